Background: an optimization exercise with open tools, aiming at small area and a short achievable clock period. Do not read the settings as production practice. RTL that was checked went through simulation tests only; none was proved equivalent to the original. Runs are listed by start time; runs that overlapped did not see each other's results, and the first one shown may already differ from the original design. The series may have gaps, and a smaller design here may also do less where the tests do not look. Only the layout flow was run in runs 3 to 16; the RTL was not checked for function there. In runs 17 to 36 the design's own scripts or RTL, not TritonCTS, make the clock network. The clock input has no modelled driver; a real chip could not lean on it and would need a root buffer or a full tree.

File: flow/design.v
module UART_TX_CTRL
#(
    parameter [ 1:0] RDY       = 2'b01,
    parameter [ 1:0] LOAD      = 2'b10,
    parameter [ 1:0] SEND      = 2'b11,
    parameter [ 3:0] IDX_MAX   = 10,
    parameter [13:0] TMR_MAX   = 14'b10100010110000  
)
(
    input  wire       CLK,
    input  wire       rst,
    input  wire       send,
    input  wire [7:0] send_data,
    output wire       ready,
    output wire       UART_TX
);
reg         tx_bit;
reg  [ 1:0] tx_state;
reg  [ 9:0] tx_data;
reg  [ 3:0] index;
reg  [13:0] tx_tmr;
wire        bit_done;
always @(posedge CLK) begin : state_transition
    if (rst)
        tx_state <= RDY;
    else
    case (tx_state)
        RDY:
            if (send)
                tx_state <= LOAD;
        LOAD:
            tx_state <= SEND;
        SEND:
            if (bit_done) begin
                if (index == IDX_MAX)
                    tx_state <= RDY;
                else
                    tx_state <= LOAD;
            end
        default:  
            tx_state <= RDY;
    endcase
end
always @(posedge CLK) begin : timing
    if (rst || tx_state == RDY) begin
        tx_tmr <= 14'd0;
    end
    else begin
        if (bit_done)
            tx_tmr <= 14'd0;
        else
            tx_tmr <= tx_tmr + 1;
    end
end
always @(posedge CLK) begin : increment_index
    if (rst || tx_state == RDY)
        index <= 0;
    else if (tx_state == LOAD)
        index <= index + 1;
end
always @(posedge CLK) begin : data_latch
    if (send)
        tx_data <= {1'b1, send_data, 1'b0};
end
always @(posedge CLK) begin : bit0
    if (rst || tx_state == RDY)
        tx_bit <= 1'b1;
    else if (tx_state == LOAD)
        tx_bit <= tx_data[index];
end
assign bit_done = (tx_tmr == TMR_MAX)? 1 : 0;
assign UART_TX   = tx_bit;
assign ready     = (tx_state == RDY)? 1 : 0;
endmodule
module UART_RX_CTRL
#(
    parameter [ 2:0] WAIT_START  = 3'b001,
    parameter [ 2:0] STORE_START = 3'b010,
    parameter [ 2:0] STORE_DATA  = 3'b011,
    parameter [ 2:0] STORE_STOP  = 3'b100,
    parameter [ 2:0] STORE_LAST  = 3'b101,
    parameter [13:0] TMR_MAX     = 14'b10100010110000  
)(
    input  wire        CLK,
    input  wire        rst,
    input  wire        UART_RX,
    output reg  [ 7:0] recv_data,
    output wire        vald_data
);
reg  [ 2:0] rx_reg;
reg  [ 2:0] rx_state;
reg  [13:0] rx_tmr;
reg  [ 2:0] bit_count;
wire        sample_point;
wire        startbit_detected;
always @(posedge CLK) begin : rx_latch_n_shift
    if (rst)
        rx_reg <= 3'd0;
    else
        rx_reg <= {rx_reg[1:0], UART_RX};
end
function set_startbit_detected;
    input state, rx2, rx1;
    begin
        if (state==WAIT_START && rx2==1'b1 && rx1==1'b0)
            set_startbit_detected = 1'b1;
        else
            set_startbit_detected = 1'b0;
    end
endfunction
assign startbit_detected = set_startbit_detected(
                            rx_state,
                            rx_reg[2],
                            rx_reg[1]
                        );
always @(posedge CLK) begin : rx_timer
    if (rst) begin
        rx_tmr <= 14'd0;
    end
    else if (startbit_detected == 1'b1) begin
        rx_tmr <= 14'd0;
    end
    else begin
        if (rx_tmr == TMR_MAX)
            rx_tmr <= 14'd0;
        else
            rx_tmr <= rx_tmr + 14'd1;
    end
end
assign sample_point = (rx_tmr == 14'd0)? 1'b1 : 1'b0;
always @(posedge CLK) begin : state_transition_n_bit_count
    if (rst) begin
        rx_state  <= WAIT_START;
        bit_count <= 3'd0;
    end
    else
    case (rx_state)
        WAIT_START:
            if (startbit_detected == 1'b1) begin
                rx_state <= STORE_START;
                bit_count <= 3'd0;
            end
        STORE_START:
            if (sample_point == 1'b1) begin
                if (rx_reg[1] == 1'b0)
                    rx_state <= STORE_DATA;
                else  
                    rx_state <= WAIT_START;
            end
        STORE_DATA:
            if (sample_point == 1'b1) begin
                recv_data <= {rx_reg[1], recv_data[7:1]};
                if (bit_count == 3'd7)
                    rx_state <= STORE_STOP;
                else
                    bit_count <= bit_count + 3'd1;
            end
        STORE_STOP:
            if (sample_point == 1'b1) begin
                if (rx_reg[1] == 1'b1)
                    rx_state <= STORE_LAST;
                else  
                    rx_state <= WAIT_START;
            end
        STORE_LAST:
            rx_state <= WAIT_START;
        default:  
            rx_state <= WAIT_START;
    endcase
end
assign vald_data = (rx_state == STORE_LAST)? 1'b1 : 1'b0;
endmodule
module FIFO
#(
    parameter ADDR_WIDTH = 8,
    parameter DATA_WIDTH = 8
)
(
    input  wire                  CLK,
    input  wire                  rst,
    input  wire                  w_enable,
    input  wire                  r_enable,
    input  wire [DATA_WIDTH-1:0] w_data,
    output reg  [DATA_WIDTH-1:0] r_data,
    output reg  [ADDR_WIDTH:0]   count
);
reg [ADDR_WIDTH-1:0] w_addr;
reg [ADDR_WIDTH-1:0] r_addr;
reg [DATA_WIDTH-1:0] ram [2**ADDR_WIDTH-1:0];
always @(posedge CLK) begin : dpm
    if (w_enable)
        ram[w_addr] <= w_data;
    if (rst)
        r_data      <= 0;
    else if (r_enable)
        r_data      <= ram[r_addr];
end
always @(posedge CLK) begin : addr
    if (rst) begin
        w_addr <= 0;
        r_addr <= 0;
    end
    else begin
        if (w_enable)
            w_addr <= w_addr + 1'b1;
        if (r_enable)
            r_addr <= r_addr + 1'b1;
    end
end
always @(posedge CLK) begin : count_data
    if (rst)
        count <= 0;
    else
    case ({w_enable, r_enable})
        2'b00: count <= count;
        2'b01: count <= count - 1'b1;
        2'b10: count <= count + 1'b1;
        2'b11: count <= count;
    endcase
end
endmodule
module UART
#(
    parameter [ 2:0] WAIT_ACTI      = 3'b001,
    parameter [ 2:0] SEND_CHAR      = 3'b010,
    parameter [ 2:0] RDY            = 3'b011,
    parameter [ 2:0] WAIT_RDY       = 3'b100,
    parameter [ 3:0] BTN_STR_LEN    = 4'd8,
    parameter [ 1:0] PARROT_STR_LEN = 2'd3,
    parameter        BTN            = 1'b0,
    parameter        PARROT         = 1'b1,
    parameter [13:0] BAUD_TMR_MAX   = 14'd15  
)
(
    input  wire CLK,        
    input  wire rst,        
    input  wire btn_0,      
    output wire UART_TX,    
    input  wire UART_RX     
);
reg  [ 2:0] uart_state;
wire [ 7:0] btn_str        [ 7:0];
reg  [ 3:0] str_idx;
reg         send_mode;
reg         send_char;
wire        send;
reg  [ 7:0] send_data;
wire        ready;
assign send = send_char;
wire [ 7:0] recv_data;
wire        vald_data;
wire        w_enable;
wire        r_enable;
wire [ 7:0] r_data;
wire [ 8:0] count;
assign btn_str[0] = 8'h02;  
assign btn_str[1] = 8'h41;  
assign btn_str[2] = 8'h52;  
assign btn_str[3] = 8'h54;  
assign btn_str[4] = 8'h59;  
assign btn_str[5] = 8'h0D;  
assign btn_str[6] = 8'h0A;  
assign btn_str[7] = 8'h03;  
UART_TX_CTRL #(.TMR_MAX(BAUD_TMR_MAX)) uart_tx_ctrl (
    CLK,
    rst,
    send,
    send_data,
    ready,
    UART_TX
);
UART_RX_CTRL #(.TMR_MAX(BAUD_TMR_MAX)) uart_rx_ctrl (
    CLK,
    rst,
    UART_RX,
    recv_data,
    vald_data
);
assign w_enable = (vald_data == 1'b1 && count < 2**8);
assign r_enable = (count > 0 && uart_state == WAIT_ACTI)? 1 : 0;
FIFO fifo (
    CLK,
    rst,
    w_enable,
    r_enable,
    recv_data,  
    r_data,
    count
);
always @(posedge CLK) begin : state_transition
    if (rst) begin
        uart_state <= WAIT_ACTI;
        send_mode  <= BTN;
    end
    else
    case (uart_state)
        WAIT_ACTI:
            if (r_enable) begin
                uart_state <= SEND_CHAR;
                send_mode  <= PARROT;
            end
            else if (btn_0 == 1'b1) begin
                uart_state <= SEND_CHAR;
                send_mode  <= BTN;
            end
        SEND_CHAR:
            uart_state <= RDY;
        RDY:
            uart_state <= WAIT_RDY;
        WAIT_RDY:
            if (ready == 1'b1) begin
                case (send_mode)
                    PARROT: begin
                        uart_state <= WAIT_ACTI;
                    end
                    BTN: begin
                        if (str_idx == BTN_STR_LEN)
                            uart_state <= WAIT_ACTI;
                        else
                            uart_state <= SEND_CHAR;
                    end
                endcase
            end
        default:  
            uart_state <= WAIT_ACTI;
    endcase
end
always @(posedge CLK) begin : inc_idx
    if (rst || uart_state == WAIT_ACTI)
        str_idx <= 0;
    else if (uart_state == SEND_CHAR)
        str_idx <= str_idx + 1;
end
always @(posedge CLK) begin : char_load
    if (rst) begin
        send_char <= 1'b0;
        send_data <= 0;
    end
    else if (uart_state == SEND_CHAR) begin
        send_char <= 1'b1;
        if (send_mode == PARROT)
            send_data <= r_data;
        else if (send_mode == BTN)
            send_data <= btn_str[str_idx[2:0]];
    end
    else begin
        send_char <= 1'b0;
    end
end
endmodule
File: flow/run.sh
#!/bin/bash
# synth_recipe.tcl (not shown) runs the flow's synth.tcl, then flattens the netlist and writes it again
# the make line also repeats each setting of config.mk as NAME=value (left out here)
make -C /OpenROAD-flow-scripts/flow DESIGN_CONFIG=/design/flow/config.mk WORK_HOME=/design/flow/orfs CLKGATE_MAP_FILE= SYNTH_SCRIPT=/design/flow/synth_recipe.tcl finish
File: flow/config.mk
export PLATFORM = sky130hd
export DESIGN_NAME = UART
export DESIGN_NICKNAME = UART
export VERILOG_FILES = /design/flow/design.v
export SDC_FILE = /design/flow/constraint.sdc
export NUM_CORES = 4
export LEC_CHECK = 0
export CAP_MARGIN = 20
export CORE_MARGIN = 2
export CORE_UTILIZATION = 40
export SLEW_MARGIN = 20
File: flow/constraint.sdc
create_clock -name core_clock -period 10.0 [get_ports {CLK}]
set_input_delay 2.0000 -clock core_clock [delete_from_list [all_inputs] [get_ports {CLK}]]
set_output_delay 2.0000 -clock core_clock [all_outputs]
set_load 0.01 [all_outputs]
==> metrics list, run 1 <==
* Status: timing/DRC/antenna clean
- The net count of the finished layout is roughly 4,400.
- Start point of the critical path: fifo.r_addr[0]$_SDFFE_PP0N_
- Routability-driven placement finished with a final weighted congestion of 0.899.
* Synth async-reset ratio: 0%
- Entering global routing, the biggest net connects between 150 and 200 pins.
- After technology mapping, the gate count stands at 4,352.
- The worst pin sits at a relative slew slack of 15.3%.
- Layout Area Growth over Synthesis: 11.8%
* Count of port buffers added during placement: 4
- TritonCTS Buffers: 211
- Initial core utilization: 40.3%
- Residual DRC count: 0
* Number of DRC markers after the initial detailed-route iteration: approximately 6,000
* Number of synthesized register bits: approximately 2,200
- Total nets after synthesis: roughly 4,400
* Quantity of hold-fixing buffers added after cts: 0
* Source-to-sink clock delay at the later pin of the worst-skew pair: ~0.87 ns
- From left edge to right edge, the die measures 464 um.
- Registers with the highest flip-flop counts: fifo.ram x2048, uart_rx_ctrl.rx_tmr x14, uart_tx_ctrl.tx_tmr x14
- Share of layout cells above drive strength 1: 20.0%
- Placeable core region: 210,000 sq um
- Counting flops with a built-in enable in the synthesized netlist gives 2,064.
- Worst hold path class: flip-flop to flip-flop
* Flip-flop count of the largest register, all copies and words added: between 2,000 and 2,500
- Post-synthesis cell type count: 81
* Shortest clock period the worst path allows after layout: roughly 5 ns
- The HPWL after detailed placement is roughly 140 mm.
* Master cell of the clock root buffer: sky130_fd_sc_hd__clkbuf_16
- The most used flip-flop cell after synthesis is sky130_fd_sc_hd__edfxtp_1.
- Start of the worst register-to-register path: fifo.r_addr[0]$_SDFFE_PP0N_
- Required time at the endpoint of the critical path: 10.73 ns
- After synthesis the cells add up to 84,600 sq um.
- In the global route stage, overall resource usage came out at 21.1%.
* Sequential-to-total area share from yosys stat: about three quarters
- Along the worst path, the maximum fanout reaches just under 70.
* Cell with the largest stage delay on the worst path: sky130_fd_sc_hd__dfxtp_4
* Reg with most FFs: fifo.ram
- For this run, the slowest stage of the critical path takes 0.86 ns.
- In this run the core area contains around 170 standard-cell rows.
* Warnings from Yosys: 4
- DIE AREA: between 200,000 and 250,000 sq um
- Critical setup path kind: flip-flop to flip-flop
- Once layout is done, the placed cells without fillers occupy about 95,000 sq um.
* Clock-pin slew on the worst setup and hold paths: roughly 0.070 ns
* Fmax: 199 MHz
* Total congestion overflow after global routing: 0
- In this run the deepest clock path goes through 3 buffers.
- I/O pin count: 5
- Startpoint of the tightest hold check path: send_data[0]$_SDFFE_PP0P_
- After synthesis, the cell types taking the most area are sky130_fd_sc_hd__edfxtp_1 (73%), sky130_fd_sc_hd__mux4_2 (12%), sky130_fd_sc_hd__dfxtp_1 (2.2%), sky130_fd_sc_hd__mux2i_1 (2.1%), sky130_fd_sc_hd__nor2_1 (1.7%).
- PostCTS Resize Cnt: 0
* Routed via count: 43,627
* Critical path launch point type: flip-flop
- Clock skew on the completed layout was measured at ~0.051 ns.
* Top cell types by occurrence after synthesis: sky130_fd_sc_hd__edfxtp_1 (2,064), sky130_fd_sc_hd__mux4_2 (448), sky130_fd_sc_hd__nor2_1 (375)
- Max Cap Viol: 0
- STA classifies the critical path endpoint as a flip-flop.
- For this run, the detailed router's first-pass iteration total came to 6.
* # H-tree levels: 4
- Setup repair after global routing left no endpoint under its margin.
- The total count of max-transition violations in the final report came to 0.
- TritonCTS built the clock tree.
- After detailed placement, the total cell area comes to ~88,000 sq um.
- Cells along the critical path: buf_12 > buf_4 > mux4_2 > a22oi_1 > a21oi_1 > or4_1 > a32oi_1 > o31ai_1
* Final setup fails: 0
- Post-CTS Setup Bufs: 0
- Measured along the y axis, the die boundary spans approximately 460 um.
- The number of hold violations in the final report came to 0.
* Summed negative setup slack over all endpoints: 0 ns
* Avg WL per Cell: just over 30 um
* Largest area contributor in the synthesized netlist: sky130_fd_sc_hd__edfxtp_1
- First-pass GRT wire length: 327 mm
- Averaged over all synthesized cells, the footprint is 19.5 sq um.
- Clock sinks: around 2,200
* Transition time at the pin with the least slew margin: 1.26 ns
- After layout, the worst path uses 50.1% of the clock period.
- Summed over its instances, the top area cell type makes up 73.2% of the synthesized netlist area.
- Number of global-route vias before repair: 42,575
- Wirelength, routed: ~230 mm
* Residual antenna-violating net count after detailed routing: 0
* Arrival time at the worst endpoint: ~5.7 ns
- Initial antenna violation count: 5
- The most common cell in the synthesized netlist is sky130_fd_sc_hd__edfxtp_1.
- Post-detailed-route via-to-cell ratio: just under 6
cell families after synthesis:
family                   Yosys count  synth area share (%)
AO/OA/AOI/OAI                    446                  3.63
multiplexers                     646                  14.3
XOR/XNOR                          45                 0.466
buffers and inverters            285                  1.83
flip-flops                      2158                  75.4
AND/OR/NAND/NOR                  745                  3.92
adder cells (fa/ha/maj)           27                 0.408
metal layers:
layer | vias up | GRT usage [%] | share of wire [%]
li1 | 17917 | - | -
met1 | 23147 | 29.4 | 40
met2 | 2127 | 32.8 | 47
met3 | 436 | 4.48 | 8.9
met4 | 0 | 7.91 | 4.0
met5 | - | 0 | 0
final cells by class:
| type | instances | area (sq um) |
|---|---|---|
| fill | 17687 | 115000 |
| clock inverter | 136 | 1330 |
| inverter | 24 | 92.6 |
| multi-input combinational | 1909 | 19300 |
| sequential | 2158 | 63900 |
| tap | 2805 | 3510 |
| timing repair buffer | 104 | 943 |
| clock buffer | 257 | 5520 |
| antenna | 2 | 5.00 |
cell usage in the layout (no fill, tap or decap), types with 72 or more instances in the layout:
cell type	instances
sky130_fd_sc_hd__dfxtp_1	88
sky130_fd_sc_hd__clkbuf_16	212
sky130_fd_sc_hd__mux2i_1	176
sky130_fd_sc_hd__a21oi_1	92
sky130_fd_sc_hd__buf_4	88
sky130_fd_sc_hd__nor2_1	367
sky130_fd_sc_hd__nand2_1	136
sky130_fd_sc_hd__a22oi_1	72
sky130_fd_sc_hd__mux4_2	448
sky130_fd_sc_hd__edfxtp_1	2064
worst max-delay path, delay by kind of cell, from the launching register on:
kind | cells | cell delay (ns)
buffers and inverters | 2 | 1.24
AOI/OAI and AO/OA | 4 | 1.38
DFF | 1 | 0.86
muxes | 1 | 0.59
and+or+nand+nor | 1 | 0.60
through the flow:
stage / hold WS [ns] / std cells / util (%) / setup WS, ns
floorplan: 0.403 / 4352 / - / 5.94
global placement: 0.416 / 6998 / 41.8 / 4.98
detailed placement: 0.417 / 7000 / 41.8 / 5.05
CTS: 0.431 / 7393 / 45.0 / 5.03
global route: 0.433 / 7393 / 45.1 / 4.77
finish: 0.430 / 7395 / 45.1 / 4.99
worst paths after layout:
check        cells after the start                                end  slack (ns)
max                              8        fifo.r_data[3]$_SDFFE_PP0N_        4.99
min                              0  uart_tx_ctrl.tx_data[1]$_DFFE_PP_        0.43
max reg2reg                      8        fifo.r_data[3]$_SDFFE_PP0N_        4.99
min reg2reg                      0  uart_tx_ctrl.tx_data[1]$_DFFE_PP_        0.43
Power of run 1 is not shown: the default activity estimate is doubtful for this run.
==> inputs of run 2 (changes only) <==
==> flow/design.v (replaced) <==
module UART_TX_CTRL (
    input  wire       CLK,
    input  wire       rst,
    input  wire       send,
    input  wire       load,
    input  wire [7:0] load_data,
    output wire       ready,
    output wire       UART_TX
);
localparam [1:0] RDY  = 2'b01,
                 LOAD = 2'b10,
                 SEND = 2'b11;
reg        tx_bit;
reg  [1:0] tx_state;
reg  [7:0] tx_data;
reg  [3:0] index;
reg  [3:0] tx_tmr;
wire       bit_done = (tx_tmr == 4'd15);
always @(posedge CLK) begin
    if (rst)
        tx_state <= RDY;
    else
    case (tx_state)
        RDY:
            if (send)
                tx_state <= LOAD;
        LOAD:
            tx_state <= SEND;
        SEND:
            if (bit_done)
                tx_state <= (index == 4'd10) ? RDY : LOAD;
        default:
            tx_state <= RDY;
    endcase
end
always @(posedge CLK) begin
    if (rst || tx_state == RDY)
        tx_tmr <= 4'd0;
    else
        tx_tmr <= tx_tmr + 4'd1;
end
always @(posedge CLK) begin
    if (rst || tx_state == RDY)
        index <= 4'd0;
    else if (tx_state == LOAD)
        index <= index + 4'd1;
end
always @(posedge CLK) begin
    if (load)
        tx_data <= load_data;
end
reg frame_bit;
always @(*) begin
    case (index)
        4'd0: frame_bit = 1'b0;
        4'd1: frame_bit = tx_data[0];
        4'd2: frame_bit = tx_data[1];
        4'd3: frame_bit = tx_data[2];
        4'd4: frame_bit = tx_data[3];
        4'd5: frame_bit = tx_data[4];
        4'd6: frame_bit = tx_data[5];
        4'd7: frame_bit = tx_data[6];
        4'd8: frame_bit = tx_data[7];
        default: frame_bit = 1'b1;
    endcase
end
always @(posedge CLK) begin
    if (rst || tx_state == RDY)
        tx_bit <= 1'b1;
    else if (tx_state == LOAD)
        tx_bit <= frame_bit;
end
assign UART_TX = tx_bit;
assign ready   = (tx_state == RDY);
endmodule
module UART_RX_CTRL (
    input  wire       CLK,
    input  wire       rst,
    input  wire       UART_RX,
    output reg  [7:0] recv_data,
    output wire       vald_data
);
localparam [2:0] WAIT_START  = 3'b001,
                 STORE_START = 3'b010,
                 STORE_DATA  = 3'b011,
                 STORE_STOP  = 3'b100,
                 STORE_LAST  = 3'b101;
reg  [2:0] rx_reg;
reg  [2:0] rx_state;
reg  [3:0] rx_tmr;
reg  [2:0] bit_count;
wire startbit_detected = rx_state[0] & rx_reg[2] & ~rx_reg[1];
wire sample_point      = (rx_tmr == 4'd0);
always @(posedge CLK) begin
    if (rst)
        rx_reg <= 3'd0;
    else
        rx_reg <= {rx_reg[1:0], UART_RX};
end
always @(posedge CLK) begin
    if (rst || startbit_detected)
        rx_tmr <= 4'd0;
    else
        rx_tmr <= rx_tmr + 4'd1;
end
always @(posedge CLK) begin
    if (rst) begin
        rx_state  <= WAIT_START;
        bit_count <= 3'd0;
    end
    else
    case (rx_state)
        WAIT_START:
            if (startbit_detected) begin
                rx_state  <= STORE_START;
                bit_count <= 3'd0;
            end
        STORE_START:
            if (sample_point)
                rx_state <= rx_reg[1] ? WAIT_START : STORE_DATA;
        STORE_DATA:
            if (sample_point) begin
                recv_data <= {rx_reg[1], recv_data[7:1]};
                if (bit_count == 3'd7)
                    rx_state <= STORE_STOP;
                else
                    bit_count <= bit_count + 3'd1;
            end
        STORE_STOP:
            if (sample_point)
                rx_state <= rx_reg[1] ? STORE_LAST : WAIT_START;
        default:
            rx_state <= WAIT_START;
    endcase
end
assign vald_data = (rx_state == STORE_LAST);
endmodule
module FIFO (
    input  wire       CLK,
    input  wire       rst,
    input  wire       w_enable,
    input  wire       r_enable,
    input  wire [7:0] w_data,
    output wire [7:0] head,      
    output reg  [8:0] count
);
reg  [4:0] ph;
reg  [7:0] w_buf;
reg        w_pend;
reg  [7:0] w_addr;
reg  [7:0] r_addr;
reg  [7:0] head_buf;
reg        fetch;
wire [7:0] wsel;
wire [7:0] tap [0:7];
always @(posedge CLK) begin
    if (rst)
        ph <= 5'd0;
    else
        ph <= ph + 5'd1;
end
wire flush = w_pend && (ph == w_addr[7:3]);
genvar l, b;
generate
    for (l = 0; l < 8; l = l + 1) begin : lane
        assign wsel[l] = flush && (w_addr[2:0] == l);
        for (b = 0; b < 8; b = b + 1) begin : bits
            reg [31:0] ring;
            always @(posedge CLK)
                ring <= {ring[30:0], wsel[l] ? w_buf[b] : ring[31]};
            assign tap[l][b] = ring[31];
        end
    end
endgenerate
always @(posedge CLK) begin
    if (w_enable)
        w_buf <= w_data;
end
always @(posedge CLK) begin
    if (rst) begin
        w_pend <= 1'b0;
        w_addr <= 8'd0;
    end
    else if (w_enable)
        w_pend <= 1'b1;
    else if (flush) begin
        w_pend <= 1'b0;
        w_addr <= w_addr + 8'd1;
    end
end
always @(posedge CLK) begin
    if (rst)
        r_addr <= 8'd0;
    else if (r_enable)
        r_addr <= r_addr + 8'd1;
end
wire one = (count == 9'd1);
wire two = (count == 9'd2);
always @(posedge CLK) begin
    if (rst)
        fetch <= 1'b0;
    else if (r_enable && !one && !two)
        fetch <= 1'b1;
    else if (ph == r_addr[7:3])
        fetch <= 1'b0;
end
always @(posedge CLK) begin
    if ((w_enable && !r_enable && one) || (r_enable && two))
        head_buf <= w_buf;
    else if (fetch && ph == r_addr[7:3])
        head_buf <= tap[r_addr[2:0]];
end
assign head = one ? w_buf : head_buf;
always @(posedge CLK) begin
    if (rst)
        count <= 9'd0;
    else if (w_enable && !r_enable)
        count <= count + 9'd1;
    else if (r_enable && !w_enable)
        count <= count - 9'd1;
end
endmodule
module UART (
    input  wire CLK,        
    input  wire rst,        
    input  wire btn_0,      
    output wire UART_TX,    
    input  wire UART_RX     
);
localparam [1:0] WAIT_ACTI = 2'd0,
                 SEND_CHAR = 2'd1,
                 RDY       = 2'd2,
                 WAIT_RDY  = 2'd3;
localparam       BTN       = 1'b0,
                 PARROT    = 1'b1;
reg  [1:0] uart_state;
reg  [3:0] str_idx;
reg        send_mode;
reg        send_char;
reg  [7:0] btn_char;
wire       ready;
wire [7:0] recv_data;
wire       vald_data;
wire [7:0] head;
wire [8:0] count;
wire w_enable = vald_data && !count[8];
wire r_enable = (count != 9'd0) && (uart_state == WAIT_ACTI);
always @(*) begin
    case (str_idx[2:0])
        3'd0: btn_char = 8'h02;  
        3'd1: btn_char = 8'h41;  
        3'd2: btn_char = 8'h52;  
        3'd3: btn_char = 8'h54;  
        3'd4: btn_char = 8'h59;  
        3'd5: btn_char = 8'h0D;  
        3'd6: btn_char = 8'h0A;  
        default: btn_char = 8'h03;  
    endcase
end
wire       tx_load      = r_enable || (uart_state == SEND_CHAR && send_mode == BTN);
wire [7:0] tx_load_data = r_enable ? head : btn_char;
UART_TX_CTRL uart_tx_ctrl (
    .CLK(CLK),
    .rst(rst),
    .send(send_char),
    .load(tx_load),
    .load_data(tx_load_data),
    .ready(ready),
    .UART_TX(UART_TX)
);
UART_RX_CTRL uart_rx_ctrl (
    .CLK(CLK),
    .rst(rst),
    .UART_RX(UART_RX),
    .recv_data(recv_data),
    .vald_data(vald_data)
);
FIFO fifo (
    .CLK(CLK),
    .rst(rst),
    .w_enable(w_enable),
    .r_enable(r_enable),
    .w_data(recv_data),
    .head(head),
    .count(count)
);
always @(posedge CLK) begin
    if (rst) begin
        uart_state <= WAIT_ACTI;
        send_mode  <= BTN;
    end
    else
    case (uart_state)
        WAIT_ACTI:
            if (r_enable) begin
                uart_state <= SEND_CHAR;
                send_mode  <= PARROT;
            end
            else if (btn_0) begin
                uart_state <= SEND_CHAR;
                send_mode  <= BTN;
            end
        SEND_CHAR:
            uart_state <= RDY;
        RDY:
            uart_state <= WAIT_RDY;
        WAIT_RDY:
            if (ready) begin
                if (send_mode == PARROT || str_idx == 4'd8)
                    uart_state <= WAIT_ACTI;
                else
                    uart_state <= SEND_CHAR;
            end
    endcase
end
always @(posedge CLK) begin
    if (rst || uart_state == WAIT_ACTI)
        str_idx <= 4'd0;
    else if (uart_state == SEND_CHAR)
        str_idx <= str_idx + 4'd1;
end
always @(posedge CLK) begin
    if (rst)
        send_char <= 1'b0;
    else
        send_char <= (uart_state == SEND_CHAR);
end
endmodule
==> run 2 against run 1 <==
Net effect:
- still clean
- core utilization increased by 1.9 points
- critical path depth increased by 1
- first-iteration DRC count decreased by 85%
- synthesized cell count decreased by 38%
- sequential cell count decreased by 14
- sequential share of layout area increased by 11 points
- synthesized area decreased by 44%
- clock skew decreased by 0.027 ns
- final cell count decreased by 39%
- critical endpoint is now fifo.head_buf[2]$_DFFE_PP_
==> metrics list, run 2 <==
- The worst hold path belongs to the class flip-flop to flip-flop.
- Number of iterations in the first detailed-routing pass: 5 (-1)
- Tracing the worst setup path back leads to its startpoint at fifo.count[0]$_SDFFE_PP0P_.
* Count of port buffers added during placement: 4 (unchanged)
- The largest registers in the layout are fifo.lane.bits.ring x2048, fifo.count x9.
* Total nets after synthesis: 2,737 (-38%)
- The yosys synthesis warning count was 4 (unchanged).
- The total count of max-transition violations in the final report came to 0 (unchanged).
- Most common cell after layout, fill and taps aside: sky130_fd_sc_hd__dfxtp_1
- The critical path's largest stage delay came to 0.65 ns (-0.21 ns).
* Highest net fanout along the worst path: 19 (-72%)
- Largest net degree at the start of global routing: 62 (-69%)
- Critical path launch point type: flip-flop
- Share of the cycle needed by the critical path after routing: 37.5% (-13 points)
- The slew at the pin closest to its max-slew limit came to 1.12 ns (-0.134 ns).
- Placeable core region: 118,000 sq um (-44%)
* Shortest clock period the worst path allows after layout: 3.75 ns (-1.27 ns)
- Summed negative setup slack over all endpoints: 0 ns (unchanged)
- The fraction of synthesized cell area taken by the top area cell type came to 89.4% (+16 points).
- The setup fix buffers added after clock tree synthesis is 0 (unchanged).
- TritonCTS built the clock tree.
- Type of destination of the critical path: flip-flop
- Most used flip-flop cell after synthesis: sky130_fd_sc_hd__dfxtp_1
- The flip-flop count of the largest register after layout came to 2,048 (unchanged).
* Source-to-sink clock delay at the later pin of the worst-skew pair: 0.76 ns (-0.11 ns)
- The via count of the first global-routing pass is 17,481 (-59%).
- Endpoint of the most critical register-to-register path: fifo.head_buf[2]$_DFFE_PP_
* Mapped Cells: 2,697 (-38%)
- Sequential-to-total area share from yosys stat: 91.4% (+16 points)
- Required time at the endpoint of the critical path: 10.43 ns (-0.30 ns)
* Share of layout cells above drive strength 1: 13.0% (-7.0 points)
* Post-synthesis cell type count: 68 (-16%)
- Clock tree synthesis selected as its root buffer the cell sky130_fd_sc_hd__clkbuf_16.
- By area the synthesized netlist is led by sky130_fd_sc_hd__dfxtp_1 (89%), sky130_fd_sc_hd__edfxtp_1 (2.0%), sky130_fd_sc_hd__mux2_2 (1.7%), sky130_fd_sc_hd__ha_1 (0.95%), sky130_fd_sc_hd__nor2_1 (0.40%).
- Total congestion overflow after global routing: 0 (unchanged)
* Clock sinks: 2,144 (-0.65%)
* # H-tree levels: 4 (unchanged)
* Number of cells on the worst reg-to-reg path: 9 (+1)
* Max Root-Sink Buffers: 3 (unchanged)
- Startpoint of the tightest hold check path: fifo.lane[5].bits[2].ring[17]$_DFF_P_
- The number of buffers inserted during clock tree synthesis came to 187 (-11%).
- The width of the chip came to 348 um (-25%).
* Start of the worst register-to-register path: fifo.count[0]$_SDFFE_PP0P_
- The clock transition at the registers of the reported paths came to 0.06 ns (about the same).
- The worst slew slack as a fraction of its limit came to 25.2% (+9.9 points).
* Wirelength, routed: 58.4 mm (-75%)
- The setup clock skew after layout came to 0.0233 ns (-0.0273 ns).
* Number of synthesized register bits: 2,144 (-0.65%)
- Following the worst setup path forward leads to its endpoint at fifo.head_buf[2]$_DFFE_PP_.
* Total half-perimeter wirelength after legalization and detailed placement: 33.6 mm (-76%)
- Number of DRC markers after the initial detailed-route iteration: 906 (-85%)
* Floorplan row count: 126 (-25%)
- The final routed wire length divided by cell count came to 12.9 um (-59%).
- I/O pin count: 5 (unchanged)
* Status: timing/DRC/antenna clean
* Setup repair after global routing missed its margin: false
- The number of max-cap violations was 0 (unchanged).
* Cells along the critical path: inv_1 > ha_1 > nor4b_2 > a21boi_2 > inv_2 > ha_1 > nand2_1 > a211oi_4 > a21o_1
- Initial antenna violation count: 7 (+2)
- Routed via count: 17,974 (-59%)
* PostCTS Resize Cnt: 0 (unchanged)
- First-pass GRT wire length: 92.8 mm (-72%)
- Die height: 348 um (-25%)
* GP Congestion: 0.797 (-11%)
- Fmax: 267 MHz (+34%)
- The number of enable flip-flop cells after synthesis was 32 (-98%).
* Reg with most FFs: fifo.lane.bits.ring
- Quantity of hold-fixing buffers added after cts: 0 (unchanged)
* Total GRT Usage: 9.86% (-11 points)
- The ratio of routed vias to standard cells was 3.96 (-33%).
* DIE AREA: 121,000 sq um (-44%)
* Most frequent cells in the layout: sky130_fd_sc_hd__dfxtp_1 (2,112), sky130_fd_sc_hd__clkbuf_16 (195), sky130_fd_sc_hd__mux2_2 (73)
- WP depth: 9 (+1)
- Initial core utilization: 40.2% (-0.13 points)
- Top delay family on crit path: compound AO/OA/AOI/OAI gates
* Worst-case register-to-register setup slack: 6.25 ns (+1.27 ns)
- Area of the mapped netlist: 47,300 sq um (-44%)
- The number of nets at the end of the flow is 2,891 (-35%).
- CP bufs+invs: 2 (unchanged)
- Synthesized area per cell: 17.5 sq um (-9.8%)
- The most common cell in the synthesized netlist is sky130_fd_sc_hd__dfxtp_1.
- The number of setup violations in the final report came to 0 (unchanged).
* Top cell types by occurrence after synthesis: sky130_fd_sc_hd__dfxtp_1 (2,112), sky130_fd_sc_hd__mux2_2 (73), sky130_fd_sc_hd__nor2_1 (50)
* Cell with the largest stage delay on the worst path: sky130_fd_sc_hd__a211oi_4
- Number of hold violations in the final report: 0 (unchanged)
* Residual DRC count: 0 (unchanged)
- The cell that appears most often on the critical path is sky130_fd_sc_hd__ha_1.
- Largest area contributor in the synthesized netlist: sky130_fd_sc_hd__dfxtp_1
* Critical setup path kind: flip-flop to flip-flop
- Arrival time at the worst endpoint: 4.18 ns (-1.56 ns)
- Residual antenna-violating net count after detailed routing: 0 (unchanged)
- The proportion of register bits with asynchronous set or reset after synthesis came to 0% (unchanged).
- Layout Area Growth over Synthesis: 16.9%
-- run 2: cell type report --
cell class / count / area, sq um
Fill cell: 9809 / 62400
Sequential cell: 2144 / 43200
Clock buffer: 283 / 5620
Multi-Input combinational cell: 487 / 3780
Tap cell: 1536 / 1920
Clock inverter: 56 / 602
Inverter: 25 / 93.8
Timing Repair Buffer: 6 / 50.0
Antenna cell: 7 / 17.5
-- run 2: through the flow --
stage	worst slack, ns	utilization (%)	instance area [sq um]	instances	hold slack (ns)
finish	6.25	47.0	55300	4544	0.305
global route	5.89	47.0	55300	4537	0.314
CTS	6.18	47.0	55300	4537	0.303
detailed placement	6.22	41.7	49100	4198	0.312
global placement	6.29	41.7	49100	4198	0.310
floorplan	6.78	-	47300	2697	0.310
-- run 2: cell families after synthesis --
group / share of synthesized area [%]
DFF: 91.4
xor gates and xnor gates: 0.518
adders and majority gates: 0.952
and+or+nand+nor: 2.58
muxes: 1.99
buffers and inverters: 0.640
AOI/OAI and AO/OA: 1.93
-- run 2: worst min path at each step --
stage                                                        to  slack, ns  cells past startpoint
final                     fifo.lane[5].bits[2].ring[18]$_DFF_P_       0.31                      0
after global placement    fifo.lane[7].bits[4].ring[18]$_DFF_P_       0.31                      0
after CTS                 fifo.lane[5].bits[3].ring[13]$_DFF_P_       0.30                      0
after global routing      fifo.lane[5].bits[2].ring[18]$_DFF_P_       0.31                      0
after floorplan           fifo.lane[0].bits[0].ring[10]$_DFF_P_       0.31                      0
after detailed placement  fifo.lane[3].bits[6].ring[26]$_DFF_P_       0.31                      0
-- run 2: worst register-to-register path: stages, from the launching register on --
cell and delay, ns:
sky130_fd_sc_hd__dfxtp_1 0.39, sky130_fd_sc_hd__inv_1 0.14, sky130_fd_sc_hd__ha_1 0.21, sky130_fd_sc_hd__nor4b_2 0.48
sky130_fd_sc_hd__a21boi_2 0.23, sky130_fd_sc_hd__inv_2 0.30, sky130_fd_sc_hd__ha_1 0.54, sky130_fd_sc_hd__nand2_1 0.17
sky130_fd_sc_hd__a211oi_4 0.65, sky130_fd_sc_hd__a21o_1 0.33
-- run 2: routing by layer --
metal,GRT usage [%],share of wire (%),vias up
met3,2.73,4.6,160
met5,0,0,-
met2,13.4,39,291
li1,-,-,9064
met1,13.9,52,8459
met4,5.92,4.2,0
Power of run 2 is not shown: the default activity estimate is doubtful for this run.
==> inputs of run 3 (changes only) <==
--- a/flow/design.v
+++ b/flow/design.v
@@ -142,8 +142,12 @@
     input  wire       r_enable,
     input  wire [7:0] w_data,
     output wire [7:0] head,      
-    output reg  [8:0] count
+    output reg        nempty,    
+    output reg        full       
 );
+reg  [8:0] count;
+reg        one;      
+reg        two;      
 reg  [4:0] ph;
 reg  [7:0] w_buf;
 reg        w_pend;
@@ -151,7 +155,8 @@
 reg  [7:0] r_addr;
 reg  [7:0] head_buf;
 reg        fetch;
-wire [7:0] wsel;
+reg        hit;
+reg  [7:0] wsel;
 wire [7:0] tap [0:7];
 always @(posedge CLK) begin
     if (rst)
@@ -159,19 +164,24 @@
     else
         ph <= ph + 5'd1;
 end
-wire flush = w_pend && (ph == w_addr[7:3]);
 genvar l, b;
 generate
     for (l = 0; l < 8; l = l + 1) begin : lane
-        assign wsel[l] = flush && (w_addr[2:0] == l);
         for (b = 0; b < 8; b = b + 1) begin : bits
             reg [31:0] ring;
             always @(posedge CLK)
                 ring <= {ring[30:0], wsel[l] ? w_buf[b] : ring[31]};
             assign tap[l][b] = ring[31];
         end
+        always @(posedge CLK) begin
+            if (rst)
+                wsel[l] <= 1'b0;
+            else
+                wsel[l] <= w_pend && (ph == w_addr[7:3]) && (w_addr[2:0] == l);
+        end
     end
 endgenerate
+wire flush = |wsel;
 always @(posedge CLK) begin
     if (w_enable)
         w_buf <= w_data;
@@ -194,30 +204,48 @@
     else if (r_enable)
         r_addr <= r_addr + 8'd1;
 end
-wire one = (count == 9'd1);
-wire two = (count == 9'd2);
 always @(posedge CLK) begin
-    if (rst)
-        fetch <= 1'b0;
-    else if (r_enable && !one && !two)
-        fetch <= 1'b1;
-    else if (ph == r_addr[7:3])
+    if (rst) begin
         fetch <= 1'b0;
+        hit   <= 1'b0;
+    end
+    else begin
+        hit <= fetch && (ph == r_addr[7:3]);
+        if (r_enable && !one && !two)
+            fetch <= 1'b1;
+        else if (ph == r_addr[7:3])
+            fetch <= 1'b0;
+    end
 end
 always @(posedge CLK) begin
     if ((w_enable && !r_enable && one) || (r_enable && two))
         head_buf <= w_buf;
-    else if (fetch && ph == r_addr[7:3])
+    else if (hit)
         head_buf <= tap[r_addr[2:0]];
 end
 assign head = one ? w_buf : head_buf;
 always @(posedge CLK) begin
-    if (rst)
-        count <= 9'd0;
-    else if (w_enable && !r_enable)
-        count <= count + 9'd1;
-    else if (r_enable && !w_enable)
-        count <= count - 9'd1;
+    if (rst) begin
+        count  <= 9'd0;
+        nempty <= 1'b0;
+        one    <= 1'b0;
+        two    <= 1'b0;
+        full   <= 1'b0;
+    end
+    else if (w_enable && !r_enable) begin
+        count  <= count + 9'd1;
+        nempty <= 1'b1;
+        one    <= !nempty;
+        two    <= one;
+        full   <= (count == 9'd255);
+    end
+    else if (r_enable && !w_enable) begin
+        count  <= count - 9'd1;
+        nempty <= !one;
+        one    <= two;
+        two    <= (count == 9'd3);
+        full   <= 1'b0;
+    end
 end
 endmodule
 module UART (
@@ -242,9 +270,10 @@
 wire [7:0] recv_data;
 wire       vald_data;
 wire [7:0] head;
-wire [8:0] count;
-wire w_enable = vald_data && !count[8];
-wire r_enable = (count != 9'd0) && (uart_state == WAIT_ACTI);
+wire       nempty;
+wire       full;
+wire w_enable = vald_data && !full;
+wire r_enable = nempty && (uart_state == WAIT_ACTI);
 always @(*) begin
     case (str_idx[2:0])
         3'd0: btn_char = 8'h02;  
@@ -282,7 +311,8 @@
     .r_enable(r_enable),
     .w_data(recv_data),
     .head(head),
-    .count(count)
+    .nempty(nempty),
+    .full(full)
 );
 always @(posedge CLK) begin
     if (rst) begin
==> run 3 against run 2 <==
Net effect:
- final area grew 0.59%
- maximum frequency fell by 3.9%
- hold slack got worse by 0.0028 ns
- still clean on timing, DRC and antenna
==> metrics list, run 3 <==
- The run finished with no timing, DRC or antenna violations.
- Most common cell after layout, fill and taps aside: sky130_fd_sc_hd__dfxtp_1
- The clock transition at the registers of the reported paths came to 0.06 ns (about the same).
- TritonCTS built the clock tree.
* Library cell with the highest instance count after synthesis: sky130_fd_sc_hd__dfxtp_1
* DIE AREA: 122,000 sq um (+0.60%)
- Critical path launch point type: flip-flop
* Final nets: 2,923 (+1.1%)
- Most used flip-flop cell after synthesis: sky130_fd_sc_hd__dfxtp_1
- Arrival time at the worst endpoint: 4.52 ns (+0.34 ns)
* Startpoint of the tightest hold check path: fifo.lane[6].bits[4].ring[8]$_DFF_P_
- Routed via count: 18,133 (+0.88%)
- For hold timing, the worst endpoint is fifo.lane[6].bits[4].ring[9]$_DFF_P_.
- The number of cells in the finished layout apart from fillers was 4,556 (+0.26%).
- Proportion of netlist area held by the largest area contributor: 89.4% (about the same)
* Count of flip-flops with a built-in enable after synthesis: 32 (unchanged)
* Top delay family on crit path: adder cells
* Warnings from Yosys: 4 (unchanged)
- Initial core utilization: 40.3% (+0.14 points)
- PostCTS Resize Cnt: 0 (unchanged)
* Area of the mapped netlist: 47,600 sq um (+0.61%)
- Start of the worst register-to-register path: uart_state[0]$_SDFFE_PP0P_
* First-pass GRT wire length: 92.3 mm (-0.52%)
- The distinct cell type count of the synthesized netlist is 63 (-7.4%).
- Number of filler cells placed in the layout: 9,872 (+0.64%)
- Registers with the highest flip-flop counts: fifo.lane.bits.ring x2048, fifo.count x9
- The number of ports placed on the die boundary was 5 (unchanged).
- Count of port buffers added during placement: 4 (unchanged)
- The final routed wire length divided by cell count came to 12.7 um (-1.5%).
* GP Congestion: 0.753 (-5.5%)
* Mapped Cells: 2,738 (+1.5%)
- Largest area contributor in the synthesized netlist: sky130_fd_sc_hd__dfxtp_1
- WHS Path Cells: 0 (unchanged)
- The peak fanout along the critical path was 14 (-5).
* Summed negative setup slack over all endpoints: 0 ns (unchanged)
* Residual antenna-violating net count after detailed routing: 0 (unchanged)
- Flip-flop count of the largest register, all copies and words added: 2,048 (unchanged)
- The number of antenna violations at the first check in global routing was 5 (-2).
- Shortest clock period the worst path allows after layout: 3.90 ns (+0.150 ns)
- Master cell of the clock root buffer: sky130_fd_sc_hd__clkbuf_16
* Most frequent cells in the layout: sky130_fd_sc_hd__dfxtp_1 (2,125), sky130_fd_sc_hd__clkbuf_16 (187), sky130_fd_sc_hd__mux2_2 (69)
- The count of placed standard cells including taps came to 4,228 (+0.71%).
- Synth async-reset ratio: 0% (unchanged)
- Cells along the critical path: inv_1 > ha_1 > and2_0 > inv_1 > ha_1 > inv_1 > ha_1 > a211oi_1 > o21ai_0 > xnor2_1 > o22ai_1
* Post-detailed-route via-to-cell ratio: 3.98 (+0.62%)
* Chip width: 349 um (+0.30%)
- Die height: 349 um (+0.30%)
- Type of destination of the critical path: flip-flop
* TritonCTS Buffers: 185 (-1.1%)
- Transition time at the pin with the least slew margin: 0.851 ns (-0.270 ns)
- Cell with the largest stage delay on the worst path: sky130_fd_sc_hd__and2_0
- The number of register bits inferred by synthesis is 2,157 (+0.61%).
* Wirelength, routed: 57.7 mm (-1.2%)
- The via count of the first global-routing pass was 17,673 (+1.1%).
* Share of the cycle needed by the critical path after routing: 39.0% (+1.5 points)
* Total congestion overflow after global routing: 0 (unchanged)
* Quantity of hold-fixing buffers added after cts: 0 (unchanged)
- Worst hold path class: flip-flop to flip-flop
- Layout Area Growth over Synthesis: 16.9% (about the same)
- Total half-perimeter wirelength after legalization and detailed placement: 33.0 mm (-1.8%)
- Clock sinks: 2,157 (+0.61%)
* Floorplan row count: 126 (unchanged)
* Endpoint of the most critical register-to-register path: fifo.count[6]$_SDFFE_PP0P_
* Setup repair after global routing missed its margin: false
- Number of hold violations in the final report: 0 (unchanged)
* Fmax: 257 MHz (-3.9%)
- Largest net degree at the start of global routing: 62 (unchanged)
- Number of iterations in the first detailed-routing pass: 7 (+2)
* Worst-case register-to-register setup slack: 6.10 ns (-0.15 ns)
* Setup Skew: 0.0373 ns (+0.0140 ns)
- Critical setup path kind: flip-flop to flip-flop
* Stage delay of the slowest cell on the critical path: 0.67 ns (+0.02 ns)
- CP bufs+invs: 3 (+1)
- Synthesized area per cell: 17.4 sq um (-0.90%)
* Max Root-Sink Buffers: 3 (unchanged)
- The critical path data required time was 10.62 ns (+0.19 ns).
- Number of DRC markers after the initial detailed-route iteration: 1,095 (+21%)
- Top area cells in the synthesized netlist: sky130_fd_sc_hd__dfxtp_1 (89%), sky130_fd_sc_hd__edfxtp_1 (2.0%), sky130_fd_sc_hd__mux2_2 (1.6%), sky130_fd_sc_hd__ha_1 (1.0%), sky130_fd_sc_hd__a21oi_1 (0.42%)
* # H-tree levels: 4 (unchanged)
* Sequential-to-total area share from yosys stat: 91.4% (about the same)
* Worst slew margin relative to its limit: 43.2% (+18 points)
- Reg with most FFs: fifo.lane.bits.ring
* Total nets after synthesis: 2,782 (+1.6%)
* Residual DRC count: 0 (unchanged)
- Counting instances in the post-synthesis netlist gives the leading cell types as sky130_fd_sc_hd__dfxtp_1 (2,125), sky130_fd_sc_hd__mux2_2 (69), sky130_fd_sc_hd__nor2_1 (50).
- Post-CTS Setup Bufs: 0 (unchanged)
* Placeable core region: 118,000 sq um (+0.27%)
- Source-to-sink clock delay at the later pin of the worst-skew pair: 0.77 ns (about the same)
- The number of setup violations in the final report came to 0 (unchanged).
- The number of cells on the worst reg-to-reg path was 11 (+2).
- Total GRT Usage: 9.71% (-0.15 points)
- Share of layout cells above drive strength 1: 12.2% (-0.77 points)
* Final slew viol count: 0 (unchanged)
* Max Cap Viol: 0 (unchanged)
==> run 3: metrics by stage <==
| stage | hold slack [ns] | setup WS, ns | cell area, sq um | utilization, % |
|---|---|---|---|---|
| finish | 0.302 | 6.10 | 55700 | 47.1 |
| global route | 0.305 | 5.71 | 55600 | 47.1 |
| CTS | 0.297 | 6.16 | 55600 | 47.1 |
| detailed placement | 0.312 | 6.15 | 49300 | 41.8 |
| global placement | 0.310 | 6.16 | 49300 | 41.8 |
| floorplan | 0.310 | 6.81 | 47600 | - |
==> run 3: worst max path at each step <==
stage,slack (ns),cells past startpoint,start,to
6_report,6.10,11,uart_state[0]$_SDFFE_PP0P_,fifo.count[6]$_SDFFE_PP0P_
5_1_grt,5.71,11,uart_state[0]$_SDFFE_PP0P_,fifo.count[7]$_SDFFE_PP0P_
3_5_place_dp,6.15,11,uart_state[0]$_SDFFE_PP0P_,fifo.count[7]$_SDFFE_PP0P_
3_3_place_gp,6.16,5,rst,uart_rx_ctrl.recv_data[3]$_DFFE_PP_
4_1_cts,6.16,11,uart_state[0]$_SDFFE_PP0P_,fifo.count[7]$_SDFFE_PP0P_
2_1_floorplan,6.81,15,uart_state[0]$_SDFFE_PP0P_,fifo.count[7]$_SDFFE_PP0P_
==> run 3: layout make-up <==
class	instances	area (sq um)	share of cell area (%)
diodes	1	2.50	0.00450
clock inverters	59	903	1.62
multi-input cells	504	3780	6.80
clock buffers	268	5390	9.69
well taps	1536	1920	3.45
repair buffers	6	50.0	0.0899
inverters	25	93.8	0.169
flip-flops and latches	2157	43500	78.2
==> run 3: per-layer routing <==
metal / routed length (um) / vias to the layer above / track usage, %
met3: 2710 / 147 / 2.80
met1: 30100 / 8518 / 13.6
li1: - / 9142 / -
met4: 2070 / 0 / 5.32
met5: 0 / - / 0
met2: 22800 / 326 / 13.4
==> run 3: cells by family (layout without fill, tap and decap cells) <==
kind of cell	Yosys count	after routing	share of synthesized area, %
compound gates	135	135	1.91
xor+xnor	34	34	0.626
fa+ha+maj	40	40	1.07
buf+inv	77	358	0.683
flops	2157	2157	91.4
mux	83	83	1.93
other cells	0	1	0
simple gates	212	212	2.40
Power of run 3 is not shown: the default activity estimate is doubtful for this run.
==> inputs of run 4 (changes only) <==
--- a/flow/design.v
+++ b/flow/design.v
@@ -37,13 +37,13 @@
     if (rst || tx_state == RDY)
         tx_tmr <= 4'd0;
     else
-        tx_tmr <= tx_tmr + 4'd1;
+        tx_tmr <= tx_tmr ^ {&tx_tmr[2:0], &tx_tmr[1:0], tx_tmr[0], 1'b1};
 end
 always @(posedge CLK) begin
     if (rst || tx_state == RDY)
         index <= 4'd0;
     else if (tx_state == LOAD)
-        index <= index + 4'd1;
+        index <= index ^ {&index[2:0], &index[1:0], index[0], 1'b1};
 end
 always @(posedge CLK) begin
     if (load)
@@ -101,7 +101,7 @@
     if (rst || startbit_detected)
         rx_tmr <= 4'd0;
     else
-        rx_tmr <= rx_tmr + 4'd1;
+        rx_tmr <= rx_tmr ^ {&rx_tmr[2:0], &rx_tmr[1:0], rx_tmr[0], 1'b1};
 end
 always @(posedge CLK) begin
     if (rst) begin
@@ -124,7 +124,7 @@
                 if (bit_count == 3'd7)
                     rx_state <= STORE_STOP;
                 else
-                    bit_count <= bit_count + 3'd1;
+                    bit_count <= bit_count ^ {&bit_count[1:0], bit_count[0], 1'b1};
             end
         STORE_STOP:
             if (sample_point)
@@ -156,13 +156,18 @@
 reg  [7:0] head_buf;
 reg        fetch;
 reg        hit;
-reg  [7:0] wsel;
+reg        flush;
+wire [7:0] wsel;
 wire [7:0] tap [0:7];
+function [7:0] inc8;
+    input [7:0] x;
+    inc8 = x ^ {&x[6:0], &x[5:0], &x[4:0], &x[3:0], &x[2:0], &x[1:0], x[0], 1'b1};
+endfunction
 always @(posedge CLK) begin
     if (rst)
         ph <= 5'd0;
     else
-        ph <= ph + 5'd1;
+        ph <= ph ^ {&ph[3:0], &ph[2:0], &ph[1:0], ph[0], 1'b1};
 end
 genvar l, b;
 generate
@@ -173,15 +178,15 @@
                 ring <= {ring[30:0], wsel[l] ? w_buf[b] : ring[31]};
             assign tap[l][b] = ring[31];
         end
-        always @(posedge CLK) begin
-            if (rst)
-                wsel[l] <= 1'b0;
-            else
-                wsel[l] <= w_pend && (ph == w_addr[7:3]) && (w_addr[2:0] == l);
-        end
+        assign wsel[l] = flush && (w_addr[2:0] == l);
     end
 endgenerate
-wire flush = |wsel;
+always @(posedge CLK) begin
+    if (rst)
+        flush <= 1'b0;
+    else
+        flush <= w_pend && !flush && (ph == w_addr[7:3]);
+end
 always @(posedge CLK) begin
     if (w_enable)
         w_buf <= w_data;
@@ -195,14 +200,14 @@
         w_pend <= 1'b1;
     else if (flush) begin
         w_pend <= 1'b0;
-        w_addr <= w_addr + 8'd1;
+        w_addr <= inc8(w_addr);
     end
 end
 always @(posedge CLK) begin
     if (rst)
         r_addr <= 8'd0;
     else if (r_enable)
-        r_addr <= r_addr + 8'd1;
+        r_addr <= inc8(r_addr);
 end
 always @(posedge CLK) begin
     if (rst) begin
@@ -233,14 +238,14 @@
         full   <= 1'b0;
     end
     else if (w_enable && !r_enable) begin
-        count  <= count + 9'd1;
+        count  <= count ^ {&count[7:0], &count[6:0], &count[5:0], &count[4:0], &count[3:0], &count[2:0], &count[1:0], count[0], 1'b1};
         nempty <= 1'b1;
         one    <= !nempty;
         two    <= one;
         full   <= (count == 9'd255);
     end
     else if (r_enable && !w_enable) begin
-        count  <= count - 9'd1;
+        count  <= count ^ {~|count[7:0], ~|count[6:0], ~|count[5:0], ~|count[4:0], ~|count[3:0], ~|count[2:0], ~|count[1:0], ~count[0], 1'b1};
         nempty <= !one;
         one    <= two;
         two    <= (count == 9'd3);
@@ -347,7 +352,7 @@
     if (rst || uart_state == WAIT_ACTI)
         str_idx <= 4'd0;
     else if (uart_state == SEND_CHAR)
-        str_idx <= str_idx + 4'd1;
+        str_idx <= str_idx ^ {&str_idx[2:0], &str_idx[1:0], str_idx[0], 1'b1};
 end
 always @(posedge CLK) begin
     if (rst)
--- a/flow/config.mk
+++ b/flow/config.mk
@@ -5,6 +5,7 @@
 export SDC_FILE = /design/flow/constraint.sdc
 export NUM_CORES = 4
 export LEC_CHECK = 0
+export ABC_CLOCK_PERIOD_IN_PS = 2000
 export CAP_MARGIN = 20
 export CORE_MARGIN = 2
 export CORE_UTILIZATION = 40
==> run 4 against run 3 <==
Net effect:
- via count decreased by 2.2%
- core utilization is 0.14 points lower
- maximum frequency rose by 6.5%
- sequential cell count is 7 lower
- sequential share of layout area is 0.30 points higher
- routed wire length is 2.7% lower
- critical endpoint is now UART_TX
- non-clock buffer count stayed put
- die area decreased by 0.70%
- synthesized cell count down 2.1%
- synthesized area decreased by 0.71%
- first-iteration DRC count is 14% lower
- hold slack got worse by 0.0012 ns
==> metrics list, run 4 <==
- The run finished with no timing, DRC or antenna violations.
- Most frequent cells in the layout: sky130_fd_sc_hd__dfxtp_1 (2,118), sky130_fd_sc_hd__clkbuf_16 (189), sky130_fd_sc_hd__nor2_1 (58)
* Count of flip-flops with a built-in enable after synthesis: 32 (unchanged)
* Total GRT Usage: 9.40% (-0.31 points)
- In the post-synthesis netlist, the biggest area contributors are sky130_fd_sc_hd__dfxtp_1 (90%), sky130_fd_sc_hd__edfxtp_1 (2.0%), sky130_fd_sc_hd__ha_1 (1.0%), sky130_fd_sc_hd__mux2_2 (1.0%), sky130_fd_sc_hd__mux2_1 (0.88%).
- The slew at the pin closest to its max-slew limit came to 0.835 ns (-0.0165 ns).
- The worst setup slack after placement is 6.31 ns (+0.155 ns).
* Simple-gate area share of the yosys netlist: 2.16% (-0.24 points)
* Number of hold violations in the final report: 0 (unchanged)
- Quantity of hold-fixing buffers added after cts: 0 (unchanged)
- Total congestion overflow after global routing: 0 (unchanged)
* Post-detailed-route via-to-cell ratio: 3.92 (-1.5%)
- Largest area contributor in the synthesized netlist: sky130_fd_sc_hd__dfxtp_1
- Clock tree from TritonCTS: done
* Share of the cycle needed by the critical path after routing: 36.6% (-2.4 points)
- By area, the combinational part of the netlist is dominated by multiplexers.
* Source-to-sink clock delay at the later pin of the worst-skew pair: 0.77 ns (about the same)
- Clock-pin slew on the worst setup and hold paths: 0.06 ns (about the same)
- The floorplan core area came to 118,000 sq um (-0.40%).
- Adder and majority gate portion of the synthesized area: 1.01% (-0.061 points)
- The total length of routed wires came to 56.1 mm (-2.7%).
- Setup repair after global routing left no endpoint under its margin.
* Post-synthesis cell type count: 70 (+11%)
* Most common cell after layout, fill and taps aside: sky130_fd_sc_hd__dfxtp_1
* Die height: 348 um (-0.35%)
* Number of global-route vias before repair: 17,033 (-3.6%)
- The number of setup violations in the final report is 0 (unchanged).
- The detailed router's first-iteration violation count is 943 (-14%).
- The number of register bits inferred by synthesis was 2,150 (-0.32%).
* DIE AREA: 121,000 sq um (-0.70%)
* Shortest clock period the worst path allows after layout: 3.66 ns (-0.237 ns)
- Number of iterations in the first detailed-routing pass: 6 (-1)
- Routed via count: 17,735 (-2.2%)
* Worst-case register-to-register setup slack: 7.09 ns (+0.99 ns)
- The global placer's final weighted congestion came to 0.833 (+11%).
- Arrival time at the worst endpoint: 1.66 ns (-2.86 ns)
- Floorplan row count: 126 (unchanged)
- The largest registers in the layout are fifo.lane.bits.ring x2048, fifo.count x9.
- In this run the critical register-to-register path is launched from uart_rx_ctrl.rx_state[1]$_SDFFE_PP0P_.
- Hold slack final: 0.301 ns (-0.00117 ns)
- Sequential-to-total area share from yosys stat: 91.7% (+0.35 points)
* Highest net fanout along the worst path: 2 (-12)
* Cells along the critical path: clkdlybuf4s50_1
* Initial core utilization: 40.2% (-0.12 points)
- The total half-perimeter wirelength after legalization and detailed placement is 32.1 mm (-2.9%).
- The post-cts sizing count was 0 (unchanged).
- Ranked by flip-flop count, first place goes to fifo.lane.bits.ring.
* Max Root-Sink Buffers: 3 (unchanged)
* Top cell types by occurrence after synthesis: sky130_fd_sc_hd__dfxtp_1 (2,118), sky130_fd_sc_hd__nor2_1 (58), sky130_fd_sc_hd__mux2_2 (42)
* Residual DRC count: 0 (unchanged)
* Critical path launch point type: flip-flop
* CP bufs+invs: 1 (-2)
- The total negative slack is 0 ns (unchanged).
- Largest net degree at the start of global routing: 75 (+21%)
- The proportion of register bits with asynchronous set or reset after synthesis was 0% (unchanged).
* Total nets after synthesis: 2,723 (-2.1%)
- Warnings from Yosys: 4 (unchanged)
- The number of antenna violations at the first check in global routing is 3 (-2).
- The critical path data required time is 8.00 ns (-2.62 ns).
- The number of nets at the end of the flow was 2,872 (-1.7%).
- The xor and xnor area share after synthesis is 0.593% (-0.033 points).
- The worst hold path begins at fifo.lane[4].bits[2].ring[30]$_DFF_P_.
- The setup fix buffers added after clock tree synthesis is 0 (unchanged).
- The critical path's largest stage delay came to 0.57 ns (-0.10 ns).
* I/O pin count: 5 (unchanged)
- The setup clock skew after layout was 0.0392 ns (+0.00191 ns).
- Cell with the largest stage delay on the worst path: sky130_fd_sc_hd__clkdlybuf4s50_1
- Share of cell area taken by muxes after synthesis: 2.30% (+0.37 points)
- The number of cells on the worst reg-to-reg path is 7 (-4).
- Type of destination of the critical path: primary output
- Clock sinks: 2,150 (-0.32%)
* Worst slew margin relative to its limit: 44.3% (+1.0 points)
- WHS Path Cells: 0 (unchanged)
- Residual antenna-violating net count after detailed routing: 0 (unchanged)
* Avg WL per Cell: 12.4 um (-2.0%)
* Fmax: 273 MHz (+6.5%)
* Most used flip-flop cell after synthesis: sky130_fd_sc_hd__dfxtp_1
- Layout Area Growth over Synthesis: 16.9% (about the same)
* Chip width: 348 um (-0.35%)
- In this run the worst hold path is classified as flip-flop to flip-flop.
* First-pass GRT wire length: 88.5 mm (-4.1%)
- Proportion of netlist area held by the largest area contributor: 89.7% (+0.34 points)
* Top delay family on crit path: buffers and inverters
- The netlist area before placement was 47,300 sq um (-0.71%).
- Final slew viol count: 0 (unchanged)
- The number of buffers inserted during clock tree synthesis came to 185 (unchanged).
- The post-synthesis instance total came to 2,681 (-2.1%).
- The tree is rooted in a sky130_fd_sc_hd__clkbuf_16.
- Count of port buffers added during placement: 4 (unchanged)
- The count of H-tree levels built during CTS was 4 (unchanged).
- Library cell with the highest instance count after synthesis: sky130_fd_sc_hd__dfxtp_1
- Critical setup path kind: flip-flop to primary output
* Fin worst setup slack: 6.34 ns (+0.237 ns)
* Hold Crit Endpoint: fifo.lane[4].bits[2].ring[31]$_DFF_P_
- Endpoint of the most critical register-to-register path: fifo.count[7]$_SDFFE_PP0P_
- Compound-gate portion of the synthesized area: 1.54% (-0.37 points)
* Share of layout cells above drive strength 1: 11.6% (-0.57 points)
- The mean instance size in the synthesized netlist was 17.6 sq um (+1.4%).
- The flip-flop count of the largest register after layout is 2,048 (unchanged).
- The number of max-cap violations is 0 (unchanged).
==> run 4: cell count changes after synthesis, sizes merged, moves of 5 or more <==
cell    delta
a22oi     -11
nor2       +8
dfxtp      -7
clkbuf    -13
mux2      +11
a22o       +7
buf        +5
or3        -6
a221oi     +6
a31oi      -5
nand2      +7
nand3     -11
a21oi     -11
and3      -11
==> run 4: cells by family (layout without fill, tap and decap cells) <==
group                    after synthesis  in the layout
flip-flops                          2150           2150
other                                  0              9
adder cells (fa/ha/maj)               38             38
XOR/XNOR                              32             32
buffers and inverters                 71            367
multiplexers                          98             98
AO/OA/AOI/OAI                        100            100
AND/OR/NAND/NOR                      192            192
==> run 4: worst max path at each step <==
stage                                                 from                                   to  slack (ns)  cells after the start
after floorplan                                        rst  uart_rx_ctrl.recv_data[0]$_DFFE_PP_        6.90                      3
after global placement                                 rst  uart_rx_ctrl.recv_data[2]$_DFFE_PP_        6.38                      4
after detailed placement                               rst  uart_rx_ctrl.recv_data[6]$_DFFE_PP_        6.31                      4
after CTS                 uart_tx_ctrl.tx_bit$_SDFFE_PP1P_                              UART_TX        6.26                      1
after global routing      uart_tx_ctrl.tx_bit$_SDFFE_PP1P_                              UART_TX        6.24                      1
final                     uart_tx_ctrl.tx_bit$_SDFFE_PP1P_                              UART_TX        6.34                      1
==> run 4: routing by layer <==
| metal | vias to the layer above | part of all wire (%) | wire length (um) | track usage [%] |
|---|---|---|---|---|
| met5 | - | 0 | 0 | 0 |
| met1 | 8333 | 52 | 28900 | 12.9 |
| li1 | 8926 | - | - | - |
| met4 | 0 | 4.9 | 2730 | 5.89 |
| met3 | 163 | 4.5 | 2510 | 2.93 |
| met2 | 313 | 39 | 22000 | 12.8 |
==> run 4: final cells by class <==
| cell class | instances | area, sq um |
|---|---|---|
| sequential | 2150 | 43400 |
| multi-input combinational | 460 | 3590 |
| inverter | 27 | 101 |
| antenna | 9 | 22.5 |
| tap | 1536 | 1920 |
| fill | 9889 | 62300 |
| clock buffer | 271 | 5430 |
| clock inverter | 63 | 790 |
| timing repair buffer | 6 | 50.0 |
==> run 4: metrics by stage <==
stage	utilization (%)	cell area (sq um)	std cells
after global placement	41.7	49000	4179
after floorplan	-	47300	2681
after CTS	47.0	55200	4513
after detailed placement	41.7	49000	4179
after global routing	47.0	55200	4513
final	47.0	55300	4522
==> run 4: worst reg2reg max path: stages (launching register included) <==
cell and delay [ns]:
sky130_fd_sc_hd__dfxtp_1 0.40, sky130_fd_sc_hd__nand4bb_1 0.41, sky130_fd_sc_hd__inv_1 0.43, sky130_fd_sc_hd__ha_1 0.50, sky130_fd_sc_hd__nand4_1 0.16, sky130_fd_sc_hd__or3_1 0.39
sky130_fd_sc_hd__a21oi_1 0.16, sky130_fd_sc_hd__mux2_1 0.33
Power of run 4 is not shown: the default activity estimate is doubtful for this run.
==> inputs of run 5 (changes only) <==
--- a/flow/config.mk
+++ b/flow/config.mk
@@ -5,7 +5,6 @@
 export SDC_FILE = /design/flow/constraint.sdc
 export NUM_CORES = 4
 export LEC_CHECK = 0
-export ABC_CLOCK_PERIOD_IN_PS = 2000
 export CAP_MARGIN = 20
 export CORE_MARGIN = 2
 export CORE_UTILIZATION = 40
==> run 5 against run 4 <==
Net effect:
- still clean on timing, DRC and antenna
- clock-buffer cell count unchanged
- sequential cell count unchanged
- critical path depth is the same
- via count did not move
- highest routed layer unchanged
==> metrics list, run 5 <==
* Final slew viol count: 0 (unchanged)
- The slowest stage of the critical path belongs to the cell sky130_fd_sc_hd__clkdlybuf4s50_1.
- Startpoint of the tightest hold check path: fifo.lane[4].bits[2].ring[30]$_DFF_P_
* Clock-pin slew on the worst setup and hold paths: 0.06 ns (about the same)
- The slew at the pin closest to its max-slew limit was 0.835 ns (unchanged).
- I/O pin count: 5 (unchanged)
* Final nets: 2,872 (unchanged)
- The yosys synthesis warning count is 4 (unchanged).
* Critical path launch point type: flip-flop
- In this run the critical register-to-register path is launched from uart_rx_ctrl.rx_state[1]$_SDFFE_PP0P_.
- On the critical path the largest part of the delay comes from buffers and inverters.
- Max Root-Sink Buffers: 3 (unchanged)
- Top area cells in the synthesized netlist: sky130_fd_sc_hd__dfxtp_1 (90%), sky130_fd_sc_hd__edfxtp_1 (2.0%), sky130_fd_sc_hd__ha_1 (1.0%), sky130_fd_sc_hd__mux2_2 (1.0%), sky130_fd_sc_hd__mux2_1 (0.88%)
- Number of DRC markers after the initial detailed-route iteration: 943 (unchanged)
- The arithmetic-cell share of the synthesized area counting full adders, half adders and majority gates came to 1.01% (unchanged).
- Top cell types by occurrence after synthesis: sky130_fd_sc_hd__dfxtp_1 (2,118), sky130_fd_sc_hd__nor2_1 (58), sky130_fd_sc_hd__mux2_2 (42)
- Clock tree synthesis selected as its root buffer the cell sky130_fd_sc_hd__clkbuf_16.
- Status: timing/DRC/antenna clean
- The number of max-cap violations was 0 (unchanged).
- PostCTS Resize Cnt: 0 (unchanged)
- The worst hold path belongs to the class flip-flop to flip-flop.
* Largest area contributor in the synthesized netlist: sky130_fd_sc_hd__dfxtp_1
* Cells along the critical path: clkdlybuf4s50_1
* Die height: 348 um (unchanged)
- The post-synthesis instance total came to 2,681 (unchanged).
* DIE AREA: 121,000 sq um (unchanged)
- The total met2 wirelength after detailed routing came to 22.0 mm (unchanged).
- Registers with the highest flip-flop counts: fifo.lane.bits.ring x2048, fifo.count x9
- Total nets after synthesis: 2,723 (unchanged)
- The total iterations of the first detailed-routing run came to 6 (unchanged).
* Synthesized area per cell: 17.6 sq um (unchanged)
- The clock period minus worst slack came to 3.66 ns (unchanged).
* Arrival time at the worst endpoint: 1.66 ns (about the same)
* GP Congestion: 0.833 (unchanged)
- Leaving out fill and tap cells, the most frequent cells in the layout are sky130_fd_sc_hd__dfxtp_1 (2,118), sky130_fd_sc_hd__clkbuf_16 (189), sky130_fd_sc_hd__nor2_1 (58).
- The flip-flop count of the largest register after layout came to 2,048 (unchanged).
- Avg WL per Cell: 12.4 um (unchanged)
- The number of enable flip-flop cells after synthesis came to 32 (unchanged).
- The critical path in this run is classified as flip-flop to primary output.
* Layout Area Growth over Synthesis: 16.9% (unchanged)
- The total negative slack is 0 ns (unchanged).
* Most common cell after layout, fill and taps aside: sky130_fd_sc_hd__dfxtp_1
- Routed via count: 17,735 (unchanged)
- The peak fanout along the critical path came to 2 (unchanged).
- The number of buffers inserted during clock tree synthesis is 185 (unchanged).
- The TritonCTS sink count is 2,150 (unchanged).
* Number of hold violations in the final report: 0 (unchanged)
* Initial antenna violation count: 3 (unchanged)
- First-pass GRT wire length: 88.5 mm (unchanged)
- Stage delay of the slowest cell on the critical path: 0.57 ns (about the same)
- Hold slack final: 0.301 ns (unchanged)
- The via count of the first global-routing pass was 17,033 (unchanged).
- The number of setup violations in the final report is 0 (unchanged).
- Residual DRC count: 0 (unchanged)
* Type of destination of the critical path: primary output
* Total GRT Usage: 9.40% (unchanged)
* Residual antenna-violating net count after detailed routing: 0 (unchanged)
* Post-CTS Setup Bufs: 0 (unchanged)
- # H-tree levels: 4 (unchanged)
- Fmax: 273 MHz (unchanged)
- Count of port buffers added during placement: 4 (unchanged)
* Post-detailed-route via-to-cell ratio: 3.92 (unchanged)
* Routed met3 length: 2.51 mm (unchanged)
- Most used flip-flop cell after synthesis: sky130_fd_sc_hd__dfxtp_1
- The detailed-route wire length on metal 1 was 28.9 mm (unchanged).
- The buffers plus inverters on the worst setup path is 1 (unchanged).
* Initial core utilization: 40.2% (unchanged)
* Synth async-reset ratio: 0% (unchanged)
- TritonCTS built the clock tree.
* Setup repair after global routing missed its margin: false
- Source-to-sink clock delay at the later pin of the worst-skew pair: 0.77 ns (about the same)
- Proportion of netlist area held by the largest area contributor: 89.7% (unchanged)
- Required time at the endpoint of the critical path: 8.00 ns (about the same)
- Total congestion overflow after global routing: 0 (unchanged)
- Wirelength, routed: 56.1 mm (unchanged)
- The detailed router used layers up to and including met4.
* Start point of the critical path: uart_tx_ctrl.tx_bit$_SDFFE_PP1P_
* Share of cell area taken by muxes after synthesis: 2.30% (unchanged)
- Floorplan row count: 126 (unchanged)
* Compound-gate portion of the synthesized area: 1.54% (unchanged)
- The worst slew slack as a fraction of its limit is 44.3% (unchanged).
- Placeable core region: 118,000 sq um (unchanged)
- The final period utilization came to 36.6% (unchanged).
- More flip-flops sit in one register than any other, and that register is fifo.lane.bits.ring.
- Simple-gate area share of the yosys netlist: 2.16% (unchanged)
- The netlist area before placement was 47,300 sq um (unchanged).
* Parity-gate share of the synthesized area counting xor and xnor cells: 0.593% (unchanged)
* Share of layout cells above drive strength 1: 11.6% (unchanged)
- The width of the chip was 348 um (unchanged).
* Library cell with the highest instance count after synthesis: sky130_fd_sc_hd__dfxtp_1
- After synthesis, the largest family of logic cells by area is multiplexers.
- Largest net degree at the start of global routing: 75 (unchanged)
- Post-synthesis cell type count: 70 (unchanged)
* Number of synthesized register bits: 2,150 (unchanged)
* Total half-perimeter wirelength after legalization and detailed placement: 32.1 mm (unchanged)
- Setup Skew: 0.0392 ns (unchanged)
- The total of hold buffers inserted after clock tree synthesis came to 0 (unchanged).
* Sequential-to-total area share from yosys stat: 91.7% (unchanged)
## run 5: cell counts in the layout (fill, tap and decap cells not counted)
Identical to the previous run, type by type.
## run 5: worst paths after layout
| kind | to | slack, ns | cells past startpoint |
|---|---|---|---|
| setup / recovery | UART_TX | 6.34 | 1 |
| setup reg to reg | fifo.count[7]$_SDFFE_PP0P_ | 7.09 | 7 |
| hold / removal | fifo.lane[4].bits[2].ring[31]$_DFF_P_ | 0.30 | 0 |
| hold reg to reg | fifo.lane[4].bits[2].ring[31]$_DFF_P_ | 0.30 | 0 |
## run 5: routing by layer
metal,vias up,global-route usage (%)
met3,163,2.93
met4,0,5.89
met5,-,0
met1,8333,12.9
met2,313,12.8
li1,8926,-
## run 5: logic make-up after synthesis
group,Yosys count
DFF,2150
and+or+nand+nor,192
AOI/OAI and AO/OA,100
muxes,98
buffers and inverters,71
adders and majority gates,38
xor gates and xnor gates,32
## run 5: layout make-up
| type | count | area, sq um |
|---|---|---|
| tap | 1536 | 1920 |
| multi-input combinational | 460 | 3590 |
| inverter | 27 | 101 |
| fill | 9889 | 62300 |
| clock buffer | 271 | 5430 |
| sequential | 2150 | 43400 |
| antenna | 9 | 22.5 |
| timing repair buffer | 6 | 50.0 |
| clock inverter | 63 | 790 |
## run 5: through the flow
stage | setup WS (ns) | cell area, sq um | utilization, % | instances
3_5_place_dp | 6.31 | 49000 | 41.7 | 4179
6_report | 6.34 | 55300 | 47.0 | 4522
2_1_floorplan | 6.90 | 47300 | - | 2681
5_1_grt | 6.24 | 55200 | 47.0 | 4513
4_1_cts | 6.26 | 55200 | 47.0 | 4513
3_3_place_gp | 6.38 | 49000 | 41.7 | 4179
Power of run 5 is not shown: the default activity estimate is doubtful for this run.
==> inputs of run 6 (changes only) <==
==> flow/flow/run.sh (new file) <==
#!/bin/bash
# The standard layout flow (standard synthesis unchanged), with
#  - a buf_4 on each port instead of the default port buffer,
#  - larger clock-tree sink clusters and no dummy loads in the clock tree.
set -uo pipefail
bash standard.sh \
  BUFFER_PORTS_ARGS="-buffer_cell sky130_fd_sc_hd__buf_4" \
  CTS_ARGS="-sink_clustering_enable -repair_clock_nets -sink_clustering_size 30 -sink_clustering_max_diameter 100 -dont_use_dummy_load" \
  finish > standard.log 2>&1
==> flow/standard.sh (new file) <==
#!/bin/bash
# synth_recipe.tcl (not shown) runs the flow's synth.tcl, then flattens the netlist and writes it again
# the make line also repeats each setting of config.mk as NAME=value (left out here)
make -C /OpenROAD-flow-scripts/flow DESIGN_CONFIG=/design/flow/config.mk WORK_HOME=/design/flow/orfs CLKGATE_MAP_FILE= SYNTH_SCRIPT=/design/flow/synth_recipe.tcl "${@:-finish}"
removed: flow/run.sh
==> run 6 against run 5 <==
Net effect:
- routed wire length decreased by 5.6%
- worst setup slack improved by 0.53 ns
- maximum frequency increased by 17%
- clock skew decreased by 0.011 ns
- sequential cell count unchanged
- via count decreased by 5.6%
- highest routed layer unchanged
- non-clock buffer count decreased by 1
- hold slack improved by 0.015 ns
- still clean
==> metrics list, run 6 <==
- The fraction of the yosys area taken by sequential cells was 91.7% (unchanged).
- Stage delay of the slowest cell on the critical path: 0.35 ns (-0.22 ns)
- The number of buffers inserted during clock tree synthesis is 81 (-56%).
- The distinct cell type count of the synthesized netlist came to 70 (unchanged).
- The total half-perimeter wirelength after legalization and detailed placement is 32.3 mm (+0.64%).
- The tightest min-delay check is of the flip-flop to flip-flop type.
- Critical path launch point type: flip-flop
- The total placed instance area is 49,000 sq um (about the same).
- Master cell of the clock root buffer: sky130_fd_sc_hd__clkbuf_16
* Largest area contributor in the synthesized netlist: sky130_fd_sc_hd__dfxtp_1
- The overall track demand over capacity in global routing was 8.82% (-0.58 points).
* Status: timing/DRC/antenna clean
- The ratio of routed vias to standard cells came to 3.93 (+0.11%).
- The area growth from synthesis to layout is 8.02%.
- Warnings from Yosys: 4 (unchanged)
- I/O pin count: 5 (unchanged)
* Avg WL per Cell: 12.4 um (about the same)
- The die span in y is 348 um (unchanged).
- Fraction of the core area covered by cells at the end of the flow: 43.4% (-3.6 points)
- Residual DRC count: 0 (unchanged)
- Required time at the endpoint of the critical path: 8.00 ns (about the same)
- Shortest clock period the worst path allows after layout: 3.13 ns (-0.527 ns)
- PostCTS Resize Cnt: 0 (unchanged)
- Most frequent cells in the layout: sky130_fd_sc_hd__dfxtp_1 (2,118), sky130_fd_sc_hd__clkbuf_16 (81), sky130_fd_sc_hd__nor2_1 (58)
- Chip width: 348 um (unchanged)
* Highest net fanout along the worst path: 2 (unchanged)
- The buffers plus inverters on the worst setup path is 1 (unchanged).
- Among all stages on the critical path, the largest delay is contributed by sky130_fd_sc_hd__dfxtp_1.
- The cell family contributing the most delay on the critical path is flip-flops.
- Hold slack final: 0.316 ns (+0.0152 ns)
- The setup clock skew after layout came to 0.0286 ns (-0.0106 ns).
- The TritonCTS sink count was 2,150 (unchanged).
- Most common cell after layout, fill and taps aside: sky130_fd_sc_hd__dfxtp_1
- The netlist area before placement came to 47,300 sq um (unchanged).
- Type of destination of the critical path: primary output
- The maximum number of pins on one net before global-route repair came to 75 (unchanged).
- The number of buffers added on ports came to 4 (unchanged).
- Total nets after synthesis: 2,723 (unchanged)
* Library cell with the highest instance count after synthesis: sky130_fd_sc_hd__dfxtp_1
- Setup repair after global routing missed its margin: false
- The fraction of synthesized cell area taken by the top area cell type came to 89.7% (unchanged).
- Final slew viol count: 0 (unchanged)
- The number of setup violations in the final report was 0 (unchanged).
* Placeable core region: 118,000 sq um (unchanged)
* Share of the cycle needed by the critical path after routing: 31.3% (-5.3 points)
- Residual antenna-violating net count after detailed routing: 0 (unchanged)
- The total negative slack is 0 ns (unchanged).
- Worst slew margin relative to its limit: 36.2% (-8.0 points)
* Critical setup path kind: flip-flop to primary output
- The register with the most flip-flops in the final layout is fifo.lane.bits.ring.
* Share of layout cells above drive strength 1: 5.25% (-6.4 points)
- First-pass GRT wire length: 83.7 mm (-5.4%)
- Quantity of hold-fixing buffers added after cts: 0 (unchanged)
* Worst-case register-to-register setup slack: 6.91 ns (-0.18 ns)
- The number of hold violations in the final report came to 0 (unchanged).
- Clock tree from TritonCTS: done
* Initial core utilization: 40.2% (unchanged)
- The number of nets at the end of the flow is 2,767 (-3.7%).
* Source-to-sink clock delay at the later pin of the worst-skew pair: 0.65 ns (-0.12 ns)
- The placement row count was 126 (unchanged).
- Sorting the synthesized cells by how often they occur yields sky130_fd_sc_hd__dfxtp_1 (2,118), sky130_fd_sc_hd__nor2_1 (58), sky130_fd_sc_hd__mux2_2 (42).
- Post-layout instance area: 51,100 sq um (-7.6%)
* Wirelength, routed: 53.0 mm (-5.6%)
* Count of flip-flops with a built-in enable after synthesis: 32 (unchanged)
- Initial antenna violation count: 2 (-1)
* Top area cells in the synthesized netlist: sky130_fd_sc_hd__dfxtp_1 (90%), sky130_fd_sc_hd__edfxtp_1 (2.0%), sky130_fd_sc_hd__ha_1 (1.0%), sky130_fd_sc_hd__mux2_2 (1.0%), sky130_fd_sc_hd__mux2_1 (0.88%)
* # H-tree levels: 3 (-1)
- GP Congestion: 0.838 (+0.55%)
- Clock-pin slew on the worst setup and hold paths: 0.10 ns (+0.04 ns)
- Number of synthesized register bits: 2,150 (unchanged)
- Synthesized area per cell: 17.6 sq um (unchanged)
- The most used flip-flop cell after synthesis is sky130_fd_sc_hd__dfxtp_1.
- Post-CTS Setup Bufs: 0 (unchanged)
- The flip-flop count of the largest register after layout is 2,048 (unchanged).
- The detailed router's first-iteration violation count was 934 (-0.95%).
- Transition time at the pin with the least slew margin: 0.947 ns (+0.112 ns)
- The maximum number of buffers from clock root to sink is 3 (unchanged).
* Total congestion overflow after global routing: 0 (unchanged)
* Max Cap Viol: 0 (unchanged)
- The proportion of register bits with asynchronous set or reset after synthesis is 0% (unchanged).
* Routed via count: 16,745 (-5.6%)
* DIE AREA: 121,000 sq um (unchanged)
* Number of iterations in the first detailed-routing pass: 5 (-1)
- Cells along the critical path: buf_4
* Arrival time at the worst endpoint: 1.13 ns (-0.53 ns)
- The via count of the first global-routing pass was 15,844 (-7.0%).
- The largest registers in the layout are fifo.lane.bits.ring x2048, fifo.count x9.
- Mapped Cells: 2,681 (unchanged)
- Fmax: 319 MHz (+17%)
## run 6: kinds of logic (layout without fill, tap and decap cells)
kind of cell	after synthesis	after routing	synth area share, %
adders and majority gates	38	38	1.01
and+or+nand+nor	192	192	2.16
muxes	98	98	2.30
AOI/OAI and AO/OA	100	100	1.54
DFF	2150	2150	91.7
other	0	6	0
buffers and inverters	71	113	0.664
xor gates and xnor gates	32	32	0.593
## run 6: path summary, 6_finish.rpt
check | startpoint | to | cells after the start
worst max-delay path | uart_tx_ctrl.tx_bit$_SDFFE_PP1P_ | UART_TX | 1
worst min-delay path | fifo.lane[1].bits[5].ring[26]$_DFF_P_ | fifo.lane[1].bits[5].ring[27]$_DFF_P_ | 0
worst max register to register | uart_state[0]$_SDFFE_PP0P_ | fifo.count[8]$_SDFFE_PP0P_ | 10
worst min register to register | fifo.lane[1].bits[5].ring[26]$_DFF_P_ | fifo.lane[1].bits[5].ring[27]$_DFF_P_ | 0
## run 6: layout make-up
class                   instances  area (sq um)
diodes                          6          15.0
clock buffers                  81          2030
fillers                     10348         66600
inverters                      27           101
multi-input cells             460          3590
flip-flops and latches       2150         43400
well taps                    1536          1920
repair buffers                  5          37.5
## run 6: stage by stage
| stage | setup WS, ns | instances |
|---|---|---|
| after floorplan | 6.90 | 2681 |
| after global placement | 6.48 | 4178 |
| after detailed placement | 6.39 | 4178 |
| after CTS | 6.79 | 4259 |
| after global routing | 6.60 | 4259 |
| final | 6.87 | 4265 |
## run 6: worst reg2reg max path: stages, from the launching register on
cell and delay [ns]:
sky130_fd_sc_hd__dfxtp_1 0.35, sky130_fd_sc_hd__inv_1 0.13, sky130_fd_sc_hd__ha_1 0.37, sky130_fd_sc_hd__and2_1 0.18
sky130_fd_sc_hd__buf_4 0.24, sky130_fd_sc_hd__inv_2 0.16, sky130_fd_sc_hd__ha_1 0.56, sky130_fd_sc_hd__nand2b_1 0.25
sky130_fd_sc_hd__nor4_1 0.30, sky130_fd_sc_hd__a21oi_1 0.11, sky130_fd_sc_hd__mux2_4 0.31
## run 6: layer usage
metal	track usage [%]	vias to the layer above	part of all wire [%]
li1	-	8547	-
met1	12.8	7901	53
met2	12.3	190	39
met3	2.05	107	4.0
met4	4.41	0	4.1
met5	0	-	0
Power of run 6 is not shown: the default activity estimate is doubtful for this run.
==> inputs of run 7 (changes only) <==
--- a/flow/design.v
+++ b/flow/design.v
@@ -2,9 +2,9 @@
     input  wire       CLK,
     input  wire       rst,
     input  wire       send,
-    input  wire       load,
-    input  wire [7:0] load_data,
+    input  wire [7:0] data,      
     output wire       ready,
+    output wire       tail,      
     output wire       UART_TX
 );
 localparam [1:0] RDY  = 2'b01,
@@ -12,7 +12,6 @@
                  SEND = 2'b11;
 reg        tx_bit;
 reg  [1:0] tx_state;
-reg  [7:0] tx_data;
 reg  [3:0] index;
 reg  [3:0] tx_tmr;
 wire       bit_done = (tx_tmr == 4'd15);
@@ -45,22 +44,18 @@
     else if (tx_state == LOAD)
         index <= index ^ {&index[2:0], &index[1:0], index[0], 1'b1};
 end
-always @(posedge CLK) begin
-    if (load)
-        tx_data <= load_data;
-end
 reg frame_bit;
 always @(*) begin
     case (index)
         4'd0: frame_bit = 1'b0;
-        4'd1: frame_bit = tx_data[0];
-        4'd2: frame_bit = tx_data[1];
-        4'd3: frame_bit = tx_data[2];
-        4'd4: frame_bit = tx_data[3];
-        4'd5: frame_bit = tx_data[4];
-        4'd6: frame_bit = tx_data[5];
-        4'd7: frame_bit = tx_data[6];
-        4'd8: frame_bit = tx_data[7];
+        4'd1: frame_bit = data[0];
+        4'd2: frame_bit = data[1];
+        4'd3: frame_bit = data[2];
+        4'd4: frame_bit = data[3];
+        4'd5: frame_bit = data[4];
+        4'd6: frame_bit = data[5];
+        4'd7: frame_bit = data[6];
+        4'd8: frame_bit = data[7];
         default: frame_bit = 1'b1;
     endcase
 end
@@ -72,6 +67,7 @@
 end
 assign UART_TX = tx_bit;
 assign ready   = (tx_state == RDY);
+assign tail    = index[3] & (index[1] | index[0]);
 endmodule
 module UART_RX_CTRL (
     input  wire       CLK,
@@ -140,21 +136,20 @@
     input  wire       rst,
     input  wire       w_enable,
     input  wire       r_enable,
+    input  wire       allow,
     input  wire [7:0] w_data,
-    output wire [7:0] head,      
+    output reg  [7:0] cur,
     output reg        nempty,    
     output reg        full       
 );
 reg  [8:0] count;
 reg        one;      
-reg        two;      
 reg  [4:0] ph;
 reg  [7:0] w_buf;
 reg        w_pend;
 reg  [7:0] w_addr;
 reg  [7:0] r_addr;
-reg  [7:0] head_buf;
-reg        fetch;
+reg        cur_ok;   
 reg        hit;
 reg        flush;
 wire [7:0] wsel;
@@ -209,46 +204,43 @@
     else if (r_enable)
         r_addr <= inc8(r_addr);
 end
+wire want = allow && !cur_ok && nempty;
 always @(posedge CLK) begin
     if (rst) begin
-        fetch <= 1'b0;
-        hit   <= 1'b0;
+        cur_ok <= 1'b0;
+        hit    <= 1'b0;
     end
     else begin
-        hit <= fetch && (ph == r_addr[7:3]);
-        if (r_enable && !one && !two)
-            fetch <= 1'b1;
-        else if (ph == r_addr[7:3])
-            fetch <= 1'b0;
+        hit <= want && !one && (ph == r_addr[7:3]);
+        if (r_enable)
+            cur_ok <= 1'b0;
+        else if ((want && one) || hit)
+            cur_ok <= 1'b1;
     end
 end
 always @(posedge CLK) begin
-    if ((w_enable && !r_enable && one) || (r_enable && two))
-        head_buf <= w_buf;
+    if ((r_enable || want) && one)
+        cur <= w_buf;
     else if (hit)
-        head_buf <= tap[r_addr[2:0]];
+        cur <= tap[r_addr[2:0]];
 end
-assign head = one ? w_buf : head_buf;
 always @(posedge CLK) begin
     if (rst) begin
         count  <= 9'd0;
         nempty <= 1'b0;
         one    <= 1'b0;
-        two    <= 1'b0;
         full   <= 1'b0;
     end
     else if (w_enable && !r_enable) begin
         count  <= count ^ {&count[7:0], &count[6:0], &count[5:0], &count[4:0], &count[3:0], &count[2:0], &count[1:0], count[0], 1'b1};
         nempty <= 1'b1;
         one    <= !nempty;
-        two    <= one;
         full   <= (count == 9'd255);
     end
     else if (r_enable && !w_enable) begin
         count  <= count ^ {~|count[7:0], ~|count[6:0], ~|count[5:0], ~|count[4:0], ~|count[3:0], ~|count[2:0], ~|count[1:0], ~count[0], 1'b1};
         nempty <= !one;
-        one    <= two;
-        two    <= (count == 9'd3);
+        one    <= (count == 9'd2);
         full   <= 1'b0;
     end
 end
@@ -272,34 +264,33 @@
 reg        send_char;
 reg  [7:0] btn_char;
 wire       ready;
+wire       tail;
 wire [7:0] recv_data;
 wire       vald_data;
-wire [7:0] head;
+wire [7:0] cur;
 wire       nempty;
 wire       full;
 wire w_enable = vald_data && !full;
 wire r_enable = nempty && (uart_state == WAIT_ACTI);
 always @(*) begin
     case (str_idx[2:0])
-        3'd0: btn_char = 8'h02;  
-        3'd1: btn_char = 8'h41;  
-        3'd2: btn_char = 8'h52;  
-        3'd3: btn_char = 8'h54;  
-        3'd4: btn_char = 8'h59;  
-        3'd5: btn_char = 8'h0D;  
-        3'd6: btn_char = 8'h0A;  
+        3'd1: btn_char = 8'h02;  
+        3'd2: btn_char = 8'h41;  
+        3'd3: btn_char = 8'h52;  
+        3'd4: btn_char = 8'h54;  
+        3'd5: btn_char = 8'h59;  
+        3'd6: btn_char = 8'h0D;  
+        3'd7: btn_char = 8'h0A;  
         default: btn_char = 8'h03;  
     endcase
 end
-wire       tx_load      = r_enable || (uart_state == SEND_CHAR && send_mode == BTN);
-wire [7:0] tx_load_data = r_enable ? head : btn_char;
 UART_TX_CTRL uart_tx_ctrl (
     .CLK(CLK),
     .rst(rst),
     .send(send_char),
-    .load(tx_load),
-    .load_data(tx_load_data),
+    .data(send_mode == PARROT ? cur : btn_char),
     .ready(ready),
+    .tail(tail),
     .UART_TX(UART_TX)
 );
 UART_RX_CTRL uart_rx_ctrl (
@@ -314,8 +305,9 @@
     .rst(rst),
     .w_enable(w_enable),
     .r_enable(r_enable),
+    .allow(uart_state == WAIT_ACTI || send_mode == BTN || tail),
     .w_data(recv_data),
-    .head(head),
+    .cur(cur),
     .nempty(nempty),
     .full(full)
 );
==> run 7 against run 6 <==
Net effect:
- clock skew rose by 0.020 ns
- final area shrank 0.90%
- sequential cell count shrank 9
- die area is 1.0% lower
- first-iteration DRC count is 0.54% higher
- via count fell by 1.3%
- synthesized area down 1.0%
- largest cell class unchanged
- highest routed layer unchanged
==> metrics list, run 7 <==
- Yosys attributes the largest share of cell area to sky130_fd_sc_hd__dfxtp_1 (91%), sky130_fd_sc_hd__mux2_2 (1.8%), sky130_fd_sc_hd__edfxtp_1 (1.5%), sky130_fd_sc_hd__ha_1 (1.1%), sky130_fd_sc_hd__nor2_1 (0.48%).
- Setup Skew: 0.0486 ns (+0.0201 ns)
* Largest area contributor in the synthesized netlist: sky130_fd_sc_hd__dfxtp_1
* Required time at the endpoint of the critical path: 10.50 ns (+2.50 ns)
- The net count after synthesis is 2,686 (-1.4%).
- Post-layout instance area: 50,600 sq um (-0.90%)
- # H-tree levels: 3 (unchanged)
- Counting flops per register, the top entry is fifo.lane.bits.ring.
- Synthesized area per cell: 17.7 sq um (+0.49%)
* Registers with the highest flip-flop counts: fifo.lane.bits.ring x2048, fifo.count x9
- Final setup fails: 0 (unchanged)
- The critical path goes through inv_1 > ha_1 > and2_1 > inv_1 > ha_1 > nor3_1 > a32oi_1 > a21oi_1 > xnor2_1 > nor2_1.
- The total half-perimeter wirelength after legalization and detailed placement was 31.6 mm (-2.0%).
- Initial antenna violation count: 8 (+6)
- The number of register bits inferred by synthesis was 2,141 (-0.42%).
- Stage delay of the slowest cell on the critical path: 0.56 ns (+0.21 ns)
- In this run the most critical hold path is launched from fifo.lane[2].bits[5].ring[6]$_DFF_P_.
- The post-synthesis instance total came to 2,640 (-1.5%).
- Max Cap Viol: 0 (unchanged)
* Type of destination of the critical path: flip-flop
- PostCTS Resize Cnt: 0 (unchanged)
* Highest net fanout along the worst path: 17 (+15)
- Place WS: 6.33 ns (-0.0640 ns)
- The worst register-to-register path ends at fifo.count[8]$_SDFFE_PP0P_.
- Arrival time at the worst endpoint: 3.62 ns (+2.49 ns)
- The count of cells along the worst hold path came to 0 (unchanged).
- The setup fix buffers added after clock tree synthesis came to 0 (unchanged).
- The maximum number of pins on one net before global-route repair came to 69 (-8.0%).
* Number of iterations in the first detailed-routing pass: 7 (+2)
- Post-synthesis cell type count: 58 (-17%)
* Clock-pin slew on the worst setup and hold paths: 0.11 ns (about the same)
- The DRC violation count after routing was 0 (unchanged).
- The number of ports placed on the die boundary was 5 (unchanged).
- Most common cell after layout, fill and taps aside: sky130_fd_sc_hd__dfxtp_1
- The maximum number of buffers from clock root to sink was 3 (unchanged).
- Worst hold path class: flip-flop to flip-flop
- STA classifies the critical path startpoint as a flip-flop.
- Master cell of the clock root buffer: sky130_fd_sc_hd__clkbuf_16
- The clock period minus worst slack is 3.12 ns (-0.0136 ns).
* Source-to-sink clock delay at the later pin of the worst-skew pair: 0.65 ns (about the same)
- Most frequent cells in the layout: sky130_fd_sc_hd__dfxtp_1 (2,117), sky130_fd_sc_hd__clkbuf_16 (81), sky130_fd_sc_hd__mux2_2 (76)
* Layout Area Growth over Synthesis: 8.17%
- The final routed wire length divided by cell count was 12.3 um (-0.90%).
* Total GRT Usage: 8.66% (-0.17 points)
- The netlist area before placement came to 46,800 sq um (-1.0%).
- Initial core utilization: 40.3% (+0.12 points)
- Number of hold violations in the final report: 0 (unchanged)
* Hold slack final: 0.288 ns (-0.0285 ns)
* Most used flip-flop cell after synthesis: sky130_fd_sc_hd__dfxtp_1
- The leftover overflow at the end of global routing was 0 (unchanged).
- Post-detailed-route via-to-cell ratio: 3.92 (-0.27%)
- Final slew viol count: 0 (unchanged)
- The detailed router's first-iteration violation count was 939 (+0.54%).
* Die height: 346 um (-0.52%)
- The number of nets at the end of the flow was 2,741 (-0.94%).
* Sequential-to-total area share from yosys stat: 92.2% (+0.41 points)
- The maximum achievable frequency is 320 MHz (+0.44%).
* Library cell with the highest instance count after synthesis: sky130_fd_sc_hd__dfxtp_1
* Fin worst setup slack: 6.88 ns (+0.0136 ns)
- Flip-flop count of the largest register, all copies and words added: 2,048 (unchanged)
- Placeable core region: 116,000 sq um (-1.3%)
- Warnings from Yosys: 4 (unchanged)
* Proportion of netlist area held by the largest area contributor: 90.6% (+0.90 points)
- The proportion of register bits with asynchronous set or reset after synthesis is 0% (unchanged).
* Summed negative setup slack over all endpoints: 0 ns (unchanged)
- The via count of the first global-routing pass was 15,377 (-2.9%).
* Status: timing/DRC/antenna clean
* Worst-case register-to-register setup slack: 6.88 ns (-0.03 ns)
* Placement-stage cell area: 48,600 sq um (-0.93%)
- Top cell types by occurrence after synthesis: sky130_fd_sc_hd__dfxtp_1 (2,117), sky130_fd_sc_hd__mux2_2 (76), sky130_fd_sc_hd__nor2_1 (60)
* Count of flip-flops with a built-in enable after synthesis: 24 (-25%)
- The number of buffers inserted during clock tree synthesis came to 81 (unchanged).
* Routed via count: 16,528 (-1.3%)
- Residual antenna-violating net count after detailed routing: 0 (unchanged)
- Setup repair after global routing missed its margin: false
* GP Congestion: 0.795 (-5.1%)
- Quantity of hold-fixing buffers added after cts: 0 (unchanged)
* Start of the worst register-to-register path: uart_state[0]$_SDFFE_PP0P_
- First-pass GRT wire length: 81.7 mm (-2.3%)
- The number of cells on the worst reg-to-reg path is 10 (unchanged).
- Share of layout cells above drive strength 1: 6.31% (+1.1 points)
* Clock sinks: 2,141 (-0.42%)
- Cell with the largest stage delay on the worst path: sky130_fd_sc_hd__and2_1
* Hold Crit Endpoint: fifo.lane[2].bits[5].ring[7]$_DFF_P_
- Floorplan row count: 125 (-0.79%)
- The final period utilization is 31.2% (-0.14 points).
- Wirelength, routed: 51.9 mm (-1.9%)
- The area enclosed by the die boundary was 120,000 sq um (-1.0%).
* Count of port buffers added during placement: 4 (unchanged)
- Number of filler cells placed in the layout: 10,136 (-2.0%)
- Worst slew margin relative to its limit: 37.5% (+1.3 points)
* Transition time at the pin with the least slew margin: 0.931 ns (-0.0162 ns)
- Clock tree from TritonCTS: done
- The width of the chip came to 346 um (-0.52%).
* Critical setup path kind: flip-flop to flip-flop
## run 7: critical path: cells and delay by family, from the launching register on
kind                       cells  cell delay [ns]
and+or+nand+nor                3             0.93
adders and majority gates      2             0.92
DFF                            1             0.35
buffers and inverters          2             0.34
AOI/OAI and AO/OA              2             0.30
xor gates and xnor gates       1             0.13
## run 7: how the worst max path moves through the flow
stage / start / to / slack, ns / depth (start not counted)
4_1_cts: uart_tx_ctrl.tx_bit$_SDFFE_PP1P_ / UART_TX / 6.83 / 1
3_3_place_gp: rst / uart_rx_ctrl.recv_data[0]$_DFFE_PP_ / 6.44 / 2
3_5_place_dp: rst / uart_rx_ctrl.recv_data[1]$_DFFE_PP_ / 6.33 / 2
6_report: uart_state[0]$_SDFFE_PP0P_ / fifo.count[8]$_SDFFE_PP0P_ / 6.88 / 10
2_1_floorplan: rst / uart_rx_ctrl.recv_data[0]$_DFFE_PP_ / 6.78 / 2
5_1_grt: uart_state[1]$_SDFFE_PP0P_ / fifo.count[8]$_SDFFE_PP0P_ / 6.66 / 10
## run 7: metrics by stage
stage,util [%],std cells
after floorplan,-,2640
after global placement,41.8,4136
after detailed placement,41.8,4136
after CTS,43.6,4217
after global routing,43.6,4217
final,43.6,4221
## run 7: cell type report
type | instances | area, sq um | area share [%]
timing repair buffer | 4 | 30.0 | 0.0594
antenna | 4 | 10.0 | 0.0198
sequential | 2141 | 43100 | 85.2
tap | 1524 | 1910 | 3.77
multi-input combinational | 445 | 3430 | 6.79
inverter | 22 | 82.6 | 0.163
clock buffer | 81 | 2030 | 4.01
## run 7: metal layers
layer / global-route usage (%) / wire (um) / vias up
li1: - / - / 8451
met1: 13.6 / 29300 / 7766
met2: 11.4 / 19000 / 197
met3: 1.82 / 1830 / 114
met4: 3.48 / 1790 / 0
met5: 0 / 0 / -
## run 7: logic make-up after synthesis
family | after synthesis | share of synthesized area [%]
AO/OA/AOI/OAI | 110 | 1.67
XOR/XNOR | 35 | 0.655
adder cells (fa/ha/maj) | 42 | 1.12
buffers and inverters | 54 | 0.506
flip-flops | 2141 | 92.2
multiplexers | 83 | 1.99
AND/OR/NAND/NOR | 175 | 1.90
Power of run 7 is not shown: the default activity estimate is doubtful for this run.
==> inputs of run 8 (changes only) <==
--- a/flow/design.v
+++ b/flow/design.v
@@ -74,7 +74,8 @@
     input  wire       rst,
     input  wire       UART_RX,
     output reg  [7:0] recv_data,
-    output wire       vald_data
+    output wire       vald_data,
+    output wire       vald_next    
 );
 localparam [2:0] WAIT_START  = 3'b001,
                  STORE_START = 3'b010,
@@ -130,6 +131,7 @@
     endcase
 end
 assign vald_data = (rx_state == STORE_LAST);
+assign vald_next = !rst && (rx_state == STORE_STOP) && sample_point && rx_reg[1];
 endmodule
 module FIFO (
     input  wire       CLK,
@@ -140,7 +142,9 @@
     input  wire [7:0] w_data,
     output reg  [7:0] cur,
     output reg        nempty,    
-    output reg        full       
+    output reg        full,      
+    output reg        nempty_d,  
+    output reg        full_d
 );
 reg  [8:0] count;
 reg        one;      
@@ -224,24 +228,36 @@
     else if (hit)
         cur <= tap[r_addr[2:0]];
 end
+always @(*) begin
+    nempty_d = nempty;
+    full_d   = full;
+    if (rst) begin
+        nempty_d = 1'b0;
+        full_d   = 1'b0;
+    end
+    else if (w_enable && !r_enable) begin
+        nempty_d = 1'b1;
+        full_d   = (count == 9'd255);
+    end
+    else if (r_enable && !w_enable) begin
+        nempty_d = !one;
+        full_d   = 1'b0;
+    end
+end
 always @(posedge CLK) begin
+    nempty <= nempty_d;
+    full   <= full_d;
     if (rst) begin
         count  <= 9'd0;
-        nempty <= 1'b0;
         one    <= 1'b0;
-        full   <= 1'b0;
     end
     else if (w_enable && !r_enable) begin
         count  <= count ^ {&count[7:0], &count[6:0], &count[5:0], &count[4:0], &count[3:0], &count[2:0], &count[1:0], count[0], 1'b1};
-        nempty <= 1'b1;
         one    <= !nempty;
-        full   <= (count == 9'd255);
     end
     else if (r_enable && !w_enable) begin
         count  <= count ^ {~|count[7:0], ~|count[6:0], ~|count[5:0], ~|count[4:0], ~|count[3:0], ~|count[2:0], ~|count[1:0], ~count[0], 1'b1};
-        nempty <= !one;
         one    <= (count == 9'd2);
-        full   <= 1'b0;
     end
 end
 endmodule
@@ -270,8 +286,17 @@
 wire [7:0] cur;
 wire       nempty;
 wire       full;
-wire w_enable = vald_data && !full;
-wire r_enable = nempty && (uart_state == WAIT_ACTI);
+wire       vald_next;
+wire       nempty_d;
+wire       full_d;
+reg        w_enable;
+reg        r_enable;
+wire       acti_d = (uart_state == WAIT_ACTI && !r_enable && !btn_0) ||
+                    (uart_state == WAIT_RDY && ready && (send_mode == PARROT || str_idx == 4'd8));
+always @(posedge CLK) begin
+    w_enable <= vald_next && !full_d;
+    r_enable <= !rst && acti_d && nempty_d;
+end
 always @(*) begin
     case (str_idx[2:0])
         3'd1: btn_char = 8'h02;  
@@ -298,7 +323,8 @@
     .rst(rst),
     .UART_RX(UART_RX),
     .recv_data(recv_data),
-    .vald_data(vald_data)
+    .vald_data(vald_data),
+    .vald_next(vald_next)
 );
 FIFO fifo (
     .CLK(CLK),
@@ -309,7 +335,9 @@
     .w_data(recv_data),
     .cur(cur),
     .nempty(nempty),
-    .full(full)
+    .full(full),
+    .nempty_d(nempty_d),
+    .full_d(full_d)
 );
 always @(posedge CLK) begin
     if (rst) begin
==> run 8 against run 7 <==
Net effect:
- still clean on timing, DRC and antenna
- clock-buffer cell count unchanged
- via count grew 1.4%
- final cell count up 0.59%
- die area grew 0.36%
- worst setup slack got worse by 0.0024 ns
- maximum frequency about the same
- first-iteration DRC count is 1.8% higher
- clock skew up 0.014 ns
- final area is 0.38% higher
- critical path type is now flip-flop to primary output
- largest cell class unchanged
==> metrics list, run 8 <==
- Post-detailed-route via-to-cell ratio: 3.95 (+0.84%)
- The final design utilization was 43.6% (+0.048 points).
- Count of flip-flops with a built-in enable after synthesis: 24 (unchanged)
- PostCTS Resize Cnt: 0 (unchanged)
- Top cell types by occurrence after synthesis: sky130_fd_sc_hd__dfxtp_1 (2,119), sky130_fd_sc_hd__mux2_2 (83), sky130_fd_sc_hd__nor2_1 (50)
- The number of ports placed on the die boundary came to 5 (unchanged).
- Share of the cycle needed by the critical path after routing: 31.2% (about the same)
- The signed area change from the synthesized netlist to the final layout was 8.18% (about the same).
* Cells along the critical path: buf_4
- Top delay family on crit path: flip-flops
- Type of destination of the critical path: primary output
- Clock tree from TritonCTS: done
* Post-synthesis cell type count: 62 (+6.9%)
- Synthesized area per cell: 17.6 sq um (-0.58%)
* Total placed cells including tap cells: 4,159 (+0.56%)
* Clock sinks: 2,143 (+0.093%)
- The area enclosed by the die boundary came to 120,000 sq um (+0.36%).
- Top area cells in the synthesized netlist: sky130_fd_sc_hd__dfxtp_1 (90%), sky130_fd_sc_hd__mux2_2 (2.0%), sky130_fd_sc_hd__edfxtp_1 (1.5%), sky130_fd_sc_hd__ha_1 (1.1%), sky130_fd_sc_hd__nor2_1 (0.40%)
- The total of hold buffers inserted after clock tree synthesis was 0 (unchanged).
* Initial antenna violation count: 11 (+3)
* Master cell of the clock root buffer: sky130_fd_sc_hd__clkbuf_16
- Residual DRC count: 0 (unchanged)
* Synth async-reset ratio: 0% (unchanged)
- The setup clock skew after layout was 0.0629 ns (+0.0142 ns).
- Arrival time at the worst endpoint: 1.12 ns (-2.50 ns)
- The insertion delay to the later sink of the worst-skew pair is 0.66 ns (about the same).
- The global-route wire length before repair is 81.2 mm (-0.63%).
- Final nets: 2,764 (+0.84%)
- Total GRT Usage: 8.66% (about the same)
* WHS Path Cells: 0 (unchanged)
* Total nets after synthesis: 2,711 (+0.93%)
* Highest net fanout along the worst path: 2 (-15)
- Library cell with the highest instance count after synthesis: sky130_fd_sc_hd__dfxtp_1
- The critical path is of the flip-flop to primary output type.
- The maximum achievable frequency came to 320 MHz (about the same).
- Largest area contributor in the synthesized netlist: sky130_fd_sc_hd__dfxtp_1
* Number of filler cells placed in the layout: 10,205 (+0.68%)
- In this run the critical register-to-register path is launched from fifo.r_addr[2]$_SDFFE_PP0P_.
- Max Root-Sink Buffers: 3 (unchanged)
- Area of the mapped netlist: 46,900 sq um (+0.37%)
- Share of layout cells above drive strength 1: 6.52% (+0.20 points)
- The flip-flop count of the largest register after layout is 2,048 (unchanged).
- Required time at the endpoint of the critical path: 8.00 ns (-2.50 ns)
- The fraction of the yosys area taken by sequential cells came to 91.9% (-0.25 points).
- Number of global-route vias before repair: 15,038 (-2.2%)
* Reg area: 43,100 sq um (about the same)
* # H-tree levels: 3 (unchanged)
- Post-CTS Setup Bufs: 0 (unchanged)
* Critical path launch point type: flip-flop
- The placement row count was 125 (unchanged).
- The number of cells on the worst reg-to-reg path came to 6 (-4).
- Reg with most FFs: fifo.lane.bits.ring
- Max Cap Viol: 0 (unchanged)
- Cell with the largest stage delay on the worst path: sky130_fd_sc_hd__dfxtp_1
- The worst register-to-register path ends at fifo.cur[0]$_DFFE_PP_.
* Startpoint of the tightest hold check path: fifo.lane[7].bits[5].ring[0]$_DFF_P_
- Worst hold path class: flip-flop to flip-flop
- The fraction of synthesized cell area taken by the top area cell type came to 90.4% (-0.25 points).
- Total congestion overflow after global routing: 0 (unchanged)
- Final setup fails: 0 (unchanged)
- Chip width: 347 um (+0.18%)
* Shortest clock period the worst path allows after layout: 3.12 ns (+0.00245 ns)
* Die height: 347 um (+0.18%)
- Number of iterations in the first detailed-routing pass: 7 (unchanged)
* Most common cell after layout, fill and taps aside: sky130_fd_sc_hd__dfxtp_1
* TritonCTS Buffers: 81 (unchanged)
* Number of standard cells in the layout, taps in and fillers out: 4,246 (+0.59%)
- The starting utilization of the core area was 40.3% (about the same).
- Most used flip-flop cell after synthesis: sky130_fd_sc_hd__dfxtp_1
- Hold Crit Endpoint: fifo.lane[7].bits[5].ring[1]$_DFF_P_
- In the layout the commonest cells are sky130_fd_sc_hd__dfxtp_1 (2,119), sky130_fd_sc_hd__mux2_2 (83), sky130_fd_sc_hd__clkbuf_16 (81).
- GP Congestion: 0.739 (-7.1%)
- Number of DRC markers after the initial detailed-route iteration: 956 (+1.8%)
- Registers with the highest flip-flop counts: fifo.lane.bits.ring x2048, fifo.count x9
* Count of port buffers added during placement: 4 (unchanged)
* Wirelength, routed: 52.9 mm (+1.9%)
- Worst slew margin relative to its limit: 46.7% (+9.2 points)
- Stage delay of the slowest cell on the critical path: 0.36 ns (-0.20 ns)
- The smallest setup slack after layout was 6.88 ns (-0.00245 ns).
* Avg WL per Cell: 12.5 um (+1.3%)
- Setup repair after global routing missed its margin: false
* Residual antenna-violating net count after detailed routing: 0 (unchanged)
- Number of synthesized register bits: 2,143 (+0.093%)
* Summed negative setup slack over all endpoints: 0 ns (unchanged)
* Number of hold violations in the final report: 0 (unchanged)
* Multi-input gate area in the final layout: 3540 sq um (+3.2%)
* Mapped Cells: 2,665 (+0.95%)
- Final slew viol count: 0 (unchanged)
- Worst-case register-to-register setup slack: 7.07 ns (+0.19 ns)
* Routed via count: 16,765 (+1.4%)
- Status: timing/DRC/antenna clean
- The slew at the pin closest to its max-slew limit came to 0.799 ns (-0.131 ns).
- Placeable core region: 116,000 sq um (+0.27%)
* Largest net degree at the start of global routing: 76 (+10%)
* Clock-pin slew on the worst setup and hold paths: 0.11 ns (about the same)
* Total half-perimeter wirelength after legalization and detailed placement: 32.5 mm (+2.7%)
- CP bufs+invs: 1 (-1)
- The yosys synthesis warning count was 4 (unchanged).
* Place WS: 6.65 ns (+0.323 ns)
-- run 8: cell count changes after synthesis, moves of 8 or more --
cell / previous run / this run
sky130_fd_sc_hd__inv_1: 22 / 30
sky130_fd_sc_hd__a21oi_1: 40 / 26
sky130_fd_sc_hd__clkbuf_1: 14 / 23
sky130_fd_sc_hd__a31oi_1: 4 / 12
sky130_fd_sc_hd__nor2_1: 60 / 50
-- run 8: cell families (layout without fill, tap and decap cells) --
family | Yosys count | in the layout | synth area share [%]
simple gates | 187 | 187 | 2.14
other cells | 0 | 6 | 0
buf+inv | 65 | 116 | 0.549
mux | 88 | 88 | 2.10
xor+xnor | 28 | 28 | 0.522
compound gates | 112 | 112 | 1.67
flops | 2143 | 2143 | 91.9
fa+ha+maj | 42 | 42 | 1.12
-- run 8: area by class of cell --
class	instances	share of cell area, %
Sequential cell	2143	85.0
Multi-Input combinational cell	457	6.98
Clock buffer	81	3.99
Tap cell	1524	3.75
Inverter	30	0.222
Timing Repair Buffer	5	0.0739
Antenna cell	6	0.0296
-- run 8: per-stage QoR --
stage | cell area (sq um) | hold WS [ns]
after floorplan | 46900 | 0.310
after global placement | 48700 | 0.310
after detailed placement | 48700 | 0.312
after CTS | 50800 | 0.288
after global routing | 50800 | 0.285
final | 50800 | 0.287
-- run 8: worst max path at each step --
stage                                                start                                  end  slack [ns]  depth (start not counted)
final                     uart_tx_ctrl.tx_bit$_SDFFE_PP1P_                              UART_TX        6.88                          1
after global routing      uart_tx_ctrl.tx_bit$_SDFFE_PP1P_                              UART_TX        6.79                          1
after CTS                 uart_tx_ctrl.tx_bit$_SDFFE_PP1P_                              UART_TX        6.79                          1
after floorplan                                        rst  uart_rx_ctrl.recv_data[0]$_DFFE_PP_        6.50                          2
after detailed placement                               rst     uart_tx_ctrl.tx_bit$_SDFFE_PP1P_        6.65                          4
after global placement                                 rst  uart_rx_ctrl.recv_data[0]$_DFFE_PP_        6.75                          3
-- run 8: metal layers --
metal | share of wire, % | vias up | wire, um | global-route usage [%]
met5 | 0 | - | 0 | 0
met4 | 3.7 | 0 | 1960 | 3.55
met3 | 3.5 | 131 | 1840 | 1.82
met2 | 38 | 221 | 19900 | 11.7
met1 | 55 | 7860 | 29200 | 13.3
li1 | - | 8553 | - | -
Power of run 8 is not shown: the default activity estimate is doubtful for this run.
==> inputs of run 9 (changes only) <==
--- a/flow/config.mk
+++ b/flow/config.mk
@@ -7,5 +7,5 @@
 export LEC_CHECK = 0
 export CAP_MARGIN = 20
 export CORE_MARGIN = 2
-export CORE_UTILIZATION = 40
+export CORE_UTILIZATION = 65
 export SLEW_MARGIN = 20
==> run 9 against run 8 <==
Net effect:
- routed wire length grew 7.6%
- register-to-register slack gained 0.05 ns
- non-clock buffer count is the same
- still clean on timing, DRC and antenna
- sequential cell count is the same
- worst setup slack gained 0.053 ns
- die area shrank 38%
- synthesized area is the same
==> metrics list, run 9 <==
- The run finished with no timing, DRC or antenna violations.
- The routed length on met3 was 1.85 mm (+0.43%).
- The number of max-cap violations came to 0 (unchanged).
- The total area of multi-input combinational cells came to 3540 sq um (unchanged).
- The maximum number of buffers from clock root to sink is 3 (unchanged).
- Wire length on met2: 24.3 mm (+22%)
- Clock-pin slew on the worst setup and hold paths: 0.10 ns (about the same)
* Number of iterations in the first detailed-routing pass: 7 (unchanged)
* Arrival time at the worst endpoint: 1.07 ns (-0.05 ns)
- The buffers plus inverters on the worst setup path is 1 (unchanged).
* Count of port buffers added during placement: 4 (unchanged)
* Transition time at the pin with the least slew margin: 0.792 ns (-0.00698 ns)
- The floorplan core area is 71,500 sq um (-39%).
- Quantity of hold-fixing buffers added after cts: 0 (unchanged)
- # H-tree levels: 3 (unchanged)
- Post-detailed-route via-to-cell ratio: 4.62 (+17%)
- Number of global-route vias before repair: 16,598 (+10%)
* Highest layer used for signal routing: met4
- In the layout the commonest cells are sky130_fd_sc_hd__dfxtp_1 (2,119), sky130_fd_sc_hd__mux2_2 (83), sky130_fd_sc_hd__clkbuf_16 (81).
- The number of setup violations in the final report was 0 (unchanged).
- The net count after synthesis was 2,711 (unchanged).
* Area of the mapped netlist: 46,900 sq um (unchanged)
* Library cell with the highest instance count after synthesis: sky130_fd_sc_hd__dfxtp_1
- Registers with the highest flip-flop counts: fifo.lane.bits.ring x2048, fifo.count x9
- The tightest min-delay check is of the flip-flop to flip-flop type.
- The TritonCTS sink count is 2,143 (unchanged).
- Number of synthesized register bits: 2,143 (unchanged)
- The yosys synthesis warning count was 4 (unchanged).
* Final slew viol count: 0 (unchanged)
- Share of layout cells above drive strength 1: 6.52% (unchanged)
* Top area cells in the synthesized netlist: sky130_fd_sc_hd__dfxtp_1 (90%), sky130_fd_sc_hd__mux2_2 (2.0%), sky130_fd_sc_hd__edfxtp_1 (1.5%), sky130_fd_sc_hd__ha_1 (1.1%), sky130_fd_sc_hd__nor2_1 (0.40%)
- The starting utilization of the core area is 65.7% (+25 points).
- The final design utilization was 70.0% (+26 points).
- Number of DRC markers after the initial detailed-route iteration: 824 (-14%)
- Mapped Cells: 2,665 (unchanged)
* Floorplan row count: 98 (-22%)
- Worst slew margin relative to its limit: 47.2% (+0.47 points)
- The number of ports placed on the die boundary came to 5 (unchanged).
* Cell with the largest stage delay on the worst path: sky130_fd_sc_hd__dfxtp_1
* Largest net degree at the start of global routing: 76 (unchanged)
* Synthesized area per cell: 17.6 sq um (unchanged)
- Total placed cells including tap cells: 3,585 (-14%)
- Total half-perimeter wirelength after legalization and detailed placement: 34.4 mm (+5.8%)
- The total length of routed wires came to 56.9 mm (+7.6%).
- Residual antenna-violating net count after detailed routing: 0 (unchanged)
- Sequential-to-total area share from yosys stat: 91.9% (unchanged)
* Setup Skew: 0.0561 ns (-0.00677 ns)
- Critical setup path kind: flip-flop to primary output
* Most common cell after layout, fill and taps aside: sky130_fd_sc_hd__dfxtp_1
* Highest net fanout along the worst path: 2 (unchanged)
- The number of buffers inserted during clock tree synthesis came to 81 (unchanged).
- Clock tree from TritonCTS: done
- The sequential cell area came to 43,100 sq um (unchanged).
* Initial antenna violation count: 5 (-6)
- The kind of cell with the highest combined delay along the critical path is flip-flops.
- Synth async-reset ratio: 0% (unchanged)
- The maximum achievable frequency was 326 MHz (+1.7%).
- The distinct cell type count of the synthesized netlist came to 62 (unchanged).
- The detailed-route wire length on metal 1 is 28.5 mm (-2.4%).
- The biggest area contributor in the post-synthesis netlist is sky130_fd_sc_hd__dfxtp_1.
- The fraction of synthesized cell area taken by the top area cell type is 90.4% (unchanged).
- Chip width: 273 um (-21%)
- fifo.lane.bits.ring holds more flip-flops than any other register.
- The final routed wire length divided by cell count came to 15.5 um (+24%).
* Summed negative setup slack over all endpoints: 0 ns (unchanged)
- Post-CTS Setup Bufs: 0 (unchanged)
- The final period utilization was 30.7% (-0.53 points).
* Count of flip-flops with a built-in enable after synthesis: 24 (unchanged)
* First-pass GRT wire length: 89.1 mm (+9.6%)
- The die span in y is 273 um (-21%).
- Shortest clock period the worst path allows after layout: 3.07 ns (-0.0527 ns)
- The insertion delay to the later sink of the worst-skew pair was 0.66 ns (about the same).
* DIE AREA: 74,400 sq um (-38%)
- Flip-flop count of the largest register, all copies and words added: 2,048 (unchanged)
- The critical path's largest stage delay was 0.34 ns (-0.02 ns).
- Total congestion overflow after global routing: 0 (unchanged)
- The number of cells in the finished layout apart from fillers is 3,676 (-13%).
* Top cell types by occurrence after synthesis: sky130_fd_sc_hd__dfxtp_1 (2,119), sky130_fd_sc_hd__mux2_2 (83), sky130_fd_sc_hd__nor2_1 (50)
- The overall via count from detail_route was 16,973 (+1.2%).
- Type of destination of the critical path: primary output
* Number of filler cells placed in the layout: 4,533 (-56%)
* Master cell of the clock root buffer: sky130_fd_sc_hd__clkbuf_16
- Critical path launch point type: flip-flop
- The global placer's final weighted congestion is 0.820 (+11%).
- The number of nets at the end of the flow came to 2,764 (unchanged).
- PostCTS Resize Cnt: 0 (unchanged)
* Required time at the endpoint of the critical path: 8.00 ns (about the same)
* Cells along the critical path: buf_4
- Residual DRC count: 0 (unchanged)
- The overall track demand over capacity in global routing was 15.6% (+6.9 points).
* Most used flip-flop cell after synthesis: sky130_fd_sc_hd__dfxtp_1
* Setup repair after global routing missed its margin: false
* Layout Area Growth over Synthesis: 6.67%
- The number of hold violations in the final report came to 0 (unchanged).
run 9: cell types whose count changed in the layout (fill, tap and decap cells not counted), sizes merged:
| cell | delta |
|---|---|
| diode | +4 |
run 9: logic make-up after synthesis:
kind of cell             count (synthesis)  share of synthesized area, %
XOR/XNOR                                28                         0.522
AND/OR/NAND/NOR                        187                          2.14
adder cells (fa/ha/maj)                 42                          1.12
multiplexers                            88                          2.10
buffers and inverters                   65                         0.549
AO/OA/AOI/OAI                          112                          1.67
flip-flops                            2143                          91.9
run 9: cell type report:
class | instances | share of cell area (%)
diodes | 10 | 0.0500
flip-flops and latches | 2143 | 86.2
repair buffers | 5 | 0.0750
well taps | 950 | 2.37
multi-input cells | 457 | 7.08
clock buffers | 81 | 4.05
inverters | 30 | 0.225
run 9: routing by layer:
layer  vias to the layer above  GRT usage [%]
li1                       8560              -
met1                      8071           22.4
met2                       210           23.5
met3                       132           2.82
met4                         0           6.55
met5                         -              0
run 9: per-stage QoR:
stage	hold WS [ns]	setup WS, ns	area (sq um)
finish	0.296	6.93	50100
CTS	0.296	6.87	50100
global placement	0.309	6.74	48000
global route	0.299	6.85	50100
detailed placement	0.312	6.73	48000
floorplan	0.310	6.50	46900
run 9: final timing paths:
check / from / end / slack, ns / cells past startpoint
worst max-delay path: uart_tx_ctrl.tx_bit$_SDFFE_PP1P_ / UART_TX / 6.93 / 1
worst min-delay path: fifo.lane[3].bits[0].ring[22]$_DFF_P_ / fifo.lane[3].bits[0].ring[23]$_DFF_P_ / 0.30 / 0
worst max register to register: fifo.r_addr[2]$_SDFFE_PP0P_ / fifo.cur[1]$_DFFE_PP_ / 7.12 / 6
worst min register to register: fifo.lane[3].bits[0].ring[22]$_DFF_P_ / fifo.lane[3].bits[0].ring[23]$_DFF_P_ / 0.30 / 0
Power of run 9 is not shown: the default activity estimate is doubtful for this run.
==> inputs of run 10 (changes only) <==
--- a/flow/config.mk
+++ b/flow/config.mk
@@ -7,5 +7,5 @@
 export LEC_CHECK = 0
 export CAP_MARGIN = 20
 export CORE_MARGIN = 2
-export CORE_UTILIZATION = 65
+export CORE_UTILIZATION = 80
 export SLEW_MARGIN = 20
==> run 10 against run 9 <==
Net effect:
- synthesized cell count stayed put
- synthesized area stayed put
- the flow now stops in 3_5_place_dp
==> metrics list, run 10 <==
* Count of flip-flops with a built-in enable after synthesis: 24 (unchanged)
- By instance count, the leading cell after synthesis is sky130_fd_sc_hd__dfxtp_1.
- The width of the chip came to 246 um (-9.7%).
- Post-synthesis cell type count: 62 (unchanged)
- Error text reported by the tool: [ERROR DPL-0033] detailed placement checks failed during check placement.
- Last flow stage reached: 3_5_place_dp
- Sorting the synthesized cells by area gives the leading types as sky130_fd_sc_hd__dfxtp_1 (90%), sky130_fd_sc_hd__mux2_2 (2.0%), sky130_fd_sc_hd__edfxtp_1 (1.5%), sky130_fd_sc_hd__ha_1 (1.1%), sky130_fd_sc_hd__nor2_1 (0.40%).
- The number of register bits inferred by synthesis was 2,143 (unchanged).
* GP Congestion: 0.869 (+6.0%)
- Synth async-reset ratio: 0% (unchanged)
* Warnings from Yosys: 4 (unchanged)
* Status: aborted with a tool error
- The placement row count was 88 (-10%).
- Among all flip-flop cells after synthesis, the most frequent one is sky130_fd_sc_hd__dfxtp_1.
* Proportion of netlist area held by the largest area contributor: 90.4% (unchanged)
- The netlist area before placement is 46,900 sq um (unchanged).
- I/O pin count: 5 (unchanged)
* Sequential-to-total area share from yosys stat: 91.9% (unchanged)
- The number of buffers added on ports is 4 (unchanged).
* Die height: 246 um (-9.7%)
- The starting utilization of the core area was 81.2% (+16 points).
* Largest area contributor in the synthesized netlist: sky130_fd_sc_hd__dfxtp_1
* Total half-perimeter wirelength after legalization and detailed placement: 48.4 mm (+41%)
* Synthesized area per cell: 17.6 sq um (unchanged)
- The net count after synthesis was 2,711 (unchanged).
- The commonest cells after synthesis are sky130_fd_sc_hd__dfxtp_1 (2,119), sky130_fd_sc_hd__mux2_2 (83), sky130_fd_sc_hd__nor2_1 (50).
- The post-synthesis instance total was 2,665 (unchanged).
-- run 10: cell counts after synthesis --
Identical to the previous run, type by type.
-- run 10: cell families after synthesis --
group,share of synthesized area (%)
flops,91.9
simple gates,2.14
compound gates,1.67
mux,2.10
buf+inv,0.549
fa+ha+maj,1.12
xor+xnor,0.522
-- run 10: how the worst max path moves through the flow --
stage          startpoint                                  end  slack, ns  cells after the start
3_3_place_gp          rst     uart_tx_ctrl.tx_bit$_SDFFE_PP1P_       6.77                      4
2_1_floorplan         rst  uart_rx_ctrl.recv_data[0]$_DFFE_PP_       6.50                      2
-- run 10: through the flow --
stage | hold slack, ns | instance area [sq um]
floorplan | 0.310 | 46900
global placement | 0.310 | 47800
==> inputs of run 11 (changes only) <==
--- a/flow/config.mk
+++ b/flow/config.mk
@@ -7,5 +7,6 @@
 export LEC_CHECK = 0
 export CAP_MARGIN = 20
 export CORE_MARGIN = 2
-export CORE_UTILIZATION = 80
+export CORE_UTILIZATION = 85
+export PLACE_DENSITY = 0.92
 export SLEW_MARGIN = 20
==> run 11 against run 10 <==
Net effect:
- synthesized cell count unchanged
- synthesized area stayed put
- the flow again stops in 3_5_place_dp
==> metrics list, run 11 <==
- Proportion of netlist area held by the largest area contributor: 90.4% (unchanged)
- Synthesized area per cell: 17.6 sq um (unchanged)
* Initial core utilization: 85.5% (+4.3 points)
- Mapped Cells: 2,665 (unchanged)
- The number of buffers added on ports was 4 (unchanged).
- Among all cell types in the netlist, the one instantiated most often is sky130_fd_sc_hd__dfxtp_1.
- The tool reported: "[ERROR DPL-0033] detailed placement checks failed during check placement".
- The number of ports placed on the die boundary came to 5 (unchanged).
- The width of the chip was 239 um (-2.9%).
- GP Congestion: 0.876 (+0.83%)
- The run ended at 3_5_place_dp.
- Status: aborted with a tool error
- The synthesized design spends more area on one cell type than any other, namely sky130_fd_sc_hd__dfxtp_1.
- Post-synthesis cell type count: 62 (unchanged)
- The number of enable flip-flop cells after synthesis came to 24 (unchanged).
- Sequential-to-total area share from yosys stat: 91.9% (unchanged)
- The placement row count came to 86 (-2.3%).
- The proportion of register bits with asynchronous set or reset after synthesis is 0% (unchanged).
- Yosys attributes the largest share of cell area to sky130_fd_sc_hd__dfxtp_1 (90%), sky130_fd_sc_hd__mux2_2 (2.0%), sky130_fd_sc_hd__edfxtp_1 (1.5%), sky130_fd_sc_hd__ha_1 (1.1%), sky130_fd_sc_hd__nor2_1 (0.40%).
- Top cell types by occurrence after synthesis: sky130_fd_sc_hd__dfxtp_1 (2,119), sky130_fd_sc_hd__mux2_2 (83), sky130_fd_sc_hd__nor2_1 (50)
- The number of register bits inferred by synthesis came to 2,143 (unchanged).
- Most used flip-flop cell after synthesis: sky130_fd_sc_hd__dfxtp_1
* Die height: 239 um (-2.9%)
- Warnings from Yosys: 4 (unchanged)
* Total half-perimeter wirelength after legalization and detailed placement: 71.6 mm (+48%)
- The netlist area before placement came to 46,900 sq um (unchanged).
- Total nets after synthesis: 2,711 (unchanged)
## run 11: cell counts after synthesis
No cell type changed its count.
## run 11: cell families after synthesis
kind of cell	after synthesis	synth area share [%]
adders and majority gates	42	1.12
DFF	2143	91.9
AOI/OAI and AO/OA	112	1.67
muxes	88	2.10
and+or+nand+nor	187	2.14
xor gates and xnor gates	28	0.522
buffers and inverters	65	0.549
## run 11: how the worst min path moves through the flow
stage	start	to	slack, ns
2_1_floorplan	fifo.lane[0].bits[0].ring[9]$_DFF_P_	fifo.lane[0].bits[0].ring[10]$_DFF_P_	0.31
3_3_place_gp	fifo.lane[3].bits[7].ring[4]$_DFF_P_	fifo.lane[3].bits[7].ring[5]$_DFF_P_	0.31
## run 11: through the flow
step	instances	hold WS (ns)	setup slack, ns	instance area (sq um)
after floorplan	2665	0.310	6.50	46900
after global placement	3338	0.310	6.17	47700
==> inputs of run 12 (changes only) <==
--- a/flow/config.mk
+++ b/flow/config.mk
@@ -7,6 +7,5 @@
 export LEC_CHECK = 0
 export CAP_MARGIN = 20
 export CORE_MARGIN = 2
-export CORE_UTILIZATION = 85
-export PLACE_DENSITY = 0.92
+export CORE_UTILIZATION = 72
 export SLEW_MARGIN = 20
==> run 12 against run 11 <==
Net effect:
- the run now finishes clean
- synthesized cell count did not move
- synthesized area stayed put
==> metrics list, run 12 <==
* Status: timing/DRC/antenna clean
- The number of ports placed on the die boundary is 5 (unchanged).
* # H-tree levels: 3
* Max Cap Viol: 0
- Critical setup path kind: flip-flop to primary output
* Source-to-sink clock delay at the later pin of the worst-skew pair: roughly 0.66 ns
* Library cell with the highest instance count after synthesis: sky130_fd_sc_hd__dfxtp_1
* Total congestion overflow after global routing: 0
- Number of filler cells placed in the layout: between 3,000 and 4,000
- Together, buffers and inverters on the worst path number 1.
- Clock sinks: 2,143
- Transition time at the pin with the least slew margin: a little over 0.8 ns
- In this run, post-CTS repair resized a total of 0 instances.
- The die span in y came to 259 um (+8.5%).
- First-pass GRT wire length: 110 mm
* Largest area contributor in the synthesized netlist: sky130_fd_sc_hd__dfxtp_1
- Clock-pin slew was measured on the worst setup and hold paths at about 0.11 ns.
- The first routing iteration left 895 violations.
- The min-delay analysis places its worst path in the category flip-flop to flip-flop.
- Max Root-Sink Buffers: 3
- Clock tree from TritonCTS: done
* Total GRT Usage: a little over a fifth
- Post-CTS timing repair inserted 0 buffers for setup.
- TritonCTS Buffers: 81
- Type of destination of the critical path: primary output
- Cell with the largest stage delay on the worst path: sky130_fd_sc_hd__dfxtp_1
- Summing all multi-input logic gate instances after layout gives between 3000 and 4000 sq um.
- Entering global routing, the biggest net connects 76 pins.
* Sequential-to-total area share from yosys stat: 91.9% (unchanged)
* Worst-case register-to-register setup slack: 7.14 ns
- Critical path launch point type: flip-flop
* Warnings from Yosys: 4 (unchanged)
* Flip-flop count of the largest register, all copies and words added: 2,048
- Along the worst hold path, the cell count comes to 0.
- Final setup fails: 0
- For this run, the post-layout net count is about 2,800.
- The routed design has 71.2 mm of wire.
- On the worst path, the slowest cell contributes a delay of between 0.3 and 0.4 ns.
- The placement row count came to 93 (+8.1%).
- Reg with most FFs: fifo.lane.bits.ring
* Number of hold violations in the final report: 0
* Layout Area Growth over Synthesis: 6.38%
* GP Congestion: 0.858 (-2.1%)
- The number of antenna violations at the first check in global routing is 13.
- Once detail routing completed, the nets flagged for antenna violations numbered 0.
* Highest net fanout along the worst path: 2
* Quantity of hold-fixing buffers added after cts: 0
* Post-synthesis cell type count: 62 (unchanged)
- Initial core utilization: 72.8% (-13 points)
* Worst slew margin relative to its limit: a little under half
* Shortest clock period the worst path allows after layout: ~3.1 ns
- The number of buffers added on ports came to 4 (unchanged).
* Arrival time at the worst endpoint: 1.09 ns
- Share of layout cells above drive strength 1: around 6.5%
- Summing all flip-flop and latch instances after layout gives around 43,000 sq um.
* Fmax: roughly 320 MHz
- Proportion of netlist area held by the largest area contributor: 90.4% (unchanged)
* Most used flip-flop cell after synthesis: sky130_fd_sc_hd__dfxtp_1
* Number of cells on the worst reg-to-reg path: 6
* Routed via count: between 15,000 and 20,000
* Synthesized area per cell: 17.6 sq um (unchanged)
- Hold Crit Endpoint: fifo.lane[5].bits[0].ring[28]$_DFF_P_
- Number of global-route vias before repair: between 15,000 and 20,000
- Top delay family on crit path: flip-flops
- Most common cell after layout, fill and taps aside: sky130_fd_sc_hd__dfxtp_1
- Count of flip-flops with a built-in enable after synthesis: 24 (unchanged)
* Most frequent cells in the layout: sky130_fd_sc_hd__dfxtp_1 (2,119), sky130_fd_sc_hd__mux2_2 (83), sky130_fd_sc_hd__clkbuf_16 (81)
- Area of the mapped netlist: 46,900 sq um (unchanged)
- The largest registers in the layout are fifo.lane.bits.ring x2048, fifo.count x9.
- Number of iterations in the first detailed-routing pass: 5
- Summed negative setup slack over all endpoints: 0 ns
* Chip width: 259 um (+8.5%)
* Place WS: a little under 7 ns
- In the post-route analysis, the smallest setup slack over all paths is approximately 6.9 ns.
* Synth async-reset ratio: 0% (unchanged)
- STA puts the critical path data required time at roughly 8.0 ns.
- After synthesis, the cell types taking the most area are sky130_fd_sc_hd__dfxtp_1 (90%), sky130_fd_sc_hd__mux2_2 (2.0%), sky130_fd_sc_hd__edfxtp_1 (1.5%), sky130_fd_sc_hd__ha_1 (1.1%), sky130_fd_sc_hd__nor2_1 (0.40%).
- In the finished design, the share of the clock period the worst path needs comes to a little under a third.
- Avg WL per Cell: 19.9 um
- Cells along the critical path: buf_4
- Setup repair after global routing missed its margin: false
- Total nets after synthesis: 2,711 (unchanged)
- Setup Skew: between 0.06 and 0.07 ns
* Final slew viol count: 0
- The die covers between 60,000 and 70,000 sq um.
- Total half-perimeter wirelength after legalization and detailed placement: 37.8 mm (-47%)
- Top cell types by occurrence after synthesis: sky130_fd_sc_hd__dfxtp_1 (2,119), sky130_fd_sc_hd__mux2_2 (83), sky130_fd_sc_hd__nor2_1 (50)
* Placeable core region: between 60,000 and 70,000 sq um
- Post-detailed-route via-to-cell ratio: a little under 5
* Fraction of the core area covered by cells at the end of the flow: between 70 and 80%
- The post-synthesis instance total was 2,665 (unchanged).
- In this run the critical register-to-register path is captured at fifo.cur[2]$_DFFE_PP_.
- The cell sitting at the root of the clock tree is a sky130_fd_sc_hd__clkbuf_16.
- Residual DRC count: 0
- The number of register bits inferred by synthesis was 2,143 (unchanged).
* Startpoint of the tightest hold check path: fifo.lane[5].bits[0].ring[27]$_DFF_P_
- Start of the worst register-to-register path: fifo.r_addr[2]$_SDFFE_PP0P_
[run 12: cell families after synthesis]
kind of cell    Yosys count  synth area share, %
xor+xnor                 28                0.522
compound gates          112                 1.67
simple gates            187                 2.14
flops                  2143                 91.9
mux                      88                 2.10
fa+ha+maj                42                 1.12
buf+inv                  65                0.549
[run 12: layer usage]
| metal | track usage (%) | up-vias | part of all wire [%] |
|---|---|---|---|
| met4 | 7.22 | 4 | 2.8 |
| li1 | - | 8531 | - |
| met2 | 36.5 | 251 | 49 |
| met5 | 0 | - | 0.032 |
| met1 | 29.4 | 8500 | 45 |
| met3 | 3.30 | 123 | 3.3 |
[run 12: layout make-up]
class / count / area share, %
timing repair buffer: 5 / 0.0752
sequential: 2143 / 86.4
antenna: 2 / 0.0100
inverter: 30 / 0.226
clock buffer: 81 / 4.06
tap: 855 / 2.14
multi-input combinational: 457 / 7.10
[run 12: how the worst max path moves through the flow]
stage | startpoint | endpoint | slack, ns | depth (start not counted)
floorplan | rst | uart_rx_ctrl.recv_data[0]$_DFFE_PP_ | 6.50 | 2
global placement | rst | uart_tx_ctrl.tx_bit$_SDFFE_PP1P_ | 6.74 | 4
detailed placement | rst | uart_tx_ctrl.tx_bit$_SDFFE_PP1P_ | 6.73 | 4
CTS | uart_tx_ctrl.tx_bit$_SDFFE_PP1P_ | UART_TX | 6.89 | 1
global route | uart_tx_ctrl.tx_bit$_SDFFE_PP1P_ | UART_TX | 6.86 | 1
finish | uart_tx_ctrl.tx_bit$_SDFFE_PP1P_ | UART_TX | 6.91 | 1
[run 12: metrics by stage]
stage          hold WS, ns  cell area (sq um)  cells
2_1_floorplan        0.310              46900   2665
3_3_place_gp         0.310              47900   3490
3_5_place_dp         0.312              47900   3490
4_1_cts              0.286              49900   3571
5_1_grt              0.284              49900   3571
6_report             0.283              49900   3573
[run 12: worst register-to-register path: cells and delay by family (launching register included)]
| kind | cells | cell delay (ns) |
|---|---|---|
| AOI/OAI and AO/OA | 1 | 0.21 |
| adders and majority gates | 1 | 0.34 |
| buffers and inverters | 1 | 0.16 |
| DFF | 1 | 0.80 |
| muxes | 1 | 0.19 |
| and+or+nand+nor | 2 | 1.08 |
Power of run 12 is not shown: the default activity estimate is doubtful for this run.
==> inputs of run 13 (changes only) <==
--- a/flow/config.mk
+++ b/flow/config.mk
@@ -6,6 +6,8 @@
 export NUM_CORES = 4
 export LEC_CHECK = 0
 export CAP_MARGIN = 20
+export CELL_PAD_IN_SITES_DETAIL_PLACEMENT = 0
+export CELL_PAD_IN_SITES_GLOBAL_PLACEMENT = 0
 export CORE_MARGIN = 2
-export CORE_UTILIZATION = 72
+export CORE_UTILIZATION = 80
 export SLEW_MARGIN = 20
==> run 13 against run 12 <==
Net effect:
- synthesized area stayed put
- the flow now stops in 3_5_place_dp
- synthesized cell count unchanged
==> metrics list, run 13 <==
- Total half-perimeter wirelength after legalization and detailed placement: 48.4 mm (+28%)
* I/O pin count: 5 (unchanged)
- By instance count, the leading cell after synthesis is sky130_fd_sc_hd__dfxtp_1.
* Largest area contributor in the synthesized netlist: sky130_fd_sc_hd__dfxtp_1
- Chip width: 246 um (-5.1%)
* Die height: 246 um (-5.1%)
* Number of synthesized register bits: 2,143 (unchanged)
- The yosys synthesis warning count came to 4 (unchanged).
- Sequential-to-total area share from yosys stat: 91.9% (unchanged)
* Count of port buffers added during placement: 4 (unchanged)
* Synthesized area per cell: 17.6 sq um (unchanged)
* Count of flip-flops with a built-in enable after synthesis: 24 (unchanged)
* Top cell types by occurrence after synthesis: sky130_fd_sc_hd__dfxtp_1 (2,119), sky130_fd_sc_hd__mux2_2 (83), sky130_fd_sc_hd__nor2_1 (50)
- The starting utilization of the core area came to 81.2% (+8.4 points).
* Area of the mapped netlist: 46,900 sq um (unchanged)
- The post-synthesis instance total came to 2,665 (unchanged).
- Total nets after synthesis: 2,711 (unchanged)
- The run ended at 3_5_place_dp.
* Most used flip-flop cell after synthesis: sky130_fd_sc_hd__dfxtp_1
- The proportion of register bits with asynchronous set or reset after synthesis came to 0% (unchanged).
* Top area cells in the synthesized netlist: sky130_fd_sc_hd__dfxtp_1 (90%), sky130_fd_sc_hd__mux2_2 (2.0%), sky130_fd_sc_hd__edfxtp_1 (1.5%), sky130_fd_sc_hd__ha_1 (1.1%), sky130_fd_sc_hd__nor2_1 (0.40%)
* Post-synthesis cell type count: 62 (unchanged)
* Error text reported by the tool: [ERROR DPL-0033] detailed placement checks failed during check placement.
- The fraction of synthesized cell area taken by the top area cell type was 90.4% (unchanged).
- The global placer's final weighted congestion is 0.869 (+1.3%).
- The placement row count was 88 (-5.4%).
- The run stopped with a tool error.
[run 13: cell counts after synthesis]
No cell type changed its count.
[run 13: worst max path at each step]
stage / start / endpoint / slack, ns / depth (start not counted)
after global placement: rst / uart_tx_ctrl.tx_bit$_SDFFE_PP1P_ / 6.77 / 4
after floorplan: rst / uart_rx_ctrl.recv_data[0]$_DFFE_PP_ / 6.50 / 2
[run 13: logic make-up after synthesis]
kind of cell | share of synthesized area (%)
flip-flops | 91.9
AND/OR/NAND/NOR | 2.14
AO/OA/AOI/OAI | 1.67
multiplexers | 2.10
buffers and inverters | 0.549
adder cells (fa/ha/maj) | 1.12
XOR/XNOR | 0.522
[run 13: stage by stage]
stage             cell area [sq um]  setup slack, ns  instances
floorplan                     46900             6.50       2665
global placement              47800             6.77       3400
==> inputs of run 14 (changes only) <==
==> flow/flow/run.sh (replaced) <==
#!/bin/bash
# The standard layout flow (standard synthesis unchanged), with
#  - a buf_4 on each port instead of the default port buffer,
#  - larger clock-tree sink clusters and no dummy loads in the clock tree,
#  - the top of the clock tree rebuilt after CTS: the clock port drives
#    four root buffers, each driving a quarter of the leaf buffers
#    (retree.tcl), in place of the root and eight mid-level buffers.
set -uo pipefail
ARGS=(BUFFER_PORTS_ARGS="-buffer_cell sky130_fd_sc_hd__buf_4"
      CTS_ARGS="-sink_clustering_enable -repair_clock_nets -sink_clustering_size 30 -sink_clustering_max_diameter 100 -dont_use_dummy_load")
bash standard.sh "${ARGS[@]}" cts > standard_cts.log 2>&1 || exit 1
RES=$(pwd)/orfs/results/sky130hd/UART/base
RES=$RES NROOT=4 NX=2 openroad -no_init -exit flow/retree_run.tcl > retree.log 2>&1 || exit 1
bash standard.sh "${ARGS[@]}" finish > standard_finish.log 2>&1
==> flow/flow/retree.tcl (new file) <==
# Rebuild the top of the clock tree: the clock port drives NROOT root
# buffers directly, each driving a share of the leaf buffers.
set nroot $::env(NROOT)
set block [ord::get_db_block]
set db [ord::get_db]
set clknet [$block findNet CLK]
# the buffer the port drives
set oldroots {}
foreach it [$clknet getITerms] { lappend oldroots [$it getInst] }
set mids {}
foreach r $oldroots {
  set n [[$r findITerm X] getNet]
  foreach it [$n getITerms] { if {[$it isInputSignal]} { lappend mids [$it getInst] } }
}
set leaves {}
foreach m $mids {
  set n [[$m findITerm X] getNet]
  foreach it [$n getITerms] { if {[$it isInputSignal]} { lappend leaves $it } }
}
puts "roots [llength $oldroots] mids [llength $mids] leaves [llength $leaves]"
# leaf positions
set pts {}
foreach it $leaves {
  set b [[$it getInst] getBBox]
  lappend pts [list $it [expr {([$b xMin]+[$b xMax])/2}] [expr {([$b yMin]+[$b yMax])/2}]]
}
# split into groups: by x into nx columns, then by y into ny rows
set nx $::env(NX); set ny [expr {$nroot / $nx}]
set pts [lsort -integer -index 1 $pts]
set per [expr {int(ceil(double([llength $pts]) / $nx))}]
set groups {}
for {set i 0} {$i < $nx} {incr i} {
  set col [lrange $pts [expr {$i*$per}] [expr {($i+1)*$per-1}]]
  set col [lsort -integer -index 2 $col]
  set per2 [expr {int(ceil(double([llength $col]) / $ny))}]
  for {set j 0} {$j < $ny} {incr j} { lappend groups [lrange $col [expr {$j*$per2}] [expr {($j+1)*$per2-1}]] }
}
set master [$db findMaster sky130_fd_sc_hd__clkbuf_16]
# remove old mids and roots
foreach m [concat $mids $oldroots] {
  set n [[$m findITerm X] getNet]
  odb::dbInst_destroy $m
  odb::dbNet_destroy $n
}
set k 0
foreach g $groups {
  set sx 0; set sy 0
  foreach p $g { set sx [expr {$sx + [lindex $p 1]}]; set sy [expr {$sy + [lindex $p 2]}] }
  set cx [expr {$sx / [llength $g]}]; set cy [expr {$sy / [llength $g]}]
  set inst [odb::dbInst_create $block $master "clkroot_$k"]
  $inst setLocation $cx $cy
  $inst setPlacementStatus PLACED
  set net [odb::dbNet_create $block "clkroot_net_$k"]
  $net setSigType CLOCK
  [$inst findITerm A] connect $clknet
  [$inst findITerm X] connect $net
  foreach p $g { set it [lindex $p 0]; $it disconnect; $it connect $net }
  puts "root $k: [llength $g] leaves at $cx $cy"
  incr k
}
global_connect
==> flow/flow/retree_run.tcl (new file) <==
# Load the design after clock-tree synthesis, rebuild the top of the clock
# tree (retree.tcl), legalise, and write the result back for routing.
set R $::env(RES)
read_db $R/4_cts.odb
read_liberty $::env(FLOW_HOME)/platforms/sky130hd/lib/sky130_fd_sc_hd__tt_025C_1v80.lib
read_sdc $R/4_cts.sdc
source $::env(FLOW_HOME)/platforms/sky130hd/setRC.tcl
source [file dirname [info script]]/retree.tcl
detailed_placement
check_placement
estimate_parasitics -placement
set_propagated_clock [all_clocks]
report_clock_skew
report_checks -path_delay max -group_path_count 5 -format end
report_checks -path_delay min -group_path_count 5 -format end
write_db $R/4_cts.odb
==> flow/config.mk (replaced) <==
export PLATFORM = sky130hd
export DESIGN_NAME = UART
export DESIGN_NICKNAME = UART
export VERILOG_FILES = /design/flow/design.v
export SDC_FILE = /design/flow/constraint.sdc
export NUM_CORES = 4
export LEC_CHECK = 0
export CAP_MARGIN = 20
export CORE_MARGIN = 2
export CORE_UTILIZATION = 65
export SLEW_MARGIN = 20
==> run 14 against run 13 <==
Net effect:
- the run now finishes clean
- synthesized area unchanged
- synthesized cell count unchanged
==> metrics list, run 14 <==
* Status: timing/DRC/antenna clean
- After the last flow step, the layout net total stands at between 2,000 and 3,000.
- The endpoint identified for the worst register-to-register timing path is fifo.cur[0]$_DFFE_PP_.
- Post-CTS Setup Bufs: 0
- Setup violations remaining at the end of the flow were counted as 0.
- The yosys synthesis warning count is 4 (unchanged).
* Wire length on met2: 24.1 mm
- Cells along the critical path: buf_4
* CP bufs+invs: 1
* Type of destination of the critical path: primary output
- sky130_fd_sc_hd__dfxtp_1 is the most common cell in the netlist.
* Max Cap Viol: 0
* Largest net degree at the start of global routing: 76
- Static timing analysis puts the maximum clock frequency at between 300 and 400 MHz.
* Highest net fanout along the worst path: 2
* Floorplan row count: 98 (+11%)
* Registers with the highest flip-flop counts: fifo.lane.bits.ring x2048, fifo.count x9
* Most common cell after layout, fill and taps aside: sky130_fd_sc_hd__dfxtp_1
* Initial antenna violation count: 5
* Top delay family on crit path: flip-flops
- Number of DRC markers after the initial detailed-route iteration: 801
- WHS Path Cells: 0
- The worst pin sits at a relative slew slack of between 40 and 50%.
- The fraction of synthesized cell area taken by the top area cell type came to 90.4% (unchanged).
- Largest area contributor in the synthesized netlist: sky130_fd_sc_hd__dfxtp_1
- Number of iterations in the first detailed-routing pass: 7
- Setup Skew: 0.0295 ns
- Total GRT Usage: between 10% and 20%
- The distinct cell type count of the synthesized netlist was 62 (unchanged).
* Source-to-sink clock delay at the later pin of the worst-skew pair: between 0.5 and 0.6 ns
- Area of the mapped netlist: 46,900 sq um (unchanged)
- After detailed routing, the total wire length is roughly 57 mm.
- Transition time at the pin with the least slew margin: roughly 0.8 ns
- The die span in y came to 273 um (+11%).
- The first global-routing pass estimated ~89 mm of wire.
- Total nets after synthesis: 2,711 (unchanged)
- Critical path launch point type: flip-flop
* Number of standard cells in the layout, taps in and fillers out: ~3,700
* Synth async-reset ratio: 0% (unchanged)
- In this run the number of cells on the critical path is 1.
* Number of synthesized register bits: 2,143 (unchanged)
* Start of the worst register-to-register path: fifo.r_addr[2]$_SDFFE_PP0P_
* Clock sinks: approximately 2,100
- Synthesized area per cell: 17.6 sq um (unchanged)
* Post-detailed-route via-to-cell ratio: around 4.6
- STA puts the critical path data required time at approximately 8.0 ns.
- Fin worst setup slack: ~7.0 ns
* Share of the cycle needed by the critical path after routing: between 20% and 30%
- In the synthesized netlist, the cells that appear most often are sky130_fd_sc_hd__dfxtp_1 (2,119), sky130_fd_sc_hd__mux2_2 (83), sky130_fd_sc_hd__nor2_1 (50).
- GP Congestion: 0.820 (-5.7%)
* Count of flip-flops with a built-in enable after synthesis: 24 (unchanged)
- The worst path needs about 3.0 ns of the cycle, external delays included.
* Quantity of hold-fixing buffers added after cts: 0
- The starting utilization of the core area is 65.7% (-16 points).
* Sequential-to-total area share from yosys stat: 91.9% (unchanged)
- Post-CTS repair changed the size of 0 cells.
- Number of hold violations in the final report: 0
* Count of port buffers added during placement: 4 (unchanged)
* Cell with the largest stage delay on the worst path: sky130_fd_sc_hd__dfxtp_1
- For this run, the leading register cell type out of synthesis is sky130_fd_sc_hd__dfxtp_1.
- Total congestion overflow after global routing: 0
- The tightest min-delay check is of the flip-flop to flip-flop type.
- Setup repair after global routing left no endpoint under its margin.
- Place WS: ~6.7 ns
* Total half-perimeter wirelength after legalization and detailed placement: 34.4 mm (-29%)
- Routed via count: between 15,000 and 20,000
- The floorplan step defined a die boundary enclosing between 70,000 and 80,000 sq um.
- The worst setup path is of the flip-flop to primary output kind.
- The number of ports placed on the die boundary was 5 (unchanged).
* Routed met3 length: 1.98 mm
- The most critical setup path has its endpoint at UART_TX.
- Clock-pin slew was measured on the worst setup and hold paths at about 0.1 ns.
* Total placed cells including tap cells: roughly 3,600
- Residual DRC count: 0
- For this run, the share of the core covered by cells in the final layout is between 60 and 70%.
- The post-route netlist has between 6 and 7% of its cells at a drive strength greater than 1.
- Data arrives at the worst endpoint at ~0.98 ns.
* Placeable core region: around 71,000 sq um
- For the worst flop-to-flop path, the logic depth is 6.
- Summed negative setup slack over all endpoints: 0 ns
* Residual antenna-violating net count after detailed routing: 0
* Highest layer used for signal routing: met4
- The post-synthesis instance total came to 2,665 (unchanged).
- The via count of the first global-routing pass was 16,583.
* Top area cells in the synthesized netlist: sky130_fd_sc_hd__dfxtp_1 (90%), sky130_fd_sc_hd__mux2_2 (2.0%), sky130_fd_sc_hd__edfxtp_1 (1.5%), sky130_fd_sc_hd__ha_1 (1.1%), sky130_fd_sc_hd__nor2_1 (0.40%)
- Most frequent cells in the layout: sky130_fd_sc_hd__dfxtp_1 (2,119), sky130_fd_sc_hd__mux2_2 (83), sky130_fd_sc_hd__clkbuf_16 (76)
* Layout Area Growth over Synthesis: 6.39%
- Reg with most FFs: fifo.lane.bits.ring
- Flip-flop count of the largest register, all copies and words added: 2,048
- Fill cells in the final layout number 4,551.
- In this run the worst setup path begins at uart_tx_ctrl.tx_bit$_SDFFE_PP1P_.
- Final slew viol count: 0
- Chip width: 273 um (+11%)
- For this run, the slowest stage of the critical path takes 0.34 ns.
- Avg WL per Cell: around 15 um
* M1 wire length: ~28 mm
* Worst-case register-to-register setup slack: ~7.1 ns
## run 14: cell counts after synthesis
No cell type changed its count.
## run 14: cell families after synthesis
group | synth area share (%)
simple gates | 2.14
flops | 91.9
compound gates | 1.67
xor+xnor | 0.522
fa+ha+maj | 1.12
buf+inv | 0.549
mux | 2.10
## run 14: worst min path at each step
stage                                                        to                                   from  slack, ns
after floorplan           fifo.lane[0].bits[0].ring[10]$_DFF_P_   fifo.lane[0].bits[0].ring[9]$_DFF_P_       0.31
after global placement     fifo.lane[2].bits[5].ring[7]$_DFF_P_   fifo.lane[2].bits[5].ring[6]$_DFF_P_       0.31
after detailed placement  fifo.lane[1].bits[0].ring[12]$_DFF_P_  fifo.lane[1].bits[0].ring[11]$_DFF_P_       0.31
after CTS                 fifo.lane[3].bits[0].ring[13]$_DFF_P_  fifo.lane[3].bits[0].ring[12]$_DFF_P_       0.30
after global routing       fifo.lane[6].bits[6].ring[3]$_DFF_P_   fifo.lane[6].bits[6].ring[2]$_DFF_P_       0.30
final                      fifo.lane[6].bits[6].ring[3]$_DFF_P_   fifo.lane[6].bits[6].ring[2]$_DFF_P_       0.30
## run 14: routing by layer
metal | GRT usage [%] | vias to the layer above
li1 | - | 8550
met3 | 2.97 | 126
met2 | 23.1 | 200
met5 | 0 | -
met4 | 6.26 | 0
met1 | 22.4 | 8116
## run 14: final cells by class
type / count / area, sq um / share of cell area [%]
plain buffers: 4 / 100 / 0.200
well taps: 950 / 1190 / 2.38
repair buffers: 5 / 37.5 / 0.0752
flip-flops and latches: 2143 / 43100 / 86.4
clock buffers: 72 / 1800 / 3.61
diodes: 7 / 17.5 / 0.0351
multi-input cells: 457 / 3540 / 7.09
inverters: 30 / 113 / 0.225
## run 14: per-stage QoR
stage,hold slack (ns),area (sq um)
after floorplan,0.310,46900
after global placement,0.309,48000
after detailed placement,0.312,48000
after CTS,0.296,50100
after global routing,0.299,49900
final,0.298,49900
Power of run 14 is not shown: the default activity estimate is doubtful for this run.
==> inputs of run 15 (changes only) <==
==> flow/flow/run.sh (replaced) <==
#!/bin/bash
# The standard layout flow (standard synthesis unchanged), with
#  - a buf_4 on each port instead of the default port buffer,
#  - clock-tree sink clusters of up to 30 flip-flops, no dummy loads,
#  - the clock tree above the leaf buffers rebuilt as two levels of
#    inverters (post_cts.tcl, retree.tcl): the clock port drives four
#    inv_16, each driving three inv_16 that drive the leaf buffers,
#  - timing repair aiming at a setup slack of SETUP_MARGIN ns.
set -uo pipefail
F=$(pwd)/flow
SETUP_MARGIN=${SETUP_MARGIN:-7.2}
export FANOUTS="4 3"
export CELLS="sky130_fd_sc_hd__inv_16 sky130_fd_sc_hd__inv_16"
export LEAFCELL=sky130_fd_sc_hd__clkbuf_16
bash standard.sh \
  BUFFER_PORTS_ARGS="-buffer_cell sky130_fd_sc_hd__buf_4" \
  CTS_ARGS="-sink_clustering_enable -repair_clock_nets -sink_clustering_size 30 -sink_clustering_max_diameter 100 -dont_use_dummy_load" \
  SKIP_CTS_REPAIR_TIMING=1 POST_CTS_TCL=$F/post_cts.tcl \
  SETUP_SLACK_MARGIN=$SETUP_MARGIN \
  finish > standard.log 2>&1
==> flow/flow/post_cts.tcl (new file) <==
# Runs inside ORFS's CTS step (POST_CTS_TCL), after clock_tree_synthesis
# and with the CTS step's own timing repair skipped: rebuild the clock tree
# above the leaf buffers as two levels of inverters (retree.tcl), then
# repair timing and legalise as the CTS step would have.
source [file dirname [info script]]/retree.tcl
estimate_parasitics -placement
report_clock_skew
repair_timing_helper
detailed_placement
check_placement -verbose
estimate_parasitics -placement
report_clock_skew
report_checks -path_delay max -group_path_count 5 -format end
report_checks -path_delay min -group_path_count 5 -format end
==> flow/flow/retree.tcl (replaced) <==
set block [ord::get_db_block]
set db [ord::get_db]
set clknet [$block findNet CLK]
proc outterm {inst} { foreach it [$inst getITerms] { if {[$it isOutputSignal]} { return $it } } }
proc interm {inst} { foreach it [$inst getITerms] { if {[$it isInputSignal]} { return $it } } }
proc center {inst} { set b [$inst getBBox]; return [list [expr {([$b xMin]+[$b xMax])/2}] [expr {([$b yMin]+[$b yMax])/2}]] }
# collect the CTS tree: every cell on the clock net's fan-out down to the
# cells that drive flip-flops (leaves)
set tree {}
set leaves {}
set front [list $clknet]
while {[llength $front]} {
  set next {}
  foreach n $front {
    foreach it [$n getITerms] {
      if {![$it isInputSignal]} continue
      set inst [$it getInst]
      set m [[$inst getMaster] getName]
      if {![string match "*clkbuf*" $m] && ![string match "*clkinv*" $m]} continue
      set on [[outterm $inst] getNet]
      set isleaf 1
      foreach it2 [$on getITerms] {
        if {[$it2 isInputSignal] && [string match "*clkbuf*" [[[$it2 getInst] getMaster] getName]]} { set isleaf 0 }
      }
      if {$isleaf} { lappend leaves $inst } else { lappend tree $inst; lappend next $on }
    }
  }
  set front $next
}
puts "tree cells [llength $tree], leaves [llength $leaves]"
foreach t $tree {
  set n [[outterm $t] getNet]
  odb::dbInst_destroy $t
  if {$n ne "NULL" && $n ne ""} { odb::dbNet_destroy $n }
}
# replace leaf cells
set lmaster [$db findMaster $::env(LEAFCELL)]
set items {}
set k 0
foreach l $leaves {
  set on [[outterm $l] getNet]
  set loc [$l getLocation]
  odb::dbInst_destroy $l
  set ni [odb::dbInst_create $block $lmaster "clkleaf_$k"]
  $ni setLocation [lindex $loc 0] [lindex $loc 1]
  $ni setPlacementStatus PLACED
  [outterm $ni] connect $on
  lappend items [concat [list $ni] [center $ni]]
  incr k
}
# split a list of {inst x y} into k groups along the longer axis
proc split_pts {pts k} {
  if {$k <= 1} { return [list $pts] }
  set xs {}; set ys {}
  foreach p $pts { lappend xs [lindex $p 1]; lappend ys [lindex $p 2] }
  set xs [lsort -integer $xs]; set ys [lsort -integer $ys]
  set dx [expr {[lindex $xs end] - [lindex $xs 0]}]; set dy [expr {[lindex $ys end] - [lindex $ys 0]}]
  set idx [expr {$dx >= $dy ? 1 : 2}]
  set pts [lsort -integer -index $idx $pts]
  # split into two halves proportional to k, recursively
  set k1 [expr {$k / 2}]; set k2 [expr {$k - $k1}]
  set n1 [expr {int(round(double([llength $pts]) * $k1 / $k))}]
  return [concat [split_pts [lrange $pts 0 [expr {$n1-1}]] $k1] [split_pts [lrange $pts $n1 end] $k2]]
}
set fanouts $::env(FANOUTS)
set cells $::env(CELLS)
set cnt 0
# build bottom-up: groups of items at the lowest level first needs the
# whole partition, so build top-down recursively
proc build {pts level parentnet} {
  global fanouts cells db block cnt
  if {$level >= [llength $fanouts]} {
    foreach p $pts { [interm [lindex $p 0]] connect $parentnet }
    return
  }
  set groups [split_pts $pts [lindex $fanouts $level]]
  set m [$db findMaster [lindex $cells $level]]
  foreach g $groups {
    if {[llength $g] == 0} continue
    set sx 0; set sy 0
    foreach p $g { set sx [expr {$sx + [lindex $p 1]}]; set sy [expr {$sy + [lindex $p 2]}] }
    set cx [expr {$sx / [llength $g]}]; set cy [expr {$sy / [llength $g]}]
    set inst [odb::dbInst_create $block $m "clktree_${level}_$cnt"]
    set net [odb::dbNet_create $block "clktree_net_${level}_$cnt"]
    incr cnt
    $inst setLocation $cx $cy
    $inst setPlacementStatus PLACED
    $net setSigType CLOCK
    [interm $inst] connect $parentnet
    [outterm $inst] connect $net
    build $g [expr {$level+1}] $net
  }
}
build $items 0 $clknet
puts "built [expr {$cnt}] tree cells"
global_connect
removed: flow/flow/retree_run.tcl
==> run 15 against run 14 <==
Net effect:
- the run now fails in 4_1_cts
- synthesized area did not move
- synthesized cell count did not move
==> metrics list, run 15 <==
* Largest area contributor in the synthesized netlist: sky130_fd_sc_hd__dfxtp_1
- The global placer's final weighted congestion is 0.829 (+1.2%).
* Count of port buffers added during placement: 4 (unchanged)
* Proportion of netlist area held by the largest area contributor: 90.4% (unchanged)
- The yosys synthesis warning count is 4 (unchanged).
- The placement row count is 98 (unchanged).
* Chip width: 273 um (unchanged)
- The fraction of the yosys area taken by sequential cells is 91.9% (unchanged).
- Clock sinks: 2,143 (unchanged)
* Die height: 273 um (unchanged)
* Number of synthesized register bits: 2,143 (unchanged)
- Synth async-reset ratio: 0% (unchanged)
- The run stopped with a tool error.
- Ranked by instance count, the synthesized netlist is headed by sky130_fd_sc_hd__dfxtp_1 (2,119), sky130_fd_sc_hd__mux2_2 (83), sky130_fd_sc_hd__nor2_1 (50).
- Post-synthesis cell type count: 62 (unchanged)
- The starting utilization of the core area was 65.7% (unchanged).
* Error text reported by the tool: Error: cts.tcl, 90 can't read "fanouts": no such variable
* Synthesized area per cell: 17.6 sq um (unchanged)
* Area of the mapped netlist: 46,900 sq um (unchanged)
* Library cell with the highest instance count after synthesis: sky130_fd_sc_hd__dfxtp_1
- The total half-perimeter wirelength after legalization and detailed placement came to 34.5 mm (+0.28%).
- Mapped Cells: 2,665 (unchanged)
- Count of flip-flops with a built-in enable after synthesis: 24 (unchanged)
- The number of ports placed on the die boundary is 5 (unchanged).
- Top area cells in the synthesized netlist: sky130_fd_sc_hd__dfxtp_1 (90%), sky130_fd_sc_hd__mux2_2 (2.0%), sky130_fd_sc_hd__edfxtp_1 (1.5%), sky130_fd_sc_hd__ha_1 (1.1%), sky130_fd_sc_hd__nor2_1 (0.40%)
- Last flow stage reached: 4_1_cts
- The net count after synthesis came to 2,711 (unchanged).
* Most used flip-flop cell after synthesis: sky130_fd_sc_hd__dfxtp_1
-- run 15: cell counts after synthesis --
No cell type changed its count.
-- run 15: cells by family after synthesis --
family | after synthesis | synth area share [%]
XOR/XNOR | 28 | 0.522
AO/OA/AOI/OAI | 112 | 1.67
buffers and inverters | 65 | 0.549
multiplexers | 88 | 2.10
flip-flops | 2143 | 91.9
AND/OR/NAND/NOR | 187 | 2.14
adder cells (fa/ha/maj) | 42 | 1.12
-- run 15: how the worst max path moves through the flow --
stage	from	slack, ns	endpoint	cells past startpoint
detailed placement	rst	6.61	uart_rx_ctrl.recv_data[4]$_DFFE_PP_	2
floorplan	rst	7.03	uart_rx_ctrl.recv_data[0]$_DFFE_PP_	2
global placement	rst	6.67	uart_rx_ctrl.recv_data[2]$_DFFE_PP_	2
-- run 15: per-stage QoR --
stage / area, sq um / setup WS (ns) / hold slack [ns] / instances
global placement: 48000 / 6.67 / 0.310 / 3584
detailed placement: 48000 / 6.61 / 0.312 / 3584
floorplan: 47000 / 7.03 / 0.310 / 2665
==> inputs of run 16 (changes only) <==
--- a/flow/flow/run.sh
+++ b/flow/flow/run.sh
@@ -8,7 +8,7 @@
 #  - timing repair aiming at a setup slack of SETUP_MARGIN ns.
 set -uo pipefail
 F=$(pwd)/flow
-SETUP_MARGIN=${SETUP_MARGIN:-7.2}
+SETUP_MARGIN=${SETUP_MARGIN:-0}
 export FANOUTS="4 3"
 export CELLS="sky130_fd_sc_hd__inv_16 sky130_fd_sc_hd__inv_16"
 export LEAFCELL=sky130_fd_sc_hd__clkbuf_16
==> run 16 against run 15 <==
Net effect:
- the run again fails in 4_1_cts
- synthesized cell count unchanged
- synthesized area unchanged
==> metrics list, run 16 <==
- The post-synthesis instance total is 2,665 (unchanged).
- Sequential-to-total area share from yosys stat: 91.9% (unchanged)
- The mean instance size in the synthesized netlist is 17.6 sq um (unchanged).
- GP Congestion: 0.820 (-1.2%)
- Most used flip-flop cell after synthesis: sky130_fd_sc_hd__dfxtp_1
* Synth async-reset ratio: 0% (unchanged)
- The number of enable flip-flop cells after synthesis is 24 (unchanged).
- The largest total area in the synthesized netlist belongs to sky130_fd_sc_hd__dfxtp_1.
- Error text reported by the tool: Error: cts.tcl, 90 can't read "fanouts": no such variable
- The count of placed standard cells including taps is 3,585 (+0.028%).
- Post-synthesis cell type count: 62 (unchanged)
* Chip width: 273 um (unchanged)
- The fraction of synthesized cell area taken by the top area cell type was 90.4% (unchanged).
- The total half-perimeter wirelength after legalization and detailed placement was 34.4 mm (-0.28%).
* Floorplan row count: 98 (unchanged)
- The TritonCTS sink count came to 2,143 (unchanged).
- Count of port buffers added during placement: 4 (unchanged)
- Die height: 273 um (unchanged)
- Top cell types by occurrence after synthesis: sky130_fd_sc_hd__dfxtp_1 (2,119), sky130_fd_sc_hd__mux2_2 (83), sky130_fd_sc_hd__nor2_1 (50)
* I/O pin count: 5 (unchanged)
- The netlist area before placement is 46,900 sq um (unchanged).
* Top area cells in the synthesized netlist: sky130_fd_sc_hd__dfxtp_1 (90%), sky130_fd_sc_hd__mux2_2 (2.0%), sky130_fd_sc_hd__edfxtp_1 (1.5%), sky130_fd_sc_hd__ha_1 (1.1%), sky130_fd_sc_hd__nor2_1 (0.40%)
- The flow stopped in 4_1_cts.
* Initial core utilization: 65.7% (unchanged)
- By instance count, the leading cell after synthesis is sky130_fd_sc_hd__dfxtp_1.
- Number of synthesized register bits: 2,143 (unchanged)
- Status: aborted with a tool error
- The yosys synthesis warning count is 4 (unchanged).
- The net count after synthesis came to 2,711 (unchanged).
## run 16: cell counts after synthesis
Identical to the previous run, type by type.
## run 16: cell families after synthesis
| family | Yosys count | share of synthesized area (%) |
|---|---|---|
| flip-flops | 2143 | 91.9 |
| XOR/XNOR | 28 | 0.522 |
| adder cells (fa/ha/maj) | 42 | 1.12 |
| multiplexers | 88 | 2.10 |
| AO/OA/AOI/OAI | 112 | 1.67 |
| buffers and inverters | 65 | 0.549 |
| AND/OR/NAND/NOR | 187 | 2.14 |
## run 16: worst max-delay path by stage
stage	start	endpoint	slack (ns)	cells past startpoint
2_1_floorplan	rst	uart_rx_ctrl.recv_data[0]$_DFFE_PP_	6.50	2
3_3_place_gp	rst	uart_tx_ctrl.tx_bit$_SDFFE_PP1P_	6.74	4
3_5_place_dp	rst	uart_tx_ctrl.tx_bit$_SDFFE_PP1P_	6.73	4
## run 16: through the flow
stage | setup slack [ns] | utilization (%) | instance area, sq um
after floorplan | 6.50 | - | 46900
after global placement | 6.74 | 67.2 | 48000
after detailed placement | 6.73 | 67.2 | 48000
==> inputs of run 17 (changes only) <==
--- a/flow/design.v
+++ b/flow/design.v
@@ -146,22 +146,27 @@
     output reg        nempty_d,  
     output reg        full_d
 );
-reg  [8:0] count;
 reg        one;      
 reg  [4:0] ph;
 reg  [7:0] w_buf;
 reg        w_pend;
-reg  [7:0] w_addr;
-reg  [7:0] r_addr;
+reg  [7:0] w_addr;   
+reg  [7:0] r_addr;   
 reg        cur_ok;   
 reg        hit;
 reg        flush;
 wire [7:0] wsel;
 wire [7:0] tap [0:7];
+wire [7:0] w_next;
+wire [7:0] r_next;
+wire [7:0] w_next2;
 function [7:0] inc8;
     input [7:0] x;
     inc8 = x ^ {&x[6:0], &x[5:0], &x[4:0], &x[3:0], &x[2:0], &x[1:0], x[0], 1'b1};
 endfunction
+assign w_next  = inc8(w_addr);
+assign r_next  = inc8(r_addr);
+assign w_next2 = {w_addr[7:1] ^ {&w_addr[6:1], &w_addr[5:1], &w_addr[4:1], &w_addr[3:1], &w_addr[2:1], w_addr[1], 1'b1}, w_addr[0]};
 always @(posedge CLK) begin
     if (rst)
         ph <= 5'd0;
@@ -195,18 +200,18 @@
         w_pend <= 1'b0;
         w_addr <= 8'd0;
     end
-    else if (w_enable)
+    else if (w_enable) begin
         w_pend <= 1'b1;
-    else if (flush) begin
-        w_pend <= 1'b0;
-        w_addr <= inc8(w_addr);
+        w_addr <= w_next;
     end
+    else if (flush)
+        w_pend <= 1'b0;
 end
 always @(posedge CLK) begin
     if (rst)
-        r_addr <= 8'd0;
+        r_addr <= 8'd1;
     else if (r_enable)
-        r_addr <= inc8(r_addr);
+        r_addr <= r_next;
 end
 wire want = allow && !cur_ok && nempty;
 always @(posedge CLK) begin
@@ -237,7 +242,7 @@
     end
     else if (w_enable && !r_enable) begin
         nempty_d = 1'b1;
-        full_d   = (count == 9'd255);
+        full_d   = (w_next2 == r_addr);
     end
     else if (r_enable && !w_enable) begin
         nempty_d = !one;
@@ -247,18 +252,12 @@
 always @(posedge CLK) begin
     nempty <= nempty_d;
     full   <= full_d;
-    if (rst) begin
-        count  <= 9'd0;
-        one    <= 1'b0;
-    end
-    else if (w_enable && !r_enable) begin
-        count  <= count ^ {&count[7:0], &count[6:0], &count[5:0], &count[4:0], &count[3:0], &count[2:0], &count[1:0], count[0], 1'b1};
-        one    <= !nempty;
-    end
-    else if (r_enable && !w_enable) begin
-        count  <= count ^ {~|count[7:0], ~|count[6:0], ~|count[5:0], ~|count[4:0], ~|count[3:0], ~|count[2:0], ~|count[1:0], ~count[0], 1'b1};
-        one    <= (count == 9'd2);
-    end
+    if (rst)
+        one <= 1'b0;
+    else if (w_enable && !r_enable)
+        one <= !nempty;
+    else if (r_enable && !w_enable)
+        one <= (r_next == w_addr);
 end
 endmodule
 module UART (
--- a/flow/flow/retree.tcl
+++ b/flow/flow/retree.tcl
@@ -62,27 +62,28 @@
   set n1 [expr {int(round(double([llength $pts]) * $k1 / $k))}]
   return [concat [split_pts [lrange $pts 0 [expr {$n1-1}]] $k1] [split_pts [lrange $pts $n1 end] $k2]]
 }
-set fanouts $::env(FANOUTS)
-set cells $::env(CELLS)
-set cnt 0
+set ::rt_fanouts $::env(FANOUTS)
+set ::rt_cells $::env(CELLS)
+set ::rt_cnt 0
+set ::rt_db $db
+set ::rt_block $block
 # build bottom-up: groups of items at the lowest level first needs the
 # whole partition, so build top-down recursively
 proc build {pts level parentnet} {
-  global fanouts cells db block cnt
-  if {$level >= [llength $fanouts]} {
+  if {$level >= [llength $::rt_fanouts]} {
     foreach p $pts { [interm [lindex $p 0]] connect $parentnet }
     return
   }
-  set groups [split_pts $pts [lindex $fanouts $level]]
-  set m [$db findMaster [lindex $cells $level]]
+  set groups [split_pts $pts [lindex $::rt_fanouts $level]]
+  set m [$::rt_db findMaster [lindex $::rt_cells $level]]
   foreach g $groups {
     if {[llength $g] == 0} continue
     set sx 0; set sy 0
     foreach p $g { set sx [expr {$sx + [lindex $p 1]}]; set sy [expr {$sy + [lindex $p 2]}] }
     set cx [expr {$sx / [llength $g]}]; set cy [expr {$sy / [llength $g]}]
-    set inst [odb::dbInst_create $block $m "clktree_${level}_$cnt"]
-    set net [odb::dbNet_create $block "clktree_net_${level}_$cnt"]
-    incr cnt
+    set inst [odb::dbInst_create $::rt_block $m "clktree_${level}_$::rt_cnt"]
+    set net [odb::dbNet_create $::rt_block "clktree_net_${level}_$::rt_cnt"]
+    incr ::rt_cnt
     $inst setLocation $cx $cy
     $inst setPlacementStatus PLACED
     $net setSigType CLOCK
@@ -92,5 +93,5 @@
   }
 }
 build $items 0 $clknet
-puts "built [expr {$cnt}] tree cells"
+puts "built $::rt_cnt tree cells"
 global_connect
==> run 17 against run 16 <==
Net effect:
- now clean on timing, DRC and antenna
- synthesized area is 0.76% lower
- synthesized cell count down 1.6%
==> metrics list, run 17 <==
* Number of iterations in the first detailed-routing pass: 5
- Number of global-route vias before repair: approximately 16,000
* Total GRT Usage: between 10% and 20%
- Hold Crit Endpoint: fifo.lane[6].bits[4].ring[8]$_DFF_P_
- The fraction of synthesized cell area taken by the top area cell type was 90.7% (+0.31 points).
- The routed design has between 50 and 60 mm of wire.
- Worst slew margin relative to its limit: between 30% and 40%
- Post-synthesis cell type count: 60 (-3.2%)
* Warnings from Yosys: 4 (unchanged)
* Initial antenna violation count: 8
- Setup repair after global routing missed its margin: false
- Worst-case register-to-register setup slack: between 7 and 8 ns
* WHS Path Cells: 0
- The worst setup path is of the input port to flip-flop kind.
* Endpoint of the most critical register-to-register path: fifo.cur[1]$_DFFE_PP_
* Total placed cells including tap cells: 3,545 (-1.1%)
- Final setup fails: 0
* Source-to-sink clock delay at the later pin of the worst-skew pair: approximately 0.32 ns
- The proportion of register bits with asynchronous set or reset after synthesis came to 0% (unchanged).
- For this run, the leading register cell type out of synthesis is sky130_fd_sc_hd__dfxtp_1.
* Cells along the critical path: buf_4 > nor3_1
- The startpoint identified for the worst register-to-register timing path is fifo.r_addr[2]$_SDFFE_PP0P_.
- Once layout is complete, the cells apart from fillers number around 3,600.
- The starting utilization of the core area is 65.4% (-0.28 points).
- Count of flip-flops with a built-in enable after synthesis: 24 (unchanged)
* Top delay family on crit path: simple AND/OR/NAND/NOR gates
* Summed negative setup slack over all endpoints: 0 ns
- Fmax: around 310 MHz
- In the layout the commonest cells are sky130_fd_sc_hd__dfxtp_1 (2,110), sky130_fd_sc_hd__mux2_2 (75), sky130_fd_sc_hd__clkbuf_16 (72).
- Entering global routing, the biggest net connects 56 pins.
- Number of filler cells placed in the layout: roughly 4,600
- Number of cells on the worst reg-to-reg path: 7
- After routing the design area is roughly 50,000 sq um.
* Share of the cycle needed by the critical path after routing: approximately 32%
- Together, buffers and inverters on the worst path number 1.
- For this run, the slowest stage of the critical path takes around 0.90 ns.
* Die height: 272 um (-0.38%)
- Count of port buffers added during placement: 4 (unchanged)
- The placement row count came to 98 (unchanged).
* Fraction of the core area covered by cells at the end of the flow: 69.9%
* Layout Area Growth over Synthesis: 6.87%
- Flip-flop count of the largest register, all copies and words added: approximately 2,000
- The net count after synthesis came to 2,672 (-1.4%).
- The run finished with no timing, DRC or antenna violations.
- First-pass GRT wire length: a little under 90 mm
- STA puts the critical path data arrival time at around 3.2 ns.
- The total half-perimeter wirelength after legalization and detailed placement is 34.3 mm (-0.31%).
- Max-cap violations in this run came to 0.
- Final slew viol count: 0
* Most common cell after layout, fill and taps aside: sky130_fd_sc_hd__dfxtp_1
- Synthesized area per cell: 17.8 sq um (+0.83%)
* Number of synthesized register bits: 2,134 (-0.42%)
* Residual antenna-violating net count after detailed routing: 0
- Among all cell types in the netlist, the one instantiated most often is sky130_fd_sc_hd__dfxtp_1.
* GP Congestion: 0.808 (-1.5%)
- Counting I/O delays and the setup requirement, the final critical path takes roughly 3.2 ns.
- The final layout contains roughly 2,700 nets.
* Number of hold violations in the final report: 0
- The number of ports placed on the die boundary came to 5 (unchanged).
- Post-detailed-route via-to-cell ratio: 4.57
* Area of the mapped netlist: 46,600 sq um (-0.76%)
* Clock-pin slew on the worst setup and hold paths: about 0.1 ns
- Highest net fanout along the worst path: between 50 and 60
- The worst setup path is launched from an input port.
- The total area inside the core boundary comes to around 71,000 sq um.
* Sequential-to-total area share from yosys stat: 92.2% (+0.32 points)
- The critical path crosses 2 cells after its start point.
- Required time at the endpoint of the critical path: approximately 10 ns
* Number of DRC markers after the initial detailed-route iteration: about 800
* Cell with the largest stage delay on the worst path: sky130_fd_sc_hd__nor3_1
* Clock sinks: 2,134 (-0.42%)
- Of the cells placed in the final design, the portion with a size suffix greater than 1 is under 10%.
- Global routing finished with a remaining overflow of 0.
- After detailed routing, the average wire length per cell comes to roughly 15 um.
- Setup Skew: between 0.05 and 0.06 ns
- The die covers 73,800 sq um.
- The post-synthesis instance total was 2,623 (-1.6%).
- Largest area contributor in the synthesized netlist: sky130_fd_sc_hd__dfxtp_1
* Startpoint of the tightest hold check path: fifo.lane[6].bits[4].ring[7]$_DFF_P_
- The total placed instance area came to 47,600 sq um (-0.79%).
* Top cell types by occurrence after synthesis: sky130_fd_sc_hd__dfxtp_1 (2,110), sky130_fd_sc_hd__mux2_2 (75), sky130_fd_sc_hd__nor2_1 (60)
* Transition time at the pin with the least slew margin: a little over 1 ns
- Top area cells in the synthesized netlist: sky130_fd_sc_hd__dfxtp_1 (91%), sky130_fd_sc_hd__mux2_2 (1.8%), sky130_fd_sc_hd__edfxtp_1 (1.5%), sky130_fd_sc_hd__ha_1 (1.2%), sky130_fd_sc_hd__xnor2_1 (0.53%)
* Worst hold path class: flip-flop to flip-flop
- Reg with most FFs: fifo.lane.bits.ring
* Type of destination of the critical path: flip-flop
- The width of the chip came to 272 um (-0.38%).
- After detailed routing, the number of remaining DRC violations is 0.
- Routed via count: about 17,000
[run 17: changes by cell type after synthesis, moves of 5 or more]
cell	before	now
sky130_fd_sc_hd__xnor2_1	14	28
sky130_fd_sc_hd__a221oi_1	8	14
sky130_fd_sc_hd__nor3_1	19	10
sky130_fd_sc_hd__nand2_1	24	29
sky130_fd_sc_hd__xor2_1	14	19
sky130_fd_sc_hd__inv_1	30	24
sky130_fd_sc_hd__dfxtp_1	2119	2110
sky130_fd_sc_hd__mux2_2	83	75
sky130_fd_sc_hd__nand2b_1	15	7
sky130_fd_sc_hd__nor2_1	50	60
[run 17: layer usage]
| layer | GRT usage, % | routed length, um | vias to the layer above |
|---|---|---|---|
| met5 | 0 | 0 | - |
| met4 | 4.99 | 1610 | 0 |
| met3 | 3.17 | 2400 | 99 |
| met2 | 22.9 | 23600 | 219 |
| met1 | 22.9 | 28600 | 7913 |
| li1 | - | - | 8387 |
[run 17: worst max-delay path by stage]
stage | startpoint | to | slack (ns)
floorplan | rst | uart_rx_ctrl.recv_data[0]$_DFFE_PP_ | 6.58
global placement | rst | uart_rx_ctrl.recv_data[0]$_DFFE_PP_ | 6.54
detailed placement | rst | uart_rx_ctrl.recv_data[2]$_DFFE_PP_ | 6.36
global route | rst | uart_rx_ctrl.recv_data[0]$_DFFE_PP_ | 6.71
finish | rst | uart_rx_ctrl.recv_data[0]$_DFFE_PP_ | 6.77
[run 17: through the flow]
step                hold WS (ns)  setup slack [ns]
floorplan                  0.310              6.58
global placement           0.310              6.54
detailed placement         0.312              6.36
global route               0.244              6.71
finish                     0.257              6.77
[run 17: area by class of cell]
cell class	instances	area, sq um	area share [%]
plain buffers	72	1800	3.62
well taps	950	1190	2.39
multi-input cells	433	3380	6.78
flip-flops and latches	2134	43000	86.3
diodes	7	17.5	0.0352
repair buffers	4	30.0	0.0603
inverters	40	410	0.824
[run 17: logic make-up after synthesis]
group | count (synthesis) | share of synthesized area [%]
simple gates | 165 | 1.77
compound gates | 93 | 1.40
mux | 83 | 1.98
fa+ha+maj | 45 | 1.21
flops | 2134 | 92.2
xor+xnor | 47 | 0.884
buf+inv | 56 | 0.532
Power of run 17 is not shown: the default activity estimate is doubtful for this run.
==> inputs of run 18 (changes only) <==
--- a/flow/flow/run.sh
+++ b/flow/flow/run.sh
@@ -8,7 +8,7 @@
 #  - timing repair aiming at a setup slack of SETUP_MARGIN ns.
 set -uo pipefail
 F=$(pwd)/flow
-SETUP_MARGIN=${SETUP_MARGIN:-0}
+SETUP_MARGIN=${SETUP_MARGIN:-7.2}
 export FANOUTS="4 3"
 export CELLS="sky130_fd_sc_hd__inv_16 sky130_fd_sc_hd__inv_16"
 export LEAFCELL=sky130_fd_sc_hd__clkbuf_16
==> run 18 against run 17 <==
Net effect:
- still clean on timing, DRC and antenna
- synthesized area did not move
- register-to-register slack better by 0.25 ns
- sequential share of layout area barely moved
- critical path type is now flip-flop to primary output
==> metrics list, run 18 <==
- Number of hold violations in the final report: 0 (unchanged)
- Post-detailed-route via-to-cell ratio: 4.58 (+0.21%)
- The worst path arrival time was 0.80 ns (-2.41 ns).
* Shortest clock period the worst path allows after layout: 2.80 ns (-0.434 ns)
* WP depth: 1 (-1)
* Chip width: 272 um (unchanged)
- The final antenna-violating net count was 0 (unchanged).
- Area of the mapped netlist: 46,600 sq um (unchanged)
- The startpoint identified for the worst register-to-register timing path is fifo.r_addr[2]$_SDFFE_PP0P_.
- Start point of the critical path: uart_tx_ctrl.tx_bit$_SDFFE_PP1P_
- The number of nets at the end of the flow is 2,735 (+0.037%).
- Number of DRC markers after the initial detailed-route iteration: 887 (+11%)
- Post-synthesis cell type count: 60 (unchanged)
- Reg area: 43,000 sq um (about the same)
- The maximum achievable frequency was 357 MHz (+16%).
* Final setup fails: 0 (unchanged)
* Source-to-sink clock delay at the later pin of the worst-skew pair: 0.33 ns (about the same)
- The total count of max-transition violations in the final report was 0 (unchanged).
- The TritonCTS sink count came to 2,134 (unchanged).
- The number of ports placed on the die boundary was 5 (unchanged).
- The via count of the first global-routing pass is 16,359 (+0.79%).
* Transition time at the pin with the least slew margin: 0.751 ns (-0.265 ns)
- The number of antenna violations at the first check in global routing came to 7 (-1).
- The net count after synthesis is 2,672 (unchanged).
- Endpoint of the most critical register-to-register path: fifo.cur[1]$_DFFE_PP_
- Most used flip-flop cell after synthesis: sky130_fd_sc_hd__dfxtp_1
- Sequential-to-total area share from yosys stat: 92.2% (unchanged)
- Clock-pin slew on the worst setup and hold paths: 0.11 ns (about the same)
- Multi-input gate area in the final layout: 3390 sq um (+0.33%)
* Critical path launch point type: flip-flop
- The maximum number of pins on one net before global-route repair is 56 (unchanged).
- The final period utilization came to 28.0% (-4.3 points).
* Cell with the largest stage delay on the worst path: sky130_fd_sc_hd__dfxtp_2
- Cells along the critical path: buf_6
- Routed via count: 16,640 (+0.13%)
* Top cell types by occurrence after synthesis: sky130_fd_sc_hd__dfxtp_1 (2,110), sky130_fd_sc_hd__mux2_2 (75), sky130_fd_sc_hd__nor2_1 (60)
- The worst setup path is of the flip-flop to primary output kind.
- DIE AREA: 73,800 sq um (unchanged)
- Most frequent cells in the layout: sky130_fd_sc_hd__dfxtp_1 (2,108), sky130_fd_sc_hd__mux2_2 (75), sky130_fd_sc_hd__clkbuf_16 (72)
* Synthesized area per cell: 17.8 sq um (unchanged)
* Worst-case register-to-register setup slack: 7.45 ns (+0.25 ns)
- Type of destination of the critical path: primary output
- Share of layout cells above drive strength 1: 6.56% (+0.15 points)
* Avg WL per Cell: 15.4 um (about the same)
- Synth async-reset ratio: 0% (unchanged)
- Highest net fanout along the worst path: 2 (-96%)
* Top area cells in the synthesized netlist: sky130_fd_sc_hd__dfxtp_1 (91%), sky130_fd_sc_hd__mux2_2 (1.8%), sky130_fd_sc_hd__edfxtp_1 (1.5%), sky130_fd_sc_hd__ha_1 (1.2%), sky130_fd_sc_hd__xnor2_1 (0.53%)
* Number of cells on the worst reg-to-reg path: 7 (unchanged)
- Flip-flop count of the largest register, all copies and words added: 2,048 (unchanged)
- The starting utilization of the core area is 65.4% (unchanged).
* WHS Path Cells: 0 (unchanged)
- Count of port buffers added during placement: 4 (unchanged)
* Floorplan row count: 98 (unchanged)
- CP bufs+invs: 1 (unchanged)
- On the critical path the largest part of the delay comes from flip-flops.
* Number of filler cells placed in the layout: 4,608 (-0.15%)
- Setup Skew: 0.0427 ns (-0.0131 ns)
* Residual DRC count: 0 (unchanged)
- Number of synthesized register bits: 2,134 (unchanged)
* First-pass GRT wire length: 88.1 mm (-0.20%)
* Summed negative setup slack over all endpoints: 0 ns (unchanged)
- Of all cell types, the one taking the most synthesized area is sky130_fd_sc_hd__dfxtp_1.
- The total iterations of the first detailed-routing run is 7 (+2).
- Total placed cells including tap cells: 3,545 (unchanged)
- The post-synthesis instance total is 2,623 (unchanged).
- Total congestion overflow after global routing: 0 (unchanged)
* Worst hold path class: flip-flop to flip-flop
- Proportion of netlist area held by the largest area contributor: 90.7% (unchanged)
- Stage delay of the slowest cell on the critical path: 0.34 ns (-0.56 ns)
- The number of enable flip-flop cells after synthesis came to 24 (unchanged).
- Wirelength, routed: 56.1 mm (-0.17%)
* Status: timing/DRC/antenna clean
* Worst slew margin relative to its limit: 49.8% (+18 points)
- In the post-synthesis netlist, the cell with the most instances is sky130_fd_sc_hd__dfxtp_1.
- The critical path data required time was 8.00 ns (-1.97 ns).
- Counting flops per register, the top entry is fifo.lane.bits.ring.
- The total half-perimeter wirelength after legalization and detailed placement was 33.6 mm (-1.9%).
* Worst setup path endpoint: UART_TX
- Total GRT Usage: 15.3% (-0.080 points)
* Layout Area Growth over Synthesis: 6.91% (about the same)
* Warnings from Yosys: 4 (unchanged)
- Leaving out fill and tap cells, the most frequent cell in the layout is sky130_fd_sc_hd__dfxtp_1.
- Setup repair after global routing could not meet its margin everywhere.
- Placeable core region: 71,200 sq um (unchanged)
- Number of standard cells in the layout, taps in and fillers out: 3,637 (-0.082%)
- GP Congestion: 0.789 (-2.4%)
* Max Cap Viol: 0 (unchanged)
- The die span in y was 272 um (unchanged).
run 18: worst min-delay path by stage:
stage | start | end | slack (ns)
2_1_floorplan | fifo.lane[0].bits[0].ring[9]$_DFF_P_ | fifo.lane[0].bits[0].ring[10]$_DFF_P_ | 0.31
3_3_place_gp | fifo.lane[7].bits[6].ring[8]$_DFF_P_ | fifo.lane[7].bits[6].ring[9]$_DFF_P_ | 0.31
3_5_place_dp | fifo.lane[1].bits[0].ring[7]$_DFF_P_ | fifo.lane[1].bits[0].ring[8]$_DFF_P_ | 0.31
5_1_grt | fifo.lane[6].bits[3].ring[12]$_DFF_P_ | fifo.lane[6].bits[3].ring[13]$_DFF_P_ | 0.29
6_report | fifo.lane[6].bits[3].ring[12]$_DFF_P_ | fifo.lane[6].bits[3].ring[13]$_DFF_P_ | 0.28
run 18: logic make-up after synthesis:
group                    Yosys count  synth area share, %
AND/OR/NAND/NOR                  165                 1.77
flip-flops                      2134                 92.2
multiplexers                      83                 1.98
XOR/XNOR                          47                0.884
adder cells (fa/ha/maj)           45                 1.21
buffers and inverters             56                0.532
AO/OA/AOI/OAI                     93                 1.40
run 18: cell type report:
type,count,area share [%]
sequential,2134,86.3
multi-input combinational,433,6.80
inverter,40,0.824
timing repair buffer,5,0.0904
buffer,72,3.62
antenna,3,0.0151
tap,950,2.39
run 18: metrics by stage:
stage                     hold WS, ns  setup WS, ns  area (sq um)  util (%)
after floorplan                 0.310          7.12         46600         -
after global placement          0.310          6.78         47700      66.9
after detailed placement        0.312          6.76         47700      66.9
after global routing            0.288          7.16         49800      69.9
final                           0.276          7.20         49800      69.9
run 18: metal layers:
layer	wire length (um)	up-vias	share of wire, %	track usage, %
met5	0	-	0	0
met4	1370	0	2.4	4.38
met3	1930	102	3.4	2.91
met2	23800	186	42	23.3
met1	29000	7967	52	22.7
li1	-	8385	-	-
Power of run 18 is not shown: the default activity estimate is doubtful for this run.
==> inputs of run 19 (changes only) <==
==> flow/flow/run.sh (replaced) <==
#!/bin/bash
# The standard layout flow (standard synthesis unchanged), with
#  - a buf_4 on each port instead of the default port buffer,
#  - clock-tree sink clusters of up to 40 flip-flops, no dummy loads,
#  - the clock tree rebuilt as four levels of inv_16 (post_cts.tcl,
#    retree.tcl): the leaf clusters of the CTS tree are kept, each now
#    driven by an inv_16; above them the clock port drives four inv_16,
#    each driving two, each driving two that drive the leaves,
#  - timing repair aiming at a setup slack of SETUP_MARGIN ns.
set -uo pipefail
F=$(pwd)/flow
SETUP_MARGIN=${SETUP_MARGIN:-7.2}
export FANOUTS="4 2 2"
export CELLS="sky130_fd_sc_hd__inv_16 sky130_fd_sc_hd__inv_16 sky130_fd_sc_hd__inv_16"
export LEAFCELL=sky130_fd_sc_hd__inv_16
bash standard.sh \
  BUFFER_PORTS_ARGS="-buffer_cell sky130_fd_sc_hd__buf_4" \
  CTS_ARGS="-sink_clustering_enable -repair_clock_nets -sink_clustering_size 40 -sink_clustering_max_diameter 70 -dont_use_dummy_load" \
  SKIP_CTS_REPAIR_TIMING=1 POST_CTS_TCL=$F/post_cts.tcl \
  SETUP_SLACK_MARGIN=$SETUP_MARGIN \
  finish > standard.log 2>&1
==> run 19 against run 18 <==
Net effect:
- final area decreased by 0.85%
- clock skew grew 0.016 ns
- register-to-register slack about the same
- global-route usage shrank 0.22 points
- critical path depth did not move
- routed wire length shrank 1.5%
- worst setup slack better by 0.035 ns
- synthesized area did not move
- synthesized cell count stayed put
- critical path type unchanged
==> metrics list, run 19 <==
- The proportion of register bits with asynchronous set or reset after synthesis came to 0% (unchanged).
- The arithmetic-cell share of the synthesized area counting full adders, half adders and majority gates is 1.21% (unchanged).
- Total nets after synthesis: 2,672 (unchanged)
- Parity-gate share of the synthesized area counting xor and xnor cells: 0.884% (unchanged)
- Start of the worst register-to-register path: fifo.r_addr[2]$_SDFFE_PP0P_
- The library cell used most frequently in the layout, excluding fill and tap cells, is sky130_fd_sc_hd__dfxtp_1.
* Final nets: 2,732 (-0.11%)
- Start point of the critical path: uart_tx_ctrl.tx_bit$_SDFFE_PP1P_
- DIE AREA: 73,800 sq um (unchanged)
* Avg WL per Cell: 15.2 um (-1.4%)
* Cell with the largest stage delay on the worst path: sky130_fd_sc_hd__dfxtp_2
* First-pass GRT wire length: 86.9 mm (-1.3%)
- Source-to-sink clock delay at the later pin of the worst-skew pair: 0.33 ns (about the same)
- The total half-perimeter wirelength after legalization and detailed placement is 33.6 mm (unchanged).
* Number of cells on the worst reg-to-reg path: 7 (unchanged)
- The buffers plus inverters on the worst setup path was 1 (unchanged).
* Place WS: 6.76 ns (unchanged)
- Hold slack final: 0.255 ns (-0.0207 ns)
- Among all cell types in the netlist, the one instantiated most often is sky130_fd_sc_hd__dfxtp_1.
- The final period utilization came to 27.6% (-0.35 points).
* Mapped Cells: 2,623 (unchanged)
- Most frequent cells in the layout: sky130_fd_sc_hd__dfxtp_1 (2,108), sky130_fd_sc_hd__inv_16 (85), sky130_fd_sc_hd__mux2_2 (75)
- The register-to-register setup slack is 7.45 ns (about the same).
- Clock-pin slew on the worst setup and hold paths: 0.11 ns (about the same)
- Number of synthesized register bits: 2,134 (unchanged)
- Critical path launch point type: flip-flop
- The total placed instance area came to 47,700 sq um (unchanged).
- The flip-flop count of the largest register after layout came to 2,048 (unchanged).
- The fraction of synthesized cell area taken by the top area cell type is 90.7% (unchanged).
- Ranked by flip-flop count, first place goes to fifo.lane.bits.ring.
* Area of the mapped netlist: 46,600 sq um (unchanged)
- Wirelength, routed: 55.3 mm (-1.5%)
* Critical setup path kind: flip-flop to primary output
- Fmax: 362 MHz (+1.3%)
* Highest net fanout along the worst path: 2 (unchanged)
- The die span in y came to 272 um (unchanged).
* Required time at the endpoint of the critical path: 8.00 ns (about the same)
- The critical path's largest stage delay was 0.32 ns (-0.02 ns).
* Final slew viol count: 0 (unchanged)
* Post-detailed-route via-to-cell ratio: 4.56 (-0.40%)
- The distinct cell type count of the synthesized netlist is 60 (unchanged).
- Clock sinks: 2,134 (unchanged)
- The run finished with no timing, DRC or antenna violations.
* Fin worst setup slack: 7.24 ns (+0.0354 ns)
- The worst path arrival time came to 0.76 ns (-0.04 ns).
- Residual antenna-violating net count after detailed routing: 0 (unchanged)
* Largest area contributor in the synthesized netlist: sky130_fd_sc_hd__dfxtp_1
- The via count of the first global-routing pass was 16,103 (-1.6%).
- The post-route standard cell area excluding fillers was 49,400 sq um (-0.85%).
- Share of cell area taken by muxes after synthesis: 1.98% (unchanged)
- The starting utilization of the core area came to 65.4% (unchanged).
- The worst register-to-register path ends at fifo.cur[1]$_DFFE_PP_.
* Largest net degree at the start of global routing: 56 (unchanged)
* Top cell types by occurrence after synthesis: sky130_fd_sc_hd__dfxtp_1 (2,110), sky130_fd_sc_hd__mux2_2 (75), sky130_fd_sc_hd__nor2_1 (60)
- Worst setup path endpoint: UART_TX
- The number of buffers added on ports is 4 (unchanged).
* Worst slew margin relative to its limit: 49.7% (-0.17 points)
- Chip width: 272 um (unchanged)
- The yosys synthesis warning count is 4 (unchanged).
- Shortest clock period the worst path allows after layout: 2.76 ns (-0.0354 ns)
- Simple-gate area share of the yosys netlist: 1.77% (unchanged)
- The number of enable flip-flop cells after synthesis was 24 (unchanged).
* Synthesized area per cell: 17.8 sq um (unchanged)
- The overall track demand over capacity in global routing is 15.1% (-0.22 points).
- The total negative slack is 0 ns (unchanged).
- Floorplan row count: 98 (unchanged)
- Largest family of logic cells by synthesized area: multiplexers
- Relative to the synthesized area, the layout overhead comes to 6.00%.
- The fraction of the yosys area taken by sequential cells is 92.2% (unchanged).
* WHS Path Cells: 0 (unchanged)
- The setup clock skew after layout is 0.0583 ns (+0.0155 ns).
- Total congestion overflow after global routing: 0 (unchanged)
- WP depth: 1 (unchanged)
- The overall via count from detail_route came to 16,556 (-0.50%).
- The number of antenna violations at the first check in global routing came to 6 (-1).
- The global placer's final weighted congestion is 0.789 (unchanged).
- Transition time at the pin with the least slew margin: 0.754 ns (+0.00249 ns)
- Residual DRC count: 0 (unchanged)
- STA classifies the critical path endpoint as a primary output.
- Top delay family on crit path: flip-flops
* Worst hold path class: flip-flop to flip-flop
- Traced cell by cell, the critical path runs through buf_4.
* Number of hold violations in the final report: 0 (unchanged)
- The number of setup violations in the final report came to 0 (unchanged).
- The most used flip-flop cell after synthesis is sky130_fd_sc_hd__dfxtp_1.
- The floorplan core area is 71,200 sq um (unchanged).
- The fraction of layout cells with a size suffix above 1 was 6.45% (-0.10 points).
- The number of ports placed on the die boundary came to 5 (unchanged).
- Max Cap Viol: 0 (unchanged)
* Compound-gate portion of the synthesized area: 1.40% (unchanged)
- The total iterations of the first detailed-routing run is 6 (-1).
- The detailed router's first-iteration violation count is 943 (+6.3%).
- Top area cells in the synthesized netlist: sky130_fd_sc_hd__dfxtp_1 (91%), sky130_fd_sc_hd__mux2_2 (1.8%), sky130_fd_sc_hd__edfxtp_1 (1.5%), sky130_fd_sc_hd__ha_1 (1.2%), sky130_fd_sc_hd__xnor2_1 (0.53%)
- Setup repair after global routing could not meet its margin everywhere.
run 19: cell counts after synthesis:
Identical to the previous run, type by type.
run 19: layer usage:
layer  GRT usage (%)  vias up  share of wire, %
li1                -     8400                 -
met1            22.8     7868                52
met2            22.7      181                42
met3            2.28      107               3.1
met4            5.03        0               2.7
met5               0        -                 0
run 19: how the worst min path moves through the flow:
stage / from / slack [ns] / to
floorplan: fifo.lane[0].bits[0].ring[9]$_DFF_P_ / 0.31 / fifo.lane[0].bits[0].ring[10]$_DFF_P_
global placement: fifo.lane[7].bits[6].ring[8]$_DFF_P_ / 0.31 / fifo.lane[7].bits[6].ring[9]$_DFF_P_
detailed placement: fifo.lane[1].bits[0].ring[7]$_DFF_P_ / 0.31 / fifo.lane[1].bits[0].ring[8]$_DFF_P_
global route: fifo.lane[0].bits[7].ring[0]$_DFF_P_ / 0.25 / fifo.lane[0].bits[7].ring[1]$_DFF_P_
finish: fifo.lane[0].bits[7].ring[0]$_DFF_P_ / 0.25 / fifo.lane[0].bits[7].ring[1]$_DFF_P_
run 19: logic make-up after synthesis:
family,count (synthesis)
DFF,2134
and+or+nand+nor,165
AOI/OAI and AO/OA,93
muxes,83
buffers and inverters,56
xor gates and xnor gates,47
adders and majority gates,45
run 19: stage by stage:
step                      std cells  utilization, %
after floorplan                2623               -
after global placement         3545            66.9
after global routing           3631            69.3
final                          3633            69.3
after detailed placement       3545            66.9
run 19: area by class of cell:
type | instances | area, sq um
Fill cell | 4681 | 21900
Timing Repair Buffer | 5 | 45.0
Antenna cell | 2 | 5.00
Multi-Input combinational cell | 433 | 3390
Tap cell | 950 | 1190
Inverter | 109 | 1790
Sequential cell | 2134 | 43000
Power of run 19 is not shown: the default activity estimate is doubtful for this run.
==> inputs of run 20 (changes only) <==
--- a/flow/design.v
+++ b/flow/design.v
@@ -160,18 +160,22 @@
 wire [7:0] w_next;
 wire [7:0] r_next;
 wire [7:0] w_next2;
-function [7:0] inc8;
+function [7:0] step8;
     input [7:0] x;
-    inc8 = x ^ {&x[6:0], &x[5:0], &x[4:0], &x[3:0], &x[2:0], &x[1:0], x[0], 1'b1};
+    step8 = {x[6:0], x[7] ^ x[5] ^ x[4] ^ x[3] ^ ~|x[6:0]};
 endfunction
-assign w_next  = inc8(w_addr);
-assign r_next  = inc8(r_addr);
-assign w_next2 = {w_addr[7:1] ^ {&w_addr[6:1], &w_addr[5:1], &w_addr[4:1], &w_addr[3:1], &w_addr[2:1], w_addr[1], 1'b1}, w_addr[0]};
+function [4:0] step5;
+    input [4:0] x;
+    step5 = {x[3:0], x[4] ^ x[2] ^ ~|x[3:0]};
+endfunction
+assign w_next  = step8(w_addr);
+assign r_next  = step8(r_addr);
+assign w_next2 = step8(w_next);
 always @(posedge CLK) begin
     if (rst)
         ph <= 5'd0;
     else
-        ph <= ph ^ {&ph[3:0], &ph[2:0], &ph[1:0], ph[0], 1'b1};
+        ph <= step5(ph);
 end
 genvar l, b;
 generate
@@ -209,7 +213,7 @@
 end
 always @(posedge CLK) begin
     if (rst)
-        r_addr <= 8'd1;
+        r_addr <= 8'd1;    
     else if (r_enable)
         r_addr <= r_next;
 end
--- a/flow/flow/post_cts.tcl
+++ b/flow/flow/post_cts.tcl
@@ -1,6 +1,6 @@
 # Runs inside ORFS's CTS step (POST_CTS_TCL), after clock_tree_synthesis
 # and with the CTS step's own timing repair skipped: rebuild the clock tree
-# above the leaf buffers as two levels of inverters (retree.tcl), then
+# as a tree of inverters (retree.tcl), then
 # repair timing and legalise as the CTS step would have.
 source [file dirname [info script]]/retree.tcl
 estimate_parasitics -placement
==> run 20 against run 19 <==
Net effect:
- die area barely moved
- sequential share of layout area hardly changed
- register-to-register slack about the same
- critical endpoint is now w_enable$_DFF_P_
==> metrics list, run 20 <==
* Wire length on met2: 24.1 mm (+3.4%)
- STA classifies the critical path endpoint as a flip-flop.
- Number of hold violations in the final report: 0 (unchanged)
- Critical setup path kind: input port to flip-flop
* Worst slew margin relative to its limit: 34.6% (-15 points)
- The number of max-cap violations came to 0 (unchanged).
- Worst-case register-to-register setup slack: 7.44 ns (about the same)
- The flow ran to the end and the layout has no timing, DRC or antenna violations.
- Initial core utilization: 65.4% (about the same)
* Sequential-to-total area share from yosys stat: 92.2% (about the same)
- Most common cell after layout, fill and taps aside: sky130_fd_sc_hd__dfxtp_1
- Summed negative setup slack over all endpoints: 0 ns (unchanged)
- Total nets after synthesis: 2,664 (-0.30%)
- The number of buffers added on ports came to 4 (unchanged).
* Endpoint of the most critical register-to-register path: fifo.cur[2]$_DFFE_PP_
- Top area cells in the synthesized netlist: sky130_fd_sc_hd__dfxtp_1 (91%), sky130_fd_sc_hd__mux2_2 (1.7%), sky130_fd_sc_hd__edfxtp_1 (1.5%), sky130_fd_sc_hd__ha_1 (0.70%), sky130_fd_sc_hd__mux2i_1 (0.54%)
- The final antenna-violating net count was 0 (unchanged).
- The die span in y is 272 um (about the same).
* CP bufs+invs: 1 (unchanged)
- Stage delay of the slowest cell on the critical path: 0.25 ns (-0.07 ns)
* Library cell with the highest instance count after synthesis: sky130_fd_sc_hd__dfxtp_1
* Number of iterations in the first detailed-routing pass: 8 (+2)
- Final slew viol count: 0 (unchanged)
- Number of global-route vias before repair: 16,616 (+3.2%)
- The setup clock skew after layout is 0.0668 ns (+0.00856 ns).
* Synth async-reset ratio: 0% (unchanged)
* DIE AREA: 73,900 sq um (about the same)
- Warnings from Yosys: 4 (unchanged)
- The overall via count from detail_route was 16,566 (+0.060%).
- The peak fanout along the critical path is 62 (+60).
- Post-detailed-route via-to-cell ratio: 4.56 (about the same)
- The tightest min-delay check is of the flip-flop to flip-flop type.
- The fraction of layout cells with a size suffix above 1 was 6.75% (+0.29 points).
- Cell with the largest stage delay on the worst path: sky130_fd_sc_hd__a211o_1
* Proportion of netlist area held by the largest area contributor: 90.6% (about the same)
* Floorplan row count: 98 (unchanged)
- The number of setup violations in the final report came to 0 (unchanged).
* Hold slack final: 0.276 ns (+0.0207 ns)
- In this run the critical register-to-register path is launched from uart_tx_ctrl.index[0]$_SDFFE_PP0P_.
- Top cell types by occurrence after synthesis: sky130_fd_sc_hd__dfxtp_1 (2,110), sky130_fd_sc_hd__mux2_2 (69), sky130_fd_sc_hd__nor2_1 (54)
- The DRC violation count after routing came to 0 (unchanged).
* Initial antenna violation count: 8 (+2)
- For this run, the leading register cell type out of synthesis is sky130_fd_sc_hd__dfxtp_1.
* Final nets: 2,715 (-0.62%)
- Startpoint of the tightest hold check path: fifo.lane[7].bits[3].ring[22]$_DFF_P_
* Top delay family on crit path: simple AND/OR/NAND/NOR gates
- Most frequent cells in the layout: sky130_fd_sc_hd__dfxtp_1 (2,109), sky130_fd_sc_hd__inv_16 (85), sky130_fd_sc_hd__mux2_2 (69)
- The global-route wire length before repair was 89.6 mm (+3.1%).
- The worst path arrival time came to 2.94 ns (+2.18 ns).
- M1 wire length: 29.0 mm (+0.61%)
- Critical path launch point type: input port
- Setup repair after global routing could not meet its margin everywhere.
- Routed met3 length: 2.06 mm (+22%)
* Share of the cycle needed by the critical path after routing: 27.8% (+0.12 points)
- The netlist area before placement was 46,600 sq um (about the same).
* Number of DRC markers after the initial detailed-route iteration: 991 (+5.1%)
- The critical path data required time was 10.17 ns (+2.17 ns).
- Fmax: 360 MHz (-0.45%)
- The insertion delay to the later sink of the worst-skew pair is 0.33 ns (about the same).
- After detailed routing, no signal wire sits above met4.
* GP Congestion: 0.830 (+5.3%)
- The TritonCTS sink count is 2,134 (unchanged).
- Post-synthesis cell type count: 60 (unchanged)
- Total congestion overflow after global routing: 0 (unchanged)
* Cells along the critical path: buf_8 > nor3b_2 > nand4_1 > a211o_1 > nor4b_4
- The path with the worst hold slack has its endpoint at fifo.lane[7].bits[3].ring[23]$_DFF_P_.
- Layout Area Growth over Synthesis: 6.01% (about the same)
- The final routed wire length divided by cell count came to 15.6 um (+2.5%).
- Transition time at the pin with the least slew margin: 0.979 ns (+0.225 ns)
- Largest net degree at the start of global routing: 63 (+13%)
- Synthesized area per cell: 17.7 sq um (-0.37%)
- Total GRT Usage: 15.6% (+0.49 points)
* Flip-flop count of the largest register, all copies and words added: 2,048 (unchanged)
- Shortest clock period the worst path allows after layout: 2.78 ns (+0.0125 ns)
- The clock transition at the registers of the reported paths came to 0.11 ns (about the same).
* Mapped Cells: 2,634 (+0.42%)
* Placeable core region: 71,200 sq um (unchanged)
- The count of cells along the worst hold path is 0 (unchanged).
- The total length of routed wires came to 56.7 mm (+2.6%).
* Total half-perimeter wirelength after legalization and detailed placement: 33.9 mm (+0.67%)
* I/O pin count: 5 (unchanged)
- Largest area contributor in the synthesized netlist: sky130_fd_sc_hd__dfxtp_1
- The width of the chip came to 272 um (about the same).
- Number of cells on the worst reg-to-reg path: 6 (-1)
* Reg with most FFs: fifo.lane.bits.ring
- The number of register bits inferred by synthesis was 2,134 (unchanged).
- Count of flip-flops with a built-in enable after synthesis: 24 (unchanged)
run 20: final cells by class:
class,instances,area (sq um)
flip-flops and latches,2134,43000
multi-input cells,440,3420
fillers,4627,21800
repair buffers,6,56.3
inverters,103,1770
diodes,3,7.51
well taps,950,1190
run 20: metrics by stage:
step	util, %	std cells	instance area [sq um]	setup slack (ns)
after floorplan	-	2634	46600	7.10
after global placement	66.9	3548	47700	6.74
after detailed placement	66.9	3548	47700	6.71
after global routing	69.3	3633	49400	7.16
final	69.4	3636	49400	7.22
run 20: logic make-up (layout without fill, tap and decap cells):
family	after synthesis	after routing	share of synthesized area, %
flops	2134	2134	92.2
simple gates	185	185	2.12
mux	100	100	2.49
compound gates	93	93	1.27
buf+inv	60	109	0.534
xor+xnor	36	36	0.706
fa+ha+maj	26	26	0.698
other cells	0	3	0
run 20: worst max-delay path by stage:
stage,from,to,depth (start not counted)
after floorplan,rst,uart_rx_ctrl.recv_data[0]$_DFFE_PP_,3
after global placement,rst,w_enable$_DFF_P_,5
after detailed placement,rst,w_enable$_DFF_P_,5
after global routing,rst,w_enable$_DFF_P_,5
final,rst,w_enable$_DFF_P_,5
run 20: metal layers:
layer | up-vias | track usage (%)
met2 | 195 | 23.5
met4 | 0 | 4.90
met1 | 7871 | 23.0
met3 | 95 | 3.15
li1 | 8405 | -
met5 | - | 0
Power of run 20 is not shown: the default activity estimate is doubtful for this run.
==> inputs of run 21 (changes only) <==
--- a/flow/flow/run.sh
+++ b/flow/flow/run.sh
@@ -9,7 +9,7 @@
 #  - timing repair aiming at a setup slack of SETUP_MARGIN ns.
 set -uo pipefail
 F=$(pwd)/flow
-SETUP_MARGIN=${SETUP_MARGIN:-7.2}
+SETUP_MARGIN=${SETUP_MARGIN:-7.5}
 export FANOUTS="4 2 2"
 export CELLS="sky130_fd_sc_hd__inv_16 sky130_fd_sc_hd__inv_16 sky130_fd_sc_hd__inv_16"
 export LEAFCELL=sky130_fd_sc_hd__inv_16
--- a/flow/config.mk
+++ b/flow/config.mk
@@ -5,6 +5,7 @@
 export SDC_FILE = /design/flow/constraint.sdc
 export NUM_CORES = 4
 export LEC_CHECK = 0
+export ABC_AREA = 1
 export CAP_MARGIN = 20
 export CORE_MARGIN = 2
 export CORE_UTILIZATION = 65
==> run 21 against run 20 <==
Net effect:
- still clean
- sequential share of layout area rose by 0.093 points
- core utilization up 0.88 points
- first-iteration DRC count grew 17%
- register-to-register slack better by 0.29 ns
- hold slack improved by 0.030 ns
- maximum frequency rose by 0.83%
- via count up 7.0%
- worst setup slack improved by 0.023 ns
- synthesized cell count increased by 6.9%
- highest routed layer unchanged
==> metrics list, run 21 <==
- The clock transition at the registers of the reported paths was 0.10 ns (about the same).
- Total placed cells including tap cells: 3,742 (+5.5%)
- Setup Skew: 0.0580 ns (-0.00886 ns)
- The netlist area before placement came to 46,300 sq um (-0.59%).
* Fraction of the core area covered by cells at the end of the flow: 70.2% (+0.88 points)
- The final period utilization was 27.5% (-0.23 points).
- Highest net fanout along the worst path: 2 (-97%)
- Top area cells in the synthesized netlist: sky130_fd_sc_hd__dfxtp_1 (91%), sky130_fd_sc_hd__nand2_1 (1.6%), sky130_fd_sc_hd__edfxtp_1 (1.6%), sky130_fd_sc_hd__o21ai_0 (1.1%), sky130_fd_sc_hd__ha_1 (0.70%)
- The critical path data required time was 8.00 ns (-2.17 ns).
* Fmax: 363 MHz (+0.83%)
- Largest area contributor in the synthesized netlist: sky130_fd_sc_hd__dfxtp_1
* Source-to-sink clock delay at the later pin of the worst-skew pair: 0.33 ns (about the same)
- The critical path goes through buf_6.
- Post-synthesis cell type count: 42 (-30%)
- The maximum number of pins on one net before global-route repair came to 41 (-35%).
- Final setup fails: 0 (unchanged)
- Post-detailed-route via-to-cell ratio: 4.62 (+1.4%)
- Transition time at the pin with the least slew margin: 0.990 ns (+0.0108 ns)
- The TritonCTS sink count was 2,134 (unchanged).
- Worst hold path class: flip-flop to flip-flop
- Number of synthesized register bits: 2,134 (unchanged)
* Arrival time at the worst endpoint: 0.75 ns (-2.19 ns)
- Most used flip-flop cell after synthesis: sky130_fd_sc_hd__dfxtp_1
* I/O pin count: 5 (unchanged)
- Number of hold violations in the final report: 0 (unchanged)
- The worst hold slack across all endpoints was 0.306 ns (+0.0301 ns).
- The overall track demand over capacity in global routing came to 16.8% (+1.1 points).
- Floorplan row count: 97 (-1.0%)
- Top delay family on crit path: flip-flops
- Count of port buffers added during placement: 4 (unchanged)
- Setup repair after global routing missed its margin: true
- The buffers plus inverters on the worst setup path is 1 (unchanged).
- The fraction of the yosys area taken by sequential cells is 92.7% (+0.55 points).
- Placeable core region: 70,300 sq um (-1.4%)
- The yosys synthesis warning count was 4 (unchanged).
* Number of standard cells in the layout, taps in and fillers out: 3,838 (+5.6%)
* Stage delay of the slowest cell on the critical path: 0.34 ns (+0.09 ns)
- Total half-perimeter wirelength after legalization and detailed placement: 36.3 mm (+7.3%)
- The total negative slack is 0 ns (unchanged).
* Top cell types by occurrence after synthesis: sky130_fd_sc_hd__dfxtp_1 (2,110), sky130_fd_sc_hd__nand2_1 (196), sky130_fd_sc_hd__o21ai_0 (101)
* Reg with most FFs: fifo.lane.bits.ring
- Wirelength, routed: 61.3 mm (+8.0%)
- First-pass GRT wire length: 95.1 mm (+6.1%)
- Among all stages on the critical path, the largest delay is contributed by sky130_fd_sc_hd__dfxtp_2.
- Critical path launch point type: flip-flop
- Residual antenna-violating net count after detailed routing: 0 (unchanged)
* Chip width: 271 um (-0.29%)
- The clock period minus worst slack was 2.75 ns (-0.0229 ns).
* Synth async-reset ratio: 0% (unchanged)
- Number of global-route vias before repair: 17,517 (+5.4%)
- Proportion of netlist area held by the largest area contributor: 91.2% (+0.54 points)
* DIE AREA: 73,400 sq um (-0.58%)
* Type of destination of the critical path: primary output
- Routed via count: 17,727 (+7.0%)
- Initial antenna violation count: 5 (-3)
* Initial core utilization: 65.9% (+0.51 points)
- The number of nets at the end of the flow came to 2,927 (+7.8%).
- The die span in y came to 271 um (-0.29%).
* Number of iterations in the first detailed-routing pass: 5 (-3)
- Total congestion overflow after global routing: 0 (unchanged)
- The setup path with the least slack is of type flip-flop to primary output.
- Synthesized area per cell: 16.4 sq um (-7.0%)
* Share of layout cells above drive strength 1: 4.66% (-2.1 points)
* Most frequent cells in the layout: sky130_fd_sc_hd__dfxtp_1 (2,109), sky130_fd_sc_hd__nand2_1 (196), sky130_fd_sc_hd__o21ai_0 (98)
- The flow ran to the end and the layout has no timing, DRC or antenna violations.
- Library cell with the highest instance count after synthesis: sky130_fd_sc_hd__dfxtp_1
* Final slew viol count: 0 (unchanged)
* Most common cell after layout, fill and taps aside: sky130_fd_sc_hd__dfxtp_1
- GP Congestion: 0.910 (+9.5%)
* Total nets after synthesis: 2,847 (+6.9%)
- Number of DRC markers after the initial detailed-route iteration: 1,155 (+17%)
- The number of max-cap violations was 0 (unchanged).
* Residual DRC count: 0 (unchanged)
* Worst slew margin relative to its limit: 33.9% (-0.72 points)
- Mapped Cells: 2,817 (+6.9%)
* Count of flip-flops with a built-in enable after synthesis: 24 (unchanged)
* Layout Area Growth over Synthesis: 6.53%
- The final routed wire length divided by cell count is 16.0 um (+2.3%).
* Flip-flop count of the largest register, all copies and words added: 2,048 (unchanged)
==> run 21: cell count changes in the layout (fill, tap and decap cells not counted), moves of 25 or more <==
cell and delta:
sky130_fd_sc_hd__inv_1 +64, sky130_fd_sc_hd__o21ai_0 +78, sky130_fd_sc_hd__mux2i_1 -25, sky130_fd_sc_hd__mux2_2 -69, sky130_fd_sc_hd__nand2_1 +170, sky130_fd_sc_hd__nand3_1 +30
==> run 21: path summary, 6_finish.rpt <==
path         slack (ns)                                  start                                     to  cells past startpoint
max                7.25       uart_tx_ctrl.tx_bit$_SDFFE_PP1P_                                UART_TX                      1
min                0.31  fifo.lane[7].bits[3].ring[28]$_DFF_P_  fifo.lane[7].bits[3].ring[29]$_DFF_P_                      0
min reg2reg        0.31  fifo.lane[7].bits[3].ring[28]$_DFF_P_  fifo.lane[7].bits[3].ring[29]$_DFF_P_                      0
max reg2reg        7.73     uart_tx_ctrl.index[0]$_SDFFE_PP0P_                  fifo.cur[3]$_DFFE_PP_                      7
==> run 21: metal layers <==
layer | part of all wire, % | routed length, um | track usage, %
met1 | 50 | 30700 | 24.6
met2 | 43 | 26300 | 25.3
met3 | 3.6 | 2230 | 2.91
met5 | 0 | 0 | 0
met4 | 3.4 | 2070 | 6.03
==> run 21: cell type report <==
cell class                 count  area (sq um)
sequential                  2134         43000
fill                        4426         20900
multi-input combinational    567          2980
inverter                     182          2080
tap                          940          1180
timing repair buffer          11           144
timing repair inverter         1          8.76
antenna                        3          7.51
==> run 21: metrics by stage <==
| step | instance area (sq um) | setup WS [ns] |
|---|---|---|
| finish | 49400 | 7.25 |
| global route | 49300 | 7.21 |
| detailed placement | 47500 | 6.81 |
| global placement | 47500 | 6.88 |
| floorplan | 46400 | 7.26 |
==> run 21: logic make-up after synthesis <==
group / count (synthesis) / share of synthesized area, %
XOR/XNOR: 8 / 0.151
buffers and inverters: 116 / 0.972
flip-flops: 2134 / 92.7
adder cells (fa/ha/maj): 26 / 0.702
AND/OR/NAND/NOR: 343 / 3.15
AO/OA/AOI/OAI: 190 / 2.30
Power of run 21 is not shown: the default activity estimate is doubtful for this run.
==> inputs of run 22 (changes only) <==
--- a/flow/flow/run.sh
+++ b/flow/flow/run.sh
@@ -9,7 +9,7 @@
 #  - timing repair aiming at a setup slack of SETUP_MARGIN ns.
 set -uo pipefail
 F=$(pwd)/flow
-SETUP_MARGIN=${SETUP_MARGIN:-7.5}
+SETUP_MARGIN=${SETUP_MARGIN:-7.35}
 export FANOUTS="4 2 2"
 export CELLS="sky130_fd_sc_hd__inv_16 sky130_fd_sc_hd__inv_16 sky130_fd_sc_hd__inv_16"
 export LEAFCELL=sky130_fd_sc_hd__inv_16
==> run 22 against run 21 <==
Net effect:
- hold slack worse by 0.029 ns
- critical endpoint unchanged
- synthesized area unchanged
- core utilization down 0.16 points
- first-iteration DRC count down 13%
- die area unchanged
- final area down 0.23%
- global-route usage up 1.1 points
- synthesized cell count unchanged
- clock skew up 0.0052 ns
- sequential cell count unchanged
- highest routed layer unchanged
- worst setup slack worse by 0.021 ns
- via count up 0.21%
==> metrics list, run 22 <==
- The flow ran to the end and the layout has no timing, DRC or antenna violations.
- Most used flip-flop cell after synthesis: sky130_fd_sc_hd__dfxtp_1
- Max Cap Viol: 0 (unchanged)
- Summed negative setup slack over all endpoints: 0 ns (unchanged)
- The arithmetic-cell share of the synthesized area counting full adders, half adders and majority gates was 0.702% (unchanged).
- Total nets after synthesis: 2,847 (unchanged)
- Post-detailed-route via-to-cell ratio: 4.63 (+0.29%)
- The placement row count is 97 (unchanged).
* Highest net fanout along the worst path: 2 (unchanged)
* Sequential-to-total area share from yosys stat: 92.7% (unchanged)
- The starting utilization of the core area is 65.9% (unchanged).
- The number of buffers added on ports was 4 (unchanged).
- The critical path data required time is 8.00 ns (about the same).
* Count of flip-flops with a built-in enable after synthesis: 24 (unchanged)
- Cell with the largest stage delay on the worst path: sky130_fd_sc_hd__dfxtp_2
- Number of global-route vias before repair: 17,939 (+2.4%)
- Source-to-sink clock delay at the later pin of the worst-skew pair: 0.34 ns (about the same)
* Most common cell after layout, fill and taps aside: sky130_fd_sc_hd__dfxtp_1
* Residual antenna-violating net count after detailed routing: 0 (unchanged)
- The maximum number of pins on one net before global-route repair came to 41 (unchanged).
- The overall track demand over capacity in global routing was 17.8% (+1.1 points).
- The total area of multi-input combinational cells came to 2940 sq um (-1.3%).
- The clock transition at the registers of the reported paths came to 0.10 ns (about the same).
* Share of cell area taken by muxes after synthesis: 0% (unchanged)
- Number of synthesized register bits: 2,134 (unchanged)
* Most frequent cells in the layout: sky130_fd_sc_hd__dfxtp_1 (2,108), sky130_fd_sc_hd__nand2_1 (196), sky130_fd_sc_hd__o21ai_0 (100)
* Cells along the critical path: buf_6
- The total iterations of the first detailed-routing run came to 5 (unchanged).
- Placeable core region: 70,300 sq um (unchanged)
- Initial antenna violation count: 3 (-2)
- Mapped Cells: 2,817 (unchanged)
- Reg area: 43,000 sq um (about the same)
- Reg with most FFs: fifo.lane.bits.ring
- The TritonCTS sink count was 2,134 (unchanged).
- The worst path arrival time is 0.77 ns (+0.02 ns).
- Setup repair after global routing could not meet its margin everywhere.
* Number of filler cells placed in the layout: 4,370 (-1.3%)
* Area of the mapped netlist: 46,300 sq um (unchanged)
- The width of the chip came to 271 um (unchanged).
- The DRC violation count after routing came to 0 (unchanged).
- By area the synthesized netlist is led by sky130_fd_sc_hd__dfxtp_1 (91%), sky130_fd_sc_hd__nand2_1 (1.6%), sky130_fd_sc_hd__edfxtp_1 (1.6%), sky130_fd_sc_hd__o21ai_0 (1.1%), sky130_fd_sc_hd__ha_1 (0.70%).
* Final nets: 2,926 (-0.034%)
- Stage delay of the slowest cell on the critical path: 0.35 ns (about the same)
* Largest family of logic cells by synthesized area: simple AND/OR/NAND/NOR gates
* Setup Skew: 0.0631 ns (+0.00518 ns)
- Number of DRC markers after the initial detailed-route iteration: 1,002 (-13%)
- The mean instance size in the synthesized netlist was 16.4 sq um (unchanged).
- The number of hold violations in the final report is 0 (unchanged).
- Critical setup path kind: flip-flop to primary output
* Critical path launch point type: flip-flop
- The global-route wire length before repair was 101 mm (+5.9%).
- Library cell with the highest instance count after synthesis: sky130_fd_sc_hd__dfxtp_1
- Total congestion overflow after global routing: 0 (unchanged)
- Type of destination of the critical path: primary output
- Flip-flop count of the largest register, all copies and words added: 2,048 (unchanged)
- The total count of max-transition violations in the final report was 0 (unchanged).
- Post-synthesis cell type count: 42 (unchanged)
* Proportion of netlist area held by the largest area contributor: 91.2% (unchanged)
- Avg WL per Cell: 16.9 um (+6.1%)
- Compound-gate portion of the synthesized area: 2.30% (unchanged)
* Largest area contributor in the synthesized netlist: sky130_fd_sc_hd__dfxtp_1
* Share of layout cells above drive strength 1: 4.42% (-0.24 points)
- Worst hold path class: flip-flop to flip-flop
- Shortest clock period the worst path allows after layout: 2.77 ns (+0.0215 ns)
* I/O pin count: 5 (unchanged)
- DIE AREA: 73,400 sq um (unchanged)
* Final setup fails: 0 (unchanged)
- Routed via count: 17,765 (+0.21%)
- Fmax: 361 MHz (-0.78%)
* Total half-perimeter wirelength after legalization and detailed placement: 37.6 mm (+3.6%)
- The xor and xnor area share after synthesis came to 0.151% (unchanged).
- Relative to the synthesized area, the layout overhead comes to 6.28%.
- The proportion of register bits with asynchronous set or reset after synthesis came to 0% (unchanged).
- The fraction of the mapped netlist area in simple logic gates was 3.15% (unchanged).
- GP Congestion: 0.838 (-7.8%)
- Wirelength, routed: 64.9 mm (+6.0%)
- The worst slew slack as a fraction of its limit was 33.4% (-0.57 points).
- The buffers plus inverters on the worst setup path was 1 (unchanged).
- After synthesis, the most frequently instantiated cells are sky130_fd_sc_hd__dfxtp_1 (2,110), sky130_fd_sc_hd__nand2_1 (196), sky130_fd_sc_hd__o21ai_0 (101).
- Die height: 271 um (unchanged)
* Top delay family on crit path: flip-flops
- Warnings from Yosys: 4 (unchanged)
- Share of the cycle needed by the critical path after routing: 27.7% (+0.21 points)
* Transition time at the pin with the least slew margin: 0.994 ns (+0.00444 ns)
-- run 22: cell counts after synthesis --
No cell type changed its count.
-- run 22: kinds of logic after synthesis --
logic type               Yosys count
AO/OA/AOI/OAI                    190
XOR/XNOR                           8
adder cells (fa/ha/maj)           26
buffers and inverters            116
flip-flops                      2134
AND/OR/NAND/NOR                  343
-- run 22: layout make-up --
class | instances | area share [%]
inverters | 182 | 4.20
repair inverters | 1 | 0.0152
well taps | 940 | 2.39
diodes | 1 | 0.00508
repair buffers | 10 | 0.168
multi-input cells | 567 | 5.97
flip-flops and latches | 2134 | 87.3
-- run 22: path summary, 6_finish.rpt --
path                                        startpoint                                   end  slack (ns)  cells past startpoint
setup reg to reg    uart_tx_ctrl.index[0]$_SDFFE_PP0P_                 fifo.cur[0]$_DFFE_PP_        7.61                      7
hold / removal    fifo.lane[1].bits[0].ring[0]$_DFF_P_  fifo.lane[1].bits[0].ring[1]$_DFF_P_        0.28                      0
hold reg to reg   fifo.lane[1].bits[0].ring[0]$_DFF_P_  fifo.lane[1].bits[0].ring[1]$_DFF_P_        0.28                      0
setup / recovery      uart_tx_ctrl.tx_bit$_SDFFE_PP1P_                               UART_TX        7.23                      1
-- run 22: metal layers --
| metal | vias to the layer above | part of all wire (%) | routed length [um] | GRT usage, % |
|---|---|---|---|---|
| met5 | - | 0 | 0 | 0 |
| met4 | 0 | 2.6 | 1660 | 5.09 |
| met3 | 116 | 3.1 | 2040 | 2.85 |
| met2 | 312 | 45 | 28900 | 27.9 |
| met1 | 8394 | 50 | 32300 | 26.0 |
| li1 | 8943 | - | - | - |
-- run 22: stage by stage --
stage                     setup WS, ns  cell area [sq um]  util [%]  cells  hold WS, ns
after floorplan                   7.26              46400         -   2817        0.310
after global placement            6.60              47500      67.5   3742        0.310
after detailed placement          6.48              47500      67.5   3742        0.312
after global routing              7.19              49200      70.1   3834        0.281
final                             7.23              49200      70.1   3835        0.277
Power of run 22 is not shown: the default activity estimate is doubtful for this run.
==> inputs of run 23 (changes only) <==
--- a/flow/flow/run.sh
+++ b/flow/flow/run.sh
@@ -9,7 +9,7 @@
 #  - timing repair aiming at a setup slack of SETUP_MARGIN ns.
 set -uo pipefail
 F=$(pwd)/flow
-SETUP_MARGIN=${SETUP_MARGIN:-7.35}
+SETUP_MARGIN=${SETUP_MARGIN:-7.2}
 export FANOUTS="4 2 2"
 export CELLS="sky130_fd_sc_hd__inv_16 sky130_fd_sc_hd__inv_16 sky130_fd_sc_hd__inv_16"
 export LEAFCELL=sky130_fd_sc_hd__inv_16
==> run 23 against run 22 <==
Net effect:
- sequential share of layout area about the same
- synthesized cell count stayed put
- first-iteration DRC count up 2.5%
- global-route usage down 1.7 points
==> metrics list, run 23 <==
* Synth async-reset ratio: 0% (unchanged)
- Max Cap Viol: 0 (unchanged)
- Highest net fanout along the worst path: 2 (unchanged)
- Clock sinks: 2,134 (unchanged)
- Number of hold violations in the final report: 0 (unchanged)
* Arrival time at the worst endpoint: 0.76 ns (about the same)
* Number of global-route vias before repair: 16,778 (-6.5%)
- Total congestion overflow after global routing: 0 (unchanged)
- sky130_fd_sc_hd__dfxtp_1 is the most common cell in the netlist.
- The area enclosed by the die boundary was 73,400 sq um (unchanged).
- The distinct cell type count of the synthesized netlist is 42 (unchanged).
- Share of the cycle needed by the critical path after routing: 27.6% (-0.14 points)
- The register-to-register setup slack was 7.75 ns (+0.14 ns).
- The final antenna-violating net count was 0 (unchanged).
* Flip-flop count of the largest register, all copies and words added: 2,048 (unchanged)
* Source-to-sink clock delay at the later pin of the worst-skew pair: 0.33 ns (about the same)
* Most used flip-flop cell after synthesis: sky130_fd_sc_hd__dfxtp_1
* Layout Area Growth over Synthesis: 6.25% (about the same)
- I/O pin count: 5 (unchanged)
- Transition time at the pin with the least slew margin: 1.01 ns (+0.0169 ns)
- The critical path data required time was 8.00 ns (about the same).
* Most frequent cells in the layout: sky130_fd_sc_hd__dfxtp_1 (2,109), sky130_fd_sc_hd__nand2_1 (196), sky130_fd_sc_hd__o21ai_0 (101)
- Total GRT Usage: 16.1% (-1.7 points)
- Initial core utilization: 65.9% (unchanged)
* Chip width: 271 um (unchanged)
- The die span in y is 271 um (unchanged).
- GP Congestion: 0.946 (+13%)
- Stage delay of the slowest cell on the critical path: 0.34 ns (about the same)
- Synthesized area per cell: 16.4 sq um (unchanged)
- The floorplan core area is 70,300 sq um (unchanged).
- The maximum achievable frequency came to 362 MHz (+0.51%).
* Number of filler cells placed in the layout: 4,645 (+6.3%)
* Residual DRC count: 0 (unchanged)
* First-pass GRT wire length: 91.4 mm (-9.3%)
* Total nets after synthesis: 2,847 (unchanged)
* Final nets: 2,922 (-0.14%)
- STA classifies the critical path startpoint as a flip-flop.
- Count of port buffers added during placement: 4 (unchanged)
- Wirelength, routed: 58.8 mm (-9.5%)
* Setup Skew: 0.0560 ns (-0.00714 ns)
- The worst setup path is captured at a primary output.
- In the synthesized netlist, the cells that appear most often are sky130_fd_sc_hd__dfxtp_1 (2,110), sky130_fd_sc_hd__nand2_1 (196), sky130_fd_sc_hd__o21ai_0 (101).
* Largest net degree at the start of global routing: 41 (unchanged)
- Shortest clock period the worst path allows after layout: 2.76 ns (-0.0142 ns)
- Traced cell by cell, the critical path runs through buf_6.
- The detailed router's first-iteration violation count was 1,027 (+2.5%).
- The fraction of the yosys area taken by sequential cells came to 92.7% (unchanged).
- Number of iterations in the first detailed-routing pass: 11 (+6)
* Mapped Cells: 2,817 (unchanged)
* Reg with most FFs: fifo.lane.bits.ring
- The number of setup violations in the final report came to 0 (unchanged).
* CP bufs+invs: 1 (unchanged)
- The total negative slack came to 0 ns (unchanged).
- Most common cell after layout, fill and taps aside: sky130_fd_sc_hd__dfxtp_1
- Count of flip-flops with a built-in enable after synthesis: 24 (unchanged)
* Worst slew margin relative to its limit: 32.5% (-0.85 points)
* Worst hold path class: flip-flop to flip-flop
- The ratio of routed vias to standard cells came to 4.58 (-1.2%).
- The final routed wire length divided by cell count came to 15.3 um (-9.5%).
- Routed via count: 17,557 (-1.2%)
- Floorplan row count: 97 (unchanged)
- Place WS: 6.57 ns (+0.0817 ns)
* Proportion of netlist area held by the largest area contributor: 91.2% (unchanged)
- Initial antenna violation count: 8 (+5)
* Largest area contributor in the synthesized netlist: sky130_fd_sc_hd__dfxtp_1
- Share of layout cells above drive strength 1: 4.22% (-0.20 points)
* Area of the mapped netlist: 46,300 sq um (unchanged)
- Cell with the largest stage delay on the worst path: sky130_fd_sc_hd__dfxtp_2
* Number of synthesized register bits: 2,134 (unchanged)
- The total count of max-transition violations in the final report was 0 (unchanged).
* Status: timing/DRC/antenna clean
- By area the synthesized netlist is led by sky130_fd_sc_hd__dfxtp_1 (91%), sky130_fd_sc_hd__nand2_1 (1.6%), sky130_fd_sc_hd__edfxtp_1 (1.6%), sky130_fd_sc_hd__o21ai_0 (1.1%), sky130_fd_sc_hd__ha_1 (0.70%).
- Clock-pin slew on the worst setup and hold paths: 0.11 ns (about the same)
- Critical setup path kind: flip-flop to primary output
- The cell family contributing the most delay on the critical path is flip-flops.
- Total half-perimeter wirelength after legalization and detailed placement: 36.0 mm (-4.2%)
* Fin worst setup slack: 7.24 ns (+0.0142 ns)
- Warnings from Yosys: 4 (unchanged)
- Setup repair after global routing missed its margin: false
-- run 23: cell families after synthesis --
| family | synth area share, % |
|---|---|
| adders and majority gates | 0.702 |
| and+or+nand+nor | 3.15 |
| DFF | 92.7 |
| buffers and inverters | 0.972 |
| xor gates and xnor gates | 0.151 |
| AOI/OAI and AO/OA | 2.30 |
-- run 23: final cells by class --
type | instances | area (sq um) | share of cell area (%)
Antenna cell | 7 | 17.5 | 0.0356
Inverter | 182 | 2070 | 4.20
Multi-Input combinational cell | 567 | 2940 | 5.96
Sequential cell | 2134 | 43000 | 87.3
Tap cell | 940 | 1180 | 2.39
Timing Repair Buffer | 6 | 56.3 | 0.114
Timing Repair inverter | 1 | 7.51 | 0.0153
-- run 23: routing by layer --
layer / share of wire, % / global-route usage [%] / up-vias / routed length, um
li1: - / - / 8939 / -
met1: 52 / 24.4 / 8200 / 30600
met2: 41 / 23.3 / 296 / 24000
met3: 3.6 / 2.96 / 122 / 2130
met4: 3.5 / 5.77 / 0 / 2080
met5: 0 / 0 / - / 0
-- run 23: worst paths after layout --
path / start / end / depth (start not counted)
setup / recovery: uart_tx_ctrl.tx_bit$_SDFFE_PP1P_ / UART_TX / 1
hold / removal: fifo.lane[2].bits[0].ring[26]$_DFF_P_ / fifo.lane[2].bits[0].ring[27]$_DFF_P_ / 0
setup reg to reg: uart_tx_ctrl.index[0]$_SDFFE_PP0P_ / fifo.cur[5]$_DFFE_PP_ / 7
hold reg to reg: fifo.lane[2].bits[0].ring[26]$_DFF_P_ / fifo.lane[2].bits[0].ring[27]$_DFF_P_ / 0
-- run 23: per-stage QoR --
step	std cells	cell area (sq um)	hold WS (ns)	util [%]
after floorplan	2817	46300	0.310	-
after global placement	3742	47500	0.310	67.5
after detailed placement	3742	47500	0.312	67.5
after global routing	3830	49200	0.319	70.0
final	3837	49200	0.308	70.0
Power of run 23 is not shown: the default activity estimate is doubtful for this run.
==> inputs of run 24 (changes only) <==
==> flow/flow/run.sh (replaced) <==
#!/bin/bash
# The standard layout flow (standard synthesis unchanged), with
#  - a buf_4 on each port instead of the default port buffer,
#  - clock-tree sink clusters of up to 36 flip-flops, no dummy loads,
#  - the clock tree rebuilt as four levels of inv_16 (post_cts.tcl,
#    retree.tcl): the leaf clusters of the CTS tree are kept, each now
#    driven by an inv_16; above them the clock port drives four inv_16,
#    each driving two, each driving two that drive the leaves; a leaf
#    with a flip-flop clock slew over 112 ps is split in two,
#  - timing repair aiming at a setup slack of SETUP_MARGIN ns.
set -uo pipefail
F=$(pwd)/flow
SETUP_MARGIN=${SETUP_MARGIN:-7.2}
export FANOUTS="4 2 2"
export CELLS="sky130_fd_sc_hd__inv_16 sky130_fd_sc_hd__inv_16 sky130_fd_sc_hd__inv_16"
export LEAFCELL=sky130_fd_sc_hd__inv_16
bash standard.sh \
  BUFFER_PORTS_ARGS="-buffer_cell sky130_fd_sc_hd__buf_4" \
  CTS_ARGS="-sink_clustering_enable -repair_clock_nets -sink_clustering_size 36 -sink_clustering_max_diameter 70 -dont_use_dummy_load" \
  SKIP_CTS_REPAIR_TIMING=1 POST_CTS_TCL=$F/post_cts.tcl \
  SETUP_SLACK_MARGIN=$SETUP_MARGIN \
  finish > standard.log 2>&1
--- a/flow/flow/post_cts.tcl
+++ b/flow/flow/post_cts.tcl
@@ -1,8 +1,15 @@
 # Runs inside ORFS's CTS step (POST_CTS_TCL), after clock_tree_synthesis
 # and with the CTS step's own timing repair skipped: rebuild the clock tree
-# as a tree of inverters (retree.tcl), then
+# as a tree of inverters (retree.tcl), split leaves whose clock slew
+# is high, then
 # repair timing and legalise as the CTS step would have.
 source [file dirname [info script]]/retree.tcl
+set_propagated_clock [all_clocks]
+for {set i 0} {$i < 4} {incr i} {
+  set n [split_slow_leaves 0.112]
+  detailed_placement
+  if {$n == 0} break
+}
 estimate_parasitics -placement
 report_clock_skew
 repair_timing_helper
--- a/flow/flow/retree.tcl
+++ b/flow/flow/retree.tcl
@@ -95,3 +95,50 @@
 build $items 0 $clknet
 puts "built $::rt_cnt tree cells"
 global_connect
+
+# Split every leaf with a flip-flop whose clock slew (placement estimate) is
+# over limit:
+# the half of its flip-flops farther along its longer side moves to a new
+# leaf cell of the same type, driven by the same parent.
+proc split_slow_leaves {limit} {
+  set block [ord::get_db_block]
+  set db [ord::get_db]
+  set nsplit 0
+  estimate_parasitics -placement
+  foreach inst [$block getInsts] {
+    if {![string match "clkleaf_*" [$inst getName]]} continue
+    set oterm [outterm $inst]
+    set net [$oterm getNet]
+    set slew 0
+    foreach it [$net getITerms] {
+      if {![$it isInputSignal]} continue
+      set s [get_property [get_pins [[$it getInst] getName]/[[$it getMTerm] getName]] slew_max]
+      if {$s > $slew} { set slew $s }
+    }
+    if {$slew <= $limit} continue
+    set sinks {}
+    foreach it [$net getITerms] {
+      if {[$it isInputSignal]} { lappend sinks [concat [list $it] [center [$it getInst]]] }
+    }
+    set xs {}; set ys {}
+    foreach p $sinks { lappend xs [lindex $p 1]; lappend ys [lindex $p 2] }
+    set xs [lsort -integer $xs]; set ys [lsort -integer $ys]
+    set idx [expr {[lindex $xs end] - [lindex $xs 0] >= [lindex $ys end] - [lindex $ys 0] ? 1 : 2}]
+    set sinks [lsort -integer -index $idx $sinks]
+    set half [lrange $sinks [expr {[llength $sinks] / 2}] end]
+    set sx 0; set sy 0
+    foreach p $half { set sx [expr {$sx + [lindex $p 1]}]; set sy [expr {$sy + [lindex $p 2]}] }
+    set ni [odb::dbInst_create $block [$inst getMaster] "[$inst getName]_s"]
+    $ni setLocation [expr {$sx / [llength $half]}] [expr {$sy / [llength $half]}]
+    $ni setPlacementStatus PLACED
+    set nn [odb::dbNet_create $block "[$net getName]_s"]
+    $nn setSigType CLOCK
+    [interm $ni] connect [[interm $inst] getNet]
+    [outterm $ni] connect $nn
+    foreach p $half { set it [lindex $p 0]; $it disconnect; $it connect $nn }
+    puts "split [$inst getName]: slew [format %.3f $slew], [llength $sinks] sinks"
+    incr nsplit
+  }
+  global_connect
+  return $nsplit
+}
==> run 24 against run 23 <==
Net effect:
- register-to-register slack lost 0.02 ns
- synthesized area is the same
- sequential share of layout area shrank 0.19 points
- maximum frequency is essentially flat
- worst setup slack lost 0.00091 ns
- critical path depth is the same
- die area is the same
- sequential cell count is the same
- hold slack lost 0.00058 ns
- core utilization grew 0.15 points
- clock skew shrank 0.012 ns
- routed wire length grew 1.1%
- largest cell class unchanged
==> metrics list, run 24 <==
- CP bufs+invs: 1 (unchanged)
- The final period utilization came to 27.6% (about the same).
- Largest family of logic cells by synthesized area: simple AND/OR/NAND/NOR gates
- Routed via count: 17,709 (+0.87%)
- Die height: 271 um (unchanged)
* Sequential-to-total area share from yosys stat: 92.7% (unchanged)
- Required time at the endpoint of the critical path: 8.00 ns (about the same)
- sky130_fd_sc_hd__dfxtp_1 is the most common cell in the netlist.
- Setup repair after global routing left no endpoint under its margin.
- Worst hold path class: flip-flop to flip-flop
* Post-detailed-route via-to-cell ratio: 4.61 (+0.76%)
* Warnings from Yosys: 4 (unchanged)
- Total nets after synthesis: 2,847 (unchanged)
- The critical path's largest stage delay was 0.34 ns (about the same).
* Wirelength, routed: 59.5 mm (+1.1%)
* I/O pin count: 5 (unchanged)
* Share of cell area taken by muxes after synthesis: 0% (unchanged)
- The number of buffers added on ports was 4 (unchanged).
- The peak fanout along the critical path is 2 (unchanged).
* Cell with the largest stage delay on the worst path: sky130_fd_sc_hd__dfxtp_1
- Critical path launch point type: flip-flop
- Post-synthesis cell type count: 42 (unchanged)
* Startpoint of the tightest hold check path: fifo.lane[5].bits[2].ring[29]$_DFF_P_
- After synthesis, the cell types taking the most area are sky130_fd_sc_hd__dfxtp_1 (91%), sky130_fd_sc_hd__nand2_1 (1.6%), sky130_fd_sc_hd__edfxtp_1 (1.6%), sky130_fd_sc_hd__o21ai_0 (1.1%), sky130_fd_sc_hd__ha_1 (0.70%).
- Total half-perimeter wirelength after legalization and detailed placement: 36.0 mm (unchanged)
* Worst setup path endpoint: UART_TX
* Area of the mapped netlist: 46,300 sq um (unchanged)
- Fmax: 362 MHz (about the same)
- Parity-gate share of the synthesized area counting xor and xnor cells: 0.151% (unchanged)
* Layout Area Growth over Synthesis: 6.48%
- Share of layout cells above drive strength 1: 4.35% (+0.13 points)
- Type of destination of the critical path: primary output
* Clock sinks: 2,134 (unchanged)
- The starting utilization of the core area came to 65.9% (unchanged).
* WP depth: 1 (unchanged)
* Start of the worst register-to-register path: uart_tx_ctrl.index[0]$_SDFFE_PP0P_
* Proportion of netlist area held by the largest area contributor: 91.2% (unchanged)
* Final nets: 2,927 (+0.17%)
- In this run the worst setup path begins at uart_tx_ctrl.tx_bit$_SDFFE_PP1P_.
- Number of synthesized register bits: 2,134 (unchanged)
- The proportion of register bits with asynchronous set or reset after synthesis came to 0% (unchanged).
* Worst slew margin relative to its limit: 34.8% (+2.3 points)
- Placeable core region: 70,300 sq um (unchanged)
- The total negative slack came to 0 ns (unchanged).
* Final setup fails: 0 (unchanged)
* Residual DRC count: 0 (unchanged)
* DIE AREA: 73,400 sq um (unchanged)
- Number of hold violations in the final report: 0 (unchanged)
- The post-synthesis instance total is 2,817 (unchanged).
* Max Cap Viol: 0 (unchanged)
- The number of cells on the worst reg-to-reg path came to 7 (unchanged).
- Critical setup path kind: flip-flop to primary output
* Transition time at the pin with the least slew margin: 0.968 ns (-0.0434 ns)
- Most used flip-flop cell after synthesis: sky130_fd_sc_hd__dfxtp_1
- The total count of max-transition violations in the final report is 0 (unchanged).
- The width of the chip came to 271 um (unchanged).
- The setup clock skew after layout came to 0.0443 ns (-0.0117 ns).
- Most common cell after layout, fill and taps aside: sky130_fd_sc_hd__dfxtp_1
- Floorplan row count: 97 (unchanged)
* Initial antenna violation count: 5 (-3)
- Reg with most FFs: fifo.lane.bits.ring
* Endpoint of the most critical register-to-register path: fifo.cur[5]$_DFFE_PP_
* Status: timing/DRC/antenna clean
* Synthesized area per cell: 16.4 sq um (unchanged)
- The flip-flop count of the largest register after layout was 2,048 (unchanged).
* First-pass GRT wire length: 93.1 mm (+1.9%)
- Simple-gate area share of the yosys netlist: 3.15% (unchanged)
- The leftover overflow at the end of global routing was 0 (unchanged).
* Number of global-route vias before repair: 17,169 (+2.3%)
* Compound-gate portion of the synthesized area: 2.30% (unchanged)
- Avg WL per Cell: 15.5 um (+1.0%)
* Total GRT Usage: 16.4% (+0.27 points)
- Arrival time at the worst endpoint: 0.76 ns (about the same)
- Count of flip-flops with a built-in enable after synthesis: 24 (unchanged)
- Adder and majority gate portion of the synthesized area: 0.702% (unchanged)
* Largest area contributor in the synthesized netlist: sky130_fd_sc_hd__dfxtp_1
* Source-to-sink clock delay at the later pin of the worst-skew pair: 0.33 ns (about the same)
- The clock period minus worst slack is 2.76 ns (+0.000910 ns).
* Largest net degree at the start of global routing: 37 (-9.8%)
- Number of iterations in the first detailed-routing pass: 7 (-4)
- In this design, the largest share of critical-path delay is due to flip-flops.
- Number of DRC markers after the initial detailed-route iteration: 994 (-3.2%)
* GP Congestion: 0.946 (unchanged)
- The clock transition at the registers of the reported paths was 0.10 ns (about the same).
* Number of filler cells placed in the layout: 4,593 (-1.1%)
- Residual antenna-violating net count after detailed routing: 0 (unchanged)
- After synthesis, the most frequently instantiated cells are sky130_fd_sc_hd__dfxtp_1 (2,110), sky130_fd_sc_hd__nand2_1 (196), sky130_fd_sc_hd__o21ai_0 (101).
* Most frequent cells in the layout: sky130_fd_sc_hd__dfxtp_1 (2,110), sky130_fd_sc_hd__nand2_1 (196), sky130_fd_sc_hd__o21ai_0 (101)
- The signal on the critical path passes through buf_4.
- Worst-case register-to-register setup slack: 7.73 ns (-0.02 ns)
-- run 24: cell count changes in the layout (fill, tap and decap cells not counted), sizes merged --
cell   before  now
inv       181  187
buf         6    5
diode       7    6
-- run 24: worst min path at each step --
stage	end	slack [ns]	cells after the start
6_report	fifo.lane[5].bits[2].ring[30]$_DFF_P_	0.31	0
5_1_grt	fifo.lane[6].bits[6].ring[22]$_DFF_P_	0.31	0
3_5_place_dp	fifo.lane[0].bits[1].ring[9]$_DFF_P_	0.31	0
3_3_place_gp	fifo.lane[0].bits[1].ring[17]$_DFF_P_	0.31	0
2_1_floorplan	fifo.lane[0].bits[0].ring[10]$_DFF_P_	0.31	0
-- run 24: cells by family (layout without fill, tap and decap cells) --
family                   after synthesis  count (layout)
buffers and inverters                116             194
AO/OA/AOI/OAI                        190             190
XOR/XNOR                               8               8
flip-flops                          2134            2134
other                                  0               6
AND/OR/NAND/NOR                      343             343
adder cells (fa/ha/maj)               26              26
-- run 24: through the flow --
step | instance area [sq um] | util, % | hold slack, ns | cells | setup WS (ns)
5_1_grt | 49300 | 70.2 | 0.312 | 3835 | 7.21
3_3_place_gp | 47500 | 67.5 | 0.310 | 3742 | 6.60
2_1_floorplan | 46300 | - | 0.310 | 2817 | 7.23
3_5_place_dp | 47500 | 67.5 | 0.312 | 3742 | 6.57
6_report | 49300 | 70.2 | 0.307 | 3841 | 7.24
-- run 24: layout make-up --
type	count	area, sq um	share of cell area [%]
Timing Repair inverter	1	7.51	0.0152
Multi-Input combinational cell	567	2940	5.95
Timing Repair Buffer	5	45.0	0.0913
Tap cell	940	1180	2.38
Sequential cell	2134	43000	87.1
Inverter	188	2190	4.44
Antenna cell	6	15.0	0.0304
-- run 24: metal layers --
layer	vias up	track usage [%]	share of wire [%]
met5	-	0	0
met4	0	6.27	3.7
met3	133	3.01	3.9
met2	319	23.8	41
met1	8306	24.6	51
li1	8951	-	-
Power of run 24 is not shown: the default activity estimate is doubtful for this run.
==> inputs of run 25 (changes only) <==
--- a/flow/design.v
+++ b/flow/design.v
@@ -2,7 +2,9 @@
     input  wire       CLK,
     input  wire       rst,
     input  wire       send,
-    input  wire [7:0] data,      
+    input  wire       mode,      
+    input  wire [7:0] cur,       
+    input  wire [2:0] char,      
     output wire       ready,
     output wire       tail,      
     output wire       UART_TX
@@ -44,18 +46,31 @@
     else if (tx_state == LOAD)
         index <= index ^ {&index[2:0], &index[1:0], index[0], 1'b1};
 end
+reg  [7:0] btn_char;
+always @(*) begin
+    case (char)
+        3'd1: btn_char = 8'h02;  
+        3'd2: btn_char = 8'h41;  
+        3'd3: btn_char = 8'h52;  
+        3'd4: btn_char = 8'h54;  
+        3'd5: btn_char = 8'h59;  
+        3'd6: btn_char = 8'h0D;  
+        3'd7: btn_char = 8'h0A;  
+        default: btn_char = 8'h03;  
+    endcase
+end
 reg frame_bit;
 always @(*) begin
     case (index)
         4'd0: frame_bit = 1'b0;
-        4'd1: frame_bit = data[0];
-        4'd2: frame_bit = data[1];
-        4'd3: frame_bit = data[2];
-        4'd4: frame_bit = data[3];
-        4'd5: frame_bit = data[4];
-        4'd6: frame_bit = data[5];
-        4'd7: frame_bit = data[6];
-        4'd8: frame_bit = data[7];
+        4'd1: frame_bit = mode ? cur[0] : btn_char[0];
+        4'd2: frame_bit = mode ? cur[1] : btn_char[1];
+        4'd3: frame_bit = mode ? cur[2] : btn_char[2];
+        4'd4: frame_bit = mode ? cur[3] : btn_char[3];
+        4'd5: frame_bit = mode ? cur[4] : btn_char[4];
+        4'd6: frame_bit = mode ? cur[5] : btn_char[5];
+        4'd7: frame_bit = mode ? cur[6] : btn_char[6];
+        4'd8: frame_bit = mode ? cur[7] : btn_char[7];
         default: frame_bit = 1'b1;
     endcase
 end
@@ -101,10 +116,8 @@
         rx_tmr <= rx_tmr ^ {&rx_tmr[2:0], &rx_tmr[1:0], rx_tmr[0], 1'b1};
 end
 always @(posedge CLK) begin
-    if (rst) begin
+    if (rst)
         rx_state  <= WAIT_START;
-        bit_count <= 3'd0;
-    end
     else
     case (rx_state)
         WAIT_START:
@@ -281,7 +294,6 @@
 reg  [3:0] str_idx;
 reg        send_mode;
 reg        send_char;
-reg  [7:0] btn_char;
 wire       ready;
 wire       tail;
 wire [7:0] recv_data;
@@ -300,23 +312,13 @@
     w_enable <= vald_next && !full_d;
     r_enable <= !rst && acti_d && nempty_d;
 end
-always @(*) begin
-    case (str_idx[2:0])
-        3'd1: btn_char = 8'h02;  
-        3'd2: btn_char = 8'h41;  
-        3'd3: btn_char = 8'h52;  
-        3'd4: btn_char = 8'h54;  
-        3'd5: btn_char = 8'h59;  
-        3'd6: btn_char = 8'h0D;  
-        3'd7: btn_char = 8'h0A;  
-        default: btn_char = 8'h03;  
-    endcase
-end
 UART_TX_CTRL uart_tx_ctrl (
     .CLK(CLK),
     .rst(rst),
     .send(send_char),
-    .data(send_mode == PARROT ? cur : btn_char),
+    .mode(send_mode),
+    .cur(cur),
+    .char(str_idx[2:0]),       
     .ready(ready),
     .tail(tail),
     .UART_TX(UART_TX)
==> run 25 against run 24 <==
Net effect:
- still clean
- via count increased by 0.60%
- worst setup slack better by 0.034 ns
- routed wire length grew 13%
- final area barely moved
- register-to-register slack worse by 0.06 ns
- global-route usage grew 2.2 points
- synthesized area hardly changed
- maximum frequency is 1.3% higher
- clock skew rose by 0.013 ns
- hold slack worse by 0.030 ns
- sequential cell count did not move
==> metrics list, run 25 <==
- Clock sinks: 2,134 (unchanged)
- Critical setup path kind: flip-flop to primary output
- The overall track demand over capacity in global routing was 18.5% (+2.2 points).
- Number of iterations in the first detailed-routing pass: 5 (-2)
- Final nets: 2,930 (+0.10%)
* Final slew viol count: 0 (unchanged)
- Total half-perimeter wirelength after legalization and detailed placement: 36.6 mm (+1.5%)
- On the critical path, the stage with the largest delay is an instance of sky130_fd_sc_hd__dfxtp_1.
- The worst path arrival time was 0.73 ns (-0.03 ns).
- The detailed router's first-iteration violation count came to 1,086 (+9.3%).
- The floorplan core area came to 70,300 sq um (unchanged).
* Startpoint of the tightest hold check path: fifo.lane[7].bits[1].ring[25]$_DFF_P_
- Residual DRC count: 0 (unchanged)
- The compound-gate portion of the synthesized area came to 2.20% (-0.098 points).
* Avg WL per Cell: 17.4 um (+12%)
* Shortest clock period the worst path allows after layout: 2.73 ns (-0.0342 ns)
- In the synthesized netlist the dominant register cell turns out to be sky130_fd_sc_hd__dfxtp_1.
- Initial antenna violation count: 8 (+3)
- Stage delay of the slowest cell on the critical path: 0.33 ns (about the same)
* Proportion of netlist area held by the largest area contributor: 91.0% (-0.18 points)
- DIE AREA: 73,500 sq um (about the same)
- Most frequent cells in the layout: sky130_fd_sc_hd__dfxtp_1 (2,107), sky130_fd_sc_hd__nand2_1 (201), sky130_fd_sc_hd__o21ai_0 (98)
* Final setup fails: 0 (unchanged)
* Chip width: 271 um (about the same)
- The overall via count from detail_route was 17,816 (+0.60%).
- The yosys synthesis warning count was 4 (unchanged).
* Top cell types by occurrence after synthesis: sky130_fd_sc_hd__dfxtp_1 (2,107), sky130_fd_sc_hd__nand2_1 (201), sky130_fd_sc_hd__o21ai_0 (98)
* Setup Skew: 0.0569 ns (+0.0126 ns)
- Fmax: 367 MHz (+1.3%)
* Parity-gate share of the synthesized area counting xor and xnor cells: 0.151% (about the same)
- Required time at the endpoint of the critical path: 8.00 ns (about the same)
- Simple-gate area share of the yosys netlist: 3.17% (+0.017 points)
- Post-synthesis cell type count: 40 (-4.8%)
- The global-route wire length before repair was 103 mm (+11%).
* Largest net degree at the start of global routing: 37 (unchanged)
- Worst slew margin relative to its limit: 25.4% (-9.4 points)
- Number of global-route vias before repair: 18,062 (+5.2%)
* Placement-stage cell area: 47,400 sq um (about the same)
- The arithmetic-cell share of the synthesized area counting full adders, half adders and majority gates is 0.621% (-0.081 points).
- Top area cells in the synthesized netlist: sky130_fd_sc_hd__dfxtp_1 (91%), sky130_fd_sc_hd__edfxtp_1 (1.7%), sky130_fd_sc_hd__nand2_1 (1.6%), sky130_fd_sc_hd__o21ai_0 (1.1%), sky130_fd_sc_hd__inv_1 (0.78%)
- The total length of routed wires came to 66.9 mm (+13%).
* Mapped Cells: 2,823 (+0.21%)
* CP bufs+invs: 1 (unchanged)
- STA classifies the critical path startpoint as a flip-flop.
* Summed negative setup slack over all endpoints: 0 ns (unchanged)
- I/O pin count: 5 (unchanged)
- Most common cell after layout, fill and taps aside: sky130_fd_sc_hd__dfxtp_1
- The die span in y came to 271 um (about the same).
- STA classifies the critical path endpoint as a primary output.
- The startpoint identified for the worst register-to-register timing path is fifo.r_addr[2]$_SDFFE_PP0P_.
* Reg with most FFs: fifo.lane.bits.ring
* Post-layout instance area: 49,300 sq um (about the same)
- Number of synthesized register bits: 2,134 (unchanged)
* Setup repair after global routing missed its margin: false
- Synth async-reset ratio: 0% (unchanged)
- Clock-pin slew on the worst setup and hold paths: 0.10 ns (about the same)
- Transition time at the pin with the least slew margin: 1.12 ns (+0.150 ns)
- The number of buffers added on ports was 4 (unchanged).
- The placement row count came to 97 (unchanged).
- Start point of the critical path: uart_tx_ctrl.tx_bit$_SDFFE_PP1P_
* Share of cell area taken by muxes after synthesis: 0% (unchanged)
* Largest area contributor in the synthesized netlist: sky130_fd_sc_hd__dfxtp_1
* Source-to-sink clock delay at the later pin of the worst-skew pair: 0.33 ns (about the same)
* Largest family of logic cells by synthesized area: simple AND/OR/NAND/NOR gates
- Number of hold violations in the final report: 0 (unchanged)
* Sequential-to-total area share from yosys stat: 92.7% (about the same)
- Post-detailed-route via-to-cell ratio: 4.63 (+0.53%)
- The flip-flop count of the largest register after layout is 2,048 (unchanged).
- Count of flip-flops with a built-in enable after synthesis: 27 (+13%)
- Library cell with the highest instance count after synthesis: sky130_fd_sc_hd__dfxtp_1
- The starting utilization of the core area was 66.0% (about the same).
- The flow ran to the end and the layout has no timing, DRC or antenna violations.
* Cells along the critical path: buf_4
* Max Cap Viol: 0 (unchanged)
- Worst hold path class: flip-flop to flip-flop
- Total congestion overflow after global routing: 0 (unchanged)
- Residual antenna-violating net count after detailed routing: 0 (unchanged)
- The peak fanout along the critical path was 2 (unchanged).
- Total nets after synthesis: 2,850 (+0.11%)
- The global placer's final weighted congestion is 0.880 (-7.0%).
- Share of layout cells above drive strength 1: 4.27% (-0.078 points)
- Area of the mapped netlist: 46,400 sq um (about the same)
* Share of the cycle needed by the critical path after routing: 27.3% (-0.34 points)
- Top delay family on crit path: flip-flops
* Layout Area Growth over Synthesis: 6.38% (about the same)
- The mean instance size in the synthesized netlist is 16.4 sq um (-0.16%).
run 25: changes by cell type after synthesis, moves of 4 or more:
cell / change
sky130_fd_sc_hd__a21oi_1: +13
sky130_fd_sc_hd__inv_1: +11
sky130_fd_sc_hd__a22oi_1: -4
sky130_fd_sc_hd__nand2_1: +5
sky130_fd_sc_hd__buf_6: +6
run 25: final cells by class:
cell class / count / area [sq um]
tap: 940 / 1180
sequential: 2134 / 43000
fill: 4315 / 21000
antenna: 3 / 7.51
multi-input combinational: 565 / 2860
inverter: 196 / 2220
timing repair buffer: 6 / 61.3
run 25: path summary, 6_finish.rpt:
check,to,slack (ns),cells after the start
worst max-delay path,UART_TX,7.27,1
worst min-delay path,fifo.lane[7].bits[1].ring[26]$_DFF_P_,0.28,0
worst max register to register,fifo.cur[2]$_DFFE_PP_,7.67,9
worst min register to register,fifo.lane[7].bits[1].ring[26]$_DFF_P_,0.28,0
run 25: logic make-up (layout without fill, tap and decap cells):
family	count (synthesis)	count (layout)
flip-flops	2134	2134
AND/OR/NAND/NOR	346	346
AO/OA/AOI/OAI	188	188
buffers and inverters	124	202
adder cells (fa/ha/maj)	23	23
XOR/XNOR	8	8
other	0	3
run 25: stage by stage:
step | hold WS, ns | std cells | worst slack (ns) | utilization, %
detailed placement | 0.312 | 3748 | 6.28 | 67.5
floorplan | 0.310 | 2823 | 7.20 | -
finish | 0.277 | 3844 | 7.27 | 70.2
global route | 0.284 | 3841 | 7.23 | 70.2
global placement | 0.309 | 3748 | 6.34 | 67.5
run 25: layer usage:
metal | vias up | global-route usage, % | routed length, um
met5 | - | 0 | 13
met2 | 306 | 29.6 | 30500
met4 | 2 | 5.52 | 2000
met3 | 139 | 3.10 | 2250
met1 | 8433 | 26.3 | 32200
li1 | 8936 | - | -
Power of run 25 is not shown: the default activity estimate is doubtful for this run.
==> inputs of run 26 (changes only) <==
==> flow/flow/post_cts.tcl (replaced) <==
# Runs inside ORFS's CTS step (POST_CTS_TCL), after clock_tree_synthesis
# and with the CTS step's own timing repair skipped: rebuild the clock tree
# as a tree of inverters (retree.tcl), split leaves whose clock slew is
# high, then repair timing and legalise as the CTS step would have.
source [file dirname [info script]]/retree.tcl
set_propagated_clock [all_clocks]
proc legal_split {rounds} {
  for {set i 0} {$i < $rounds} {incr i} {
    detailed_placement
    if {[split_slow_leaves 0.112] == 0} break
  }
  detailed_placement
}
legal_split 4
estimate_parasitics -placement
report_clock_skew
repair_timing_helper
legal_split 2
check_placement -verbose
estimate_parasitics -placement
report_clock_skew
report_checks -path_delay max -group_path_count 5 -format end
report_checks -path_delay min -group_path_count 5 -format end
--- a/flow/config.mk
+++ b/flow/config.mk
@@ -8,5 +8,5 @@
 export ABC_AREA = 1
 export CAP_MARGIN = 20
 export CORE_MARGIN = 2
-export CORE_UTILIZATION = 65
+export CORE_UTILIZATION = 70
 export SLEW_MARGIN = 20
==> run 26 against run 25 <==
Net effect:
- critical path type is now flip-flop to flip-flop
- first-iteration DRC count up 96%
- clock skew up 0.044 ns
- largest cell class unchanged
- global-route usage up 11 points
- routed wire length up 50%
- core utilization up 5.7 points
- register-to-register slack worse by 0.44 ns
- sequential cell count unchanged
- synthesized cell count unchanged
- critical path depth up 8
==> metrics list, run 26 <==
- The number of ports placed on the die boundary was 5 (unchanged).
- The sequential cell area came to 43,000 sq um (about the same).
* Critical path launch point type: flip-flop
* Number of global-route vias before repair: 20,949 (+16%)
* Post-synthesis cell type count: 40 (unchanged)
* Transition time at the pin with the least slew margin: 1.03 ns (-0.0879 ns)
* Placeable core region: 65,600 sq um (-6.6%)
- The library cell used most frequently in the layout, excluding fill and tap cells, is sky130_fd_sc_hd__dfxtp_1.
- The worst register-to-register path begins at fifo.r_addr[2]$_SDFFE_PP0P_.
* Max Cap Viol: 0 (unchanged)
- The leftover overflow at the end of global routing came to 0 (unchanged).
* Wirelength, routed: 100 mm (+50%)
- The count of cells along the worst hold path is 0 (unchanged).
- Sequential-to-total area share from yosys stat: 92.7% (unchanged)
- The fraction of layout cells with a size suffix above 1 came to 5.29% (+1.0 points).
- The critical path in this run is classified as flip-flop to flip-flop.
* Area of the mapped netlist: 46,400 sq um (unchanged)
- Mapped Cells: 2,823 (unchanged)
- Setup repair after global routing missed its margin: false
* Status: timing/DRC/antenna clean
- The buffers plus inverters on the worst setup path is 2 (+1).
* Top cell types by occurrence after synthesis: sky130_fd_sc_hd__dfxtp_1 (2,107), sky130_fd_sc_hd__nand2_1 (201), sky130_fd_sc_hd__o21ai_0 (98)
* Cells along the critical path: inv_1 > nand3_1 > inv_1 > nand2_1 > nand2_1 > a21oi_1 > nand4_1 > a21oi_1 > o21ai_0
- Startpoint of the tightest hold check path: fifo.lane[1].bits[7].ring[12]$_DFF_P_
- Total nets after synthesis: 2,850 (unchanged)
- The path class of the tightest hold or removal check is flip-flop to flip-flop.
* Routed via count: 19,738 (+11%)
- The DRC violation count after routing was 0 (unchanged).
- Type of destination of the critical path: flip-flop
- Top delay family on crit path: flip-flops
- Worst-case register-to-register setup slack: 7.23 ns (-0.44 ns)
- The worst path arrival time is 2.79 ns (+2.06 ns).
- For hold timing, the worst endpoint is fifo.lane[1].bits[7].ring[13]$_DFF_P_.
* Number of DRC markers after the initial detailed-route iteration: 2,125 (+96%)
- Initial core utilization: 70.6% (+4.7 points)
* Reg with most FFs: fifo.lane.bits.ring
- Layout Area Growth over Synthesis: 7.40%
- The total half-perimeter wirelength after legalization and detailed placement came to 40.4 mm (+10%).
- The clock period minus worst slack came to 2.77 ns (+0.0443 ns).
- The mean instance size in the synthesized netlist was 16.4 sq um (unchanged).
- Largest area contributor in the synthesized netlist: sky130_fd_sc_hd__dfxtp_1
- Cell with the largest stage delay on the worst path: sky130_fd_sc_hd__dfxtp_1
- The number of antenna violations at the first check in global routing was 21 (+13).
- The maximum achievable frequency came to 361 MHz (-1.6%).
- After synthesis, the cell types taking the most area are sky130_fd_sc_hd__dfxtp_1 (91%), sky130_fd_sc_hd__edfxtp_1 (1.7%), sky130_fd_sc_hd__nand2_1 (1.6%), sky130_fd_sc_hd__o21ai_0 (1.1%), sky130_fd_sc_hd__inv_1 (0.78%).
* Total GRT Usage: 30.0% (+11 points)
* Number of cells on the worst reg-to-reg path: 9 (unchanged)
* Count of port buffers added during placement: 4 (unchanged)
- Most frequent cells in the layout: sky130_fd_sc_hd__dfxtp_1 (2,105), sky130_fd_sc_hd__nand2_1 (201), sky130_fd_sc_hd__inv_16 (118)
- Total placed cells including tap cells: 3,672 (-2.0%)
* Clock sinks: 2,134 (unchanged)
* Setup Skew: 0.100 ns (+0.0436 ns)
* Avg WL per Cell: 26.4 um (+52%)
- The global placer's final weighted congestion is 0.896 (+1.8%).
* Worst slew margin relative to its limit: 31.0% (+5.6 points)
- The post-route standard cell area excluding fillers is 49,800 sq um (+0.96%).
* First-pass GRT wire length: 145 mm (+40%)
- The maximum number of pins on one net before global-route repair is 37 (unchanged).
- The total count of max-transition violations in the final report came to 0 (unchanged).
- The fill cell instance count of the final layout is 3,362 (-22%).
- Number of iterations in the first detailed-routing pass: 7 (+2)
* Required time at the endpoint of the critical path: 10.01 ns (+2.01 ns)
* Endpoint of the most critical register-to-register path: fifo.cur[2]$_DFFE_PP_
* Flip-flop count of the largest register, all copies and words added: 2,048 (unchanged)
* Residual antenna-violating net count after detailed routing: 0 (unchanged)
- Number of standard cells in the layout, taps in and fillers out: 3,799 (-1.2%)
* Clock-pin slew on the worst setup and hold paths: 0.10 ns (about the same)
- Post-detailed-route via-to-cell ratio: 5.20 (+12%)
- Number of hold violations in the final report: 0 (unchanged)
- Die height: 261 um (-3.6%)
* Synth async-reset ratio: 0% (unchanged)
- The width of the chip is 261 um (-3.6%).
- The area enclosed by the die boundary was 68,300 sq um (-7.0%).
- Highest net fanout along the worst path: 15 (+13)
- Library cell with the highest instance count after synthesis: sky130_fd_sc_hd__dfxtp_1
- The total area of multi-input combinational cells came to 2860 sq um (+0.13%).
- The total placed instance area was 47,400 sq um (-0.20%).
- For this run, the leading register cell type out of synthesis is sky130_fd_sc_hd__dfxtp_1.
- Final nets: 2,959 (+0.99%)
* Count of flip-flops with a built-in enable after synthesis: 27 (unchanged)
- The placement row count is 94 (-3.1%).
* Proportion of netlist area held by the largest area contributor: 91.0% (unchanged)
- Stage delay of the slowest cell on the critical path: 0.75 ns (+0.42 ns)
- The yosys synthesis warning count was 4 (unchanged).
- The total negative slack came to 0 ns (unchanged).
- Final setup fails: 0 (unchanged)
- Source-to-sink clock delay at the later pin of the worst-skew pair: 0.38 ns (+0.05 ns)
- The final period utilization came to 27.7% (+0.44 points).
- Number of synthesized register bits: 2,134 (unchanged)
## run 26: changes by cell type in the layout (fill, tap and decap cells not counted)
| cell | previous run | this run |
|---|---|---|
| sky130_fd_sc_hd__dfxtp_1 | 2107 | 2105 |
| sky130_fd_sc_hd__a31oi_2 | 0 | 1 |
| sky130_fd_sc_hd__dfxtp_2 | 0 | 2 |
| sky130_fd_sc_hd__nor2_1 | 64 | 65 |
| sky130_fd_sc_hd__nor2_2 | 4 | 3 |
| sky130_fd_sc_hd__a31oi_1 | 5 | 4 |
| sky130_fd_sc_hd__diode_2 | 3 | 5 |
| sky130_fd_sc_hd__inv_16 | 91 | 118 |
| sky130_fd_sc_hd__buf_4 | 4 | 6 |
## run 26: how the worst max path moves through the flow
stage | startpoint | to | slack, ns | cells past startpoint
after floorplan | rst | uart_rx_ctrl.bit_count[0]$_SDFFCE_PN0P_ | 7.20 | 3
after global placement | rst | uart_rx_ctrl.bit_count[0]$_SDFFCE_PN0P_ | 6.38 | 4
after detailed placement | rst | uart_rx_ctrl.bit_count[0]$_SDFFCE_PN0P_ | 6.33 | 4
after global routing | uart_tx_ctrl.tx_bit$_SDFFE_PP1P_ | UART_TX | 7.21 | 1
final | fifo.r_addr[2]$_SDFFE_PP0P_ | fifo.cur[2]$_DFFE_PP_ | 7.23 | 9
## run 26: routing by layer
layer  vias up  share of wire (%)  global-route usage [%]
met1      9535                 40                    38.2
met2       860                 49                    50.6
met3       325                6.2                    5.78
li1       9010                  -                       -
met4         8                4.8                    12.3
met5         -              0.058                       0
## run 26: layout make-up
| class | instances | area share (%) |
|---|---|---|
| sequential | 2134 | 86.4 |
| multi-input combinational | 565 | 5.75 |
| inverter | 223 | 5.54 |
| tap | 864 | 2.17 |
| timing repair buffer | 8 | 0.153 |
| antenna | 5 | 0.0251 |
## run 26: through the flow
stage,util [%],setup slack (ns),hold slack [ns]
finish,75.9,7.23,0.284
detailed placement,72.2,6.33,0.312
global route,75.8,7.21,0.284
global placement,72.2,6.38,0.310
floorplan,-,7.20,0.310
## run 26: kinds of logic after synthesis
family	count (synthesis)	synth area share, %
adder cells (fa/ha/maj)	23	0.621
buffers and inverters	124	1.12
flip-flops	2134	92.7
XOR/XNOR	8	0.151
AO/OA/AOI/OAI	188	2.20
AND/OR/NAND/NOR	346	3.17
## run 26: worst reg2reg max path, cell delays in order, from the launching register on
cell and delay (ns):
sky130_fd_sc_hd__dfxtp_1 0.75, sky130_fd_sc_hd__inv_1 0.31, sky130_fd_sc_hd__nand3_1 0.16, sky130_fd_sc_hd__inv_1 0.19, sky130_fd_sc_hd__nand2_1 0.13, sky130_fd_sc_hd__nand2_1 0.07, sky130_fd_sc_hd__a21oi_1 0.28, sky130_fd_sc_hd__nand4_1 0.21
sky130_fd_sc_hd__a21oi_1 0.26, sky130_fd_sc_hd__o21ai_0 0.16
Power of run 26 is not shown: the default activity estimate is doubtful for this run.
==> inputs of run 27 (changes only) <==
--- a/flow/config.mk
+++ b/flow/config.mk
@@ -8,5 +8,5 @@
 export ABC_AREA = 1
 export CAP_MARGIN = 20
 export CORE_MARGIN = 2
-export CORE_UTILIZATION = 70
+export CORE_UTILIZATION = 65
 export SLEW_MARGIN = 20
==> run 27 against run 26 <==
Net effect:
- synthesized cell count unchanged
- clock skew fell by 0.016 ns
- maximum frequency rose by 1.6%
- hold slack lost 0.0073 ns
- critical path depth fell by 8
- core utilization shrank 5.6 points
- first-iteration DRC count shrank 40%
==> metrics list, run 27 <==
- The area enclosed by the die boundary is 73,500 sq um (+7.6%).
* Total half-perimeter wirelength after legalization and detailed placement: 36.6 mm (-9.5%)
- The final period utilization came to 27.3% (-0.44 points).
- Highest net fanout along the worst path: 2 (-13)
- Type of destination of the critical path: primary output
- The insertion delay to the later sink of the worst-skew pair came to 0.36 ns (-0.02 ns).
- Layout Area Growth over Synthesis: 6.51%
- Initial core utilization: 66.0% (-4.7 points)
- The routed length on met3 came to 2.28 mm (-63%).
* Placeable core region: 70,300 sq um (+7.1%)
- The number of enable flip-flop cells after synthesis was 27 (unchanged).
- Share of layout cells above drive strength 1: 4.37% (-0.92 points)
- Most common cell after layout, fill and taps aside: sky130_fd_sc_hd__dfxtp_1
- Wire length on met2: 32.9 mm (-33%)
- The detailed router's first-iteration violation count came to 1,273 (-40%).
- Arrival time at the worst endpoint: 0.73 ns (-2.06 ns)
- Transition time at the pin with the least slew margin: 1.10 ns (+0.0675 ns)
- Proportion of netlist area held by the largest area contributor: 91.0% (unchanged)
- Required time at the endpoint of the critical path: 8.00 ns (-2.01 ns)
- Critical path launch point type: flip-flop
- sky130_fd_sc_hd__dfxtp_1 takes more of the synthesized area than any other cell.
- The final routed wire length divided by cell count was 18.3 um (-31%).
- Start of the worst register-to-register path: fifo.r_addr[2]$_SDFFE_PP0P_
* Worst hold path class: flip-flop to flip-flop
- In the synthesized netlist, the cells that appear most often are sky130_fd_sc_hd__dfxtp_1 (2,107), sky130_fd_sc_hd__nand2_1 (201), sky130_fd_sc_hd__o21ai_0 (98).
* Total congestion overflow after global routing: 0 (unchanged)
* Final nets: 2,933 (-0.88%)
- The width of the chip was 271 um (+3.7%).
* WP depth: 1 (-8)
- Leaving out fill and tap cells, the most frequent cells in the layout are sky130_fd_sc_hd__dfxtp_1 (2,107), sky130_fd_sc_hd__nand2_1 (201), sky130_fd_sc_hd__o21ai_0 (98).
- Library cell with the highest instance count after synthesis: sky130_fd_sc_hd__dfxtp_1
- Start point of the critical path: uart_tx_ctrl.tx_bit$_SDFFE_PP1P_
- Number of global-route vias before repair: 18,409 (-12%)
- The maximum number of pins on one net before global-route repair is 37 (unchanged).
- Summed negative setup slack over all endpoints: 0 ns (unchanged)
- Shortest clock period the worst path allows after layout: 2.73 ns (-0.0443 ns)
- Reg with most FFs: fifo.lane.bits.ring
- The detailed-route wire length on metal 1 was 33.0 mm (-17%).
- Highest layer used for signal routing: met5
- In the synthesized netlist the dominant register cell turns out to be sky130_fd_sc_hd__dfxtp_1.
- The ratio of routed vias to standard cells came to 4.67 (-10%).
* Total GRT Usage: 19.5% (-10 points)
- Mapped Cells: 2,823 (unchanged)
- Flip-flop count of the largest register, all copies and words added: 2,048 (unchanged)
* Wirelength, routed: 70.2 mm (-30%)
- Top delay family on crit path: flip-flops
* Worst-case register-to-register setup slack: 7.65 ns (+0.42 ns)
- The maximum achievable frequency was 367 MHz (+1.6%).
- The overall via count from detail_route is 17,970 (-9.0%).
- Clock sinks: 2,134 (unchanged)
- Post-synthesis cell type count: 40 (unchanged)
- The total count of max-transition violations in the final report came to 0 (unchanged).
- Number of synthesized register bits: 2,134 (unchanged)
* Cell with the largest stage delay on the worst path: sky130_fd_sc_hd__dfxtp_1
- The die span in y was 271 um (+3.7%).
* First-pass GRT wire length: 108 mm (-25%)
- The number of buffers added on ports is 4 (unchanged).
- The number of setup violations in the final report was 0 (unchanged).
* Cells along the critical path: buf_4
- The placement row count is 97 (+3.2%).
- Clock-pin slew on the worst setup and hold paths: 0.10 ns (about the same)
- Fraction of the core area covered by cells at the end of the flow: 70.3% (-5.6 points)
- Top area cells in the synthesized netlist: sky130_fd_sc_hd__dfxtp_1 (91%), sky130_fd_sc_hd__edfxtp_1 (1.7%), sky130_fd_sc_hd__nand2_1 (1.6%), sky130_fd_sc_hd__o21ai_0 (1.1%), sky130_fd_sc_hd__inv_1 (0.78%)
- Warnings from Yosys: 4 (unchanged)
- The worst register-to-register path ends at fifo.cur[2]$_DFFE_PP_.
- Total nets after synthesis: 2,850 (unchanged)
- The fill cell instance count of the final layout was 4,251 (+26%).
- The proportion of register bits with asynchronous set or reset after synthesis came to 0% (unchanged).
- Worst slew margin relative to its limit: 26.8% (-4.2 points)
- Status: timing/DRC/antenna clean
- The total iterations of the first detailed-routing run is 7 (unchanged).
- The final antenna-violating net count came to 0 (unchanged).
- The netlist area before placement came to 46,400 sq um (unchanged).
- Critical setup path kind: flip-flop to primary output
- The critical path's largest stage delay was 0.33 ns (-0.42 ns).
- The buffers plus inverters on the worst setup path is 1 (-1).
* Initial antenna violation count: 7 (-67%)
* Setup repair after global routing missed its margin: false
- The critical path ends at UART_TX.
- The number of cells on the worst reg-to-reg path came to 9 (unchanged).
* Max Cap Viol: 0 (unchanged)
- The mean instance size in the synthesized netlist is 16.4 sq um (unchanged).
- The global placer's final weighted congestion was 0.880 (-1.8%).
* Setup Skew: 0.0842 ns (-0.0163 ns)
- I/O pin count: 5 (unchanged)
* Sequential-to-total area share from yosys stat: 92.7% (unchanged)
* Number of hold violations in the final report: 0 (unchanged)
- Residual DRC count: 0 (unchanged)
-- run 27: cell counts after synthesis --
No cell type changed its count.
-- run 27: cell type report --
cell class	count	area [sq um]	share of cell area [%]
Multi-Input combinational cell	565	2860	5.79
Timing Repair Buffer	6	61.3	0.124
Inverter	199	2280	4.62
Antenna cell	2	5.00	0.0101
Sequential cell	2134	43000	87.1
Tap cell	940	1180	2.38
-- run 27: kinds of logic (layout without fill, tap and decap cells) --
family | after synthesis | after routing | synth area share, %
buffers and inverters | 124 | 205 | 1.12
other | 0 | 2 | 0
and+or+nand+nor | 346 | 346 | 3.17
AOI/OAI and AO/OA | 188 | 188 | 2.20
adders and majority gates | 23 | 23 | 0.621
DFF | 2134 | 2134 | 92.7
xor gates and xnor gates | 8 | 8 | 0.151
-- run 27: worst min-delay path by stage --
| stage | from | end | slack, ns | cells after the start |
|---|---|---|---|---|
| global placement | fifo.lane[4].bits[7].ring[17]$_DFF_P_ | fifo.lane[4].bits[7].ring[18]$_DFF_P_ | 0.31 | 0 |
| global route | fifo.lane[7].bits[1].ring[25]$_DFF_P_ | fifo.lane[7].bits[1].ring[26]$_DFF_P_ | 0.28 | 0 |
| finish | fifo.lane[7].bits[1].ring[25]$_DFF_P_ | fifo.lane[7].bits[1].ring[26]$_DFF_P_ | 0.28 | 0 |
| floorplan | fifo.lane[0].bits[0].ring[9]$_DFF_P_ | fifo.lane[0].bits[0].ring[10]$_DFF_P_ | 0.31 | 0 |
| detailed placement | fifo.lane[1].bits[7].ring[3]$_DFF_P_ | fifo.lane[1].bits[7].ring[4]$_DFF_P_ | 0.31 | 0 |
-- run 27: stage by stage --
stage	instances	worst slack (ns)	hold slack [ns]	cell area, sq um
floorplan	2823	7.20	0.310	46400
global placement	3748	6.34	0.309	47400
detailed placement	3748	6.28	0.312	47400
global route	3844	7.23	0.284	49400
finish	3846	7.27	0.277	49400
-- run 27: layer usage --
metal	vias to the layer above	GRT usage [%]
met2	331	31.8
met3	138	3.09
met5	-	0
li1	8942	-
met1	8557	27.2
met4	2	5.71
-- run 27: worst register-to-register path, stage by stage (launching register included) --
cell                      delay [ns]
sky130_fd_sc_hd__dfxtp_1        0.69
sky130_fd_sc_hd__inv_1          0.27
sky130_fd_sc_hd__nand3_1        0.16
sky130_fd_sc_hd__inv_1          0.16
sky130_fd_sc_hd__nand2_1        0.10
sky130_fd_sc_hd__nand2_1        0.05
sky130_fd_sc_hd__a21oi_1        0.31
sky130_fd_sc_hd__nand4_1        0.13
sky130_fd_sc_hd__a21oi_1        0.17
sky130_fd_sc_hd__o21ai_0        0.09
Power of run 27 is not shown: the default activity estimate is doubtful for this run.
==> inputs of run 28 (changes only) <==
--- a/flow/config.mk
+++ b/flow/config.mk
@@ -8,5 +8,5 @@
 export ABC_AREA = 1
 export CAP_MARGIN = 20
 export CORE_MARGIN = 2
-export CORE_UTILIZATION = 65
+export CORE_UTILIZATION = 55
 export SLEW_MARGIN = 20
==> run 28 against run 27 <==
Net effect:
- still clean
- hold slack worse by 0.0061 ns
- register-to-register slack hardly changed
- clock skew is 0.022 ns lower
- global-route usage is 6.1 points lower
- sequential cell count stayed put
- via count is 1.9% lower
- first-iteration DRC count is 51% lower
- critical endpoint unchanged
==> metrics list, run 28 <==
- Number of synthesized register bits: 2,134 (unchanged)
* Residual antenna-violating net count after detailed routing: 0 (unchanged)
* Summed negative setup slack over all endpoints: 0 ns (unchanged)
- The via count of the first global-routing pass was 16,670 (-9.4%).
- Cells along the critical path: buf_4
* Setup Skew: 0.0620 ns (-0.0221 ns)
- Post-layout instance area: 49,600 sq um (+0.48%)
* Simple-gate area share of the yosys netlist: 3.17% (unchanged)
- Shortest clock period the worst path allows after layout: 2.75 ns (+0.0272 ns)
- The total half-perimeter wirelength after legalization and detailed placement came to 36.3 mm (-0.76%).
* Cell with the largest stage delay on the worst path: sky130_fd_sc_hd__dfxtp_2
* Worst setup path endpoint: UART_TX
- Final setup fails: 0 (unchanged)
* Largest area contributor in the synthesized netlist: sky130_fd_sc_hd__dfxtp_1
- Critical setup path kind: flip-flop to primary output
- Top delay family on crit path: flip-flops
- Fmax: 363 MHz (-0.99%)
* Number of iterations in the first detailed-routing pass: 5 (-2)
- The final period utilization came to 27.5% (+0.27 points).
- The starting utilization of the core area came to 55.5% (-10 points).
- Start point of the critical path: uart_tx_ctrl.tx_bit$_SDFFE_PP1P_
* Initial antenna violation count: 7 (unchanged)
* Chip width: 294 um (+8.6%)
- The worst path arrival time came to 0.75 ns (+0.02 ns).
* Final nets: 2,937 (+0.14%)
- The yosys synthesis warning count was 4 (unchanged).
- Reg with most FFs: fifo.lane.bits.ring
* Flip-flop count of the largest register, all copies and words added: 2,048 (unchanged)
* Die height: 294 um (+8.6%)
- Avg WL per Cell: 14.5 um (-21%)
- Most common cell after layout, fill and taps aside: sky130_fd_sc_hd__dfxtp_1
- Total nets after synthesis: 2,850 (unchanged)
- Share of layout cells above drive strength 1: 4.50% (+0.13 points)
- The placement row count was 106 (+9.3%).
* Multi-input gate area in the final layout: 2860 sq um (about the same)
* Mapped Cells: 2,823 (unchanged)
- Worst-case register-to-register setup slack: 7.66 ns (about the same)
- Count of port buffers added during placement: 4 (unchanged)
* Critical path launch point type: flip-flop
* Parity-gate share of the synthesized area counting xor and xnor cells: 0.151% (unchanged)
- Synthesized area per cell: 16.4 sq um (unchanged)
- Setup repair after global routing left no endpoint under its margin.
- Layout Area Growth over Synthesis: 7.02%
- Fin worst setup slack: 7.25 ns (-0.0272 ns)
* Transition time at the pin with the least slew margin: 0.924 ns (-0.172 ns)
* Clock-pin slew on the worst setup and hold paths: 0.10 ns (about the same)
* Residual DRC count: 0 (unchanged)
* Proportion of netlist area held by the largest area contributor: 91.0% (unchanged)
- Status: timing/DRC/antenna clean
- The overall track demand over capacity in global routing is 13.4% (-6.1 points).
- Post-synthesis cell type count: 40 (unchanged)
- Most frequent cells in the layout: sky130_fd_sc_hd__dfxtp_1 (2,106), sky130_fd_sc_hd__nand2_1 (201), sky130_fd_sc_hd__o21ai_0 (98)
- By area, the combinational part of the netlist is dominated by simple AND/OR/NAND/NOR gates.
- Placeable core region: 83,600 sq um (+19%)
* Share of cell area taken by muxes after synthesis: 0% (unchanged)
- The fill cell instance count of the final layout came to 6,414 (+51%).
- The tightest min-delay check is of the flip-flop to flip-flop type.
- Number of hold violations in the final report: 0 (unchanged)
- The detailed router's first-iteration violation count is 629 (-51%).
- WP depth: 1 (unchanged)
- Library cell with the highest instance count after synthesis: sky130_fd_sc_hd__dfxtp_1
- Most used flip-flop cell after synthesis: sky130_fd_sc_hd__dfxtp_1
- The overall via count from detail_route came to 17,621 (-1.9%).
- The total count of max-transition violations in the final report is 0 (unchanged).
- Post-detailed-route via-to-cell ratio: 4.41 (-5.6%)
- Largest net degree at the start of global routing: 37 (unchanged)
- The leftover overflow at the end of global routing came to 0 (unchanged).
- Sorting the synthesized cells by how often they occur yields sky130_fd_sc_hd__dfxtp_1 (2,107), sky130_fd_sc_hd__nand2_1 (201), sky130_fd_sc_hd__o21ai_0 (98).
- The netlist area before placement was 46,400 sq um (unchanged).
- The global placer's final weighted congestion came to 0.894 (+1.5%).
- The critical path data required time was 8.00 ns (about the same).
* CP bufs+invs: 1 (unchanged)
- The worst register-to-register path begins at fifo.r_addr[2]$_SDFFE_PP0P_.
- The fraction of the yosys area taken by sequential cells is 92.7% (unchanged).
- The total placed instance area came to 47,600 sq um (+0.43%).
- In this run the critical register-to-register path is captured at fifo.cur[4]$_DFFE_PP_.
* Source-to-sink clock delay at the later pin of the worst-skew pair: 0.34 ns (-0.02 ns)
- The worst slew slack as a fraction of its limit is 37.7% (+11 points).
- The compound-gate portion of the synthesized area came to 2.20% (unchanged).
* First-pass GRT wire length: 89.4 mm (-17%)
* Top area cells in the synthesized netlist: sky130_fd_sc_hd__dfxtp_1 (91%), sky130_fd_sc_hd__edfxtp_1 (1.7%), sky130_fd_sc_hd__nand2_1 (1.6%), sky130_fd_sc_hd__o21ai_0 (1.1%), sky130_fd_sc_hd__inv_1 (0.78%)
- The number of enable flip-flop cells after synthesis came to 27 (unchanged).
- The number of max-cap violations came to 0 (unchanged).
- I/O pin count: 5 (unchanged)
- The proportion of register bits with asynchronous set or reset after synthesis is 0% (unchanged).
- The sequential cell area is 43,000 sq um (about the same).
* Place WS: 6.28 ns (-0.00159 ns)
* Number of cells on the worst reg-to-reg path: 9 (unchanged)
- Highest net fanout along the worst path: 2 (unchanged)
* Adder and majority gate portion of the synthesized area: 0.621% (unchanged)
- The area enclosed by the die boundary is 86,600 sq um (+18%).
- Type of destination of the critical path: primary output
- Clock sinks: 2,134 (unchanged)
- The total length of routed wires was 57.9 mm (-18%).
- Stage delay of the slowest cell on the critical path: 0.32 ns (about the same)
==> run 28: worst min-delay path by stage <==
stage | startpoint | end | slack, ns | cells past startpoint
after floorplan | fifo.lane[0].bits[0].ring[9]$_DFF_P_ | fifo.lane[0].bits[0].ring[10]$_DFF_P_ | 0.31 | 0
after global placement | fifo.lane[5].bits[2].ring[22]$_DFF_P_ | fifo.lane[5].bits[2].ring[23]$_DFF_P_ | 0.31 | 0
after global routing | fifo.lane[3].bits[2].ring[30]$_DFF_P_ | fifo.lane[3].bits[2].ring[31]$_DFF_P_ | 0.27 | 0
final | fifo.lane[3].bits[2].ring[30]$_DFF_P_ | fifo.lane[3].bits[2].ring[31]$_DFF_P_ | 0.27 | 0
after detailed placement | fifo.lane[0].bits[4].ring[28]$_DFF_P_ | fifo.lane[0].bits[4].ring[29]$_DFF_P_ | 0.31 | 0
==> run 28: layer usage <==
metal,vias up,global-route usage [%],share of wire (%)
met3,141,2.74,3.6
met5,-,0,0
met4,0,5.62,4.2
met2,267,19.2,40
met1,8254,19.8,53
li1,8959,-,-
==> run 28: logic make-up (layout without fill, tap and decap cells) <==
group	count (synthesis)	in the layout
DFF	2134	2134
and+or+nand+nor	346	346
AOI/OAI and AO/OA	188	188
buffers and inverters	124	209
adders and majority gates	23	23
xor gates and xnor gates	8	8
other	0	7
==> run 28: stage by stage <==
| stage | util [%] | instances | hold slack (ns) |
|---|---|---|---|
| global route | 59.4 | 3988 | 0.271 |
| global placement | 57.0 | 3888 | 0.310 |
| finish | 59.4 | 3995 | 0.271 |
| floorplan | - | 2823 | 0.310 |
| detailed placement | 57.0 | 3889 | 0.312 |
==> run 28: area by class of cell <==
class                      instances  share of cell area [%]
sequential                      2134                    86.7
multi-input combinational        565                    5.76
inverter                         200                    4.64
tap                             1080                    2.72
timing repair buffer               9                   0.184
antenna                            7                  0.0353
Power of run 28 is not shown: the default activity estimate is doubtful for this run.
==> inputs of run 29 (changes only) <==
--- a/flow/config.mk
+++ b/flow/config.mk
@@ -8,5 +8,5 @@
 export ABC_AREA = 1
 export CAP_MARGIN = 20
 export CORE_MARGIN = 2
-export CORE_UTILIZATION = 55
+export CORE_UTILIZATION = 60
 export SLEW_MARGIN = 20
==> run 29 against run 28 <==
Net effect:
- routed wire length is 0.53% lower
- maximum frequency is 0.27% higher
- critical path type unchanged
- synthesized cell count stayed put
- first-iteration DRC count is 58% higher
- register-to-register slack hardly changed
- largest cell class unchanged
- critical path depth stayed put
- via count hardly changed
==> metrics list, run 29 <==
- Status: timing/DRC/antenna clean
* Area of the mapped netlist: 46,400 sq um (unchanged)
- The library cell used most frequently in the layout, excluding fill and tap cells, is sky130_fd_sc_hd__dfxtp_1.
- The fill cell instance count of the final layout is 5,426 (-15%).
* Max Cap Viol: 0 (unchanged)
- Critical path launch point type: flip-flop
* Placeable core region: 76,200 sq um (-8.8%)
* Summed negative setup slack over all endpoints: 0 ns (unchanged)
- The total count of max-transition violations in the final report is 0 (unchanged).
* Library cell with the highest instance count after synthesis: sky130_fd_sc_hd__dfxtp_1
* Initial core utilization: 60.8% (+5.4 points)
- Number of iterations in the first detailed-routing pass: 6 (+1)
- The peak fanout along the critical path came to 2 (unchanged).
- Cells along the critical path: buf_4
- The proportion of register bits with asynchronous set or reset after synthesis came to 0% (unchanged).
* Initial antenna violation count: 3 (-4)
* Total placed cells including tap cells: 3,838 (-1.3%)
- Type of destination of the critical path: primary output
* Number of global-route vias before repair: 16,826 (+0.94%)
- Transition time at the pin with the least slew margin: 1.01 ns (+0.0822 ns)
* Top delay family on crit path: flip-flops
- Setup Skew: 0.0515 ns (-0.0105 ns)
- Arrival time at the worst endpoint: 0.75 ns (about the same)
* Layout Area Growth over Synthesis: 6.69%
* Residual DRC count: 0 (unchanged)
* Number of standard cells in the layout, taps in and fillers out: 3,940 (-1.4%)
- First-pass GRT wire length: 90.2 mm (+0.86%)
* Multi-input gate area in the final layout: 2860 sq um (+0.22%)
- The number of setup violations in the final report is 0 (unchanged).
- Number of hold violations in the final report: 0 (unchanged)
- Total nets after synthesis: 2,850 (unchanged)
* Largest area contributor in the synthesized netlist: sky130_fd_sc_hd__dfxtp_1
- The width of the chip was 282 um (-4.2%).
* CP bufs+invs: 1 (unchanged)
* Mapped Cells: 2,823 (unchanged)
- The fraction of the yosys area taken by sequential cells is 92.7% (unchanged).
- The most used flip-flop cell after synthesis is sky130_fd_sc_hd__dfxtp_1.
* Clock sinks: 2,134 (unchanged)
- The sequential cell area was 43,000 sq um (about the same).
- The critical path data required time was 8.00 ns (about the same).
- The number of register bits inferred by synthesis was 2,134 (unchanged).
* Post-detailed-route via-to-cell ratio: 4.47 (+1.4%)
- Count of port buffers added during placement: 4 (unchanged)
- Total congestion overflow after global routing: 0 (unchanged)
- Share of the cycle needed by the critical path after routing: 27.5% (-0.075 points)
- The final antenna-violating net count is 0 (unchanged).
* Total half-perimeter wirelength after legalization and detailed placement: 36.1 mm (-0.52%)
- Cell with the largest stage delay on the worst path: sky130_fd_sc_hd__dfxtp_1
- Most frequent cells in the layout: sky130_fd_sc_hd__dfxtp_1 (2,107), sky130_fd_sc_hd__nand2_1 (201), sky130_fd_sc_hd__o21ai_0 (98)
- Share of layout cells above drive strength 1: 4.27% (-0.23 points)
- The worst slew slack as a fraction of its limit came to 32.8% (-4.9 points).
- Worst hold path class: flip-flop to flip-flop
* Shortest clock period the worst path allows after layout: 2.75 ns (-0.00746 ns)
- Number of DRC markers after the initial detailed-route iteration: 996 (+58%)
* Post-synthesis cell type count: 40 (unchanged)
- The global placer's final weighted congestion came to 0.906 (+1.4%).
- The maximum achievable frequency is 364 MHz (+0.27%).
- Largest net degree at the start of global routing: 37 (unchanged)
* Die height: 282 um (-4.2%)
* Avg WL per Cell: 14.6 um (+0.86%)
- The placement row count is 101 (-4.7%).
- The overall via count from detail_route is 17,620 (-0.0057%).
* Synthesized area per cell: 16.4 sq um (unchanged)
* Top area cells in the synthesized netlist: sky130_fd_sc_hd__dfxtp_1 (91%), sky130_fd_sc_hd__edfxtp_1 (1.7%), sky130_fd_sc_hd__nand2_1 (1.6%), sky130_fd_sc_hd__o21ai_0 (1.1%), sky130_fd_sc_hd__inv_1 (0.78%)
* DIE AREA: 79,500 sq um (-8.2%)
- The worst setup path is of the flip-flop to primary output kind.
* Stage delay of the slowest cell on the critical path: 0.33 ns (about the same)
- The insertion delay to the later sink of the worst-skew pair came to 0.32 ns (-0.02 ns).
- The number of ports placed on the die boundary is 5 (unchanged).
* Proportion of netlist area held by the largest area contributor: 91.0% (unchanged)
- Counting flops per register, the top entry is fifo.lane.bits.ring.
- Setup repair after global routing missed its margin: false
- Warnings from Yosys: 4 (unchanged)
- Clock-pin slew on the worst setup and hold paths: 0.10 ns (about the same)
- The total length of routed wires is 57.6 mm (-0.53%).
* Flip-flop count of the largest register, all copies and words added: 2,048 (unchanged)
- Hold slack final: 0.280 ns (+0.00880 ns)
- The number of enable flip-flop cells after synthesis is 27 (unchanged).
* Final nets: 2,930 (-0.24%)
- The overall track demand over capacity in global routing came to 14.7% (+1.3 points).
- Top cell types by occurrence after synthesis: sky130_fd_sc_hd__dfxtp_1 (2,107), sky130_fd_sc_hd__nand2_1 (201), sky130_fd_sc_hd__o21ai_0 (98)
[run 29: cell counts after synthesis]
Identical to the previous run, type by type.
[run 29: layout make-up]
class	count	share of cell area (%)
Sequential cell	2134	86.9
Tap cell	1030	2.61
Timing Repair Buffer	5	0.109
Inverter	197	4.53
Multi-Input combinational cell	565	5.79
Antenna cell	9	0.0455
[run 29: logic make-up after synthesis]
logic type	synth area share, %
XOR/XNOR	0.151
flip-flops	92.7
adder cells (fa/ha/maj)	0.621
AND/OR/NAND/NOR	3.17
AO/OA/AOI/OAI	2.20
buffers and inverters	1.12
[run 29: through the flow]
stage	util (%)	worst slack [ns]	instance area (sq um)
6_report	64.9	7.25	49500
5_1_grt	64.9	7.22	49400
3_5_place_dp	62.4	6.40	47600
3_3_place_gp	62.4	6.45	47600
2_1_floorplan	-	7.20	46400
[run 29: worst paths after layout]
path / start / endpoint / slack [ns] / depth (start not counted)
hold reg to reg: fifo.lane[7].bits[0].ring[29]$_DFF_P_ / fifo.lane[7].bits[0].ring[30]$_DFF_P_ / 0.28 / 0
hold / removal: fifo.lane[7].bits[0].ring[29]$_DFF_P_ / fifo.lane[7].bits[0].ring[30]$_DFF_P_ / 0.28 / 0
setup / recovery: uart_tx_ctrl.tx_bit$_SDFFE_PP1P_ / UART_TX / 7.25 / 1
setup reg to reg: fifo.r_addr[2]$_SDFFE_PP0P_ / fifo.cur[3]$_DFFE_PP_ / 7.67 / 9
[run 29: per-layer routing]
metal,track usage [%],part of all wire [%]
met2,21.0,40
met3,2.83,3.6
met4,6.16,4.1
met1,22.0,52
met5,0,0
Power of run 29 is not shown: the default activity estimate is doubtful for this run.
==> inputs of run 30 (changes only) <==
--- a/flow/flow/run.sh
+++ b/flow/flow/run.sh
@@ -1,6 +1,6 @@
 #!/bin/bash
 # The standard layout flow (standard synthesis unchanged), with
-#  - a buf_4 on each port instead of the default port buffer,
+#  - a buf_6 on each port instead of the default port buffer,
 #  - clock-tree sink clusters of up to 36 flip-flops, no dummy loads,
 #  - the clock tree rebuilt as four levels of inv_16 (post_cts.tcl,
 #    retree.tcl): the leaf clusters of the CTS tree are kept, each now
@@ -15,7 +15,7 @@
 export CELLS="sky130_fd_sc_hd__inv_16 sky130_fd_sc_hd__inv_16 sky130_fd_sc_hd__inv_16"
 export LEAFCELL=sky130_fd_sc_hd__inv_16
 bash standard.sh \
-  BUFFER_PORTS_ARGS="-buffer_cell sky130_fd_sc_hd__buf_4" \
+  BUFFER_PORTS_ARGS="-buffer_cell sky130_fd_sc_hd__buf_6" \
   CTS_ARGS="-sink_clustering_enable -repair_clock_nets -sink_clustering_size 36 -sink_clustering_max_diameter 70 -dont_use_dummy_load" \
   SKIP_CTS_REPAIR_TIMING=1 POST_CTS_TCL=$F/post_cts.tcl \
   SETUP_SLACK_MARGIN=$SETUP_MARGIN \
--- a/flow/config.mk
+++ b/flow/config.mk
@@ -8,5 +8,5 @@
 export ABC_AREA = 1
 export CAP_MARGIN = 20
 export CORE_MARGIN = 2
-export CORE_UTILIZATION = 60
+export CORE_UTILIZATION = 65
 export SLEW_MARGIN = 20
==> run 30 against run 29 <==
Net effect:
- register-to-register slack gained 0.02 ns
- core utilization increased by 5.4 points
- synthesized cell count is the same
- via count rose by 2.0%
- final area about the same
- sequential share of layout area increased by 0.079 points
- hold slack improved by 0.0097 ns
- worst setup slack improved by 0.015 ns
- routed wire length rose by 21%
- first-iteration DRC count is 7.9% higher
- clock skew rose by 0.021 ns
- die area fell by 7.6%
- critical path type unchanged
==> metrics list, run 30 <==
* Share of the cycle needed by the critical path after routing: 27.3% (-0.15 points)
* Source-to-sink clock delay at the later pin of the worst-skew pair: 0.36 ns (+0.04 ns)
- Count of port buffers added during placement: 4 (unchanged)
- The total count of max-transition violations in the final report is 0 (unchanged).
- GP Congestion: 0.869 (-4.1%)
- The register with the most flip-flops in the final layout is fifo.lane.bits.ring.
* Max Cap Viol: 0 (unchanged)
- Final setup fails: 0 (unchanged)
* Hold slack final: 0.290 ns (+0.00967 ns)
* Number of iterations in the first detailed-routing pass: 5 (-1)
- The placement row count was 97 (-4.0%).
* Cells along the critical path: buf_6
- The clock transition at the registers of the reported paths was 0.10 ns (about the same).
- Synthesized area per cell: 16.4 sq um (unchanged)
- Number of cells on the worst reg-to-reg path: 9 (unchanged)
* Largest net degree at the start of global routing: 37 (unchanged)
- Count of flip-flops with a built-in enable after synthesis: 27 (unchanged)
- Start point of the critical path: uart_tx_ctrl.tx_bit$_SDFFE_PP1P_
* Most used flip-flop cell after synthesis: sky130_fd_sc_hd__dfxtp_1
- The number of cells in the finished layout apart from fillers is 3,852 (-2.2%).
* Setup repair after global routing missed its margin: false
* Worst hold path class: flip-flop to flip-flop
- Stage delay of the slowest cell on the critical path: 0.34 ns (about the same)
- The slew at the pin closest to its max-slew limit is 1.05 ns (+0.0474 ns).
* Chip width: 271 um (-3.9%)
- Initial core utilization: 66.0% (+5.1 points)
* Top area cells in the synthesized netlist: sky130_fd_sc_hd__dfxtp_1 (91%), sky130_fd_sc_hd__edfxtp_1 (1.7%), sky130_fd_sc_hd__nand2_1 (1.6%), sky130_fd_sc_hd__o21ai_0 (1.1%), sky130_fd_sc_hd__inv_1 (0.78%)
* Avg WL per Cell: 18.0 um (+23%)
- The proportion of register bits with asynchronous set or reset after synthesis came to 0% (unchanged).
* Type of destination of the critical path: primary output
- The distinct cell type count of the synthesized netlist is 40 (unchanged).
- The post-synthesis instance total was 2,823 (unchanged).
- The number of ports placed on the die boundary is 5 (unchanged).
- The fraction of the yosys area taken by sequential cells came to 92.7% (unchanged).
- Total placed cells including tap cells: 3,748 (-2.3%)
- Total congestion overflow after global routing: 0 (unchanged)
- Worst setup path endpoint: UART_TX
* Endpoint of the most critical register-to-register path: fifo.cur[2]$_DFFE_PP_
- Most common cell after layout, fill and taps aside: sky130_fd_sc_hd__dfxtp_1
- Setup Skew: 0.0725 ns (+0.0210 ns)
- Residual antenna-violating net count after detailed routing: 0 (unchanged)
- The number of nets at the end of the flow was 2,934 (+0.14%).
* Total nets after synthesis: 2,850 (unchanged)
* Layout Area Growth over Synthesis: 6.60% (about the same)
- The detailed router's first-iteration violation count came to 1,075 (+7.9%).
- Total GRT Usage: 19.2% (+4.5 points)
- Post-detailed-route via-to-cell ratio: 4.66 (+4.3%)
* Warnings from Yosys: 4 (unchanged)
- Fmax: 366 MHz (+0.55%)
- Die height: 271 um (-3.9%)
* Top delay family on crit path: flip-flops
- The TritonCTS sink count came to 2,134 (unchanged).
* Area of the mapped netlist: 46,400 sq um (unchanged)
- The register-to-register setup slack is 7.69 ns (+0.02 ns).
- Initial antenna violation count: 6 (+3)
- Flip-flop count of the largest register, all copies and words added: 2,048 (unchanged)
- WP depth: 1 (unchanged)
* Number of hold violations in the final report: 0 (unchanged)
- By count the netlist is led by sky130_fd_sc_hd__dfxtp_1 (2,107), sky130_fd_sc_hd__nand2_1 (201), sky130_fd_sc_hd__o21ai_0 (98).
- Shortest clock period the worst path allows after layout: 2.73 ns (-0.0150 ns)
- The global-route wire length before repair is 107 mm (+19%).
- The peak fanout along the critical path was 2 (unchanged).
* Number of synthesized register bits: 2,134 (unchanged)
* Library cell with the highest instance count after synthesis: sky130_fd_sc_hd__dfxtp_1
- Proportion of netlist area held by the largest area contributor: 91.0% (unchanged)
- CP bufs+invs: 1 (unchanged)
- Largest area contributor in the synthesized netlist: sky130_fd_sc_hd__dfxtp_1
* Share of layout cells above drive strength 1: 4.37% (+0.097 points)
- The library cells used most frequently in the layout, excluding fill and tap cells, are sky130_fd_sc_hd__dfxtp_1 (2,107), sky130_fd_sc_hd__nand2_1 (201), sky130_fd_sc_hd__o21ai_0 (98).
- The worst path arrival time came to 0.73 ns (-0.02 ns).
- The flow ran to the end and the layout has no timing, DRC or antenna violations.
- Worst slew margin relative to its limit: 29.6% (-3.2 points)
* Cell with the largest stage delay on the worst path: sky130_fd_sc_hd__dfxtp_1
- Residual DRC count: 0 (unchanged)
* Critical path launch point type: flip-flop
- Start of the worst register-to-register path: fifo.r_addr[2]$_SDFFE_PP0P_
- Placeable core region: 70,300 sq um (-7.8%)
- Critical setup path kind: flip-flop to primary output
* Routed via count: 17,964 (+2.0%)
- The critical path data required time was 8.00 ns (about the same).
- Total half-perimeter wirelength after legalization and detailed placement: 36.5 mm (+1.3%)
* Number of global-route vias before repair: 18,509 (+10%)
- The total length of routed wires is 69.4 mm (+21%).
* DIE AREA: 73,500 sq um (-7.6%)
* Summed negative setup slack over all endpoints: 0 ns (unchanged)
==> run 30: cell counts after synthesis <==
No cell type changed its count.
==> run 30: kinds of logic after synthesis <==
kind of cell	count (synthesis)	share of synthesized area, %
and+or+nand+nor	346	3.17
xor gates and xnor gates	8	0.151
buffers and inverters	124	1.12
adders and majority gates	23	0.621
AOI/OAI and AO/OA	188	2.20
DFF	2134	92.7
==> run 30: metal layers <==
metal  GRT usage [%]  vias to the layer above  wire (um)
li1                -                     8956          -
met1            27.5                     8535      33800
met3            2.46                      156       1900
met5               0                        -          0
met2            30.5                      317      31400
met4            6.95                        0       2350
==> run 30: per-stage QoR <==
stage	util (%)	worst slack, ns	area [sq um]
after global routing	70.3	7.21	49400
after floorplan	-	7.20	46400
after detailed placement	67.5	6.45	47500
final	70.3	7.27	49400
after global placement	67.5	6.50	47500
==> run 30: worst min path at each step <==
stage / from / endpoint / cells after the start
2_1_floorplan: fifo.lane[0].bits[0].ring[9]$_DFF_P_ / fifo.lane[0].bits[0].ring[10]$_DFF_P_ / 0
3_3_place_gp: fifo.lane[3].bits[0].ring[18]$_DFF_P_ / fifo.lane[3].bits[0].ring[19]$_DFF_P_ / 0
3_5_place_dp: fifo.lane[1].bits[3].ring[28]$_DFF_P_ / fifo.lane[1].bits[3].ring[29]$_DFF_P_ / 0
5_1_grt: fifo.lane[4].bits[4].ring[0]$_DFF_P_ / fifo.lane[4].bits[4].ring[1]$_DFF_P_ / 0
6_report: fifo.lane[6].bits[1].ring[27]$_DFF_P_ / fifo.lane[6].bits[1].ring[28]$_DFF_P_ / 0
==> run 30: area by class of cell <==
type	instances	area, sq um
multi-input cells	565	2860
repair buffers	6	72.6
inverters	200	2300
well taps	940	1180
flip-flops and latches	2134	43000
diodes	7	17.5
fillers	4268	20900
Power of run 30 is not shown: the default activity estimate is doubtful for this run.
==> inputs of run 31 (changes only) <==
--- a/flow/flow/run.sh
+++ b/flow/flow/run.sh
@@ -1,6 +1,6 @@
 #!/bin/bash
 # The standard layout flow (standard synthesis unchanged), with
-#  - a buf_6 on each port instead of the default port buffer,
+#  - a buf_8 on each port instead of the default port buffer,
 #  - clock-tree sink clusters of up to 36 flip-flops, no dummy loads,
 #  - the clock tree rebuilt as four levels of inv_16 (post_cts.tcl,
 #    retree.tcl): the leaf clusters of the CTS tree are kept, each now
@@ -15,7 +15,7 @@
 export CELLS="sky130_fd_sc_hd__inv_16 sky130_fd_sc_hd__inv_16 sky130_fd_sc_hd__inv_16"
 export LEAFCELL=sky130_fd_sc_hd__inv_16
 bash standard.sh \
-  BUFFER_PORTS_ARGS="-buffer_cell sky130_fd_sc_hd__buf_6" \
+  BUFFER_PORTS_ARGS="-buffer_cell sky130_fd_sc_hd__buf_8" \
   CTS_ARGS="-sink_clustering_enable -repair_clock_nets -sink_clustering_size 36 -sink_clustering_max_diameter 70 -dont_use_dummy_load" \
   SKIP_CTS_REPAIR_TIMING=1 POST_CTS_TCL=$F/post_cts.tcl \
   SETUP_SLACK_MARGIN=$SETUP_MARGIN \
==> run 31 against run 30 <==
Net effect:
- still clean on timing, DRC and antenna
- die area unchanged
- routed wire length decreased by 1.7%
- final cell count about the same
- synthesized cell count unchanged
- hold slack improved by 0.0026 ns
- sequential cell count unchanged
- maximum frequency decreased by 0.41%
- synthesized area unchanged
- critical endpoint unchanged
- largest cell class unchanged
==> metrics list, run 31 <==
- Start of the worst register-to-register path: fifo.flush$_SDFF_PP0_
- Clock-pin slew on the worst setup and hold paths: 0.10 ns (about the same)
- The number of nets at the end of the flow is 2,934 (unchanged).
- Flip-flop count of the largest register, all copies and words added: 2,048 (unchanged)
- The count of cells along the worst hold path was 0 (unchanged).
- The global-route wire length before repair is 106 mm (-1.5%).
- Type of destination of the critical path: primary output
- The number of setup violations in the final report is 0 (unchanged).
- For this run, the leading register cell type out of synthesis is sky130_fd_sc_hd__dfxtp_1.
* Routed via count: 17,817 (-0.82%)
- The register-to-register setup slack was 7.62 ns (-0.07 ns).
- The net count after synthesis came to 2,850 (unchanged).
* Setup repair after global routing missed its margin: false
- The clock period minus worst slack was 2.74 ns (+0.0114 ns).
- Residual DRC count: 0 (unchanged)
- Transition time at the pin with the least slew margin: 1.06 ns (+0.00523 ns)
- By area the synthesized netlist is led by sky130_fd_sc_hd__dfxtp_1 (91%), sky130_fd_sc_hd__edfxtp_1 (1.7%), sky130_fd_sc_hd__nand2_1 (1.6%), sky130_fd_sc_hd__o21ai_0 (1.1%), sky130_fd_sc_hd__inv_1 (0.78%).
* Count of flip-flops with a built-in enable after synthesis: 27 (unchanged)
* Source-to-sink clock delay at the later pin of the worst-skew pair: 0.34 ns (-0.02 ns)
* Share of layout cells above drive strength 1: 4.37% (unchanged)
- Warnings from Yosys: 4 (unchanged)
- Top cell types by occurrence after synthesis: sky130_fd_sc_hd__dfxtp_1 (2,107), sky130_fd_sc_hd__nand2_1 (201), sky130_fd_sc_hd__o21ai_0 (98)
- Setup Skew: 0.0599 ns (-0.0126 ns)
- The distinct cell type count of the synthesized netlist is 40 (unchanged).
- The maximum number of pins on one net before global-route repair came to 37 (unchanged).
* Count of port buffers added during placement: 4 (unchanged)
* Wirelength, routed: 68.2 mm (-1.7%)
* Synth async-reset ratio: 0% (unchanged)
* Number of DRC markers after the initial detailed-route iteration: 1,093 (+1.7%)
* Layout Area Growth over Synthesis: 6.62% (about the same)
* Number of global-route vias before repair: 18,394 (-0.62%)
- Total GRT Usage: 18.9% (-0.32 points)
- CP bufs+invs: 1 (unchanged)
* Number of iterations in the first detailed-routing pass: 5 (unchanged)
* Most common cell after layout, fill and taps aside: sky130_fd_sc_hd__dfxtp_1
- The global placer's final weighted congestion is 0.876 (+0.76%).
* Max Cap Viol: 0 (unchanged)
- Endpoint of the most critical register-to-register path: fifo.lane[3].bits[4].ring[0]$_DFF_P_
- The number of ports placed on the die boundary is 5 (unchanged).
* Placeable core region: 70,300 sq um (unchanged)
* Status: timing/DRC/antenna clean
* Clock sinks: 2,134 (unchanged)
- In the post-synthesis netlist, the cell with the most instances is sky130_fd_sc_hd__dfxtp_1.
* Cells along the critical path: buf_8
- Fmax: 365 MHz (-0.41%)
- Critical path launch point type: flip-flop
- The post-synthesis instance total was 2,823 (unchanged).
- The number of cells on the worst reg-to-reg path came to 4 (-5).
- The starting utilization of the core area is 66.0% (unchanged).
- The number of hold violations in the final report came to 0 (unchanged).
* Critical setup path kind: flip-flop to primary output
- The netlist area before placement was 46,400 sq um (unchanged).
- The number of register bits inferred by synthesis came to 2,134 (unchanged).
- Cell with the largest stage delay on the worst path: sky130_fd_sc_hd__dfxtp_1
- The number of antenna violations at the first check in global routing came to 3 (-3).
* Worst hold path class: flip-flop to flip-flop
- The critical path data required time is 8.00 ns (about the same).
- The final period utilization came to 27.4% (+0.11 points).
* Hold Crit Endpoint: fifo.lane[7].bits[0].ring[14]$_DFF_P_
- The worst slew slack as a fraction of its limit was 29.3% (-0.35 points).
- Total half-perimeter wirelength after legalization and detailed placement: 37.3 mm (+2.1%)
* Post-detailed-route via-to-cell ratio: 4.63 (-0.77%)
* Startpoint of the tightest hold check path: fifo.lane[7].bits[0].ring[13]$_DFF_P_
- The placement row count was 97 (unchanged).
- Final slew viol count: 0 (unchanged)
- Number of filler cells placed in the layout: 4,305 (+0.87%)
- The die span in y is 271 um (unchanged).
- Arrival time at the worst endpoint: 0.74 ns (about the same)
- Stage delay of the slowest cell on the critical path: 0.36 ns (+0.02 ns)
- The mean instance size in the synthesized netlist was 16.4 sq um (unchanged).
- Largest area contributor in the synthesized netlist: sky130_fd_sc_hd__dfxtp_1
* Residual antenna-violating net count after detailed routing: 0 (unchanged)
- Reg with most FFs: fifo.lane.bits.ring
- The width of the chip came to 271 um (unchanged).
- In the layout the commonest cells are sky130_fd_sc_hd__dfxtp_1 (2,107), sky130_fd_sc_hd__nand2_1 (201), sky130_fd_sc_hd__o21ai_0 (98).
- The area enclosed by the die boundary is 73,500 sq um (unchanged).
* Avg WL per Cell: 17.7 um (-1.7%)
- The peak fanout along the critical path is 2 (unchanged).
- Top delay family on crit path: flip-flops
- The leftover overflow at the end of global routing was 0 (unchanged).
- Proportion of netlist area held by the largest area contributor: 91.0% (unchanged)
- The fraction of the yosys area taken by sequential cells came to 92.7% (unchanged).
* Summed negative setup slack over all endpoints: 0 ns (unchanged)
run 31: cell counts after synthesis:
Identical to the previous run, type by type.
run 31: layout make-up:
type                            instances  area (sq um)  share of cell area, %
Inverter                              200          2300                   4.65
Timing Repair Buffer                    6          87.6                  0.177
Antenna cell                            5          12.5                 0.0253
Tap cell                              940          1180                   2.38
Multi-Input combinational cell        565          2860                   5.78
Sequential cell                      2134         43000                   87.0
run 31: worst max-delay path by stage:
| stage | slack, ns | cells after the start | startpoint | endpoint |
|---|---|---|---|---|
| final | 7.26 | 1 | uart_tx_ctrl.tx_bit$_SDFFE_PP1P_ | UART_TX |
| after floorplan | 7.20 | 3 | rst | uart_rx_ctrl.bit_count[0]$_SDFFCE_PN0P_ |
| after global placement | 6.52 | 4 | rst | uart_rx_ctrl.bit_count[0]$_SDFFCE_PN0P_ |
| after global routing | 7.22 | 1 | uart_tx_ctrl.tx_bit$_SDFFE_PP1P_ | UART_TX |
| after detailed placement | 6.49 | 4 | rst | uart_rx_ctrl.bit_count[0]$_SDFFCE_PN0P_ |
run 31: metal layers:
metal	track usage, %	routed length (um)	up-vias
met3	3.06	2270	119
met1	27.0	32700	8432
met2	29.9	31200	314
li1	-	-	8952
met5	0	0	-
met4	5.83	1970	0
run 31: through the flow:
stage | cell area [sq um] | hold slack [ns] | utilization (%) | setup slack (ns) | instances
after floorplan | 46400 | 0.310 | - | 7.20 | 2823
after global placement | 47500 | 0.310 | 67.6 | 6.52 | 3748
after detailed placement | 47500 | 0.312 | 67.6 | 6.49 | 3748
final | 49400 | 0.292 | 70.3 | 7.26 | 3850
after global routing | 49400 | 0.289 | 70.3 | 7.22 | 3845
run 31: cells by family (layout without fill, tap and decap cells):
kind of cell | Yosys count | count (layout) | share of synthesized area, %
buf+inv | 124 | 206 | 1.12
xor+xnor | 8 | 8 | 0.151
compound gates | 188 | 188 | 2.20
other cells | 0 | 5 | 0
simple gates | 346 | 346 | 3.17
fa+ha+maj | 23 | 23 | 0.621
flops | 2134 | 2134 | 92.7
Power of run 31 is not shown: the default activity estimate is doubtful for this run.
==> inputs of run 32 (changes only) <==
==> flow/flow/run.sh (replaced) <==
#!/bin/bash
# The standard layout flow (standard synthesis unchanged), with
#  - a buf_4 on each port instead of the default port buffer,
#  - clock-tree sink clusters of up to 36 flip-flops, no dummy loads,
#  - the clock tree rebuilt as four levels of inv_16 (post_cts.tcl,
#    retree.tcl): the leaf clusters of the CTS tree are kept, each now
#    driven by an inv_16; above them the clock port drives four inv_16,
#    each driving two, each driving two that drive the leaves; a leaf
#    with a flip-flop clock slew over 112 ps is split in two, and the
#    leaves of small clusters get smaller inverters so that every
#    flip-flop's clock arrives near the median arrival (a balanced tree),
#  - timing repair aiming at a setup slack of SETUP_MARGIN ns.
set -uo pipefail
F=$(pwd)/flow
SETUP_MARGIN=${SETUP_MARGIN:-7.2}
export FANOUTS="4 2 2"
export CELLS="sky130_fd_sc_hd__inv_16 sky130_fd_sc_hd__inv_16 sky130_fd_sc_hd__inv_16"
export LEAFCELL=sky130_fd_sc_hd__inv_16
bash standard.sh \
  BUFFER_PORTS_ARGS="-buffer_cell sky130_fd_sc_hd__buf_4" \
  CTS_ARGS="-sink_clustering_enable -repair_clock_nets -sink_clustering_size 36 -sink_clustering_max_diameter 70 -dont_use_dummy_load" \
  SKIP_CTS_REPAIR_TIMING=1 POST_CTS_TCL=$F/post_cts.tcl \
  SETUP_SLACK_MARGIN=$SETUP_MARGIN \
  finish > standard.log 2>&1
--- a/flow/flow/post_cts.tcl
+++ b/flow/flow/post_cts.tcl
@@ -1,7 +1,9 @@
 # Runs inside ORFS's CTS step (POST_CTS_TCL), after clock_tree_synthesis
 # and with the CTS step's own timing repair skipped: rebuild the clock tree
 # as a tree of inverters (retree.tcl), split leaves whose clock slew is
-# high, then repair timing and legalise as the CTS step would have.
+# high, size the leaves of small clusters so that all flip-flops' clocks
+# arrive together, then repair timing and legalise as the CTS step would
+# have.
 source [file dirname [info script]]/retree.tcl
 set_propagated_clock [all_clocks]
 proc legal_split {rounds} {
@@ -12,10 +14,14 @@
   detailed_placement
 }
 legal_split 4
+size_leaves
+detailed_placement
 estimate_parasitics -placement
 report_clock_skew
 repair_timing_helper
 legal_split 2
+size_leaves
+detailed_placement
 check_placement -verbose
 estimate_parasitics -placement
 report_clock_skew
--- a/flow/flow/retree.tcl
+++ b/flow/flow/retree.tcl
@@ -33,6 +33,11 @@
   odb::dbInst_destroy $t
   if {$n ne "NULL" && $n ne ""} { odb::dbNet_destroy $n }
 }
+proc nsinks {inst} {
+  set n 0
+  foreach it [[[outterm $inst] getNet] getITerms] { if {[$it isInputSignal]} { incr n } }
+  return $n
+}
 # replace leaf cells
 set lmaster [$db findMaster $::env(LEAFCELL)]
 set items {}
@@ -142,3 +147,101 @@
   global_connect
   return $nsplit
 }
+
+# Size the leaf inverters of the small clusters so that their flip-flops'
+# clocks arrive with the others' (at the median arrival of all flip-flops),
+# not earlier: for each leaf driving fewer flip-flops than the largest
+# cluster, pick the inverter size whose flip-flops' mean clock arrival
+# (placement estimate) is closest to that median, keeping their clock slew
+# within 105 ps.
+proc leaf_arrival {inst} {
+  set sum 0.0; set n 0
+  foreach it [[[outterm $inst] getNet] getITerms] {
+    if {![$it isInputSignal]} continue
+    set sum [expr {$sum + [get_property [get_pins [[$it getInst] getName]/[[$it getMTerm] getName]] arrival_max_rise]}]
+    incr n
+  }
+  return [expr {$n ? $sum / $n : 0}]
+}
+proc leaf_slew {inst} {
+  set w 0
+  foreach it [[[outterm $inst] getNet] getITerms] {
+    if {![$it isInputSignal]} continue
+    set x [get_property [get_pins [[$it getInst] getName]/[[$it getMTerm] getName]] slew_max]
+    if {$x > $w} { set w $x }
+  }
+  return $w
+}
+proc size_leaves {} {
+  set block [ord::get_db_block]
+  set db [ord::get_db]
+  estimate_parasitics -placement
+  set arr {}
+  foreach pin [get_pins -of_objects [all_registers] -filter "direction==input"] {
+    if {[get_property $pin is_clock]} { lappend arr [get_property $pin arrival_max_rise] }
+  }
+  set arr [lsort -real $arr]
+  set median [lindex $arr [expr {[llength $arr] / 2}]]
+  set leaves {}
+  set nmax 0
+  foreach inst [$block getInsts] {
+    if {![string match "clkleaf_*" [$inst getName]]} continue
+    set n [nsinks $inst]
+    lappend leaves [list $inst $n]
+    if {$n > $nmax} { set nmax $n }
+  }
+  set k 0
+  foreach l $leaves {
+    lassign $l inst n
+    if {$n >= 0.8 * $nmax} continue
+    # options: the leaf's size, and optionally a buffer between the leaf
+    # and its parent to add delay, as clock-tree balancing does
+    set pnet [[interm $inst] getNet]
+    set dname "[$inst getName]_dly"
+    set dnet [odb::dbNet_create $block "${dname}_net"]
+    $dnet setSigType CLOCK
+    set best ""; set bestd 1e9
+    foreach d {none} {
+      if {$d ne "none"} {
+        set b [odb::dbInst_create $block [$db findMaster sky130_fd_sc_hd__$d] $dname]
+        lassign [center $inst] cx cy
+        $b setLocation $cx $cy
+        $b setPlacementStatus PLACED
+        [interm $inst] disconnect
+        [interm $b] connect $pnet
+        [outterm $b] connect $dnet
+        [interm $inst] connect $dnet
+      }
+      foreach s {1 2 4 6 8 12 16} {
+        $inst swapMaster [$db findMaster sky130_fd_sc_hd__inv_$s]
+        estimate_parasitics -placement
+        if {[leaf_slew $inst] > 0.105} continue
+        set dd [expr {abs([leaf_arrival $inst] - $median)}]
+        if {$dd < $bestd} { set bestd $dd; set best [list $d $s] }
+      }
+      if {$d ne "none"} {
+        [interm $inst] disconnect
+        odb::dbInst_destroy $b
+        [interm $inst] connect $pnet
+      }
+    }
+    if {$best eq ""} { set best {none 16} }
+    lassign $best d s
+    $inst swapMaster [$db findMaster sky130_fd_sc_hd__inv_$s]
+    if {$d ne "none"} {
+      set b [odb::dbInst_create $block [$db findMaster sky130_fd_sc_hd__$d] $dname]
+      lassign [center $inst] cx cy
+      $b setLocation $cx $cy
+      $b setPlacementStatus PLACED
+      [interm $inst] disconnect
+      [interm $b] connect $pnet
+      [outterm $b] connect $dnet
+      [interm $inst] connect $dnet
+    } else {
+      odb::dbNet_destroy $dnet
+    }
+    puts "leaf [$inst getName]: $n flip-flops, inv_$s, delay $d, [format %.3f $bestd] ns from the median clock arrival"
+  }
+  global_connect
+  estimate_parasitics -placement
+}
==> run 32 against run 31 <==
Net effect:
- sequential cell count stayed put
- first-iteration DRC count increased by 16%
- hold slack about the same
- synthesized area did not move
- critical endpoint is now uart_rx_ctrl.bit_count[0]$_SDFFCE_PN0P_
- critical path type is now input port to flip-flop
- routed wire length grew 3.1%
- core utilization down 0.18 points
- register-to-register slack about the same
==> metrics list, run 32 <==
* Number of cells on the worst reg-to-reg path: 9 (+5)
- Number of hold violations in the final report: 0 (unchanged)
- The fraction of the yosys area taken by sequential cells came to 92.7% (unchanged).
- The distinct cell type count of the synthesized netlist was 40 (unchanged).
- The final design utilization came to 70.2% (-0.18 points).
- Endpoint of the most critical register-to-register path: fifo.cur[3]$_DFFE_PP_
- The commonest cells after synthesis are sky130_fd_sc_hd__dfxtp_1 (2,107), sky130_fd_sc_hd__nand2_1 (201), sky130_fd_sc_hd__o21ai_0 (98).
- The maximum achievable frequency came to 357 MHz (-2.1%).
* Wirelength, routed: 70.3 mm (+3.1%)
- Mapped Cells: 2,823 (unchanged)
- Startpoint of the tightest hold check path: fifo.lane[5].bits[7].ring[0]$_DFF_P_
- In the layout the commonest cells are sky130_fd_sc_hd__dfxtp_1 (2,106), sky130_fd_sc_hd__nand2_1 (201), sky130_fd_sc_hd__o21ai_0 (98).
- The flow ran to the end and the layout has no timing, DRC or antenna violations.
* WHS Path Cells: 0 (unchanged)
- The total negative slack came to 0 ns (unchanged).
* Library cell with the highest instance count after synthesis: sky130_fd_sc_hd__dfxtp_1
- The tightest min-delay check is of the flip-flop to flip-flop type.
- GP Congestion: 0.880 (+0.54%)
* Top area cells in the synthesized netlist: sky130_fd_sc_hd__dfxtp_1 (91%), sky130_fd_sc_hd__edfxtp_1 (1.7%), sky130_fd_sc_hd__nand2_1 (1.6%), sky130_fd_sc_hd__o21ai_0 (1.1%), sky130_fd_sc_hd__inv_1 (0.78%)
- The signal on the critical path passes through buf_4 > clkinvlp_4 > o21ai_0 > a31oi_1.
- The number of buffers added on ports came to 4 (unchanged).
* Residual antenna-violating net count after detailed routing: 0 (unchanged)
- Initial core utilization: 66.0% (unchanged)
- The maximum number of pins on one net before global-route repair was 37 (unchanged).
* Post-detailed-route via-to-cell ratio: 4.66 (+0.75%)
* Die height: 271 um (unchanged)
- The global-route wire length before repair was 108 mm (+2.4%).
- Final slew viol count: 0 (unchanged)
- Start of the worst register-to-register path: fifo.r_addr[2]$_SDFFE_PP0P_
* Floorplan row count: 97 (unchanged)
- Critical setup path kind: input port to flip-flop
* Chip width: 271 um (unchanged)
- The leftover overflow at the end of global routing was 0 (unchanged).
- Critical path launch point type: input port
- Number of iterations in the first detailed-routing pass: 5 (unchanged)
* Worst-case register-to-register setup slack: 7.63 ns (about the same)
* Required time at the endpoint of the critical path: 10.00 ns (+2.00 ns)
* Multi-input gate area in the final layout: 2860 sq um (about the same)
* Largest area contributor in the synthesized netlist: sky130_fd_sc_hd__dfxtp_1
- The most used flip-flop cell after synthesis is sky130_fd_sc_hd__dfxtp_1.
- The yosys synthesis warning count came to 4 (unchanged).
* Total nets after synthesis: 2,850 (unchanged)
- I/O pin count: 5 (unchanged)
- Type of destination of the critical path: flip-flop
- Area of the mapped netlist: 46,400 sq um (unchanged)
* Final setup fails: 0 (unchanged)
- The setup clock skew after layout is 0.0749 ns (+0.0150 ns).
- Synthesized area per cell: 16.4 sq um (unchanged)
* Placement-stage cell area: 47,400 sq um (about the same)
* Hold Crit Endpoint: fifo.lane[5].bits[7].ring[1]$_DFF_P_
- The total half-perimeter wirelength after legalization and detailed placement was 36.6 mm (-2.1%).
* Flip-flop count of the largest register, all copies and words added: 2,048 (unchanged)
* Transition time at the pin with the least slew margin: 1.12 ns (+0.0577 ns)
* Number of filler cells placed in the layout: 4,272 (-0.77%)
- The worst slew slack as a fraction of its limit is 25.4% (-3.9 points).
* Reg with most FFs: fifo.lane.bits.ring
- Total GRT Usage: 19.5% (+0.60 points)
* Hold slack final: 0.292 ns (-0.000319 ns)
* Avg WL per Cell: 18.3 um (+3.2%)
* Setup repair after global routing missed its margin: true
* Layout Area Growth over Synthesis: 6.35%
- The clock transition at the registers of the reported paths was 0.11 ns (about the same).
- The post-route standard cell area excluding fillers came to 49,300 sq um (-0.26%).
- The slowest stage of the critical path is the sky130_fd_sc_hd__a31oi_1 cell.
- DIE AREA: 73,500 sq um (unchanged)
* Routed via count: 17,937 (+0.67%)
* Shortest clock period the worst path allows after layout: 2.80 ns (+0.0584 ns)
- The peak fanout along the critical path was 25 (+23).
* Max Cap Viol: 0 (unchanged)
- Synth async-reset ratio: 0% (unchanged)
- The worst path arrival time came to 2.80 ns (+2.06 ns).
- Source-to-sink clock delay at the later pin of the worst-skew pair: 0.36 ns (+0.02 ns)
- The number of nets at the end of the flow is 2,933 (-0.034%).
- Proportion of netlist area held by the largest area contributor: 91.0% (unchanged)
* Count of flip-flops with a built-in enable after synthesis: 27 (unchanged)
- Number of synthesized register bits: 2,134 (unchanged)
- Stage delay of the slowest cell on the critical path: 0.31 ns (-0.05 ns)
- The final period utilization is 28.0% (+0.58 points).
- Number of global-route vias before repair: 18,409 (+0.082%)
* Reg area: 43,000 sq um (about the same)
- Residual DRC count: 0 (unchanged)
* Most common cell after layout, fill and taps aside: sky130_fd_sc_hd__dfxtp_1
* Initial antenna violation count: 7 (+4)
- Share of layout cells above drive strength 1: 4.41% (+0.036 points)
* Clock sinks: 2,134 (unchanged)
* Number of DRC markers after the initial detailed-route iteration: 1,268 (+16%)
- The floorplan core area is 70,300 sq um (unchanged).
==> run 32: worst max-delay path by stage <==
stage / startpoint / endpoint / cells past startpoint
finish: rst / uart_rx_ctrl.bit_count[0]$_SDFFCE_PN0P_ / 4
global route: rst / uart_rx_ctrl.bit_count[2]$_SDFFCE_PN0P_ / 4
detailed placement: rst / uart_rx_ctrl.bit_count[2]$_SDFFCE_PN0P_ / 4
global placement: rst / uart_rx_ctrl.bit_count[0]$_SDFFCE_PN0P_ / 4
floorplan: rst / uart_rx_ctrl.bit_count[0]$_SDFFCE_PN0P_ / 3
==> run 32: cells by family (layout without fill, tap and decap cells) <==
kind of cell / after synthesis / count (layout) / synth area share [%]
AND/OR/NAND/NOR: 346 / 346 / 3.17
flip-flops: 2134 / 2134 / 92.7
adder cells (fa/ha/maj): 23 / 23 / 0.621
other: 0 / 3 / 0
XOR/XNOR: 8 / 8 / 0.151
buffers and inverters: 124 / 205 / 1.12
AO/OA/AOI/OAI: 188 / 188 / 2.20
==> run 32: area by class of cell <==
cell class,instances,share of cell area (%)
antenna,3,0.0152
inverter,199,4.47
multi-input combinational,565,5.80
sequential,2134,87.2
tap,940,2.39
timing repair buffer,6,0.117
==> run 32: routing by layer <==
layer  global-route usage (%)  up-vias  wire length (um)
li1                         -     8940                 -
met1                     27.2     8554             33200
met2                     31.8      309             32900
met3                     3.10      132              2150
met4                     5.71        2              1990
met5                        0        -                13
==> run 32: worst max-delay path: cells and delay by family <==
kind                   cells  cell delay [ns]
AO/OA/AOI/OAI              2             0.41
buffers and inverters      2             0.37
==> run 32: per-stage QoR <==
step,setup slack (ns),cells
2_1_floorplan,7.20,2823
3_3_place_gp,6.34,3748
3_5_place_dp,6.28,3748
5_1_grt,7.20,3844
6_report,7.20,3847
Power of run 32 is not shown: the default activity estimate is doubtful for this run.
==> inputs of run 33 (changes only) <==
==> flow/design.v: back to that of run 20 <==
==> flow/flow/run.sh (replaced) <==
#!/bin/bash
# The standard layout flow (standard synthesis unchanged), with
#  - a buf_4 on each port instead of the default port buffer,
#  - clock-tree sink clusters of up to 36 flip-flops within 100 um, no dummy loads,
#  - the clock tree rebuilt as four levels of inv_16 (post_cts.tcl,
#    retree.tcl): the leaf clusters of the CTS tree are kept, each now
#    driven by an inv_16; above them the clock port drives four inv_16,
#    each driving two, each driving two that drive the leaves; a leaf
#    with a flip-flop clock slew over 112 ps is split in two,
#  - timing repair aiming at a setup slack of SETUP_MARGIN ns.
set -uo pipefail
F=$(pwd)/flow
SETUP_MARGIN=${SETUP_MARGIN:-7.2}
export FANOUTS="4 2 2"
export CELLS="sky130_fd_sc_hd__inv_16 sky130_fd_sc_hd__inv_16 sky130_fd_sc_hd__inv_16"
export LEAFCELL=sky130_fd_sc_hd__inv_16
bash standard.sh \
  BUFFER_PORTS_ARGS="-buffer_cell sky130_fd_sc_hd__buf_4" \
  CTS_ARGS="-sink_clustering_enable -repair_clock_nets -sink_clustering_size 36 -sink_clustering_max_diameter 100 -dont_use_dummy_load" \
  SKIP_CTS_REPAIR_TIMING=1 POST_CTS_TCL=$F/post_cts.tcl \
  SETUP_SLACK_MARGIN=$SETUP_MARGIN \
  finish > standard.log 2>&1
==> flow/flow/post_cts.tcl (replaced) <==
# Runs inside ORFS's CTS step (POST_CTS_TCL), after clock_tree_synthesis
# and with the CTS step's own timing repair skipped: rebuild the clock tree
# as a tree of inverters (retree.tcl), split leaves whose clock slew is
# high, then repair timing and legalise as the CTS step would have.
source [file dirname [info script]]/retree.tcl
set_propagated_clock [all_clocks]
proc legal_split {rounds} {
  for {set i 0} {$i < $rounds} {incr i} {
    detailed_placement
    if {[split_slow_leaves 0.112] == 0} break
  }
  detailed_placement
}
legal_split 4
estimate_parasitics -placement
report_clock_skew
repair_timing_helper
legal_split 2
check_placement -verbose
estimate_parasitics -placement
report_clock_skew
report_checks -path_delay max -group_path_count 5 -format end
report_checks -path_delay min -group_path_count 5 -format end
==> flow/flow/retree.tcl: back to that of run 24 <==
==> run 33 against run 32 <==
Net effect:
- synthesized area is essentially flat
- register-to-register slack gained 0.07 ns
- via count shrank 1.6%
- global-route usage shrank 3.0 points
- hold slack gained 0.016 ns
- core utilization is essentially flat
- final area is essentially flat
- still clean on timing, DRC and antenna
==> metrics list, run 33 <==
- The DRC violation count after routing came to 0 (unchanged).
- First-pass GRT wire length: 93.9 mm (-13%)
* Synth async-reset ratio: 0% (unchanged)
* Most common cell after layout, fill and taps aside: sky130_fd_sc_hd__dfxtp_1
- After synthesis, the cell types taking the most area are sky130_fd_sc_hd__dfxtp_1 (91%), sky130_fd_sc_hd__nand2_1 (1.6%), sky130_fd_sc_hd__edfxtp_1 (1.6%), sky130_fd_sc_hd__o21ai_0 (1.1%), sky130_fd_sc_hd__ha_1 (0.70%).
- Source-to-sink clock delay at the later pin of the worst-skew pair: 0.32 ns (-0.04 ns)
- Sequential-to-total area share from yosys stat: 92.7% (about the same)
- Total nets after synthesis: 2,847 (-0.11%)
- Most used flip-flop cell after synthesis: sky130_fd_sc_hd__dfxtp_1
* Count of port buffers added during placement: 4 (unchanged)
- The fraction of the mapped netlist area in simple logic gates came to 3.15% (-0.017 points).
- The number of ports placed on the die boundary was 5 (unchanged).
- Most frequent cells in the layout: sky130_fd_sc_hd__dfxtp_1 (2,109), sky130_fd_sc_hd__nand2_1 (196), sky130_fd_sc_hd__o21ai_0 (101)
* Final setup fails: 0 (unchanged)
- The die span in y was 271 um (about the same).
* Adder and majority gate portion of the synthesized area: 0.702% (+0.081 points)
* Mapped Cells: 2,817 (-0.21%)
* Post-detailed-route via-to-cell ratio: 4.60 (-1.4%)
- Final nets: 2,925 (-0.27%)
- Status: timing/DRC/antenna clean
- Count of flip-flops with a built-in enable after synthesis: 24 (-11%)
- The critical path's largest stage delay was 0.34 ns (+0.03 ns).
* Clock sinks: 2,134 (unchanged)
- The final antenna-violating net count was 0 (unchanged).
- GP Congestion: 0.946 (+7.5%)
- The total half-perimeter wirelength after legalization and detailed placement came to 36.0 mm (-1.5%).
- Counting instances in the post-synthesis netlist gives the leading cell types as sky130_fd_sc_hd__dfxtp_1 (2,110), sky130_fd_sc_hd__nand2_1 (196), sky130_fd_sc_hd__o21ai_0 (101).
- The xor and xnor area share after synthesis came to 0.151% (about the same).
- Number of standard cells in the layout, taps in and fillers out: 3,838 (-0.23%)
- The portion of netlist area occupied by mux cells came to 0% (unchanged).
- Walking the worst path, the cells encountered are buf_6.
- Area of the mapped netlist: 46,300 sq um (about the same)
- Total placed cells including tap cells: 3,742 (-0.16%)
* Summed negative setup slack over all endpoints: 0 ns (unchanged)
- Number of DRC markers after the initial detailed-route iteration: 1,058 (-17%)
- The critical path data required time is 8.00 ns (-2.00 ns).
- Cell with the largest stage delay on the worst path: sky130_fd_sc_hd__dfxtp_2
* Critical setup path kind: flip-flop to primary output
- The clock transition at the registers of the reported paths was 0.10 ns (about the same).
* Largest family of logic cells by synthesized area: simple AND/OR/NAND/NOR gates
- Compound-gate portion of the synthesized area: 2.30% (+0.098 points)
- The number of register bits inferred by synthesis is 2,134 (unchanged).
- Yosys instantiated no cell more often than sky130_fd_sc_hd__dfxtp_1.
- Worst hold path class: flip-flop to flip-flop
- Number of hold violations in the final report: 0 (unchanged)
- Highest net fanout along the worst path: 2 (-92%)
* Chip width: 271 um (about the same)
- Number of filler cells placed in the layout: 4,596 (+7.6%)
* Share of the cycle needed by the critical path after routing: 27.6% (-0.46 points)
- The area enclosed by the die boundary was 73,400 sq um (about the same).
- Post-synthesis cell type count: 42 (+5.0%)
- The total count of max-transition violations in the final report is 0 (unchanged).
- Worst slew margin relative to its limit: 32.4% (+6.9 points)
* Setup Skew: 0.0287 ns (-0.0462 ns)
* Wirelength, routed: 60.2 mm (-14%)
- Avg WL per Cell: 15.7 um (-14%)
- The flip-flop count of the largest register after layout was 2,048 (unchanged).
- STA classifies the critical path startpoint as a flip-flop.
* Number of global-route vias before repair: 17,265 (-6.2%)
- Synthesized area per cell: 16.4 sq um (+0.16%)
- The floorplan core area is 70,300 sq um (unchanged).
- The starting utilization of the core area is 65.9% (about the same).
* Share of layout cells above drive strength 1: 4.29% (-0.12 points)
- Layout Area Growth over Synthesis: 6.34% (about the same)
- Largest area contributor in the synthesized netlist: sky130_fd_sc_hd__dfxtp_1
- Initial antenna violation count: 6 (-1)
- The leftover overflow at the end of global routing is 0 (unchanged).
- Floorplan row count: 97 (unchanged)
- The worst path arrival time is 0.76 ns (-2.04 ns).
- Shortest clock period the worst path allows after layout: 2.76 ns (-0.0457 ns)
- Reg with most FFs: fifo.lane.bits.ring
- The yosys synthesis warning count is 4 (unchanged).
- The overall track demand over capacity in global routing came to 16.5% (-3.0 points).
* Routed via count: 17,645 (-1.6%)
* Transition time at the pin with the least slew margin: 1.01 ns (-0.104 ns)
- Largest net degree at the start of global routing: 37 (unchanged)
- The maximum achievable frequency was 363 MHz (+1.7%).
- Broken down by cell family, the worst path's largest delay share belongs to flip-flops.
* CP bufs+invs: 1 (-1)
- Type of destination of the critical path: primary output
- The number of max-cap violations is 0 (unchanged).
- The total iterations of the first detailed-routing run was 5 (unchanged).
* Proportion of netlist area held by the largest area contributor: 91.2% (+0.18 points)
- Setup repair after global routing missed its margin: false
-- run 33: cell count changes after synthesis, moves of 4 or more --
| cell | before | now |
|---|---|---|
| sky130_fd_sc_hd__nand2_1 | 201 | 196 |
| sky130_fd_sc_hd__buf_6 | 6 | 0 |
| sky130_fd_sc_hd__a21oi_1 | 55 | 42 |
| sky130_fd_sc_hd__a22oi_1 | 1 | 5 |
| sky130_fd_sc_hd__inv_1 | 96 | 85 |
-- run 33: final cells by class --
class                           count  area [sq um]  share of cell area [%]
Antenna cell                        5          12.5                  0.0254
Inverter                          185          2130                    4.32
Multi-Input combinational cell    567          2930                    5.95
Sequential cell                  2134         43000                    87.2
Tap cell                          940          1180                    2.39
Timing Repair Buffer                6          48.8                  0.0990
Timing Repair inverter              1          7.51                  0.0152
-- run 33: metrics by stage --
stage / hold WS [ns] / setup WS [ns] / utilization (%) / instance area, sq um
finish: 0.308 / 7.24 / 70.1 / 49300
global route: 0.313 / 7.21 / 70.1 / 49300
detailed placement: 0.312 / 6.57 / 67.5 / 47500
global placement: 0.310 / 6.60 / 67.5 / 47500
floorplan: 0.310 / 7.23 / - / 46300
-- run 33: worst paths after layout --
path | start | end | slack, ns | cells past startpoint
max | uart_tx_ctrl.tx_bit$_SDFFE_PP1P_ | UART_TX | 7.24 | 1
min | fifo.lane[6].bits[2].ring[20]$_DFF_P_ | fifo.lane[6].bits[2].ring[21]$_DFF_P_ | 0.31 | 0
max reg2reg | uart_tx_ctrl.index[0]$_SDFFE_PP0P_ | fifo.cur[2]$_DFFE_PP_ | 7.70 | 7
min reg2reg | fifo.lane[6].bits[2].ring[20]$_DFF_P_ | fifo.lane[6].bits[2].ring[21]$_DFF_P_ | 0.31 | 0
-- run 33: kinds of logic after synthesis --
group                      after synthesis
xor gates and xnor gates                 8
adders and majority gates               26
AOI/OAI and AO/OA                      190
buffers and inverters                  116
DFF                                   2134
and+or+nand+nor                        343
-- run 33: layer usage --
layer | wire (um) | track usage, %
met2 | 24900 | 24.3
met4 | 2350 | 6.37
met5 | 0 | 0
met1 | 30600 | 24.6
met3 | 2320 | 2.92
-- run 33: worst register-to-register path, cell delays in order, from the launching register on --
cell and delay, ns:
sky130_fd_sc_hd__dfxtp_1 0.39, sky130_fd_sc_hd__inv_1 0.10, sky130_fd_sc_hd__ha_1 0.27, sky130_fd_sc_hd__o211ai_1 0.28, sky130_fd_sc_hd__nand3_1 0.15, sky130_fd_sc_hd__nand2_1 0.08, sky130_fd_sc_hd__nand2_1 0.31, sky130_fd_sc_hd__nand2_1 0.41
Power of run 33 is not shown: the default activity estimate is doubtful for this run.
==> inputs of run 34 (changes only) <==
==> flow/design.v: back to that of run 25 <==
==> run 34 against run 33 <==
Net effect:
- die area hardly changed
- sequential share of layout area fell by 0.39 points
- highest routed layer unchanged
- final cell count is 0.42% higher
- still clean on timing, DRC and antenna
- maximum frequency fell by 0.52%
- global-route usage grew 4.2 points
- clock skew rose by 0.066 ns
- final area up 0.52%
- critical path type unchanged
==> metrics list, run 34 <==
- The number of register bits inferred by synthesis was 2,134 (unchanged).
- Floorplan row count: 97 (unchanged)
- The net count after synthesis came to 2,850 (+0.11%).
- Stage delay of the slowest cell on the critical path: 0.34 ns (about the same)
- The maximum achievable frequency came to 361 MHz (-0.52%).
* Fin worst setup slack: 7.23 ns (-0.0145 ns)
- The floorplan core area was 70,300 sq um (unchanged).
- The slew at the pin closest to its max-slew limit is 1.09 ns (+0.0765 ns).
- Initial antenna violation count: 8 (+2)
- The fraction of the yosys area taken by sequential cells is 92.7% (about the same).
- The netlist area before placement is 46,400 sq um (about the same).
* Count of port buffers added during placement: 4 (unchanged)
- Reg area: 43,000 sq um (about the same)
- The peak fanout along the critical path is 2 (unchanged).
- Residual antenna-violating net count after detailed routing: 0 (unchanged)
- The slowest stage of the critical path is the sky130_fd_sc_hd__dfxtp_2 cell.
- The area enclosed by the die boundary came to 73,500 sq um (about the same).
- The worst slew slack as a fraction of its limit is 27.3% (-5.1 points).
- Final slew viol count: 0 (unchanged)
* Placement-stage cell area: 47,400 sq um (about the same)
- Library cell with the highest instance count after synthesis: sky130_fd_sc_hd__dfxtp_1
- Final setup fails: 0 (unchanged)
* First-pass GRT wire length: 113 mm (+21%)
- The critical path is of the flip-flop to primary output type.
- In the layout the commonest cells are sky130_fd_sc_hd__dfxtp_1 (2,106), sky130_fd_sc_hd__nand2_1 (201), sky130_fd_sc_hd__inv_16 (101).
* Summed negative setup slack over all endpoints: 0 ns (unchanged)
- The maximum number of pins on one net before global-route repair came to 37 (unchanged).
- The fraction of synthesized cell area taken by the top area cell type was 91.0% (-0.18 points).
* Most common cell after layout, fill and taps aside: sky130_fd_sc_hd__dfxtp_1
- Flip-flop count of the largest register, all copies and words added: 2,048 (unchanged)
- The die span in y was 271 um (about the same).
- Most used flip-flop cell after synthesis: sky130_fd_sc_hd__dfxtp_1
- Critical path launch point type: flip-flop
- The DRC violation count after routing is 0 (unchanged).
* Avg WL per Cell: 19.4 um (+24%)
- Multi-input gate area in the final layout: 2860 sq um (-2.5%)
* Top delay family on crit path: flip-flops
- Top cell types by occurrence after synthesis: sky130_fd_sc_hd__dfxtp_1 (2,107), sky130_fd_sc_hd__nand2_1 (201), sky130_fd_sc_hd__o21ai_0 (98)
- Source-to-sink clock delay at the later pin of the worst-skew pair: 0.37 ns (+0.05 ns)
- Ranked by flip-flop count, first place goes to fifo.lane.bits.ring.
* Post-synthesis cell type count: 40 (-4.8%)
- The total length of routed wires is 74.9 mm (+24%).
- Top area cells in the synthesized netlist: sky130_fd_sc_hd__dfxtp_1 (91%), sky130_fd_sc_hd__edfxtp_1 (1.7%), sky130_fd_sc_hd__nand2_1 (1.6%), sky130_fd_sc_hd__o21ai_0 (1.1%), sky130_fd_sc_hd__inv_1 (0.78%)
- The width of the chip is 271 um (about the same).
* I/O pin count: 5 (unchanged)
- STA classifies the critical path endpoint as a primary output.
- The total half-perimeter wirelength after legalization and detailed placement is 36.6 mm (+1.5%).
- Cells along the critical path: buf_6
- The clock period minus worst slack is 2.77 ns (+0.0145 ns).
* Largest area contributor in the synthesized netlist: sky130_fd_sc_hd__dfxtp_1
- The min-delay analysis places its worst path in the category flip-flop to flip-flop.
- Place WS: 6.28 ns (-0.285 ns)
- Status: timing/DRC/antenna clean
- Final nets: 2,941 (+0.55%)
* Total GRT Usage: 20.8% (+4.2 points)
* Total congestion overflow after global routing: 0 (unchanged)
* Number of filler cells placed in the layout: 4,219 (-8.2%)
- The final period utilization came to 27.7% (+0.15 points).
- The overall via count from detail_route is 18,181 (+3.0%).
- Arrival time at the worst endpoint: 0.77 ns (about the same)
* Required time at the endpoint of the critical path: 8.00 ns (about the same)
* Max Cap Viol: 0 (unchanged)
* Mapped Cells: 2,823 (+0.21%)
- The starting utilization of the core area was 66.0% (about the same).
- The mean instance size in the synthesized netlist came to 16.4 sq um (-0.16%).
* Share of layout cells above drive strength 1: 4.64% (+0.35 points)
- Setup repair after global routing missed its margin: true
- The TritonCTS sink count is 2,134 (unchanged).
- Post-layout instance area: 49,500 sq um (+0.52%)
* Post-detailed-route via-to-cell ratio: 4.72 (+2.6%)
* Layout Area Growth over Synthesis: 6.83%
- Clock-pin slew on the worst setup and hold paths: 0.11 ns (about the same)
- The buffers plus inverters on the worst setup path is 1 (unchanged).
- Number of hold violations in the final report: 0 (unchanged)
* Synth async-reset ratio: 0% (unchanged)
- The detailed router's first-iteration violation count was 1,196 (+13%).
- Count of flip-flops with a built-in enable after synthesis: 27 (+13%)
- The yosys synthesis warning count came to 4 (unchanged).
- Setup Skew: 0.0951 ns (+0.0664 ns)
- GP Congestion: 0.880 (-7.0%)
- Number of iterations in the first detailed-routing pass: 7 (+2)
- Number of global-route vias before repair: 18,667 (+8.1%)
-- run 34: cell type report --
class / instances / share of cell area [%]
Timing Repair Buffer: 7 / 0.147
Multi-Input combinational cell: 565 / 5.77
Antenna cell: 2 / 0.0101
Tap cell: 940 / 2.38
Sequential cell: 2134 / 86.8
Inverter: 206 / 4.89
-- run 34: worst paths after layout --
check                                                           start                                     to  slack (ns)  depth (start not counted)
worst max-delay path                 uart_tx_ctrl.tx_bit$_SDFFE_PP1P_                                UART_TX        7.23                          1
worst min-delay path            fifo.lane[5].bits[6].ring[15]$_DFF_P_  fifo.lane[5].bits[6].ring[16]$_DFF_P_        0.29                          0
worst max register to register            fifo.r_addr[2]$_SDFFE_PP0P_                  fifo.cur[2]$_DFFE_PP_        7.66                          9
worst min register to register  fifo.lane[5].bits[6].ring[15]$_DFF_P_  fifo.lane[5].bits[6].ring[16]$_DFF_P_        0.29                          0
-- run 34: logic make-up (layout without fill, tap and decap cells) --
logic type / Yosys count / in the layout / share of synthesized area [%]
AO/OA/AOI/OAI: 188 / 188 / 2.20
XOR/XNOR: 8 / 8 / 0.151
other: 0 / 2 / 0
buffers and inverters: 124 / 213 / 1.12
flip-flops: 2134 / 2134 / 92.7
AND/OR/NAND/NOR: 346 / 346 / 3.17
adder cells (fa/ha/maj): 23 / 23 / 0.621
-- run 34: worst reg2reg max path, cell delays in order (launching register included) --
cell and delay [ns]:
sky130_fd_sc_hd__dfxtp_1 0.69, sky130_fd_sc_hd__inv_1 0.27, sky130_fd_sc_hd__nand3_1 0.16, sky130_fd_sc_hd__inv_1 0.16
sky130_fd_sc_hd__nand2_1 0.10, sky130_fd_sc_hd__nand2_1 0.05, sky130_fd_sc_hd__a21oi_1 0.30, sky130_fd_sc_hd__nand4_1 0.13
sky130_fd_sc_hd__a21oi_1 0.16, sky130_fd_sc_hd__o21ai_0 0.09
-- run 34: routing by layer --
| layer | up-vias | wire length, um | GRT usage [%] | share of wire [%] |
|---|---|---|---|---|
| met3 | 135 | 2290 | 3.14 | 3.1 |
| li1 | 8959 | - | - | - |
| met1 | 8750 | 34500 | 28.6 | 46 |
| met4 | 0 | 2090 | 5.96 | 2.8 |
| met2 | 337 | 36000 | 34.5 | 48 |
| met5 | - | 0 | 0 | 0 |
-- run 34: through the flow --
stage / hold WS, ns / utilization, % / instances
final: 0.288 / 70.5 / 3854
after global routing: 0.293 / 70.5 / 3852
after detailed placement: 0.312 / 67.5 / 3748
after global placement: 0.309 / 67.5 / 3748
after floorplan: 0.310 / - / 2823
Power of run 34 is not shown: the default activity estimate is doubtful for this run.
==> inputs of run 35 (changes only) <==
==> flow/design.v: back to that of run 20 <==
--- a/flow/flow/run.sh
+++ b/flow/flow/run.sh
@@ -5,13 +5,13 @@
 #  - the clock tree rebuilt as four levels of inv_16 (post_cts.tcl,
 #    retree.tcl): the leaf clusters of the CTS tree are kept, each now
 #    driven by an inv_16; above them the clock port drives four inv_16,
-#    each driving two, each driving two that drive the leaves; a leaf
+#    each driving three, each driving two that drive the leaves; a leaf
 #    with a flip-flop clock slew over 112 ps is split in two,
 #  - timing repair aiming at a setup slack of SETUP_MARGIN ns.
 set -uo pipefail
 F=$(pwd)/flow
 SETUP_MARGIN=${SETUP_MARGIN:-7.2}
-export FANOUTS="4 2 2"
+export FANOUTS="4 3 2"
 export CELLS="sky130_fd_sc_hd__inv_16 sky130_fd_sc_hd__inv_16 sky130_fd_sc_hd__inv_16"
 export LEAFCELL=sky130_fd_sc_hd__inv_16
 bash standard.sh \
==> run 35 against run 34 <==
Net effect:
- sequential cell count stayed put
- hold slack gained 0.022 ns
- synthesized cell count decreased by 0.21%
- core utilization about the same
- via count is 2.5% lower
- register-to-register slack improved by 0.04 ns
- global-route usage fell by 3.9 points
- clock skew down 0.062 ns
- critical endpoint unchanged
- highest routed layer unchanged
==> metrics list, run 35 <==
- I/O pin count: 5 (unchanged)
- The post-synthesis instance total was 2,817 (-0.21%).
- The clock transition at the registers of the reported paths was 0.10 ns (about the same).
- The critical path data required time came to 8.00 ns (about the same).
- Worst slew margin relative to its limit: 33.4% (+6.1 points)
- Setup repair after global routing left no endpoint under its margin.
- Synth async-reset ratio: 0% (unchanged)
- Top area cells in the synthesized netlist: sky130_fd_sc_hd__dfxtp_1 (91%), sky130_fd_sc_hd__nand2_1 (1.6%), sky130_fd_sc_hd__edfxtp_1 (1.6%), sky130_fd_sc_hd__o21ai_0 (1.1%), sky130_fd_sc_hd__ha_1 (0.70%)
- Worst-case register-to-register setup slack: 7.70 ns (+0.04 ns)
- Number of cells on the worst reg-to-reg path: 7 (-2)
* Stage delay of the slowest cell on the critical path: 0.33 ns (about the same)
- Total half-perimeter wirelength after legalization and detailed placement: 36.0 mm (-1.5%)
- Start of the worst register-to-register path: uart_tx_ctrl.index[0]$_SDFFE_PP0P_
* Reg with most FFs: fifo.lane.bits.ring
* Total nets after synthesis: 2,847 (-0.11%)
* Summed negative setup slack over all endpoints: 0 ns (unchanged)
* CP bufs+invs: 1 (unchanged)
- The worst setup path is captured at a primary output.
- Number of DRC markers after the initial detailed-route iteration: 1,047 (-12%)
- The yosys synthesis warning count is 4 (unchanged).
* Most used flip-flop cell after synthesis: sky130_fd_sc_hd__dfxtp_1
- The mean instance size in the synthesized netlist came to 16.4 sq um (+0.16%).
* Number of synthesized register bits: 2,134 (unchanged)
* Library cell with the highest instance count after synthesis: sky130_fd_sc_hd__dfxtp_1
* Source-to-sink clock delay at the later pin of the worst-skew pair: 0.33 ns (-0.04 ns)
- Transition time at the pin with the least slew margin: 0.998 ns (-0.0919 ns)
* Number of hold violations in the final report: 0 (unchanged)
- Startpoint of the tightest hold check path: fifo.lane[2].bits[5].ring[18]$_DFF_P_
- Largest area contributor in the synthesized netlist: sky130_fd_sc_hd__dfxtp_1
* Count of flip-flops with a built-in enable after synthesis: 24 (-11%)
- The total count of max-transition violations in the final report came to 0 (unchanged).
- The final period utilization came to 27.7% (about the same).
* Highest net fanout along the worst path: 2 (unchanged)
- The number of antenna violations at the first check in global routing came to 6 (-2).
- The die span in y came to 271 um (about the same).
* GP Congestion: 0.946 (+7.5%)
- Hold Crit Endpoint: fifo.lane[2].bits[5].ring[19]$_DFF_P_
* Final setup fails: 0 (unchanged)
* Most frequent cells in the layout: sky130_fd_sc_hd__dfxtp_1 (2,109), sky130_fd_sc_hd__nand2_1 (196), sky130_fd_sc_hd__o21ai_0 (101)
* Total congestion overflow after global routing: 0 (unchanged)
* Proportion of netlist area held by the largest area contributor: 91.2% (+0.18 points)
- Total GRT Usage: 16.9% (-3.9 points)
* Wirelength, routed: 61.3 mm (-18%)
- Number of global-route vias before repair: 17,364 (-7.0%)
- Leaving out fill and tap cells, the most frequent cell in the layout is sky130_fd_sc_hd__dfxtp_1.
* Share of layout cells above drive strength 1: 4.68% (+0.046 points)
- Cells along the critical path: buf_4
- Arrival time at the worst endpoint: 0.77 ns (about the same)
* Setup Skew: 0.0336 ns (-0.0615 ns)
- The overall via count from detail_route came to 17,734 (-2.5%).
- The count of cells along the worst hold path was 0 (unchanged).
- The starting utilization of the core area came to 65.9% (about the same).
* Critical path launch point type: flip-flop
- The number of buffers added on ports came to 4 (unchanged).
* Floorplan row count: 97 (unchanged)
- Chip width: 271 um (about the same)
- Flip-flop count of the largest register, all copies and words added: 2,048 (unchanged)
- The slowest stage of the critical path is the sky130_fd_sc_hd__dfxtp_2 cell.
- Final nets: 2,937 (-0.14%)
- The signed area change from the synthesized netlist to the final layout is 6.84% (about the same).
- The global-route wire length before repair came to 95.4 mm (-16%).
- The commonest cells after synthesis are sky130_fd_sc_hd__dfxtp_1 (2,110), sky130_fd_sc_hd__nand2_1 (196), sky130_fd_sc_hd__o21ai_0 (101).
- Clock sinks: 2,134 (unchanged)
- Critical setup path kind: flip-flop to primary output
* Placeable core region: 70,300 sq um (unchanged)
- The area enclosed by the die boundary came to 73,400 sq um (about the same).
- Sequential-to-total area share from yosys stat: 92.7% (about the same)
- The maximum achievable frequency is 361 MHz (about the same).
- Status: timing/DRC/antenna clean
* Endpoint of the most critical register-to-register path: fifo.cur[5]$_DFFE_PP_
* Residual antenna-violating net count after detailed routing: 0 (unchanged)
- The final routed wire length divided by cell count came to 15.9 um (-18%).
- Shortest clock period the worst path allows after layout: 2.77 ns (-0.000700 ns)
- On the critical path the largest part of the delay comes from flip-flops.
* Largest net degree at the start of global routing: 37 (unchanged)
- The netlist area before placement was 46,300 sq um (about the same).
* Residual DRC count: 0 (unchanged)
* Worst hold path class: flip-flop to flip-flop
- The ratio of routed vias to standard cells was 4.61 (-2.3%).
* Number of iterations in the first detailed-routing pass: 8 (+1)
- The number of max-cap violations is 0 (unchanged).
* Post-synthesis cell type count: 42 (+5.0%)
[run 35: logic make-up after synthesis]
family / share of synthesized area [%]
AOI/OAI and AO/OA: 2.30
buffers and inverters: 0.972
DFF: 92.7
and+or+nand+nor: 3.15
adders and majority gates: 0.702
xor gates and xnor gates: 0.151
[run 35: metal layers]
layer	up-vias	part of all wire, %	track usage [%]
li1	8971	-	-
met1	8316	50	24.9
met2	303	42	25.0
met3	144	3.5	2.98
met4	0	4.0	6.76
met5	-	0	0
[run 35: metrics by stage]
step	instances	hold WS (ns)	setup slack (ns)	cell area [sq um]	util (%)
after floorplan	2817	0.310	7.23	46300	-
after global placement	3742	0.310	6.60	47500	67.5
after detailed placement	3742	0.312	6.57	47500	67.5
after global routing	3845	0.314	7.20	49500	70.4
final	3848	0.310	7.23	49500	70.4
[run 35: worst max path at each step]
| stage | start | end | slack, ns | depth (start not counted) |
|---|---|---|---|---|
| 2_1_floorplan | rst | uart_rx_ctrl.recv_data[0]$_DFFE_PP_ | 7.23 | 2 |
| 3_3_place_gp | rst | str_idx[1]$_SDFFE_PP0P_ | 6.60 | 4 |
| 3_5_place_dp | rst | fifo.flush$_SDFF_PP0_ | 6.57 | 4 |
| 5_1_grt | uart_tx_ctrl.tx_bit$_SDFFE_PP1P_ | UART_TX | 7.20 | 1 |
| 6_report | uart_tx_ctrl.tx_bit$_SDFFE_PP1P_ | UART_TX | 7.23 | 1 |
[run 35: final cells by class]
type                       count  area [sq um]
sequential                  2134         43000
fill                        4544         20800
multi-input combinational    567          2930
inverter                     197          2370
tap                          940          1180
timing repair buffer           6          45.0
timing repair inverter         1          7.51
antenna                        3          7.51
Power of run 35 is not shown: the default activity estimate is doubtful for this run.
==> inputs of run 36 (changes only) <==
==> flow/design.v: back to that of run 25 <==
==> run 36 against run 35 <==
Net effect:
- final area about the same
- global-route usage increased by 1.9 points
- routed wire length increased by 10%
- worst setup slack got worse by 0.010 ns
- sequential share of layout area about the same
- largest cell class unchanged
- highest routed layer unchanged
==> metrics list, run 36 <==
- Worst slew margin relative to its limit: 28.0% (-5.4 points)
* Transition time at the pin with the least slew margin: 1.08 ns (+0.0816 ns)
- Synth async-reset ratio: 0% (unchanged)
* Highest net fanout along the worst path: 25 (+23)
* Most used flip-flop cell after synthesis: sky130_fd_sc_hd__dfxtp_1
* Status: timing/DRC/antenna clean
- Count of flip-flops with a built-in enable after synthesis: 27 (+13%)
- The overall via count from detail_route is 17,837 (+0.58%).
- The detailed router's first-iteration violation count was 1,137 (+8.6%).
- Hold slack final: 0.307 ns (-0.00293 ns)
* Reg with most FFs: fifo.lane.bits.ring
- Largest net degree at the start of global routing: 37 (unchanged)
- Number of iterations in the first detailed-routing pass: 8 (unchanged)
- Number of cells on the worst reg-to-reg path: 9 (+2)
- The floorplan core area came to 70,300 sq um (unchanged).
- Count of port buffers added during placement: 4 (unchanged)
* GP Congestion: 0.880 (-7.0%)
* Chip width: 271 um (about the same)
- Final nets: 2,941 (+0.14%)
- First-pass GRT wire length: 105 mm (+9.7%)
* Area of the mapped netlist: 46,400 sq um (about the same)
- The net count after synthesis came to 2,850 (+0.11%).
* DIE AREA: 73,500 sq um (about the same)
- The final period utilization came to 27.8% (+0.10 points).
- The sequential cell area was 43,000 sq um (about the same).
* Floorplan row count: 97 (unchanged)
- The number of antenna violations at the first check in global routing is 6 (unchanged).
* Post-detailed-route via-to-cell ratio: 4.62 (+0.35%)
* Initial core utilization: 66.0% (about the same)
* Top area cells in the synthesized netlist: sky130_fd_sc_hd__dfxtp_1 (91%), sky130_fd_sc_hd__edfxtp_1 (1.7%), sky130_fd_sc_hd__nand2_1 (1.6%), sky130_fd_sc_hd__o21ai_0 (1.1%), sky130_fd_sc_hd__inv_1 (0.78%)
* Endpoint of the most critical register-to-register path: fifo.cur[2]$_DFFE_PP_
- STA classifies the critical path startpoint as an input port.
- Summed over all instances, the cell type with the most area after synthesis is sky130_fd_sc_hd__dfxtp_1.
* Fmax: 360 MHz (-0.38%)
- The critical path data required time was 10.01 ns (+2.01 ns).
- Share of layout cells above drive strength 1: 4.64% (-0.046 points)
- Clock-pin slew on the worst setup and hold paths: 0.11 ns (about the same)
- The flip-flop count of the largest register after layout was 2,048 (unchanged).
- Avg WL per Cell: 17.5 um (+10%)
- Total congestion overflow after global routing: 0 (unchanged)
* Start of the worst register-to-register path: fifo.r_addr[2]$_SDFFE_PP0P_
- Sequential-to-total area share from yosys stat: 92.7% (about the same)
- Max Cap Viol: 0 (unchanged)
- The overall track demand over capacity in global routing was 18.7% (+1.9 points).
- The total half-perimeter wirelength after legalization and detailed placement was 36.6 mm (+1.5%).
* Multi-input gate area in the final layout: 2860 sq um (-2.5%)
* Fraction of the core area covered by cells at the end of the flow: 70.5% (about the same)
- The count of placed standard cells including taps is 3,748 (+0.16%).
- The DRC violation count after routing came to 0 (unchanged).
- The number of cells in the finished layout apart from fillers was 3,857 (+0.23%).
- Worst setup path endpoint: uart_rx_ctrl.bit_count[2]$_SDFFCE_PN0P_
- Number of filler cells placed in the layout: 4,229 (-6.9%)
* Final slew viol count: 0 (unchanged)
- Residual antenna-violating net count after detailed routing: 0 (unchanged)
- The setup clock skew after layout came to 0.0310 ns (-0.00261 ns).
- Most common cell after layout, fill and taps aside: sky130_fd_sc_hd__dfxtp_1
- The TritonCTS sink count came to 2,134 (unchanged).
- sky130_fd_sc_hd__dfxtp_1 is the most common cell in the netlist.
- Start point of the critical path: rst
- The total negative slack was 0 ns (unchanged).
- Arrival time at the worst endpoint: 2.78 ns (+2.01 ns)
- The via count of the first global-routing pass is 18,277 (+5.3%).
- Leaving out fill and tap cells, the most frequent cells in the layout are sky130_fd_sc_hd__dfxtp_1 (2,106), sky130_fd_sc_hd__nand2_1 (201), sky130_fd_sc_hd__inv_16 (101).
- I/O pin count: 5 (unchanged)
* Source-to-sink clock delay at the later pin of the worst-skew pair: 0.33 ns (about the same)
* Layout Area Growth over Synthesis: 6.84% (about the same)
- Setup repair after global routing missed its margin: false
* Die height: 271 um (about the same)
- Number of hold violations in the final report: 0 (unchanged)
- Type of destination of the critical path: flip-flop
- Worst-case register-to-register setup slack: 7.66 ns (-0.04 ns)
- Proportion of netlist area held by the largest area contributor: 91.0% (-0.18 points)
* Worst hold path class: flip-flop to flip-flop
- Post-synthesis cell type count: 40 (-4.8%)
- Ranked by instance count, the synthesized netlist is headed by sky130_fd_sc_hd__dfxtp_1 (2,107), sky130_fd_sc_hd__nand2_1 (201), sky130_fd_sc_hd__o21ai_0 (98).
* Shortest clock period the worst path allows after layout: 2.78 ns (+0.0104 ns)
* Final setup fails: 0 (unchanged)
- Synthesized area per cell: 16.4 sq um (-0.16%)
- Critical setup path kind: input port to flip-flop
- The number of register bits inferred by synthesis was 2,134 (unchanged).
- The total length of routed wires was 67.7 mm (+10%).
- Mapped Cells: 2,823 (+0.21%)
* Warnings from Yosys: 4 (unchanged)
[run 36: kinds of logic after synthesis]
kind of cell               Yosys count  share of synthesized area, %
AOI/OAI and AO/OA                  188                          2.20
and+or+nand+nor                    346                          3.17
buffers and inverters              124                          1.12
adders and majority gates           23                         0.621
DFF                               2134                          92.7
xor gates and xnor gates             8                         0.151
[run 36: cell type report]
type / count / area share (%)
timing repair buffer: 7 / 0.139
sequential: 2134 / 86.8
tap: 940 / 2.37
multi-input combinational: 565 / 5.77
antenna: 5 / 0.0253
inverter: 206 / 4.89
[run 36: stage by stage]
step	area (sq um)	setup WS [ns]
2_1_floorplan	46400	7.20
3_3_place_gp	47400	6.34
3_5_place_dp	47400	6.28
5_1_grt	49500	7.21
6_report	49500	7.22
[run 36: critical path: stages]
cell and delay (ns):
sky130_fd_sc_hd__buf_4 0.22, sky130_fd_sc_hd__clkinvlp_4 0.15, sky130_fd_sc_hd__o21ai_0 0.09, sky130_fd_sc_hd__a31oi_1 0.31
[run 36: layer usage]
metal / vias up / share of wire, % / GRT usage [%]
met3: 127 / 3.3 / 3.19
li1: 8962 / - / -
met2: 298 / 46 / 29.9
met1: 8450 / 48 / 26.6
met5: - / 0 / 0
met4: 0 / 2.7 / 5.61
[run 36: worst min-delay path by stage]
stage / from / to / slack [ns] / cells after the start
after floorplan: fifo.lane[0].bits[0].ring[9]$_DFF_P_ / fifo.lane[0].bits[0].ring[10]$_DFF_P_ / 0.31 / 0
after global placement: fifo.lane[4].bits[7].ring[17]$_DFF_P_ / fifo.lane[4].bits[7].ring[18]$_DFF_P_ / 0.31 / 0
after detailed placement: fifo.lane[1].bits[7].ring[3]$_DFF_P_ / fifo.lane[1].bits[7].ring[4]$_DFF_P_ / 0.31 / 0
after global routing: fifo.lane[3].bits[3].ring[5]$_DFF_P_ / fifo.lane[3].bits[3].ring[6]$_DFF_P_ / 0.32 / 0
final: fifo.lane[6].bits[2].ring[28]$_DFF_P_ / fifo.lane[6].bits[2].ring[29]$_DFF_P_ / 0.31 / 0
Power of run 36 is not shown: the default activity estimate is doubtful for this run.

-- static timing again, ports no longer ideal --
The flow's constraints put no driver on any port. The routed layouts listed below were extracted and timed again, unchanged, in two steps.
Step 1 sets driving cells, clkbuf_16 on the clock port and buf_2 on the other inputs (assumed; they add their load-dependent delay and slew).
Step 2, shift: input delay + t, output delay - t, t = (earliest + latest rising clock arrival at the registers) / 2. This alone moves slack from input paths to output paths.
Slacks: ideal ports / drivers / drivers and shift; pairs: ideal ports / drivers.
run	shift t [ns]	slack for setup (ns)	hold slack, ns	slew at the worst register clock pin (ns)
run 1	0.943	4.985 / 4.985 / 4.985	0.430 / 0.430 / 0.430	0.07 / 0.07
run 2	0.811	6.252 / 6.252 / 6.252	0.305 / 0.305 / 0.305	0.06 / 0.06
run 3	0.812	6.102 / 6.102 / 6.102	0.302 / 0.302 / 0.302	0.06 / 0.06
run 4	0.817	6.339 / 6.271 / 6.316	0.301 / 0.301 / 0.301	0.07 / 0.07
run 5	0.817	6.339 / 6.271 / 6.316	0.301 / 0.301 / 0.301	0.07 / 0.07
run 6	0.710	6.866 / 6.798 / 6.435	0.316 / 0.316 / 0.316	0.10 / 0.10
run 7	0.692	6.879 / 6.843 / 6.407	0.288 / 0.288 / 0.288	0.11 / 0.11
run 8	0.694	6.877 / 6.814 / 6.679	0.287 / 0.287 / 0.287	0.12 / 0.12
run 9	0.688	6.930 / 6.866 / 6.683	0.296 / 0.296 / 0.296	0.11 / 0.11
run 12	0.691	6.906 / 6.844 / 6.680	0.283 / 0.283 / 0.283	0.12 / 0.12
run 14	0.624	7.018 / 6.882 / 6.751	0.298 / 0.298 / 0.298	0.11 / 0.11
run 17	0.545	6.767 / 6.928 / 6.428	0.257 / 0.257 / 0.257	0.12 / 0.12
run 18	0.556	7.202 / 6.965 / 6.916	0.276 / 0.276 / 0.276	0.11 / 0.11
run 19	0.518	7.237 / 7.018 / 6.912	0.255 / 0.255 / 0.255	0.11 / 0.11
run 20	0.518	7.225 / 7.019 / 6.885	0.276 / 0.276 / 0.276	0.11 / 0.11
run 21	0.526	7.248 / 7.031 / 7.108	0.306 / 0.307 / 0.307	0.12 / 0.12
run 22	0.524	7.226 / 7.012 / 7.072	0.277 / 0.277 / 0.277	0.12 / 0.12
run 23	0.516	7.240 / 7.027 / 6.978	0.308 / 0.307 / 0.307	0.11 / 0.11
run 24	0.529	7.239 / 7.020 / 6.986	0.307 / 0.307 / 0.307	0.10 / 0.10
run 25	0.522	7.274 / 7.054 / 6.950	0.277 / 0.277 / 0.277	0.11 / 0.11
run 26	0.552	7.229 / 7.014 / 6.936	0.284 / 0.284 / 0.284	0.12 / 0.12
run 27	0.537	7.274 / 7.053 / 6.935	0.277 / 0.277 / 0.277	0.11 / 0.11
run 28	0.529	7.246 / 7.026 / 6.911	0.271 / 0.271 / 0.271	0.10 / 0.10
run 29	0.516	7.254 / 7.035 / 7.002	0.280 / 0.280 / 0.280	0.10 / 0.10
run 30	0.535	7.269 / 7.052 / 6.946	0.290 / 0.290 / 0.290	0.11 / 0.11
run 31	0.535	7.257 / 7.040 / 6.964	0.292 / 0.292 / 0.292	0.11 / 0.11
run 32	0.544	7.199 / 7.026 / 6.849	0.292 / 0.292 / 0.292	0.11 / 0.11
run 33	0.533	7.245 / 7.025 / 6.988	0.308 / 0.306 / 0.306	0.10 / 0.10
run 34	0.543	7.230 / 7.009 / 6.928	0.288 / 0.288 / 0.288	0.12 / 0.12
run 35	0.542	7.231 / 7.000 / 6.988	0.310 / 0.310 / 0.310	0.11 / 0.11
run 36	0.545	7.220 / 7.012 / 6.881	0.307 / 0.307 / 0.307	0.11 / 0.11
After both steps every run listed still meets setup and hold. For run 7, which loses most, drivers alone change the setup slack by -0.036 ns; drivers and shift together by -0.472 ns.
